Background: an optimization exercise with open tools, aiming at small area, a short achievable clock period and few clock cycles per item. Do not read the settings as production practice. At most, simulation tests tie the RTL to the original design; equivalence was not proved. The runs stand in the order in which they began. Some may have run side by side, so a run need not build on the results above it, and the first need not be the original design. Not every run is shown, and edits may drop behaviour that the tests do not exercise. No functional check of the RTL was part of runs 4, 5, 7, 10, 13 and 17.

$ cat flow/design.v
module DW_sqrt (a, root);
parameter width   = 20;
parameter tc_mode = 0;
input  [width-1:0]       a;
output [(width+1)/2-1:0] root;
localparam RW = (width + 1) / 2;
reg [RW-1:0]  r;
reg [2*RW-1:0] rem;
reg [2*RW-1:0] trial;
reg [2*RW-1:0] aa;
integer k;
always @(*) begin
    aa  = a;
    r   = {RW{1'b0}};
    rem = {2*RW{1'b0}};
    for (k = RW - 1; k >= 0; k = k - 1) begin
        rem   = {rem[2*RW-3:0], aa[2*k+1], aa[2*k]};
        trial = {{RW{1'b0}}, r} << 2 | {{2*RW-1{1'b0}}, 1'b1};
        if (rem >= trial) begin
            rem = rem - trial;
            r   = {r[RW-2:0], 1'b1};
        end else begin
            r   = {r[RW-2:0], 1'b0};
        end
    end
end
assign root = r;
endmodule
module geofence (clk, reset, X, Y, R, valid, is_inside);
input clk;
input reset;
input [9:0] X;
input [9:0] Y;
input [10:0] R;
output reg valid;
output is_inside;
parameter ST_INIT   = 3'b000,
          ST_READ   = 3'b001,
          ST_SORT   = 3'b010,
          ST_FAREA  = 3'b011,
          ST_CALSIDE= 3'b100,
          ST_OAREA  = 3'b101,
          ST_OUTPUT = 3'b110;
reg [2:0] curr_state, next_state;
reg signed [10:0] x_in [0:6];
reg signed [10:0] y_in [0:6];
reg [10:0] r_in [0:6];
reg [3:0] counter;               
reg [2:0] s_idx;
reg [2:0] o_idx;
reg [9:0] sidelen [0:6];
reg signed [10:0] x_vec [0:4];    
reg signed [10:0] y_vec [0:4];
wire signed [20:0] mul_out1;       
wire signed [20:0] mul_out2;       
reg signed [11:0] mul1, mul2, mul3, mul4;
reg signed [24:0] fence_area;
reg [24:0]  obj_area;
reg [19:0] sqrt_in;
wire [9:0] sqrt_out;
reg [10:0] temp1, temp2;
reg sort, read;
reg [11:0] s;            
wire sort_done;
assign mul_out1 = mul1 * mul2;
assign mul_out2 = mul3 * mul4;
assign sort_done = (s_idx == 3'h4);
assign is_inside = ((fence_area >> 1) >= obj_area);
DW_sqrt #(20,0) Sqrt(.a(sqrt_in), .root(sqrt_out));
always @(*) begin
    case (curr_state)
        ST_INIT: next_state = (!reset) ? ST_READ : ST_INIT;
        ST_READ: next_state = (counter == 4'h5) ? ST_SORT : ST_READ;
        ST_SORT: next_state = (sort_done) ? ST_FAREA : ST_SORT;
        ST_FAREA: next_state = (counter == 4'h5) ? ST_CALSIDE : ST_FAREA;
        ST_CALSIDE: next_state = (counter == 4'h5) ? ST_OAREA : ST_CALSIDE;
        ST_OAREA: next_state = (counter == 4'h6) ? ST_OUTPUT : ST_OAREA;
        ST_OUTPUT: next_state = ST_READ;
        default: next_state = ST_INIT;
    endcase
end
always @(posedge clk or posedge reset) begin
    if (reset)
        curr_state  <= ST_INIT;
    else
        curr_state  <= next_state;
end
always @(*) begin
    case(curr_state)
        ST_INIT: begin
            valid = 1'b0; sort = 1'b0;
            read = (!reset) ? 1'b1 : 1'b0;
        end
        ST_READ: begin
            read = 1'b1; valid = 1'b0; sort = 1'b0;
        end
        ST_SORT: begin
            read = 1'b0; valid = 1'b0; sort = 1'b1;
        end
        ST_FAREA: begin
            read = 1'b0; valid = 1'b0; sort = 1'b0;
        end
        ST_CALSIDE: begin
            read = 1'b0; valid = 1'b0; sort = 1'b0;
        end
        ST_OAREA: begin
            read = 1'b0; valid = 1'b0; sort = 1'b0;
        end
        ST_OUTPUT: begin
            read = 1'b0; valid = 1'b1; sort = 1'b0;
        end
        default: begin
            read = 1'b0; valid = 1'b0; sort = 1'b0;
        end
    endcase
end
always @(posedge clk or posedge reset) begin
    if (reset) begin
        counter     <= 4'h0;
        o_idx       <= 0;
    end
    else begin
        case (curr_state)
            ST_INIT: begin
                counter     <= (reset) ? 4'h0 : counter + 4'b1;
            end
            ST_READ: begin
                counter     <= counter + 4'b1;
            end
            ST_SORT: begin
                counter     <= 4'h0;
            end
            ST_FAREA: begin
                counter     <= (counter == 4'h5) ? 4'h0 : (counter + 4'b1);
            end
            ST_CALSIDE: begin
                counter     <= (counter == 4'h5) ? 4'h0 : (counter + 4'b1);
            end
            ST_OAREA: begin
                counter     <= (o_idx == 3'h3) ? (counter + 4'b1) : counter;
                o_idx       <= (o_idx == 3'h3) ? 3'b0 : (o_idx + 3'b1);
            end
            ST_OUTPUT: begin
                counter     <= 4'h0;
                o_idx       <= 3'h0;
            end
        endcase
    end
end
always @(posedge clk) begin
    if (read)begin
        x_in[counter]   <= X;
        y_in[counter]   <= Y;
        r_in[counter]   <= R;
    end
    else if (sort) begin
        x_in[6]     <= x_in[0];
        y_in[6]     <= y_in[0];
        r_in[6]     <= r_in[0];
        if (mul_out1 < mul_out2 ) begin
            s_idx                  <= 3'b0;
            x_in[s_idx + 3'h1]     <= x_in[s_idx + 3'h2];
            y_in[s_idx + 3'h1]     <= y_in[s_idx + 3'h2];
            r_in[s_idx + 3'h1]     <= r_in[s_idx + 3'h2];
            x_in[s_idx + 3'h2]     <= x_in[s_idx + 3'h1];
            y_in[s_idx + 3'h2]     <= y_in[s_idx + 3'h1];
            r_in[s_idx + 3'h2]     <= r_in[s_idx + 3'h1];
        end
        else begin
            s_idx   <= s_idx + 3'b1;
        end
    end
    else begin
        s_idx   <= 3'b0;
    end
end
always @(posedge clk)begin
    case(curr_state)
        ST_READ: begin
            fence_area  <= 0;
            obj_area    <= 0;
        end
        ST_FAREA: begin
            fence_area  <= fence_area + (mul_out1 - mul_out2);    
        end
        ST_CALSIDE: begin
            sidelen[counter]    <= sqrt_out;
            sidelen[6]          <= sidelen[0];
        end
        ST_OAREA: begin
            case (o_idx) 
                3'h0: begin
                    temp1   <= sqrt_out;
                end
                3'h1: begin
                    temp2   <= sqrt_out;
                end
                3'h2: begin
                    obj_area    <= obj_area + mul_out1;
                end
            endcase
        end
    endcase
end
always @(*) begin
    case (curr_state)
        ST_SORT: begin
           case(s_idx)
               3'h0: begin
                   mul1 = x_vec[0]; mul2 = y_vec[1];
                   mul3 = x_vec[1]; mul4 = y_vec[0];
               end
               3'h1: begin
                   mul1 = x_vec[1]; mul2 = y_vec[2];
                   mul3 = x_vec[2]; mul4 = y_vec[1];
               end
               3'h2: begin
                   mul1 = x_vec[2]; mul2 = y_vec[3];
                   mul3 = x_vec[3]; mul4 = y_vec[2];
               end
               3'h3: begin
                   mul1 = x_vec[3]; mul2 = y_vec[4];
                   mul3 = x_vec[4]; mul4 = y_vec[3];
               end
               default: begin
                   mul1 = 0; mul2 = 0; mul3 = 0; mul4 = 0;
               end
           endcase
        end
        ST_FAREA: begin
           case(counter)
               4'h0: begin
                   mul1 = x_in[0]; mul2 = y_in[1];
                   mul3 = x_in[1]; mul4 = y_in[0];
               end
               4'h1: begin
                   mul1 = x_in[1]; mul2 = y_in[2];
                   mul3 = x_in[2]; mul4 = y_in[1];
               end
               4'h2: begin
                   mul1 = x_in[2]; mul2 = y_in[3];
                   mul3 = x_in[3]; mul4 = y_in[2];
               end
               4'h3: begin
                   mul1 = x_in[3]; mul2 = y_in[4];
                   mul3 = x_in[4]; mul4 = y_in[3];
               end
               4'h4: begin
                   mul1 = x_in[4]; mul2 = y_in[5];
                   mul3 = x_in[5]; mul4 = y_in[4];
               end
               4'h5: begin
                   mul1 = x_in[5]; mul2 = y_in[0];
                   mul3 = x_in[0]; mul4 = y_in[5];
               end
               default: begin
                   mul1 = 0; mul2 = 0; mul3 = 0; mul4 = 0;
               end
           endcase
        end
        ST_CALSIDE: begin
            case (counter)
                4'h0: begin
                    mul1 = (x_in[0] - x_in[1]); mul2 = (x_in[0] - x_in[1]);
                    mul3 = (y_in[0] - y_in[1]); mul4 = (y_in[0] - y_in[1]);
                end
                4'h1: begin
                    mul1 = (x_in[1] - x_in[2]); mul2 = (x_in[1] - x_in[2]);
                    mul3 = (y_in[1] - y_in[2]); mul4 = (y_in[1] - y_in[2]);
                end
                4'h2: begin
                    mul1 = (x_in[2] - x_in[3]); mul2 = (x_in[2] - x_in[3]);
                    mul3 = (y_in[2] - y_in[3]); mul4 = (y_in[2] - y_in[3]);
                end
                4'h3: begin
                    mul1 = (x_in[3] - x_in[4]); mul2 = (x_in[3] - x_in[4]);
                    mul3 = (y_in[3] - y_in[4]); mul4 = (y_in[3] - y_in[4]);
                end
                4'h4: begin
                    mul1 = (x_in[4] - x_in[5]); mul2 = (x_in[4] - x_in[5]);
                    mul3 = (y_in[4] - y_in[5]); mul4 = (y_in[4] - y_in[5]);
                end
                4'h5: begin
                    mul1 = (x_in[5] - x_in[0]); mul2 = (x_in[5] - x_in[0]);
                    mul3 = (y_in[5] - y_in[0]); mul4 = (y_in[5] - y_in[0]);
                end
                default: begin
                    mul1 = 0; mul2 = 0; mul3 = 0; mul4 = 0;
                end
            endcase
        end
        ST_OAREA: begin
            case (o_idx)
                3'h0: begin
                    mul1 = s;
                    mul2 = (s > sidelen[counter]) ? (s - sidelen[counter]) : (sidelen[counter] - s);
                    mul3 = 0; mul4 = 0;
                end
                3'h1: begin
                    mul1 = 0; mul2 = 0;
                    mul3 = (s > r_in[counter]) ? (s - r_in[counter]) : (r_in[counter] - s);
                    mul4 = (s > r_in[counter + 1]) ? (s - r_in[counter + 1]) : (r_in[counter + 1] - s);
                end
                3'h2: begin
                    mul1 = temp1;
                    mul2 = temp2;
                    mul3 = 0; mul4 = 0;
                end
                default: begin
                    mul1 = 0; mul2 = 0; mul3 = 0; mul4 = 0;
                end
            endcase
        end
        default: begin
            mul1 = 0; mul2 = 0; mul3 = 0; mul4 = 0;
        end
    endcase
end
always@(*) begin
    case (counter)
        4'h0: s = (sidelen[0] + r_in[0] + r_in[1]) >> 1;
        4'h1: s = (sidelen[1] + r_in[1] + r_in[2]) >> 1;
        4'h2: s = (sidelen[2] + r_in[2] + r_in[3]) >> 1;
        4'h3: s = (sidelen[3] + r_in[3] + r_in[4]) >> 1;
        4'h4: s = (sidelen[4] + r_in[4] + r_in[5]) >> 1;
        4'h5: s = (sidelen[5] + r_in[5] + r_in[0]) >> 1;
        default: s = 0;
    endcase
end
always @(*) begin
    case (curr_state)
        ST_CALSIDE: begin
            sqrt_in = mul_out1[19:0] + mul_out2[19:0];
        end
        ST_OAREA: begin
            case (o_idx)
                3'h0: sqrt_in = mul_out1[19:0];
                3'h1: sqrt_in = mul_out2[19:0];
                default: sqrt_in = 20'b0;
            endcase
        end
        default: 
            sqrt_in = 20'b0;
    endcase
end
always @(*) begin
    x_vec[0] = x_in[1] - x_in[0]; y_vec[0] = y_in[1] - y_in[0];
    x_vec[1] = x_in[2] - x_in[0]; y_vec[1] = y_in[2] - y_in[0];
    x_vec[2] = x_in[3] - x_in[0]; y_vec[2] = y_in[3] - y_in[0];
    x_vec[3] = x_in[4] - x_in[0]; y_vec[3] = y_in[4] - y_in[0];
    x_vec[4] = x_in[5] - x_in[0]; y_vec[4] = y_in[5] - y_in[0];
end
endmodule    
$ cat flow/run.sh
#!/bin/bash
# synth_recipe.tcl (not shown) runs the flow's synth.tcl, then flattens the netlist and writes it again
# the make line also repeats each setting of config.mk as NAME=value (left out here)
make -C /OpenROAD-flow-scripts/flow DESIGN_CONFIG=/design/flow/config.mk WORK_HOME=/design/flow/orfs CLKGATE_MAP_FILE= SYNTH_SCRIPT=/design/flow/synth_recipe.tcl finish
$ cat flow/config.mk
export PLATFORM = sky130hd
export DESIGN_NAME = geofence
export DESIGN_NICKNAME = geofence
export VERILOG_FILES = /design/flow/design.v
export SDC_FILE = /design/flow/constraint.sdc
export NUM_CORES = 4
export LEC_CHECK = 0
export CAP_MARGIN = 40
export CORE_MARGIN = 2
export CORE_UTILIZATION = 40
export SLEW_MARGIN = 40
$ cat flow/constraint.sdc
create_clock -name core_clock -period 32.0 [get_ports {clk}]
set_input_delay 6.4000 -clock core_clock [delete_from_list [all_inputs] [get_ports {clk}]]
set_output_delay 6.4000 -clock core_clock [all_outputs]
set_load 0.01 [all_outputs]
==> impl_metrics.prom, run 1 <==
# TYPE chip_impl_metric gauge
chip_impl_info{name="outcome",value="finished clean"} 1
chip_impl_metric{name="synthesis.instances",unit=""} 7193
chip_impl_metric{name="worst_case_headroom_to_the_max_slew_limit",unit=""} 0.379
chip_impl_info{name="clk_root_buffer_cell",value="clkbuf_16"} 1
chip_impl_metric{name="io_pins",unit=""} 35
chip_impl_metric{name="grt_pass1_wl",unit="µm"} 370000
chip_impl_metric{name="critical-path-max-stage-delay",unit="ps"} 560
chip_impl_info{name="worst_path_max_delay_cell",value="or4_4"} 1
chip_impl_metric{name="remaining_drc_errors",unit=""} 0
chip_impl_metric{name="layout_cells_sized_above_1",unit=""} 0.116
chip_impl_metric{name="drtIter0Drc",unit=""} 6662
chip_impl_metric{name="max-cap-violations",unit=""} 0
chip_impl_metric{name="cts-hold-fix-buffers",unit=""} 0
chip_impl_metric{name="synth_seq_cells",unit=""} 427
chip_impl_metric{name="number_of_flops_mapped_to_enable_cells_by_yosys",unit=""} 417
chip_impl_metric{name="seqCellArea",unit="µm²"} 12800
chip_impl_metric{name="overflow",unit=""} 0
chip_impl_info{name="startpoint_type",value="flip-flop"} 1
chip_impl_metric{name="placement_rows",unit=""} 145
chip_impl_metric{name="global_route.usage.total",unit=""} 0.303
chip_impl_metric{name="fillerInstances",unit=""} 15200
chip_impl_metric{name="cp.buffers_inverters",unit=""} 23
chip_impl_metric{name="antenna_found_initial",unit=""} 9
chip_impl_info{name="cts_tree",value="built"} 1
chip_impl_metric{name="multiInputGateArea",unit="µm²"} 46500
chip_impl_info{name="path_common_cell",value="ha_1"} 1
chip_impl_metric{name="synth-warning-count",unit=""} 4
chip_impl_metric{name="worstPathArrival",unit="ps"} 30980
chip_impl_metric{name="dieArea",unit="µm²"} 161000
chip_impl_metric{name="detail_route.vias_per_cell",unit=""} 6.24
chip_impl_info{name="setup.worst_path.class",value="reg -> reg"} 1
chip_impl_info{name="min-delay-path-class",value="reg -> reg"} 1
chip_impl_metric{name="grt_start_max_net_pins",unit=""} 67
chip_impl_metric{name="num_vias",unit=""} 58200
chip_impl_metric{name="initial_utilization",unit=""} 0.403
chip_impl_metric{name="slew_violations",unit=""} 0
chip_impl_info{name="r2r_end",value="temp2[0]"} 1
chip_impl_metric{name="detail-route-antenna-nets",unit=""} 0
chip_impl_info{name="timing.rr.start",value="r_in[1][1]"} 1
chip_impl_metric{name="clkLatencyLatePin",unit="ps"} 720
chip_impl_metric{name="core-area",unit="µm²"} 156000
chip_impl_metric{name="floorplan.die.width",unit="µm"} 401
chip_impl_metric{name="reg2reg_depth",unit=""} 153
chip_impl_metric{name="routed_wire_length_per_instance",unit="µm"} 26.8
chip_impl_metric{name="tightest_slew",unit="ps"} 927
chip_impl_metric{name="syn2layout_area_growth",unit="%"} 10.5
chip_impl_info{name="critical_path.top_delay_family",value="compound AO/OA/AOI/OAI gates"} 1
chip_impl_metric{name="grt_pass1_vias",unit=""} 57100
chip_impl_metric{name="period_needed",unit="ps"} 30590
chip_impl_metric{name="clk_transition_reported_paths",unit="ps"} 60
chip_impl_info{name="worstSetupEndpointType",value="flip-flop"} 1
chip_impl_metric{name="place_congestion",unit=""} 0.995
chip_impl_metric{name="netlist-cell-type-count",unit=""} 111
chip_impl_metric{name="core_util_final",unit=""} 0.446
chip_impl_metric{name="worst-endpoint-required",unit="ps"} 32390
chip_impl_metric{name="detailed_place_hpwl",unit="µm"} 187000
chip_impl_metric{name="placement.cell_area",unit="µm²"} 67000
chip_impl_metric{name="drt_pass1_iterations",unit=""} 9
chip_impl_metric{name="setup_viol",unit=""} 0
chip_impl_info{name="synth.top_cells.by_area",value="edfxtp_1, ha_1, fa_1"} 1
chip_impl_metric{name="finish.instance_area",unit="µm²"} 69700
chip_impl_metric{name="die_height",unit="µm"} 401
chip_impl_metric{name="worst_hold_path.num_cells",unit=""} 2
chip_impl_metric{name="clock_skew",unit="ps"} 80.6
chip_impl_metric{name="maxClockFrequency",unit="GHz"} 0.0327
chip_impl_metric{name="mapped_avg_cell_area",unit="µm²"} 8.77
chip_impl_metric{name="mappedNetlistArea",unit="µm²"} 63100
chip_impl_metric{name="rrSetupSlack",unit="ps"} 1410
chip_impl_metric{name="fin_nets",unit=""} 8233
chip_impl_info{name="whs_endpoint",value="o_idx[2]"} 1
chip_impl_metric{name="worst-path-max-fanout",unit=""} 20
chip_impl_metric{name="routed_wirelength",unit="µm"} 250000
chip_impl_metric{name="ctsHtreeMaxLevel",unit=""} 2
chip_impl_metric{name="clock-sinks",unit=""} 427
chip_impl_info{name="hold_path.startpoint",value="o_idx[2]"} 1
chip_impl_metric{name="cts_buffers",unit=""} 55
chip_impl_metric{name="cts_max_path_buffers",unit=""} 3
chip_impl_metric{name="yosys.area.top_type_share",unit=""} 0.199
chip_impl_metric{name="final_min_period_over_clock_period",unit=""} 0.956
chip_impl_info{name="synth_ff_type",value="edfxtp_1"} 1
chip_impl_metric{name="share_of_the_yosys_chip_area_belonging_to_registers",unit=""} 0.202
chip_impl_metric{name="finalHoldViolations",unit=""} 0
chip_impl_metric{name="asyncSetResetFlopFracSynth",unit=""} 0.0234
chip_impl_info{name="synth_top_area_cell",value="edfxtp_1"} 1
chip_impl_metric{name="portbufs",unit=""} 34
[kinds of logic after synthesis]
kind of cell    Yosys count  share of synthesized area
compound gates         2249                      0.231
simple gates           1536                      0.119
buf+inv                1259                     0.0756
fa+ha+maj               985                      0.238
flops                   427                      0.202
xor+xnor                424                     0.0590
mux                     312                     0.0750
other cells               1                  0.0000595
[what timing repair did]
action,in CTS,in global routing
gates cloned,0,2
hold endpoints to repair,0,0
buffers inserted,5,27
pin swaps,2,28
setup endpoints to repair,10,20
resized for setup,7,103
[cells in the mapped netlist, types with 54 or more instances]
cell	number
inv_1	884
ha_1	631
nand2_1	451
a21oi_1	441
o21ai_0	439
edfxtp_1	417
nor2_1	375
fa_1	354
o22ai_1	301
clkbuf_1	283
xnor2_1	277
nand2b_1	267
o211ai_1	215
a21o_1	177
o21bai_1	173
xor2_1	146
mux4_2	118
nor3_1	112
mux2_2	102
mux2i_1	91
a22oi_1	80
a221oi_1	65
buf_1	65
nor2b_1	60
nand3_1	57
o21ai_1	54
[sequential cells by signal (all words and copies together) (netlist names), 4 cells and up]
name / count
r_in: 88
x_in: 88
y_in: 88
sidelen: 80
fence_area: 25
obj_area: 25
temp1: 10
temp2: 10
counter: 4
[stage by stage]
stage,setup TNS [ps],hold slack (ps),setup WS [ps],instances
floorplan,0,500,46.7,7194
global placement,0,523,141,9170
detailed placement,-4630,521,-483,9179
CTS,0,531,3.25,9286
global route,-1140,572,-136,9318
finish,0,534,1410,9321
[worst min-delay path, stage by stage (launching register included)]
cell and delay (ps):
dfrtp_1 370, inv_1 80, a211oi_1 50
[cell usage in the layout (no fill, tap or decap), types with 80 or more instances in the layout]
cell type and n:
xnor2_1 275, nor3_1 99, a21o_1 177, buf_4 259, o22ai_1 298, o211ai_1 215
inv_1 875, nor2_1 358, nand2b_1 267, xor2_1 145, mux2i_1 87, a21oi_1 421
ha_1 616, mux4_2 118, o21ai_0 425, nand2_1 431, a22oi_1 80, o21bai_1 171
mux2_2 102, fa_1 354, edfxtp_1 417
[worst max-delay path by stage]
stage / start / endpoint / slack [ps] / depth (start not counted)
6_report: r_in[1][1] / temp2[0] / 1410 / 153
5_1_grt: r_in[2][1] / temp2[0] / -140 / 161
4_1_cts: r_in[2][1] / temp2[0] / 3 / 153
3_5_place_dp: r_in[1][1] / sidelen[3][0] / -480 / 155
3_3_place_gp: r_in[4][2] / sidelen[0][0] / 140 / 153
2_1_floorplan: r_in[1][1] / sidelen[0][0] / 50 / 164
[area by class of cell]
class,instances,area share
Tap cell,2058,0.0369
Clock inverter,37,0.00644
Sequential cell,427,0.183
Timing Repair Buffer,325,0.0376
Multi-Input combinational cell,5510,0.667
Clock buffer,65,0.0203
Inverter,896,0.0485
Antenna cell,3,0.000108
[metal layers]
| layer | up-vias | track usage | share of wire |
|---|---|---|---|
| met5 | - | 0 | 0.00034 |
| met2 | 3095 | 0.482 | 0.45 |
| met3 | 589 | 0.0563 | 0.096 |
| li1 | 25900 | - | - |
| met1 | 28600 | 0.408 | 0.41 |
| met4 | 12 | 0.119 | 0.044 |
Testbench counts, summed over its fixed seeds: cycles 23,145, objects 384.
Power of run 1 is left out: the tool's default activity adds up to more than one toggle a clock period on the data nets, which glitch-free logic cannot reach.
--- run 2: outline of the changes from run 1 ---
flow/design.v: 353 -> 1610 lines; modules unchanged: 0
  geofence: edited, 325 -> 1610 lines, shown in part
  removed: DW_sqrt
==> module geofence, changes in run 2, first 53 of 1902 lines <==
@@ -6,320 +6,1605 @@
 input [10:0] R;
 output reg valid;
 output is_inside;
-parameter ST_INIT   = 3'b000,
-          ST_READ   = 3'b001,
-          ST_SORT   = 3'b010,
-          ST_FAREA  = 3'b011,
-          ST_CALSIDE= 3'b100,
-          ST_OAREA  = 3'b101,
-          ST_OUTPUT = 3'b110;
-reg [2:0] curr_state, next_state;
-reg signed [10:0] x_in [0:6];
-reg signed [10:0] y_in [0:6];
-reg [10:0] r_in [0:6];
-reg [3:0] counter;               
-reg [2:0] s_idx;
-reg [2:0] o_idx;
-reg [9:0] sidelen [0:6];
-reg signed [10:0] x_vec [0:4];    
-reg signed [10:0] y_vec [0:4];
-wire signed [20:0] mul_out1;       
-wire signed [20:0] mul_out2;       
-reg signed [11:0] mul1, mul2, mul3, mul4;
-reg signed [24:0] fence_area;
-reg [24:0]  obj_area;
-reg [19:0] sqrt_in;
-wire [9:0] sqrt_out;
-reg [10:0] temp1, temp2;
-reg sort, read;
-reg [11:0] s;            
-wire sort_done;
-assign mul_out1 = mul1 * mul2;
-assign mul_out2 = mul3 * mul4;
-assign sort_done = (s_idx == 3'h4);
-assign is_inside = ((fence_area >> 1) >= obj_area);
-DW_sqrt #(20,0) Sqrt(.a(sqrt_in), .root(sqrt_out));
-always @(*) begin
-    case (curr_state)
-        ST_INIT: next_state = (!reset) ? ST_READ : ST_INIT;
-        ST_READ: next_state = (counter == 4'h5) ? ST_SORT : ST_READ;
-        ST_SORT: next_state = (sort_done) ? ST_FAREA : ST_SORT;
-        ST_FAREA: next_state = (counter == 4'h5) ? ST_CALSIDE : ST_FAREA;
-        ST_CALSIDE: next_state = (counter == 4'h5) ? ST_OAREA : ST_CALSIDE;
-        ST_OAREA: next_state = (counter == 4'h6) ? ST_OUTPUT : ST_OAREA;
-        ST_OUTPUT: next_state = ST_READ;
-        default: next_state = ST_INIT;
-    endcase
-end
+localparam KM = 8;             
+localparam KW = KM + 2;        
+localparam C_LAST = 5'd21;     
+reg [4:0] c;
--- a/flow/config.mk
+++ b/flow/config.mk
@@ -5,6 +5,7 @@
 export SDC_FILE = /design/flow/constraint.sdc
 export NUM_CORES = 4
 export LEC_CHECK = 0
+export ABC_AREA = 1
 export CAP_MARGIN = 40
 export CORE_MARGIN = 2
 export CORE_UTILIZATION = 40
==> run 2 against run 1 <==
Compared with the run above:
- synthesized area down 18%
- wire length down 52%
- sequential share of layout area up 6.7 points
- setup slack better by 20000 ps
- register-to-register slack better by 20000 ps
==> impl_metrics.prom, run 2 <==
# TYPE chip_impl_metric gauge
chip_impl_metric{name="detail-route-antenna-nets",unit=""} 0
chip_impl_info{name="commonest_cells_after_routing_fill_and_taps_aside",value="nand2_1, inv_1, ha_1, o21ai_0, nor2_1"} 1
chip_impl_metric{name="routed_wirelength",unit="µm"} 119000
chip_impl_metric{name="syn2layout_area_growth",unit="%"} 8.86
chip_impl_metric{name="grt_pass1_vias",unit=""} 39100
chip_impl_info{name="startpoint_type",value="flip-flop"} 1
chip_impl_metric{name="mappedNetlistArea",unit="µm²"} 52000
chip_impl_metric{name="num_antenna_cells",unit=""} 0
chip_impl_info{name="synth_ff_type",value="dfxtp_1"} 1
chip_impl_metric{name="slew_violations",unit=""} 0
chip_impl_metric{name="grt_pass1_wl",unit="µm"} 198000
chip_impl_metric{name="setup_total_negative_slack",unit="ps"} 0
chip_impl_metric{name="dieArea",unit="µm²"} 133000
chip_impl_metric{name="num_vias",unit=""} 40000
chip_impl_metric{name="remaining_drc_errors",unit=""} 0
chip_impl_info{name="outcome",value="finished clean"} 1
chip_impl_info{name="r2r_end",value="q4_w[6]"} 1
chip_impl_metric{name="max-cap-violations",unit=""} 0
chip_impl_metric{name="maxClockFrequency",unit="GHz"} 0.0976
chip_impl_metric{name="placement_rows",unit=""} 132
chip_impl_metric{name="initial_utilization",unit=""} 0.402
chip_impl_metric{name="place_congestion",unit=""} 0.899
chip_impl_info{name="timing.rr.start",value="q2_root[2]"} 1
chip_impl_metric{name="number_of_flops_mapped_to_enable_cells_by_yosys",unit=""} 220
chip_impl_metric{name="grt_start_max_net_pins",unit=""} 68
chip_impl_metric{name="core-area",unit="µm²"} 129000
chip_impl_info{name="synth.top_cells.by_area",value="dfxtp_1, fa_1, ha_1"} 1
chip_impl_info{name="synth_most_common_cell",value="nand2_1"} 1
chip_impl_metric{name="cts_post_setup_buffers_inserted",unit=""} 0
chip_impl_metric{name="clk_transition_reported_paths",unit="ps"} 60
chip_impl_metric{name="floorplan.die.width",unit="µm"} 365
chip_impl_metric{name="global_route.usage.total",unit=""} 0.182
chip_impl_metric{name="share_of_the_yosys_chip_area_belonging_to_registers",unit=""} 0.272
chip_impl_metric{name="cts_buffers",unit=""} 70
chip_impl_info{name="whs_endpoint",value="ny[5]"} 1
chip_impl_metric{name="cp.buffers_inverters",unit=""} 6
chip_impl_info{name="worstSetupEndpointType",value="flip-flop"} 1
chip_impl_info{name="clk_root_buffer_cell",value="clkbuf_16"} 1
chip_impl_metric{name="tightest_slew",unit="ps"} 852
chip_impl_info{name="setup.worst_path.class",value="reg -> reg"} 1
chip_impl_metric{name="overflow",unit=""} 0
chip_impl_metric{name="drt_pass1_iterations",unit=""} 6
chip_impl_metric{name="detailed_place_hpwl",unit="µm"} 93500
chip_impl_metric{name="ctsHtreeMaxLevel",unit=""} 3
chip_impl_metric{name="clock-sinks",unit=""} 596
chip_impl_metric{name="layout_cells_sized_above_1",unit=""} 0.0465
chip_impl_metric{name="die_height",unit="µm"} 365
chip_impl_metric{name="worst-endpoint-required",unit="ps"} 32510
chip_impl_metric{name="synth_seq_cells",unit=""} 596
chip_impl_metric{name="cts-hold-fix-buffers",unit=""} 0
chip_impl_metric{name="worst_case_headroom_to_the_max_slew_limit",unit=""} 0.431
chip_impl_info{name="worst_path_max_delay_cell",value="and2_1"} 1
chip_impl_info{name="rsz0062_at_grt",value="false"} 1
chip_impl_metric{name="detail_route.vias_per_cell",unit=""} 4.83
chip_impl_metric{name="clock_skew",unit="ps"} 27.4
chip_impl_metric{name="worstPathArrival",unit="ps"} 10760
chip_impl_metric{name="critical-path-max-stage-delay",unit="ps"} 600
chip_impl_metric{name="netlist-cell-type-count",unit=""} 81
chip_impl_metric{name="worst_hold_slack",unit="ps"} 314
chip_impl_info{name="critical_path.top_delay_family",value="compound AO/OA/AOI/OAI gates"} 1
chip_impl_metric{name="ctsResizeCount",unit=""} 0
chip_impl_metric{name="synthesis.instances",unit=""} 6507
chip_impl_metric{name="fin_nets",unit=""} 7435
chip_impl_metric{name="drtIter0Drc",unit=""} 2480
chip_impl_info{name="layout.cells.most_common",value="nand2_1"} 1
chip_impl_metric{name="synth-warning-count",unit=""} 5
chip_impl_info{name="min-delay-path-class",value="reg -> reg"} 1
chip_impl_metric{name="portbufs",unit=""} 33
chip_impl_info{name="cts_tree",value="built"} 1
chip_impl_info{name="hold_path.startpoint",value="py[5]"} 1
chip_impl_info{name="path_common_cell",value="nand2_1"} 1
chip_impl_metric{name="clkLatencyLatePin",unit="ps"} 650
chip_impl_info{name="ys_top_cells_by_count",value="nand2_1, inv_1, ha_1, o21ai_0, nor2_1"} 1
chip_impl_metric{name="period_needed",unit="ps"} 10250
chip_impl_metric{name="finalHoldViolations",unit=""} 0
chip_impl_metric{name="final_min_period_over_clock_period",unit=""} 0.320
chip_impl_metric{name="setup_viol",unit=""} 0
chip_impl_metric{name="yosys.area.top_type_share",unit=""} 0.142
chip_impl_metric{name="io_pins",unit=""} 35
chip_impl_metric{name="asyncSetResetFlopFracSynth",unit=""} 0.0101
chip_impl_metric{name="mapped_avg_cell_area",unit="µm²"} 7.99
chip_impl_metric{name="worst-path-max-fanout",unit=""} 19
chip_impl_info{name="synth_top_area_cell",value="dfxtp_1"} 1
chip_impl_info{name="top_regs",value="sr: 60 flops, sx: 60 flops, sy: 60 flops"} 1
chip_impl_metric{name="cts_max_path_buffers",unit=""} 3
chip_impl_metric{name="reg2reg_depth",unit=""} 47
chip_impl_metric{name="worst_hold_path.num_cells",unit=""} 0
chip_impl_metric{name="routed_wire_length_per_instance",unit="µm"} 14.4
chip_impl_metric{name="rrSetupSlack",unit="ps"} 21750
chip_impl_metric{name="antenna_found_initial",unit=""} 1
-- run 2: cell types whose count changed after synthesis, sizes merged, moves of 120 or more --
| cell | previous run | this run |
|---|---|---|
| o22ai | 301 | 4 |
| a21o | 177 | 22 |
| dfxtp | 0 | 370 |
| xnor2 | 278 | 104 |
| nand2 | 452 | 1349 |
| edfxtp | 417 | 220 |
| xor2 | 146 | 266 |
| nand2b | 267 | 0 |
| inv | 893 | 1279 |
| o211ai | 215 | 13 |
| o21bai | 173 | 34 |
| clkbuf | 283 | 133 |
| nand3 | 59 | 182 |
-- run 2: final cells by class --
cell class | count | area (µm²)
clock inverters | 39 | 418
clock buffers | 91 | 2060
fillers | 12900 | 72700
well taps | 1742 | 2180
multi-input cells | 4466 | 32400
repair buffers | 55 | 508
inverters | 1291 | 4850
flip-flops and latches | 596 | 14200
-- run 2: how the worst max path moves through the flow --
stage	to	startpoint	depth (start not counted)	slack, ps
2_1_floorplan	n_rem[7]	p_d[2]	71	23440
4_1_cts	q4_w[6]	q2_root[4]	47	21610
3_3_place_gp	q4_w[6]	q2_root[4]	47	21750
6_report	q4_w[6]	q2_root[2]	47	21750
5_1_grt	q4_u[6]	q2_root[4]	48	20560
3_5_place_dp	q4_w[6]	q2_root[4]	47	21640
-- run 2: kinds of logic after synthesis --
group                    Yosys count  share of synthesized area
buffers and inverters           1445                      0.105
adder cells (fa/ha/maj)          922                      0.275
AO/OA/AOI/OAI                   1060                      0.112
flip-flops                       596                      0.272
AND/OR/NAND/NOR                 2089                      0.167
multiplexers                      25                    0.00520
XOR/XNOR                         370                     0.0629
-- run 2: worst register-to-register path, delay by kind of cell, from the launching register on --
family / cells / cell delay, ps
compound gates: 20 / 3700
fa+ha+maj: 7 / 2350
simple gates: 12 / 1840
buf+inv: 6 / 1360
xor+xnor: 2 / 500
flops: 1 / 400
-- run 2: through the flow --
step / setup slack (ps) / instance area, µm² / cells / utilization
after floorplan: 23440 / 52000 / 6507 / -
after global placement: 21750 / 54100 / 8149 / 0.418
after detailed placement: 21640 / 54100 / 8149 / 0.419
after CTS: 21610 / 56600 / 8279 / 0.438
after global routing: 20560 / 56600 / 8280 / 0.438
final: 21750 / 56600 / 8280 / 0.438
-- run 2: routing by layer --
| metal | global-route usage | routed length, µm |
|---|---|---|
| met1 | 0.254 | 57800 |
| met3 | 0.0259 | 5690 |
| met5 | 0 | 0 |
| met2 | 0.292 | 52900 |
| met4 | 0.0530 | 2790 |
Testbench counts for the RTL of run 2, summed over its fixed seeds: cycles 8,448, objects 384.
Power of run 2 is left out for the same reason.
## Run 3: large edit since run 2, in outline
flow/design.v: 1610 -> 3907 lines; modules unchanged: 0
  geofence: edited, 1610 -> 3907 lines, shown in part
==> module geofence, changes in run 3, first 52 of 5072 lines <==
@@ -6,8 +6,7 @@
 input [10:0] R;
 output reg valid;
 output is_inside;
-localparam KM = 8;             
-localparam KW = KM + 2;        
+localparam KW = 10;        
 localparam C_LAST = 5'd21;     
 reg [4:0] c;
 always @(posedge clk or posedge reset) begin
@@ -27,86 +26,838 @@
 reg [9:0] sy [0:5];
 reg [9:0] sr [0:5];
 reg [KW-1:0] sk [1:5];
-wire [10:0] kxp = {1'b0, ix} - {1'b0, sx[0]};
-wire [10:0] kxn = {1'b0, sx[0]} - {1'b0, ix};
-wire [10:0] kyp = {1'b0, iy} - {1'b0, sy[0]};
-wire [10:0] kyn = {1'b0, sy[0]} - {1'b0, iy};
-wire kx_neg = kxp[10];
-wire ky_neg = kyp[10];
-wire kx_zero = (ix == sx[0]);
-wire ky_zero = (iy == sy[0]);
-wire [9:0] ax = kx_neg ? kxn[9:0] : kxp[9:0];
-wire [9:0] ay = ky_neg ? kyn[9:0] : kyp[9:0];
+wire [9:0] sx0 = sx[0], sy0 = sy[0], sx5 = sx[5], sy5 = sy[5];
+wire [9:0] sr1 = sr[1], sr2 = sr[2];
+wire kaxp_g0 = ix[0] & ~sx0[0];
+wire kaxp_p0 = ix[0] ^ ~sx0[0];
+wire kaxp_g1 = ix[1] & ~sx0[1];
+wire kaxp_p1 = ix[1] ^ ~sx0[1];
+wire kaxp_g2 = ix[2] & ~sx0[2];
+wire kaxp_p2 = ix[2] ^ ~sx0[2];
+wire kaxp_g3 = ix[3] & ~sx0[3];
+wire kaxp_p3 = ix[3] ^ ~sx0[3];
+wire kaxp_g4 = ix[4] & ~sx0[4];
+wire kaxp_p4 = ix[4] ^ ~sx0[4];
+wire kaxp_g5 = ix[5] & ~sx0[5];
+wire kaxp_p5 = ix[5] ^ ~sx0[5];
+wire kaxp_g6 = ix[6] & ~sx0[6];
+wire kaxp_p6 = ix[6] ^ ~sx0[6];
+wire kaxp_g7 = ix[7] & ~sx0[7];
+wire kaxp_p7 = ix[7] ^ ~sx0[7];
+wire kaxp_g8 = ix[8] & ~sx0[8];
+wire kaxp_p8 = ix[8] ^ ~sx0[8];
+wire kaxp_g9 = ix[9] & ~sx0[9];
+wire kaxp_p9 = ix[9] ^ ~sx0[9];
+wire kaxp_g0c = kaxp_g0 | (kaxp_p0 & 1'b1);
+wire kaxp_G1 = kaxp_g1 | (kaxp_p1 & kaxp_g0c);
+wire kaxp_G2 = kaxp_g3 | (kaxp_p3 & kaxp_g2);
+wire kaxp_P2 = kaxp_p3 & kaxp_p2;
+wire kaxp_G3 = kaxp_g5 | (kaxp_p5 & kaxp_g4);
+wire kaxp_P3 = kaxp_p5 & kaxp_p4;
--- a/flow/config.mk
+++ b/flow/config.mk
@@ -6,7 +6,7 @@
 export NUM_CORES = 4
 export LEC_CHECK = 0
 export ABC_AREA = 1
-export CAP_MARGIN = 40
+export CAP_MARGIN = 20
 export CORE_MARGIN = 2
-export CORE_UTILIZATION = 40
-export SLEW_MARGIN = 40
+export CORE_UTILIZATION = 60
+export SLEW_MARGIN = 20
==> run 3 against run 2 <==
Compared with the run above:
- clock skew up 22 ps
- maximum frequency down 2.1%
- synthesized area down 7.2%
- global-route usage up 9.0 points
- critical path depth down 8
- first-iteration DRC count down 28%
- cell area down 8.3%
- clock-buffer cell count down 2
- sequential cell count down 9
- highest routed layer unchanged
==> impl_metrics.prom, run 3 <==
# TYPE chip_impl_metric gauge
chip_impl_info{name="outcome",value="finished clean"} 1
chip_impl_metric{name="worst_case_headroom_to_the_max_slew_limit",unit=""} 0.311
chip_impl_metric{name="ctsResizeCount",unit=""} 0
chip_impl_metric{name="antenna_found_initial",unit=""} 1
chip_impl_metric{name="slew_violations",unit=""} 0
chip_impl_metric{name="place_congestion",unit=""} 0.937
chip_impl_metric{name="num_vias",unit=""} 33000
chip_impl_info{name="rsz0062_at_grt",value="false"} 1
chip_impl_metric{name="cts-hold-fix-buffers",unit=""} 0
chip_impl_metric{name="worst-path-max-fanout",unit=""} 13
chip_impl_metric{name="setup_viol",unit=""} 0
chip_impl_info{name="layout.cells.most_common",value="inv_1"} 1
chip_impl_metric{name="netlist-cell-type-count",unit=""} 64
chip_impl_metric{name="routed_wirelength",unit="µm"} 106000
chip_impl_metric{name="cts_post_setup_buffers_inserted",unit=""} 0
chip_impl_metric{name="dieArea",unit="µm²"} 82700
chip_impl_metric{name="clock-sinks",unit=""} 587
chip_impl_metric{name="clock_skew",unit="ps"} 49.6
chip_impl_metric{name="global_route.usage.total",unit=""} 0.272
chip_impl_metric{name="grt_pass1_vias",unit=""} 34000
chip_impl_info{name="synth_ff_type",value="dfxtp_1"} 1
chip_impl_metric{name="initial_utilization",unit=""} 0.609
chip_impl_info{name="synth_top_area_cell",value="fa_1"} 1
chip_impl_metric{name="detailed_place_hpwl",unit="µm"} 85100
chip_impl_metric{name="portbufs",unit=""} 33
chip_impl_metric{name="worst-endpoint-required",unit="ps"} 32470
chip_impl_metric{name="setup_total_negative_slack",unit="ps"} 0
chip_impl_info{name="worst_path_max_delay_cell",value="a221oi_1"} 1
chip_impl_metric{name="layout_cells_sized_above_1",unit=""} 0.0450
chip_impl_metric{name="overflow",unit=""} 0
chip_impl_metric{name="placement_rows",unit=""} 103
chip_impl_metric{name="period_needed",unit="ps"} 10460
chip_impl_metric{name="maxClockFrequency",unit="GHz"} 0.0956
chip_impl_metric{name="tightest_slew",unit="ps"} 1030
chip_impl_metric{name="yosys.area.top_type_share",unit=""} 0.239
chip_impl_metric{name="asyncSetResetFlopFracSynth",unit=""} 0.0102
chip_impl_metric{name="routed_wire_length_per_instance",unit="µm"} 16.6
chip_impl_metric{name="die_height",unit="µm"} 288
chip_impl_metric{name="synth_fa_ha_area_frac",unit=""} 0.365
chip_impl_info{name="startpoint_type",value="flip-flop"} 1
chip_impl_metric{name="post_synth_mux_area_share",unit=""} 0.00695
chip_impl_info{name="clk_root_buffer_cell",value="clkbuf_16"} 1
chip_impl_metric{name="number_of_flops_mapped_to_enable_cells_by_yosys",unit=""} 220
chip_impl_info{name="largest_family_of_logic_cells_by_synthesized_area",value="adder cells"} 1
chip_impl_info{name="synth.top_cells.by_area",value="fa_1, dfxtp_1, edfxtp_1"} 1
chip_impl_metric{name="grt_pass1_wl",unit="µm"} 177000
chip_impl_info{name="setup.worst_path.class",value="reg -> reg"} 1
chip_impl_metric{name="ctsHtreeMaxLevel",unit=""} 3
chip_impl_metric{name="detail_route.vias_per_cell",unit=""} 5.15
chip_impl_metric{name="synth_seq_cells",unit=""} 587
chip_impl_metric{name="clkLatencyLatePin",unit="ps"} 650
chip_impl_metric{name="grt_start_max_net_pins",unit=""} 61
chip_impl_info{name="worstSetupEndpointType",value="flip-flop"} 1
chip_impl_metric{name="share_of_the_yosys_chip_area_belonging_to_registers",unit=""} 0.290
chip_impl_metric{name="cts_buffers",unit=""} 68
chip_impl_metric{name="fin_nets",unit=""} 6399
chip_impl_info{name="top_regs",value="sr: 60 flops, sx: 60 flops, sy: 60 flops"} 1
chip_impl_metric{name="synthesis.instances",unit=""} 5309
chip_impl_metric{name="detail-route-antenna-nets",unit=""} 0
chip_impl_metric{name="final_min_period_over_clock_period",unit=""} 0.327
chip_impl_metric{name="synth_xor_xnor_area_share",unit=""} 0.0407
chip_impl_info{name="synth_most_common_cell",value="inv_1"} 1
chip_impl_metric{name="simple_gate_fraction_of_synth_area",unit=""} 0.121
chip_impl_info{name="cts_tree",value="built"} 1
chip_impl_metric{name="mappedNetlistArea",unit="µm²"} 48300
chip_impl_metric{name="synth-compound-area-share",unit=""} 0.0735
chip_impl_metric{name="fillerInstances",unit=""} 6740
chip_impl_metric{name="worstPathArrival",unit="ps"} 10930
chip_impl_info{name="min-delay-path-class",value="reg -> reg"} 1
chip_impl_metric{name="core-area",unit="µm²"} 79300
chip_impl_metric{name="finalHoldViolations",unit=""} 0
chip_impl_metric{name="drt_pass1_iterations",unit=""} 5
chip_impl_metric{name="mapped_avg_cell_area",unit="µm²"} 9.09
chip_impl_metric{name="critical-path-max-stage-delay",unit="ps"} 570
chip_impl_metric{name="drtIter0Drc",unit=""} 1788
chip_impl_metric{name="remaining_drc_errors",unit=""} 0
chip_impl_metric{name="cp.buffers_inverters",unit=""} 9
chip_impl_metric{name="io_pins",unit=""} 35
chip_impl_metric{name="max-cap-violations",unit=""} 0
chip_impl_metric{name="syn2layout_area_growth",unit="%"} 7.67
chip_impl_info{name="path_common_cell",value="inv_1"} 1
chip_impl_info{name="critical_path.top_delay_family",value="compound AO/OA/AOI/OAI gates"} 1
chip_impl_metric{name="synth-warning-count",unit=""} 5
chip_impl_metric{name="cts_max_path_buffers",unit=""} 3
chip_impl_info{name="ys_top_cells_by_count",value="inv_1, nand2_1, fa_1, ha_1, o21ai_0"} 1
chip_impl_metric{name="clk_transition_reported_paths",unit="ps"} 60
chip_impl_info{name="commonest_cells_after_routing_fill_and_taps_aside",value="inv_1, nand2_1, fa_1, ha_1, o21ai_0"} 1
chip_impl_metric{name="floorplan.die.width",unit="µm"} 288
run 3: cell count changes after synthesis, sizes merged, moves of 19 or more:
cell,change
clkbuf,-36
ha,-67
a21oi,-230
inv,-92
fa,+206
o21ai,-134
xnor2,-30
o21bai,-19
nor2,-139
xor2,-119
nand3,-95
nand2,-370
run 3: per-layer routing:
layer / up-vias / routed length, µm / global-route usage
met2: 754 / 49000 / 0.443
met1: 15800 / 48800 / 0.377
met4: 0 / 2680 / 0.0728
met5: - / 0 / 0
li1: 16300 / - / -
met3: 159 / 5980 / 0.0483
run 3: worst paths after layout:
check | start | slack (ps) | cells past startpoint | end
max | q2_root[3] | 21540 | 39 | q4_u[0]
min | q5_b[2] | 320 | 0 | q6b_lo[2]
max reg2reg | q2_root[3] | 21540 | 39 | q4_u[0]
min reg2reg | q5_b[2] | 320 | 0 | q6b_lo[2]
max in group asynchronous | reset | 25730 | 2 | c[4]
min in group asynchronous | reset | 6060 | 2 | c[2]
run 3: through the flow:
step | cell area [µm²] | instances | setup slack, ps | util | hold WS (ps)
floorplan | 48300 | 5309 | 24320 | - | 310
global placement | 49600 | 6284 | 21720 | 0.625 | 310
detailed placement | 49600 | 6284 | 21590 | 0.625 | 312
CTS | 51900 | 6408 | 21560 | 0.655 | 321
global route | 51900 | 6409 | 20790 | 0.655 | 327
finish | 52000 | 6410 | 21540 | 0.655 | 320
run 3: logic make-up (layout without fill, tap and decap cells):
group | Yosys count | in the layout
simple gates | 1445 | 1445
compound gates | 643 | 643
flops | 587 | 587
mux | 31 | 31
xor+xnor | 221 | 221
buf+inv | 1321 | 1371
other cells | 0 | 1
fa+ha+maj | 1061 | 1061
run 3: worst register-to-register path: cells and delay by family, from the launching register on:
kind,cells,cell delay (ps)
adder cells (fa/ha/maj),6,2220
flip-flops,1,520
buffers and inverters,9,1740
XOR/XNOR,1,310
AO/OA/AOI/OAI,15,3740
AND/OR/NAND/NOR,8,1760
run 3: final cells by class:
class	instances	area, µm²	area share
Clock inverter	35	473	0.00910
Timing Repair Buffer	50	470	0.00906
Clock buffer	89	1910	0.0367
Antenna cell	1	2.50	0.0000482
Sequential cell	587	14000	0.269
Tap cell	1050	1310	0.0253
Inverter	1197	4490	0.0865
Multi-Input combinational cell	3401	29300	0.564
Testbench counts for the RTL of run 3, summed over its fixed seeds: cycles 8,448, objects 384.
Power of run 3 is left out for the same reason.
==> run 4: too many edits to list; what changed since run 3 <==
flow/design.v: 3907 -> 4299 lines; modules unchanged: 0
  geofence: edited, 3907 -> 4299 lines, shown in part
==> module geofence as of run 4, first 60 of 4299 lines <==
module geofence (clk, reset, X, Y, R, valid, is_inside);
input clk;
input reset;
input [9:0] X;
input [9:0] Y;
input [10:0] R;
output reg valid;
output is_inside;
localparam KW = 10;        
localparam C_LAST = 5'd21;     
reg [4:0] c;
always @(posedge clk or posedge reset) begin
    if (reset) begin
        c     <= 5'd0;
        valid <= 1'b0;
    end else begin
        c     <= (c == C_LAST) ? 5'd0 : c + 5'd1;
        valid <= (c == C_LAST - 5'd1);
    end
end
reg [9:0] ix, iy, ir;
always @(posedge clk) begin
    ix <= X; iy <= Y; ir <= R[9:0];
end
reg [9:0] sx [0:5];
reg [9:0] sy [0:5];
reg [9:0] sr [0:5];
reg [KW-1:0] sk [1:5];
wire [9:0] sx0 = sx[0], sy0 = sy[0], sx5 = sx[5], sy5 = sy[5];
wire [9:0] sr1 = sr[1], sr2 = sr[2];
wire kaxp_g0 = ix[0] & ~sx0[0];
wire kaxp_p0 = ix[0] ^ ~sx0[0];
wire kaxp_g1 = ix[1] & ~sx0[1];
wire kaxp_p1 = ix[1] ^ ~sx0[1];
wire kaxp_g2 = ix[2] & ~sx0[2];
wire kaxp_p2 = ix[2] ^ ~sx0[2];
wire kaxp_g3 = ix[3] & ~sx0[3];
wire kaxp_p3 = ix[3] ^ ~sx0[3];
wire kaxp_g4 = ix[4] & ~sx0[4];
wire kaxp_p4 = ix[4] ^ ~sx0[4];
wire kaxp_g5 = ix[5] & ~sx0[5];
wire kaxp_p5 = ix[5] ^ ~sx0[5];
wire kaxp_g6 = ix[6] & ~sx0[6];
wire kaxp_p6 = ix[6] ^ ~sx0[6];
wire kaxp_g7 = ix[7] & ~sx0[7];
wire kaxp_p7 = ix[7] ^ ~sx0[7];
wire kaxp_g8 = ix[8] & ~sx0[8];
wire kaxp_p8 = ix[8] ^ ~sx0[8];
wire kaxp_g9 = ix[9] & ~sx0[9];
wire kaxp_p9 = ix[9] ^ ~sx0[9];
wire kaxp_g0c = kaxp_g0 | (kaxp_p0 & 1'b1);
wire kaxp_G1 = kaxp_g1 | (kaxp_p1 & kaxp_g0c);
wire kaxp_G2 = kaxp_g3 | (kaxp_p3 & kaxp_g2);
wire kaxp_P2 = kaxp_p3 & kaxp_p2;
wire kaxp_G3 = kaxp_g5 | (kaxp_p5 & kaxp_g4);
wire kaxp_P3 = kaxp_p5 & kaxp_p4;
wire kaxp_G4 = kaxp_g7 | (kaxp_p7 & kaxp_g6);
wire kaxp_P4 = kaxp_p7 & kaxp_p6;
wire kaxp_G5 = kaxp_g9 | (kaxp_p9 & kaxp_g8);
wire kaxp_P5 = kaxp_p9 & kaxp_p8;
==> run 4 against run 3 <==
Compared with the run above:
- utilization shrank 0.63 points
- sequential cell count grew 22
- clock-buffer cell count grew 6
- maximum frequency grew 17%
- critical endpoint is now q4_u[8]
==> impl_metrics.prom, run 4 <==
# TYPE chip_impl_metric gauge
chip_impl_info{name="layout.cells.most_common",value="inv_1"} 1
chip_impl_metric{name="reg2reg_depth",unit=""} 38
chip_impl_metric{name="detail_route.vias_per_cell",unit=""} 5.21
chip_impl_info{name="commonest_cells_after_routing_fill_and_taps_aside",value="inv_1, nand2_1, ha_1, fa_1, o21ai_0"} 1
chip_impl_metric{name="share_of_the_yosys_chip_area_belonging_to_registers",unit=""} 0.293
chip_impl_metric{name="drt_pass1_iterations",unit=""} 6
chip_impl_metric{name="finalHoldViolations",unit=""} 0
chip_impl_metric{name="place_congestion",unit=""} 0.901
chip_impl_info{name="synth_most_common_cell",value="inv_1"} 1
chip_impl_info{name="largest_family_of_logic_cells_by_synthesized_area",value="adder cells"} 1
chip_impl_metric{name="worstPathArrival",unit="ps"} 9450
chip_impl_metric{name="clock_skew",unit="ps"} 35.8
chip_impl_metric{name="maxClockFrequency",unit="GHz"} 0.112
chip_impl_metric{name="period_needed",unit="ps"} 8930
chip_impl_metric{name="clk_transition_reported_paths",unit="ps"} 50
chip_impl_metric{name="layout_cells_sized_above_1",unit=""} 0.0439
chip_impl_metric{name="syn2layout_area_growth",unit="%"} 7.72
chip_impl_metric{name="asyncSetResetFlopFracSynth",unit=""} 0.00985
chip_impl_info{name="worstSetupEndpointType",value="flip-flop"} 1
chip_impl_info{name="synth_ff_type",value="dfxtp_1"} 1
chip_impl_metric{name="yosys.area.top_type_share",unit=""} 0.208
chip_impl_metric{name="synth-compound-area-share",unit=""} 0.0977
chip_impl_metric{name="io_pins",unit=""} 35
chip_impl_metric{name="global_route.usage.total",unit=""} 0.271
chip_impl_metric{name="post_synth_mux_area_share",unit=""} 0.00615
chip_impl_metric{name="final_min_period_over_clock_period",unit=""} 0.279
chip_impl_metric{name="non_filler_instance_count_after_layout",unit=""} 6602
chip_impl_info{name="clk_root_buffer_cell",value="clkbuf_16"} 1
chip_impl_metric{name="synth_fa_ha_area_frac",unit=""} 0.349
chip_impl_metric{name="number_of_flops_mapped_to_enable_cells_by_yosys",unit=""} 220
chip_impl_metric{name="placement.cell_area",unit="µm²"} 50600
chip_impl_metric{name="worst_hold_path.num_cells",unit=""} 0
chip_impl_metric{name="clkLatencyLatePin",unit="ps"} 660
chip_impl_info{name="rsz0062_at_grt",value="false"} 1
chip_impl_metric{name="grt_pass1_wl",unit="µm"} 183000
chip_impl_metric{name="tightest_slew",unit="ps"} 1150
chip_impl_metric{name="netlist-cell-type-count",unit=""} 67
chip_impl_metric{name="detail-route-antenna-nets",unit=""} 0
chip_impl_metric{name="routed_wire_length_per_instance",unit="µm"} 16.7
chip_impl_metric{name="multiInputGateArea",unit="µm²"} 29900
chip_impl_metric{name="ctsResizeCount",unit=""} 0
chip_impl_metric{name="drtIter0Drc",unit=""} 2075
chip_impl_metric{name="cts_max_path_buffers",unit=""} 3
chip_impl_metric{name="seqCellArea",unit="µm²"} 14400
chip_impl_metric{name="ctsHtreeMaxLevel",unit=""} 3
chip_impl_metric{name="cts-hold-fix-buffers",unit=""} 0
chip_impl_metric{name="synth-warning-count",unit=""} 5
chip_impl_metric{name="die_height",unit="µm"} 290
chip_impl_metric{name="dieArea",unit="µm²"} 84400
chip_impl_metric{name="num_vias",unit=""} 34400
chip_impl_info{name="setup.worst_path.class",value="reg -> reg"} 1
chip_impl_metric{name="synth_seq_cells",unit=""} 609
chip_impl_metric{name="setup_total_negative_slack",unit="ps"} 0
chip_impl_metric{name="worst-path-max-fanout",unit=""} 18
chip_impl_metric{name="detailed_place_hpwl",unit="µm"} 86400
chip_impl_metric{name="portbufs",unit=""} 33
chip_impl_metric{name="routed_wirelength",unit="µm"} 110000
chip_impl_metric{name="setup_viol",unit=""} 0
chip_impl_metric{name="grt_start_max_net_pins",unit=""} 69
chip_impl_metric{name="initial_utilization",unit=""} 0.603
chip_impl_metric{name="overflow",unit=""} 0
chip_impl_metric{name="placement_rows",unit=""} 105
chip_impl_metric{name="worst-endpoint-required",unit="ps"} 32520
chip_impl_metric{name="core-area",unit="µm²"} 81700
chip_impl_metric{name="fillerInstances",unit=""} 6968
chip_impl_info{name="synth.top_cells.by_area",value="fa_1, dfxtp_1, ha_1"} 1
chip_impl_info{name="synth_top_area_cell",value="fa_1"} 1
chip_impl_info{name="startpoint_type",value="flip-flop"} 1
chip_impl_info{name="cts_tree",value="built"} 1
chip_impl_metric{name="mappedNetlistArea",unit="µm²"} 49200
chip_impl_metric{name="cts_buffers",unit=""} 71
chip_impl_metric{name="fin_nets",unit=""} 6573
chip_impl_metric{name="remaining_drc_errors",unit=""} 0
chip_impl_metric{name="simple_gate_fraction_of_synth_area",unit=""} 0.112
chip_impl_info{name="path_common_cell",value="nand2_1"} 1
chip_impl_metric{name="slew_violations",unit=""} 0
chip_impl_metric{name="synthesis.instances",unit=""} 5477
chip_impl_metric{name="synth_xor_xnor_area_share",unit=""} 0.0408
chip_impl_info{name="min-delay-path-class",value="reg -> reg"} 1
chip_impl_metric{name="finish.instance_area",unit="µm²"} 53000
chip_impl_metric{name="clock-sinks",unit=""} 609
chip_impl_metric{name="worst_case_headroom_to_the_max_slew_limit",unit=""} 0.229
chip_impl_info{name="ys_top_cells_by_count",value="inv_1, nand2_1, ha_1, fa_1, o21ai_0"} 1
chip_impl_metric{name="floorplan.die.width",unit="µm"} 290
chip_impl_metric{name="max-cap-violations",unit=""} 0
chip_impl_metric{name="critical-path-max-stage-delay",unit="ps"} 680
chip_impl_metric{name="cts_post_setup_buffers_inserted",unit=""} 0
chip_impl_info{name="top_regs",value="sr: 60 flops, sx: 60 flops, sy: 60 flops"} 1
chip_impl_info{name="outcome",value="finished clean"} 1
chip_impl_info{name="worst_path_max_delay_cell",value="nor2_1"} 1
chip_impl_metric{name="dp_cells",unit=""} 6469
chip_impl_metric{name="grt_pass1_vias",unit=""} 35700
chip_impl_metric{name="antenna_found_initial",unit=""} 2
chip_impl_metric{name="num_antenna_cells",unit=""} 0
chip_impl_metric{name="mapped_avg_cell_area",unit="µm²"} 8.99
run 4: path summary, 6_finish.rpt:
kind / start / endpoint / slack [ps]
worst max-delay path: q2_root[5] / q4_u[8] / 23070
worst min-delay path: q1_d2[2] / q2_lo[2] / 320
worst max register to register: q2_root[5] / q4_u[8] / 23070
worst min register to register: q1_d2[2] / q2_lo[2] / 320
max in group asynchronous: reset / c[2] / 25730
min in group asynchronous: reset / valid / 6050
run 4: metal layers:
layer,vias to the layer above,part of all wire,global-route usage
li1,17100,-,-
met1,16300,0.44,0.356
met2,689,0.48,0.473
met3,191,0.039,0.0259
met4,0,0.034,0.0915
met5,-,0,0
run 4: final cells by class:
| cell class | instances | share of cell area |
|---|---|---|
| Clock buffer | 95 | 0.0383 |
| Timing Repair Buffer | 57 | 0.00958 |
| Tap cell | 1070 | 0.0252 |
| Clock inverter | 37 | 0.00759 |
| Multi-Input combinational cell | 3550 | 0.564 |
| Inverter | 1184 | 0.0838 |
| Sequential cell | 609 | 0.272 |
run 4: critical path, delay by kind of cell, from the launching register on:
| kind | cells | cell delay [ps] |
|---|---|---|
| fa+ha+maj | 4 | 1330 |
| xor+xnor | 1 | 180 |
| compound gates | 11 | 2180 |
| flops | 1 | 540 |
| buf+inv | 6 | 1640 |
| simple gates | 16 | 2950 |
run 4: per-stage QoR:
step | hold WS (ps) | worst slack, ps | util
2_1_floorplan | 310 | 24490 | -
3_3_place_gp | 310 | 22800 | 0.619
3_5_place_dp | 312 | 22710 | 0.619
4_1_cts | 325 | 22660 | 0.649
5_1_grt | 325 | 22180 | 0.649
6_report | 323 | 23070 | 0.649
run 4: kinds of logic (layout without fill, tap and decap cells):
kind of cell,count (synthesis),count (layout)
other,1,1
buffers and inverters,1318,1373
flip-flops,609,609
AND/OR/NAND/NOR,1363,1363
multiplexers,28,28
AO/OA/AOI/OAI,864,864
adder cells (fa/ha/maj),1067,1067
XOR/XNOR,227,227
Power of run 4 is left out for the same reason.
--- run 5: outline of the changes from run 4 ---
flow/design.v: 4299 -> 4299 lines; modules unchanged: 0
  geofence: edited, 4299 -> 4299 lines, shown in part
==> module geofence, changes in run 5, first 37 of 893 lines <==
@@ -1286,9 +1286,9 @@
 wire ey_n = ~edy_ge;
 wire [9:0] ex_m = edx_d ^ {10{ex_n}};
 wire [9:0] ey_m = edy_d ^ {10{ey_n}};
-wire a_on = (c >= 5'd9) && (c <= 5'd14);
-wire b_on = (c >= 5'd15) && (c <= 5'd20);
-wire [10:0] ex = {ex_n, edx_d} & {11{a_on}};
+reg a_on;
+always @(posedge clk) a_on <= (c >= 5'd8) && (c <= 5'd13);
+wire [10:0] ex = {ex_n, edx_d};
 wire eys_g0 = sy5[0] & sy0[0];
 wire eys_p0 = sy5[0] ^ sy0[0];
 wire eys_g1 = sy5[1] & sy0[1];
@@ -1868,70 +1868,70 @@
 wire [7:0] sa10_d = {(sa10_p7 ^ sa10_G11), (sa10_p6 ^ sa10_G8), (sa10_p5 ^ sa10_G10), (sa10_p4 ^ sa10_G5), (sa10_p3 ^ sa10_G9), (sa10_p2 ^ sa10_G1), (sa10_p1 ^ sa10_g0c), (sa10_p0 ^ 1'b1)};
 wire sa10_ge = sa10_G7;
 wire [6:0] sa10_r = sa10_ge ? {sa10_d[6], sa10_d[5], sa10_d[4], sa10_d[3], sa10_d[2], sa10_d[1], sa10_d[0]} : {sa9_r[4], sa9_r[3], sa9_r[2], sa9_r[1], sa9_r[0], q1_d2[7], q1_d2[6]};
-reg [6:0] q2_rem;
-always @(posedge clk) q2_rem <= {sa10_r[6], sa10_r[5], sa10_r[4], sa10_r[3], sa10_r[2], sa10_r[1], sa10_r[0]};
-reg [5:0] q2_root;
-always @(posedge clk) q2_root <= {sa5_ge, sa6_ge, sa7_ge, sa8_ge, sa9_ge, sa10_ge};
-reg [5:0] q2_lo;
-always @(posedge clk) q2_lo <= {q1_d2[5], q1_d2[4], q1_d2[3], q1_d2[2], q1_d2[1], q1_d2[0]};
-wire sb11_g0 = q2_lo[4] & 1'b0;
-wire sb11_p0 = q2_lo[4] ^ 1'b0;
-wire sb11_g1 = q2_lo[5] & 1'b1;
-wire sb11_p1 = q2_lo[5] ^ 1'b1;
-wire sb11_g2 = q2_rem[0] & ~q2_root[0];
-wire sb11_p2 = q2_rem[0] ^ ~q2_root[0];
-wire sb11_g3 = q2_rem[1] & ~q2_root[1];
-wire sb11_p3 = q2_rem[1] ^ ~q2_root[1];
-wire sb11_g4 = q2_rem[2] & ~q2_root[2];
-wire sb11_p4 = q2_rem[2] ^ ~q2_root[2];
-wire sb11_g5 = q2_rem[3] & ~q2_root[3];
-wire sb11_p5 = q2_rem[3] ^ ~q2_root[3];
-wire sb11_g6 = q2_rem[4] & ~q2_root[4];
-wire sb11_p6 = q2_rem[4] ^ ~q2_root[4];
==> run 5 against run 4 <==
Compared with the run above:
- via count increased by 2.9%
- critical path depth decreased by 2
- maximum frequency increased by 7.4%
- still clean
- sequential share of layout area decreased by 0.40 points
- die area increased by 1.6%
- synthesized area increased by 1.6%
- highest routed layer is now met5
==> impl_metrics.prom, run 5 <==
# TYPE chip_impl_metric gauge
chip_impl_info{name="outcome",value="finished clean"} 1
chip_impl_metric{name="detail_route.vias_per_cell",unit=""} 5.25
chip_impl_info{name="synth_ff_type",value="dfxtp_1"} 1
chip_impl_metric{name="period_needed",unit="ps"} 8320
chip_impl_info{name="ys_top_cells_by_count",value="inv_1, nand2_1, ha_1, fa_1, o21ai_0"} 1
chip_impl_metric{name="synth-compound-area-share",unit=""} 0.0976
chip_impl_metric{name="place_congestion",unit=""} 0.935
chip_impl_metric{name="asyncSetResetFlopFracSynth",unit=""} 0.00984
chip_impl_metric{name="clk_transition_reported_paths",unit="ps"} 60
chip_impl_metric{name="rrSetupSlack",unit="ps"} 23680
chip_impl_metric{name="core-area",unit="µm²"} 82400
chip_impl_metric{name="worstPathArrival",unit="ps"} 8810
chip_impl_metric{name="synth_fa_ha_area_frac",unit=""} 0.344
chip_impl_metric{name="finalHoldViolations",unit=""} 0
chip_impl_metric{name="cts-hold-fix-buffers",unit=""} 0
chip_impl_metric{name="cts_max_path_buffers",unit=""} 3
chip_impl_metric{name="syn2layout_area_growth",unit="%"} 7.74
chip_impl_metric{name="synth-warning-count",unit=""} 5
chip_impl_info{name="clk_root_buffer_cell",value="clkbuf_16"} 1
chip_impl_metric{name="post_synth_mux_area_share",unit=""} 0.00457
chip_impl_info{name="rsz0062_at_grt",value="false"} 1
chip_impl_metric{name="overflow",unit=""} 0
chip_impl_info{name="top_regs",value="sr: 60 flops, sx: 60 flops, sy: 60 flops"} 1
chip_impl_metric{name="placement_rows",unit=""} 105
chip_impl_info{name="setup.worst_path.class",value="reg -> reg"} 1
chip_impl_metric{name="number_of_flops_mapped_to_enable_cells_by_yosys",unit=""} 220
chip_impl_metric{name="layout_cells_sized_above_1",unit=""} 0.0502
chip_impl_metric{name="max-cap-violations",unit=""} 0
chip_impl_metric{name="clock-sinks",unit=""} 610
chip_impl_metric{name="worst-endpoint-required",unit="ps"} 32490
chip_impl_metric{name="simple_gate_fraction_of_synth_area",unit=""} 0.117
chip_impl_metric{name="tightest_slew",unit="ps"} 1090
chip_impl_info{name="startpoint_type",value="flip-flop"} 1
chip_impl_metric{name="dieArea",unit="µm²"} 85700
chip_impl_metric{name="fillerInstances",unit=""} 7006
chip_impl_metric{name="worst-path-max-fanout",unit=""} 12
chip_impl_metric{name="drt_pass1_iterations",unit=""} 6
chip_impl_metric{name="num_vias",unit=""} 35400
chip_impl_metric{name="remaining_drc_errors",unit=""} 0
chip_impl_metric{name="synth_xor_xnor_area_share",unit=""} 0.0393
chip_impl_metric{name="die_height",unit="µm"} 293
chip_impl_metric{name="cts_buffers",unit=""} 70
chip_impl_metric{name="ctsResizeCount",unit=""} 0
chip_impl_metric{name="critical-path-max-stage-delay",unit="ps"} 630
chip_impl_metric{name="worst_case_headroom_to_the_max_slew_limit",unit=""} 0.274
chip_impl_info{name="critical_path.top_delay_family",value="adder cells"} 1
chip_impl_info{name="cts_tree",value="built"} 1
chip_impl_metric{name="placement.cell_area",unit="µm²"} 51400
chip_impl_info{name="commonest_cells_after_routing_fill_and_taps_aside",value="inv_1, nand2_1, ha_1, fa_1, o21ai_0"} 1
chip_impl_metric{name="detail-route-antenna-nets",unit=""} 0
chip_impl_info{name="layout.cells.most_common",value="inv_1"} 1
chip_impl_metric{name="synth_seq_cells",unit=""} 610
chip_impl_metric{name="floorplan.die.width",unit="µm"} 293
chip_impl_metric{name="initial_utilization",unit=""} 0.608
chip_impl_metric{name="dp_cells",unit=""} 6604
chip_impl_info{name="synth.top_cells.by_area",value="fa_1, dfxtp_1, ha_1"} 1
chip_impl_info{name="worstSetupEndpointType",value="flip-flop"} 1
chip_impl_info{name="synth_most_common_cell",value="inv_1"} 1
chip_impl_metric{name="share_of_the_yosys_chip_area_belonging_to_registers",unit=""} 0.289
chip_impl_metric{name="cts_post_setup_buffers_inserted",unit=""} 0
chip_impl_info{name="largest_family_of_logic_cells_by_synthesized_area",value="adder cells"} 1
chip_impl_metric{name="fin_nets",unit=""} 6707
chip_impl_metric{name="grt_pass1_wl",unit="µm"} 189000
chip_impl_metric{name="clkLatencyLatePin",unit="ps"} 650
chip_impl_metric{name="grt_pass1_vias",unit=""} 35800
chip_impl_metric{name="finish.instance_area",unit="µm²"} 53900
chip_impl_metric{name="io_pins",unit=""} 35
chip_impl_metric{name="global_route.usage.total",unit=""} 0.278
chip_impl_metric{name="routed_wirelength",unit="µm"} 114000
chip_impl_info{name="worst_path_max_delay_cell",value="ha_1"} 1
chip_impl_metric{name="final_min_period_over_clock_period",unit=""} 0.260
chip_impl_metric{name="grt_start_max_net_pins",unit=""} 91
chip_impl_info{name="min-delay-path-class",value="reg -> reg"} 1
chip_impl_metric{name="mappedNetlistArea",unit="µm²"} 50100
chip_impl_metric{name="setup_viol",unit=""} 0
chip_impl_metric{name="antenna_found_initial",unit=""} 5
chip_impl_metric{name="yosys.area.top_type_share",unit=""} 0.205
chip_impl_metric{name="setup_total_negative_slack",unit="ps"} 0
chip_impl_metric{name="mapped_avg_cell_area",unit="µm²"} 8.91
chip_impl_metric{name="drtIter0Drc",unit=""} 2337
chip_impl_metric{name="maxClockFrequency",unit="GHz"} 0.120
chip_impl_metric{name="synthesis.instances",unit=""} 5617
chip_impl_metric{name="portbufs",unit=""} 33
chip_impl_metric{name="slew_violations",unit=""} 0
chip_impl_metric{name="netlist-cell-type-count",unit=""} 73
chip_impl_info{name="synth_top_area_cell",value="fa_1"} 1
chip_impl_metric{name="detailed_place_hpwl",unit="µm"} 89000
chip_impl_metric{name="non_filler_instance_count_after_layout",unit=""} 6734
chip_impl_metric{name="clock_skew",unit="ps"} 37.7
chip_impl_metric{name="cp.buffers_inverters",unit=""} 5
chip_impl_metric{name="routed_wire_length_per_instance",unit="µm"} 17.0
chip_impl_metric{name="ctsHtreeMaxLevel",unit=""} 3
run 5: cell count changes in the layout (fill, tap and decap cells not counted), moves of 13 or more:
cell / before / now
inv_1: 1162 / 1288
nor2_1: 306 / 206
nand2_1: 863 / 933
a21oi_1: 238 / 208
a22oi_1: 9 / 23
o21ai_1: 13 / 26
xnor2_1: 93 / 80
run 5: layout make-up:
type	instances	area (µm²)	share of cell area
clock inverters	33	489	0.00907
inverters	1313	4940	0.0916
repair buffers	52	473	0.00877
flip-flops and latches	610	14400	0.268
diodes	1	2.50	0.0000464
multi-input cells	3559	30200	0.560
clock buffers	96	2040	0.0379
well taps	1070	1340	0.0248
run 5: layer usage:
layer  up-vias  track usage  share of wire
li1      17500            -              -
met2       774        0.465           0.47
met4         2       0.0827          0.028
met5         -            0       0.000070
met1     17000        0.376           0.45
met3       151       0.0408          0.052
run 5: cell families after synthesis:
family	Yosys count
flip-flops	610
XOR/XNOR	223
AND/OR/NAND/NOR	1374
adder cells (fa/ha/maj)	1068
AO/OA/AOI/OAI	872
multiplexers	21
other	1
buffers and inverters	1448
run 5: path summary, 6_finish.rpt:
| path | start | to | cells after the start |
|---|---|---|---|
| setup / recovery | sx[0][0] | q1_d2[17] | 36 |
| hold / removal | px[4] | nx[4] | 0 |
| setup reg to reg | sx[0][0] | q1_d2[17] | 36 |
| hold reg to reg | px[4] | nx[4] | 0 |
| max in group asynchronous | reset | valid | 2 |
| min in group asynchronous | reset | c[0] | 2 |
run 5: per-stage QoR:
stage	hold slack, ps	setup WS [ps]	utilization
2_1_floorplan	310	24530	-
3_3_place_gp	310	23630	0.624
3_5_place_dp	312	23700	0.624
4_1_cts	308	23620	0.655
5_1_grt	316	23070	0.655
6_report	311	23680	0.655
run 5: worst register-to-register path, delay by kind of cell (launching register included):
kind | cells | cell delay (ps)
AOI/OAI and AO/OA | 8 | 1290
and+or+nand+nor | 10 | 1290
xor gates and xnor gates | 4 | 670
buffers and inverters | 5 | 820
adders and majority gates | 9 | 3680
DFF | 1 | 450
Power of run 5 is left out for the same reason.
==> run 6: changes to the inputs <==
--- a/flow/design.v
+++ b/flow/design.v
@@ -997,7 +997,7 @@
 wire cmp1_G14 = cmp1_g8 | (cmp1_p8 & cmp1_G8);
 wire [9:0] cmp1_d = {(cmp1_p9 ^ cmp1_G14), (cmp1_p8 ^ cmp1_G8), (cmp1_p7 ^ cmp1_G13), (cmp1_p6 ^ cmp1_G9), (cmp1_p5 ^ cmp1_G12), (cmp1_p4 ^ cmp1_G6), (cmp1_p3 ^ cmp1_G11), (cmp1_p2 ^ cmp1_G1), (cmp1_p1 ^ cmp1_g0c), (cmp1_p0 ^ 1'b1)};
 wire cmp1_ge = cmp1_G10;
-assign bef[1] = (c < 5'd5) | ((cmp1_d != 0) & ~cmp1_d[9]);
+assign bef[1] = (c < 5'd5) | ~cmp1_d[9];    
 wire [KW-1:0] sk2 = sk[2];
 wire cmp2_g0 = sk2[0] & ~nkey[0];
 wire cmp2_p0 = sk2[0] ^ ~nkey[0];
@@ -1041,7 +1041,7 @@
 wire cmp2_G14 = cmp2_g8 | (cmp2_p8 & cmp2_G8);
 wire [9:0] cmp2_d = {(cmp2_p9 ^ cmp2_G14), (cmp2_p8 ^ cmp2_G8), (cmp2_p7 ^ cmp2_G13), (cmp2_p6 ^ cmp2_G9), (cmp2_p5 ^ cmp2_G12), (cmp2_p4 ^ cmp2_G6), (cmp2_p3 ^ cmp2_G11), (cmp2_p2 ^ cmp2_G1), (cmp2_p1 ^ cmp2_g0c), (cmp2_p0 ^ 1'b1)};
 wire cmp2_ge = cmp2_G10;
-assign bef[2] = (c < 5'd6) | ((cmp2_d != 0) & ~cmp2_d[9]);
+assign bef[2] = (c < 5'd6) | ~cmp2_d[9];    
 wire [KW-1:0] sk3 = sk[3];
 wire cmp3_g0 = sk3[0] & ~nkey[0];
 wire cmp3_p0 = sk3[0] ^ ~nkey[0];
@@ -1085,7 +1085,7 @@
 wire cmp3_G14 = cmp3_g8 | (cmp3_p8 & cmp3_G8);
 wire [9:0] cmp3_d = {(cmp3_p9 ^ cmp3_G14), (cmp3_p8 ^ cmp3_G8), (cmp3_p7 ^ cmp3_G13), (cmp3_p6 ^ cmp3_G9), (cmp3_p5 ^ cmp3_G12), (cmp3_p4 ^ cmp3_G6), (cmp3_p3 ^ cmp3_G11), (cmp3_p2 ^ cmp3_G1), (cmp3_p1 ^ cmp3_g0c), (cmp3_p0 ^ 1'b1)};
 wire cmp3_ge = cmp3_G10;
-assign bef[3] = (c < 5'd7) | ((cmp3_d != 0) & ~cmp3_d[9]);
+assign bef[3] = (c < 5'd7) | ~cmp3_d[9];    
 wire [KW-1:0] sk4 = sk[4];
 wire cmp4_g0 = sk4[0] & ~nkey[0];
 wire cmp4_p0 = sk4[0] ^ ~nkey[0];
@@ -1129,7 +1129,7 @@
 wire cmp4_G14 = cmp4_g8 | (cmp4_p8 & cmp4_G8);
 wire [9:0] cmp4_d = {(cmp4_p9 ^ cmp4_G14), (cmp4_p8 ^ cmp4_G8), (cmp4_p7 ^ cmp4_G13), (cmp4_p6 ^ cmp4_G9), (cmp4_p5 ^ cmp4_G12), (cmp4_p4 ^ cmp4_G6), (cmp4_p3 ^ cmp4_G11), (cmp4_p2 ^ cmp4_G1), (cmp4_p1 ^ cmp4_g0c), (cmp4_p0 ^ 1'b1)};
 wire cmp4_ge = cmp4_G10;
-assign bef[4] = (c < 5'd8) | ((cmp4_d != 0) & ~cmp4_d[9]);
+assign bef[4] = (c < 5'd8) | ~cmp4_d[9];    
 wire [KW-1:0] sk5 = sk[5];
 wire cmp5_g0 = sk5[0] & ~nkey[0];
 wire cmp5_p0 = sk5[0] ^ ~nkey[0];
@@ -1173,7 +1173,7 @@
 wire cmp5_G14 = cmp5_g8 | (cmp5_p8 & cmp5_G8);
 wire [9:0] cmp5_d = {(cmp5_p9 ^ cmp5_G14), (cmp5_p8 ^ cmp5_G8), (cmp5_p7 ^ cmp5_G13), (cmp5_p6 ^ cmp5_G9), (cmp5_p5 ^ cmp5_G12), (cmp5_p4 ^ cmp5_G6), (cmp5_p3 ^ cmp5_G11), (cmp5_p2 ^ cmp5_G1), (cmp5_p1 ^ cmp5_g0c), (cmp5_p0 ^ 1'b1)};
 wire cmp5_ge = cmp5_G10;
-assign bef[5] = (c < 5'd9) | ((cmp5_d != 0) & ~cmp5_d[9]);
+assign bef[5] = (c < 5'd9) | ~cmp5_d[9];    
 wire ins = (c >= 5'd4) && (c <= 5'd8);
 wire rot = (c >= 5'd9);
 integer s;
@@ -3543,10 +3543,9 @@
 always @(posedge clk) q7_t1 <= {q6a_root[5], q6a_root[4], q6a_root[3], q6a_root[2], q6a_root[1], q6a_root[0], tc25_ge, tc26_ge, tc27_ge, tc28_ge};
 reg [7:0] q7_t2;
 always @(posedge clk) q7_t2 <= {q6b_root[4], q6b_root[3], q6b_root[2], q6b_root[1], q6b_root[0], td29_ge, td30_ge, td31_ge};
-reg [23:0] vs, vc;
+reg [23:0] vs;
 wire v_clr = (c == 5'd8);    
 wire [23:0] vs_in = vs;
-wire [23:0] vc_in = vc;
 wire [9:0] t1m = q7_t1;
 wire acc_1 = ex[0] & eys[0];
 wire acc_2 = ex[0] & eys[1];
@@ -3870,320 +3869,254 @@
 wire acc_320 = a_on & acc_110;
 wire acc_321 = a_on & acc_120;
 wire acc_322 = a_on & acc_121;
-wire acc_323 = vc_in[10] ^ vs_in[10];
-wire acc_324 = vc_in[10] & vs_in[10];
-wire acc_325 = vc_in[11] ^ vs_in[11];
-wire acc_326 = vc_in[11] & vs_in[11];
-wire acc_327 = vc_in[6] ^ vs_in[6];
-wire acc_328 = vc_in[6] & vs_in[6];
-wire acc_329 = vc_in[7] ^ vs_in[7] ^ ~a_on;
-wire acc_330 = (vc_in[7] & vs_in[7]) | (vc_in[7] & ~a_on) | (vs_in[7] & ~a_on);
-wire acc_331 = acc_237 ^ acc_236;
-wire acc_332 = acc_237 & acc_236;
-wire acc_333 = vc_in[8] ^ vs_in[8] ^ ~a_on;
-wire acc_334 = (vc_in[8] & vs_in[8]) | (vc_in[8] & ~a_on) | (vs_in[8] & ~a_on);
-wire acc_335 = acc_246 ^ acc_245 ^ acc_244;
-wire acc_336 = (acc_246 & acc_245) | (acc_246 & acc_244) | (acc_245 & acc_244);
-wire acc_337 = acc_243 ^ acc_242;
-wire acc_338 = acc_243 & acc_242;
-wire acc_339 = vc_in[9] ^ vs_in[9] ^ acc_256;
-wire acc_340 = (vc_in[9] & vs_in[9]) | (vc_in[9] & acc_256) | (vs_in[9] & acc_256);
-wire acc_341 = acc_255 ^ acc_254 ^ acc_253;
-wire acc_342 = (acc_255 & acc_254) | (acc_255 & acc_253) | (acc_254 & acc_253);
-wire acc_343 = acc_252 ^ acc_251 ^ acc_250;
-wire acc_344 = (acc_252 & acc_251) | (acc_252 & acc_250) | (acc_251 & acc_250);
-wire acc_345 = a_on ^ acc_267 ^ acc_266;
-wire acc_346 = (a_on & acc_267) | (a_on & acc_266) | (acc_267 & acc_266);
-wire acc_347 = acc_265 ^ acc_264 ^ acc_263;
-wire acc_348 = (acc_265 & acc_264) | (acc_265 & acc_263) | (acc_264 & acc_263);
-wire acc_349 = acc_262 ^ acc_261 ^ acc_260;
-wire acc_350 = (acc_262 & acc_261) | (acc_262 & acc_260) | (acc_261 & acc_260);
-wire acc_351 = acc_259 ^ acc_258;
-wire acc_352 = acc_259 & acc_258;
-wire acc_353 = ~a_on ^ acc_277 ^ acc_276;
-wire acc_354 = (~a_on & acc_277) | (~a_on & acc_276) | (acc_277 & acc_276);
-wire acc_355 = acc_275 ^ acc_274 ^ acc_273;
-wire acc_356 = (acc_275 & acc_274) | (acc_275 & acc_273) | (acc_274 & acc_273);
-wire acc_357 = acc_272 ^ acc_271 ^ acc_270;
-wire acc_358 = (acc_272 & acc_271) | (acc_272 & acc_270) | (acc_271 & acc_270);
-wire acc_359 = acc_269 ^ acc_268 ^ acc_325;
-wire acc_360 = (acc_269 & acc_268) | (acc_269 & acc_325) | (acc_268 & acc_325);
-wire acc_361 = vc_in[12] ^ vs_in[12] ^ acc_286;
-wire acc_362 = (vc_in[12] & vs_in[12]) | (vc_in[12] & acc_286) | (vs_in[12] & acc_286);
-wire acc_363 = acc_285 ^ acc_284 ^ acc_283;
-wire acc_364 = (acc_285 & acc_284) | (acc_285 & acc_283) | (acc_284 & acc_283);
-wire acc_365 = acc_282 ^ acc_281 ^ acc_280;
-wire acc_366 = (acc_282 & acc_281) | (acc_282 & acc_280) | (acc_281 & acc_280);
-wire acc_367 = acc_279 ^ acc_278;
-wire acc_368 = acc_279 & acc_278;
-wire acc_369 = vc_in[13] ^ vs_in[13] ^ acc_294;
-wire acc_370 = (vc_in[13] & vs_in[13]) | (vc_in[13] & acc_294) | (vs_in[13] & acc_294);
-wire acc_371 = acc_293 ^ acc_292 ^ acc_291;
-wire acc_372 = (acc_293 & acc_292) | (acc_293 & acc_291) | (acc_292 & acc_291);
-wire acc_373 = acc_290 ^ acc_289;
-wire acc_374 = acc_290 & acc_289;
-wire acc_375 = vc_in[14] ^ vs_in[14] ^ acc_301;
-wire acc_376 = (vc_in[14] & vs_in[14]) | (vc_in[14] & acc_301) | (vs_in[14] & acc_301);
-wire acc_377 = acc_300 ^ acc_299;
-wire acc_378 = acc_300 & acc_299;
-wire acc_379 = vc_in[15] ^ vs_in[15];
-wire acc_380 = vc_in[15] & vs_in[15];
-wire acc_381 = vc_in[3] ^ vs_in[3];
-wire acc_382 = vc_in[3] & vs_in[3];
-wire acc_383 = vc_in[4] ^ vs_in[4] ^ ~a_on;
-wire acc_384 = (vc_in[4] & vs_in[4]) | (vc_in[4] & ~a_on) | (vs_in[4] & ~a_on);
-wire acc_385 = acc_216 ^ acc_215;
-wire acc_386 = acc_216 & acc_215;
-wire acc_387 = vc_in[5] ^ vs_in[5] ^ ~a_on;
-wire acc_388 = (vc_in[5] & vs_in[5]) | (vc_in[5] & ~a_on) | (vs_in[5] & ~a_on);
-wire acc_389 = acc_222 ^ acc_221 ^ acc_220;
-wire acc_390 = (acc_222 & acc_221) | (acc_222 & acc_220) | (acc_221 & acc_220);
-wire acc_391 = acc_219 ^ acc_218;
-wire acc_392 = acc_219 & acc_218;
-wire acc_393 = ~a_on ^ acc_229 ^ acc_228;
-wire acc_394 = (~a_on & acc_229) | (~a_on & acc_228) | (acc_229 & acc_228);
-wire acc_395 = acc_227 ^ acc_226 ^ acc_225;
-wire acc_396 = (acc_227 & acc_226) | (acc_227 & acc_225) | (acc_226 & acc_225);
-wire acc_397 = acc_224 ^ acc_223 ^ acc_327;
-wire acc_398 = (acc_224 & acc_223) | (acc_224 & acc_327) | (acc_223 & acc_327);
-wire acc_399 = acc_235 ^ acc_234 ^ acc_233;
-wire acc_400 = (acc_235 & acc_234) | (acc_235 & acc_233) | (acc_234 & acc_233);
-wire acc_401 = acc_232 ^ acc_231 ^ acc_230;
-wire acc_402 = (acc_232 & acc_231) | (acc_232 & acc_230) | (acc_231 & acc_230);
-wire acc_403 = acc_331 ^ acc_329 ^ acc_328;
-wire acc_404 = (acc_331 & acc_329) | (acc_331 & acc_328) | (acc_329 & acc_328);
-wire acc_405 = acc_241 ^ acc_240 ^ acc_239;
-wire acc_406 = (acc_241 & acc_240) | (acc_241 & acc_239) | (acc_240 & acc_239);
-wire acc_407 = acc_238 ^ acc_337 ^ acc_335;
-wire acc_408 = (acc_238 & acc_337) | (acc_238 & acc_335) | (acc_337 & acc_335);
-wire acc_409 = acc_333 ^ acc_332 ^ acc_330;
-wire acc_410 = (acc_333 & acc_332) | (acc_333 & acc_330) | (acc_332 & acc_330);
-wire acc_411 = acc_249 ^ acc_248 ^ acc_247;
-wire acc_412 = (acc_249 & acc_248) | (acc_249 & acc_247) | (acc_248 & acc_247);
-wire acc_413 = acc_343 ^ acc_341 ^ acc_339;
-wire acc_414 = (acc_343 & acc_341) | (acc_343 & acc_339) | (acc_341 & acc_339);
-wire acc_415 = acc_338 ^ acc_336 ^ acc_334;
-wire acc_416 = (acc_338 & acc_336) | (acc_338 & acc_334) | (acc_336 & acc_334);
-wire acc_417 = acc_257 ^ acc_323 ^ acc_351;
-wire acc_418 = (acc_257 & acc_323) | (acc_257 & acc_351) | (acc_323 & acc_351);
-wire acc_419 = acc_349 ^ acc_347 ^ acc_345;
-wire acc_420 = (acc_349 & acc_347) | (acc_349 & acc_345) | (acc_347 & acc_345);
-wire acc_421 = acc_344 ^ acc_342 ^ acc_340;
-wire acc_422 = (acc_344 & acc_342) | (acc_344 & acc_340) | (acc_342 & acc_340);
-wire acc_423 = acc_324 ^ acc_359 ^ acc_357;
-wire acc_424 = (acc_324 & acc_359) | (acc_324 & acc_357) | (acc_359 & acc_357);
-wire acc_425 = acc_355 ^ acc_353 ^ acc_352;
-wire acc_426 = (acc_355 & acc_353) | (acc_355 & acc_352) | (acc_353 & acc_352);
-wire acc_427 = acc_350 ^ acc_348 ^ acc_346;
-wire acc_428 = (acc_350 & acc_348) | (acc_350 & acc_346) | (acc_348 & acc_346);
-wire acc_429 = acc_326 ^ acc_367 ^ acc_365;
-wire acc_430 = (acc_326 & acc_367) | (acc_326 & acc_365) | (acc_367 & acc_365);
-wire acc_431 = acc_363 ^ acc_361 ^ acc_360;
-wire acc_432 = (acc_363 & acc_361) | (acc_363 & acc_360) | (acc_361 & acc_360);
-wire acc_433 = acc_358 ^ acc_356 ^ acc_354;
-wire acc_434 = (acc_358 & acc_356) | (acc_358 & acc_354) | (acc_356 & acc_354);
-wire acc_435 = acc_288 ^ acc_287 ^ acc_373;
-wire acc_436 = (acc_288 & acc_287) | (acc_288 & acc_373) | (acc_287 & acc_373);
-wire acc_437 = acc_371 ^ acc_369 ^ acc_368;
-wire acc_438 = (acc_371 & acc_369) | (acc_371 & acc_368) | (acc_369 & acc_368);
-wire acc_439 = acc_366 ^ acc_364 ^ acc_362;
-wire acc_440 = (acc_366 & acc_364) | (acc_366 & acc_362) | (acc_364 & acc_362);
-wire acc_441 = acc_298 ^ acc_297 ^ acc_296;
-wire acc_442 = (acc_298 & acc_297) | (acc_298 & acc_296) | (acc_297 & acc_296);
-wire acc_443 = acc_295 ^ acc_377 ^ acc_375;
-wire acc_444 = (acc_295 & acc_377) | (acc_295 & acc_375) | (acc_377 & acc_375);
+wire acc_323 = vs_in[7] ^ ~a_on;
+wire acc_324 = vs_in[7] & ~a_on;
+wire acc_325 = vs_in[8] ^ ~a_on ^ acc_246;
+wire acc_326 = (vs_in[8] & ~a_on) | (vs_in[8] & acc_246) | (~a_on & acc_246);
+wire acc_327 = acc_245 ^ acc_244;
+wire acc_328 = acc_245 & acc_244;
+wire acc_329 = vs_in[9] ^ acc_256 ^ acc_255;
+wire acc_330 = (vs_in[9] & acc_256) | (vs_in[9] & acc_255) | (acc_256 & acc_255);
+wire acc_331 = acc_254 ^ acc_253 ^ acc_252;
+wire acc_332 = (acc_254 & acc_253) | (acc_254 & acc_252) | (acc_253 & acc_252);
+wire acc_333 = vs_in[10] ^ a_on ^ acc_267;
+wire acc_334 = (vs_in[10] & a_on) | (vs_in[10] & acc_267) | (a_on & acc_267);
+wire acc_335 = acc_266 ^ acc_265 ^ acc_264;
+wire acc_336 = (acc_266 & acc_265) | (acc_266 & acc_264) | (acc_265 & acc_264);
+wire acc_337 = acc_263 ^ acc_262 ^ acc_261;
+wire acc_338 = (acc_263 & acc_262) | (acc_263 & acc_261) | (acc_262 & acc_261);
+wire acc_339 = vs_in[11] ^ ~a_on ^ acc_277;
+wire acc_340 = (vs_in[11] & ~a_on) | (vs_in[11] & acc_277) | (~a_on & acc_277);
+wire acc_341 = acc_276 ^ acc_275 ^ acc_274;
+wire acc_342 = (acc_276 & acc_275) | (acc_276 & acc_274) | (acc_275 & acc_274);
+wire acc_343 = acc_273 ^ acc_272 ^ acc_271;
+wire acc_344 = (acc_273 & acc_272) | (acc_273 & acc_271) | (acc_272 & acc_271);
+wire acc_345 = vs_in[12] ^ acc_286 ^ acc_285;
+wire acc_346 = (vs_in[12] & acc_286) | (vs_in[12] & acc_285) | (acc_286 & acc_285);
+wire acc_347 = acc_284 ^ acc_283 ^ acc_282;
+wire acc_348 = (acc_284 & acc_283) | (acc_284 & acc_282) | (acc_283 & acc_282);
+wire acc_349 = vs_in[13] ^ acc_294 ^ acc_293;
+wire acc_350 = (vs_in[13] & acc_294) | (vs_in[13] & acc_293) | (acc_294 & acc_293);
+wire acc_351 = vs_in[4] ^ ~a_on;
+wire acc_352 = vs_in[4] & ~a_on;
+wire acc_353 = vs_in[5] ^ ~a_on ^ acc_222;
+wire acc_354 = (vs_in[5] & ~a_on) | (vs_in[5] & acc_222) | (~a_on & acc_222);
+wire acc_355 = acc_221 ^ acc_220;
+wire acc_356 = acc_221 & acc_220;
+wire acc_357 = vs_in[6] ^ ~a_on ^ acc_229;
+wire acc_358 = (vs_in[6] & ~a_on) | (vs_in[6] & acc_229) | (~a_on & acc_229);
+wire acc_359 = acc_228 ^ acc_227 ^ acc_226;
+wire acc_360 = (acc_228 & acc_227) | (acc_228 & acc_226) | (acc_227 & acc_226);
+wire acc_361 = acc_225 ^ acc_224;
+wire acc_362 = acc_225 & acc_224;
+wire acc_363 = acc_237 ^ acc_236 ^ acc_235;
+wire acc_364 = (acc_237 & acc_236) | (acc_237 & acc_235) | (acc_236 & acc_235);
+wire acc_365 = acc_234 ^ acc_233 ^ acc_232;
+wire acc_366 = (acc_234 & acc_233) | (acc_234 & acc_232) | (acc_233 & acc_232);
+wire acc_367 = acc_231 ^ acc_230 ^ acc_323;
+wire acc_368 = (acc_231 & acc_230) | (acc_231 & acc_323) | (acc_230 & acc_323);
+wire acc_369 = acc_243 ^ acc_242 ^ acc_241;
+wire acc_370 = (acc_243 & acc_242) | (acc_243 & acc_241) | (acc_242 & acc_241);
+wire acc_371 = acc_240 ^ acc_239 ^ acc_238;
+wire acc_372 = (acc_240 & acc_239) | (acc_240 & acc_238) | (acc_239 & acc_238);
+wire acc_373 = acc_327 ^ acc_325 ^ acc_324;
+wire acc_374 = (acc_327 & acc_325) | (acc_327 & acc_324) | (acc_325 & acc_324);
+wire acc_375 = acc_251 ^ acc_250 ^ acc_249;
+wire acc_376 = (acc_251 & acc_250) | (acc_251 & acc_249) | (acc_250 & acc_249);
+wire acc_377 = acc_248 ^ acc_247 ^ acc_331;
+wire acc_378 = (acc_248 & acc_247) | (acc_248 & acc_331) | (acc_247 & acc_331);
+wire acc_379 = acc_329 ^ acc_328 ^ acc_326;
+wire acc_380 = (acc_329 & acc_328) | (acc_329 & acc_326) | (acc_328 & acc_326);
+wire acc_381 = acc_260 ^ acc_259 ^ acc_258;
+wire acc_382 = (acc_260 & acc_259) | (acc_260 & acc_258) | (acc_259 & acc_258);
+wire acc_383 = acc_257 ^ acc_337 ^ acc_335;
+wire acc_384 = (acc_257 & acc_337) | (acc_257 & acc_335) | (acc_337 & acc_335);
+wire acc_385 = acc_333 ^ acc_332 ^ acc_330;
+wire acc_386 = (acc_333 & acc_332) | (acc_333 & acc_330) | (acc_332 & acc_330);
+wire acc_387 = acc_270 ^ acc_269 ^ acc_268;
+wire acc_388 = (acc_270 & acc_269) | (acc_270 & acc_268) | (acc_269 & acc_268);
+wire acc_389 = acc_343 ^ acc_341 ^ acc_339;
+wire acc_390 = (acc_343 & acc_341) | (acc_343 & acc_339) | (acc_341 & acc_339);
+wire acc_391 = acc_338 ^ acc_336 ^ acc_334;
+wire acc_392 = (acc_338 & acc_336) | (acc_338 & acc_334) | (acc_336 & acc_334);
+wire acc_393 = acc_281 ^ acc_280 ^ acc_279;
+wire acc_394 = (acc_281 & acc_280) | (acc_281 & acc_279) | (acc_280 & acc_279);
+wire acc_395 = acc_278 ^ acc_347 ^ acc_345;
+wire acc_396 = (acc_278 & acc_347) | (acc_278 & acc_345) | (acc_347 & acc_345);
+wire acc_397 = acc_344 ^ acc_342 ^ acc_340;
+wire acc_398 = (acc_344 & acc_342) | (acc_344 & acc_340) | (acc_342 & acc_340);
+wire acc_399 = acc_292 ^ acc_291 ^ acc_290;
+wire acc_400 = (acc_292 & acc_291) | (acc_292 & acc_290) | (acc_291 & acc_290);
+wire acc_401 = acc_289 ^ acc_288 ^ acc_287;
+wire acc_402 = (acc_289 & acc_288) | (acc_289 & acc_287) | (acc_288 & acc_287);
+wire acc_403 = acc_349 ^ acc_348 ^ acc_346;
+wire acc_404 = (acc_349 & acc_348) | (acc_349 & acc_346) | (acc_348 & acc_346);
+wire acc_405 = vs_in[14] ^ acc_301 ^ acc_300;
+wire acc_406 = (vs_in[14] & acc_301) | (vs_in[14] & acc_300) | (acc_301 & acc_300);
+wire acc_407 = acc_299 ^ acc_298 ^ acc_297;
+wire acc_408 = (acc_299 & acc_298) | (acc_299 & acc_297) | (acc_298 & acc_297);
+wire acc_409 = acc_296 ^ acc_295 ^ acc_350;
+wire acc_410 = (acc_296 & acc_295) | (acc_296 & acc_350) | (acc_295 & acc_350);
+wire acc_411 = vs_in[15] ^ acc_307 ^ acc_306;
+wire acc_412 = (vs_in[15] & acc_307) | (vs_in[15] & acc_306) | (acc_307 & acc_306);
+wire acc_413 = acc_305 ^ acc_304 ^ acc_303;
+wire acc_414 = (acc_305 & acc_304) | (acc_305 & acc_303) | (acc_304 & acc_303);
+wire acc_415 = vs_in[16] ^ acc_312 ^ acc_311;
+wire acc_416 = (vs_in[16] & acc_312) | (vs_in[16] & acc_311) | (acc_312 & acc_311);
+wire acc_417 = vs_in[2] ^ ~a_on;
+wire acc_418 = vs_in[2] & ~a_on;
+wire acc_419 = vs_in[3] ^ ~a_on ^ acc_211;
+wire acc_420 = (vs_in[3] & ~a_on) | (vs_in[3] & acc_211) | (~a_on & acc_211);
+wire acc_421 = acc_210 ^ acc_209;
+wire acc_422 = acc_210 & acc_209;
+wire acc_423 = acc_216 ^ acc_215 ^ acc_214;
+wire acc_424 = (acc_216 & acc_215) | (acc_216 & acc_214) | (acc_215 & acc_214);
+wire acc_425 = acc_213 ^ acc_212 ^ acc_351;
+wire acc_426 = (acc_213 & acc_212) | (acc_213 & acc_351) | (acc_212 & acc_351);
+wire acc_427 = acc_219 ^ acc_218 ^ acc_217;
+wire acc_428 = (acc_219 & acc_218) | (acc_219 & acc_217) | (acc_218 & acc_217);
+wire acc_429 = acc_355 ^ acc_353 ^ acc_352;
+wire acc_430 = (acc_355 & acc_353) | (acc_355 & acc_352) | (acc_353 & acc_352);
+wire acc_431 = acc_223 ^ acc_361 ^ acc_359;
+wire acc_432 = (acc_223 & acc_361) | (acc_223 & acc_359) | (acc_361 & acc_359);
+wire acc_433 = acc_357 ^ acc_356 ^ acc_354;
+wire acc_434 = (acc_357 & acc_356) | (acc_357 & acc_354) | (acc_356 & acc_354);
+wire acc_435 = acc_367 ^ acc_365 ^ acc_363;
+wire acc_436 = (acc_367 & acc_365) | (acc_367 & acc_363) | (acc_365 & acc_363);
+wire acc_437 = acc_362 ^ acc_360 ^ acc_358;
+wire acc_438 = (acc_362 & acc_360) | (acc_362 & acc_358) | (acc_360 & acc_358);
+wire acc_439 = acc_373 ^ acc_371 ^ acc_369;
+wire acc_440 = (acc_373 & acc_371) | (acc_373 & acc_369) | (acc_371 & acc_369);
+wire acc_441 = acc_368 ^ acc_366 ^ acc_364;
+wire acc_442 = (acc_368 & acc_366) | (acc_368 & acc_364) | (acc_366 & acc_364);
+wire acc_443 = acc_379 ^ acc_377 ^ acc_375;
+wire acc_444 = (acc_379 & acc_377) | (acc_379 & acc_375) | (acc_377 & acc_375);
 wire acc_445 = acc_374 ^ acc_372 ^ acc_370;
 wire acc_446 = (acc_374 & acc_372) | (acc_374 & acc_370) | (acc_372 & acc_370);
-wire acc_447 = acc_307 ^ acc_306 ^ acc_305;
-wire acc_448 = (acc_307 & acc_306) | (acc_307 & acc_305) | (acc_306 & acc_305);
-wire acc_449 = acc_304 ^ acc_303 ^ acc_302;
-wire acc_450 = (acc_304 & acc_303) | (acc_304 & acc_302) | (acc_303 & acc_302);
-wire acc_451 = acc_379 ^ acc_378 ^ acc_376;
-wire acc_452 = (acc_379 & acc_378) | (acc_379 & acc_376) | (acc_378 & acc_376);
-wire acc_453 = vc_in[16] ^ vs_in[16] ^ acc_312;
-wire acc_454 = (vc_in[16] & vs_in[16]) | (vc_in[16] & acc_312) | (vs_in[16] & acc_312);
-wire acc_455 = acc_311 ^ acc_310 ^ acc_309;
-wire acc_456 = (acc_311 & acc_310) | (acc_311 & acc_309) | (acc_310 & acc_309);
-wire acc_457 = acc_308 ^ acc_380;
-wire acc_458 = acc_308 & acc_380;
-wire acc_459 = vc_in[17] ^ vs_in[17] ^ acc_316;
-wire acc_460 = (vc_in[17] & vs_in[17]) | (vc_in[17] & acc_316) | (vs_in[17] & acc_316);
-wire acc_461 = acc_315 ^ acc_314;
-wire acc_462 = acc_315 & acc_314;
-wire acc_463 = vc_in[18] ^ vs_in[18];
-wire acc_464 = vc_in[18] & vs_in[18];
-wire acc_465 = vc_in[1] ^ vs_in[1];
-wire acc_466 = vc_in[1] & vs_in[1];
-wire acc_467 = vc_in[2] ^ vs_in[2] ^ ~a_on;
-wire acc_468 = (vc_in[2] & vs_in[2]) | (vc_in[2] & ~a_on) | (vs_in[2] & ~a_on);
-wire acc_469 = acc_207 ^ acc_206;
-wire acc_470 = acc_207 & acc_206;
-wire acc_471 = ~a_on ^ acc_211 ^ acc_210;
-wire acc_472 = (~a_on & acc_211) | (~a_on & acc_210) | (acc_211 & acc_210);
-wire acc_473 = acc_209 ^ acc_208 ^ acc_381;
-wire acc_474 = (acc_209 & acc_208) | (acc_209 & acc_381) | (acc_208 & acc_381);
-wire acc_475 = acc_214 ^ acc_213 ^ acc_212;
-wire acc_476 = (acc_214 & acc_213) | (acc_214 & acc_212) | (acc_213 & acc_212);
-wire acc_477 = acc_385 ^ acc_383 ^ acc_382;
-wire acc_478 = (acc_385 & acc_383) | (acc_385 & acc_382) | (acc_383 & acc_382);
-wire acc_479 = acc_217 ^ acc_391 ^ acc_389;
-wire acc_480 = (acc_217 & acc_391) | (acc_217 & acc_389) | (acc_391 & acc_389);
-wire acc_481 = acc_387 ^ acc_386 ^ acc_384;
-wire acc_482 = (acc_387 & acc_386) | (acc_387 & acc_384) | (acc_386 & acc_384);
-wire acc_483 = acc_397 ^ acc_395 ^ acc_393;
-wire acc_484 = (acc_397 & acc_395) | (acc_397 & acc_393) | (acc_395 & acc_393);
-wire acc_485 = acc_392 ^ acc_390 ^ acc_388;
-wire acc_486 = (acc_392 & acc_390) | (acc_392 & acc_388) | (acc_390 & acc_388);
-wire acc_487 = acc_403 ^ acc_401 ^ acc_399;
-wire acc_488 = (acc_403 & acc_401) | (acc_403 & acc_399) | (acc_401 & acc_399);
-wire acc_489 = acc_398 ^ acc_396 ^ acc_394;
-wire acc_490 = (acc_398 & acc_396) | (acc_398 & acc_394) | (acc_396 & acc_394);
-wire acc_491 = acc_409 ^ acc_407 ^ acc_405;
-wire acc_492 = (acc_409 & acc_407) | (acc_409 & acc_405) | (acc_407 & acc_405);
-wire acc_493 = acc_404 ^ acc_402 ^ acc_400;
-wire acc_494 = (acc_404 & acc_402) | (acc_404 & acc_400) | (acc_402 & acc_400);
-wire acc_495 = acc_415 ^ acc_413 ^ acc_411;
-wire acc_496 = (acc_415 & acc_413) | (acc_415 & acc_411) | (acc_413 & acc_411);
-wire acc_497 = acc_410 ^ acc_408 ^ acc_406;
-wire acc_498 = (acc_410 & acc_408) | (acc_410 & acc_406) | (acc_408 & acc_406);
-wire acc_499 = acc_421 ^ acc_419 ^ acc_417;
-wire acc_500 = (acc_421 & acc_419) | (acc_421 & acc_417) | (acc_419 & acc_417);
-wire acc_501 = acc_416 ^ acc_414 ^ acc_412;
-wire acc_502 = (acc_416 & acc_414) | (acc_416 & acc_412) | (acc_414 & acc_412);
-wire acc_503 = acc_427 ^ acc_425 ^ acc_423;
-wire acc_504 = (acc_427 & acc_425) | (acc_427 & acc_423) | (acc_425 & acc_423);
-wire acc_505 = acc_422 ^ acc_420 ^ acc_418;
-wire acc_506 = (acc_422 & acc_420) | (acc_422 & acc_418) | (acc_420 & acc_418);
-wire acc_507 = acc_433 ^ acc_431 ^ acc_429;
-wire acc_508 = (acc_433 & acc_431) | (acc_433 & acc_429) | (acc_431 & acc_429);
-wire acc_509 = acc_428 ^ acc_426 ^ acc_424;
-wire acc_510 = (acc_428 & acc_426) | (acc_428 & acc_424) | (acc_426 & acc_424);
-wire acc_511 = acc_439 ^ acc_437 ^ acc_435;
-wire acc_512 = (acc_439 & acc_437) | (acc_439 & acc_435) | (acc_437 & acc_435);
-wire acc_513 = acc_434 ^ acc_432 ^ acc_430;
-wire acc_514 = (acc_434 & acc_432) | (acc_434 & acc_430) | (acc_432 & acc_430);
-wire acc_515 = acc_445 ^ acc_443 ^ acc_441;
-wire acc_516 = (acc_445 & acc_443) | (acc_445 & acc_441) | (acc_443 & acc_441);
-wire acc_517 = acc_440 ^ acc_438 ^ acc_436;
-wire acc_518 = (acc_440 & acc_438) | (acc_440 & acc_436) | (acc_438 & acc_436);
-wire acc_519 = acc_451 ^ acc_449 ^ acc_447;
-wire acc_520 = (acc_451 & acc_449) | (acc_451 & acc_447) | (acc_449 & acc_447);
-wire acc_521 = acc_446 ^ acc_444 ^ acc_442;
-wire acc_522 = (acc_446 & acc_444) | (acc_446 & acc_442) | (acc_444 & acc_442);
-wire acc_523 = acc_457 ^ acc_455 ^ acc_453;
-wire acc_524 = (acc_457 & acc_455) | (acc_457 & acc_453) | (acc_455 & acc_453);
-wire acc_525 = acc_452 ^ acc_450 ^ acc_448;
-wire acc_526 = (acc_452 & acc_450) | (acc_452 & acc_448) | (acc_450 & acc_448);
-wire acc_527 = acc_313 ^ acc_461 ^ acc_459;
-wire acc_528 = (acc_313 & acc_461) | (acc_313 & acc_459) | (acc_461 & acc_459);
-wire acc_529 = acc_458 ^ acc_456 ^ acc_454;
-wire acc_530 = (acc_458 & acc_456) | (acc_458 & acc_454) | (acc_456 & acc_454);
-wire acc_531 = acc_319 ^ acc_318 ^ acc_317;
-wire acc_532 = (acc_319 & acc_318) | (acc_319 & acc_317) | (acc_318 & acc_317);
-wire acc_533 = acc_463 ^ acc_462 ^ acc_460;
-wire acc_534 = (acc_463 & acc_462) | (acc_463 & acc_460) | (acc_462 & acc_460);
-wire acc_535 = vc_in[19] ^ vs_in[19] ^ ~a_on;
-wire acc_536 = (vc_in[19] & vs_in[19]) | (vc_in[19] & ~a_on) | (vs_in[19] & ~a_on);
-wire acc_537 = acc_321 ^ acc_320 ^ acc_464;
-wire acc_538 = (acc_321 & acc_320) | (acc_321 & acc_464) | (acc_320 & acc_464);
-wire acc_539 = vc_in[20] ^ vs_in[20] ^ ~a_on;
-wire acc_540 = (vc_in[20] & vs_in[20]) | (vc_in[20] & ~a_on) | (vs_in[20] & ~a_on);
-wire acc_541 = ~a_on ^ acc_204;
-wire acc_542 = ~a_on & acc_204;
-wire acc_543 = acc_205 ^ acc_469 ^ acc_467;
-wire acc_544 = (acc_205 & acc_469) | (acc_205 & acc_467) | (acc_469 & acc_467);
-wire acc_545 = acc_473 ^ acc_471 ^ acc_470;
-wire acc_546 = (acc_473 & acc_471) | (acc_473 & acc_470) | (acc_471 & acc_470);
-wire acc_547 = acc_477 ^ acc_475 ^ acc_474;
-wire acc_548 = (acc_477 & acc_475) | (acc_477 & acc_474) | (acc_475 & acc_474);
-wire acc_549 = acc_481 ^ acc_479 ^ acc_478;
-wire acc_550 = (acc_481 & acc_479) | (acc_481 & acc_478) | (acc_479 & acc_478);
-wire acc_551 = acc_485 ^ acc_483 ^ acc_482;
-wire acc_552 = (acc_485 & acc_483) | (acc_485 & acc_482) | (acc_483 & acc_482);
-wire acc_553 = acc_489 ^ acc_487 ^ acc_486;
-wire acc_554 = (acc_489 & acc_487) | (acc_489 & acc_486) | (acc_487 & acc_486);
-wire acc_555 = acc_493 ^ acc_491 ^ acc_490;
-wire acc_556 = (acc_493 & acc_491) | (acc_493 & acc_490) | (acc_491 & acc_490);
-wire acc_557 = acc_497 ^ acc_495 ^ acc_494;
-wire acc_558 = (acc_497 & acc_495) | (acc_497 & acc_494) | (acc_495 & acc_494);
-wire acc_559 = acc_501 ^ acc_499 ^ acc_498;
-wire acc_560 = (acc_501 & acc_499) | (acc_501 & acc_498) | (acc_499 & acc_498);
-wire acc_561 = acc_505 ^ acc_503 ^ acc_502;
-wire acc_562 = (acc_505 & acc_503) | (acc_505 & acc_502) | (acc_503 & acc_502);
-wire acc_563 = acc_509 ^ acc_507 ^ acc_506;
-wire acc_564 = (acc_509 & acc_507) | (acc_509 & acc_506) | (acc_507 & acc_506);
-wire acc_565 = acc_513 ^ acc_511 ^ acc_510;
-wire acc_566 = (acc_513 & acc_511) | (acc_513 & acc_510) | (acc_511 & acc_510);
-wire acc_567 = acc_517 ^ acc_515 ^ acc_514;
-wire acc_568 = (acc_517 & acc_515) | (acc_517 & acc_514) | (acc_515 & acc_514);
-wire acc_569 = acc_521 ^ acc_519 ^ acc_518;
-wire acc_570 = (acc_521 & acc_519) | (acc_521 & acc_518) | (acc_519 & acc_518);
-wire acc_571 = acc_525 ^ acc_523 ^ acc_522;
-wire acc_572 = (acc_525 & acc_523) | (acc_525 & acc_522) | (acc_523 & acc_522);
-wire acc_573 = acc_529 ^ acc_527 ^ acc_526;
-wire acc_574 = (acc_529 & acc_527) | (acc_529 & acc_526) | (acc_527 & acc_526);
-wire acc_575 = acc_533 ^ acc_531 ^ acc_530;
-wire acc_576 = (acc_533 & acc_531) | (acc_533 & acc_530) | (acc_531 & acc_530);
-wire acc_577 = acc_537 ^ acc_535 ^ acc_534;
-wire acc_578 = (acc_537 & acc_535) | (acc_537 & acc_534) | (acc_535 & acc_534);
-wire acc_579 = acc_322 ^ acc_539 ^ acc_538;
-wire acc_580 = (acc_322 & acc_539) | (acc_322 & acc_538) | (acc_539 & acc_538);
-wire acc_581 = vc_in[21] ^ vs_in[21] ^ 1'b1;
-wire acc_582 = (vc_in[21] & vs_in[21]) | (vc_in[21] & 1'b1) | (vs_in[21] & 1'b1);
-wire acc_583 = vc_in[22] ^ vs_in[22];
-wire acc_584 = vc_in[22] & vs_in[22];
-wire acc_585 = vc_in[23] ^ vs_in[23];
-wire acc_586 = vc_in[23] & vs_in[23];
-wire acc_587 = vc_in[0] ^ vs_in[0];
-wire acc_588 = vc_in[0] & vs_in[0];
-wire acc_589 = acc_203 ^ acc_465 ^ acc_541;
-wire acc_590 = (acc_203 & acc_465) | (acc_203 & acc_541) | (acc_465 & acc_541);
-wire acc_591 = acc_466 ^ acc_543 ^ acc_542;
-wire acc_592 = (acc_466 & acc_543) | (acc_466 & acc_542) | (acc_543 & acc_542);
-wire acc_593 = acc_468 ^ acc_545 ^ acc_544;
-wire acc_594 = (acc_468 & acc_545) | (acc_468 & acc_544) | (acc_545 & acc_544);
-wire acc_595 = acc_472 ^ acc_547 ^ acc_546;
-wire acc_596 = (acc_472 & acc_547) | (acc_472 & acc_546) | (acc_547 & acc_546);
-wire acc_597 = acc_476 ^ acc_549 ^ acc_548;
-wire acc_598 = (acc_476 & acc_549) | (acc_476 & acc_548) | (acc_549 & acc_548);
-wire acc_599 = acc_480 ^ acc_551 ^ acc_550;
-wire acc_600 = (acc_480 & acc_551) | (acc_480 & acc_550) | (acc_551 & acc_550);
-wire acc_601 = acc_484 ^ acc_553 ^ acc_552;
-wire acc_602 = (acc_484 & acc_553) | (acc_484 & acc_552) | (acc_553 & acc_552);
-wire acc_603 = acc_488 ^ acc_555 ^ acc_554;
-wire acc_604 = (acc_488 & acc_555) | (acc_488 & acc_554) | (acc_555 & acc_554);
-wire acc_605 = acc_492 ^ acc_557 ^ acc_556;
-wire acc_606 = (acc_492 & acc_557) | (acc_492 & acc_556) | (acc_557 & acc_556);
-wire acc_607 = acc_496 ^ acc_559 ^ acc_558;
-wire acc_608 = (acc_496 & acc_559) | (acc_496 & acc_558) | (acc_559 & acc_558);
-wire acc_609 = acc_500 ^ acc_561 ^ acc_560;
-wire acc_610 = (acc_500 & acc_561) | (acc_500 & acc_560) | (acc_561 & acc_560);
-wire acc_611 = acc_504 ^ acc_563 ^ acc_562;
-wire acc_612 = (acc_504 & acc_563) | (acc_504 & acc_562) | (acc_563 & acc_562);
-wire acc_613 = acc_508 ^ acc_565 ^ acc_564;
-wire acc_614 = (acc_508 & acc_565) | (acc_508 & acc_564) | (acc_565 & acc_564);
-wire acc_615 = acc_512 ^ acc_567 ^ acc_566;
-wire acc_616 = (acc_512 & acc_567) | (acc_512 & acc_566) | (acc_567 & acc_566);
-wire acc_617 = acc_516 ^ acc_569 ^ acc_568;
-wire acc_618 = (acc_516 & acc_569) | (acc_516 & acc_568) | (acc_569 & acc_568);
-wire acc_619 = acc_520 ^ acc_571 ^ acc_570;
-wire acc_620 = (acc_520 & acc_571) | (acc_520 & acc_570) | (acc_571 & acc_570);
-wire acc_621 = acc_524 ^ acc_573 ^ acc_572;
-wire acc_622 = (acc_524 & acc_573) | (acc_524 & acc_572) | (acc_573 & acc_572);
-wire acc_623 = acc_528 ^ acc_575 ^ acc_574;
-wire acc_624 = (acc_528 & acc_575) | (acc_528 & acc_574) | (acc_575 & acc_574);
-wire acc_625 = acc_532 ^ acc_577 ^ acc_576;
-wire acc_626 = (acc_532 & acc_577) | (acc_532 & acc_576) | (acc_577 & acc_576);
-wire acc_627 = acc_536 ^ acc_579 ^ acc_578;
-wire acc_628 = (acc_536 & acc_579) | (acc_536 & acc_578) | (acc_579 & acc_578);
-wire acc_629 = acc_540 ^ acc_581 ^ acc_580;
-wire acc_630 = (acc_540 & acc_581) | (acc_540 & acc_580) | (acc_581 & acc_580);
-wire acc_631 = 1'b1 ^ acc_583 ^ acc_582;
-wire acc_632 = (1'b1 & acc_583) | (1'b1 & acc_582) | (acc_583 & acc_582);
-wire acc_633 = 1'b1 ^ acc_585 ^ acc_584;
-wire acc_634 = (1'b1 & acc_585) | (1'b1 & acc_584) | (acc_585 & acc_584);
-wire [23:0] v_s = {acc_632, acc_630, acc_628, acc_626, acc_624, acc_622, acc_620, acc_618, acc_616, acc_614, acc_612, acc_610, acc_608, acc_606, acc_604, acc_602, acc_600, acc_598, acc_596, acc_594, acc_592, acc_590, acc_588, acc_587};
-wire [23:0] v_c = {acc_633, acc_631, acc_629, acc_627, acc_625, acc_623, acc_621, acc_619, acc_617, acc_615, acc_613, acc_611, acc_609, acc_607, acc_605, acc_603, acc_601, acc_599, acc_597, acc_595, acc_593, acc_591, acc_589, acc_202};
+wire acc_447 = acc_385 ^ acc_383 ^ acc_381;
+wire acc_448 = (acc_385 & acc_383) | (acc_385 & acc_381) | (acc_383 & acc_381);
+wire acc_449 = acc_380 ^ acc_378 ^ acc_376;
+wire acc_450 = (acc_380 & acc_378) | (acc_380 & acc_376) | (acc_378 & acc_376);
+wire acc_451 = acc_391 ^ acc_389 ^ acc_387;
+wire acc_452 = (acc_391 & acc_389) | (acc_391 & acc_387) | (acc_389 & acc_387);
+wire acc_453 = acc_386 ^ acc_384 ^ acc_382;
+wire acc_454 = (acc_386 & acc_384) | (acc_386 & acc_382) | (acc_384 & acc_382);
+wire acc_455 = acc_397 ^ acc_395 ^ acc_393;
+wire acc_456 = (acc_397 & acc_395) | (acc_397 & acc_393) | (acc_395 & acc_393);
+wire acc_457 = acc_392 ^ acc_390 ^ acc_388;
+wire acc_458 = (acc_392 & acc_390) | (acc_392 & acc_388) | (acc_390 & acc_388);
+wire acc_459 = acc_403 ^ acc_401 ^ acc_399;
+wire acc_460 = (acc_403 & acc_401) | (acc_403 & acc_399) | (acc_401 & acc_399);
+wire acc_461 = acc_398 ^ acc_396 ^ acc_394;
+wire acc_462 = (acc_398 & acc_396) | (acc_398 & acc_394) | (acc_396 & acc_394);
+wire acc_463 = acc_409 ^ acc_407 ^ acc_405;
+wire acc_464 = (acc_409 & acc_407) | (acc_409 & acc_405) | (acc_407 & acc_405);
+wire acc_465 = acc_404 ^ acc_402 ^ acc_400;
+wire acc_466 = (acc_404 & acc_402) | (acc_404 & acc_400) | (acc_402 & acc_400);
+wire acc_467 = acc_302 ^ acc_413 ^ acc_411;
+wire acc_468 = (acc_302 & acc_413) | (acc_302 & acc_411) | (acc_413 & acc_411);
+wire acc_469 = acc_410 ^ acc_408 ^ acc_406;
+wire acc_470 = (acc_410 & acc_408) | (acc_410 & acc_406) | (acc_408 & acc_406);
+wire acc_471 = acc_310 ^ acc_309 ^ acc_308;
+wire acc_472 = (acc_310 & acc_309) | (acc_310 & acc_308) | (acc_309 & acc_308);
+wire acc_473 = acc_415 ^ acc_414 ^ acc_412;
+wire acc_474 = (acc_415 & acc_414) | (acc_415 & acc_412) | (acc_414 & acc_412);
+wire acc_475 = vs_in[17] ^ acc_316 ^ acc_315;
+wire acc_476 = (vs_in[17] & acc_316) | (vs_in[17] & acc_315) | (acc_316 & acc_315);
+wire acc_477 = acc_314 ^ acc_313 ^ acc_416;
+wire acc_478 = (acc_314 & acc_313) | (acc_314 & acc_416) | (acc_313 & acc_416);
+wire acc_479 = vs_in[18] ^ acc_319 ^ acc_318;
+wire acc_480 = (vs_in[18] & acc_319) | (vs_in[18] & acc_318) | (acc_319 & acc_318);
+wire acc_481 = vs_in[19] ^ ~a_on;
+wire acc_482 = vs_in[19] & ~a_on;
+wire acc_483 = vs_in[1] ^ ~a_on;
+wire acc_484 = vs_in[1] & ~a_on;
+wire acc_485 = acc_207 ^ acc_206 ^ acc_205;
+wire acc_486 = (acc_207 & acc_206) | (acc_207 & acc_205) | (acc_206 & acc_205);
+wire acc_487 = acc_208 ^ acc_421 ^ acc_419;
+wire acc_488 = (acc_208 & acc_421) | (acc_208 & acc_419) | (acc_421 & acc_419);
+wire acc_489 = acc_425 ^ acc_423 ^ acc_422;
+wire acc_490 = (acc_425 & acc_423) | (acc_425 & acc_422) | (acc_423 & acc_422);
+wire acc_491 = acc_429 ^ acc_427 ^ acc_426;
+wire acc_492 = (acc_429 & acc_427) | (acc_429 & acc_426) | (acc_427 & acc_426);
+wire acc_493 = acc_433 ^ acc_431 ^ acc_430;
+wire acc_494 = (acc_433 & acc_431) | (acc_433 & acc_430) | (acc_431 & acc_430);
+wire acc_495 = acc_437 ^ acc_435 ^ acc_434;
+wire acc_496 = (acc_437 & acc_435) | (acc_437 & acc_434) | (acc_435 & acc_434);
+wire acc_497 = acc_441 ^ acc_439 ^ acc_438;
+wire acc_498 = (acc_441 & acc_439) | (acc_441 & acc_438) | (acc_439 & acc_438);
+wire acc_499 = acc_445 ^ acc_443 ^ acc_442;
+wire acc_500 = (acc_445 & acc_443) | (acc_445 & acc_442) | (acc_443 & acc_442);
+wire acc_501 = acc_449 ^ acc_447 ^ acc_446;
+wire acc_502 = (acc_449 & acc_447) | (acc_449 & acc_446) | (acc_447 & acc_446);
+wire acc_503 = acc_453 ^ acc_451 ^ acc_450;
+wire acc_504 = (acc_453 & acc_451) | (acc_453 & acc_450) | (acc_451 & acc_450);
+wire acc_505 = acc_457 ^ acc_455 ^ acc_454;
+wire acc_506 = (acc_457 & acc_455) | (acc_457 & acc_454) | (acc_455 & acc_454);
+wire acc_507 = acc_461 ^ acc_459 ^ acc_458;
+wire acc_508 = (acc_461 & acc_459) | (acc_461 & acc_458) | (acc_459 & acc_458);
+wire acc_509 = acc_465 ^ acc_463 ^ acc_462;
+wire acc_510 = (acc_465 & acc_463) | (acc_465 & acc_462) | (acc_463 & acc_462);
+wire acc_511 = acc_469 ^ acc_467 ^ acc_466;
+wire acc_512 = (acc_469 & acc_467) | (acc_469 & acc_466) | (acc_467 & acc_466);
+wire acc_513 = acc_473 ^ acc_471 ^ acc_470;
+wire acc_514 = (acc_473 & acc_471) | (acc_473 & acc_470) | (acc_471 & acc_470);
+wire acc_515 = acc_477 ^ acc_475 ^ acc_474;
+wire acc_516 = (acc_477 & acc_475) | (acc_477 & acc_474) | (acc_475 & acc_474);
+wire acc_517 = acc_317 ^ acc_479 ^ acc_478;
+wire acc_518 = (acc_317 & acc_479) | (acc_317 & acc_478) | (acc_479 & acc_478);
+wire acc_519 = acc_321 ^ acc_320 ^ acc_481;
+wire acc_520 = (acc_321 & acc_320) | (acc_321 & acc_481) | (acc_320 & acc_481);
+wire acc_521 = vs_in[20] ^ ~a_on ^ acc_322;
+wire acc_522 = (vs_in[20] & ~a_on) | (vs_in[20] & acc_322) | (~a_on & acc_322);
+wire acc_523 = acc_204 ^ acc_203;
+wire acc_524 = acc_204 & acc_203;
+wire acc_525 = acc_417 ^ acc_485 ^ acc_484;
+wire acc_526 = (acc_417 & acc_485) | (acc_417 & acc_484) | (acc_485 & acc_484);
+wire acc_527 = acc_418 ^ acc_487 ^ acc_486;
+wire acc_528 = (acc_418 & acc_487) | (acc_418 & acc_486) | (acc_487 & acc_486);
+wire acc_529 = acc_420 ^ acc_489 ^ acc_488;
+wire acc_530 = (acc_420 & acc_489) | (acc_420 & acc_488) | (acc_489 & acc_488);
+wire acc_531 = acc_424 ^ acc_491 ^ acc_490;
+wire acc_532 = (acc_424 & acc_491) | (acc_424 & acc_490) | (acc_491 & acc_490);
+wire acc_533 = acc_428 ^ acc_493 ^ acc_492;
+wire acc_534 = (acc_428 & acc_493) | (acc_428 & acc_492) | (acc_493 & acc_492);
+wire acc_535 = acc_432 ^ acc_495 ^ acc_494;
+wire acc_536 = (acc_432 & acc_495) | (acc_432 & acc_494) | (acc_495 & acc_494);
+wire acc_537 = acc_436 ^ acc_497 ^ acc_496;
+wire acc_538 = (acc_436 & acc_497) | (acc_436 & acc_496) | (acc_497 & acc_496);
+wire acc_539 = acc_440 ^ acc_499 ^ acc_498;
+wire acc_540 = (acc_440 & acc_499) | (acc_440 & acc_498) | (acc_499 & acc_498);
+wire acc_541 = acc_444 ^ acc_501 ^ acc_500;
+wire acc_542 = (acc_444 & acc_501) | (acc_444 & acc_500) | (acc_501 & acc_500);
+wire acc_543 = acc_448 ^ acc_503 ^ acc_502;
+wire acc_544 = (acc_448 & acc_503) | (acc_448 & acc_502) | (acc_503 & acc_502);
+wire acc_545 = acc_452 ^ acc_505 ^ acc_504;
+wire acc_546 = (acc_452 & acc_505) | (acc_452 & acc_504) | (acc_505 & acc_504);
+wire acc_547 = acc_456 ^ acc_507 ^ acc_506;
+wire acc_548 = (acc_456 & acc_507) | (acc_456 & acc_506) | (acc_507 & acc_506);
+wire acc_549 = acc_460 ^ acc_509 ^ acc_508;
+wire acc_550 = (acc_460 & acc_509) | (acc_460 & acc_508) | (acc_509 & acc_508);
+wire acc_551 = acc_464 ^ acc_511 ^ acc_510;
+wire acc_552 = (acc_464 & acc_511) | (acc_464 & acc_510) | (acc_511 & acc_510);
+wire acc_553 = acc_468 ^ acc_513 ^ acc_512;
+wire acc_554 = (acc_468 & acc_513) | (acc_468 & acc_512) | (acc_513 & acc_512);
+wire acc_555 = acc_472 ^ acc_515 ^ acc_514;
+wire acc_556 = (acc_472 & acc_515) | (acc_472 & acc_514) | (acc_515 & acc_514);
+wire acc_557 = acc_476 ^ acc_517 ^ acc_516;
+wire acc_558 = (acc_476 & acc_517) | (acc_476 & acc_516) | (acc_517 & acc_516);
+wire acc_559 = acc_480 ^ acc_519 ^ acc_518;
+wire acc_560 = (acc_480 & acc_519) | (acc_480 & acc_518) | (acc_519 & acc_518);
+wire acc_561 = acc_482 ^ acc_521 ^ acc_520;
+wire acc_562 = (acc_482 & acc_521) | (acc_482 & acc_520) | (acc_521 & acc_520);
+wire acc_563 = vs_in[21] ^ 1'b1 ^ acc_522;
+wire acc_564 = (vs_in[21] & 1'b1) | (vs_in[21] & acc_522) | (1'b1 & acc_522);
+wire acc_565 = vs_in[22] ^ 1'b1;
+wire acc_566 = vs_in[22] & 1'b1;
+wire acc_567 = vs_in[23] ^ 1'b1;
+wire acc_568 = vs_in[23] & 1'b1;
+wire [23:0] v_s = {acc_566, acc_564, acc_562, acc_560, acc_558, acc_556, acc_554, acc_552, acc_550, acc_548, acc_546, acc_544, acc_542, acc_540, acc_538, acc_536, acc_534, acc_532, acc_530, acc_528, acc_526, acc_524, acc_523, acc_202};
+wire [23:0] v_c = {acc_567, acc_565, acc_563, acc_561, acc_559, acc_557, acc_555, acc_553, acc_551, acc_549, acc_547, acc_545, acc_543, acc_541, acc_539, acc_537, acc_535, acc_533, acc_531, acc_529, acc_527, acc_525, acc_483, vs_in[0]};
 wire vsum_g0 = v_s[0] & v_c[0];
 wire vsum_p0 = v_s[0] ^ v_c[0];
 wire vsum_g1 = v_s[1] & v_c[1];
@@ -4293,7 +4226,7 @@
 wire vsum_G41 = vsum_g22 | (vsum_p22 & vsum_G30);
 reg v_neg;
 always @(posedge clk) begin
-    vs <= v_s & {24{~v_clr}}; vc <= v_c & {24{~v_clr}}; v_neg <= (vsum_p23 ^ vsum_G41);
+    vs <= {(vsum_p23 ^ vsum_G41), (vsum_p22 ^ vsum_G30), (vsum_p21 ^ vsum_G40), (vsum_p20 ^ vsum_G25), (vsum_p19 ^ vsum_G39), (vsum_p18 ^ vsum_G29), (vsum_p17 ^ vsum_G38), (vsum_p16 ^ vsum_G22), (vsum_p15 ^ vsum_G37), (vsum_p14 ^ vsum_G28), (vsum_p13 ^ vsum_G36), (vsum_p12 ^ vsum_G24), (vsum_p11 ^ vsum_G35), (vsum_p10 ^ vsum_G27), (vsum_p9 ^ vsum_G34), (vsum_p8 ^ vsum_G19), (vsum_p7 ^ vsum_G33), (vsum_p6 ^ vsum_G26), (vsum_p5 ^ vsum_G32), (vsum_p4 ^ vsum_G13), (vsum_p3 ^ vsum_G31), (vsum_p2 ^ vsum_G1), (vsum_p1 ^ vsum_g0), vsum_p0} & {24{~v_clr}}; v_neg <= (vsum_p23 ^ vsum_G41);
 end
 assign is_inside = !v_neg;
 endmodule
==> run 6 against run 5 <==
Compared with the run above:
- critical path depth decreased by 1
- critical endpoint is now vs[22]
- clock-buffer cell count fell by 13
- via count is 0.83% lower
- maximum frequency is 6.9% lower
==> impl_metrics.prom, run 6 <==
# TYPE chip_impl_metric gauge
chip_impl_metric{name="asyncSetResetFlopFracSynth",unit=""} 0.0102
chip_impl_metric{name="place_congestion",unit=""} 0.918
chip_impl_metric{name="routed_wire_length_per_instance",unit="µm"} 16.9
chip_impl_metric{name="cts-hold-fix-buffers",unit=""} 0
chip_impl_metric{name="mappedNetlistArea",unit="µm²"} 48900
chip_impl_info{name="rsz0062_at_grt",value="false"} 1
chip_impl_info{name="setup.worst_path.class",value="reg -> reg"} 1
chip_impl_metric{name="ctsHtreeMaxLevel",unit=""} 3
chip_impl_metric{name="number_of_flops_mapped_to_enable_cells_by_yosys",unit=""} 220
chip_impl_metric{name="synthesis.instances",unit=""} 5547
chip_impl_metric{name="slew_violations",unit=""} 0
chip_impl_info{name="worstSetupEndpointType",value="flip-flop"} 1
chip_impl_metric{name="core_util_final",unit=""} 0.654
chip_impl_metric{name="setup_viol",unit=""} 0
chip_impl_metric{name="worst_case_headroom_to_the_max_slew_limit",unit=""} 0.401
chip_impl_metric{name="die_height",unit="µm"} 289
chip_impl_metric{name="grt_pass1_wl",unit="µm"} 183000
chip_impl_metric{name="placement.cell_area",unit="µm²"} 50200
chip_impl_info{name="ys_top_cells_by_count",value="inv_1, nand2_1, ha_1, fa_1, dfxtp_1"} 1
chip_impl_metric{name="portbufs",unit=""} 33
chip_impl_metric{name="detail-route-antenna-nets",unit=""} 0
chip_impl_metric{name="global_route.usage.total",unit=""} 0.279
chip_impl_metric{name="clock_skew",unit="ps"} 46.7
chip_impl_info{name="commonest_cells_after_routing_fill_and_taps_aside",value="inv_1, nand2_1, ha_1, fa_1, dfxtp_1"} 1
chip_impl_metric{name="netlist-cell-type-count",unit=""} 70
chip_impl_metric{name="antenna_found_initial",unit=""} 3
chip_impl_info{name="synth_most_common_cell",value="inv_1"} 1
chip_impl_metric{name="synth-warning-count",unit=""} 5
chip_impl_metric{name="cts_max_path_buffers",unit=""} 3
chip_impl_metric{name="layout_cells_sized_above_1",unit=""} 0.0545
chip_impl_metric{name="fillerInstances",unit=""} 6789
chip_impl_metric{name="io_pins",unit=""} 35
chip_impl_info{name="synth.top_cells.by_area",value="fa_1, dfxtp_1, ha_1"} 1
chip_impl_metric{name="max-cap-violations",unit=""} 0
chip_impl_metric{name="drt_pass1_iterations",unit=""} 6
chip_impl_info{name="worst_path_max_delay_cell",value="fa_1"} 1
chip_impl_metric{name="core-area",unit="µm²"} 80500
chip_impl_metric{name="clk_transition_reported_paths",unit="ps"} 60
chip_impl_metric{name="worstPathArrival",unit="ps"} 9510
chip_impl_metric{name="overflow",unit=""} 0
chip_impl_metric{name="finalHoldViolations",unit=""} 0
chip_impl_info{name="cts_tree",value="built"} 1
chip_impl_metric{name="placement_rows",unit=""} 104
chip_impl_metric{name="detail_route.vias_per_cell",unit=""} 5.27
chip_impl_metric{name="final_min_period_over_clock_period",unit=""} 0.279
chip_impl_metric{name="routed_wirelength",unit="µm"} 112000
chip_impl_info{name="min-delay-path-class",value="reg -> reg"} 1
chip_impl_info{name="clk_root_buffer_cell",value="clkbuf_16"} 1
chip_impl_info{name="layout.cells.most_common",value="inv_1"} 1
chip_impl_metric{name="drtIter0Drc",unit=""} 2309
chip_impl_metric{name="detailed_place_hpwl",unit="µm"} 88300
chip_impl_metric{name="synth_seq_cells",unit=""} 586
chip_impl_metric{name="syn2layout_area_growth",unit="%"} 7.82
chip_impl_metric{name="grt_start_max_net_pins",unit=""} 78
chip_impl_metric{name="maxClockFrequency",unit="GHz"} 0.112
chip_impl_info{name="outcome",value="finished clean"} 1
chip_impl_metric{name="initial_utilization",unit=""} 0.607
chip_impl_metric{name="setup_total_negative_slack",unit="ps"} 0
chip_impl_info{name="synth_top_area_cell",value="fa_1"} 1
chip_impl_metric{name="cts_buffers",unit=""} 70
chip_impl_metric{name="preCtsSetupSlack",unit="ps"} 23100
chip_impl_metric{name="share_of_the_yosys_chip_area_belonging_to_registers",unit=""} 0.286
chip_impl_metric{name="cts_post_setup_buffers_inserted",unit=""} 0
chip_impl_metric{name="final.setup.worst_slack",unit="ps"} 23060
chip_impl_metric{name="worst-endpoint-required",unit="ps"} 32580
chip_impl_metric{name="clkLatencyLatePin",unit="ps"} 650
chip_impl_metric{name="remaining_drc_errors",unit=""} 0
chip_impl_metric{name="num_vias",unit=""} 35100
chip_impl_metric{name="yosys.area.top_type_share",unit=""} 0.201
chip_impl_metric{name="critical-path-max-stage-delay",unit="ps"} 640
chip_impl_info{name="synth_ff_type",value="dfxtp_1"} 1
chip_impl_metric{name="fin_nets",unit=""} 6602
chip_impl_metric{name="finish.instance_area",unit="µm²"} 52700
chip_impl_metric{name="dieArea",unit="µm²"} 83700
chip_impl_info{name="startpoint_type",value="flip-flop"} 1
chip_impl_metric{name="grt_pass1_vias",unit=""} 34900
chip_impl_info{name="top_regs",value="sr: 60 flops, sx: 60 flops, sy: 60 flops"} 1
chip_impl_metric{name="ctsResizeCount",unit=""} 0
chip_impl_info{name="path_common_cell",value="inv_1"} 1
chip_impl_metric{name="clock-sinks",unit=""} 586
chip_impl_metric{name="period_needed",unit="ps"} 8940
chip_impl_metric{name="worst-path-max-fanout",unit=""} 6
chip_impl_metric{name="tightest_slew",unit="ps"} 895
chip_impl_metric{name="mapped_avg_cell_area",unit="µm²"} 8.81
chip_impl_metric{name="floorplan.die.width",unit="µm"} 289
==> run 6: cell types whose count changed after synthesis, sizes merged, moves of 11 or more <==
cell    delta
ha        -11
dfxtp     -24
fa        -22
clkbuf    -15
o21ai    -129
buf       +23
nand2    +131
inv      -136
nand3    +114
or2       +12
nor2      +19
==> run 6: cells by family (layout without fill, tap and decap cells) <==
group / Yosys count / after routing / share of synthesized area
simple gates: 1639 / 1639 / 0.143
other cells: 0 / 2 / 0
fa+ha+maj: 1035 / 1035 / 0.340
xor+xnor: 216 / 216 / 0.0390
compound gates: 731 / 731 / 0.0846
buf+inv: 1319 / 1364 / 0.102
mux: 21 / 21 / 0.00469
flops: 586 / 586 / 0.286
==> run 6: final cells by class <==
| cell class | count | area, µm² | share of cell area |
|---|---|---|---|
| antenna | 2 | 5.00 | 0.0000950 |
| tap | 1060 | 1330 | 0.0252 |
| multi-input combinational | 3642 | 29900 | 0.568 |
| timing repair buffer | 58 | 538 | 0.0102 |
| clock inverter | 47 | 612 | 0.0116 |
| sequential | 586 | 14000 | 0.265 |
| clock buffer | 83 | 1890 | 0.0359 |
| inverter | 1176 | 4420 | 0.0840 |
==> run 6: stage by stage <==
step,cells,hold WS (ps)
3_5_place_dp,6522,312
3_3_place_gp,6520,310
4_1_cts,6652,306
2_1_floorplan,5547,310
6_report,6654,316
5_1_grt,6652,323
==> run 6: path summary, 6_finish.rpt <==
kind | startpoint | end | slack (ps) | cells after the start
worst max-delay path | sy[0][2] | vs[22] | 23060 | 35
worst min-delay path | py[2] | ny[2] | 320 | 0
worst max register to register | sy[0][2] | vs[22] | 23060 | 35
worst min register to register | py[2] | ny[2] | 320 | 0
max in group asynchronous | reset | c[1] | 25810 | 2
min in group asynchronous | reset | c[4] | 6000 | 2
==> run 6: worst max-delay path: cells and delay by family, from the launching register on <==
family          cells  cell delay, ps
buf+inv             8             790
simple gates       10            1370
compound gates      8            1940
flops               1             480
fa+ha+maj           9            4230
==> run 6: routing by layer <==
layer	global-route usage	vias to the layer above	routed length, µm
li1	-	17300	-
met1	0.400	16700	51400
met5	0	-	0
met3	0.0461	161	7500
met4	0.0704	0	2800
met2	0.441	902	50700
Testbench counts for the RTL of run 6, summed over its fixed seeds: cycles 8,448, objects 384.
Power of run 6 is left out for the same reason.
==> run 7: changes to the inputs <==
--- a/flow/design.v
+++ b/flow/design.v
@@ -1654,84 +1654,7 @@
 wire e_d2_212 = (e_d2_136 & e_d2_175) | (e_d2_136 & e_d2_174) | (e_d2_175 & e_d2_174);
 wire e_d2_213 = e_d2_140 ^ e_d2_177 ^ e_d2_176;
 wire e_d2_214 = (e_d2_140 & e_d2_177) | (e_d2_140 & e_d2_176) | (e_d2_177 & e_d2_176);
-wire e_d2_215bk_g0 = e_d2_179 & e_d2_145;
-wire e_d2_215bk_p0 = e_d2_179 ^ e_d2_145;
-wire e_d2_215bk_g1 = e_d2_180 & e_d2_181;
-wire e_d2_215bk_p1 = e_d2_180 ^ e_d2_181;
-wire e_d2_215bk_g2 = e_d2_182 & e_d2_183;
-wire e_d2_215bk_p2 = e_d2_182 ^ e_d2_183;
-wire e_d2_215bk_g3 = e_d2_184 & e_d2_185;
-wire e_d2_215bk_p3 = e_d2_184 ^ e_d2_185;
-wire e_d2_215bk_g4 = e_d2_186 & e_d2_187;
-wire e_d2_215bk_p4 = e_d2_186 ^ e_d2_187;
-wire e_d2_215bk_g5 = e_d2_188 & e_d2_189;
-wire e_d2_215bk_p5 = e_d2_188 ^ e_d2_189;
-wire e_d2_215bk_g6 = e_d2_190 & e_d2_191;
-wire e_d2_215bk_p6 = e_d2_190 ^ e_d2_191;
-wire e_d2_215bk_g7 = e_d2_192 & e_d2_193;
-wire e_d2_215bk_p7 = e_d2_192 ^ e_d2_193;
-wire e_d2_215bk_g8 = e_d2_194 & e_d2_195;
-wire e_d2_215bk_p8 = e_d2_194 ^ e_d2_195;
-wire e_d2_215bk_g9 = e_d2_196 & e_d2_197;
-wire e_d2_215bk_p9 = e_d2_196 ^ e_d2_197;
-wire e_d2_215bk_g10 = e_d2_198 & e_d2_199;
-wire e_d2_215bk_p10 = e_d2_198 ^ e_d2_199;
-wire e_d2_215bk_g11 = e_d2_200 & e_d2_201;
-wire e_d2_215bk_p11 = e_d2_200 ^ e_d2_201;
-wire e_d2_215bk_g12 = e_d2_202 & e_d2_203;
-wire e_d2_215bk_p12 = e_d2_202 ^ e_d2_203;
-wire e_d2_215bk_g13 = e_d2_204 & e_d2_205;
-wire e_d2_215bk_p13 = e_d2_204 ^ e_d2_205;
-wire e_d2_215bk_g14 = e_d2_206 & e_d2_207;
-wire e_d2_215bk_p14 = e_d2_206 ^ e_d2_207;
-wire e_d2_215bk_g15 = e_d2_208 & e_d2_209;
-wire e_d2_215bk_p15 = e_d2_208 ^ e_d2_209;
-wire e_d2_215bk_g16 = e_d2_210 & e_d2_211;
-wire e_d2_215bk_p16 = e_d2_210 ^ e_d2_211;
-wire e_d2_215bk_g17 = e_d2_212 & e_d2_213;
-wire e_d2_215bk_p17 = e_d2_212 ^ e_d2_213;
-wire e_d2_215bk_G1 = e_d2_215bk_g1 | (e_d2_215bk_p1 & e_d2_215bk_g0);
-wire e_d2_215bk_G2 = e_d2_215bk_g3 | (e_d2_215bk_p3 & e_d2_215bk_g2);
-wire e_d2_215bk_P2 = e_d2_215bk_p3 & e_d2_215bk_p2;
-wire e_d2_215bk_G3 = e_d2_215bk_g5 | (e_d2_215bk_p5 & e_d2_215bk_g4);
-wire e_d2_215bk_P3 = e_d2_215bk_p5 & e_d2_215bk_p4;
-wire e_d2_215bk_G4 = e_d2_215bk_g7 | (e_d2_215bk_p7 & e_d2_215bk_g6);
-wire e_d2_215bk_P4 = e_d2_215bk_p7 & e_d2_215bk_p6;
-wire e_d2_215bk_G5 = e_d2_215bk_g9 | (e_d2_215bk_p9 & e_d2_215bk_g8);
-wire e_d2_215bk_P5 = e_d2_215bk_p9 & e_d2_215bk_p8;
-wire e_d2_215bk_G6 = e_d2_215bk_g11 | (e_d2_215bk_p11 & e_d2_215bk_g10);
-wire e_d2_215bk_P6 = e_d2_215bk_p11 & e_d2_215bk_p10;
-wire e_d2_215bk_G7 = e_d2_215bk_g13 | (e_d2_215bk_p13 & e_d2_215bk_g12);
-wire e_d2_215bk_P7 = e_d2_215bk_p13 & e_d2_215bk_p12;
-wire e_d2_215bk_G8 = e_d2_215bk_g15 | (e_d2_215bk_p15 & e_d2_215bk_g14);
-wire e_d2_215bk_P8 = e_d2_215bk_p15 & e_d2_215bk_p14;
-wire e_d2_215bk_G9 = e_d2_215bk_g17 | (e_d2_215bk_p17 & e_d2_215bk_g16);
-wire e_d2_215bk_P9 = e_d2_215bk_p17 & e_d2_215bk_p16;
-wire e_d2_215bk_G10 = e_d2_215bk_G2 | (e_d2_215bk_P2 & e_d2_215bk_G1);
-wire e_d2_215bk_G11 = e_d2_215bk_G4 | (e_d2_215bk_P4 & e_d2_215bk_G3);
-wire e_d2_215bk_P11 = e_d2_215bk_P4 & e_d2_215bk_P3;
-wire e_d2_215bk_G12 = e_d2_215bk_G6 | (e_d2_215bk_P6 & e_d2_215bk_G5);
-wire e_d2_215bk_P12 = e_d2_215bk_P6 & e_d2_215bk_P5;
-wire e_d2_215bk_G13 = e_d2_215bk_G8 | (e_d2_215bk_P8 & e_d2_215bk_G7);
-wire e_d2_215bk_P13 = e_d2_215bk_P8 & e_d2_215bk_P7;
-wire e_d2_215bk_G14 = e_d2_215bk_G11 | (e_d2_215bk_P11 & e_d2_215bk_G10);
-wire e_d2_215bk_G15 = e_d2_215bk_G13 | (e_d2_215bk_P13 & e_d2_215bk_G12);
-wire e_d2_215bk_P15 = e_d2_215bk_P13 & e_d2_215bk_P12;
-wire e_d2_215bk_G16 = e_d2_215bk_G15 | (e_d2_215bk_P15 & e_d2_215bk_G14);
-wire e_d2_215bk_G17 = e_d2_215bk_G12 | (e_d2_215bk_P12 & e_d2_215bk_G14);
-wire e_d2_215bk_G18 = e_d2_215bk_G3 | (e_d2_215bk_P3 & e_d2_215bk_G10);
-wire e_d2_215bk_G19 = e_d2_215bk_G5 | (e_d2_215bk_P5 & e_d2_215bk_G14);
-wire e_d2_215bk_G20 = e_d2_215bk_G7 | (e_d2_215bk_P7 & e_d2_215bk_G17);
-wire e_d2_215bk_G21 = e_d2_215bk_G9 | (e_d2_215bk_P9 & e_d2_215bk_G16);
-wire e_d2_215bk_G22 = e_d2_215bk_g2 | (e_d2_215bk_p2 & e_d2_215bk_G1);
-wire e_d2_215bk_G23 = e_d2_215bk_g4 | (e_d2_215bk_p4 & e_d2_215bk_G10);
-wire e_d2_215bk_G24 = e_d2_215bk_g6 | (e_d2_215bk_p6 & e_d2_215bk_G18);
-wire e_d2_215bk_G25 = e_d2_215bk_g8 | (e_d2_215bk_p8 & e_d2_215bk_G14);
-wire e_d2_215bk_G26 = e_d2_215bk_g10 | (e_d2_215bk_p10 & e_d2_215bk_G19);
-wire e_d2_215bk_G27 = e_d2_215bk_g12 | (e_d2_215bk_p12 & e_d2_215bk_G17);
-wire e_d2_215bk_G28 = e_d2_215bk_g14 | (e_d2_215bk_p14 & e_d2_215bk_G20);
-wire e_d2_215bk_G29 = e_d2_215bk_g16 | (e_d2_215bk_p16 & e_d2_215bk_G16);
-wire [17:0] e_d2 = {(e_d2_215bk_p17 ^ e_d2_215bk_G29), (e_d2_215bk_p16 ^ e_d2_215bk_G16), (e_d2_215bk_p15 ^ e_d2_215bk_G28), (e_d2_215bk_p14 ^ e_d2_215bk_G20), (e_d2_215bk_p13 ^ e_d2_215bk_G27), (e_d2_215bk_p12 ^ e_d2_215bk_G17), (e_d2_215bk_p11 ^ e_d2_215bk_G26), (e_d2_215bk_p10 ^ e_d2_215bk_G19), (e_d2_215bk_p9 ^ e_d2_215bk_G25), (e_d2_215bk_p8 ^ e_d2_215bk_G14), (e_d2_215bk_p7 ^ e_d2_215bk_G24), (e_d2_215bk_p6 ^ e_d2_215bk_G18), (e_d2_215bk_p5 ^ e_d2_215bk_G23), (e_d2_215bk_p4 ^ e_d2_215bk_G10), (e_d2_215bk_p3 ^ e_d2_215bk_G22), (e_d2_215bk_p2 ^ e_d2_215bk_G1), (e_d2_215bk_p1 ^ e_d2_215bk_g0), e_d2_215bk_p0};
+wire [17:0] e_d2 = ({e_d2_212, e_d2_210, e_d2_208, e_d2_206, e_d2_204, e_d2_202, e_d2_200, e_d2_198, e_d2_196, e_d2_194, e_d2_192, e_d2_190, e_d2_188, e_d2_186, e_d2_184, e_d2_182, e_d2_180, e_d2_179} + {e_d2_213, e_d2_211, e_d2_209, e_d2_207, e_d2_205, e_d2_203, e_d2_201, e_d2_199, e_d2_197, e_d2_195, e_d2_193, e_d2_191, e_d2_189, e_d2_187, e_d2_185, e_d2_183, e_d2_181, e_d2_145});
 reg [17:0] q1_d2;
 always @(posedge clk) q1_d2 <= {e_d2[17], e_d2[16], e_d2[15], e_d2[14], e_d2[13], e_d2[12], e_d2[11], e_d2[10], e_d2[9], e_d2[8], e_d2[7], e_d2[6], e_d2[5], e_d2[4], e_d2[3], e_d2[2], e_d2[1], e_d2[0]};
 wire sa5_g0 = q1_d2[16] & 1'b0;
--- a/flow/config.mk
+++ b/flow/config.mk
@@ -8,5 +8,5 @@
 export ABC_AREA = 1
 export CAP_MARGIN = 20
 export CORE_MARGIN = 2
-export CORE_UTILIZATION = 60
+export CORE_UTILIZATION = 70
 export SLEW_MARGIN = 20
==> run 7 against run 6 <==
Compared with the run above:
- maximum frequency shrank 0.93%
- setup slack worse by 84 ps
- still clean
- critical path depth increased by 1
- cell area down 0.41%
- utilization grew 11 points
- final cell count shrank 1.7%
- synthesized area about the same
- clock-buffer cell count is 6 higher
- non-clock buffer count is 6 lower
- first-iteration DRC count up 17%
- clock skew is 15 ps lower
- sequential share of layout area increased by 0.11 points
==> impl_metrics.prom, run 7 <==
# TYPE chip_impl_metric gauge
chip_impl_metric{name="detail-route-antenna-nets",unit=""} 0
chip_impl_metric{name="reg2reg_depth",unit=""} 36
chip_impl_metric{name="num_antenna_cells",unit=""} 0
chip_impl_info{name="synth_most_common_cell",value="inv_1"} 1
chip_impl_info{name="clk_root_buffer_cell",value="clkbuf_16"} 1
chip_impl_metric{name="core_util_final",unit=""} 0.762
chip_impl_metric{name="critical-path-max-stage-delay",unit="ps"} 510
chip_impl_metric{name="worstPathArrival",unit="ps"} 9590
chip_impl_metric{name="floorplan.die.width",unit="µm"} 268
chip_impl_metric{name="ctsResizeCount",unit=""} 0
chip_impl_metric{name="clk_transition_reported_paths",unit="ps"} 60
chip_impl_metric{name="number_of_flops_mapped_to_enable_cells_by_yosys",unit=""} 220
chip_impl_info{name="top_regs",value="sr: 60 flops, sx: 60 flops, sy: 60 flops"} 1
chip_impl_metric{name="multiInputGateArea",unit="µm²"} 29900
chip_impl_info{name="worstSetupEndpointType",value="flip-flop"} 1
chip_impl_metric{name="final_min_period_over_clock_period",unit=""} 0.282
chip_impl_metric{name="cts_post_setup_buffers_inserted",unit=""} 0
chip_impl_metric{name="maxClockFrequency",unit="GHz"} 0.111
chip_impl_info{name="ys_top_cells_by_count",value="inv_1, nand2_1, ha_1, fa_1, dfxtp_1"} 1
chip_impl_metric{name="cts-hold-fix-buffers",unit=""} 0
chip_impl_metric{name="io_pins",unit=""} 35
chip_impl_info{name="synth_top_area_cell",value="fa_1"} 1
chip_impl_metric{name="fillerInstances",unit=""} 4986
chip_impl_info{name="cts_tree",value="built"} 1
chip_impl_info{name="commonest_cells_after_routing_fill_and_taps_aside",value="inv_1, nand2_1, ha_1, fa_1, dfxtp_1"} 1
chip_impl_info{name="layout.cells.most_common",value="inv_1"} 1
chip_impl_metric{name="dieArea",unit="µm²"} 71900
chip_impl_metric{name="mappedNetlistArea",unit="µm²"} 48800
chip_impl_metric{name="remaining_drc_errors",unit=""} 0
chip_impl_metric{name="portbufs",unit=""} 33
chip_impl_info{name="startpoint",value="sy[0][0]"} 1
chip_impl_metric{name="die_height",unit="µm"} 268
chip_impl_metric{name="non_filler_instance_count_after_layout",unit=""} 6538
chip_impl_metric{name="synthesis.instances",unit=""} 5575
chip_impl_metric{name="setup_total_negative_slack",unit="ps"} 0
chip_impl_info{name="rsz0062_at_grt",value="false"} 1
chip_impl_metric{name="ctsHtreeMaxLevel",unit=""} 3
chip_impl_metric{name="synth-warning-count",unit=""} 5
chip_impl_metric{name="layout_cells_sized_above_1",unit=""} 0.0498
chip_impl_info{name="synth_ff_type",value="dfxtp_1"} 1
chip_impl_metric{name="worst-endpoint-required",unit="ps"} 32570
chip_impl_info{name="timing.rr.start",value="sy[0][0]"} 1
chip_impl_metric{name="routed_wirelength",unit="µm"} 111000
chip_impl_metric{name="seqCellArea",unit="µm²"} 14000
chip_impl_metric{name="detailed_place_hpwl",unit="µm"} 85100
chip_impl_metric{name="clock-sinks",unit=""} 586
chip_impl_metric{name="tightest_slew",unit="ps"} 944
chip_impl_info{name="synth.top_cells.by_area",value="fa_1, dfxtp_1, ha_1"} 1
chip_impl_metric{name="grt_pass1_wl",unit="µm"} 182000
chip_impl_metric{name="routed_wire_length_per_instance",unit="µm"} 16.9
chip_impl_info{name="startpoint_type",value="flip-flop"} 1
chip_impl_metric{name="period_needed",unit="ps"} 9020
chip_impl_info{name="min-delay-path-class",value="reg -> reg"} 1
chip_impl_metric{name="clock_skew",unit="ps"} 31.4
chip_impl_info{name="outcome",value="finished clean"} 1
chip_impl_metric{name="asyncSetResetFlopFracSynth",unit=""} 0.0102
chip_impl_metric{name="global_route.usage.total",unit=""} 0.319
chip_impl_metric{name="place_congestion",unit=""} 0.950
chip_impl_metric{name="initial_utilization",unit=""} 0.710
chip_impl_metric{name="cts_buffers",unit=""} 67
chip_impl_metric{name="slew_violations",unit=""} 0
chip_impl_metric{name="rrSetupSlack",unit="ps"} 22980
chip_impl_metric{name="netlist-cell-type-count",unit=""} 66
chip_impl_metric{name="dp_cells",unit=""} 6414
chip_impl_metric{name="mapped_avg_cell_area",unit="µm²"} 8.76
chip_impl_info{name="setup.worst_path.class",value="reg -> reg"} 1
chip_impl_metric{name="worst-path-max-fanout",unit=""} 7
chip_impl_metric{name="share_of_the_yosys_chip_area_belonging_to_registers",unit=""} 0.286
chip_impl_metric{name="detail_route.vias_per_cell",unit=""} 5.50
chip_impl_metric{name="max-cap-violations",unit=""} 0
chip_impl_metric{name="grt_pass1_vias",unit=""} 36000
chip_impl_metric{name="syn2layout_area_growth",unit="%"} 7.39
chip_impl_metric{name="placement_rows",unit=""} 96
chip_impl_metric{name="fin_nets",unit=""} 6614
chip_impl_metric{name="antenna_found_initial",unit=""} 0
chip_impl_metric{name="drtIter0Drc",unit=""} 2708
chip_impl_metric{name="finalHoldViolations",unit=""} 0
chip_impl_metric{name="synth_seq_cells",unit=""} 586
chip_impl_metric{name="num_vias",unit=""} 36000
chip_impl_info{name="worst_path_max_delay_cell",value="fa_1"} 1
chip_impl_metric{name="worst_case_headroom_to_the_max_slew_limit",unit=""} 0.369
chip_impl_metric{name="yosys.area.top_type_share",unit=""} 0.198
chip_impl_metric{name="grt_start_max_net_pins",unit=""} 95
chip_impl_metric{name="core-area",unit="µm²"} 68800
chip_impl_metric{name="overflow",unit=""} 0
chip_impl_metric{name="drt_pass1_iterations",unit=""} 5
chip_impl_info{name="worst_setup_path_endpoint",value="vs[22]"} 1
chip_impl_metric{name="setup_viol",unit=""} 0
chip_impl_metric{name="cts_max_path_buffers",unit=""} 3
chip_impl_info{name="r2r_end",value="vs[22]"} 1
chip_impl_metric{name="clkLatencyLatePin",unit="ps"} 630
-- run 7: cell count changes in the layout (fill, tap and decap cells not counted), sizes merged, moves of 9 or more --
cell	before	now
inv	1179	1192
clkinv	29	20
nand2	1104	1120
nand3	215	200
a21oi	217	243
o21ai	341	310
xnor2	75	92
-- run 7: cells by family after synthesis --
family | synth area share
AO/OA/AOI/OAI | 0.0864
XOR/XNOR | 0.0415
adder cells (fa/ha/maj) | 0.338
buffers and inverters | 0.103
flip-flops | 0.286
multiplexers | 0.00489
AND/OR/NAND/NOR | 0.141
-- run 7: layer usage --
layer,share of wire,vias up,track usage
li1,-,17400,-
met1,0.42,17200,0.420
met2,0.49,1120,0.547
met3,0.060,216,0.0413
met4,0.032,0,0.106
met5,0,-,0
-- run 7: how the worst min path moves through the flow --
stage                        start  slack [ps]  cells after the start         to
after global placement       px[1]         310                      0      nx[1]
after detailed placement     pr[8]         310                      0      nr[8]
after global routing      q1_d2[1]         330                      0   q2_lo[1]
after floorplan            p_hi[0]         310                      0    n_hi[4]
final                      q5_b[2]         320                      0  q6b_lo[2]
after CTS                  q5_b[2]         320                      0  q6b_lo[2]
-- run 7: stage by stage --
step / hold slack (ps) / cell area (µm²) / setup slack [ps]
4_1_cts: 323 / 52400 / 23020
5_1_grt: 327 / 52500 / 22380
2_1_floorplan: 310 / 48800 / 24110
6_report: 323 / 52500 / 22980
3_3_place_gp: 310 / 50000 / 23140
3_5_place_dp: 312 / 50000 / 23080
-- run 7: worst max-delay path: cells and delay by family, from the launching register on --
family | cells | cell delay (ps)
fa+ha+maj | 10 | 4170
compound gates | 10 | 2030
buf+inv | 6 | 630
simple gates | 9 | 1420
xor+xnor | 1 | 210
flops | 1 | 470
-- run 7: cell type report --
type	instances	area share
multi-input cells	3658	0.570
flip-flops and latches	586	0.266
inverters	1187	0.0850
clock buffers	89	0.0376
well taps	931	0.0222
clock inverters	35	0.00985
repair buffers	52	0.00902
Power of run 7 is left out for the same reason.
==> run 8: changes to the inputs <==
--- a/flow/design.v
+++ b/flow/design.v
@@ -3466,9 +3466,10 @@
 always @(posedge clk) q7_t1 <= {q6a_root[5], q6a_root[4], q6a_root[3], q6a_root[2], q6a_root[1], q6a_root[0], tc25_ge, tc26_ge, tc27_ge, tc28_ge};
 reg [7:0] q7_t2;
 always @(posedge clk) q7_t2 <= {q6b_root[4], q6b_root[3], q6b_root[2], q6b_root[1], q6b_root[0], td29_ge, td30_ge, td31_ge};
-reg [23:0] vs;
+reg [23:0] vs, vc;
 wire v_clr = (c == 5'd8);    
 wire [23:0] vs_in = vs;
+wire [23:0] vc_in = vc;
 wire [9:0] t1m = q7_t1;
 wire acc_1 = ex[0] & eys[0];
 wire acc_2 = ex[0] & eys[1];
@@ -3792,254 +3793,320 @@
 wire acc_320 = a_on & acc_110;
 wire acc_321 = a_on & acc_120;
 wire acc_322 = a_on & acc_121;
-wire acc_323 = vs_in[7] ^ ~a_on;
-wire acc_324 = vs_in[7] & ~a_on;
-wire acc_325 = vs_in[8] ^ ~a_on ^ acc_246;
-wire acc_326 = (vs_in[8] & ~a_on) | (vs_in[8] & acc_246) | (~a_on & acc_246);
-wire acc_327 = acc_245 ^ acc_244;
-wire acc_328 = acc_245 & acc_244;
-wire acc_329 = vs_in[9] ^ acc_256 ^ acc_255;
-wire acc_330 = (vs_in[9] & acc_256) | (vs_in[9] & acc_255) | (acc_256 & acc_255);
-wire acc_331 = acc_254 ^ acc_253 ^ acc_252;
-wire acc_332 = (acc_254 & acc_253) | (acc_254 & acc_252) | (acc_253 & acc_252);
-wire acc_333 = vs_in[10] ^ a_on ^ acc_267;
-wire acc_334 = (vs_in[10] & a_on) | (vs_in[10] & acc_267) | (a_on & acc_267);
-wire acc_335 = acc_266 ^ acc_265 ^ acc_264;
-wire acc_336 = (acc_266 & acc_265) | (acc_266 & acc_264) | (acc_265 & acc_264);
-wire acc_337 = acc_263 ^ acc_262 ^ acc_261;
-wire acc_338 = (acc_263 & acc_262) | (acc_263 & acc_261) | (acc_262 & acc_261);
-wire acc_339 = vs_in[11] ^ ~a_on ^ acc_277;
-wire acc_340 = (vs_in[11] & ~a_on) | (vs_in[11] & acc_277) | (~a_on & acc_277);
-wire acc_341 = acc_276 ^ acc_275 ^ acc_274;
-wire acc_342 = (acc_276 & acc_275) | (acc_276 & acc_274) | (acc_275 & acc_274);
-wire acc_343 = acc_273 ^ acc_272 ^ acc_271;
-wire acc_344 = (acc_273 & acc_272) | (acc_273 & acc_271) | (acc_272 & acc_271);
-wire acc_345 = vs_in[12] ^ acc_286 ^ acc_285;
-wire acc_346 = (vs_in[12] & acc_286) | (vs_in[12] & acc_285) | (acc_286 & acc_285);
-wire acc_347 = acc_284 ^ acc_283 ^ acc_282;
-wire acc_348 = (acc_284 & acc_283) | (acc_284 & acc_282) | (acc_283 & acc_282);
-wire acc_349 = vs_in[13] ^ acc_294 ^ acc_293;
-wire acc_350 = (vs_in[13] & acc_294) | (vs_in[13] & acc_293) | (acc_294 & acc_293);
-wire acc_351 = vs_in[4] ^ ~a_on;
-wire acc_352 = vs_in[4] & ~a_on;
-wire acc_353 = vs_in[5] ^ ~a_on ^ acc_222;
-wire acc_354 = (vs_in[5] & ~a_on) | (vs_in[5] & acc_222) | (~a_on & acc_222);
-wire acc_355 = acc_221 ^ acc_220;
-wire acc_356 = acc_221 & acc_220;
-wire acc_357 = vs_in[6] ^ ~a_on ^ acc_229;
-wire acc_358 = (vs_in[6] & ~a_on) | (vs_in[6] & acc_229) | (~a_on & acc_229);
-wire acc_359 = acc_228 ^ acc_227 ^ acc_226;
-wire acc_360 = (acc_228 & acc_227) | (acc_228 & acc_226) | (acc_227 & acc_226);
-wire acc_361 = acc_225 ^ acc_224;
-wire acc_362 = acc_225 & acc_224;
-wire acc_363 = acc_237 ^ acc_236 ^ acc_235;
-wire acc_364 = (acc_237 & acc_236) | (acc_237 & acc_235) | (acc_236 & acc_235);
-wire acc_365 = acc_234 ^ acc_233 ^ acc_232;
-wire acc_366 = (acc_234 & acc_233) | (acc_234 & acc_232) | (acc_233 & acc_232);
-wire acc_367 = acc_231 ^ acc_230 ^ acc_323;
-wire acc_368 = (acc_231 & acc_230) | (acc_231 & acc_323) | (acc_230 & acc_323);
-wire acc_369 = acc_243 ^ acc_242 ^ acc_241;
-wire acc_370 = (acc_243 & acc_242) | (acc_243 & acc_241) | (acc_242 & acc_241);
-wire acc_371 = acc_240 ^ acc_239 ^ acc_238;
-wire acc_372 = (acc_240 & acc_239) | (acc_240 & acc_238) | (acc_239 & acc_238);
-wire acc_373 = acc_327 ^ acc_325 ^ acc_324;
-wire acc_374 = (acc_327 & acc_325) | (acc_327 & acc_324) | (acc_325 & acc_324);
-wire acc_375 = acc_251 ^ acc_250 ^ acc_249;
-wire acc_376 = (acc_251 & acc_250) | (acc_251 & acc_249) | (acc_250 & acc_249);
-wire acc_377 = acc_248 ^ acc_247 ^ acc_331;
-wire acc_378 = (acc_248 & acc_247) | (acc_248 & acc_331) | (acc_247 & acc_331);
-wire acc_379 = acc_329 ^ acc_328 ^ acc_326;
-wire acc_380 = (acc_329 & acc_328) | (acc_329 & acc_326) | (acc_328 & acc_326);
-wire acc_381 = acc_260 ^ acc_259 ^ acc_258;
-wire acc_382 = (acc_260 & acc_259) | (acc_260 & acc_258) | (acc_259 & acc_258);
-wire acc_383 = acc_257 ^ acc_337 ^ acc_335;
-wire acc_384 = (acc_257 & acc_337) | (acc_257 & acc_335) | (acc_337 & acc_335);
-wire acc_385 = acc_333 ^ acc_332 ^ acc_330;
-wire acc_386 = (acc_333 & acc_332) | (acc_333 & acc_330) | (acc_332 & acc_330);
-wire acc_387 = acc_270 ^ acc_269 ^ acc_268;
-wire acc_388 = (acc_270 & acc_269) | (acc_270 & acc_268) | (acc_269 & acc_268);
-wire acc_389 = acc_343 ^ acc_341 ^ acc_339;
-wire acc_390 = (acc_343 & acc_341) | (acc_343 & acc_339) | (acc_341 & acc_339);
-wire acc_391 = acc_338 ^ acc_336 ^ acc_334;
-wire acc_392 = (acc_338 & acc_336) | (acc_338 & acc_334) | (acc_336 & acc_334);
-wire acc_393 = acc_281 ^ acc_280 ^ acc_279;
-wire acc_394 = (acc_281 & acc_280) | (acc_281 & acc_279) | (acc_280 & acc_279);
-wire acc_395 = acc_278 ^ acc_347 ^ acc_345;
-wire acc_396 = (acc_278 & acc_347) | (acc_278 & acc_345) | (acc_347 & acc_345);
-wire acc_397 = acc_344 ^ acc_342 ^ acc_340;
-wire acc_398 = (acc_344 & acc_342) | (acc_344 & acc_340) | (acc_342 & acc_340);
-wire acc_399 = acc_292 ^ acc_291 ^ acc_290;
-wire acc_400 = (acc_292 & acc_291) | (acc_292 & acc_290) | (acc_291 & acc_290);
-wire acc_401 = acc_289 ^ acc_288 ^ acc_287;
-wire acc_402 = (acc_289 & acc_288) | (acc_289 & acc_287) | (acc_288 & acc_287);
-wire acc_403 = acc_349 ^ acc_348 ^ acc_346;
-wire acc_404 = (acc_349 & acc_348) | (acc_349 & acc_346) | (acc_348 & acc_346);
-wire acc_405 = vs_in[14] ^ acc_301 ^ acc_300;
-wire acc_406 = (vs_in[14] & acc_301) | (vs_in[14] & acc_300) | (acc_301 & acc_300);
-wire acc_407 = acc_299 ^ acc_298 ^ acc_297;
-wire acc_408 = (acc_299 & acc_298) | (acc_299 & acc_297) | (acc_298 & acc_297);
-wire acc_409 = acc_296 ^ acc_295 ^ acc_350;
-wire acc_410 = (acc_296 & acc_295) | (acc_296 & acc_350) | (acc_295 & acc_350);
-wire acc_411 = vs_in[15] ^ acc_307 ^ acc_306;
-wire acc_412 = (vs_in[15] & acc_307) | (vs_in[15] & acc_306) | (acc_307 & acc_306);
-wire acc_413 = acc_305 ^ acc_304 ^ acc_303;
-wire acc_414 = (acc_305 & acc_304) | (acc_305 & acc_303) | (acc_304 & acc_303);
-wire acc_415 = vs_in[16] ^ acc_312 ^ acc_311;
-wire acc_416 = (vs_in[16] & acc_312) | (vs_in[16] & acc_311) | (acc_312 & acc_311);
-wire acc_417 = vs_in[2] ^ ~a_on;
-wire acc_418 = vs_in[2] & ~a_on;
-wire acc_419 = vs_in[3] ^ ~a_on ^ acc_211;
-wire acc_420 = (vs_in[3] & ~a_on) | (vs_in[3] & acc_211) | (~a_on & acc_211);
-wire acc_421 = acc_210 ^ acc_209;
-wire acc_422 = acc_210 & acc_209;
-wire acc_423 = acc_216 ^ acc_215 ^ acc_214;
-wire acc_424 = (acc_216 & acc_215) | (acc_216 & acc_214) | (acc_215 & acc_214);
-wire acc_425 = acc_213 ^ acc_212 ^ acc_351;
-wire acc_426 = (acc_213 & acc_212) | (acc_213 & acc_351) | (acc_212 & acc_351);
-wire acc_427 = acc_219 ^ acc_218 ^ acc_217;
-wire acc_428 = (acc_219 & acc_218) | (acc_219 & acc_217) | (acc_218 & acc_217);
-wire acc_429 = acc_355 ^ acc_353 ^ acc_352;
-wire acc_430 = (acc_355 & acc_353) | (acc_355 & acc_352) | (acc_353 & acc_352);
-wire acc_431 = acc_223 ^ acc_361 ^ acc_359;
-wire acc_432 = (acc_223 & acc_361) | (acc_223 & acc_359) | (acc_361 & acc_359);
-wire acc_433 = acc_357 ^ acc_356 ^ acc_354;
-wire acc_434 = (acc_357 & acc_356) | (acc_357 & acc_354) | (acc_356 & acc_354);
-wire acc_435 = acc_367 ^ acc_365 ^ acc_363;
-wire acc_436 = (acc_367 & acc_365) | (acc_367 & acc_363) | (acc_365 & acc_363);
-wire acc_437 = acc_362 ^ acc_360 ^ acc_358;
-wire acc_438 = (acc_362 & acc_360) | (acc_362 & acc_358) | (acc_360 & acc_358);
-wire acc_439 = acc_373 ^ acc_371 ^ acc_369;
-wire acc_440 = (acc_373 & acc_371) | (acc_373 & acc_369) | (acc_371 & acc_369);
-wire acc_441 = acc_368 ^ acc_366 ^ acc_364;
-wire acc_442 = (acc_368 & acc_366) | (acc_368 & acc_364) | (acc_366 & acc_364);
-wire acc_443 = acc_379 ^ acc_377 ^ acc_375;
-wire acc_444 = (acc_379 & acc_377) | (acc_379 & acc_375) | (acc_377 & acc_375);
+wire acc_323 = vc_in[10] ^ vs_in[10];
+wire acc_324 = vc_in[10] & vs_in[10];
+wire acc_325 = vc_in[11] ^ vs_in[11];
+wire acc_326 = vc_in[11] & vs_in[11];
+wire acc_327 = vc_in[6] ^ vs_in[6];
+wire acc_328 = vc_in[6] & vs_in[6];
+wire acc_329 = vc_in[7] ^ vs_in[7] ^ ~a_on;
+wire acc_330 = (vc_in[7] & vs_in[7]) | (vc_in[7] & ~a_on) | (vs_in[7] & ~a_on);
+wire acc_331 = acc_237 ^ acc_236;
+wire acc_332 = acc_237 & acc_236;
+wire acc_333 = vc_in[8] ^ vs_in[8] ^ ~a_on;
+wire acc_334 = (vc_in[8] & vs_in[8]) | (vc_in[8] & ~a_on) | (vs_in[8] & ~a_on);
+wire acc_335 = acc_246 ^ acc_245 ^ acc_244;
+wire acc_336 = (acc_246 & acc_245) | (acc_246 & acc_244) | (acc_245 & acc_244);
+wire acc_337 = acc_243 ^ acc_242;
+wire acc_338 = acc_243 & acc_242;
+wire acc_339 = vc_in[9] ^ vs_in[9] ^ acc_256;
+wire acc_340 = (vc_in[9] & vs_in[9]) | (vc_in[9] & acc_256) | (vs_in[9] & acc_256);
+wire acc_341 = acc_255 ^ acc_254 ^ acc_253;
+wire acc_342 = (acc_255 & acc_254) | (acc_255 & acc_253) | (acc_254 & acc_253);
+wire acc_343 = acc_252 ^ acc_251 ^ acc_250;
+wire acc_344 = (acc_252 & acc_251) | (acc_252 & acc_250) | (acc_251 & acc_250);
+wire acc_345 = a_on ^ acc_267 ^ acc_266;
+wire acc_346 = (a_on & acc_267) | (a_on & acc_266) | (acc_267 & acc_266);
+wire acc_347 = acc_265 ^ acc_264 ^ acc_263;
+wire acc_348 = (acc_265 & acc_264) | (acc_265 & acc_263) | (acc_264 & acc_263);
+wire acc_349 = acc_262 ^ acc_261 ^ acc_260;
+wire acc_350 = (acc_262 & acc_261) | (acc_262 & acc_260) | (acc_261 & acc_260);
+wire acc_351 = acc_259 ^ acc_258;
+wire acc_352 = acc_259 & acc_258;
+wire acc_353 = ~a_on ^ acc_277 ^ acc_276;
+wire acc_354 = (~a_on & acc_277) | (~a_on & acc_276) | (acc_277 & acc_276);
+wire acc_355 = acc_275 ^ acc_274 ^ acc_273;
+wire acc_356 = (acc_275 & acc_274) | (acc_275 & acc_273) | (acc_274 & acc_273);
+wire acc_357 = acc_272 ^ acc_271 ^ acc_270;
+wire acc_358 = (acc_272 & acc_271) | (acc_272 & acc_270) | (acc_271 & acc_270);
+wire acc_359 = acc_269 ^ acc_268 ^ acc_325;
+wire acc_360 = (acc_269 & acc_268) | (acc_269 & acc_325) | (acc_268 & acc_325);
+wire acc_361 = vc_in[12] ^ vs_in[12] ^ acc_286;
+wire acc_362 = (vc_in[12] & vs_in[12]) | (vc_in[12] & acc_286) | (vs_in[12] & acc_286);
+wire acc_363 = acc_285 ^ acc_284 ^ acc_283;
+wire acc_364 = (acc_285 & acc_284) | (acc_285 & acc_283) | (acc_284 & acc_283);
+wire acc_365 = acc_282 ^ acc_281 ^ acc_280;
+wire acc_366 = (acc_282 & acc_281) | (acc_282 & acc_280) | (acc_281 & acc_280);
+wire acc_367 = acc_279 ^ acc_278;
+wire acc_368 = acc_279 & acc_278;
+wire acc_369 = vc_in[13] ^ vs_in[13] ^ acc_294;
+wire acc_370 = (vc_in[13] & vs_in[13]) | (vc_in[13] & acc_294) | (vs_in[13] & acc_294);
+wire acc_371 = acc_293 ^ acc_292 ^ acc_291;
+wire acc_372 = (acc_293 & acc_292) | (acc_293 & acc_291) | (acc_292 & acc_291);
+wire acc_373 = acc_290 ^ acc_289;
+wire acc_374 = acc_290 & acc_289;
+wire acc_375 = vc_in[14] ^ vs_in[14] ^ acc_301;
+wire acc_376 = (vc_in[14] & vs_in[14]) | (vc_in[14] & acc_301) | (vs_in[14] & acc_301);
+wire acc_377 = acc_300 ^ acc_299;
+wire acc_378 = acc_300 & acc_299;
+wire acc_379 = vc_in[15] ^ vs_in[15];
+wire acc_380 = vc_in[15] & vs_in[15];
+wire acc_381 = vc_in[3] ^ vs_in[3];
+wire acc_382 = vc_in[3] & vs_in[3];
+wire acc_383 = vc_in[4] ^ vs_in[4] ^ ~a_on;
+wire acc_384 = (vc_in[4] & vs_in[4]) | (vc_in[4] & ~a_on) | (vs_in[4] & ~a_on);
+wire acc_385 = acc_216 ^ acc_215;
+wire acc_386 = acc_216 & acc_215;
+wire acc_387 = vc_in[5] ^ vs_in[5] ^ ~a_on;
+wire acc_388 = (vc_in[5] & vs_in[5]) | (vc_in[5] & ~a_on) | (vs_in[5] & ~a_on);
+wire acc_389 = acc_222 ^ acc_221 ^ acc_220;
+wire acc_390 = (acc_222 & acc_221) | (acc_222 & acc_220) | (acc_221 & acc_220);
+wire acc_391 = acc_219 ^ acc_218;
+wire acc_392 = acc_219 & acc_218;
+wire acc_393 = ~a_on ^ acc_229 ^ acc_228;
+wire acc_394 = (~a_on & acc_229) | (~a_on & acc_228) | (acc_229 & acc_228);
+wire acc_395 = acc_227 ^ acc_226 ^ acc_225;
+wire acc_396 = (acc_227 & acc_226) | (acc_227 & acc_225) | (acc_226 & acc_225);
+wire acc_397 = acc_224 ^ acc_223 ^ acc_327;
+wire acc_398 = (acc_224 & acc_223) | (acc_224 & acc_327) | (acc_223 & acc_327);
+wire acc_399 = acc_235 ^ acc_234 ^ acc_233;
+wire acc_400 = (acc_235 & acc_234) | (acc_235 & acc_233) | (acc_234 & acc_233);
+wire acc_401 = acc_232 ^ acc_231 ^ acc_230;
+wire acc_402 = (acc_232 & acc_231) | (acc_232 & acc_230) | (acc_231 & acc_230);
+wire acc_403 = acc_331 ^ acc_329 ^ acc_328;
+wire acc_404 = (acc_331 & acc_329) | (acc_331 & acc_328) | (acc_329 & acc_328);
+wire acc_405 = acc_241 ^ acc_240 ^ acc_239;
+wire acc_406 = (acc_241 & acc_240) | (acc_241 & acc_239) | (acc_240 & acc_239);
+wire acc_407 = acc_238 ^ acc_337 ^ acc_335;
+wire acc_408 = (acc_238 & acc_337) | (acc_238 & acc_335) | (acc_337 & acc_335);
+wire acc_409 = acc_333 ^ acc_332 ^ acc_330;
+wire acc_410 = (acc_333 & acc_332) | (acc_333 & acc_330) | (acc_332 & acc_330);
+wire acc_411 = acc_249 ^ acc_248 ^ acc_247;
+wire acc_412 = (acc_249 & acc_248) | (acc_249 & acc_247) | (acc_248 & acc_247);
+wire acc_413 = acc_343 ^ acc_341 ^ acc_339;
+wire acc_414 = (acc_343 & acc_341) | (acc_343 & acc_339) | (acc_341 & acc_339);
+wire acc_415 = acc_338 ^ acc_336 ^ acc_334;
+wire acc_416 = (acc_338 & acc_336) | (acc_338 & acc_334) | (acc_336 & acc_334);
+wire acc_417 = acc_257 ^ acc_323 ^ acc_351;
+wire acc_418 = (acc_257 & acc_323) | (acc_257 & acc_351) | (acc_323 & acc_351);
+wire acc_419 = acc_349 ^ acc_347 ^ acc_345;
+wire acc_420 = (acc_349 & acc_347) | (acc_349 & acc_345) | (acc_347 & acc_345);
+wire acc_421 = acc_344 ^ acc_342 ^ acc_340;
+wire acc_422 = (acc_344 & acc_342) | (acc_344 & acc_340) | (acc_342 & acc_340);
+wire acc_423 = acc_324 ^ acc_359 ^ acc_357;
+wire acc_424 = (acc_324 & acc_359) | (acc_324 & acc_357) | (acc_359 & acc_357);
+wire acc_425 = acc_355 ^ acc_353 ^ acc_352;
+wire acc_426 = (acc_355 & acc_353) | (acc_355 & acc_352) | (acc_353 & acc_352);
+wire acc_427 = acc_350 ^ acc_348 ^ acc_346;
+wire acc_428 = (acc_350 & acc_348) | (acc_350 & acc_346) | (acc_348 & acc_346);
+wire acc_429 = acc_326 ^ acc_367 ^ acc_365;
+wire acc_430 = (acc_326 & acc_367) | (acc_326 & acc_365) | (acc_367 & acc_365);
+wire acc_431 = acc_363 ^ acc_361 ^ acc_360;
+wire acc_432 = (acc_363 & acc_361) | (acc_363 & acc_360) | (acc_361 & acc_360);
+wire acc_433 = acc_358 ^ acc_356 ^ acc_354;
+wire acc_434 = (acc_358 & acc_356) | (acc_358 & acc_354) | (acc_356 & acc_354);
+wire acc_435 = acc_288 ^ acc_287 ^ acc_373;
+wire acc_436 = (acc_288 & acc_287) | (acc_288 & acc_373) | (acc_287 & acc_373);
+wire acc_437 = acc_371 ^ acc_369 ^ acc_368;
+wire acc_438 = (acc_371 & acc_369) | (acc_371 & acc_368) | (acc_369 & acc_368);
+wire acc_439 = acc_366 ^ acc_364 ^ acc_362;
+wire acc_440 = (acc_366 & acc_364) | (acc_366 & acc_362) | (acc_364 & acc_362);
+wire acc_441 = acc_298 ^ acc_297 ^ acc_296;
+wire acc_442 = (acc_298 & acc_297) | (acc_298 & acc_296) | (acc_297 & acc_296);
+wire acc_443 = acc_295 ^ acc_377 ^ acc_375;
+wire acc_444 = (acc_295 & acc_377) | (acc_295 & acc_375) | (acc_377 & acc_375);
 wire acc_445 = acc_374 ^ acc_372 ^ acc_370;
 wire acc_446 = (acc_374 & acc_372) | (acc_374 & acc_370) | (acc_372 & acc_370);
-wire acc_447 = acc_385 ^ acc_383 ^ acc_381;
-wire acc_448 = (acc_385 & acc_383) | (acc_385 & acc_381) | (acc_383 & acc_381);
-wire acc_449 = acc_380 ^ acc_378 ^ acc_376;
-wire acc_450 = (acc_380 & acc_378) | (acc_380 & acc_376) | (acc_378 & acc_376);
-wire acc_451 = acc_391 ^ acc_389 ^ acc_387;
-wire acc_452 = (acc_391 & acc_389) | (acc_391 & acc_387) | (acc_389 & acc_387);
-wire acc_453 = acc_386 ^ acc_384 ^ acc_382;
-wire acc_454 = (acc_386 & acc_384) | (acc_386 & acc_382) | (acc_384 & acc_382);
-wire acc_455 = acc_397 ^ acc_395 ^ acc_393;
-wire acc_456 = (acc_397 & acc_395) | (acc_397 & acc_393) | (acc_395 & acc_393);
-wire acc_457 = acc_392 ^ acc_390 ^ acc_388;
-wire acc_458 = (acc_392 & acc_390) | (acc_392 & acc_388) | (acc_390 & acc_388);
-wire acc_459 = acc_403 ^ acc_401 ^ acc_399;
-wire acc_460 = (acc_403 & acc_401) | (acc_403 & acc_399) | (acc_401 & acc_399);
-wire acc_461 = acc_398 ^ acc_396 ^ acc_394;
-wire acc_462 = (acc_398 & acc_396) | (acc_398 & acc_394) | (acc_396 & acc_394);
-wire acc_463 = acc_409 ^ acc_407 ^ acc_405;
-wire acc_464 = (acc_409 & acc_407) | (acc_409 & acc_405) | (acc_407 & acc_405);
-wire acc_465 = acc_404 ^ acc_402 ^ acc_400;
-wire acc_466 = (acc_404 & acc_402) | (acc_404 & acc_400) | (acc_402 & acc_400);
-wire acc_467 = acc_302 ^ acc_413 ^ acc_411;
-wire acc_468 = (acc_302 & acc_413) | (acc_302 & acc_411) | (acc_413 & acc_411);
-wire acc_469 = acc_410 ^ acc_408 ^ acc_406;
-wire acc_470 = (acc_410 & acc_408) | (acc_410 & acc_406) | (acc_408 & acc_406);
-wire acc_471 = acc_310 ^ acc_309 ^ acc_308;
-wire acc_472 = (acc_310 & acc_309) | (acc_310 & acc_308) | (acc_309 & acc_308);
-wire acc_473 = acc_415 ^ acc_414 ^ acc_412;
-wire acc_474 = (acc_415 & acc_414) | (acc_415 & acc_412) | (acc_414 & acc_412);
-wire acc_475 = vs_in[17] ^ acc_316 ^ acc_315;
-wire acc_476 = (vs_in[17] & acc_316) | (vs_in[17] & acc_315) | (acc_316 & acc_315);
-wire acc_477 = acc_314 ^ acc_313 ^ acc_416;
-wire acc_478 = (acc_314 & acc_313) | (acc_314 & acc_416) | (acc_313 & acc_416);
-wire acc_479 = vs_in[18] ^ acc_319 ^ acc_318;
-wire acc_480 = (vs_in[18] & acc_319) | (vs_in[18] & acc_318) | (acc_319 & acc_318);
-wire acc_481 = vs_in[19] ^ ~a_on;
-wire acc_482 = vs_in[19] & ~a_on;
-wire acc_483 = vs_in[1] ^ ~a_on;
-wire acc_484 = vs_in[1] & ~a_on;
-wire acc_485 = acc_207 ^ acc_206 ^ acc_205;
-wire acc_486 = (acc_207 & acc_206) | (acc_207 & acc_205) | (acc_206 & acc_205);
-wire acc_487 = acc_208 ^ acc_421 ^ acc_419;
-wire acc_488 = (acc_208 & acc_421) | (acc_208 & acc_419) | (acc_421 & acc_419);
-wire acc_489 = acc_425 ^ acc_423 ^ acc_422;
-wire acc_490 = (acc_425 & acc_423) | (acc_425 & acc_422) | (acc_423 & acc_422);
-wire acc_491 = acc_429 ^ acc_427 ^ acc_426;
-wire acc_492 = (acc_429 & acc_427) | (acc_429 & acc_426) | (acc_427 & acc_426);
-wire acc_493 = acc_433 ^ acc_431 ^ acc_430;
-wire acc_494 = (acc_433 & acc_431) | (acc_433 & acc_430) | (acc_431 & acc_430);
-wire acc_495 = acc_437 ^ acc_435 ^ acc_434;
-wire acc_496 = (acc_437 & acc_435) | (acc_437 & acc_434) | (acc_435 & acc_434);
-wire acc_497 = acc_441 ^ acc_439 ^ acc_438;
-wire acc_498 = (acc_441 & acc_439) | (acc_441 & acc_438) | (acc_439 & acc_438);
-wire acc_499 = acc_445 ^ acc_443 ^ acc_442;
-wire acc_500 = (acc_445 & acc_443) | (acc_445 & acc_442) | (acc_443 & acc_442);
-wire acc_501 = acc_449 ^ acc_447 ^ acc_446;
-wire acc_502 = (acc_449 & acc_447) | (acc_449 & acc_446) | (acc_447 & acc_446);
-wire acc_503 = acc_453 ^ acc_451 ^ acc_450;
-wire acc_504 = (acc_453 & acc_451) | (acc_453 & acc_450) | (acc_451 & acc_450);
-wire acc_505 = acc_457 ^ acc_455 ^ acc_454;
-wire acc_506 = (acc_457 & acc_455) | (acc_457 & acc_454) | (acc_455 & acc_454);
-wire acc_507 = acc_461 ^ acc_459 ^ acc_458;
-wire acc_508 = (acc_461 & acc_459) | (acc_461 & acc_458) | (acc_459 & acc_458);
-wire acc_509 = acc_465 ^ acc_463 ^ acc_462;
-wire acc_510 = (acc_465 & acc_463) | (acc_465 & acc_462) | (acc_463 & acc_462);
-wire acc_511 = acc_469 ^ acc_467 ^ acc_466;
-wire acc_512 = (acc_469 & acc_467) | (acc_469 & acc_466) | (acc_467 & acc_466);
-wire acc_513 = acc_473 ^ acc_471 ^ acc_470;
-wire acc_514 = (acc_473 & acc_471) | (acc_473 & acc_470) | (acc_471 & acc_470);
-wire acc_515 = acc_477 ^ acc_475 ^ acc_474;
-wire acc_516 = (acc_477 & acc_475) | (acc_477 & acc_474) | (acc_475 & acc_474);
-wire acc_517 = acc_317 ^ acc_479 ^ acc_478;
-wire acc_518 = (acc_317 & acc_479) | (acc_317 & acc_478) | (acc_479 & acc_478);
-wire acc_519 = acc_321 ^ acc_320 ^ acc_481;
-wire acc_520 = (acc_321 & acc_320) | (acc_321 & acc_481) | (acc_320 & acc_481);
-wire acc_521 = vs_in[20] ^ ~a_on ^ acc_322;
-wire acc_522 = (vs_in[20] & ~a_on) | (vs_in[20] & acc_322) | (~a_on & acc_322);
-wire acc_523 = acc_204 ^ acc_203;
-wire acc_524 = acc_204 & acc_203;
-wire acc_525 = acc_417 ^ acc_485 ^ acc_484;
-wire acc_526 = (acc_417 & acc_485) | (acc_417 & acc_484) | (acc_485 & acc_484);
-wire acc_527 = acc_418 ^ acc_487 ^ acc_486;
-wire acc_528 = (acc_418 & acc_487) | (acc_418 & acc_486) | (acc_487 & acc_486);
-wire acc_529 = acc_420 ^ acc_489 ^ acc_488;
-wire acc_530 = (acc_420 & acc_489) | (acc_420 & acc_488) | (acc_489 & acc_488);
-wire acc_531 = acc_424 ^ acc_491 ^ acc_490;
-wire acc_532 = (acc_424 & acc_491) | (acc_424 & acc_490) | (acc_491 & acc_490);
-wire acc_533 = acc_428 ^ acc_493 ^ acc_492;
-wire acc_534 = (acc_428 & acc_493) | (acc_428 & acc_492) | (acc_493 & acc_492);
-wire acc_535 = acc_432 ^ acc_495 ^ acc_494;
-wire acc_536 = (acc_432 & acc_495) | (acc_432 & acc_494) | (acc_495 & acc_494);
-wire acc_537 = acc_436 ^ acc_497 ^ acc_496;
-wire acc_538 = (acc_436 & acc_497) | (acc_436 & acc_496) | (acc_497 & acc_496);
-wire acc_539 = acc_440 ^ acc_499 ^ acc_498;
-wire acc_540 = (acc_440 & acc_499) | (acc_440 & acc_498) | (acc_499 & acc_498);
-wire acc_541 = acc_444 ^ acc_501 ^ acc_500;
-wire acc_542 = (acc_444 & acc_501) | (acc_444 & acc_500) | (acc_501 & acc_500);
-wire acc_543 = acc_448 ^ acc_503 ^ acc_502;
-wire acc_544 = (acc_448 & acc_503) | (acc_448 & acc_502) | (acc_503 & acc_502);
-wire acc_545 = acc_452 ^ acc_505 ^ acc_504;
-wire acc_546 = (acc_452 & acc_505) | (acc_452 & acc_504) | (acc_505 & acc_504);
-wire acc_547 = acc_456 ^ acc_507 ^ acc_506;
-wire acc_548 = (acc_456 & acc_507) | (acc_456 & acc_506) | (acc_507 & acc_506);
-wire acc_549 = acc_460 ^ acc_509 ^ acc_508;
-wire acc_550 = (acc_460 & acc_509) | (acc_460 & acc_508) | (acc_509 & acc_508);
-wire acc_551 = acc_464 ^ acc_511 ^ acc_510;
-wire acc_552 = (acc_464 & acc_511) | (acc_464 & acc_510) | (acc_511 & acc_510);
-wire acc_553 = acc_468 ^ acc_513 ^ acc_512;
-wire acc_554 = (acc_468 & acc_513) | (acc_468 & acc_512) | (acc_513 & acc_512);
-wire acc_555 = acc_472 ^ acc_515 ^ acc_514;
-wire acc_556 = (acc_472 & acc_515) | (acc_472 & acc_514) | (acc_515 & acc_514);
-wire acc_557 = acc_476 ^ acc_517 ^ acc_516;
-wire acc_558 = (acc_476 & acc_517) | (acc_476 & acc_516) | (acc_517 & acc_516);
-wire acc_559 = acc_480 ^ acc_519 ^ acc_518;
-wire acc_560 = (acc_480 & acc_519) | (acc_480 & acc_518) | (acc_519 & acc_518);
-wire acc_561 = acc_482 ^ acc_521 ^ acc_520;
-wire acc_562 = (acc_482 & acc_521) | (acc_482 & acc_520) | (acc_521 & acc_520);
-wire acc_563 = vs_in[21] ^ 1'b1 ^ acc_522;
-wire acc_564 = (vs_in[21] & 1'b1) | (vs_in[21] & acc_522) | (1'b1 & acc_522);
-wire acc_565 = vs_in[22] ^ 1'b1;
-wire acc_566 = vs_in[22] & 1'b1;
-wire acc_567 = vs_in[23] ^ 1'b1;
-wire acc_568 = vs_in[23] & 1'b1;
-wire [23:0] v_s = {acc_566, acc_564, acc_562, acc_560, acc_558, acc_556, acc_554, acc_552, acc_550, acc_548, acc_546, acc_544, acc_542, acc_540, acc_538, acc_536, acc_534, acc_532, acc_530, acc_528, acc_526, acc_524, acc_523, acc_202};
-wire [23:0] v_c = {acc_567, acc_565, acc_563, acc_561, acc_559, acc_557, acc_555, acc_553, acc_551, acc_549, acc_547, acc_545, acc_543, acc_541, acc_539, acc_537, acc_535, acc_533, acc_531, acc_529, acc_527, acc_525, acc_483, vs_in[0]};
+wire acc_447 = acc_307 ^ acc_306 ^ acc_305;
+wire acc_448 = (acc_307 & acc_306) | (acc_307 & acc_305) | (acc_306 & acc_305);
+wire acc_449 = acc_304 ^ acc_303 ^ acc_302;
+wire acc_450 = (acc_304 & acc_303) | (acc_304 & acc_302) | (acc_303 & acc_302);
+wire acc_451 = acc_379 ^ acc_378 ^ acc_376;
+wire acc_452 = (acc_379 & acc_378) | (acc_379 & acc_376) | (acc_378 & acc_376);
+wire acc_453 = vc_in[16] ^ vs_in[16] ^ acc_312;
+wire acc_454 = (vc_in[16] & vs_in[16]) | (vc_in[16] & acc_312) | (vs_in[16] & acc_312);
+wire acc_455 = acc_311 ^ acc_310 ^ acc_309;
+wire acc_456 = (acc_311 & acc_310) | (acc_311 & acc_309) | (acc_310 & acc_309);
+wire acc_457 = acc_308 ^ acc_380;
+wire acc_458 = acc_308 & acc_380;
+wire acc_459 = vc_in[17] ^ vs_in[17] ^ acc_316;
+wire acc_460 = (vc_in[17] & vs_in[17]) | (vc_in[17] & acc_316) | (vs_in[17] & acc_316);
+wire acc_461 = acc_315 ^ acc_314;
+wire acc_462 = acc_315 & acc_314;
+wire acc_463 = vc_in[18] ^ vs_in[18];
+wire acc_464 = vc_in[18] & vs_in[18];
+wire acc_465 = vc_in[1] ^ vs_in[1];
+wire acc_466 = vc_in[1] & vs_in[1];
+wire acc_467 = vc_in[2] ^ vs_in[2] ^ ~a_on;
+wire acc_468 = (vc_in[2] & vs_in[2]) | (vc_in[2] & ~a_on) | (vs_in[2] & ~a_on);
+wire acc_469 = acc_207 ^ acc_206;
+wire acc_470 = acc_207 & acc_206;
+wire acc_471 = ~a_on ^ acc_211 ^ acc_210;
+wire acc_472 = (~a_on & acc_211) | (~a_on & acc_210) | (acc_211 & acc_210);
+wire acc_473 = acc_209 ^ acc_208 ^ acc_381;
+wire acc_474 = (acc_209 & acc_208) | (acc_209 & acc_381) | (acc_208 & acc_381);
+wire acc_475 = acc_214 ^ acc_213 ^ acc_212;
+wire acc_476 = (acc_214 & acc_213) | (acc_214 & acc_212) | (acc_213 & acc_212);
+wire acc_477 = acc_385 ^ acc_383 ^ acc_382;
+wire acc_478 = (acc_385 & acc_383) | (acc_385 & acc_382) | (acc_383 & acc_382);
+wire acc_479 = acc_217 ^ acc_391 ^ acc_389;
+wire acc_480 = (acc_217 & acc_391) | (acc_217 & acc_389) | (acc_391 & acc_389);
+wire acc_481 = acc_387 ^ acc_386 ^ acc_384;
+wire acc_482 = (acc_387 & acc_386) | (acc_387 & acc_384) | (acc_386 & acc_384);
+wire acc_483 = acc_397 ^ acc_395 ^ acc_393;
+wire acc_484 = (acc_397 & acc_395) | (acc_397 & acc_393) | (acc_395 & acc_393);
+wire acc_485 = acc_392 ^ acc_390 ^ acc_388;
+wire acc_486 = (acc_392 & acc_390) | (acc_392 & acc_388) | (acc_390 & acc_388);
+wire acc_487 = acc_403 ^ acc_401 ^ acc_399;
+wire acc_488 = (acc_403 & acc_401) | (acc_403 & acc_399) | (acc_401 & acc_399);
+wire acc_489 = acc_398 ^ acc_396 ^ acc_394;
+wire acc_490 = (acc_398 & acc_396) | (acc_398 & acc_394) | (acc_396 & acc_394);
+wire acc_491 = acc_409 ^ acc_407 ^ acc_405;
+wire acc_492 = (acc_409 & acc_407) | (acc_409 & acc_405) | (acc_407 & acc_405);
+wire acc_493 = acc_404 ^ acc_402 ^ acc_400;
+wire acc_494 = (acc_404 & acc_402) | (acc_404 & acc_400) | (acc_402 & acc_400);
+wire acc_495 = acc_415 ^ acc_413 ^ acc_411;
+wire acc_496 = (acc_415 & acc_413) | (acc_415 & acc_411) | (acc_413 & acc_411);
+wire acc_497 = acc_410 ^ acc_408 ^ acc_406;
+wire acc_498 = (acc_410 & acc_408) | (acc_410 & acc_406) | (acc_408 & acc_406);
+wire acc_499 = acc_421 ^ acc_419 ^ acc_417;
+wire acc_500 = (acc_421 & acc_419) | (acc_421 & acc_417) | (acc_419 & acc_417);
+wire acc_501 = acc_416 ^ acc_414 ^ acc_412;
+wire acc_502 = (acc_416 & acc_414) | (acc_416 & acc_412) | (acc_414 & acc_412);
+wire acc_503 = acc_427 ^ acc_425 ^ acc_423;
+wire acc_504 = (acc_427 & acc_425) | (acc_427 & acc_423) | (acc_425 & acc_423);
+wire acc_505 = acc_422 ^ acc_420 ^ acc_418;
+wire acc_506 = (acc_422 & acc_420) | (acc_422 & acc_418) | (acc_420 & acc_418);
+wire acc_507 = acc_433 ^ acc_431 ^ acc_429;
+wire acc_508 = (acc_433 & acc_431) | (acc_433 & acc_429) | (acc_431 & acc_429);
+wire acc_509 = acc_428 ^ acc_426 ^ acc_424;
+wire acc_510 = (acc_428 & acc_426) | (acc_428 & acc_424) | (acc_426 & acc_424);
+wire acc_511 = acc_439 ^ acc_437 ^ acc_435;
+wire acc_512 = (acc_439 & acc_437) | (acc_439 & acc_435) | (acc_437 & acc_435);
+wire acc_513 = acc_434 ^ acc_432 ^ acc_430;
+wire acc_514 = (acc_434 & acc_432) | (acc_434 & acc_430) | (acc_432 & acc_430);
+wire acc_515 = acc_445 ^ acc_443 ^ acc_441;
+wire acc_516 = (acc_445 & acc_443) | (acc_445 & acc_441) | (acc_443 & acc_441);
+wire acc_517 = acc_440 ^ acc_438 ^ acc_436;
+wire acc_518 = (acc_440 & acc_438) | (acc_440 & acc_436) | (acc_438 & acc_436);
+wire acc_519 = acc_451 ^ acc_449 ^ acc_447;
+wire acc_520 = (acc_451 & acc_449) | (acc_451 & acc_447) | (acc_449 & acc_447);
+wire acc_521 = acc_446 ^ acc_444 ^ acc_442;
+wire acc_522 = (acc_446 & acc_444) | (acc_446 & acc_442) | (acc_444 & acc_442);
+wire acc_523 = acc_457 ^ acc_455 ^ acc_453;
+wire acc_524 = (acc_457 & acc_455) | (acc_457 & acc_453) | (acc_455 & acc_453);
+wire acc_525 = acc_452 ^ acc_450 ^ acc_448;
+wire acc_526 = (acc_452 & acc_450) | (acc_452 & acc_448) | (acc_450 & acc_448);
+wire acc_527 = acc_313 ^ acc_461 ^ acc_459;
+wire acc_528 = (acc_313 & acc_461) | (acc_313 & acc_459) | (acc_461 & acc_459);
+wire acc_529 = acc_458 ^ acc_456 ^ acc_454;
+wire acc_530 = (acc_458 & acc_456) | (acc_458 & acc_454) | (acc_456 & acc_454);
+wire acc_531 = acc_319 ^ acc_318 ^ acc_317;
+wire acc_532 = (acc_319 & acc_318) | (acc_319 & acc_317) | (acc_318 & acc_317);
+wire acc_533 = acc_463 ^ acc_462 ^ acc_460;
+wire acc_534 = (acc_463 & acc_462) | (acc_463 & acc_460) | (acc_462 & acc_460);
+wire acc_535 = vc_in[19] ^ vs_in[19] ^ ~a_on;
+wire acc_536 = (vc_in[19] & vs_in[19]) | (vc_in[19] & ~a_on) | (vs_in[19] & ~a_on);
+wire acc_537 = acc_321 ^ acc_320 ^ acc_464;
+wire acc_538 = (acc_321 & acc_320) | (acc_321 & acc_464) | (acc_320 & acc_464);
+wire acc_539 = vc_in[20] ^ vs_in[20] ^ ~a_on;
+wire acc_540 = (vc_in[20] & vs_in[20]) | (vc_in[20] & ~a_on) | (vs_in[20] & ~a_on);
+wire acc_541 = ~a_on ^ acc_204;
+wire acc_542 = ~a_on & acc_204;
+wire acc_543 = acc_205 ^ acc_469 ^ acc_467;
+wire acc_544 = (acc_205 & acc_469) | (acc_205 & acc_467) | (acc_469 & acc_467);
+wire acc_545 = acc_473 ^ acc_471 ^ acc_470;
+wire acc_546 = (acc_473 & acc_471) | (acc_473 & acc_470) | (acc_471 & acc_470);
+wire acc_547 = acc_477 ^ acc_475 ^ acc_474;
+wire acc_548 = (acc_477 & acc_475) | (acc_477 & acc_474) | (acc_475 & acc_474);
+wire acc_549 = acc_481 ^ acc_479 ^ acc_478;
+wire acc_550 = (acc_481 & acc_479) | (acc_481 & acc_478) | (acc_479 & acc_478);
+wire acc_551 = acc_485 ^ acc_483 ^ acc_482;
+wire acc_552 = (acc_485 & acc_483) | (acc_485 & acc_482) | (acc_483 & acc_482);
+wire acc_553 = acc_489 ^ acc_487 ^ acc_486;
+wire acc_554 = (acc_489 & acc_487) | (acc_489 & acc_486) | (acc_487 & acc_486);
+wire acc_555 = acc_493 ^ acc_491 ^ acc_490;
+wire acc_556 = (acc_493 & acc_491) | (acc_493 & acc_490) | (acc_491 & acc_490);
+wire acc_557 = acc_497 ^ acc_495 ^ acc_494;
+wire acc_558 = (acc_497 & acc_495) | (acc_497 & acc_494) | (acc_495 & acc_494);
+wire acc_559 = acc_501 ^ acc_499 ^ acc_498;
+wire acc_560 = (acc_501 & acc_499) | (acc_501 & acc_498) | (acc_499 & acc_498);
+wire acc_561 = acc_505 ^ acc_503 ^ acc_502;
+wire acc_562 = (acc_505 & acc_503) | (acc_505 & acc_502) | (acc_503 & acc_502);
+wire acc_563 = acc_509 ^ acc_507 ^ acc_506;
+wire acc_564 = (acc_509 & acc_507) | (acc_509 & acc_506) | (acc_507 & acc_506);
+wire acc_565 = acc_513 ^ acc_511 ^ acc_510;
+wire acc_566 = (acc_513 & acc_511) | (acc_513 & acc_510) | (acc_511 & acc_510);
+wire acc_567 = acc_517 ^ acc_515 ^ acc_514;
+wire acc_568 = (acc_517 & acc_515) | (acc_517 & acc_514) | (acc_515 & acc_514);
+wire acc_569 = acc_521 ^ acc_519 ^ acc_518;
+wire acc_570 = (acc_521 & acc_519) | (acc_521 & acc_518) | (acc_519 & acc_518);
+wire acc_571 = acc_525 ^ acc_523 ^ acc_522;
+wire acc_572 = (acc_525 & acc_523) | (acc_525 & acc_522) | (acc_523 & acc_522);
+wire acc_573 = acc_529 ^ acc_527 ^ acc_526;
+wire acc_574 = (acc_529 & acc_527) | (acc_529 & acc_526) | (acc_527 & acc_526);
+wire acc_575 = acc_533 ^ acc_531 ^ acc_530;
+wire acc_576 = (acc_533 & acc_531) | (acc_533 & acc_530) | (acc_531 & acc_530);
+wire acc_577 = acc_537 ^ acc_535 ^ acc_534;
+wire acc_578 = (acc_537 & acc_535) | (acc_537 & acc_534) | (acc_535 & acc_534);
+wire acc_579 = acc_322 ^ acc_539 ^ acc_538;
+wire acc_580 = (acc_322 & acc_539) | (acc_322 & acc_538) | (acc_539 & acc_538);
+wire acc_581 = vc_in[21] ^ vs_in[21] ^ 1'b1;
+wire acc_582 = (vc_in[21] & vs_in[21]) | (vc_in[21] & 1'b1) | (vs_in[21] & 1'b1);
+wire acc_583 = vc_in[22] ^ vs_in[22];
+wire acc_584 = vc_in[22] & vs_in[22];
+wire acc_585 = vc_in[23] ^ vs_in[23];
+wire acc_586 = vc_in[23] & vs_in[23];
+wire acc_587 = vc_in[0] ^ vs_in[0];
+wire acc_588 = vc_in[0] & vs_in[0];
+wire acc_589 = acc_203 ^ acc_465 ^ acc_541;
+wire acc_590 = (acc_203 & acc_465) | (acc_203 & acc_541) | (acc_465 & acc_541);
+wire acc_591 = acc_466 ^ acc_543 ^ acc_542;
+wire acc_592 = (acc_466 & acc_543) | (acc_466 & acc_542) | (acc_543 & acc_542);
+wire acc_593 = acc_468 ^ acc_545 ^ acc_544;
+wire acc_594 = (acc_468 & acc_545) | (acc_468 & acc_544) | (acc_545 & acc_544);
+wire acc_595 = acc_472 ^ acc_547 ^ acc_546;
+wire acc_596 = (acc_472 & acc_547) | (acc_472 & acc_546) | (acc_547 & acc_546);
+wire acc_597 = acc_476 ^ acc_549 ^ acc_548;
+wire acc_598 = (acc_476 & acc_549) | (acc_476 & acc_548) | (acc_549 & acc_548);
+wire acc_599 = acc_480 ^ acc_551 ^ acc_550;
+wire acc_600 = (acc_480 & acc_551) | (acc_480 & acc_550) | (acc_551 & acc_550);
+wire acc_601 = acc_484 ^ acc_553 ^ acc_552;
+wire acc_602 = (acc_484 & acc_553) | (acc_484 & acc_552) | (acc_553 & acc_552);
+wire acc_603 = acc_488 ^ acc_555 ^ acc_554;
+wire acc_604 = (acc_488 & acc_555) | (acc_488 & acc_554) | (acc_555 & acc_554);
+wire acc_605 = acc_492 ^ acc_557 ^ acc_556;
+wire acc_606 = (acc_492 & acc_557) | (acc_492 & acc_556) | (acc_557 & acc_556);
+wire acc_607 = acc_496 ^ acc_559 ^ acc_558;
+wire acc_608 = (acc_496 & acc_559) | (acc_496 & acc_558) | (acc_559 & acc_558);
+wire acc_609 = acc_500 ^ acc_561 ^ acc_560;
+wire acc_610 = (acc_500 & acc_561) | (acc_500 & acc_560) | (acc_561 & acc_560);
+wire acc_611 = acc_504 ^ acc_563 ^ acc_562;
+wire acc_612 = (acc_504 & acc_563) | (acc_504 & acc_562) | (acc_563 & acc_562);
+wire acc_613 = acc_508 ^ acc_565 ^ acc_564;
+wire acc_614 = (acc_508 & acc_565) | (acc_508 & acc_564) | (acc_565 & acc_564);
+wire acc_615 = acc_512 ^ acc_567 ^ acc_566;
+wire acc_616 = (acc_512 & acc_567) | (acc_512 & acc_566) | (acc_567 & acc_566);
+wire acc_617 = acc_516 ^ acc_569 ^ acc_568;
+wire acc_618 = (acc_516 & acc_569) | (acc_516 & acc_568) | (acc_569 & acc_568);
+wire acc_619 = acc_520 ^ acc_571 ^ acc_570;
+wire acc_620 = (acc_520 & acc_571) | (acc_520 & acc_570) | (acc_571 & acc_570);
+wire acc_621 = acc_524 ^ acc_573 ^ acc_572;
+wire acc_622 = (acc_524 & acc_573) | (acc_524 & acc_572) | (acc_573 & acc_572);
+wire acc_623 = acc_528 ^ acc_575 ^ acc_574;
+wire acc_624 = (acc_528 & acc_575) | (acc_528 & acc_574) | (acc_575 & acc_574);
+wire acc_625 = acc_532 ^ acc_577 ^ acc_576;
+wire acc_626 = (acc_532 & acc_577) | (acc_532 & acc_576) | (acc_577 & acc_576);
+wire acc_627 = acc_536 ^ acc_579 ^ acc_578;
+wire acc_628 = (acc_536 & acc_579) | (acc_536 & acc_578) | (acc_579 & acc_578);
+wire acc_629 = acc_540 ^ acc_581 ^ acc_580;
+wire acc_630 = (acc_540 & acc_581) | (acc_540 & acc_580) | (acc_581 & acc_580);
+wire acc_631 = 1'b1 ^ acc_583 ^ acc_582;
+wire acc_632 = (1'b1 & acc_583) | (1'b1 & acc_582) | (acc_583 & acc_582);
+wire acc_633 = 1'b1 ^ acc_585 ^ acc_584;
+wire acc_634 = (1'b1 & acc_585) | (1'b1 & acc_584) | (acc_585 & acc_584);
+wire [23:0] v_s = {acc_632, acc_630, acc_628, acc_626, acc_624, acc_622, acc_620, acc_618, acc_616, acc_614, acc_612, acc_610, acc_608, acc_606, acc_604, acc_602, acc_600, acc_598, acc_596, acc_594, acc_592, acc_590, acc_588, acc_587};
+wire [23:0] v_c = {acc_633, acc_631, acc_629, acc_627, acc_625, acc_623, acc_621, acc_619, acc_617, acc_615, acc_613, acc_611, acc_609, acc_607, acc_605, acc_603, acc_601, acc_599, acc_597, acc_595, acc_593, acc_591, acc_589, acc_202};
 wire vsum_g0 = v_s[0] & v_c[0];
 wire vsum_p0 = v_s[0] ^ v_c[0];
 wire vsum_g1 = v_s[1] & v_c[1];
@@ -4149,7 +4216,7 @@
 wire vsum_G41 = vsum_g22 | (vsum_p22 & vsum_G30);
 reg v_neg;
 always @(posedge clk) begin
-    vs <= {(vsum_p23 ^ vsum_G41), (vsum_p22 ^ vsum_G30), (vsum_p21 ^ vsum_G40), (vsum_p20 ^ vsum_G25), (vsum_p19 ^ vsum_G39), (vsum_p18 ^ vsum_G29), (vsum_p17 ^ vsum_G38), (vsum_p16 ^ vsum_G22), (vsum_p15 ^ vsum_G37), (vsum_p14 ^ vsum_G28), (vsum_p13 ^ vsum_G36), (vsum_p12 ^ vsum_G24), (vsum_p11 ^ vsum_G35), (vsum_p10 ^ vsum_G27), (vsum_p9 ^ vsum_G34), (vsum_p8 ^ vsum_G19), (vsum_p7 ^ vsum_G33), (vsum_p6 ^ vsum_G26), (vsum_p5 ^ vsum_G32), (vsum_p4 ^ vsum_G13), (vsum_p3 ^ vsum_G31), (vsum_p2 ^ vsum_G1), (vsum_p1 ^ vsum_g0), vsum_p0} & {24{~v_clr}}; v_neg <= (vsum_p23 ^ vsum_G41);
+    vs <= v_s & {24{~v_clr}}; vc <= v_c & {24{~v_clr}}; v_neg <= (vsum_p23 ^ vsum_G41);
 end
 assign is_inside = !v_neg;
 endmodule
--- a/flow/config.mk
+++ b/flow/config.mk
@@ -8,5 +8,5 @@
 export ABC_AREA = 1
 export CAP_MARGIN = 20
 export CORE_MARGIN = 2
-export CORE_UTILIZATION = 70
+export CORE_UTILIZATION = 60
 export SLEW_MARGIN = 20
==> run 8 against run 7 <==
Compared with the run above:
- global-route usage decreased by 4.2 points
- hold slack got worse by 9.3 ps
- largest cell class unchanged
- setup slack improved by 720 ps
- die area increased by 19%
- synthesized area increased by 2.4%
- sequential cell count increased by 24
- cell area increased by 2.3%
- register-to-register slack improved by 720 ps
- non-clock buffer count increased by 2
- wire length increased by 4.1%
- sequential share of layout area increased by 0.28 points
==> impl_metrics.prom, run 8 <==
# TYPE chip_impl_metric gauge
chip_impl_metric{name="tightest_slew",unit="ps"} 1020
chip_impl_metric{name="clock-sinks",unit=""} 610
chip_impl_metric{name="placement_rows",unit=""} 105
chip_impl_metric{name="detailed_place_hpwl",unit="µm"} 90300
chip_impl_metric{name="worst-path-max-fanout",unit=""} 8
chip_impl_metric{name="cts_buffers",unit=""} 70
chip_impl_metric{name="clkLatencyLatePin",unit="ps"} 650
chip_impl_info{name="worstSetupEndpointType",value="flip-flop"} 1
chip_impl_info{name="cts_tree",value="built"} 1
chip_impl_metric{name="place_congestion",unit=""} 0.899
chip_impl_metric{name="cts_max_path_buffers",unit=""} 3
chip_impl_metric{name="grt_pass1_wl",unit="µm"} 188000
chip_impl_info{name="rsz0062_at_grt",value="false"} 1
chip_impl_metric{name="ctsHtreeMaxLevel",unit=""} 3
chip_impl_info{name="synth_top_area_cell",value="fa_1"} 1
chip_impl_metric{name="maxClockFrequency",unit="GHz"} 0.121
chip_impl_metric{name="clk_transition_reported_paths",unit="ps"} 60
chip_impl_metric{name="die_height",unit="µm"} 293
chip_impl_metric{name="fillerInstances",unit=""} 7111
chip_impl_metric{name="routed_wirelength",unit="µm"} 115000
chip_impl_metric{name="core-area",unit="µm²"} 82400
chip_impl_metric{name="core_util_final",unit=""} 0.652
chip_impl_metric{name="synth_xor_xnor_area_share",unit=""} 0.0395
chip_impl_info{name="clk_root_buffer_cell",value="clkbuf_16"} 1
chip_impl_info{name="top_regs",value="sr: 60 flops, sx: 60 flops, sy: 60 flops"} 1
chip_impl_metric{name="period_needed",unit="ps"} 8300
chip_impl_metric{name="portbufs",unit=""} 33
chip_impl_info{name="r2r_end",value="v_neg"} 1
chip_impl_info{name="worst_setup_path_endpoint",value="v_neg"} 1
chip_impl_metric{name="floorplan.die.width",unit="µm"} 293
chip_impl_metric{name="global_route.usage.total",unit=""} 0.276
chip_impl_metric{name="post_synth_mux_area_share",unit=""} 0.00478
chip_impl_metric{name="clock_skew",unit="ps"} 37.7
chip_impl_metric{name="final_min_period_over_clock_period",unit=""} 0.259
chip_impl_metric{name="detail_route.vias_per_cell",unit=""} 5.25
chip_impl_metric{name="synth_fa_ha_area_frac",unit=""} 0.335
chip_impl_metric{name="setup_viol",unit=""} 0
chip_impl_metric{name="worst_case_headroom_to_the_max_slew_limit",unit=""} 0.312
chip_impl_info{name="synth.top_cells.by_area",value="fa_1, dfxtp_1, ha_1"} 1
chip_impl_info{name="timing.rr.start",value="sx[5][0]"} 1
chip_impl_metric{name="cp.buffers_inverters",unit=""} 8
chip_impl_metric{name="number_of_flops_mapped_to_enable_cells_by_yosys",unit=""} 220
chip_impl_metric{name="ctsResizeCount",unit=""} 0
chip_impl_metric{name="setup_total_negative_slack",unit="ps"} 0
chip_impl_metric{name="worstPathArrival",unit="ps"} 8850
chip_impl_info{name="worst_path_max_delay_cell",value="fa_1"} 1
chip_impl_metric{name="detail-route-antenna-nets",unit=""} 0
chip_impl_metric{name="num_antenna_cells",unit=""} 0
chip_impl_metric{name="netlist-cell-type-count",unit=""} 73
chip_impl_metric{name="max-cap-violations",unit=""} 0
chip_impl_metric{name="routed_wire_length_per_instance",unit="µm"} 16.9
chip_impl_metric{name="drt_pass1_iterations",unit=""} 6
chip_impl_metric{name="share_of_the_yosys_chip_area_belonging_to_registers",unit=""} 0.289
chip_impl_metric{name="fin_nets",unit=""} 6789
chip_impl_metric{name="synth-warning-count",unit=""} 5
chip_impl_metric{name="overflow",unit=""} 0
chip_impl_info{name="ys_top_cells_by_count",value="inv_1, nand2_1, ha_1, fa_1, dfxtp_1"} 1
chip_impl_info{name="startpoint",value="sx[5][0]"} 1
chip_impl_info{name="outcome",value="finished clean"} 1
chip_impl_metric{name="cts_post_setup_buffers_inserted",unit=""} 0
chip_impl_metric{name="reg2reg_depth",unit=""} 35
chip_impl_metric{name="drtIter0Drc",unit=""} 2256
chip_impl_metric{name="cts-hold-fix-buffers",unit=""} 0
chip_impl_metric{name="layout_cells_sized_above_1",unit=""} 0.0473
chip_impl_metric{name="finalHoldViolations",unit=""} 0
chip_impl_metric{name="slew_violations",unit=""} 0
chip_impl_metric{name="mapped_avg_cell_area",unit="µm²"} 8.73
chip_impl_metric{name="worst-endpoint-required",unit="ps"} 32560
chip_impl_metric{name="critical-path-max-stage-delay",unit="ps"} 920
chip_impl_metric{name="grt_pass1_vias",unit=""} 35500
chip_impl_metric{name="initial_utilization",unit=""} 0.607
chip_impl_metric{name="simple_gate_fraction_of_synth_area",unit=""} 0.141
chip_impl_metric{name="yosys.area.top_type_share",unit=""} 0.195
chip_impl_info{name="synth_most_common_cell",value="inv_1"} 1
chip_impl_metric{name="dieArea",unit="µm²"} 85700
chip_impl_metric{name="asyncSetResetFlopFracSynth",unit=""} 0.00984
chip_impl_metric{name="synthesis.instances",unit=""} 5730
chip_impl_metric{name="multiInputGateArea",unit="µm²"} 30300
chip_impl_metric{name="grt_start_max_net_pins",unit=""} 88
chip_impl_info{name="path_common_cell",value="inv_1"} 1
chip_impl_info{name="startpoint_type",value="flip-flop"} 1
chip_impl_info{name="commonest_cells_after_routing_fill_and_taps_aside",value="inv_1, nand2_1, ha_1, fa_1, dfxtp_1"} 1
chip_impl_info{name="largest_family_of_logic_cells_by_synthesized_area",value="adder cells"} 1
chip_impl_metric{name="antenna_found_initial",unit=""} 0
chip_impl_info{name="synth_ff_type",value="dfxtp_1"} 1
chip_impl_info{name="layout.cells.most_common",value="inv_1"} 1
chip_impl_metric{name="syn2layout_area_growth",unit="%"} 7.33
chip_impl_metric{name="remaining_drc_errors",unit=""} 0
chip_impl_metric{name="num_vias",unit=""} 35900
chip_impl_metric{name="seqCellArea",unit="µm²"} 14400
chip_impl_metric{name="mappedNetlistArea",unit="µm²"} 50000
chip_impl_info{name="critical_path.top_delay_family",value="adder cells"} 1
chip_impl_metric{name="synth_seq_cells",unit=""} 610
chip_impl_metric{name="rrSetupSlack",unit="ps"} 23700
chip_impl_metric{name="synth-compound-area-share",unit=""} 0.0838
chip_impl_info{name="setup.worst_path.class",value="reg -> reg"} 1
chip_impl_metric{name="io_pins",unit=""} 35
chip_impl_info{name="min-delay-path-class",value="reg -> reg"} 1
chip_impl_metric{name="crit_cells",unit=""} 35
==> run 8: metal layers <==
metal / track usage / part of all wire
met1: 0.358 / 0.43
met2: 0.493 / 0.50
met3: 0.0327 / 0.041
met4: 0.0658 / 0.022
met5: 0 / 0
==> run 8: area by class of cell <==
type | count | share of cell area
Clock inverter | 44 | 0.00872
Multi-Input combinational cell | 3694 | 0.564
Timing Repair Buffer | 54 | 0.00909
Clock buffer | 86 | 0.0349
Sequential cell | 610 | 0.269
Tap cell | 1070 | 0.0249
Inverter | 1280 | 0.0897
==> run 8: kinds of logic (layout without fill, tap and decap cells) <==
logic type	after synthesis	after routing
xor+xnor	224	224
mux	22	22
compound gates	744	744
simple gates	1657	1657
buf+inv	1426	1464
flops	610	610
fa+ha+maj	1046	1046
other cells	1	1
==> run 8: how the worst min path moves through the flow <==
stage / endpoint / depth (start not counted) / start
floorplan: n_hi[4] / 0 / p_hi[0]
global placement: nr[9] / 0 / pr[9]
detailed placement: nx[9] / 0 / px[9]
CTS: nx[9] / 0 / px[9]
global route: nx[9] / 0 / px[9]
finish: nx[9] / 0 / px[9]
==> run 8: through the flow <==
stage	worst slack, ps	hold slack [ps]	cells	cell area, µm²
global placement	23760	310	6708	51300
floorplan	24960	310	5730	50000
CTS	23690	317	6838	53700
global route	23140	322	6838	53700
detailed placement	23750	312	6708	51300
finish	23700	314	6838	53700
Testbench counts for the RTL of run 8, summed over its fixed seeds: cycles 8,448, objects 384.
Power of run 8 is left out for the same reason.
==> run 9: too many edits to list; what changed since run 8 <==
flow/design.v: 4222 -> 4100 lines; modules unchanged: 0
  geofence: edited, 4222 -> 4100 lines, shown in part
==> module geofence, changes in run 9, first 61 of 2447 lines <==
@@ -7,7 +7,7 @@
 output reg valid;
 output is_inside;
 localparam KW = 10;        
-localparam C_LAST = 5'd21;     
+localparam C_LAST = 5'd20;     
 reg [4:0] c;
 always @(posedge clk or posedge reset) begin
     if (reset) begin
@@ -18,36 +18,36 @@
         valid <= (c == C_LAST - 5'd1);
     end
 end
-reg [9:0] ix, iy, ir;
-always @(posedge clk) begin
-    ix <= X; iy <= Y; ir <= R[9:0];
-end
 reg [9:0] sx [0:5];
 reg [9:0] sy [0:5];
 reg [9:0] sr [0:5];
 reg [KW-1:0] sk [1:5];
 wire [9:0] sx0 = sx[0], sy0 = sy[0], sx5 = sx[5], sy5 = sy[5];
 wire [9:0] sr1 = sr[1], sr2 = sr[2];
-wire kaxp_g0 = ix[0] & ~sx0[0];
-wire kaxp_p0 = ix[0] ^ ~sx0[0];
-wire kaxp_g1 = ix[1] & ~sx0[1];
-wire kaxp_p1 = ix[1] ^ ~sx0[1];
-wire kaxp_g2 = ix[2] & ~sx0[2];
-wire kaxp_p2 = ix[2] ^ ~sx0[2];
-wire kaxp_g3 = ix[3] & ~sx0[3];
-wire kaxp_p3 = ix[3] ^ ~sx0[3];
-wire kaxp_g4 = ix[4] & ~sx0[4];
-wire kaxp_p4 = ix[4] ^ ~sx0[4];
-wire kaxp_g5 = ix[5] & ~sx0[5];
-wire kaxp_p5 = ix[5] ^ ~sx0[5];
-wire kaxp_g6 = ix[6] & ~sx0[6];
-wire kaxp_p6 = ix[6] ^ ~sx0[6];
-wire kaxp_g7 = ix[7] & ~sx0[7];
-wire kaxp_p7 = ix[7] ^ ~sx0[7];
-wire kaxp_g8 = ix[8] & ~sx0[8];
-wire kaxp_p8 = ix[8] ^ ~sx0[8];
-wire kaxp_g9 = ix[9] & ~sx0[9];
-wire kaxp_p9 = ix[9] ^ ~sx0[9];
+reg [9:0] ix, iy, ir;
+always @(posedge clk) begin
+    ix <= X; iy <= Y; ir <= R[9:0];
+end
+wire kaxp_g0 = X[0] & ~sx0[0];
+wire kaxp_p0 = X[0] ^ ~sx0[0];
+wire kaxp_g1 = X[1] & ~sx0[1];
+wire kaxp_p1 = X[1] ^ ~sx0[1];
+wire kaxp_g2 = X[2] & ~sx0[2];
+wire kaxp_p2 = X[2] ^ ~sx0[2];
+wire kaxp_g3 = X[3] & ~sx0[3];
+wire kaxp_p3 = X[3] ^ ~sx0[3];
+wire kaxp_g4 = X[4] & ~sx0[4];
+wire kaxp_p4 = X[4] ^ ~sx0[4];
+wire kaxp_g5 = X[5] & ~sx0[5];
+wire kaxp_p5 = X[5] ^ ~sx0[5];
+wire kaxp_g6 = X[6] & ~sx0[6];
+wire kaxp_p6 = X[6] ^ ~sx0[6];
==> run 9 against run 8 <==
Compared with the run above:
- still clean on timing, DRC and antenna
- non-clock buffer count shrank 6
- via count grew 0.87%
- critical path depth shrank 20
- cell area shrank 0.71%
- sequential cell count shrank 43
- first-iteration DRC count shrank 4.7%
- clock-buffer cell count grew 6
- synthesized area shrank 0.42%
- synthesized cell count grew 0.47%
- die area shrank 0.42%
- final cell count grew 0.12%
- utilization shrank 0.26 points
- critical path type is now in -> reg
==> impl_metrics.prom, run 9 <==
# TYPE chip_impl_metric gauge
chip_impl_info{name="outcome",value="finished clean"} 1
chip_impl_metric{name="synthesis.instances",unit=""} 5757
chip_impl_info{name="cts_tree",value="built"} 1
chip_impl_info{name="synth.top_cells.by_area",value="fa_1, ha_1, dfxtp_1"} 1
chip_impl_metric{name="clock_skew",unit="ps"} 26.6
chip_impl_metric{name="core_util_final",unit=""} 0.649
chip_impl_metric{name="number_of_flops_mapped_to_enable_cells_by_yosys",unit=""} 220
chip_impl_metric{name="routed_wirelength",unit="µm"} 116000
chip_impl_metric{name="detail-route-antenna-nets",unit=""} 0
chip_impl_metric{name="cts_max_path_buffers",unit=""} 3
chip_impl_info{name="synth_top_area_cell",value="fa_1"} 1
chip_impl_metric{name="drt_pass1_iterations",unit=""} 6
chip_impl_metric{name="layout_cells_sized_above_1",unit=""} 0.0455
chip_impl_info{name="synth_most_common_cell",value="inv_1"} 1
chip_impl_metric{name="tightest_slew",unit="ps"} 1030
chip_impl_metric{name="global_route.usage.total",unit=""} 0.278
chip_impl_metric{name="setup_total_negative_slack",unit="ps"} 0
chip_impl_metric{name="worst-path-max-fanout",unit=""} 10
chip_impl_metric{name="worst_hold_path.num_cells",unit=""} 0
chip_impl_metric{name="finish.instance_area",unit="µm²"} 53300
chip_impl_metric{name="antenna_found_initial",unit=""} 0
chip_impl_metric{name="syn2layout_area_growth",unit="%"} 7.02
chip_impl_metric{name="maxClockFrequency",unit="GHz"} 0.113
chip_impl_metric{name="mapped_avg_cell_area",unit="µm²"} 8.65
chip_impl_metric{name="num_vias",unit=""} 36200
chip_impl_metric{name="place_congestion",unit=""} 0.906
chip_impl_metric{name="setup_viol",unit=""} 0
chip_impl_metric{name="drtIter0Drc",unit=""} 2151
chip_impl_metric{name="die_height",unit="µm"} 292
chip_impl_metric{name="max-cap-violations",unit=""} 0
chip_impl_info{name="worstSetupEndpointType",value="flip-flop"} 1
chip_impl_metric{name="remaining_drc_errors",unit=""} 0
chip_impl_metric{name="io_pins",unit=""} 35
chip_impl_info{name="rsz0062_at_grt",value="false"} 1
chip_impl_metric{name="clk_transition_reported_paths",unit="ps"} 60
chip_impl_info{name="min-delay-path-class",value="reg -> reg"} 1
chip_impl_metric{name="reg2reg_depth",unit=""} 36
chip_impl_metric{name="placement.cell_area",unit="µm²"} 50900
chip_impl_metric{name="grt_pass1_vias",unit=""} 36200
chip_impl_info{name="hold_path.startpoint",value="q5_b[4]"} 1
chip_impl_info{name="timing.rr.start",value="iyn"} 1
chip_impl_metric{name="grt_pass1_wl",unit="µm"} 190000
chip_impl_metric{name="worstPathArrival",unit="ps"} 9400
chip_impl_metric{name="overflow",unit=""} 0
chip_impl_metric{name="netlist-cell-type-count",unit=""} 68
chip_impl_metric{name="asyncSetResetFlopFracSynth",unit=""} 0.0106
chip_impl_metric{name="finalHoldViolations",unit=""} 0
chip_impl_metric{name="share_of_the_yosys_chip_area_belonging_to_registers",unit=""} 0.273
chip_impl_metric{name="worst_case_headroom_to_the_max_slew_limit",unit=""} 0.312
chip_impl_metric{name="cts_buffers",unit=""} 68
chip_impl_info{name="startpoint_type",value="input pin"} 1
chip_impl_metric{name="ctsHtreeMaxLevel",unit=""} 3
chip_impl_info{name="ys_top_cells_by_count",value="inv_1, nand2_1, ha_1, fa_1, dfxtp_1"} 1
chip_impl_metric{name="dieArea",unit="µm²"} 85300
chip_impl_metric{name="initial_utilization",unit=""} 0.607
chip_impl_metric{name="cts-hold-fix-buffers",unit=""} 0
chip_impl_metric{name="clock-sinks",unit=""} 567
chip_impl_metric{name="final_min_period_over_clock_period",unit=""} 0.277
chip_impl_metric{name="grt_start_max_net_pins",unit=""} 183
chip_impl_metric{name="fillerInstances",unit=""} 7047
chip_impl_metric{name="ctsResizeCount",unit=""} 0
chip_impl_metric{name="yosys.area.top_type_share",unit=""} 0.199
chip_impl_metric{name="period_needed",unit="ps"} 8850
chip_impl_metric{name="synth_seq_cells",unit=""} 567
chip_impl_metric{name="worst-endpoint-required",unit="ps"} 32540
chip_impl_metric{name="cts_post_setup_buffers_inserted",unit=""} 0
chip_impl_metric{name="placement_rows",unit=""} 105
chip_impl_metric{name="detail_route.vias_per_cell",unit=""} 5.29
chip_impl_info{name="startpoint",value="Y[0]"} 1
chip_impl_metric{name="floorplan.die.width",unit="µm"} 292
chip_impl_metric{name="fin_nets",unit=""} 6819
chip_impl_metric{name="synth-warning-count",unit=""} 7
chip_impl_info{name="synth_ff_type",value="dfxtp_1"} 1
chip_impl_info{name="setup.worst_path.class",value="in -> reg"} 1
chip_impl_metric{name="routed_wire_length_per_instance",unit="µm"} 17.0
chip_impl_info{name="layout.cells.most_common",value="inv_1"} 1
chip_impl_metric{name="mappedNetlistArea",unit="µm²"} 49800
chip_impl_metric{name="num_antenna_cells",unit=""} 0
chip_impl_info{name="commonest_cells_after_routing_fill_and_taps_aside",value="inv_1, nand2_1, ha_1, fa_1, dfxtp_1"} 1
chip_impl_info{name="top_regs",value="sr: 60 flops, sx: 60 flops, sy: 60 flops"} 1
chip_impl_metric{name="slew_violations",unit=""} 0
chip_impl_metric{name="clkLatencyLatePin",unit="ps"} 640
chip_impl_metric{name="portbufs",unit=""} 33
chip_impl_metric{name="core-area",unit="µm²"} 82100
chip_impl_metric{name="detailed_place_hpwl",unit="µm"} 92000
chip_impl_info{name="clk_root_buffer_cell",value="clkbuf_16"} 1
## run 9: area by class of cell
class / instances / area (µm²) / area share
multi-input cells: 3787 / 30800 / 0.578
flip-flops and latches: 567 / 13600 / 0.255
inverters: 1250 / 4700 / 0.0881
clock buffers: 92 / 1990 / 0.0373
well taps: 1070 / 1340 / 0.0251
repair buffers: 48 / 455 / 0.00854
clock inverters: 32 / 420 / 0.00789
## run 9: stage by stage
stage,std cells,hold WS [ps],setup slack (ps)
2_1_floorplan,5757,310,23680
3_3_place_gp,6722,310,22460
3_5_place_dp,6722,312,22530
4_1_cts,6846,319,23180
5_1_grt,6846,319,22790
6_report,6846,318,23150
## run 9: path summary, 6_finish.rpt
kind	slack [ps]	to
worst max-delay path	23150	iay[5]
worst min-delay path	320	q6b_lo[4]
worst max register to register	23580	p_rem[8]
worst min register to register	320	q6b_lo[4]
max in group asynchronous	25630	c[1]
min in group asynchronous	6060	valid
## run 9: kinds of logic after synthesis
kind of cell | count (synthesis) | synth area share
compound gates | 724 | 0.0832
xor+xnor | 231 | 0.0409
fa+ha+maj | 1064 | 0.342
buf+inv | 1403 | 0.109
flops | 567 | 0.273
mux | 26 | 0.00553
other cells | 1 | 0.0000753
simple gates | 1741 | 0.147
## run 9: layer usage
layer	up-vias	global-route usage	share of wire
met5	-	0	0
met4	0	0.0883	0.032
met3	189	0.0316	0.038
met2	745	0.497	0.50
met1	17400	0.353	0.43
li1	17900	-	-
## run 9: critical path: stages
cell	delay, ps
clkdlybuf4s50_1	580
inv_1	90
ha_1	220
fa_1	430
nor3_1	210
nor2_1	60
nand2_1	120
nand2_1	70
o2111ai_1	130
nand3_1	120
nand2_1	410
inv_1	230
nand2_1	100
nand2_1	60
xnor2_1	180
Testbench counts for the RTL of run 9, summed over its fixed seeds: cycles 8,064, objects 384.
Power of run 9 is left out for the same reason.
--- run 10: outline of the changes from run 9 ---
flow/design.v: 4100 -> 4176 lines; modules unchanged: 0
  geofence: edited, 4100 -> 4176 lines, shown in part
==> module geofence, changes in run 10, first 42 of 1563 lines <==
@@ -1164,8 +1164,7 @@
 wire ey_n = ~edy_ge;
 wire [9:0] ex_m = edx_d ^ {10{ex_n}};
 wire [9:0] ey_m = edy_d ^ {10{ey_n}};
-reg a_on;
-always @(posedge clk) a_on <= (c >= 5'd7) && (c <= 5'd12);
+wire a_win = (c >= 5'd8) && (c <= 5'd13);    
 wire [10:0] ex = {ex_n, edx_d};
 wire eys_g0 = sy5[0] & sy0[0];
 wire eys_p0 = sy5[0] ^ sy0[0];
@@ -1669,70 +1668,70 @@
 wire [7:0] sa9_d = {(sa9_p7 ^ sa9_G11), (sa9_p6 ^ sa9_G8), (sa9_p5 ^ sa9_G10), (sa9_p4 ^ sa9_G5), (sa9_p3 ^ sa9_G9), (sa9_p2 ^ sa9_G1), (sa9_p1 ^ sa9_g0c), (sa9_p0 ^ 1'b1)};
 wire sa9_ge = sa9_G7;
 wire [6:0] sa9_r = sa9_ge ? {sa9_d[6], sa9_d[5], sa9_d[4], sa9_d[3], sa9_d[2], sa9_d[1], sa9_d[0]} : {sa8_r[4], sa8_r[3], sa8_r[2], sa8_r[1], sa8_r[0], q1_d2[7], q1_d2[6]};
-wire sa10_g0 = q1_d2[4] & 1'b0;
-wire sa10_p0 = q1_d2[4] ^ 1'b0;
-wire sa10_g1 = q1_d2[5] & 1'b1;
-wire sa10_p1 = q1_d2[5] ^ 1'b1;
-wire sa10_g2 = sa9_r[0] & ~sa9_ge;
-wire sa10_p2 = sa9_r[0] ^ ~sa9_ge;
-wire sa10_g3 = sa9_r[1] & ~sa8_ge;
-wire sa10_p3 = sa9_r[1] ^ ~sa8_ge;
-wire sa10_g4 = sa9_r[2] & ~sa7_ge;
-wire sa10_p4 = sa9_r[2] ^ ~sa7_ge;
-wire sa10_g5 = sa9_r[3] & ~sa6_ge;
-wire sa10_p5 = sa9_r[3] ^ ~sa6_ge;
-wire sa10_g6 = sa9_r[4] & ~sa5_ge;
-wire sa10_p6 = sa9_r[4] ^ ~sa5_ge;
-wire sa10_g7 = sa9_r[5] & ~sa4_ge;
-wire sa10_p7 = sa9_r[5] ^ ~sa4_ge;
-wire sa10_g8 = sa9_r[6] & 1'b1;
-wire sa10_p8 = sa9_r[6] ^ 1'b1;
-wire sa10_g0c = sa10_g0 | (sa10_p0 & 1'b1);
-wire sa10_G1 = sa10_g1 | (sa10_p1 & sa10_g0c);
-wire sa10_G2 = sa10_g3 | (sa10_p3 & sa10_g2);
-wire sa10_P2 = sa10_p3 & sa10_p2;
-wire sa10_G3 = sa10_g5 | (sa10_p5 & sa10_g4);
-wire sa10_P3 = sa10_p5 & sa10_p4;
-wire sa10_G4 = sa10_g7 | (sa10_p7 & sa10_g6);
-wire sa10_P4 = sa10_p7 & sa10_p6;
-wire sa10_G5 = sa10_G2 | (sa10_P2 & sa10_G1);
-wire sa10_G6 = sa10_G4 | (sa10_P4 & sa10_G3);
==> run 10 against run 9 <==
Compared with the run above:
- final cell count increased by 5.1%
- global-route usage down 0.70 points
- non-clock buffer count up 7
- clock skew is 20 ps higher
- die area is 5.9% higher
- critical path depth unchanged
- clock-buffer cell count up 11
- hold slack got worse by 4.9 ps
- via count up 2.7%
- register-to-register slack worse by 40 ps
- sequential cell count grew 41
- critical path type unchanged
- largest cell class unchanged
==> impl_metrics.prom, run 10 <==
# TYPE chip_impl_metric gauge
chip_impl_metric{name="clock-sinks",unit=""} 608
chip_impl_metric{name="multiInputGateArea",unit="µm²"} 32700
chip_impl_metric{name="slew_violations",unit=""} 0
chip_impl_metric{name="drtIter0Drc",unit=""} 2237
chip_impl_metric{name="detailed_place_hpwl",unit="µm"} 92500
chip_impl_metric{name="routed_wirelength",unit="µm"} 117000
chip_impl_metric{name="grt_start_max_net_pins",unit=""} 183
chip_impl_info{name="synth_most_common_cell",value="inv_1"} 1
chip_impl_metric{name="worst-endpoint-required",unit="ps"} 32540
chip_impl_metric{name="cts_post_setup_buffers_inserted",unit=""} 0
chip_impl_metric{name="num_vias",unit=""} 37200
chip_impl_metric{name="global_route.usage.total",unit=""} 0.271
chip_impl_info{name="clk_root_buffer_cell",value="clkbuf_16"} 1
chip_impl_info{name="setup.worst_path.class",value="in -> reg"} 1
chip_impl_info{name="synth_top_area_cell",value="fa_1"} 1
chip_impl_metric{name="remaining_drc_errors",unit=""} 0
chip_impl_metric{name="maxClockFrequency",unit="GHz"} 0.112
chip_impl_info{name="synth.top_cells.by_area",value="fa_1, dfxtp_1, ha_1"} 1
chip_impl_metric{name="place_congestion",unit=""} 0.910
chip_impl_metric{name="detail_route.vias_per_cell",unit=""} 5.16
chip_impl_metric{name="fin_nets",unit=""} 7174
chip_impl_info{name="worstSetupEndpointType",value="flip-flop"} 1
chip_impl_metric{name="share_of_the_yosys_chip_area_belonging_to_registers",unit=""} 0.273
chip_impl_metric{name="placement_rows",unit=""} 108
chip_impl_metric{name="number_of_flops_mapped_to_enable_cells_by_yosys",unit=""} 220
chip_impl_metric{name="portbufs",unit=""} 33
chip_impl_metric{name="grt_pass1_vias",unit=""} 38000
chip_impl_metric{name="max-cap-violations",unit=""} 0
chip_impl_metric{name="tightest_slew",unit="ps"} 1130
chip_impl_metric{name="worst-path-max-fanout",unit=""} 10
chip_impl_metric{name="ctsResizeCount",unit=""} 0
chip_impl_metric{name="final_min_period_over_clock_period",unit=""} 0.280
chip_impl_metric{name="num_antenna_cells",unit=""} 0
chip_impl_metric{name="fillerInstances",unit=""} 7420
chip_impl_metric{name="yosys.area.top_type_share",unit=""} 0.216
chip_impl_metric{name="netlist-cell-type-count",unit=""} 69
chip_impl_metric{name="drt_pass1_iterations",unit=""} 5
chip_impl_metric{name="syn2layout_area_growth",unit="%"} 7.17
chip_impl_metric{name="synth_seq_cells",unit=""} 608
chip_impl_metric{name="mapped_avg_cell_area",unit="µm²"} 8.77
chip_impl_metric{name="die_height",unit="µm"} 301
chip_impl_metric{name="clk_transition_reported_paths",unit="ps"} 60
chip_impl_metric{name="mappedNetlistArea",unit="µm²"} 52800
chip_impl_info{name="ys_top_cells_by_count",value="inv_1, nand2_1, ha_1, fa_1, dfxtp_1"} 1
chip_impl_metric{name="core-area",unit="µm²"} 87000
chip_impl_metric{name="asyncSetResetFlopFracSynth",unit=""} 0.00987
chip_impl_metric{name="overflow",unit=""} 0
chip_impl_metric{name="cts_max_path_buffers",unit=""} 3
chip_impl_info{name="rsz0062_at_grt",value="false"} 1
chip_impl_metric{name="detail-route-antenna-nets",unit=""} 0
chip_impl_metric{name="ctsHtreeMaxLevel",unit=""} 3
chip_impl_metric{name="finalHoldViolations",unit=""} 0
chip_impl_metric{name="synth-warning-count",unit=""} 7
chip_impl_info{name="layout.cells.most_common",value="inv_1"} 1
chip_impl_metric{name="floorplan.die.width",unit="µm"} 301
chip_impl_info{name="outcome",value="finished clean"} 1
chip_impl_info{name="synth_ff_type",value="dfxtp_1"} 1
chip_impl_metric{name="period_needed",unit="ps"} 8960
chip_impl_metric{name="dieArea",unit="µm²"} 90400
chip_impl_metric{name="initial_utilization",unit=""} 0.607
chip_impl_metric{name="antenna_found_initial",unit=""} 6
chip_impl_metric{name="dp_cells",unit=""} 7066
chip_impl_info{name="top_regs",value="sr: 60 flops, sx: 60 flops, sy: 60 flops"} 1
chip_impl_metric{name="worst_case_headroom_to_the_max_slew_limit",unit=""} 0.247
chip_impl_metric{name="synthesis.instances",unit=""} 6020
chip_impl_metric{name="clkLatencyLatePin",unit="ps"} 660
chip_impl_metric{name="clock_skew",unit="ps"} 46.9
chip_impl_metric{name="setup_viol",unit=""} 0
chip_impl_metric{name="non_filler_instance_count_after_layout",unit=""} 7197
chip_impl_info{name="startpoint_type",value="input pin"} 1
chip_impl_info{name="commonest_cells_after_routing_fill_and_taps_aside",value="inv_1, nand2_1, ha_1, fa_1, dfxtp_1"} 1
chip_impl_metric{name="setup_total_negative_slack",unit="ps"} 0
chip_impl_info{name="min-delay-path-class",value="reg -> reg"} 1
chip_impl_metric{name="grt_pass1_wl",unit="µm"} 196000
chip_impl_metric{name="seqCellArea",unit="µm²"} 14400
chip_impl_metric{name="routed_wire_length_per_instance",unit="µm"} 16.3
chip_impl_metric{name="cts_buffers",unit=""} 72
chip_impl_metric{name="cts-hold-fix-buffers",unit=""} 0
chip_impl_metric{name="io_pins",unit=""} 35
chip_impl_info{name="cts_tree",value="built"} 1
chip_impl_metric{name="worstPathArrival",unit="ps"} 9500
chip_impl_metric{name="layout_cells_sized_above_1",unit=""} 0.0505
run 10: cell types whose count changed after synthesis, sizes merged, moves of 16 or more:
cell,previous run,this run
o21ai,335,207
fa,495,571
inv,1244,1329
nand4,20,37
nor2,269,339
nand2,1130,1231
dfxtp,341,382
ha,569,585
a22oi,21,1
run 10: per-stage QoR:
stage | cell area (µm²) | utilization | hold slack (ps) | setup WS [ps]
2_1_floorplan | 52800 | - | 310 | 23680
3_3_place_gp | 54000 | 0.621 | 310 | 22470
3_5_place_dp | 54000 | 0.621 | 312 | 22440
4_1_cts | 56600 | 0.650 | 312 | 23110
5_1_grt | 56600 | 0.650 | 319 | 22720
6_report | 56600 | 0.650 | 313 | 23040
run 10: final cells by class:
cell class              instances  area share
repair buffers                 55     0.00933
well taps                    1155      0.0255
multi-input cells            3916       0.577
clock inverters                28     0.00657
flip-flops and latches        608       0.255
clock buffers                 103      0.0382
inverters                    1332      0.0883
run 10: kinds of logic after synthesis:
logic type | Yosys count | synth area share
AOI/OAI and AO/OA | 568 | 0.0648
xor gates and xnor gates | 237 | 0.0396
adders and majority gates | 1156 | 0.355
buffers and inverters | 1496 | 0.109
DFF | 608 | 0.273
muxes | 25 | 0.00502
and+or+nand+nor | 1930 | 0.153
run 10: worst max-delay path, stage by stage:
cell and delay (ps):
clkdlybuf4s50_1 580, inv_1 80, ha_1 210, fa_1 400, nor3_1 220, nor2_1 60, nand2_1 140, nand2_1 80
o2111ai_1 120, nand3_1 130, nand2_1 430, inv_1 280, nand2_1 110, nand2_1 60, xnor2_1 190
run 10: final timing paths:
kind | start | endpoint | slack [ps] | depth (start not counted)
max | Y[0] | iay[5] | 23040 | 15
max reg2reg | q2_root[1] | q4_u[8] | 23540 | 38
max in group asynchronous | reset | c[3] | 25780 | 2
min | q1_d2[5] | q2_lo[5] | 310 | 0
min in group asynchronous | reset | c[2] | 5990 | 2
min reg2reg | q1_d2[5] | q2_lo[5] | 310 | 0
run 10: per-layer routing:
metal  up-vias  GRT usage  part of all wire
li1      18500          -                 -
met1     17800      0.370              0.46
met2       747      0.452              0.47
met3       162     0.0395             0.049
met4         2     0.0783             0.028
met5         -          0          0.000094
Power of run 10 is left out for the same reason.
==> run 11: changes to the inputs <==
==> flow/design.v: back to that of run 8 <==
--- a/flow/config.mk
+++ b/flow/config.mk
@@ -6,7 +6,7 @@
 export NUM_CORES = 4
 export LEC_CHECK = 0
 export ABC_AREA = 1
-export CAP_MARGIN = 20
+export CAP_MARGIN = 5
 export CORE_MARGIN = 2
 export CORE_UTILIZATION = 60
-export SLEW_MARGIN = 20
+export SLEW_MARGIN = 5
==> run 11 against run 10 <==
Compared with the run above:
- still clean on timing, DRC and antenna
- non-clock buffer count fell by 1
- synthesized cell count shrank 4.8%
- wire length is 1.9% lower
- die area fell by 5.2%
- largest cell class unchanged
==> impl_metrics.prom, run 11 <==
# TYPE chip_impl_metric gauge
chip_impl_metric{name="syn2layout_area_growth",unit="%"} 7.31
chip_impl_metric{name="slew_violations",unit=""} 0
chip_impl_metric{name="floorplan.die.width",unit="µm"} 293
chip_impl_info{name="layout.cells.most_common",value="inv_1"} 1
chip_impl_metric{name="clkLatencyLatePin",unit="ps"} 640
chip_impl_info{name="commonest_cells_after_routing_fill_and_taps_aside",value="inv_1, nand2_1, ha_1, fa_1, dfxtp_1"} 1
chip_impl_metric{name="dp_cells",unit=""} 6708
chip_impl_metric{name="ctsHtreeMaxLevel",unit=""} 3
chip_impl_metric{name="worst_case_headroom_to_the_max_slew_limit",unit=""} 0.267
chip_impl_metric{name="cts_post_setup_buffers_inserted",unit=""} 0
chip_impl_metric{name="netlist-cell-type-count",unit=""} 73
chip_impl_info{name="startpoint",value="sy[0][0]"} 1
chip_impl_info{name="clk_root_buffer_cell",value="clkbuf_16"} 1
chip_impl_metric{name="cts_max_path_buffers",unit=""} 3
chip_impl_metric{name="remaining_drc_errors",unit=""} 0
chip_impl_info{name="rsz0062_at_grt",value="false"} 1
chip_impl_metric{name="rrSetupSlack",unit="ps"} 23700
chip_impl_metric{name="ctsResizeCount",unit=""} 0
chip_impl_metric{name="global_route.usage.total",unit=""} 0.276
chip_impl_metric{name="routed_wire_length_per_instance",unit="µm"} 16.8
chip_impl_metric{name="synth-compound-area-share",unit=""} 0.0838
chip_impl_metric{name="synth_xor_xnor_area_share",unit=""} 0.0395
chip_impl_metric{name="portbufs",unit=""} 33
chip_impl_metric{name="detail-route-antenna-nets",unit=""} 0
chip_impl_info{name="startpoint_type",value="flip-flop"} 1
chip_impl_info{name="r2r_end",value="v_neg"} 1
chip_impl_info{name="worst_setup_path_endpoint",value="v_neg"} 1
chip_impl_info{name="min-delay-path-class",value="reg -> reg"} 1
chip_impl_info{name="timing.rr.start",value="sy[0][0]"} 1
chip_impl_metric{name="synth_seq_cells",unit=""} 610
chip_impl_metric{name="clk_transition_reported_paths",unit="ps"} 60
chip_impl_metric{name="synth_fa_ha_area_frac",unit=""} 0.335
chip_impl_metric{name="mapped_avg_cell_area",unit="µm²"} 8.73
chip_impl_metric{name="clock_skew",unit="ps"} 36.8
chip_impl_metric{name="synthesis.instances",unit=""} 5730
chip_impl_info{name="synth_ff_type",value="dfxtp_1"} 1
chip_impl_metric{name="initial_utilization",unit=""} 0.607
chip_impl_metric{name="place_congestion",unit=""} 0.899
chip_impl_info{name="path_common_cell",value="fa_1"} 1
chip_impl_info{name="setup.worst_path.class",value="reg -> reg"} 1
chip_impl_info{name="cts_tree",value="built"} 1
chip_impl_info{name="synth_most_common_cell",value="inv_1"} 1
chip_impl_metric{name="setup_viol",unit=""} 0
chip_impl_metric{name="finalHoldViolations",unit=""} 0
chip_impl_metric{name="setup_total_negative_slack",unit="ps"} 0
chip_impl_info{name="worstSetupEndpointType",value="flip-flop"} 1
chip_impl_metric{name="num_vias",unit=""} 35900
chip_impl_metric{name="drtIter0Drc",unit=""} 2294
chip_impl_metric{name="worst-endpoint-required",unit="ps"} 32560
chip_impl_metric{name="yosys.area.top_type_share",unit=""} 0.195
chip_impl_metric{name="overflow",unit=""} 0
chip_impl_info{name="largest_family_of_logic_cells_by_synthesized_area",value="adder cells"} 1
chip_impl_metric{name="cts-hold-fix-buffers",unit=""} 0
chip_impl_info{name="outcome",value="finished clean"} 1
chip_impl_metric{name="number_of_flops_mapped_to_enable_cells_by_yosys",unit=""} 220
chip_impl_metric{name="dieArea",unit="µm²"} 85700
chip_impl_metric{name="fin_nets",unit=""} 6789
chip_impl_metric{name="io_pins",unit=""} 35
chip_impl_metric{name="cts_buffers",unit=""} 70
chip_impl_metric{name="detailed_place_hpwl",unit="µm"} 90300
chip_impl_metric{name="asyncSetResetFlopFracSynth",unit=""} 0.00984
chip_impl_info{name="synth.top_cells.by_area",value="fa_1, dfxtp_1, ha_1"} 1
chip_impl_metric{name="clock-sinks",unit=""} 610
chip_impl_metric{name="critical-path-max-stage-delay",unit="ps"} 600
chip_impl_metric{name="synth-warning-count",unit=""} 5
chip_impl_metric{name="worst-path-max-fanout",unit=""} 7
chip_impl_metric{name="maxClockFrequency",unit="GHz"} 0.120
chip_impl_metric{name="core-area",unit="µm²"} 82400
chip_impl_metric{name="grt_pass1_vias",unit=""} 35500
chip_impl_metric{name="simple_gate_fraction_of_synth_area",unit=""} 0.141
chip_impl_metric{name="num_antenna_cells",unit=""} 0
chip_impl_metric{name="share_of_the_yosys_chip_area_belonging_to_registers",unit=""} 0.289
chip_impl_metric{name="drt_pass1_iterations",unit=""} 6
chip_impl_metric{name="grt_start_max_net_pins",unit=""} 88
chip_impl_info{name="synth_top_area_cell",value="fa_1"} 1
chip_impl_metric{name="layout_cells_sized_above_1",unit=""} 0.0470
chip_impl_metric{name="worstPathArrival",unit="ps"} 8860
chip_impl_metric{name="non_filler_instance_count_after_layout",unit=""} 6838
chip_impl_metric{name="detail_route.vias_per_cell",unit=""} 5.24
chip_impl_metric{name="final_min_period_over_clock_period",unit=""} 0.259
chip_impl_metric{name="post_synth_mux_area_share",unit=""} 0.00478
chip_impl_metric{name="grt_pass1_wl",unit="µm"} 188000
chip_impl_metric{name="period_needed",unit="ps"} 8300
chip_impl_info{name="ys_top_cells_by_count",value="inv_1, nand2_1, ha_1, fa_1, dfxtp_1"} 1
chip_impl_metric{name="reg2reg_depth",unit=""} 36
chip_impl_metric{name="max-cap-violations",unit=""} 0
chip_impl_metric{name="routed_wirelength",unit="µm"} 115000
chip_impl_metric{name="antenna_found_initial",unit=""} 0
chip_impl_metric{name="placement_rows",unit=""} 105
chip_impl_info{name="top_regs",value="sr: 60 flops, sx: 60 flops, sy: 60 flops"} 1
chip_impl_info{name="worst_path_max_delay_cell",value="fa_1"} 1
chip_impl_metric{name="die_height",unit="µm"} 293
chip_impl_metric{name="mappedNetlistArea",unit="µm²"} 50000
chip_impl_metric{name="tightest_slew",unit="ps"} 1100
==> run 11: worst min-delay path by stage <==
stage               startpoint  endpoint  slack, ps  cells past startpoint
detailed placement       px[9]     nx[9]        310                      0
floorplan              p_hi[0]   n_hi[4]        310                      0
global placement         pr[9]     nr[9]        310                      0
finish                   px[9]     nx[9]        310                      0
global route             px[9]     nx[9]        320                      0
CTS                      px[9]     nx[9]        320                      0
==> run 11: worst max-delay path: cells and delay by family, from the launching register on <==
| kind | cells | cell delay (ps) |
|---|---|---|
| DFF | 1 | 470 |
| AOI/OAI and AO/OA | 9 | 1930 |
| xor gates and xnor gates | 1 | 160 |
| and+or+nand+nor | 11 | 1330 |
| adders and majority gates | 9 | 3860 |
| buffers and inverters | 6 | 470 |
==> run 11: area by class of cell <==
class                           count  area, µm²
Fill cell                        7109      28700
Clock buffer                       86       1870
Multi-Input combinational cell   3694      30300
Sequential cell                   610      14400
Inverter                         1280       4820
Timing Repair Buffer               54        488
Clock inverter                     44        468
Tap cell                         1070       1340
==> run 11: kinds of logic after synthesis <==
kind of cell / after synthesis
and+or+nand+nor: 1657
buffers and inverters: 1426
adders and majority gates: 1046
AOI/OAI and AO/OA: 744
DFF: 610
xor gates and xnor gates: 224
muxes: 22
other: 1
==> run 11: metal layers <==
| metal | global-route usage | up-vias | share of wire |
|---|---|---|---|
| li1 | - | 17800 | - |
| met1 | 0.358 | 17100 | 0.43 |
| met2 | 0.493 | 783 | 0.50 |
| met3 | 0.0327 | 155 | 0.043 |
| met4 | 0.0658 | 0 | 0.022 |
| met5 | 0 | - | 0 |
==> run 11: per-stage QoR <==
stage,area (µm²),setup WS (ps),utilization,hold slack [ps]
2_1_floorplan,50000,24960,-,310
3_3_place_gp,51300,23760,0.623,310
3_5_place_dp,51300,23750,0.623,312
4_1_cts,53700,23690,0.652,317
5_1_grt,53700,23120,0.652,322
6_report,53700,23700,0.652,315
Testbench counts for the RTL of run 11, summed over its fixed seeds: cycles 8,448, objects 384.
Power of run 11 is left out for the same reason.
==> run 12: too many edits to list; what changed since run 11 <==
flow/design.v: 4222 -> 4097 lines; modules unchanged: 0
  geofence: edited, 4222 -> 4097 lines, shown in part
==> module geofence, changes in run 12, first 55 of 2598 lines <==
@@ -7,7 +7,7 @@
 output reg valid;
 output is_inside;
 localparam KW = 10;        
-localparam C_LAST = 5'd21;     
+localparam C_LAST = 5'd20;     
 reg [4:0] c;
 always @(posedge clk or posedge reset) begin
     if (reset) begin
@@ -18,218 +18,218 @@
         valid <= (c == C_LAST - 5'd1);
     end
 end
-reg [9:0] ix, iy, ir;
-always @(posedge clk) begin
-    ix <= X; iy <= Y; ir <= R[9:0];
-end
 reg [9:0] sx [0:5];
 reg [9:0] sy [0:5];
 reg [9:0] sr [0:5];
 reg [KW-1:0] sk [1:5];
 wire [9:0] sx0 = sx[0], sy0 = sy[0], sx5 = sx[5], sy5 = sy[5];
 wire [9:0] sr1 = sr[1], sr2 = sr[2];
-wire kaxp_g0 = ix[0] & ~sx0[0];
-wire kaxp_p0 = ix[0] ^ ~sx0[0];
-wire kaxp_g1 = ix[1] & ~sx0[1];
-wire kaxp_p1 = ix[1] ^ ~sx0[1];
-wire kaxp_g2 = ix[2] & ~sx0[2];
-wire kaxp_p2 = ix[2] ^ ~sx0[2];
-wire kaxp_g3 = ix[3] & ~sx0[3];
-wire kaxp_p3 = ix[3] ^ ~sx0[3];
-wire kaxp_g4 = ix[4] & ~sx0[4];
-wire kaxp_p4 = ix[4] ^ ~sx0[4];
-wire kaxp_g5 = ix[5] & ~sx0[5];
-wire kaxp_p5 = ix[5] ^ ~sx0[5];
-wire kaxp_g6 = ix[6] & ~sx0[6];
-wire kaxp_p6 = ix[6] ^ ~sx0[6];
-wire kaxp_g7 = ix[7] & ~sx0[7];
-wire kaxp_p7 = ix[7] ^ ~sx0[7];
-wire kaxp_g8 = ix[8] & ~sx0[8];
-wire kaxp_p8 = ix[8] ^ ~sx0[8];
-wire kaxp_g9 = ix[9] & ~sx0[9];
-wire kaxp_p9 = ix[9] ^ ~sx0[9];
-wire kaxp_g0c = kaxp_g0 | (kaxp_p0 & 1'b1);
-wire kaxp_G1 = kaxp_g1 | (kaxp_p1 & kaxp_g0c);
-wire kaxp_G2 = kaxp_g3 | (kaxp_p3 & kaxp_g2);
-wire kaxp_P2 = kaxp_p3 & kaxp_p2;
-wire kaxp_G3 = kaxp_g5 | (kaxp_p5 & kaxp_g4);
-wire kaxp_P3 = kaxp_p5 & kaxp_p4;
-wire kaxp_G4 = kaxp_g7 | (kaxp_p7 & kaxp_g6);
-wire kaxp_P4 = kaxp_p7 & kaxp_p6;
-wire kaxp_G5 = kaxp_g9 | (kaxp_p9 & kaxp_g8);
-wire kaxp_P5 = kaxp_p9 & kaxp_p8;
-wire kaxp_G6 = kaxp_G2 | (kaxp_P2 & kaxp_G1);
-wire kaxp_G7 = kaxp_G4 | (kaxp_P4 & kaxp_G3);
--- a/flow/config.mk
+++ b/flow/config.mk
@@ -6,7 +6,7 @@
 export NUM_CORES = 4
 export LEC_CHECK = 0
 export ABC_AREA = 1
-export CAP_MARGIN = 5
+export CAP_MARGIN = 20
 export CORE_MARGIN = 2
 export CORE_UTILIZATION = 60
-export SLEW_MARGIN = 5
+export SLEW_MARGIN = 20
==> run 12 against run 11 <==
Compared with the run above:
- still clean on timing, DRC and antenna
- critical path depth decreased by 1
- setup slack got worse by 280 ps
- hold slack got worse by 3.3 ps
- synthesized area increased by 0.88%
- register-to-register slack got worse by 280 ps
- clock-buffer cell count increased by 9
- wire length increased by 2.4%
- non-clock buffer count increased by 5
==> impl_metrics.prom, run 12 <==
# TYPE chip_impl_metric gauge
chip_impl_metric{name="ctsHtreeMaxLevel",unit=""} 3
chip_impl_metric{name="cp.buffers_inverters",unit=""} 8
chip_impl_metric{name="netlist-cell-type-count",unit=""} 77
chip_impl_metric{name="portbufs",unit=""} 33
chip_impl_metric{name="worst-path-max-fanout",unit=""} 9
chip_impl_metric{name="cts-hold-fix-buffers",unit=""} 0
chip_impl_info{name="worst_path_max_delay_cell",value="fa_1"} 1
chip_impl_metric{name="setup_viol",unit=""} 0
chip_impl_metric{name="asyncSetResetFlopFracSynth",unit=""} 0.0103
chip_impl_metric{name="overflow",unit=""} 0
chip_impl_metric{name="core-area",unit="µm²"} 83400
chip_impl_metric{name="die_height",unit="µm"} 294
chip_impl_metric{name="num_vias",unit=""} 36300
chip_impl_info{name="rsz0062_at_grt",value="false"} 1
chip_impl_metric{name="synthesis.instances",unit=""} 5777
chip_impl_info{name="worstSetupEndpointType",value="flip-flop"} 1
chip_impl_metric{name="critical-path-max-stage-delay",unit="ps"} 840
chip_impl_metric{name="worst-endpoint-required",unit="ps"} 32500
chip_impl_info{name="whs_endpoint",value="q6b_lo[0]"} 1
chip_impl_metric{name="clk_transition_reported_paths",unit="ps"} 60
chip_impl_metric{name="detailed_place_hpwl",unit="µm"} 92800
chip_impl_info{name="cts_tree",value="built"} 1
chip_impl_metric{name="dieArea",unit="µm²"} 86400
chip_impl_metric{name="mappedNetlistArea",unit="µm²"} 50500
chip_impl_metric{name="share_of_the_yosys_chip_area_belonging_to_registers",unit=""} 0.276
chip_impl_metric{name="grt_pass1_vias",unit=""} 36400
chip_impl_info{name="synth_ff_type",value="dfxtp_1"} 1
chip_impl_metric{name="drt_pass1_iterations",unit=""} 6
chip_impl_metric{name="max-cap-violations",unit=""} 0
chip_impl_metric{name="routed_wirelength",unit="µm"} 118000
chip_impl_metric{name="period_needed",unit="ps"} 8580
chip_impl_metric{name="reg2reg_depth",unit=""} 35
chip_impl_info{name="synth.top_cells.by_area",value="fa_1, dfxtp_1, ha_1"} 1
chip_impl_metric{name="drtIter0Drc",unit=""} 2305
chip_impl_metric{name="clkLatencyLatePin",unit="ps"} 650
chip_impl_metric{name="worst_case_headroom_to_the_max_slew_limit",unit=""} 0.263
chip_impl_metric{name="io_pins",unit=""} 35
chip_impl_metric{name="number_of_flops_mapped_to_enable_cells_by_yosys",unit=""} 220
chip_impl_metric{name="layout_cells_sized_above_1",unit=""} 0.0513
chip_impl_metric{name="worstPathArrival",unit="ps"} 9080
chip_impl_metric{name="cts_buffers",unit=""} 69
chip_impl_metric{name="rrSetupSlack",unit="ps"} 23420
chip_impl_info{name="startpoint_type",value="flip-flop"} 1
chip_impl_metric{name="grt_pass1_wl",unit="µm"} 191000
chip_impl_info{name="critical_path.top_delay_family",value="adder cells"} 1
chip_impl_metric{name="synth-warning-count",unit=""} 7
chip_impl_metric{name="remaining_drc_errors",unit=""} 0
chip_impl_metric{name="routed_wire_length_per_instance",unit="µm"} 17.1
chip_impl_info{name="synth_most_common_cell",value="inv_1"} 1
chip_impl_info{name="synth_top_area_cell",value="fa_1"} 1
chip_impl_metric{name="placement_rows",unit=""} 106
chip_impl_info{name="timing.rr.start",value="sx[5][0]"} 1
chip_impl_metric{name="slew_violations",unit=""} 0
chip_impl_metric{name="yosys.area.top_type_share",unit=""} 0.198
chip_impl_info{name="ys_top_cells_by_count",value="inv_1, nand2_1, ha_1, fa_1, dfxtp_1"} 1
chip_impl_metric{name="global_route.usage.total",unit=""} 0.281
chip_impl_metric{name="cts_max_path_buffers",unit=""} 3
chip_impl_metric{name="antenna_found_initial",unit=""} 1
chip_impl_metric{name="clock_skew",unit="ps"} 30.2
chip_impl_info{name="startpoint",value="sx[5][0]"} 1
chip_impl_info{name="layout.cells.most_common",value="inv_1"} 1
chip_impl_metric{name="crit_cells",unit=""} 35
chip_impl_info{name="top_regs",value="sr: 60 flops, sx: 60 flops, sy: 60 flops"} 1
chip_impl_info{name="hold_path.startpoint",value="q5_b[0]"} 1
chip_impl_info{name="clk_root_buffer_cell",value="clkbuf_16"} 1
chip_impl_metric{name="place_congestion",unit=""} 0.904
chip_impl_metric{name="grt_start_max_net_pins",unit=""} 94
chip_impl_metric{name="floorplan.die.width",unit="µm"} 294
chip_impl_metric{name="final_min_period_over_clock_period",unit=""} 0.268
chip_impl_metric{name="detail-route-antenna-nets",unit=""} 0
chip_impl_metric{name="fin_nets",unit=""} 6858
chip_impl_metric{name="setup_total_negative_slack",unit="ps"} 0
chip_impl_info{name="r2r_end",value="v_neg"} 1
chip_impl_info{name="outcome",value="finished clean"} 1
chip_impl_metric{name="clock-sinks",unit=""} 585
chip_impl_info{name="commonest_cells_after_routing_fill_and_taps_aside",value="inv_1, nand2_1, ha_1, fa_1, dfxtp_1"} 1
chip_impl_metric{name="synth_seq_cells",unit=""} 585
chip_impl_metric{name="tightest_slew",unit="ps"} 1110
chip_impl_metric{name="detail_route.vias_per_cell",unit=""} 5.28
chip_impl_metric{name="mapped_avg_cell_area",unit="µm²"} 8.74
chip_impl_metric{name="finalHoldViolations",unit=""} 0
chip_impl_info{name="setup.worst_path.class",value="reg -> reg"} 1
chip_impl_metric{name="ctsResizeCount",unit=""} 0
chip_impl_metric{name="initial_utilization",unit=""} 0.605
chip_impl_metric{name="cts_post_setup_buffers_inserted",unit=""} 0
chip_impl_metric{name="maxClockFrequency",unit="GHz"} 0.117
chip_impl_metric{name="syn2layout_area_growth",unit="%"} 7.12
chip_impl_info{name="min-delay-path-class",value="reg -> reg"} 1
chip_impl_metric{name="num_antenna_cells",unit=""} 0
chip_impl_metric{name="worst_hold_path.num_cells",unit=""} 0
[run 12: cell families after synthesis]
kind of cell    Yosys count  share of synthesized area
other cells               1                  0.0000743
mux                      15                    0.00327
xor+xnor                239                     0.0418
simple gates           1684                      0.142
fa+ha+maj              1073                      0.340
flops                   585                      0.276
buf+inv                1419                      0.108
compound gates          761                     0.0882
[run 12: worst max-delay path by stage]
stage	endpoint
floorplan	idyp[9]
global placement	idyp[9]
detailed placement	idyp[9]
CTS	v_neg
global route	p_rem[7]
finish	v_neg
[run 12: routing by layer]
| layer | wire [µm] | global-route usage | vias up |
|---|---|---|---|
| met5 | 10 | 0 | - |
| met4 | 4460 | 0.101 | 2 |
| met3 | 5700 | 0.0376 | 201 |
| met2 | 57500 | 0.485 | 805 |
| met1 | 50200 | 0.363 | 17300 |
| li1 | - | - | 18000 |
[run 12: area by class of cell]
cell class,instances,area (µm²)
Fill cell,7209,29400
Inverter,1264,4750
Sequential cell,585,13900
Clock buffer,95,1980
Multi-Input combinational cell,3773,31100
Clock inverter,32,394
Tap cell,1080,1350
Timing Repair Buffer,59,526
[run 12: through the flow]
step	instances	hold WS (ps)	instance area, µm²	util	setup WS (ps)
3_3_place_gp	6761	310	51700	0.619	22940
4_1_cts	6888	311	54000	0.648	23440
5_1_grt	6888	313	54100	0.648	22790
6_report	6888	312	54100	0.648	23420
3_5_place_dp	6761	312	51700	0.619	22960
2_1_floorplan	5777	310	50500	-	23860
Testbench counts for the RTL of run 12, summed over its fixed seeds: cycles 8,064, objects 384.
Power of run 12 is left out for the same reason.
--- run 13: outline of the changes from run 12 ---
flow/design.v: 4097 -> 4080 lines; modules unchanged: 0
  geofence: edited, 4097 -> 4080 lines, shown in part
==> module geofence, changes in run 13, first 42 of 1448 lines <==
@@ -295,144 +295,81 @@
 wire kd3b_G15 = kd3b_g10 | (kd3b_p10 & kd3b_G10);
 wire [11:0] kd3b_s = {kd3b_G15, {(kd3b_p10 ^ kd3b_G10), (kd3b_p9 ^ kd3b_G14), (kd3b_p8 ^ kd3b_G8), (kd3b_p7 ^ kd3b_G13), (kd3b_p6 ^ kd3b_G9), (kd3b_p5 ^ kd3b_G12), (kd3b_p4 ^ kd3b_G6), (kd3b_p3 ^ kd3b_G11), (kd3b_p2 ^ kd3b_G1), (kd3b_p1 ^ kd3b_g0), kd3b_p0}};
 wire [11:0] kdv3 = {kd3b_s[11], kd3b_s[10], kd3b_s[9], kd3b_s[8], kd3b_s[7], kd3b_s[6], kd3b_s[5], kd3b_s[4], kd3b_s[3], kd3b_s[2], kd3b_s[1], kd3b_s[0]};
-wire kn3_g0 = kn[0] & 1'b0;
-wire kn3_p0 = kn[0] ^ 1'b0;
-wire kn3_g1 = kn[1] & kn[0];
-wire kn3_p1 = kn[1] ^ kn[0];
-wire kn3_g2 = kn[2] & kn[1];
-wire kn3_p2 = kn[2] ^ kn[1];
-wire kn3_g3 = kn[3] & kn[2];
-wire kn3_p3 = kn[3] ^ kn[2];
-wire kn3_g4 = kn[4] & kn[3];
-wire kn3_p4 = kn[4] ^ kn[3];
-wire kn3_g5 = kn[5] & kn[4];
-wire kn3_p5 = kn[5] ^ kn[4];
-wire kn3_g6 = kn[6] & kn[5];
-wire kn3_p6 = kn[6] ^ kn[5];
-wire kn3_g7 = kn[7] & kn[6];
-wire kn3_p7 = kn[7] ^ kn[6];
-wire kn3_g8 = kn[8] & kn[7];
-wire kn3_p8 = kn[8] ^ kn[7];
-wire kn3_g9 = kn[9] & kn[8];
-wire kn3_p9 = kn[9] ^ kn[8];
-wire kn3_g10 = 1'b0 & kn[9];
-wire kn3_p10 = 1'b0 ^ kn[9];
-wire kn3_G1 = kn3_g1 | (kn3_p1 & kn3_g0);
-wire kn3_G2 = kn3_g3 | (kn3_p3 & kn3_g2);
-wire kn3_P2 = kn3_p3 & kn3_p2;
-wire kn3_G3 = kn3_g5 | (kn3_p5 & kn3_g4);
-wire kn3_P3 = kn3_p5 & kn3_p4;
-wire kn3_G4 = kn3_g7 | (kn3_p7 & kn3_g6);
-wire kn3_P4 = kn3_p7 & kn3_p6;
-wire kn3_G5 = kn3_g9 | (kn3_p9 & kn3_g8);
-wire kn3_P5 = kn3_p9 & kn3_p8;
-wire kn3_G6 = kn3_G2 | (kn3_P2 & kn3_G1);
-wire kn3_G7 = kn3_G4 | (kn3_P4 & kn3_G3);
-wire kn3_P7 = kn3_P4 & kn3_P3;
-wire kn3_G8 = kn3_G7 | (kn3_P7 & kn3_G6);
-wire kn3_G9 = kn3_G3 | (kn3_P3 & kn3_G6);
-wire kn3_G10 = kn3_G5 | (kn3_P5 & kn3_G8);
-wire kn3_G11 = kn3_g2 | (kn3_p2 & kn3_G1);
==> run 13 against run 12 <==
Compared with the run above:
- critical path type is now in -> reg
- clock skew rose by 4.5 ps
- still clean
- die area rose by 0.81%
- maximum frequency increased by 2.0%
- synthesized area rose by 0.83%
==> impl_metrics.prom, run 13 <==
# TYPE chip_impl_metric gauge
chip_impl_metric{name="detail_route.vias_per_cell",unit=""} 5.21
chip_impl_info{name="worst_path_max_delay_cell",value="clkdlybuf4s50_1"} 1
chip_impl_metric{name="global_route.usage.total",unit=""} 0.277
chip_impl_metric{name="dr_wl_met3",unit="µm"} 4900
chip_impl_metric{name="setup_total_negative_slack",unit="ps"} 0
chip_impl_metric{name="ctsResizeCount",unit=""} 0
chip_impl_metric{name="non_filler_instance_count_after_layout",unit=""} 7011
chip_impl_metric{name="drt_pass1_iterations",unit=""} 7
chip_impl_info{name="outcome",value="finished clean"} 1
chip_impl_info{name="min-delay-path-class",value="reg -> reg"} 1
chip_impl_metric{name="layout_cells_sized_above_1",unit=""} 0.0480
chip_impl_metric{name="remaining_drc_errors",unit=""} 0
chip_impl_metric{name="slew_violations",unit=""} 0
chip_impl_info{name="top_signal_layer_used",value="met5"} 1
chip_impl_metric{name="synthesis.instances",unit=""} 5855
chip_impl_metric{name="preCtsSetupSlack",unit="ps"} 22970
chip_impl_metric{name="io_pins",unit=""} 35
chip_impl_metric{name="die_height",unit="µm"} 295
chip_impl_metric{name="routed_wire_length_per_instance",unit="µm"} 16.7
chip_impl_metric{name="synth_seq_cells",unit=""} 597
chip_impl_metric{name="critical-path-max-stage-delay",unit="ps"} 580
chip_impl_metric{name="mapped_avg_cell_area",unit="µm²"} 8.69
chip_impl_metric{name="clk_transition_reported_paths",unit="ps"} 60
chip_impl_info{name="top_regs",value="sr: 60 flops, sx: 60 flops, sy: 60 flops"} 1
chip_impl_info{name="clk_root_buffer_cell",value="clkbuf_16"} 1
chip_impl_metric{name="max-cap-violations",unit=""} 0
chip_impl_metric{name="worstPathArrival",unit="ps"} 8920
chip_impl_metric{name="core-area",unit="µm²"} 83800
chip_impl_info{name="rsz0062_at_grt",value="false"} 1
chip_impl_metric{name="route.layer.met1.wl",unit="µm"} 49400
chip_impl_info{name="synth_ff_type",value="dfxtp_1"} 1
chip_impl_metric{name="ctsHtreeMaxLevel",unit=""} 3
chip_impl_metric{name="worst-path-max-fanout",unit=""} 3
chip_impl_metric{name="worst_case_headroom_to_the_max_slew_limit",unit=""} 0.289
chip_impl_info{name="synth_top_area_cell",value="fa_1"} 1
chip_impl_info{name="setup.worst_path.class",value="in -> reg"} 1
chip_impl_metric{name="dp_cells",unit=""} 6888
chip_impl_metric{name="number_of_flops_mapped_to_enable_cells_by_yosys",unit=""} 220
chip_impl_metric{name="detail-route-antenna-nets",unit=""} 0
chip_impl_metric{name="maxClockFrequency",unit="GHz"} 0.119
chip_impl_metric{name="period_needed",unit="ps"} 8420
chip_impl_metric{name="cts_buffers",unit=""} 67
chip_impl_metric{name="netlist-cell-type-count",unit=""} 71
chip_impl_info{name="cts_tree",value="built"} 1
chip_impl_metric{name="finalHoldViolations",unit=""} 0
chip_impl_metric{name="asyncSetResetFlopFracSynth",unit=""} 0.0101
chip_impl_info{name="layout.cells.most_common",value="inv_1"} 1
chip_impl_metric{name="num_vias",unit=""} 36500
chip_impl_info{name="critical_path.top_delay_family",value="adder cells"} 1
chip_impl_metric{name="portbufs",unit=""} 33
chip_impl_metric{name="clock_skew",unit="ps"} 34.7
chip_impl_metric{name="core_util_final",unit=""} 0.650
chip_impl_metric{name="share_of_the_yosys_chip_area_belonging_to_registers",unit=""} 0.279
chip_impl_metric{name="clock-sinks",unit=""} 597
chip_impl_metric{name="grt_pass1_wl",unit="µm"} 192000
chip_impl_metric{name="final.setup.worst_slack",unit="ps"} 23580
chip_impl_info{name="ys_top_cells_by_count",value="inv_1, nand2_1, ha_1, fa_1, dfxtp_1"} 1
chip_impl_metric{name="overflow",unit=""} 0
chip_impl_metric{name="detailed_place_hpwl",unit="µm"} 92200
chip_impl_metric{name="tightest_slew",unit="ps"} 1060
chip_impl_metric{name="placement_rows",unit=""} 106
chip_impl_metric{name="cts_post_setup_buffers_inserted",unit=""} 0
chip_impl_info{name="synth.top_cells.by_area",value="fa_1, dfxtp_1, ha_1"} 1
chip_impl_info{name="startpoint_type",value="input pin"} 1
chip_impl_metric{name="num_antenna_cells",unit=""} 0
chip_impl_metric{name="clkLatencyLatePin",unit="ps"} 650
chip_impl_info{name="commonest_cells_after_routing_fill_and_taps_aside",value="inv_1, nand2_1, ha_1, fa_1, dfxtp_1"} 1
chip_impl_metric{name="grt_start_max_net_pins",unit=""} 96
chip_impl_metric{name="place_congestion",unit=""} 0.934
chip_impl_metric{name="final_min_period_over_clock_period",unit=""} 0.263
chip_impl_metric{name="worst-endpoint-required",unit="ps"} 32500
chip_impl_metric{name="syn2layout_area_growth",unit="%"} 7.14
chip_impl_metric{name="fin_nets",unit=""} 6934
chip_impl_metric{name="grt_pass1_vias",unit=""} 37000
chip_impl_metric{name="yosys.area.top_type_share",unit=""} 0.200
chip_impl_metric{name="mappedNetlistArea",unit="µm²"} 50900
chip_impl_metric{name="routed_wirelength",unit="µm"} 117000
chip_impl_metric{name="cts-hold-fix-buffers",unit=""} 0
chip_impl_metric{name="setup_viol",unit=""} 0
chip_impl_metric{name="met2RoutedLength",unit="µm"} 58900
chip_impl_info{name="critical_path.cell_chain",value="clkdlybuf4s50_1, inv_1, ha_1, fa_1, nor3_1, nor2_1, nand2_1, nand2_1, o2111ai_1, inv_1, fa_1, xnor2_1"} 1
chip_impl_metric{name="dieArea",unit="µm²"} 87100
chip_impl_metric{name="synth-warning-count",unit=""} 7
chip_impl_metric{name="cts_max_path_buffers",unit=""} 3
chip_impl_info{name="synth_most_common_cell",value="inv_1"} 1
chip_impl_metric{name="antenna_found_initial",unit=""} 3
chip_impl_metric{name="drtIter0Drc",unit=""} 2291
chip_impl_metric{name="floorplan.die.width",unit="µm"} 295
chip_impl_metric{name="cp.buffers_inverters",unit=""} 3
chip_impl_metric{name="initial_utilization",unit=""} 0.607
chip_impl_info{name="worstSetupEndpointType",value="flip-flop"} 1
-- run 13: cell count changes in the layout (fill, tap and decap cells not counted), sizes merged, moves of 8 or more --
cell,before,now
a21oi,214,199
clkbuf,95,87
dfxtp,359,371
fa,499,508
inv,1272,1320
nand2,1106,1119
nor2,269,280
o21ai,336,349
-- run 13: metal layers --
layer	vias to the layer above	track usage
li1	18100	-
met1	17400	0.348
met2	754	0.496
met3	207	0.0340
met4	6	0.0906
met5	-	0
-- run 13: cells by family after synthesis --
| kind of cell | synth area share |
|---|---|
| other | 0.0000737 |
| adders and majority gates | 0.340 |
| buffers and inverters | 0.112 |
| AOI/OAI and AO/OA | 0.0841 |
| DFF | 0.279 |
| and+or+nand+nor | 0.142 |
| muxes | 0.00325 |
| xor gates and xnor gates | 0.0399 |
-- run 13: stage by stage --
step	hold slack, ps	cell area (µm²)
finish	323	54500
global route	326	54500
CTS	321	54500
detailed placement	312	52100
global placement	310	52100
floorplan	310	50900
-- run 13: final timing paths --
kind	start	end	slack, ps	cells after the start
setup / recovery	Y[0]	idyp[9]	23580	12
hold / removal	ix[1]	px[1]	320	0
setup reg to reg	igy	p_rem[2]	23960	37
hold reg to reg	ix[1]	px[1]	320	0
max in group asynchronous	reset	c[3]	25620	2
min in group asynchronous	reset	c[1]	6080	2
-- run 13: cell type report --
cell class,instances,area [µm²]
clock inverter,36,549
fill,7193,29300
multi-input combinational,3779,31000
sequential,597,14200
tap,1134,1420
inverter,1319,4960
clock buffer,87,1840
timing repair buffer,59,526
Power of run 13 is left out for the same reason.
==> run 14: changes to the inputs <==
--- a/flow/design.v
+++ b/flow/design.v
@@ -28,174 +28,18 @@
 always @(posedge clk) begin
     ix <= X; iy <= Y; ir <= R[9:0];
 end
-wire kdxp_g0 = X[0] & ~sx0[0];
-wire kdxp_p0 = X[0] ^ ~sx0[0];
-wire kdxp_g1 = X[1] & ~sx0[1];
-wire kdxp_p1 = X[1] ^ ~sx0[1];
-wire kdxp_g2 = X[2] & ~sx0[2];
-wire kdxp_p2 = X[2] ^ ~sx0[2];
-wire kdxp_g3 = X[3] & ~sx0[3];
-wire kdxp_p3 = X[3] ^ ~sx0[3];
-wire kdxp_g4 = X[4] & ~sx0[4];
-wire kdxp_p4 = X[4] ^ ~sx0[4];
-wire kdxp_g5 = X[5] & ~sx0[5];
-wire kdxp_p5 = X[5] ^ ~sx0[5];
-wire kdxp_g6 = X[6] & ~sx0[6];
-wire kdxp_p6 = X[6] ^ ~sx0[6];
-wire kdxp_g7 = X[7] & ~sx0[7];
-wire kdxp_p7 = X[7] ^ ~sx0[7];
-wire kdxp_g8 = X[8] & ~sx0[8];
-wire kdxp_p8 = X[8] ^ ~sx0[8];
-wire kdxp_g9 = X[9] & ~sx0[9];
-wire kdxp_p9 = X[9] ^ ~sx0[9];
-wire kdxp_g0c = kdxp_g0 | (kdxp_p0 & 1'b1);
-wire kdxp_G1 = kdxp_g1 | (kdxp_p1 & kdxp_g0c);
-wire kdxp_G2 = kdxp_g3 | (kdxp_p3 & kdxp_g2);
-wire kdxp_P2 = kdxp_p3 & kdxp_p2;
-wire kdxp_G3 = kdxp_g5 | (kdxp_p5 & kdxp_g4);
-wire kdxp_P3 = kdxp_p5 & kdxp_p4;
-wire kdxp_G4 = kdxp_g7 | (kdxp_p7 & kdxp_g6);
-wire kdxp_P4 = kdxp_p7 & kdxp_p6;
-wire kdxp_G5 = kdxp_g9 | (kdxp_p9 & kdxp_g8);
-wire kdxp_P5 = kdxp_p9 & kdxp_p8;
-wire kdxp_G6 = kdxp_G2 | (kdxp_P2 & kdxp_G1);
-wire kdxp_G7 = kdxp_G4 | (kdxp_P4 & kdxp_G3);
-wire kdxp_P7 = kdxp_P4 & kdxp_P3;
-wire kdxp_G8 = kdxp_G7 | (kdxp_P7 & kdxp_G6);
-wire kdxp_G9 = kdxp_G3 | (kdxp_P3 & kdxp_G6);
-wire kdxp_G10 = kdxp_G5 | (kdxp_P5 & kdxp_G8);
-wire kdxp_G11 = kdxp_g2 | (kdxp_p2 & kdxp_G1);
-wire kdxp_G12 = kdxp_g4 | (kdxp_p4 & kdxp_G6);
-wire kdxp_G13 = kdxp_g6 | (kdxp_p6 & kdxp_G9);
-wire kdxp_G14 = kdxp_g8 | (kdxp_p8 & kdxp_G8);
-wire [9:0] kdxp_d = {(kdxp_p9 ^ kdxp_G14), (kdxp_p8 ^ kdxp_G8), (kdxp_p7 ^ kdxp_G13), (kdxp_p6 ^ kdxp_G9), (kdxp_p5 ^ kdxp_G12), (kdxp_p4 ^ kdxp_G6), (kdxp_p3 ^ kdxp_G11), (kdxp_p2 ^ kdxp_G1), (kdxp_p1 ^ kdxp_g0c), (kdxp_p0 ^ 1'b1)};
-wire kdxp_ge = kdxp_G10;
-wire kdxn_g0 = sx0[0] & ~X[0];
-wire kdxn_p0 = sx0[0] ^ ~X[0];
-wire kdxn_g1 = sx0[1] & ~X[1];
-wire kdxn_p1 = sx0[1] ^ ~X[1];
-wire kdxn_g2 = sx0[2] & ~X[2];
-wire kdxn_p2 = sx0[2] ^ ~X[2];
-wire kdxn_g3 = sx0[3] & ~X[3];
-wire kdxn_p3 = sx0[3] ^ ~X[3];
-wire kdxn_g4 = sx0[4] & ~X[4];
-wire kdxn_p4 = sx0[4] ^ ~X[4];
-wire kdxn_g5 = sx0[5] & ~X[5];
-wire kdxn_p5 = sx0[5] ^ ~X[5];
-wire kdxn_g6 = sx0[6] & ~X[6];
-wire kdxn_p6 = sx0[6] ^ ~X[6];
-wire kdxn_g7 = sx0[7] & ~X[7];
-wire kdxn_p7 = sx0[7] ^ ~X[7];
-wire kdxn_g8 = sx0[8] & ~X[8];
-wire kdxn_p8 = sx0[8] ^ ~X[8];
-wire kdxn_g9 = sx0[9] & ~X[9];
-wire kdxn_p9 = sx0[9] ^ ~X[9];
-wire kdxn_g0c = kdxn_g0 | (kdxn_p0 & 1'b1);
-wire kdxn_G1 = kdxn_g1 | (kdxn_p1 & kdxn_g0c);
-wire kdxn_G2 = kdxn_g3 | (kdxn_p3 & kdxn_g2);
-wire kdxn_P2 = kdxn_p3 & kdxn_p2;
-wire kdxn_G3 = kdxn_g5 | (kdxn_p5 & kdxn_g4);
-wire kdxn_P3 = kdxn_p5 & kdxn_p4;
-wire kdxn_G4 = kdxn_g7 | (kdxn_p7 & kdxn_g6);
-wire kdxn_P4 = kdxn_p7 & kdxn_p6;
-wire kdxn_G5 = kdxn_g9 | (kdxn_p9 & kdxn_g8);
-wire kdxn_P5 = kdxn_p9 & kdxn_p8;
-wire kdxn_G6 = kdxn_G2 | (kdxn_P2 & kdxn_G1);
-wire kdxn_G7 = kdxn_G4 | (kdxn_P4 & kdxn_G3);
-wire kdxn_P7 = kdxn_P4 & kdxn_P3;
-wire kdxn_G8 = kdxn_G7 | (kdxn_P7 & kdxn_G6);
-wire kdxn_G9 = kdxn_G3 | (kdxn_P3 & kdxn_G6);
-wire kdxn_G10 = kdxn_G5 | (kdxn_P5 & kdxn_G8);
-wire kdxn_G11 = kdxn_g2 | (kdxn_p2 & kdxn_G1);
-wire kdxn_G12 = kdxn_g4 | (kdxn_p4 & kdxn_G6);
-wire kdxn_G13 = kdxn_g6 | (kdxn_p6 & kdxn_G9);
-wire kdxn_G14 = kdxn_g8 | (kdxn_p8 & kdxn_G8);
-wire [9:0] kdxn_d = {(kdxn_p9 ^ kdxn_G14), (kdxn_p8 ^ kdxn_G8), (kdxn_p7 ^ kdxn_G13), (kdxn_p6 ^ kdxn_G9), (kdxn_p5 ^ kdxn_G12), (kdxn_p4 ^ kdxn_G6), (kdxn_p3 ^ kdxn_G11), (kdxn_p2 ^ kdxn_G1), (kdxn_p1 ^ kdxn_g0c), (kdxn_p0 ^ 1'b1)};
-wire kdxn_ge = kdxn_G10;
-wire kdyp_g0 = Y[0] & ~sy0[0];
-wire kdyp_p0 = Y[0] ^ ~sy0[0];
-wire kdyp_g1 = Y[1] & ~sy0[1];
-wire kdyp_p1 = Y[1] ^ ~sy0[1];
-wire kdyp_g2 = Y[2] & ~sy0[2];
-wire kdyp_p2 = Y[2] ^ ~sy0[2];
-wire kdyp_g3 = Y[3] & ~sy0[3];
-wire kdyp_p3 = Y[3] ^ ~sy0[3];
-wire kdyp_g4 = Y[4] & ~sy0[4];
-wire kdyp_p4 = Y[4] ^ ~sy0[4];
-wire kdyp_g5 = Y[5] & ~sy0[5];
-wire kdyp_p5 = Y[5] ^ ~sy0[5];
-wire kdyp_g6 = Y[6] & ~sy0[6];
-wire kdyp_p6 = Y[6] ^ ~sy0[6];
-wire kdyp_g7 = Y[7] & ~sy0[7];
-wire kdyp_p7 = Y[7] ^ ~sy0[7];
-wire kdyp_g8 = Y[8] & ~sy0[8];
-wire kdyp_p8 = Y[8] ^ ~sy0[8];
-wire kdyp_g9 = Y[9] & ~sy0[9];
-wire kdyp_p9 = Y[9] ^ ~sy0[9];
-wire kdyp_g0c = kdyp_g0 | (kdyp_p0 & 1'b1);
-wire kdyp_G1 = kdyp_g1 | (kdyp_p1 & kdyp_g0c);
-wire kdyp_G2 = kdyp_g3 | (kdyp_p3 & kdyp_g2);
-wire kdyp_P2 = kdyp_p3 & kdyp_p2;
-wire kdyp_G3 = kdyp_g5 | (kdyp_p5 & kdyp_g4);
-wire kdyp_P3 = kdyp_p5 & kdyp_p4;
-wire kdyp_G4 = kdyp_g7 | (kdyp_p7 & kdyp_g6);
-wire kdyp_P4 = kdyp_p7 & kdyp_p6;
-wire kdyp_G5 = kdyp_g9 | (kdyp_p9 & kdyp_g8);
-wire kdyp_P5 = kdyp_p9 & kdyp_p8;
-wire kdyp_G6 = kdyp_G2 | (kdyp_P2 & kdyp_G1);
-wire kdyp_G7 = kdyp_G4 | (kdyp_P4 & kdyp_G3);
-wire kdyp_P7 = kdyp_P4 & kdyp_P3;
-wire kdyp_G8 = kdyp_G7 | (kdyp_P7 & kdyp_G6);
-wire kdyp_G9 = kdyp_G3 | (kdyp_P3 & kdyp_G6);
-wire kdyp_G10 = kdyp_G5 | (kdyp_P5 & kdyp_G8);
-wire kdyp_G11 = kdyp_g2 | (kdyp_p2 & kdyp_G1);
-wire kdyp_G12 = kdyp_g4 | (kdyp_p4 & kdyp_G6);
-wire kdyp_G13 = kdyp_g6 | (kdyp_p6 & kdyp_G9);
-wire kdyp_G14 = kdyp_g8 | (kdyp_p8 & kdyp_G8);
-wire [9:0] kdyp_d = {(kdyp_p9 ^ kdyp_G14), (kdyp_p8 ^ kdyp_G8), (kdyp_p7 ^ kdyp_G13), (kdyp_p6 ^ kdyp_G9), (kdyp_p5 ^ kdyp_G12), (kdyp_p4 ^ kdyp_G6), (kdyp_p3 ^ kdyp_G11), (kdyp_p2 ^ kdyp_G1), (kdyp_p1 ^ kdyp_g0c), (kdyp_p0 ^ 1'b1)};
-wire kdyp_ge = kdyp_G10;
-wire kdyn_g0 = sy0[0] & ~Y[0];
-wire kdyn_p0 = sy0[0] ^ ~Y[0];
-wire kdyn_g1 = sy0[1] & ~Y[1];
-wire kdyn_p1 = sy0[1] ^ ~Y[1];
-wire kdyn_g2 = sy0[2] & ~Y[2];
-wire kdyn_p2 = sy0[2] ^ ~Y[2];
-wire kdyn_g3 = sy0[3] & ~Y[3];
-wire kdyn_p3 = sy0[3] ^ ~Y[3];
-wire kdyn_g4 = sy0[4] & ~Y[4];
-wire kdyn_p4 = sy0[4] ^ ~Y[4];
-wire kdyn_g5 = sy0[5] & ~Y[5];
-wire kdyn_p5 = sy0[5] ^ ~Y[5];
-wire kdyn_g6 = sy0[6] & ~Y[6];
-wire kdyn_p6 = sy0[6] ^ ~Y[6];
-wire kdyn_g7 = sy0[7] & ~Y[7];
-wire kdyn_p7 = sy0[7] ^ ~Y[7];
-wire kdyn_g8 = sy0[8] & ~Y[8];
-wire kdyn_p8 = sy0[8] ^ ~Y[8];
-wire kdyn_g9 = sy0[9] & ~Y[9];
-wire kdyn_p9 = sy0[9] ^ ~Y[9];
-wire kdyn_g0c = kdyn_g0 | (kdyn_p0 & 1'b1);
-wire kdyn_G1 = kdyn_g1 | (kdyn_p1 & kdyn_g0c);
-wire kdyn_G2 = kdyn_g3 | (kdyn_p3 & kdyn_g2);
-wire kdyn_P2 = kdyn_p3 & kdyn_p2;
-wire kdyn_G3 = kdyn_g5 | (kdyn_p5 & kdyn_g4);
-wire kdyn_P3 = kdyn_p5 & kdyn_p4;
-wire kdyn_G4 = kdyn_g7 | (kdyn_p7 & kdyn_g6);
-wire kdyn_P4 = kdyn_p7 & kdyn_p6;
-wire kdyn_G5 = kdyn_g9 | (kdyn_p9 & kdyn_g8);
-wire kdyn_P5 = kdyn_p9 & kdyn_p8;
-wire kdyn_G6 = kdyn_G2 | (kdyn_P2 & kdyn_G1);
-wire kdyn_G7 = kdyn_G4 | (kdyn_P4 & kdyn_G3);
-wire kdyn_P7 = kdyn_P4 & kdyn_P3;
-wire kdyn_G8 = kdyn_G7 | (kdyn_P7 & kdyn_G6);
-wire kdyn_G9 = kdyn_G3 | (kdyn_P3 & kdyn_G6);
-wire kdyn_G10 = kdyn_G5 | (kdyn_P5 & kdyn_G8);
-wire kdyn_G11 = kdyn_g2 | (kdyn_p2 & kdyn_G1);
-wire kdyn_G12 = kdyn_g4 | (kdyn_p4 & kdyn_G6);
-wire kdyn_G13 = kdyn_g6 | (kdyn_p6 & kdyn_G9);
-wire kdyn_G14 = kdyn_g8 | (kdyn_p8 & kdyn_G8);
-wire [9:0] kdyn_d = {(kdyn_p9 ^ kdyn_G14), (kdyn_p8 ^ kdyn_G8), (kdyn_p7 ^ kdyn_G13), (kdyn_p6 ^ kdyn_G9), (kdyn_p5 ^ kdyn_G12), (kdyn_p4 ^ kdyn_G6), (kdyn_p3 ^ kdyn_G11), (kdyn_p2 ^ kdyn_G1), (kdyn_p1 ^ kdyn_g0c), (kdyn_p0 ^ 1'b1)};
-wire kdyn_ge = kdyn_G10;
+wire [10:0] kdxp_f = {1'b0, X} - {1'b0, sx0};
+wire [9:0] kdxp_d = kdxp_f[9:0];
+wire kdxp_ge = ~kdxp_f[10];
+wire [10:0] kdxn_f = {1'b0, sx0} - {1'b0, X};
+wire [9:0] kdxn_d = kdxn_f[9:0];
+wire kdxn_ge = ~kdxn_f[10];
+wire [10:0] kdyp_f = {1'b0, Y} - {1'b0, sy0};
+wire [9:0] kdyp_d = kdyp_f[9:0];
+wire kdyp_ge = ~kdyp_f[10];
+wire [10:0] kdyn_f = {1'b0, sy0} - {1'b0, Y};
+wire [9:0] kdyn_d = kdyn_f[9:0];
+wire kdyn_ge = ~kdyn_f[10];
 reg [9:0] idxp, idxn, idyp, idyn;
 reg igx, igy, ixz, iyz;
 always @(posedge clk) begin
@@ -1141,8 +985,6 @@
 wire edy_ge = edy_G10;
 wire ex_n = ~edx_ge;
 wire ey_n = ~edy_ge;
-wire [9:0] ex_m = edx_d ^ {10{ex_n}};
-wire [9:0] ey_m = edy_d ^ {10{ey_n}};
 reg a_on;
 always @(posedge clk) a_on <= (c >= 5'd7) && (c <= 5'd12);
 wire [10:0] ex = {ex_n, edx_d};
@@ -1187,331 +1029,297 @@
 wire eys_G14 = eys_g8 | (eys_p8 & eys_G8);
 wire [10:0] eys_s = {eys_G10, {(eys_p9 ^ eys_G14), (eys_p8 ^ eys_G8), (eys_p7 ^ eys_G13), (eys_p6 ^ eys_G9), (eys_p5 ^ eys_G12), (eys_p4 ^ eys_G6), (eys_p3 ^ eys_G11), (eys_p2 ^ eys_G1), (eys_p1 ^ eys_g0), eys_p0}};
 wire [10:0] eys = {eys_s[10], eys_s[9], eys_s[8], eys_s[7], eys_s[6], eys_s[5], eys_s[4], eys_s[3], eys_s[2], eys_s[1], eys_s[0]};
-wire sq_1 = ex_m[0] & ex_m[1];
-wire sq_2 = ex_m[0] & ex_m[2];
-wire sq_3 = ex_m[0] & ex_m[3];
-wire sq_4 = ex_m[0] & ex_m[4];
-wire sq_5 = ex_m[0] & ex_m[5];
-wire sq_6 = ex_m[0] & ex_m[6];
-wire sq_7 = ex_m[0] & ex_m[7];
-wire sq_8 = ex_m[0] & ex_m[8];
-wire sq_9 = ex_m[0] & ex_m[9];
-wire sq_10 = ex_m[1] & ex_m[2];
-wire sq_11 = ex_m[1] & ex_m[3];
-wire sq_12 = ex_m[1] & ex_m[4];
-wire sq_13 = ex_m[1] & ex_m[5];
-wire sq_14 = ex_m[1] & ex_m[6];
-wire sq_15 = ex_m[1] & ex_m[7];
-wire sq_16 = ex_m[1] & ex_m[8];
-wire sq_17 = ex_m[1] & ex_m[9];
-wire sq_18 = ex_m[2] & ex_m[3];
-wire sq_19 = ex_m[2] & ex_m[4];
-wire sq_20 = ex_m[2] & ex_m[5];
-wire sq_21 = ex_m[2] & ex_m[6];
-wire sq_22 = ex_m[2] & ex_m[7];
-wire sq_23 = ex_m[2] & ex_m[8];
-wire sq_24 = ex_m[2] & ex_m[9];
-wire sq_25 = ex_m[3] & ex_m[4];
-wire sq_26 = ex_m[3] & ex_m[5];
-wire sq_27 = ex_m[3] & ex_m[6];
-wire sq_28 = ex_m[3] & ex_m[7];
-wire sq_29 = ex_m[3] & ex_m[8];
-wire sq_30 = ex_m[3] & ex_m[9];
-wire sq_31 = ex_m[4] & ex_m[5];
-wire sq_32 = ex_m[4] & ex_m[6];
-wire sq_33 = ex_m[4] & ex_m[7];
-wire sq_34 = ex_m[4] & ex_m[8];
-wire sq_35 = ex_m[4] & ex_m[9];
-wire sq_36 = ex_m[5] & ex_m[6];
-wire sq_37 = ex_m[5] & ex_m[7];
-wire sq_38 = ex_m[5] & ex_m[8];
-wire sq_39 = ex_m[5] & ex_m[9];
-wire sq_40 = ex_m[6] & ex_m[7];
-wire sq_41 = ex_m[6] & ex_m[8];
-wire sq_42 = ex_m[6] & ex_m[9];
-wire sq_43 = ex_m[7] & ex_m[8];
-wire sq_44 = ex_m[7] & ex_m[9];
-wire sq_45 = ex_m[8] & ex_m[9];
-wire sq_46 = ex_n & ex_m[0];
-wire sq_47 = ex_n & ex_m[1];
-wire sq_48 = ex_n & ex_m[2];
-wire sq_49 = ex_n & ex_m[3];
-wire sq_50 = ex_n & ex_m[4];
-wire sq_51 = ex_n & ex_m[5];
-wire sq_52 = ex_n & ex_m[6];
-wire sq_53 = ex_n & ex_m[7];
-wire sq_54 = ex_n & ex_m[8];
-wire sq_55 = ex_n & ex_m[9];
-wire sq_56 = ey_m[0] & ey_m[1];
-wire sq_57 = ey_m[0] & ey_m[2];
-wire sq_58 = ey_m[0] & ey_m[3];
-wire sq_59 = ey_m[0] & ey_m[4];
-wire sq_60 = ey_m[0] & ey_m[5];
-wire sq_61 = ey_m[0] & ey_m[6];
-wire sq_62 = ey_m[0] & ey_m[7];
-wire sq_63 = ey_m[0] & ey_m[8];
-wire sq_64 = ey_m[0] & ey_m[9];
-wire sq_65 = ey_m[1] & ey_m[2];
-wire sq_66 = ey_m[1] & ey_m[3];
-wire sq_67 = ey_m[1] & ey_m[4];
-wire sq_68 = ey_m[1] & ey_m[5];
-wire sq_69 = ey_m[1] & ey_m[6];
-wire sq_70 = ey_m[1] & ey_m[7];
-wire sq_71 = ey_m[1] & ey_m[8];
-wire sq_72 = ey_m[1] & ey_m[9];
-wire sq_73 = ey_m[2] & ey_m[3];
-wire sq_74 = ey_m[2] & ey_m[4];
-wire sq_75 = ey_m[2] & ey_m[5];
-wire sq_76 = ey_m[2] & ey_m[6];
-wire sq_77 = ey_m[2] & ey_m[7];
-wire sq_78 = ey_m[2] & ey_m[8];
-wire sq_79 = ey_m[2] & ey_m[9];
-wire sq_80 = ey_m[3] & ey_m[4];
-wire sq_81 = ey_m[3] & ey_m[5];
-wire sq_82 = ey_m[3] & ey_m[6];
-wire sq_83 = ey_m[3] & ey_m[7];
-wire sq_84 = ey_m[3] & ey_m[8];
-wire sq_85 = ey_m[3] & ey_m[9];
-wire sq_86 = ey_m[4] & ey_m[5];
-wire sq_87 = ey_m[4] & ey_m[6];
-wire sq_88 = ey_m[4] & ey_m[7];
-wire sq_89 = ey_m[4] & ey_m[8];
-wire sq_90 = ey_m[4] & ey_m[9];
-wire sq_91 = ey_m[5] & ey_m[6];
-wire sq_92 = ey_m[5] & ey_m[7];
-wire sq_93 = ey_m[5] & ey_m[8];
-wire sq_94 = ey_m[5] & ey_m[9];
-wire sq_95 = ey_m[6] & ey_m[7];
-wire sq_96 = ey_m[6] & ey_m[8];
-wire sq_97 = ey_m[6] & ey_m[9];
-wire sq_98 = ey_m[7] & ey_m[8];
-wire sq_99 = ey_m[7] & ey_m[9];
-wire sq_100 = ey_m[8] & ey_m[9];
-wire sq_101 = ey_n & ey_m[0];
-wire sq_102 = ey_n & ey_m[1];
-wire sq_103 = ey_n & ey_m[2];
-wire sq_104 = ey_n & ey_m[3];
-wire sq_105 = ey_n & ey_m[4];
-wire sq_106 = ey_n & ey_m[5];
-wire sq_107 = ey_n & ey_m[6];
-wire sq_108 = ey_n & ey_m[7];
-wire sq_109 = ey_n & ey_m[8];
-wire sq_110 = ey_n & ey_m[9];
-wire e_d2_1 = sq_110 ^ ey_m[5];
-wire e_d2_2 = sq_110 & ey_m[5];
-wire e_d2_3 = sq_106 ^ ey_m[3];
-wire e_d2_4 = sq_106 & ey_m[3];
-wire e_d2_5 = sq_108 ^ ey_m[4] ^ sq_80;
-wire e_d2_6 = (sq_108 & ey_m[4]) | (sq_108 & sq_80) | (ey_m[4] & sq_80);
-wire e_d2_7 = sq_75 ^ sq_69;
-wire e_d2_8 = sq_75 & sq_69;
-wire e_d2_9 = sq_109 ^ sq_81 ^ sq_76;
-wire e_d2_10 = (sq_109 & sq_81) | (sq_109 & sq_76) | (sq_81 & sq_76);
-wire e_d2_11 = sq_70 ^ sq_63;
-wire e_d2_12 = sq_70 & sq_63;
-wire e_d2_13 = sq_86 ^ sq_82 ^ sq_77;
-wire e_d2_14 = (sq_86 & sq_82) | (sq_86 & sq_77) | (sq_82 & sq_77);
-wire e_d2_15 = sq_71 ^ sq_64 ^ sq_55;
-wire e_d2_16 = (sq_71 & sq_64) | (sq_71 & sq_55) | (sq_64 & sq_55);
-wire e_d2_17 = ex_m[5] ^ sq_31 ^ sq_27;
-wire e_d2_18 = (ex_m[5] & sq_31) | (ex_m[5] & sq_27) | (sq_31 & sq_27);
-wire e_d2_19 = sq_87 ^ sq_83 ^ sq_78;
-wire e_d2_20 = (sq_87 & sq_83) | (sq_87 & sq_78) | (sq_83 & sq_78);
-wire e_d2_21 = sq_72 ^ sq_32;
-wire e_d2_22 = sq_72 & sq_32;
-wire e_d2_23 = ey_m[6] ^ sq_91 ^ sq_88;
-wire e_d2_24 = (ey_m[6] & sq_91) | (ey_m[6] & sq_88) | (sq_91 & sq_88);
-wire e_d2_25 = sq_84 ^ sq_79;
-wire e_d2_26 = sq_84 & sq_79;
-wire e_d2_27 = sq_104 ^ ey_m[2] ^ sq_65;
-wire e_d2_28 = (sq_104 & ey_m[2]) | (sq_104 & sq_65) | (ey_m[2] & sq_65);
-wire e_d2_29 = sq_105 ^ sq_66;
-wire e_d2_30 = sq_105 & sq_66;
-wire e_d2_31 = sq_73 ^ sq_67 ^ sq_60;
-wire e_d2_32 = (sq_73 & sq_67) | (sq_73 & sq_60) | (sq_67 & sq_60);
-wire e_d2_33 = sq_51 ^ ex_m[3] ^ sq_18;
-wire e_d2_34 = (sq_51 & ex_m[3]) | (sq_51 & sq_18) | (ex_m[3] & sq_18);
-wire e_d2_35 = sq_107 ^ sq_74 ^ sq_68;
-wire e_d2_36 = (sq_107 & sq_74) | (sq_107 & sq_68) | (sq_74 & sq_68);
-wire e_d2_37 = sq_61 ^ sq_52 ^ sq_19;
-wire e_d2_38 = (sq_61 & sq_52) | (sq_61 & sq_19) | (sq_52 & sq_19);
-wire e_d2_39 = sq_13 ^ sq_6;
-wire e_d2_40 = sq_13 & sq_6;
-wire e_d2_41 = sq_62 ^ sq_53 ^ ex_m[4];
-wire e_d2_42 = (sq_62 & sq_53) | (sq_62 & ex_m[4]) | (sq_53 & ex_m[4]);
-wire e_d2_43 = sq_25 ^ sq_20 ^ sq_14;
-wire e_d2_44 = (sq_25 & sq_20) | (sq_25 & sq_14) | (sq_20 & sq_14);
-wire e_d2_45 = sq_7 ^ e_d2_7 ^ e_d2_5;
-wire e_d2_46 = (sq_7 & e_d2_7) | (sq_7 & e_d2_5) | (e_d2_7 & e_d2_5);
-wire e_d2_47 = sq_54 ^ sq_26 ^ sq_21;
-wire e_d2_48 = (sq_54 & sq_26) | (sq_54 & sq_21) | (sq_26 & sq_21);
-wire e_d2_49 = sq_15 ^ sq_8 ^ e_d2_11;
-wire e_d2_50 = (sq_15 & sq_8) | (sq_15 & e_d2_11) | (sq_8 & e_d2_11);
-wire e_d2_51 = e_d2_9 ^ e_d2_8 ^ e_d2_6;
-wire e_d2_52 = (e_d2_9 & e_d2_8) | (e_d2_9 & e_d2_6) | (e_d2_8 & e_d2_6);
-wire e_d2_53 = sq_22 ^ sq_16 ^ sq_9;
-wire e_d2_54 = (sq_22 & sq_16) | (sq_22 & sq_9) | (sq_16 & sq_9);
-wire e_d2_55 = e_d2_1 ^ e_d2_17 ^ e_d2_15;
-wire e_d2_56 = (e_d2_1 & e_d2_17) | (e_d2_1 & e_d2_15) | (e_d2_17 & e_d2_15);
-wire e_d2_57 = e_d2_13 ^ e_d2_12 ^ e_d2_10;
-wire e_d2_58 = (e_d2_13 & e_d2_12) | (e_d2_13 & e_d2_10) | (e_d2_12 & e_d2_10);
-wire e_d2_59 = sq_28 ^ sq_23 ^ sq_17;
-wire e_d2_60 = (sq_28 & sq_23) | (sq_28 & sq_17) | (sq_23 & sq_17);
-wire e_d2_61 = e_d2_2 ^ e_d2_21 ^ e_d2_19;
-wire e_d2_62 = (e_d2_2 & e_d2_21) | (e_d2_2 & e_d2_19) | (e_d2_21 & e_d2_19);
-wire e_d2_63 = e_d2_18 ^ e_d2_16 ^ e_d2_14;
-wire e_d2_64 = (e_d2_18 & e_d2_16) | (e_d2_18 & e_d2_14) | (e_d2_16 & e_d2_14);
-wire e_d2_65 = ex_m[6] ^ sq_36 ^ sq_33;
-wire e_d2_66 = (ex_m[6] & sq_36) | (ex_m[6] & sq_33) | (sq_36 & sq_33);
-wire e_d2_67 = sq_29 ^ sq_24 ^ e_d2_25;
-wire e_d2_68 = (sq_29 & sq_24) | (sq_29 & e_d2_25) | (sq_24 & e_d2_25);
-wire e_d2_69 = e_d2_23 ^ e_d2_22 ^ e_d2_20;
-wire e_d2_70 = (e_d2_23 & e_d2_22) | (e_d2_23 & e_d2_20) | (e_d2_22 & e_d2_20);
-wire e_d2_71 = sq_92 ^ sq_89 ^ sq_85;
-wire e_d2_72 = (sq_92 & sq_89) | (sq_92 & sq_85) | (sq_89 & sq_85);
-wire e_d2_73 = sq_37 ^ sq_34 ^ sq_30;
-wire e_d2_74 = (sq_37 & sq_34) | (sq_37 & sq_30) | (sq_34 & sq_30);
-wire e_d2_75 = e_d2_26 ^ e_d2_24;
-wire e_d2_76 = e_d2_26 & e_d2_24;
-wire e_d2_77 = ey_m[7] ^ sq_95 ^ sq_93;
-wire e_d2_78 = (ey_m[7] & sq_95) | (ey_m[7] & sq_93) | (sq_95 & sq_93);
-wire e_d2_79 = sq_90 ^ ex_m[7] ^ sq_40;
-wire e_d2_80 = (sq_90 & ex_m[7]) | (sq_90 & sq_40) | (ex_m[7] & sq_40);
-wire e_d2_81 = sq_38 ^ sq_35;
-wire e_d2_82 = sq_38 & sq_35;
-wire e_d2_83 = sq_96 ^ sq_94;
-wire e_d2_84 = sq_96 & sq_94;
-wire e_d2_85 = ey_m[8] ^ sq_98;
-wire e_d2_86 = ey_m[8] & sq_98;
-wire e_d2_87 = sq_102 ^ ey_m[1] ^ sq_56;
-wire e_d2_88 = (sq_102 & ey_m[1]) | (sq_102 & sq_56) | (ey_m[1] & sq_56);
-wire e_d2_89 = sq_103 ^ sq_57;
-wire e_d2_90 = sq_103 & sq_57;
-wire e_d2_91 = sq_58 ^ sq_49 ^ ex_m[2];
-wire e_d2_92 = (sq_58 & sq_49) | (sq_58 & ex_m[2]) | (sq_49 & ex_m[2]);
-wire e_d2_93 = sq_10 ^ sq_3;
-wire e_d2_94 = sq_10 & sq_3;
-wire e_d2_95 = sq_59 ^ sq_50 ^ sq_11;
-wire e_d2_96 = (sq_59 & sq_50) | (sq_59 & sq_11) | (sq_50 & sq_11);
-wire e_d2_97 = sq_4 ^ e_d2_29 ^ e_d2_28;
-wire e_d2_98 = (sq_4 & e_d2_29) | (sq_4 & e_d2_28) | (e_d2_29 & e_d2_28);
-wire e_d2_99 = sq_12 ^ sq_5 ^ e_d2_3;
-wire e_d2_100 = (sq_12 & sq_5) | (sq_12 & e_d2_3) | (sq_5 & e_d2_3);
-wire e_d2_101 = e_d2_33 ^ e_d2_31 ^ e_d2_30;
-wire e_d2_102 = (e_d2_33 & e_d2_31) | (e_d2_33 & e_d2_30) | (e_d2_31 & e_d2_30);
-wire e_d2_103 = e_d2_4 ^ e_d2_39 ^ e_d2_37;
-wire e_d2_104 = (e_d2_4 & e_d2_39) | (e_d2_4 & e_d2_37) | (e_d2_39 & e_d2_37);
-wire e_d2_105 = e_d2_35 ^ e_d2_34 ^ e_d2_32;
-wire e_d2_106 = (e_d2_35 & e_d2_34) | (e_d2_35 & e_d2_32) | (e_d2_34 & e_d2_32);
-wire e_d2_107 = e_d2_45 ^ e_d2_43 ^ e_d2_41;
-wire e_d2_108 = (e_d2_45 & e_d2_43) | (e_d2_45 & e_d2_41) | (e_d2_43 & e_d2_41);
-wire e_d2_109 = e_d2_40 ^ e_d2_38 ^ e_d2_36;
-wire e_d2_110 = (e_d2_40 & e_d2_38) | (e_d2_40 & e_d2_36) | (e_d2_38 & e_d2_36);
-wire e_d2_111 = e_d2_51 ^ e_d2_49 ^ e_d2_47;
-wire e_d2_112 = (e_d2_51 & e_d2_49) | (e_d2_51 & e_d2_47) | (e_d2_49 & e_d2_47);
-wire e_d2_113 = e_d2_46 ^ e_d2_44 ^ e_d2_42;
-wire e_d2_114 = (e_d2_46 & e_d2_44) | (e_d2_46 & e_d2_42) | (e_d2_44 & e_d2_42);
-wire e_d2_115 = e_d2_57 ^ e_d2_55 ^ e_d2_53;
-wire e_d2_116 = (e_d2_57 & e_d2_55) | (e_d2_57 & e_d2_53) | (e_d2_55 & e_d2_53);
-wire e_d2_117 = e_d2_52 ^ e_d2_50 ^ e_d2_48;
-wire e_d2_118 = (e_d2_52 & e_d2_50) | (e_d2_52 & e_d2_48) | (e_d2_50 & e_d2_48);
-wire e_d2_119 = e_d2_63 ^ e_d2_61 ^ e_d2_59;
-wire e_d2_120 = (e_d2_63 & e_d2_61) | (e_d2_63 & e_d2_59) | (e_d2_61 & e_d2_59);
-wire e_d2_121 = e_d2_58 ^ e_d2_56 ^ e_d2_54;
-wire e_d2_122 = (e_d2_58 & e_d2_56) | (e_d2_58 & e_d2_54) | (e_d2_56 & e_d2_54);
-wire e_d2_123 = e_d2_69 ^ e_d2_67 ^ e_d2_65;
-wire e_d2_124 = (e_d2_69 & e_d2_67) | (e_d2_69 & e_d2_65) | (e_d2_67 & e_d2_65);
-wire e_d2_125 = e_d2_64 ^ e_d2_62 ^ e_d2_60;
-wire e_d2_126 = (e_d2_64 & e_d2_62) | (e_d2_64 & e_d2_60) | (e_d2_62 & e_d2_60);
-wire e_d2_127 = e_d2_75 ^ e_d2_73 ^ e_d2_71;
-wire e_d2_128 = (e_d2_75 & e_d2_73) | (e_d2_75 & e_d2_71) | (e_d2_73 & e_d2_71);
-wire e_d2_129 = e_d2_70 ^ e_d2_68 ^ e_d2_66;
-wire e_d2_130 = (e_d2_70 & e_d2_68) | (e_d2_70 & e_d2_66) | (e_d2_68 & e_d2_66);
-wire e_d2_131 = e_d2_81 ^ e_d2_79 ^ e_d2_77;
-wire e_d2_132 = (e_d2_81 & e_d2_79) | (e_d2_81 & e_d2_77) | (e_d2_79 & e_d2_77);
-wire e_d2_133 = e_d2_76 ^ e_d2_74 ^ e_d2_72;
-wire e_d2_134 = (e_d2_76 & e_d2_74) | (e_d2_76 & e_d2_72) | (e_d2_74 & e_d2_72);
-wire e_d2_135 = sq_41 ^ sq_39 ^ e_d2_83;
-wire e_d2_136 = (sq_41 & sq_39) | (sq_41 & e_d2_83) | (sq_39 & e_d2_83);
-wire e_d2_137 = e_d2_82 ^ e_d2_80 ^ e_d2_78;
-wire e_d2_138 = (e_d2_82 & e_d2_80) | (e_d2_82 & e_d2_78) | (e_d2_80 & e_d2_78);
-wire e_d2_139 = sq_97 ^ ex_m[8] ^ sq_43;
-wire e_d2_140 = (sq_97 & ex_m[8]) | (sq_97 & sq_43) | (ex_m[8] & sq_43);
-wire e_d2_141 = sq_42 ^ e_d2_85 ^ e_d2_84;
-wire e_d2_142 = (sq_42 & e_d2_85) | (sq_42 & e_d2_84) | (e_d2_85 & e_d2_84);
-wire e_d2_143 = sq_99 ^ sq_44;
-wire e_d2_144 = sq_99 & sq_44;
-wire e_d2_145 = ey_n ^ ey_m[0];
-wire e_d2_146 = ey_n & ey_m[0];
-wire e_d2_147 = sq_47 ^ ex_m[1];
-wire e_d2_148 = sq_47 & ex_m[1];
-wire e_d2_149 = sq_48 ^ sq_2 ^ e_d2_89;
-wire e_d2_150 = (sq_48 & sq_2) | (sq_48 & e_d2_89) | (sq_2 & e_d2_89);
-wire e_d2_151 = e_d2_27 ^ e_d2_93 ^ e_d2_91;
-wire e_d2_152 = (e_d2_27 & e_d2_93) | (e_d2_27 & e_d2_91) | (e_d2_93 & e_d2_91);
-wire e_d2_153 = e_d2_97 ^ e_d2_95 ^ e_d2_94;
-wire e_d2_154 = (e_d2_97 & e_d2_95) | (e_d2_97 & e_d2_94) | (e_d2_95 & e_d2_94);
-wire e_d2_155 = e_d2_101 ^ e_d2_99 ^ e_d2_98;
-wire e_d2_156 = (e_d2_101 & e_d2_99) | (e_d2_101 & e_d2_98) | (e_d2_99 & e_d2_98);
-wire e_d2_157 = e_d2_105 ^ e_d2_103 ^ e_d2_102;
-wire e_d2_158 = (e_d2_105 & e_d2_103) | (e_d2_105 & e_d2_102) | (e_d2_103 & e_d2_102);
-wire e_d2_159 = e_d2_109 ^ e_d2_107 ^ e_d2_106;
-wire e_d2_160 = (e_d2_109 & e_d2_107) | (e_d2_109 & e_d2_106) | (e_d2_107 & e_d2_106);
-wire e_d2_161 = e_d2_113 ^ e_d2_111 ^ e_d2_110;
-wire e_d2_162 = (e_d2_113 & e_d2_111) | (e_d2_113 & e_d2_110) | (e_d2_111 & e_d2_110);
-wire e_d2_163 = e_d2_117 ^ e_d2_115 ^ e_d2_114;
-wire e_d2_164 = (e_d2_117 & e_d2_115) | (e_d2_117 & e_d2_114) | (e_d2_115 & e_d2_114);
-wire e_d2_165 = e_d2_121 ^ e_d2_119 ^ e_d2_118;
-wire e_d2_166 = (e_d2_121 & e_d2_119) | (e_d2_121 & e_d2_118) | (e_d2_119 & e_d2_118);
-wire e_d2_167 = e_d2_125 ^ e_d2_123 ^ e_d2_122;
-wire e_d2_168 = (e_d2_125 & e_d2_123) | (e_d2_125 & e_d2_122) | (e_d2_123 & e_d2_122);
-wire e_d2_169 = e_d2_129 ^ e_d2_127 ^ e_d2_126;
-wire e_d2_170 = (e_d2_129 & e_d2_127) | (e_d2_129 & e_d2_126) | (e_d2_127 & e_d2_126);
-wire e_d2_171 = e_d2_133 ^ e_d2_131 ^ e_d2_130;
-wire e_d2_172 = (e_d2_133 & e_d2_131) | (e_d2_133 & e_d2_130) | (e_d2_131 & e_d2_130);
-wire e_d2_173 = e_d2_137 ^ e_d2_135 ^ e_d2_134;
-wire e_d2_174 = (e_d2_137 & e_d2_135) | (e_d2_137 & e_d2_134) | (e_d2_135 & e_d2_134);
-wire e_d2_175 = e_d2_141 ^ e_d2_139 ^ e_d2_138;
-wire e_d2_176 = (e_d2_141 & e_d2_139) | (e_d2_141 & e_d2_138) | (e_d2_139 & e_d2_138);
-wire e_d2_177 = e_d2_86 ^ e_d2_143 ^ e_d2_142;
-wire e_d2_178 = (e_d2_86 & e_d2_143) | (e_d2_86 & e_d2_142) | (e_d2_143 & e_d2_142);
-wire e_d2_179 = ex_n ^ ex_m[0];
-wire e_d2_180 = ex_n & ex_m[0];
-wire e_d2_181 = sq_101 ^ sq_46 ^ e_d2_146;
-wire e_d2_182 = (sq_101 & sq_46) | (sq_101 & e_d2_146) | (sq_46 & e_d2_146);
-wire e_d2_183 = sq_1 ^ e_d2_87 ^ e_d2_147;
-wire e_d2_184 = (sq_1 & e_d2_87) | (sq_1 & e_d2_147) | (e_d2_87 & e_d2_147);
-wire e_d2_185 = e_d2_88 ^ e_d2_149 ^ e_d2_148;
-wire e_d2_186 = (e_d2_88 & e_d2_149) | (e_d2_88 & e_d2_148) | (e_d2_149 & e_d2_148);
-wire e_d2_187 = e_d2_90 ^ e_d2_151 ^ e_d2_150;
-wire e_d2_188 = (e_d2_90 & e_d2_151) | (e_d2_90 & e_d2_150) | (e_d2_151 & e_d2_150);
-wire e_d2_189 = e_d2_92 ^ e_d2_153 ^ e_d2_152;
-wire e_d2_190 = (e_d2_92 & e_d2_153) | (e_d2_92 & e_d2_152) | (e_d2_153 & e_d2_152);
-wire e_d2_191 = e_d2_96 ^ e_d2_155 ^ e_d2_154;
-wire e_d2_192 = (e_d2_96 & e_d2_155) | (e_d2_96 & e_d2_154) | (e_d2_155 & e_d2_154);
-wire e_d2_193 = e_d2_100 ^ e_d2_157 ^ e_d2_156;
-wire e_d2_194 = (e_d2_100 & e_d2_157) | (e_d2_100 & e_d2_156) | (e_d2_157 & e_d2_156);
-wire e_d2_195 = e_d2_104 ^ e_d2_159 ^ e_d2_158;
-wire e_d2_196 = (e_d2_104 & e_d2_159) | (e_d2_104 & e_d2_158) | (e_d2_159 & e_d2_158);
-wire e_d2_197 = e_d2_108 ^ e_d2_161 ^ e_d2_160;
-wire e_d2_198 = (e_d2_108 & e_d2_161) | (e_d2_108 & e_d2_160) | (e_d2_161 & e_d2_160);
-wire e_d2_199 = e_d2_112 ^ e_d2_163 ^ e_d2_162;
-wire e_d2_200 = (e_d2_112 & e_d2_163) | (e_d2_112 & e_d2_162) | (e_d2_163 & e_d2_162);
-wire e_d2_201 = e_d2_116 ^ e_d2_165 ^ e_d2_164;
-wire e_d2_202 = (e_d2_116 & e_d2_165) | (e_d2_116 & e_d2_164) | (e_d2_165 & e_d2_164);
-wire e_d2_203 = e_d2_120 ^ e_d2_167 ^ e_d2_166;
-wire e_d2_204 = (e_d2_120 & e_d2_167) | (e_d2_120 & e_d2_166) | (e_d2_167 & e_d2_166);
-wire e_d2_205 = e_d2_124 ^ e_d2_169 ^ e_d2_168;
-wire e_d2_206 = (e_d2_124 & e_d2_169) | (e_d2_124 & e_d2_168) | (e_d2_169 & e_d2_168);
-wire e_d2_207 = e_d2_128 ^ e_d2_171 ^ e_d2_170;
-wire e_d2_208 = (e_d2_128 & e_d2_171) | (e_d2_128 & e_d2_170) | (e_d2_171 & e_d2_170);
-wire e_d2_209 = e_d2_132 ^ e_d2_173 ^ e_d2_172;
-wire e_d2_210 = (e_d2_132 & e_d2_173) | (e_d2_132 & e_d2_172) | (e_d2_173 & e_d2_172);
-wire e_d2_211 = e_d2_136 ^ e_d2_175 ^ e_d2_174;
-wire e_d2_212 = (e_d2_136 & e_d2_175) | (e_d2_136 & e_d2_174) | (e_d2_175 & e_d2_174);
-wire e_d2_213 = e_d2_140 ^ e_d2_177 ^ e_d2_176;
-wire e_d2_214 = (e_d2_140 & e_d2_177) | (e_d2_140 & e_d2_176) | (e_d2_177 & e_d2_176);
-wire [17:0] e_d2 = ({e_d2_212, e_d2_210, e_d2_208, e_d2_206, e_d2_204, e_d2_202, e_d2_200, e_d2_198, e_d2_196, e_d2_194, e_d2_192, e_d2_190, e_d2_188, e_d2_186, e_d2_184, e_d2_182, e_d2_180, e_d2_179} + {e_d2_213, e_d2_211, e_d2_209, e_d2_207, e_d2_205, e_d2_203, e_d2_201, e_d2_199, e_d2_197, e_d2_195, e_d2_193, e_d2_191, e_d2_189, e_d2_187, e_d2_185, e_d2_183, e_d2_181, e_d2_145});
+wire sq_1 = edx_d[0] & edx_d[1];
+wire sq_2 = edx_d[0] & edx_d[2];
+wire sq_3 = edx_d[0] & edx_d[3];
+wire sq_4 = edx_d[0] & edx_d[4];
+wire sq_5 = edx_d[0] & edx_d[5];
+wire sq_6 = edx_d[0] & edx_d[6];
+wire sq_7 = edx_d[0] & edx_d[7];
+wire sq_8 = edx_d[0] & edx_d[8];
+wire sq_9 = edx_d[0] & edx_d[9];
+wire sq_10 = edx_d[1] & edx_d[2];
+wire sq_11 = edx_d[1] & edx_d[3];
+wire sq_12 = edx_d[1] & edx_d[4];
+wire sq_13 = edx_d[1] & edx_d[5];
+wire sq_14 = edx_d[1] & edx_d[6];
+wire sq_15 = edx_d[1] & edx_d[7];
+wire sq_16 = edx_d[1] & edx_d[8];
+wire sq_17 = edx_d[1] & edx_d[9];
+wire sq_18 = edx_d[2] & edx_d[3];
+wire sq_19 = edx_d[2] & edx_d[4];
+wire sq_20 = edx_d[2] & edx_d[5];
+wire sq_21 = edx_d[2] & edx_d[6];
+wire sq_22 = edx_d[2] & edx_d[7];
+wire sq_23 = edx_d[2] & edx_d[8];
+wire sq_24 = edx_d[2] & edx_d[9];
+wire sq_25 = edx_d[3] & edx_d[4];
+wire sq_26 = edx_d[3] & edx_d[5];
+wire sq_27 = edx_d[3] & edx_d[6];
+wire sq_28 = edx_d[3] & edx_d[7];
+wire sq_29 = edx_d[3] & edx_d[8];
+wire sq_30 = edx_d[3] & edx_d[9];
+wire sq_31 = edx_d[4] & edx_d[5];
+wire sq_32 = edx_d[4] & edx_d[6];
+wire sq_33 = edx_d[4] & edx_d[7];
+wire sq_34 = edx_d[4] & edx_d[8];
+wire sq_35 = edx_d[4] & edx_d[9];
+wire sq_36 = edx_d[5] & edx_d[6];
+wire sq_37 = edx_d[5] & edx_d[7];
+wire sq_38 = edx_d[5] & edx_d[8];
+wire sq_39 = edx_d[5] & edx_d[9];
+wire sq_40 = edx_d[6] & edx_d[7];
+wire sq_41 = edx_d[6] & edx_d[8];
+wire sq_42 = edx_d[6] & edx_d[9];
+wire sq_43 = edx_d[7] & edx_d[8];
+wire sq_44 = edx_d[7] & edx_d[9];
+wire sq_45 = edx_d[8] & edx_d[9];
+wire sq_46 = ~(ex_n & edx_d[0]);
+wire sq_47 = ~(ex_n & edx_d[1]);
+wire sq_48 = ~(ex_n & edx_d[2]);
+wire sq_49 = ~(ex_n & edx_d[3]);
+wire sq_50 = ~(ex_n & edx_d[4]);
+wire sq_51 = ~(ex_n & edx_d[5]);
+wire sq_52 = ~(ex_n & edx_d[6]);
+wire sq_53 = edy_d[0] & edy_d[1];
+wire sq_54 = edy_d[0] & edy_d[2];
+wire sq_55 = edy_d[0] & edy_d[3];
+wire sq_56 = edy_d[0] & edy_d[4];
+wire sq_57 = edy_d[0] & edy_d[5];
+wire sq_58 = edy_d[0] & edy_d[6];
+wire sq_59 = edy_d[0] & edy_d[7];
+wire sq_60 = edy_d[0] & edy_d[8];
+wire sq_61 = edy_d[0] & edy_d[9];
+wire sq_62 = edy_d[1] & edy_d[2];
+wire sq_63 = edy_d[1] & edy_d[3];
+wire sq_64 = edy_d[1] & edy_d[4];
+wire sq_65 = edy_d[1] & edy_d[5];
+wire sq_66 = edy_d[1] & edy_d[6];
+wire sq_67 = edy_d[1] & edy_d[7];
+wire sq_68 = edy_d[1] & edy_d[8];
+wire sq_69 = edy_d[1] & edy_d[9];
+wire sq_70 = edy_d[2] & edy_d[3];
+wire sq_71 = edy_d[2] & edy_d[4];
+wire sq_72 = edy_d[2] & edy_d[5];
+wire sq_73 = edy_d[2] & edy_d[6];
+wire sq_74 = edy_d[2] & edy_d[7];
+wire sq_75 = edy_d[2] & edy_d[8];
+wire sq_76 = edy_d[2] & edy_d[9];
+wire sq_77 = edy_d[3] & edy_d[4];
+wire sq_78 = edy_d[3] & edy_d[5];
+wire sq_79 = edy_d[3] & edy_d[6];
+wire sq_80 = edy_d[3] & edy_d[7];
+wire sq_81 = edy_d[3] & edy_d[8];
+wire sq_82 = edy_d[3] & edy_d[9];
+wire sq_83 = edy_d[4] & edy_d[5];
+wire sq_84 = edy_d[4] & edy_d[6];
+wire sq_85 = edy_d[4] & edy_d[7];
+wire sq_86 = edy_d[4] & edy_d[8];
+wire sq_87 = edy_d[4] & edy_d[9];
+wire sq_88 = edy_d[5] & edy_d[6];
+wire sq_89 = edy_d[5] & edy_d[7];
+wire sq_90 = edy_d[5] & edy_d[8];
+wire sq_91 = edy_d[5] & edy_d[9];
+wire sq_92 = edy_d[6] & edy_d[7];
+wire sq_93 = edy_d[6] & edy_d[8];
+wire sq_94 = edy_d[6] & edy_d[9];
+wire sq_95 = edy_d[7] & edy_d[8];
+wire sq_96 = edy_d[7] & edy_d[9];
+wire sq_97 = edy_d[8] & edy_d[9];
+wire sq_98 = ~(ey_n & edy_d[0]);
+wire sq_99 = ~(ey_n & edy_d[1]);
+wire sq_100 = ~(ey_n & edy_d[2]);
+wire sq_101 = ~(ey_n & edy_d[3]);
+wire sq_102 = ~(ey_n & edy_d[4]);
+wire sq_103 = ~(ey_n & edy_d[5]);
+wire sq_104 = ~(ey_n & edy_d[6]);
+wire e_d2_1 = edy_d[4] ^ sq_77;
+wire e_d2_2 = edy_d[4] & sq_77;
+wire e_d2_3 = edy_d[5] ^ sq_83 ^ sq_79;
+wire e_d2_4 = (edy_d[5] & sq_83) | (edy_d[5] & sq_79) | (sq_83 & sq_79);
+wire e_d2_5 = sq_74 ^ sq_68;
+wire e_d2_6 = sq_74 & sq_68;
+wire e_d2_7 = sq_98 ^ sq_84 ^ sq_80;
+wire e_d2_8 = (sq_98 & sq_84) | (sq_98 & sq_80) | (sq_84 & sq_80);
+wire e_d2_9 = sq_75 ^ sq_69;
+wire e_d2_10 = sq_75 & sq_69;
+wire e_d2_11 = 1'b1 ^ sq_99 ^ edy_d[6];
+wire e_d2_12 = (1'b1 & sq_99) | (1'b1 & edy_d[6]) | (sq_99 & edy_d[6]);
+wire e_d2_13 = sq_88 ^ sq_85 ^ sq_81;
+wire e_d2_14 = (sq_88 & sq_85) | (sq_88 & sq_81) | (sq_85 & sq_81);
+wire e_d2_15 = sq_76 ^ sq_47 ^ edx_d[6];
+wire e_d2_16 = (sq_76 & sq_47) | (sq_76 & edx_d[6]) | (sq_47 & edx_d[6]);
+wire e_d2_17 = sq_100 ^ sq_89 ^ sq_86;
+wire e_d2_18 = (sq_100 & sq_89) | (sq_100 & sq_86) | (sq_89 & sq_86);
+wire e_d2_19 = sq_101 ^ edy_d[7] ^ sq_92;
+wire e_d2_20 = (sq_101 & edy_d[7]) | (sq_101 & sq_92) | (edy_d[7] & sq_92);
+wire e_d2_21 = edy_d[3] ^ sq_70 ^ sq_64;
+wire e_d2_22 = (edy_d[3] & sq_70) | (edy_d[3] & sq_64) | (sq_70 & sq_64);
+wire e_d2_23 = sq_71 ^ sq_65;
+wire e_d2_24 = sq_71 & sq_65;
+wire e_d2_25 = sq_72 ^ sq_66 ^ sq_59;
+wire e_d2_26 = (sq_72 & sq_66) | (sq_72 & sq_59) | (sq_66 & sq_59);
+wire e_d2_27 = edx_d[4] ^ sq_25 ^ sq_20;
+wire e_d2_28 = (edx_d[4] & sq_25) | (edx_d[4] & sq_20) | (sq_25 & sq_20);
+wire e_d2_29 = sq_78 ^ sq_73 ^ sq_67;
+wire e_d2_30 = (sq_78 & sq_73) | (sq_78 & sq_67) | (sq_73 & sq_67);
+wire e_d2_31 = sq_60 ^ sq_26 ^ sq_21;
+wire e_d2_32 = (sq_60 & sq_26) | (sq_60 & sq_21) | (sq_26 & sq_21);
+wire e_d2_33 = sq_15 ^ sq_8;
+wire e_d2_34 = sq_15 & sq_8;
+wire e_d2_35 = sq_61 ^ edx_d[5] ^ sq_31;
+wire e_d2_36 = (sq_61 & edx_d[5]) | (sq_61 & sq_31) | (edx_d[5] & sq_31);
+wire e_d2_37 = sq_27 ^ sq_22 ^ sq_16;
+wire e_d2_38 = (sq_27 & sq_22) | (sq_27 & sq_16) | (sq_22 & sq_16);
+wire e_d2_39 = sq_9 ^ e_d2_5 ^ e_d2_3;
+wire e_d2_40 = (sq_9 & e_d2_5) | (sq_9 & e_d2_3) | (e_d2_5 & e_d2_3);
+wire e_d2_41 = sq_46 ^ sq_32 ^ sq_28;
+wire e_d2_42 = (sq_46 & sq_32) | (sq_46 & sq_28) | (sq_32 & sq_28);
+wire e_d2_43 = sq_23 ^ sq_17 ^ e_d2_9;
+wire e_d2_44 = (sq_23 & sq_17) | (sq_23 & e_d2_9) | (sq_17 & e_d2_9);
+wire e_d2_45 = e_d2_7 ^ e_d2_6 ^ e_d2_4;
+wire e_d2_46 = (e_d2_7 & e_d2_6) | (e_d2_7 & e_d2_4) | (e_d2_6 & e_d2_4);
+wire e_d2_47 = sq_36 ^ sq_33 ^ sq_29;
+wire e_d2_48 = (sq_36 & sq_33) | (sq_36 & sq_29) | (sq_33 & sq_29);
+wire e_d2_49 = sq_24 ^ e_d2_15 ^ e_d2_13;
+wire e_d2_50 = (sq_24 & e_d2_15) | (sq_24 & e_d2_13) | (e_d2_15 & e_d2_13);
+wire e_d2_51 = e_d2_11 ^ e_d2_10 ^ e_d2_8;
+wire e_d2_52 = (e_d2_11 & e_d2_10) | (e_d2_11 & e_d2_8) | (e_d2_10 & e_d2_8);
+wire e_d2_53 = sq_82 ^ sq_48 ^ sq_37;
+wire e_d2_54 = (sq_82 & sq_48) | (sq_82 & sq_37) | (sq_48 & sq_37);
+wire e_d2_55 = sq_34 ^ sq_30 ^ e_d2_17;
+wire e_d2_56 = (sq_34 & sq_30) | (sq_34 & e_d2_17) | (sq_30 & e_d2_17);
+wire e_d2_57 = e_d2_16 ^ e_d2_14 ^ e_d2_12;
+wire e_d2_58 = (e_d2_16 & e_d2_14) | (e_d2_16 & e_d2_12) | (e_d2_14 & e_d2_12);
+wire e_d2_59 = sq_90 ^ sq_87 ^ sq_49;
+wire e_d2_60 = (sq_90 & sq_87) | (sq_90 & sq_49) | (sq_87 & sq_49);
+wire e_d2_61 = edx_d[7] ^ sq_40 ^ sq_38;
+wire e_d2_62 = (edx_d[7] & sq_40) | (edx_d[7] & sq_38) | (sq_40 & sq_38);
+wire e_d2_63 = sq_35 ^ e_d2_19 ^ e_d2_18;
+wire e_d2_64 = (sq_35 & e_d2_19) | (sq_35 & e_d2_18) | (e_d2_19 & e_d2_18);
+wire e_d2_65 = sq_102 ^ sq_93 ^ sq_91;
+wire e_d2_66 = (sq_102 & sq_93) | (sq_102 & sq_91) | (sq_93 & sq_91);
+wire e_d2_67 = sq_50 ^ sq_41 ^ sq_39;
+wire e_d2_68 = (sq_50 & sq_41) | (sq_50 & sq_39) | (sq_41 & sq_39);
+wire e_d2_69 = sq_103 ^ edy_d[8] ^ sq_95;
+wire e_d2_70 = (sq_103 & edy_d[8]) | (sq_103 & sq_95) | (edy_d[8] & sq_95);
+wire e_d2_71 = sq_94 ^ sq_51 ^ edx_d[8];
+wire e_d2_72 = (sq_94 & sq_51) | (sq_94 & edx_d[8]) | (sq_51 & edx_d[8]);
+wire e_d2_73 = edy_d[2] ^ sq_62 ^ sq_55;
+wire e_d2_74 = (edy_d[2] & sq_62) | (edy_d[2] & sq_55) | (sq_62 & sq_55);
+wire e_d2_75 = sq_63 ^ sq_56;
+wire e_d2_76 = sq_63 & sq_56;
+wire e_d2_77 = sq_57 ^ edx_d[3] ^ sq_18;
+wire e_d2_78 = (sq_57 & edx_d[3]) | (sq_57 & sq_18) | (edx_d[3] & sq_18);
+wire e_d2_79 = sq_12 ^ sq_5;
+wire e_d2_80 = sq_12 & sq_5;
+wire e_d2_81 = sq_58 ^ sq_19 ^ sq_13;
+wire e_d2_82 = (sq_58 & sq_19) | (sq_58 & sq_13) | (sq_19 & sq_13);
+wire e_d2_83 = sq_6 ^ e_d2_23 ^ e_d2_22;
+wire e_d2_84 = (sq_6 & e_d2_23) | (sq_6 & e_d2_22) | (e_d2_23 & e_d2_22);
+wire e_d2_85 = sq_14 ^ sq_7 ^ e_d2_1;
+wire e_d2_86 = (sq_14 & sq_7) | (sq_14 & e_d2_1) | (sq_7 & e_d2_1);
+wire e_d2_87 = e_d2_27 ^ e_d2_25 ^ e_d2_24;
+wire e_d2_88 = (e_d2_27 & e_d2_25) | (e_d2_27 & e_d2_24) | (e_d2_25 & e_d2_24);
+wire e_d2_89 = e_d2_2 ^ e_d2_33 ^ e_d2_31;
+wire e_d2_90 = (e_d2_2 & e_d2_33) | (e_d2_2 & e_d2_31) | (e_d2_33 & e_d2_31);
+wire e_d2_91 = e_d2_29 ^ e_d2_28 ^ e_d2_26;
+wire e_d2_92 = (e_d2_29 & e_d2_28) | (e_d2_29 & e_d2_26) | (e_d2_28 & e_d2_26);
+wire e_d2_93 = e_d2_39 ^ e_d2_37 ^ e_d2_35;
+wire e_d2_94 = (e_d2_39 & e_d2_37) | (e_d2_39 & e_d2_35) | (e_d2_37 & e_d2_35);
+wire e_d2_95 = e_d2_34 ^ e_d2_32 ^ e_d2_30;
+wire e_d2_96 = (e_d2_34 & e_d2_32) | (e_d2_34 & e_d2_30) | (e_d2_32 & e_d2_30);
+wire e_d2_97 = e_d2_45 ^ e_d2_43 ^ e_d2_41;
+wire e_d2_98 = (e_d2_45 & e_d2_43) | (e_d2_45 & e_d2_41) | (e_d2_43 & e_d2_41);
+wire e_d2_99 = e_d2_40 ^ e_d2_38 ^ e_d2_36;
+wire e_d2_100 = (e_d2_40 & e_d2_38) | (e_d2_40 & e_d2_36) | (e_d2_38 & e_d2_36);
+wire e_d2_101 = e_d2_51 ^ e_d2_49 ^ e_d2_47;
+wire e_d2_102 = (e_d2_51 & e_d2_49) | (e_d2_51 & e_d2_47) | (e_d2_49 & e_d2_47);
+wire e_d2_103 = e_d2_46 ^ e_d2_44 ^ e_d2_42;
+wire e_d2_104 = (e_d2_46 & e_d2_44) | (e_d2_46 & e_d2_42) | (e_d2_44 & e_d2_42);
+wire e_d2_105 = e_d2_57 ^ e_d2_55 ^ e_d2_53;
+wire e_d2_106 = (e_d2_57 & e_d2_55) | (e_d2_57 & e_d2_53) | (e_d2_55 & e_d2_53);
+wire e_d2_107 = e_d2_52 ^ e_d2_50 ^ e_d2_48;
+wire e_d2_108 = (e_d2_52 & e_d2_50) | (e_d2_52 & e_d2_48) | (e_d2_50 & e_d2_48);
+wire e_d2_109 = e_d2_63 ^ e_d2_61 ^ e_d2_59;
+wire e_d2_110 = (e_d2_63 & e_d2_61) | (e_d2_63 & e_d2_59) | (e_d2_61 & e_d2_59);
+wire e_d2_111 = e_d2_58 ^ e_d2_56 ^ e_d2_54;
+wire e_d2_112 = (e_d2_58 & e_d2_56) | (e_d2_58 & e_d2_54) | (e_d2_56 & e_d2_54);
+wire e_d2_113 = e_d2_20 ^ e_d2_67 ^ e_d2_65;
+wire e_d2_114 = (e_d2_20 & e_d2_67) | (e_d2_20 & e_d2_65) | (e_d2_67 & e_d2_65);
+wire e_d2_115 = e_d2_64 ^ e_d2_62 ^ e_d2_60;
+wire e_d2_116 = (e_d2_64 & e_d2_62) | (e_d2_64 & e_d2_60) | (e_d2_62 & e_d2_60);
+wire e_d2_117 = sq_43 ^ sq_42 ^ e_d2_71;
+wire e_d2_118 = (sq_43 & sq_42) | (sq_43 & e_d2_71) | (sq_42 & e_d2_71);
+wire e_d2_119 = e_d2_69 ^ e_d2_68 ^ e_d2_66;
+wire e_d2_120 = (e_d2_69 & e_d2_68) | (e_d2_69 & e_d2_66) | (e_d2_68 & e_d2_66);
+wire e_d2_121 = sq_104 ^ sq_96 ^ sq_52;
+wire e_d2_122 = (sq_104 & sq_96) | (sq_104 & sq_52) | (sq_96 & sq_52);
+wire e_d2_123 = sq_44 ^ e_d2_72 ^ e_d2_70;
+wire e_d2_124 = (sq_44 & e_d2_72) | (sq_44 & e_d2_70) | (e_d2_72 & e_d2_70);
+wire e_d2_125 = edy_d[1] ^ sq_53;
+wire e_d2_126 = edy_d[1] & sq_53;
+wire e_d2_127 = edx_d[2] ^ sq_10;
+wire e_d2_128 = edx_d[2] & sq_10;
+wire e_d2_129 = sq_11 ^ sq_4 ^ e_d2_75;
+wire e_d2_130 = (sq_11 & sq_4) | (sq_11 & e_d2_75) | (sq_4 & e_d2_75);
+wire e_d2_131 = e_d2_21 ^ e_d2_79 ^ e_d2_77;
+wire e_d2_132 = (e_d2_21 & e_d2_79) | (e_d2_21 & e_d2_77) | (e_d2_79 & e_d2_77);
+wire e_d2_133 = e_d2_83 ^ e_d2_81 ^ e_d2_80;
+wire e_d2_134 = (e_d2_83 & e_d2_81) | (e_d2_83 & e_d2_80) | (e_d2_81 & e_d2_80);
+wire e_d2_135 = e_d2_87 ^ e_d2_85 ^ e_d2_84;
+wire e_d2_136 = (e_d2_87 & e_d2_85) | (e_d2_87 & e_d2_84) | (e_d2_85 & e_d2_84);
+wire e_d2_137 = e_d2_91 ^ e_d2_89 ^ e_d2_88;
+wire e_d2_138 = (e_d2_91 & e_d2_89) | (e_d2_91 & e_d2_88) | (e_d2_89 & e_d2_88);
+wire e_d2_139 = e_d2_95 ^ e_d2_93 ^ e_d2_92;
+wire e_d2_140 = (e_d2_95 & e_d2_93) | (e_d2_95 & e_d2_92) | (e_d2_93 & e_d2_92);
+wire e_d2_141 = e_d2_99 ^ e_d2_97 ^ e_d2_96;
+wire e_d2_142 = (e_d2_99 & e_d2_97) | (e_d2_99 & e_d2_96) | (e_d2_97 & e_d2_96);
+wire e_d2_143 = e_d2_103 ^ e_d2_101 ^ e_d2_100;
+wire e_d2_144 = (e_d2_103 & e_d2_101) | (e_d2_103 & e_d2_100) | (e_d2_101 & e_d2_100);
+wire e_d2_145 = e_d2_107 ^ e_d2_105 ^ e_d2_104;
+wire e_d2_146 = (e_d2_107 & e_d2_105) | (e_d2_107 & e_d2_104) | (e_d2_105 & e_d2_104);
+wire e_d2_147 = e_d2_111 ^ e_d2_109 ^ e_d2_108;
+wire e_d2_148 = (e_d2_111 & e_d2_109) | (e_d2_111 & e_d2_108) | (e_d2_109 & e_d2_108);
+wire e_d2_149 = e_d2_115 ^ e_d2_113 ^ e_d2_112;
+wire e_d2_150 = (e_d2_115 & e_d2_113) | (e_d2_115 & e_d2_112) | (e_d2_113 & e_d2_112);
+wire e_d2_151 = e_d2_119 ^ e_d2_117 ^ e_d2_116;
+wire e_d2_152 = (e_d2_119 & e_d2_117) | (e_d2_119 & e_d2_116) | (e_d2_117 & e_d2_116);
+wire e_d2_153 = e_d2_123 ^ e_d2_121 ^ e_d2_120;
+wire e_d2_154 = (e_d2_123 & e_d2_121) | (e_d2_123 & e_d2_120) | (e_d2_121 & e_d2_120);
+wire e_d2_155 = edx_d[1] ^ sq_1;
+wire e_d2_156 = edx_d[1] & sq_1;
+wire e_d2_157 = sq_54 ^ sq_2 ^ e_d2_126;
+wire e_d2_158 = (sq_54 & sq_2) | (sq_54 & e_d2_126) | (sq_2 & e_d2_126);
+wire e_d2_159 = sq_3 ^ e_d2_73 ^ e_d2_127;
+wire e_d2_160 = (sq_3 & e_d2_73) | (sq_3 & e_d2_127) | (e_d2_73 & e_d2_127);
+wire e_d2_161 = e_d2_74 ^ e_d2_129 ^ e_d2_128;
+wire e_d2_162 = (e_d2_74 & e_d2_129) | (e_d2_74 & e_d2_128) | (e_d2_129 & e_d2_128);
+wire e_d2_163 = e_d2_76 ^ e_d2_131 ^ e_d2_130;
+wire e_d2_164 = (e_d2_76 & e_d2_131) | (e_d2_76 & e_d2_130) | (e_d2_131 & e_d2_130);
+wire e_d2_165 = e_d2_78 ^ e_d2_133 ^ e_d2_132;
+wire e_d2_166 = (e_d2_78 & e_d2_133) | (e_d2_78 & e_d2_132) | (e_d2_133 & e_d2_132);
+wire e_d2_167 = e_d2_82 ^ e_d2_135 ^ e_d2_134;
+wire e_d2_168 = (e_d2_82 & e_d2_135) | (e_d2_82 & e_d2_134) | (e_d2_135 & e_d2_134);
+wire e_d2_169 = e_d2_86 ^ e_d2_137 ^ e_d2_136;
+wire e_d2_170 = (e_d2_86 & e_d2_137) | (e_d2_86 & e_d2_136) | (e_d2_137 & e_d2_136);
+wire e_d2_171 = e_d2_90 ^ e_d2_139 ^ e_d2_138;
+wire e_d2_172 = (e_d2_90 & e_d2_139) | (e_d2_90 & e_d2_138) | (e_d2_139 & e_d2_138);
+wire e_d2_173 = e_d2_94 ^ e_d2_141 ^ e_d2_140;
+wire e_d2_174 = (e_d2_94 & e_d2_141) | (e_d2_94 & e_d2_140) | (e_d2_141 & e_d2_140);
+wire e_d2_175 = e_d2_98 ^ e_d2_143 ^ e_d2_142;
+wire e_d2_176 = (e_d2_98 & e_d2_143) | (e_d2_98 & e_d2_142) | (e_d2_143 & e_d2_142);
+wire e_d2_177 = e_d2_102 ^ e_d2_145 ^ e_d2_144;
+wire e_d2_178 = (e_d2_102 & e_d2_145) | (e_d2_102 & e_d2_144) | (e_d2_145 & e_d2_144);
+wire e_d2_179 = e_d2_106 ^ e_d2_147 ^ e_d2_146;
+wire e_d2_180 = (e_d2_106 & e_d2_147) | (e_d2_106 & e_d2_146) | (e_d2_147 & e_d2_146);
+wire e_d2_181 = e_d2_110 ^ e_d2_149 ^ e_d2_148;
+wire e_d2_182 = (e_d2_110 & e_d2_149) | (e_d2_110 & e_d2_148) | (e_d2_149 & e_d2_148);
+wire e_d2_183 = e_d2_114 ^ e_d2_151 ^ e_d2_150;
+wire e_d2_184 = (e_d2_114 & e_d2_151) | (e_d2_114 & e_d2_150) | (e_d2_151 & e_d2_150);
+wire e_d2_185 = e_d2_118 ^ e_d2_153 ^ e_d2_152;
+wire e_d2_186 = (e_d2_118 & e_d2_153) | (e_d2_118 & e_d2_152) | (e_d2_153 & e_d2_152);
+wire [17:0] e_d2 = ({e_d2_184, e_d2_182, e_d2_180, e_d2_178, e_d2_176, e_d2_174, e_d2_172, e_d2_170, e_d2_168, e_d2_166, e_d2_164, e_d2_162, e_d2_160, e_d2_158, e_d2_156, e_d2_155, 1'b0, edx_d[0]} + {e_d2_185, e_d2_183, e_d2_181, e_d2_179, e_d2_177, e_d2_175, e_d2_173, e_d2_171, e_d2_169, e_d2_167, e_d2_165, e_d2_163, e_d2_161, e_d2_159, e_d2_157, e_d2_125, 1'b0, edy_d[0]});
 reg [17:0] q1_d2;
 always @(posedge clk) q1_d2 <= {e_d2[17], e_d2[16], e_d2[15], e_d2[14], e_d2[13], e_d2[12], e_d2[11], e_d2[10], e_d2[9], e_d2[8], e_d2[7], e_d2[6], e_d2[5], e_d2[4], e_d2[3], e_d2[2], e_d2[1], e_d2[0]};
 wire sa4_g0 = q1_d2[16] & 1'b0;
--- a/flow/config.mk
+++ b/flow/config.mk
@@ -8,5 +8,5 @@
 export ABC_AREA = 1
 export CAP_MARGIN = 20
 export CORE_MARGIN = 2
-export CORE_UTILIZATION = 60
+export CORE_UTILIZATION = 75
 export SLEW_MARGIN = 20
==> run 14 against run 13 <==
Compared with the run above:
- non-clock buffer count is 5 higher
- wire length rose by 1.5%
- clock-buffer cell count up 11
- sequential share of layout area increased by 0.49 points
- first-iteration DRC count rose by 40%
- utilization rose by 16 points
- still clean
- die area shrank 21%
- highest routed layer is now met4
- critical path type is now reg -> reg
- clock skew decreased by 2.4 ps
- setup slack gained 95 ps
==> impl_metrics.prom, run 14 <==
# TYPE chip_impl_metric gauge
chip_impl_info{name="hold_path.startpoint",value="ir[5]"} 1
chip_impl_info{name="top_signal_layer_used",value="met4"} 1
chip_impl_metric{name="antenna_found_initial",unit=""} 0
chip_impl_metric{name="worstPathArrival",unit="ps"} 8820
chip_impl_metric{name="number_of_flops_mapped_to_enable_cells_by_yosys",unit=""} 220
chip_impl_info{name="largest_family_of_logic_cells_by_synthesized_area",value="adder cells"} 1
chip_impl_metric{name="ctsResizeCount",unit=""} 0
chip_impl_metric{name="clkLatencyLatePin",unit="ps"} 640
chip_impl_info{name="synth_top_area_cell",value="fa_1"} 1
chip_impl_metric{name="cts-hold-fix-buffers",unit=""} 0
chip_impl_metric{name="dp_cells",unit=""} 6573
chip_impl_metric{name="drtIter0Drc",unit=""} 3200
chip_impl_info{name="worst_path_max_delay_cell",value="fa_1"} 1
chip_impl_metric{name="cts_post_setup_buffers_inserted",unit=""} 0
chip_impl_metric{name="portbufs",unit=""} 33
chip_impl_metric{name="detailed_place_hpwl",unit="µm"} 91000
chip_impl_metric{name="tightest_slew",unit="ps"} 1120
chip_impl_info{name="cts_tree",value="built"} 1
chip_impl_metric{name="maxClockFrequency",unit="GHz"} 0.120
chip_impl_metric{name="global_route.usage.total",unit=""} 0.352
chip_impl_info{name="synth_most_common_cell",value="inv_1"} 1
chip_impl_metric{name="num_vias",unit=""} 38000
chip_impl_metric{name="preCtsSetupSlack",unit="ps"} 23220
chip_impl_info{name="min-delay-path-class",value="reg -> reg"} 1
chip_impl_info{name="r2r_end",value="v_neg"} 1
chip_impl_info{name="path_common_cell",value="inv_1"} 1
chip_impl_metric{name="syn2layout_area_growth",unit="%"} 6.44
chip_impl_metric{name="reg2reg_depth",unit=""} 34
chip_impl_metric{name="netlist-cell-type-count",unit=""} 70
chip_impl_metric{name="num_antenna_cells",unit=""} 0
chip_impl_info{name="layout.cells.most_common",value="inv_1"} 1
chip_impl_metric{name="slew_violations",unit=""} 0
chip_impl_metric{name="place_congestion",unit=""} 0.972
chip_impl_metric{name="grt_start_max_net_pins",unit=""} 94
chip_impl_metric{name="routed_wire_length_per_instance",unit="µm"} 17.8
chip_impl_metric{name="grt_pass1_wl",unit="µm"} 196000
chip_impl_metric{name="share_of_the_yosys_chip_area_belonging_to_registers",unit=""} 0.282
chip_impl_metric{name="max-cap-violations",unit=""} 0
chip_impl_metric{name="route.layer.met1.wl",unit="µm"} 47000
chip_impl_metric{name="finalHoldViolations",unit=""} 0
chip_impl_metric{name="synth_xor_xnor_area_share",unit=""} 0.0430
chip_impl_metric{name="synthesis.instances",unit=""} 5813
chip_impl_metric{name="worst-path-max-fanout",unit=""} 16
chip_impl_metric{name="cts_buffers",unit=""} 68
chip_impl_metric{name="dr_wl_met3",unit="µm"} 8210
chip_impl_metric{name="critical-path-max-stage-delay",unit="ps"} 970
chip_impl_metric{name="clk_transition_reported_paths",unit="ps"} 60
chip_impl_info{name="worstSetupEndpointType",value="flip-flop"} 1
chip_impl_info{name="outcome",value="finished clean"} 1
chip_impl_metric{name="detail_route.vias_per_cell",unit=""} 5.67
chip_impl_metric{name="cp.buffers_inverters",unit=""} 8
chip_impl_metric{name="synth_fa_ha_area_frac",unit=""} 0.328
chip_impl_metric{name="yosys.area.top_type_share",unit=""} 0.194
chip_impl_metric{name="layout_cells_sized_above_1",unit=""} 0.0476
chip_impl_metric{name="post_synth_mux_area_share",unit=""} 0.00348
chip_impl_metric{name="synth_seq_cells",unit=""} 597
chip_impl_metric{name="clock-sinks",unit=""} 597
chip_impl_metric{name="initial_utilization",unit=""} 0.761
chip_impl_metric{name="period_needed",unit="ps"} 8320
chip_impl_metric{name="met2RoutedLength",unit="µm"} 58700
chip_impl_info{name="commonest_cells_after_routing_fill_and_taps_aside",value="inv_1, nand2_1, ha_1, fa_1, dfxtp_1"} 1
chip_impl_metric{name="final.setup.worst_slack",unit="ps"} 23680
chip_impl_metric{name="mappedNetlistArea",unit="µm²"} 50300
chip_impl_metric{name="setup_total_negative_slack",unit="ps"} 0
chip_impl_metric{name="synth-warning-count",unit=""} 7
chip_impl_metric{name="non_filler_instance_count_after_layout",unit=""} 6699
chip_impl_metric{name="remaining_drc_errors",unit=""} 0
chip_impl_info{name="clk_root_buffer_cell",value="clkbuf_16"} 1
chip_impl_metric{name="placement_rows",unit=""} 94
chip_impl_metric{name="worst_case_headroom_to_the_max_slew_limit",unit=""} 0.250
chip_impl_metric{name="cts_max_path_buffers",unit=""} 3
chip_impl_metric{name="dieArea",unit="µm²"} 69100
chip_impl_metric{name="simple_gate_fraction_of_synth_area",unit=""} 0.146
chip_impl_metric{name="asyncSetResetFlopFracSynth",unit=""} 0.0101
chip_impl_metric{name="mapped_avg_cell_area",unit="µm²"} 8.65
chip_impl_metric{name="final_min_period_over_clock_period",unit=""} 0.260
chip_impl_metric{name="clock_skew",unit="ps"} 32.3
chip_impl_metric{name="worst_hold_path.num_cells",unit=""} 0
chip_impl_metric{name="drt_pass1_iterations",unit=""} 9
chip_impl_metric{name="fin_nets",unit=""} 6839
chip_impl_metric{name="rrSetupSlack",unit="ps"} 23680
chip_impl_metric{name="die_height",unit="µm"} 263
chip_impl_metric{name="floorplan.die.width",unit="µm"} 263
chip_impl_info{name="startpoint_type",value="flip-flop"} 1
chip_impl_metric{name="worst-endpoint-required",unit="ps"} 32500
chip_impl_info{name="whs_endpoint",value="pr[5]"} 1
chip_impl_metric{name="grt_pass1_vias",unit=""} 39400
chip_impl_info{name="synth_ff_type",value="dfxtp_1"} 1
chip_impl_metric{name="overflow",unit=""} 0
chip_impl_info{name="rsz0062_at_grt",value="false"} 1
chip_impl_metric{name="routed_wirelength",unit="µm"} 119000
chip_impl_info{name="setup.worst_path.class",value="reg -> reg"} 1
chip_impl_info{name="ys_top_cells_by_count",value="inv_1, nand2_1, ha_1, fa_1, dfxtp_1"} 1
chip_impl_info{name="synth.top_cells.by_area",value="fa_1, dfxtp_1, ha_1"} 1
chip_impl_metric{name="io_pins",unit=""} 35
chip_impl_metric{name="synth-compound-area-share",unit=""} 0.0884
chip_impl_info{name="timing.rr.start",value="sx[5][0]"} 1
chip_impl_info{name="critical_path.top_delay_family",value="adder cells"} 1
chip_impl_metric{name="detail-route-antenna-nets",unit=""} 0
chip_impl_metric{name="ctsHtreeMaxLevel",unit=""} 3
chip_impl_metric{name="core-area",unit="µm²"} 66100
chip_impl_metric{name="setup_viol",unit=""} 0
chip_impl_info{name="top_regs",value="sr: 60 flops, sx: 60 flops, sy: 60 flops"} 1
## run 14: layer usage
metal / track usage / up-vias
li1: - / 18100
met1: 0.439 / 18200
met2: 0.618 / 1366
met3: 0.0505 / 342
met4: 0.143 / 0
met5: 0 / -
## run 14: layout make-up
type / count / area [µm²]
Clock buffer: 98 / 1930
Clock inverter: 28 / 390
Fill cell: 4391 / 12600
Inverter: 1251 / 4700
Multi-Input combinational cell: 3797 / 30700
Sequential cell: 597 / 14200
Tap cell: 864 / 1080
Timing Repair Buffer: 64 / 563
## run 14: kinds of logic (layout without fill, tap and decap cells)
| kind of cell | after synthesis | after routing |
|---|---|---|
| adders and majority gates | 1027 | 1027 |
| muxes | 16 | 16 |
| buffers and inverters | 1419 | 1441 |
| and+or+nand+nor | 1741 | 1741 |
| other | 1 | 1 |
| AOI/OAI and AO/OA | 767 | 767 |
| xor gates and xnor gates | 245 | 245 |
| DFF | 597 | 597 |
## run 14: worst max path at each step
stage / slack [ps] / depth (start not counted) / to / startpoint
2_1_floorplan: 24020 / 11 / idyn[8] / Y[3]
3_3_place_gp: 23280 / 9 / idyp[9] / Y[1]
3_5_place_dp: 23220 / 9 / idyn[9] / Y[2]
4_1_cts: 23780 / 34 / v_neg / sx[5][0]
5_1_grt: 23200 / 43 / p_rem[5] / igy
6_report: 23680 / 34 / v_neg / sx[5][0]
## run 14: stage by stage
| step | area, µm² | utilization | hold WS [ps] |
|---|---|---|---|
| floorplan | 50300 | - | 310 |
| global route | 53500 | 0.810 | 331 |
| CTS | 53500 | 0.809 | 325 |
| detailed placement | 51200 | 0.774 | 312 |
| global placement | 51200 | 0.774 | 310 |
| finish | 53500 | 0.810 | 326 |
## run 14: worst register-to-register path, delay by kind of cell, from the launching register on
| kind | cells | cell delay (ps) |
|---|---|---|
| adder cells (fa/ha/maj) | 9 | 4460 |
| AO/OA/AOI/OAI | 10 | 1710 |
| buffers and inverters | 8 | 1040 |
| flip-flops | 1 | 440 |
| AND/OR/NAND/NOR | 6 | 410 |
| XOR/XNOR | 1 | 110 |
Testbench counts for the RTL of run 14, summed over its fixed seeds: cycles 8,064, objects 384.
Power of run 14 is left out for the same reason.
==> run 15: changes to the inputs <==
--- a/flow/config.mk
+++ b/flow/config.mk
@@ -8,5 +8,5 @@
 export ABC_AREA = 1
 export CAP_MARGIN = 20
 export CORE_MARGIN = 2
-export CORE_UTILIZATION = 75
+export CORE_UTILIZATION = 60
 export SLEW_MARGIN = 20
==> run 15 against run 14 <==
Compared with the run above:
- still clean on timing, DRC and antenna
- cell area grew 0.76%
- setup slack gained 110 ps
- via count down 3.7%
==> impl_metrics.prom, run 15 <==
# TYPE chip_impl_metric gauge
chip_impl_metric{name="core-area",unit="µm²"} 83300
chip_impl_info{name="setup.worst_path.class",value="in -> reg"} 1
chip_impl_metric{name="finalHoldViolations",unit=""} 0
chip_impl_metric{name="worst-path-max-fanout",unit=""} 7
chip_impl_metric{name="clock-sinks",unit=""} 597
chip_impl_metric{name="asyncSetResetFlopFracSynth",unit=""} 0.0101
chip_impl_metric{name="ctsResizeCount",unit=""} 0
chip_impl_metric{name="place_congestion",unit=""} 0.929
chip_impl_metric{name="routed_wirelength",unit="µm"} 118000
chip_impl_metric{name="rrSetupSlack",unit="ps"} 23880
chip_impl_metric{name="synth_xor_xnor_area_share",unit=""} 0.0430
chip_impl_metric{name="maxClockFrequency",unit="GHz"} 0.122
chip_impl_metric{name="setup_viol",unit=""} 0
chip_impl_metric{name="die_height",unit="µm"} 293
chip_impl_metric{name="tightest_slew",unit="ps"} 977
chip_impl_metric{name="critical-path-max-stage-delay",unit="ps"} 630
chip_impl_metric{name="overflow",unit=""} 0
chip_impl_metric{name="num_antenna_cells",unit=""} 0
chip_impl_info{name="synth.top_cells.by_area",value="fa_1, dfxtp_1, ha_1"} 1
chip_impl_metric{name="antenna_found_initial",unit=""} 0
chip_impl_metric{name="grt_pass1_wl",unit="µm"} 192000
chip_impl_metric{name="mappedNetlistArea",unit="µm²"} 50300
chip_impl_metric{name="netlist-cell-type-count",unit=""} 70
chip_impl_metric{name="layout_cells_sized_above_1",unit=""} 0.0498
chip_impl_metric{name="routed_wire_length_per_instance",unit="µm"} 17.0
chip_impl_metric{name="fin_nets",unit=""} 6848
chip_impl_metric{name="portbufs",unit=""} 33
chip_impl_metric{name="cts_max_path_buffers",unit=""} 3
chip_impl_metric{name="synth_seq_cells",unit=""} 597
chip_impl_info{name="timing.rr.start",value="sy[0][0]"} 1
chip_impl_metric{name="max-cap-violations",unit=""} 0
chip_impl_metric{name="slew_violations",unit=""} 0
chip_impl_metric{name="ctsHtreeMaxLevel",unit=""} 3
chip_impl_info{name="synth_top_area_cell",value="fa_1"} 1
chip_impl_info{name="largest_family_of_logic_cells_by_synthesized_area",value="adder cells"} 1
chip_impl_metric{name="number_of_flops_mapped_to_enable_cells_by_yosys",unit=""} 220
chip_impl_info{name="worstSetupEndpointType",value="flip-flop"} 1
chip_impl_metric{name="synthesis.instances",unit=""} 5813
chip_impl_metric{name="cts-hold-fix-buffers",unit=""} 0
chip_impl_info{name="top_regs",value="sr: 60 flops, sx: 60 flops, sy: 60 flops"} 1
chip_impl_metric{name="syn2layout_area_growth",unit="%"} 7.24
chip_impl_metric{name="drtIter0Drc",unit=""} 2215
chip_impl_metric{name="share_of_the_yosys_chip_area_belonging_to_registers",unit=""} 0.282
chip_impl_metric{name="detail-route-antenna-nets",unit=""} 0
chip_impl_metric{name="yosys.area.top_type_share",unit=""} 0.194
chip_impl_metric{name="worst_case_headroom_to_the_max_slew_limit",unit=""} 0.348
chip_impl_metric{name="worst_hold_path.num_cells",unit=""} 0
chip_impl_metric{name="remaining_drc_errors",unit=""} 0
chip_impl_info{name="synth_ff_type",value="dfxtp_1"} 1
chip_impl_metric{name="cts_post_setup_buffers_inserted",unit=""} 0
chip_impl_metric{name="detail_route.vias_per_cell",unit=""} 5.28
chip_impl_metric{name="period_needed",unit="ps"} 8210
chip_impl_metric{name="global_route.usage.total",unit=""} 0.281
chip_impl_info{name="min-delay-path-class",value="reg -> reg"} 1
chip_impl_metric{name="mapped_avg_cell_area",unit="µm²"} 8.65
chip_impl_info{name="whs_endpoint",value="q6b_lo[2]"} 1
chip_impl_info{name="r2r_end",value="v_neg"} 1
chip_impl_metric{name="cts_buffers",unit=""} 71
chip_impl_metric{name="detailed_place_hpwl",unit="µm"} 92300
chip_impl_metric{name="worstPathArrival",unit="ps"} 8720
chip_impl_info{name="hold_path.startpoint",value="q5_b[2]"} 1
chip_impl_metric{name="io_pins",unit=""} 35
chip_impl_metric{name="worst-endpoint-required",unit="ps"} 32510
chip_impl_info{name="worst_path_max_delay_cell",value="clkdlybuf4s50_1"} 1
chip_impl_info{name="critical_path.cell_chain",value="clkdlybuf4s50_1, inv_1, ha_1, nand2_1, o21ai_0, a21oi_1, o21bai_1, a21oi_1, nor2_1, nor2_1, xnor2_1"} 1
chip_impl_metric{name="initial_utilization",unit=""} 0.604
chip_impl_info{name="startpoint_type",value="input pin"} 1
chip_impl_metric{name="clkLatencyLatePin",unit="ps"} 640
chip_impl_metric{name="drt_pass1_iterations",unit=""} 6
chip_impl_info{name="synth_most_common_cell",value="inv_1"} 1
chip_impl_info{name="layout.cells.most_common",value="inv_1"} 1
chip_impl_metric{name="clk_transition_reported_paths",unit="ps"} 60
chip_impl_metric{name="synth-compound-area-share",unit=""} 0.0884
chip_impl_metric{name="simple_gate_fraction_of_synth_area",unit=""} 0.146
chip_impl_metric{name="setup_total_negative_slack",unit="ps"} 0
chip_impl_info{name="rsz0062_at_grt",value="false"} 1
chip_impl_info{name="commonest_cells_after_routing_fill_and_taps_aside",value="inv_1, nand2_1, ha_1, fa_1, dfxtp_1"} 1
chip_impl_info{name="ys_top_cells_by_count",value="inv_1, nand2_1, ha_1, fa_1, dfxtp_1"} 1
chip_impl_metric{name="post_synth_mux_area_share",unit=""} 0.00348
chip_impl_metric{name="floorplan.die.width",unit="µm"} 293
chip_impl_metric{name="clock_skew",unit="ps"} 40.3
chip_impl_metric{name="grt_pass1_vias",unit=""} 36600
chip_impl_metric{name="reg2reg_depth",unit=""} 32
chip_impl_metric{name="num_vias",unit=""} 36600
chip_impl_metric{name="synth-warning-count",unit=""} 7
chip_impl_metric{name="dieArea",unit="µm²"} 86100
chip_impl_metric{name="final_min_period_over_clock_period",unit=""} 0.257
chip_impl_info{name="cts_tree",value="built"} 1
chip_impl_metric{name="placement_rows",unit=""} 106
chip_impl_metric{name="synth_fa_ha_area_frac",unit=""} 0.328
chip_impl_info{name="clk_root_buffer_cell",value="clkbuf_16"} 1
chip_impl_metric{name="grt_start_max_net_pins",unit=""} 104
chip_impl_info{name="outcome",value="finished clean"} 1
run 15: cell counts after synthesis:
No cell type changed its count.
run 15: area by class of cell:
class	instances	area, µm²
fill	7274	29400
sequential	597	14200
multi-input combinational	3797	30700
tap	1080	1350
clock inverter	35	470
clock buffer	95	1940
inverter	1251	4700
timing repair buffer	70	608
run 15: cell families after synthesis:
kind of cell	count (synthesis)
flip-flops	597
multiplexers	16
buffers and inverters	1419
XOR/XNOR	245
AO/OA/AOI/OAI	767
other	1
AND/OR/NAND/NOR	1741
adder cells (fa/ha/maj)	1027
run 15: how the worst max path moves through the flow:
| stage | startpoint | end | slack [ps] | cells past startpoint |
|---|---|---|---|---|
| after floorplan | Y[3] | idyn[8] | 24020 | 11 |
| after global placement | Y[0] | idyn[8] | 23180 | 10 |
| after detailed placement | Y[0] | idyn[8] | 23180 | 10 |
| after CTS | v_neg | is_inside | 23720 | 2 |
| after global routing | igy | p_rem[4] | 23190 | 43 |
| final | Y[3] | idyn[8] | 23790 | 11 |
run 15: per-layer routing:
layer | global-route usage | wire length [µm] | share of wire | vias to the layer above
met3 | 0.0299 | 5110 | 0.043 | 207
met2 | 0.496 | 58500 | 0.50 | 789
met4 | 0.0865 | 3420 | 0.029 | 0
met1 | 0.364 | 50800 | 0.43 | 17500
met5 | 0 | 0 | 0 | -
li1 | - | - | - | 18100
run 15: critical path: cells and delay by family:
family / cells / cell delay [ps]
buffers and inverters: 2 / 730
and+or+nand+nor: 3 / 280
adders and majority gates: 1 / 420
AOI/OAI and AO/OA: 4 / 760
xor gates and xnor gates: 1 / 130
run 15: per-stage QoR:
stage	cell area [µm²]	instances	utilization	hold WS, ps	setup WS, ps
final	53900	6925	0.647	293	23790
after global routing	53900	6925	0.647	309	23190
after CTS	53900	6924	0.647	300	23720
after detailed placement	51500	6794	0.618	312	23180
after global placement	51500	6794	0.618	310	23180
after floorplan	50300	5813	-	310	24020
Power of run 15 is left out for the same reason.
==> run 16: changes to the inputs <==
--- a/flow/config.mk
+++ b/flow/config.mk
@@ -9,4 +9,6 @@
 export CAP_MARGIN = 20
 export CORE_MARGIN = 2
 export CORE_UTILIZATION = 60
+export CTS_BUF_LIST = sky130_fd_sc_hd__clkbuf_8
+export CTS_CLUSTER_SIZE = 30
 export SLEW_MARGIN = 20
==> run 16 against run 15 <==
Compared with the run above:
- critical path depth is 9 lower
- global-route usage is essentially flat
- non-clock buffer count stayed put
- first-iteration DRC count up 7.3%
- largest cell class unchanged
- utilization barely moved
- cell area about the same
- clock skew grew 7.6 ps
- via count up 0.95%
- wire length up 0.31%
- hold slack better by 5.3 ps
- die area did not move
- register-to-register slack improved by 40 ps
==> impl_metrics.prom, run 16 <==
# TYPE chip_impl_metric gauge
chip_impl_metric{name="routed_wire_length_per_instance",unit="µm"} 16.9
chip_impl_metric{name="asyncSetResetFlopFracSynth",unit=""} 0.0101
chip_impl_info{name="critical_path.top_delay_family",value="flip-flops"} 1
chip_impl_metric{name="clkLatencyLatePin",unit="ps"} 790
chip_impl_metric{name="placement_rows",unit=""} 106
chip_impl_metric{name="max-cap-violations",unit=""} 0
chip_impl_info{name="clk_root_buffer_cell",value="clkbuf_8"} 1
chip_impl_info{name="hold_path.startpoint",value="iy[3]"} 1
chip_impl_info{name="min-delay-path-class",value="reg -> reg"} 1
chip_impl_metric{name="antenna_found_initial",unit=""} 2
chip_impl_metric{name="cts_post_setup_buffers_inserted",unit=""} 0
chip_impl_info{name="timing.rr.start",value="sy[5][0]"} 1
chip_impl_info{name="cts_tree",value="built"} 1
chip_impl_metric{name="clock-sinks",unit=""} 597
chip_impl_info{name="rsz0062_at_grt",value="false"} 1
chip_impl_metric{name="multiInputGateArea",unit="µm²"} 30700
chip_impl_metric{name="synthesis.instances",unit=""} 5813
chip_impl_info{name="commonest_cells_after_routing_fill_and_taps_aside",value="inv_1, nand2_1, ha_1, fa_1, dfxtp_1"} 1
chip_impl_info{name="critical_path.cell_chain",value="inv_1, clkdlybuf4s50_1"} 1
chip_impl_metric{name="critical-path-max-stage-delay",unit="ps"} 570
chip_impl_metric{name="reg2reg_depth",unit=""} 32
chip_impl_metric{name="detail-route-antenna-nets",unit=""} 0
chip_impl_metric{name="core-area",unit="µm²"} 83300
chip_impl_metric{name="ctsResizeCount",unit=""} 0
chip_impl_metric{name="synth-warning-count",unit=""} 7
chip_impl_info{name="synth_most_common_cell",value="inv_1"} 1
chip_impl_info{name="worst_path_max_delay_cell",value="dfxtp_1"} 1
chip_impl_metric{name="slew_violations",unit=""} 0
chip_impl_metric{name="seqCellArea",unit="µm²"} 14200
chip_impl_info{name="r2r_end",value="v_neg"} 1
chip_impl_metric{name="global_route.usage.total",unit=""} 0.281
chip_impl_metric{name="io_pins",unit=""} 35
chip_impl_metric{name="detail_route.vias_per_cell",unit=""} 5.28
chip_impl_metric{name="routed_wirelength",unit="µm"} 118000
chip_impl_info{name="synth_ff_type",value="dfxtp_1"} 1
chip_impl_info{name="synth_top_area_cell",value="fa_1"} 1
chip_impl_info{name="worstSetupEndpointType",value="output port"} 1
chip_impl_info{name="setup.worst_path.class",value="reg -> out"} 1
chip_impl_metric{name="worstPathArrival",unit="ps"} 1890
chip_impl_info{name="outcome",value="finished clean"} 1
chip_impl_metric{name="die_height",unit="µm"} 293
chip_impl_metric{name="layout_cells_sized_above_1",unit=""} 0.0606
chip_impl_info{name="synth.top_cells.by_area",value="fa_1, dfxtp_1, ha_1"} 1
chip_impl_metric{name="setup_total_negative_slack",unit="ps"} 0
chip_impl_metric{name="detailed_place_hpwl",unit="µm"} 92300
chip_impl_metric{name="grt_pass1_vias",unit=""} 36700
chip_impl_metric{name="grt_start_max_net_pins",unit=""} 104
chip_impl_metric{name="setup_viol",unit=""} 0
chip_impl_metric{name="drtIter0Drc",unit=""} 2377
chip_impl_metric{name="cts_max_path_buffers",unit=""} 3
chip_impl_info{name="layout.cells.most_common",value="inv_1"} 1
chip_impl_metric{name="clk_transition_reported_paths",unit="ps"} 70
chip_impl_metric{name="share_of_the_yosys_chip_area_belonging_to_registers",unit=""} 0.282
chip_impl_info{name="startpoint_type",value="flip-flop"} 1
chip_impl_info{name="ys_top_cells_by_count",value="inv_1, nand2_1, ha_1, fa_1, dfxtp_1"} 1
chip_impl_metric{name="portbufs",unit=""} 33
chip_impl_metric{name="final_min_period_over_clock_period",unit=""} 0.259
chip_impl_metric{name="fin_nets",unit=""} 6881
chip_impl_metric{name="cp.buffers_inverters",unit=""} 2
chip_impl_metric{name="tightest_slew",unit="ps"} 979
chip_impl_metric{name="place_congestion",unit=""} 0.929
chip_impl_info{name="whs_endpoint",value="py[3]"} 1
chip_impl_metric{name="worst-endpoint-required",unit="ps"} 25600
chip_impl_metric{name="worst_hold_path.num_cells",unit=""} 0
chip_impl_metric{name="cts-hold-fix-buffers",unit=""} 0
chip_impl_metric{name="worst_case_headroom_to_the_max_slew_limit",unit=""} 0.347
chip_impl_metric{name="maxClockFrequency",unit="GHz"} 0.121
chip_impl_metric{name="cts_buffers",unit=""} 104
chip_impl_metric{name="worst-path-max-fanout",unit=""} 1
chip_impl_metric{name="netlist-cell-type-count",unit=""} 70
chip_impl_metric{name="grt_pass1_wl",unit="µm"} 192000
chip_impl_metric{name="rrSetupSlack",unit="ps"} 23920
chip_impl_metric{name="drt_pass1_iterations",unit=""} 6
chip_impl_metric{name="period_needed",unit="ps"} 8290
chip_impl_metric{name="yosys.area.top_type_share",unit=""} 0.194
chip_impl_metric{name="number_of_flops_mapped_to_enable_cells_by_yosys",unit=""} 220
chip_impl_info{name="top_regs",value="sr: 60 flops, sx: 60 flops, sy: 60 flops"} 1
chip_impl_metric{name="floorplan.die.width",unit="µm"} 293
chip_impl_metric{name="remaining_drc_errors",unit=""} 0
chip_impl_metric{name="mapped_avg_cell_area",unit="µm²"} 8.65
chip_impl_metric{name="finalHoldViolations",unit=""} 0
chip_impl_metric{name="initial_utilization",unit=""} 0.604
chip_impl_metric{name="dieArea",unit="µm²"} 86100
chip_impl_metric{name="overflow",unit=""} 0
chip_impl_metric{name="syn2layout_area_growth",unit="%"} 7.31
chip_impl_metric{name="ctsHtreeMaxLevel",unit=""} 3
chip_impl_metric{name="synth_seq_cells",unit=""} 597
chip_impl_metric{name="mappedNetlistArea",unit="µm²"} 50300
chip_impl_metric{name="clock_skew",unit="ps"} 47.9
chip_impl_metric{name="num_vias",unit=""} 36900
chip_impl_metric{name="fillerInstances",unit=""} 7314
## run 16: how the worst max path moves through the flow
stage                     cells after the start  startpoint  slack, ps   endpoint
after floorplan                              11        Y[3]      24020    idyn[8]
after global placement                       10        Y[0]      23180    idyn[8]
after detailed placement                     10        Y[0]      23180    idyn[8]
after CTS                                     2       v_neg      23560  is_inside
after global routing                         43         igy      23200   p_rem[4]
final                                         2       v_neg      23710  is_inside
## run 16: kinds of logic after synthesis
group,synth area share
other cells,0.0000746
mux,0.00348
fa+ha+maj,0.328
buf+inv,0.108
compound gates,0.0884
xor+xnor,0.0430
flops,0.282
simple gates,0.146
## run 16: area by class of cell
class | instances | share of cell area
multi-input cells | 3797 | 0.568
inverters | 1251 | 0.0871
flip-flops and latches | 597 | 0.263
clock inverters | 59 | 0.0104
diodes | 3 | 0.000139
repair buffers | 70 | 0.0113
clock buffers | 136 | 0.0347
well taps | 1080 | 0.0250
## run 16: per-layer routing
metal	up-vias	GRT usage	wire length, µm
met5	-	0	0
met4	0	0.0851	3280
met3	236	0.0356	5570
met2	866	0.494	58400
met1	17600	0.363	51000
li1	18200	-	-
## run 16: stage by stage
step	worst slack [ps]	std cells	instance area, µm²	hold WS, ps	util
floorplan	24020	5813	50300	310	-
global placement	23180	6794	51500	310	0.618
detailed placement	23180	6794	51500	312	0.618
CTS	23560	6989	53900	303	0.648
global route	23200	6992	53900	327	0.648
finish	23710	6993	53900	298	0.648
Power of run 16 is left out for the same reason.
==> run 17: changes to the inputs <==
--- a/flow/design.v
+++ b/flow/design.v
@@ -3131,7 +3131,7 @@
 always @(posedge clk) q7_t1 <= {q6a_root[5], q6a_root[4], q6a_root[3], q6a_root[2], q6a_root[1], q6a_root[0], tc24_ge, tc25_ge, tc26_ge, tc27_ge};
 reg [7:0] q7_t2;
 always @(posedge clk) q7_t2 <= {q6b_root[4], q6b_root[3], q6b_root[2], q6b_root[1], q6b_root[0], td28_ge, td29_ge, td30_ge};
-reg [23:0] vs, vc;
+reg [23:0] vs;
 wire v_clr = (c == 5'd7);    
 wire [23:0] vs_in = vs;
 reg ex_sr;
@@ -3140,7 +3140,6 @@
     ex_sr <= ex[10] & (c >= 5'd8) & (c <= 5'd13);
     eys_r <= eys;
 end
-wire [23:0] vc_in = vc;
 wire [9:0] t1m = q7_t1;
 wire acc_1 = ex[0] & eys[0];
 wire acc_2 = ex[0] & eys[1];
@@ -3453,326 +3452,260 @@
 wire acc_309 = ~(ex_sr & eys_r[8]);
 wire acc_310 = ~(ex_sr & eys_r[9]);
 wire acc_311 = ~(ex_sr & eys_r[10]);
-wire acc_312 = vc_in[10] ^ vs_in[10];
-wire acc_313 = vc_in[10] & vs_in[10];
-wire acc_314 = vc_in[11] ^ vs_in[11];
-wire acc_315 = vc_in[11] & vs_in[11];
-wire acc_316 = vc_in[6] ^ vs_in[6];
-wire acc_317 = vc_in[6] & vs_in[6];
-wire acc_318 = vc_in[7] ^ vs_in[7] ^ ~a_on;
-wire acc_319 = (vc_in[7] & vs_in[7]) | (vc_in[7] & ~a_on) | (vs_in[7] & ~a_on);
-wire acc_320 = acc_226 ^ acc_225;
-wire acc_321 = acc_226 & acc_225;
-wire acc_322 = vc_in[8] ^ vs_in[8] ^ ~a_on;
-wire acc_323 = (vc_in[8] & vs_in[8]) | (vc_in[8] & ~a_on) | (vs_in[8] & ~a_on);
-wire acc_324 = acc_235 ^ acc_234 ^ acc_233;
-wire acc_325 = (acc_235 & acc_234) | (acc_235 & acc_233) | (acc_234 & acc_233);
-wire acc_326 = acc_232 ^ acc_231;
-wire acc_327 = acc_232 & acc_231;
-wire acc_328 = vc_in[9] ^ vs_in[9] ^ acc_245;
-wire acc_329 = (vc_in[9] & vs_in[9]) | (vc_in[9] & acc_245) | (vs_in[9] & acc_245);
-wire acc_330 = acc_244 ^ acc_243 ^ acc_242;
-wire acc_331 = (acc_244 & acc_243) | (acc_244 & acc_242) | (acc_243 & acc_242);
-wire acc_332 = acc_241 ^ acc_240 ^ acc_239;
-wire acc_333 = (acc_241 & acc_240) | (acc_241 & acc_239) | (acc_240 & acc_239);
-wire acc_334 = 1'b1 ^ acc_301 ^ acc_255;
-wire acc_335 = (1'b1 & acc_301) | (1'b1 & acc_255) | (acc_301 & acc_255);
-wire acc_336 = acc_254 ^ acc_253 ^ acc_252;
-wire acc_337 = (acc_254 & acc_253) | (acc_254 & acc_252) | (acc_253 & acc_252);
-wire acc_338 = acc_251 ^ acc_250 ^ acc_249;
-wire acc_339 = (acc_251 & acc_250) | (acc_251 & acc_249) | (acc_250 & acc_249);
-wire acc_340 = acc_248 ^ acc_247;
-wire acc_341 = acc_248 & acc_247;
-wire acc_342 = acc_302 ^ ~a_on ^ acc_264;
-wire acc_343 = (acc_302 & ~a_on) | (acc_302 & acc_264) | (~a_on & acc_264);
-wire acc_344 = acc_263 ^ acc_262 ^ acc_261;
-wire acc_345 = (acc_263 & acc_262) | (acc_263 & acc_261) | (acc_262 & acc_261);
-wire acc_346 = acc_260 ^ acc_259 ^ acc_258;
-wire acc_347 = (acc_260 & acc_259) | (acc_260 & acc_258) | (acc_259 & acc_258);
-wire acc_348 = acc_257 ^ acc_256 ^ acc_314;
-wire acc_349 = (acc_257 & acc_256) | (acc_257 & acc_314) | (acc_256 & acc_314);
-wire acc_350 = vc_in[12] ^ vs_in[12] ^ acc_303;
-wire acc_351 = (vc_in[12] & vs_in[12]) | (vc_in[12] & acc_303) | (vs_in[12] & acc_303);
-wire acc_352 = acc_272 ^ acc_271 ^ acc_270;
-wire acc_353 = (acc_272 & acc_271) | (acc_272 & acc_270) | (acc_271 & acc_270);
-wire acc_354 = acc_269 ^ acc_268 ^ acc_267;
-wire acc_355 = (acc_269 & acc_268) | (acc_269 & acc_267) | (acc_268 & acc_267);
-wire acc_356 = acc_266 ^ acc_265;
-wire acc_357 = acc_266 & acc_265;
-wire acc_358 = vc_in[13] ^ vs_in[13] ^ acc_304;
-wire acc_359 = (vc_in[13] & vs_in[13]) | (vc_in[13] & acc_304) | (vs_in[13] & acc_304);
-wire acc_360 = acc_279 ^ acc_278 ^ acc_277;
-wire acc_361 = (acc_279 & acc_278) | (acc_279 & acc_277) | (acc_278 & acc_277);
-wire acc_362 = acc_276 ^ acc_275;
-wire acc_363 = acc_276 & acc_275;
-wire acc_364 = vc_in[14] ^ vs_in[14] ^ acc_305;
-wire acc_365 = (vc_in[14] & vs_in[14]) | (vc_in[14] & acc_305) | (vs_in[14] & acc_305);
-wire acc_366 = acc_285 ^ acc_284;
-wire acc_367 = acc_285 & acc_284;
-wire acc_368 = vc_in[15] ^ vs_in[15];
-wire acc_369 = vc_in[15] & vs_in[15];
-wire acc_370 = vc_in[3] ^ vs_in[3];
-wire acc_371 = vc_in[3] & vs_in[3];
-wire acc_372 = vc_in[4] ^ vs_in[4] ^ ~a_on;
-wire acc_373 = (vc_in[4] & vs_in[4]) | (vc_in[4] & ~a_on) | (vs_in[4] & ~a_on);
-wire acc_374 = acc_205 ^ acc_204;
-wire acc_375 = acc_205 & acc_204;
-wire acc_376 = vc_in[5] ^ vs_in[5] ^ ~a_on;
-wire acc_377 = (vc_in[5] & vs_in[5]) | (vc_in[5] & ~a_on) | (vs_in[5] & ~a_on);
-wire acc_378 = acc_211 ^ acc_210 ^ acc_209;
-wire acc_379 = (acc_211 & acc_210) | (acc_211 & acc_209) | (acc_210 & acc_209);
-wire acc_380 = acc_208 ^ acc_207;
-wire acc_381 = acc_208 & acc_207;
-wire acc_382 = ~a_on ^ acc_218 ^ acc_217;
-wire acc_383 = (~a_on & acc_218) | (~a_on & acc_217) | (acc_218 & acc_217);
-wire acc_384 = acc_216 ^ acc_215 ^ acc_214;
-wire acc_385 = (acc_216 & acc_215) | (acc_216 & acc_214) | (acc_215 & acc_214);
-wire acc_386 = acc_213 ^ acc_212 ^ acc_316;
-wire acc_387 = (acc_213 & acc_212) | (acc_213 & acc_316) | (acc_212 & acc_316);
-wire acc_388 = acc_224 ^ acc_223 ^ acc_222;
-wire acc_389 = (acc_224 & acc_223) | (acc_224 & acc_222) | (acc_223 & acc_222);
-wire acc_390 = acc_221 ^ acc_220 ^ acc_219;
-wire acc_391 = (acc_221 & acc_220) | (acc_221 & acc_219) | (acc_220 & acc_219);
-wire acc_392 = acc_320 ^ acc_318 ^ acc_317;
-wire acc_393 = (acc_320 & acc_318) | (acc_320 & acc_317) | (acc_318 & acc_317);
-wire acc_394 = acc_230 ^ acc_229 ^ acc_228;
-wire acc_395 = (acc_230 & acc_229) | (acc_230 & acc_228) | (acc_229 & acc_228);
-wire acc_396 = acc_227 ^ acc_326 ^ acc_324;
-wire acc_397 = (acc_227 & acc_326) | (acc_227 & acc_324) | (acc_326 & acc_324);
-wire acc_398 = acc_322 ^ acc_321 ^ acc_319;
-wire acc_399 = (acc_322 & acc_321) | (acc_322 & acc_319) | (acc_321 & acc_319);
-wire acc_400 = acc_238 ^ acc_237 ^ acc_236;
-wire acc_401 = (acc_238 & acc_237) | (acc_238 & acc_236) | (acc_237 & acc_236);
-wire acc_402 = acc_332 ^ acc_330 ^ acc_328;
-wire acc_403 = (acc_332 & acc_330) | (acc_332 & acc_328) | (acc_330 & acc_328);
-wire acc_404 = acc_327 ^ acc_325 ^ acc_323;
-wire acc_405 = (acc_327 & acc_325) | (acc_327 & acc_323) | (acc_325 & acc_323);
-wire acc_406 = acc_246 ^ acc_312 ^ acc_340;
-wire acc_407 = (acc_246 & acc_312) | (acc_246 & acc_340) | (acc_312 & acc_340);
-wire acc_408 = acc_338 ^ acc_336 ^ acc_334;
-wire acc_409 = (acc_338 & acc_336) | (acc_338 & acc_334) | (acc_336 & acc_334);
-wire acc_410 = acc_333 ^ acc_331 ^ acc_329;
-wire acc_411 = (acc_333 & acc_331) | (acc_333 & acc_329) | (acc_331 & acc_329);
-wire acc_412 = acc_313 ^ acc_348 ^ acc_346;
-wire acc_413 = (acc_313 & acc_348) | (acc_313 & acc_346) | (acc_348 & acc_346);
-wire acc_414 = acc_344 ^ acc_342 ^ acc_341;
-wire acc_415 = (acc_344 & acc_342) | (acc_344 & acc_341) | (acc_342 & acc_341);
-wire acc_416 = acc_339 ^ acc_337 ^ acc_335;
-wire acc_417 = (acc_339 & acc_337) | (acc_339 & acc_335) | (acc_337 & acc_335);
-wire acc_418 = acc_315 ^ acc_356 ^ acc_354;
-wire acc_419 = (acc_315 & acc_356) | (acc_315 & acc_354) | (acc_356 & acc_354);
-wire acc_420 = acc_352 ^ acc_350 ^ acc_349;
-wire acc_421 = (acc_352 & acc_350) | (acc_352 & acc_349) | (acc_350 & acc_349);
-wire acc_422 = acc_347 ^ acc_345 ^ acc_343;
-wire acc_423 = (acc_347 & acc_345) | (acc_347 & acc_343) | (acc_345 & acc_343);
-wire acc_424 = acc_274 ^ acc_273 ^ acc_362;
-wire acc_425 = (acc_274 & acc_273) | (acc_274 & acc_362) | (acc_273 & acc_362);
-wire acc_426 = acc_360 ^ acc_358 ^ acc_357;
-wire acc_427 = (acc_360 & acc_358) | (acc_360 & acc_357) | (acc_358 & acc_357);
-wire acc_428 = acc_355 ^ acc_353 ^ acc_351;
-wire acc_429 = (acc_355 & acc_353) | (acc_355 & acc_351) | (acc_353 & acc_351);
-wire acc_430 = acc_283 ^ acc_282 ^ acc_281;
-wire acc_431 = (acc_283 & acc_282) | (acc_283 & acc_281) | (acc_282 & acc_281);
-wire acc_432 = acc_280 ^ acc_366 ^ acc_364;
-wire acc_433 = (acc_280 & acc_366) | (acc_280 & acc_364) | (acc_366 & acc_364);
+wire acc_312 = vs_in[7] ^ ~a_on;
+wire acc_313 = vs_in[7] & ~a_on;
+wire acc_314 = vs_in[8] ^ ~a_on ^ acc_235;
+wire acc_315 = (vs_in[8] & ~a_on) | (vs_in[8] & acc_235) | (~a_on & acc_235);
+wire acc_316 = acc_234 ^ acc_233;
+wire acc_317 = acc_234 & acc_233;
+wire acc_318 = vs_in[9] ^ acc_245 ^ acc_244;
+wire acc_319 = (vs_in[9] & acc_245) | (vs_in[9] & acc_244) | (acc_245 & acc_244);
+wire acc_320 = acc_243 ^ acc_242 ^ acc_241;
+wire acc_321 = (acc_243 & acc_242) | (acc_243 & acc_241) | (acc_242 & acc_241);
+wire acc_322 = vs_in[10] ^ 1'b1 ^ acc_301;
+wire acc_323 = (vs_in[10] & 1'b1) | (vs_in[10] & acc_301) | (1'b1 & acc_301);
+wire acc_324 = acc_255 ^ acc_254 ^ acc_253;
+wire acc_325 = (acc_255 & acc_254) | (acc_255 & acc_253) | (acc_254 & acc_253);
+wire acc_326 = acc_252 ^ acc_251 ^ acc_250;
+wire acc_327 = (acc_252 & acc_251) | (acc_252 & acc_250) | (acc_251 & acc_250);
+wire acc_328 = vs_in[11] ^ acc_302 ^ ~a_on;
+wire acc_329 = (vs_in[11] & acc_302) | (vs_in[11] & ~a_on) | (acc_302 & ~a_on);
+wire acc_330 = acc_264 ^ acc_263 ^ acc_262;
+wire acc_331 = (acc_264 & acc_263) | (acc_264 & acc_262) | (acc_263 & acc_262);
+wire acc_332 = acc_261 ^ acc_260 ^ acc_259;
+wire acc_333 = (acc_261 & acc_260) | (acc_261 & acc_259) | (acc_260 & acc_259);
+wire acc_334 = vs_in[12] ^ acc_303 ^ acc_272;
+wire acc_335 = (vs_in[12] & acc_303) | (vs_in[12] & acc_272) | (acc_303 & acc_272);
+wire acc_336 = acc_271 ^ acc_270 ^ acc_269;
+wire acc_337 = (acc_271 & acc_270) | (acc_271 & acc_269) | (acc_270 & acc_269);
+wire acc_338 = vs_in[13] ^ acc_304 ^ acc_279;
+wire acc_339 = (vs_in[13] & acc_304) | (vs_in[13] & acc_279) | (acc_304 & acc_279);
+wire acc_340 = vs_in[4] ^ ~a_on;
+wire acc_341 = vs_in[4] & ~a_on;
+wire acc_342 = vs_in[5] ^ ~a_on ^ acc_211;
+wire acc_343 = (vs_in[5] & ~a_on) | (vs_in[5] & acc_211) | (~a_on & acc_211);
+wire acc_344 = acc_210 ^ acc_209;
+wire acc_345 = acc_210 & acc_209;
+wire acc_346 = vs_in[6] ^ ~a_on ^ acc_218;
+wire acc_347 = (vs_in[6] & ~a_on) | (vs_in[6] & acc_218) | (~a_on & acc_218);
+wire acc_348 = acc_217 ^ acc_216 ^ acc_215;
+wire acc_349 = (acc_217 & acc_216) | (acc_217 & acc_215) | (acc_216 & acc_215);
+wire acc_350 = acc_214 ^ acc_213;
+wire acc_351 = acc_214 & acc_213;
+wire acc_352 = acc_226 ^ acc_225 ^ acc_224;
+wire acc_353 = (acc_226 & acc_225) | (acc_226 & acc_224) | (acc_225 & acc_224);
+wire acc_354 = acc_223 ^ acc_222 ^ acc_221;
+wire acc_355 = (acc_223 & acc_222) | (acc_223 & acc_221) | (acc_222 & acc_221);
+wire acc_356 = acc_220 ^ acc_219 ^ acc_312;
+wire acc_357 = (acc_220 & acc_219) | (acc_220 & acc_312) | (acc_219 & acc_312);
+wire acc_358 = acc_232 ^ acc_231 ^ acc_230;
+wire acc_359 = (acc_232 & acc_231) | (acc_232 & acc_230) | (acc_231 & acc_230);
+wire acc_360 = acc_229 ^ acc_228 ^ acc_227;
+wire acc_361 = (acc_229 & acc_228) | (acc_229 & acc_227) | (acc_228 & acc_227);
+wire acc_362 = acc_316 ^ acc_314 ^ acc_313;
+wire acc_363 = (acc_316 & acc_314) | (acc_316 & acc_313) | (acc_314 & acc_313);
+wire acc_364 = acc_240 ^ acc_239 ^ acc_238;
+wire acc_365 = (acc_240 & acc_239) | (acc_240 & acc_238) | (acc_239 & acc_238);
+wire acc_366 = acc_237 ^ acc_236 ^ acc_320;
+wire acc_367 = (acc_237 & acc_236) | (acc_237 & acc_320) | (acc_236 & acc_320);
+wire acc_368 = acc_318 ^ acc_317 ^ acc_315;
+wire acc_369 = (acc_318 & acc_317) | (acc_318 & acc_315) | (acc_317 & acc_315);
+wire acc_370 = acc_249 ^ acc_248 ^ acc_247;
+wire acc_371 = (acc_249 & acc_248) | (acc_249 & acc_247) | (acc_248 & acc_247);
+wire acc_372 = acc_246 ^ acc_326 ^ acc_324;
+wire acc_373 = (acc_246 & acc_326) | (acc_246 & acc_324) | (acc_326 & acc_324);
+wire acc_374 = acc_322 ^ acc_321 ^ acc_319;
+wire acc_375 = (acc_322 & acc_321) | (acc_322 & acc_319) | (acc_321 & acc_319);
+wire acc_376 = acc_258 ^ acc_257 ^ acc_256;
+wire acc_377 = (acc_258 & acc_257) | (acc_258 & acc_256) | (acc_257 & acc_256);
+wire acc_378 = acc_332 ^ acc_330 ^ acc_328;
+wire acc_379 = (acc_332 & acc_330) | (acc_332 & acc_328) | (acc_330 & acc_328);
+wire acc_380 = acc_327 ^ acc_325 ^ acc_323;
+wire acc_381 = (acc_327 & acc_325) | (acc_327 & acc_323) | (acc_325 & acc_323);
+wire acc_382 = acc_268 ^ acc_267 ^ acc_266;
+wire acc_383 = (acc_268 & acc_267) | (acc_268 & acc_266) | (acc_267 & acc_266);
+wire acc_384 = acc_265 ^ acc_336 ^ acc_334;
+wire acc_385 = (acc_265 & acc_336) | (acc_265 & acc_334) | (acc_336 & acc_334);
+wire acc_386 = acc_333 ^ acc_331 ^ acc_329;
+wire acc_387 = (acc_333 & acc_331) | (acc_333 & acc_329) | (acc_331 & acc_329);
+wire acc_388 = acc_278 ^ acc_277 ^ acc_276;
+wire acc_389 = (acc_278 & acc_277) | (acc_278 & acc_276) | (acc_277 & acc_276);
+wire acc_390 = acc_275 ^ acc_274 ^ acc_273;
+wire acc_391 = (acc_275 & acc_274) | (acc_275 & acc_273) | (acc_274 & acc_273);
+wire acc_392 = acc_338 ^ acc_337 ^ acc_335;
+wire acc_393 = (acc_338 & acc_337) | (acc_338 & acc_335) | (acc_337 & acc_335);
+wire acc_394 = vs_in[14] ^ acc_305 ^ acc_285;
+wire acc_395 = (vs_in[14] & acc_305) | (vs_in[14] & acc_285) | (acc_305 & acc_285);
+wire acc_396 = acc_284 ^ acc_283 ^ acc_282;
+wire acc_397 = (acc_284 & acc_283) | (acc_284 & acc_282) | (acc_283 & acc_282);
+wire acc_398 = acc_281 ^ acc_280 ^ acc_339;
+wire acc_399 = (acc_281 & acc_280) | (acc_281 & acc_339) | (acc_280 & acc_339);
+wire acc_400 = vs_in[15] ^ acc_306 ^ acc_290;
+wire acc_401 = (vs_in[15] & acc_306) | (vs_in[15] & acc_290) | (acc_306 & acc_290);
+wire acc_402 = acc_289 ^ acc_288 ^ acc_287;
+wire acc_403 = (acc_289 & acc_288) | (acc_289 & acc_287) | (acc_288 & acc_287);
+wire acc_404 = vs_in[16] ^ acc_307 ^ acc_294;
+wire acc_405 = (vs_in[16] & acc_307) | (vs_in[16] & acc_294) | (acc_307 & acc_294);
+wire acc_406 = vs_in[2] ^ ~a_on;
+wire acc_407 = vs_in[2] & ~a_on;
+wire acc_408 = vs_in[3] ^ ~a_on ^ acc_200;
+wire acc_409 = (vs_in[3] & ~a_on) | (vs_in[3] & acc_200) | (~a_on & acc_200);
+wire acc_410 = acc_199 ^ acc_198;
+wire acc_411 = acc_199 & acc_198;
+wire acc_412 = acc_205 ^ acc_204 ^ acc_203;
+wire acc_413 = (acc_205 & acc_204) | (acc_205 & acc_203) | (acc_204 & acc_203);
+wire acc_414 = acc_202 ^ acc_201 ^ acc_340;
+wire acc_415 = (acc_202 & acc_201) | (acc_202 & acc_340) | (acc_201 & acc_340);
+wire acc_416 = acc_208 ^ acc_207 ^ acc_206;
+wire acc_417 = (acc_208 & acc_207) | (acc_208 & acc_206) | (acc_207 & acc_206);
+wire acc_418 = acc_344 ^ acc_342 ^ acc_341;
+wire acc_419 = (acc_344 & acc_342) | (acc_344 & acc_341) | (acc_342 & acc_341);
+wire acc_420 = acc_212 ^ acc_350 ^ acc_348;
+wire acc_421 = (acc_212 & acc_350) | (acc_212 & acc_348) | (acc_350 & acc_348);
+wire acc_422 = acc_346 ^ acc_345 ^ acc_343;
+wire acc_423 = (acc_346 & acc_345) | (acc_346 & acc_343) | (acc_345 & acc_343);
+wire acc_424 = acc_356 ^ acc_354 ^ acc_352;
+wire acc_425 = (acc_356 & acc_354) | (acc_356 & acc_352) | (acc_354 & acc_352);
+wire acc_426 = acc_351 ^ acc_349 ^ acc_347;
+wire acc_427 = (acc_351 & acc_349) | (acc_351 & acc_347) | (acc_349 & acc_347);
+wire acc_428 = acc_362 ^ acc_360 ^ acc_358;
+wire acc_429 = (acc_362 & acc_360) | (acc_362 & acc_358) | (acc_360 & acc_358);
+wire acc_430 = acc_357 ^ acc_355 ^ acc_353;
+wire acc_431 = (acc_357 & acc_355) | (acc_357 & acc_353) | (acc_355 & acc_353);
+wire acc_432 = acc_368 ^ acc_366 ^ acc_364;
+wire acc_433 = (acc_368 & acc_366) | (acc_368 & acc_364) | (acc_366 & acc_364);
 wire acc_434 = acc_363 ^ acc_361 ^ acc_359;
 wire acc_435 = (acc_363 & acc_361) | (acc_363 & acc_359) | (acc_361 & acc_359);
-wire acc_436 = acc_306 ^ acc_290 ^ acc_289;
-wire acc_437 = (acc_306 & acc_290) | (acc_306 & acc_289) | (acc_290 & acc_289);
-wire acc_438 = acc_288 ^ acc_287 ^ acc_286;
-wire acc_439 = (acc_288 & acc_287) | (acc_288 & acc_286) | (acc_287 & acc_286);
-wire acc_440 = acc_368 ^ acc_367 ^ acc_365;
-wire acc_441 = (acc_368 & acc_367) | (acc_368 & acc_365) | (acc_367 & acc_365);
-wire acc_442 = vc_in[16] ^ vs_in[16] ^ acc_307;
-wire acc_443 = (vc_in[16] & vs_in[16]) | (vc_in[16] & acc_307) | (vs_in[16] & acc_307);
-wire acc_444 = acc_294 ^ acc_293 ^ acc_292;
-wire acc_445 = (acc_294 & acc_293) | (acc_294 & acc_292) | (acc_293 & acc_292);
-wire acc_446 = acc_291 ^ acc_369;
-wire acc_447 = acc_291 & acc_369;
-wire acc_448 = vc_in[17] ^ vs_in[17] ^ acc_308;
-wire acc_449 = (vc_in[17] & vs_in[17]) | (vc_in[17] & acc_308) | (vs_in[17] & acc_308);
-wire acc_450 = acc_297 ^ acc_296;
-wire acc_451 = acc_297 & acc_296;
-wire acc_452 = vc_in[18] ^ vs_in[18];
-wire acc_453 = vc_in[18] & vs_in[18];
-wire acc_454 = vc_in[1] ^ vs_in[1];
-wire acc_455 = vc_in[1] & vs_in[1];
-wire acc_456 = vc_in[2] ^ vs_in[2] ^ ~a_on;
-wire acc_457 = (vc_in[2] & vs_in[2]) | (vc_in[2] & ~a_on) | (vs_in[2] & ~a_on);
-wire acc_458 = acc_196 ^ acc_195;
-wire acc_459 = acc_196 & acc_195;
-wire acc_460 = ~a_on ^ acc_200 ^ acc_199;
-wire acc_461 = (~a_on & acc_200) | (~a_on & acc_199) | (acc_200 & acc_199);
-wire acc_462 = acc_198 ^ acc_197 ^ acc_370;
-wire acc_463 = (acc_198 & acc_197) | (acc_198 & acc_370) | (acc_197 & acc_370);
-wire acc_464 = acc_203 ^ acc_202 ^ acc_201;
-wire acc_465 = (acc_203 & acc_202) | (acc_203 & acc_201) | (acc_202 & acc_201);
-wire acc_466 = acc_374 ^ acc_372 ^ acc_371;
-wire acc_467 = (acc_374 & acc_372) | (acc_374 & acc_371) | (acc_372 & acc_371);
-wire acc_468 = acc_206 ^ acc_380 ^ acc_378;
-wire acc_469 = (acc_206 & acc_380) | (acc_206 & acc_378) | (acc_380 & acc_378);
-wire acc_470 = acc_376 ^ acc_375 ^ acc_373;
-wire acc_471 = (acc_376 & acc_375) | (acc_376 & acc_373) | (acc_375 & acc_373);
-wire acc_472 = acc_386 ^ acc_384 ^ acc_382;
-wire acc_473 = (acc_386 & acc_384) | (acc_386 & acc_382) | (acc_384 & acc_382);
-wire acc_474 = acc_381 ^ acc_379 ^ acc_377;
-wire acc_475 = (acc_381 & acc_379) | (acc_381 & acc_377) | (acc_379 & acc_377);
-wire acc_476 = acc_392 ^ acc_390 ^ acc_388;
-wire acc_477 = (acc_392 & acc_390) | (acc_392 & acc_388) | (acc_390 & acc_388);
-wire acc_478 = acc_387 ^ acc_385 ^ acc_383;
-wire acc_479 = (acc_387 & acc_385) | (acc_387 & acc_383) | (acc_385 & acc_383);
-wire acc_480 = acc_398 ^ acc_396 ^ acc_394;
-wire acc_481 = (acc_398 & acc_396) | (acc_398 & acc_394) | (acc_396 & acc_394);
-wire acc_482 = acc_393 ^ acc_391 ^ acc_389;
-wire acc_483 = (acc_393 & acc_391) | (acc_393 & acc_389) | (acc_391 & acc_389);
-wire acc_484 = acc_404 ^ acc_402 ^ acc_400;
-wire acc_485 = (acc_404 & acc_402) | (acc_404 & acc_400) | (acc_402 & acc_400);
-wire acc_486 = acc_399 ^ acc_397 ^ acc_395;
-wire acc_487 = (acc_399 & acc_397) | (acc_399 & acc_395) | (acc_397 & acc_395);
-wire acc_488 = acc_410 ^ acc_408 ^ acc_406;
-wire acc_489 = (acc_410 & acc_408) | (acc_410 & acc_406) | (acc_408 & acc_406);
-wire acc_490 = acc_405 ^ acc_403 ^ acc_401;
-wire acc_491 = (acc_405 & acc_403) | (acc_405 & acc_401) | (acc_403 & acc_401);
-wire acc_492 = acc_416 ^ acc_414 ^ acc_412;
-wire acc_493 = (acc_416 & acc_414) | (acc_416 & acc_412) | (acc_414 & acc_412);
-wire acc_494 = acc_411 ^ acc_409 ^ acc_407;
-wire acc_495 = (acc_411 & acc_409) | (acc_411 & acc_407) | (acc_409 & acc_407);
-wire acc_496 = acc_422 ^ acc_420 ^ acc_418;
-wire acc_497 = (acc_422 & acc_420) | (acc_422 & acc_418) | (acc_420 & acc_418);
-wire acc_498 = acc_417 ^ acc_415 ^ acc_413;
-wire acc_499 = (acc_417 & acc_415) | (acc_417 & acc_413) | (acc_415 & acc_413);
-wire acc_500 = acc_428 ^ acc_426 ^ acc_424;
-wire acc_501 = (acc_428 & acc_426) | (acc_428 & acc_424) | (acc_426 & acc_424);
-wire acc_502 = acc_423 ^ acc_421 ^ acc_419;
-wire acc_503 = (acc_423 & acc_421) | (acc_423 & acc_419) | (acc_421 & acc_419);
-wire acc_504 = acc_434 ^ acc_432 ^ acc_430;
-wire acc_505 = (acc_434 & acc_432) | (acc_434 & acc_430) | (acc_432 & acc_430);
-wire acc_506 = acc_429 ^ acc_427 ^ acc_425;
-wire acc_507 = (acc_429 & acc_427) | (acc_429 & acc_425) | (acc_427 & acc_425);
-wire acc_508 = acc_440 ^ acc_438 ^ acc_436;
-wire acc_509 = (acc_440 & acc_438) | (acc_440 & acc_436) | (acc_438 & acc_436);
-wire acc_510 = acc_435 ^ acc_433 ^ acc_431;
-wire acc_511 = (acc_435 & acc_433) | (acc_435 & acc_431) | (acc_433 & acc_431);
-wire acc_512 = acc_446 ^ acc_444 ^ acc_442;
-wire acc_513 = (acc_446 & acc_444) | (acc_446 & acc_442) | (acc_444 & acc_442);
-wire acc_514 = acc_441 ^ acc_439 ^ acc_437;
-wire acc_515 = (acc_441 & acc_439) | (acc_441 & acc_437) | (acc_439 & acc_437);
-wire acc_516 = acc_295 ^ acc_450 ^ acc_448;
-wire acc_517 = (acc_295 & acc_450) | (acc_295 & acc_448) | (acc_450 & acc_448);
-wire acc_518 = acc_447 ^ acc_445 ^ acc_443;
-wire acc_519 = (acc_447 & acc_445) | (acc_447 & acc_443) | (acc_445 & acc_443);
-wire acc_520 = acc_309 ^ acc_299 ^ acc_298;
-wire acc_521 = (acc_309 & acc_299) | (acc_309 & acc_298) | (acc_299 & acc_298);
-wire acc_522 = acc_452 ^ acc_451 ^ acc_449;
-wire acc_523 = (acc_452 & acc_451) | (acc_452 & acc_449) | (acc_451 & acc_449);
-wire acc_524 = vc_in[19] ^ vs_in[19] ^ acc_310;
-wire acc_525 = (vc_in[19] & vs_in[19]) | (vc_in[19] & acc_310) | (vs_in[19] & acc_310);
-wire acc_526 = ~a_on ^ acc_300 ^ acc_453;
-wire acc_527 = (~a_on & acc_300) | (~a_on & acc_453) | (acc_300 & acc_453);
-wire acc_528 = vc_in[20] ^ vs_in[20] ^ acc_311;
-wire acc_529 = (vc_in[20] & vs_in[20]) | (vc_in[20] & acc_311) | (vs_in[20] & acc_311);
-wire acc_530 = vc_in[21] ^ vs_in[21];
-wire acc_531 = vc_in[21] & vs_in[21];
-wire acc_532 = vc_in[22] ^ vs_in[22];
-wire acc_533 = vc_in[22] & vs_in[22];
-wire acc_534 = vc_in[23] ^ vs_in[23];
-wire acc_535 = vc_in[23] & vs_in[23];
-wire acc_536 = ~a_on ^ acc_193;
-wire acc_537 = ~a_on & acc_193;
-wire acc_538 = acc_194 ^ acc_458 ^ acc_456;
-wire acc_539 = (acc_194 & acc_458) | (acc_194 & acc_456) | (acc_458 & acc_456);
-wire acc_540 = acc_462 ^ acc_460 ^ acc_459;
-wire acc_541 = (acc_462 & acc_460) | (acc_462 & acc_459) | (acc_460 & acc_459);
-wire acc_542 = acc_466 ^ acc_464 ^ acc_463;
-wire acc_543 = (acc_466 & acc_464) | (acc_466 & acc_463) | (acc_464 & acc_463);
-wire acc_544 = acc_470 ^ acc_468 ^ acc_467;
-wire acc_545 = (acc_470 & acc_468) | (acc_470 & acc_467) | (acc_468 & acc_467);
-wire acc_546 = acc_474 ^ acc_472 ^ acc_471;
-wire acc_547 = (acc_474 & acc_472) | (acc_474 & acc_471) | (acc_472 & acc_471);
-wire acc_548 = acc_478 ^ acc_476 ^ acc_475;
-wire acc_549 = (acc_478 & acc_476) | (acc_478 & acc_475) | (acc_476 & acc_475);
-wire acc_550 = acc_482 ^ acc_480 ^ acc_479;
-wire acc_551 = (acc_482 & acc_480) | (acc_482 & acc_479) | (acc_480 & acc_479);
-wire acc_552 = acc_486 ^ acc_484 ^ acc_483;
-wire acc_553 = (acc_486 & acc_484) | (acc_486 & acc_483) | (acc_484 & acc_483);
-wire acc_554 = acc_490 ^ acc_488 ^ acc_487;
-wire acc_555 = (acc_490 & acc_488) | (acc_490 & acc_487) | (acc_488 & acc_487);
-wire acc_556 = acc_494 ^ acc_492 ^ acc_491;
-wire acc_557 = (acc_494 & acc_492) | (acc_494 & acc_491) | (acc_492 & acc_491);
-wire acc_558 = acc_498 ^ acc_496 ^ acc_495;
-wire acc_559 = (acc_498 & acc_496) | (acc_498 & acc_495) | (acc_496 & acc_495);
-wire acc_560 = acc_502 ^ acc_500 ^ acc_499;
-wire acc_561 = (acc_502 & acc_500) | (acc_502 & acc_499) | (acc_500 & acc_499);
-wire acc_562 = acc_506 ^ acc_504 ^ acc_503;
-wire acc_563 = (acc_506 & acc_504) | (acc_506 & acc_503) | (acc_504 & acc_503);
-wire acc_564 = acc_510 ^ acc_508 ^ acc_507;
-wire acc_565 = (acc_510 & acc_508) | (acc_510 & acc_507) | (acc_508 & acc_507);
-wire acc_566 = acc_514 ^ acc_512 ^ acc_511;
-wire acc_567 = (acc_514 & acc_512) | (acc_514 & acc_511) | (acc_512 & acc_511);
-wire acc_568 = acc_518 ^ acc_516 ^ acc_515;
-wire acc_569 = (acc_518 & acc_516) | (acc_518 & acc_515) | (acc_516 & acc_515);
-wire acc_570 = acc_522 ^ acc_520 ^ acc_519;
-wire acc_571 = (acc_522 & acc_520) | (acc_522 & acc_519) | (acc_520 & acc_519);
-wire acc_572 = acc_526 ^ acc_524 ^ acc_523;
-wire acc_573 = (acc_526 & acc_524) | (acc_526 & acc_523) | (acc_524 & acc_523);
-wire acc_574 = ~a_on ^ acc_528 ^ acc_527;
-wire acc_575 = (~a_on & acc_528) | (~a_on & acc_527) | (acc_528 & acc_527);
-wire acc_576 = 1'b1 ^ ~a_on ^ acc_530;
-wire acc_577 = (1'b1 & ~a_on) | (1'b1 & acc_530) | (~a_on & acc_530);
-wire acc_578 = 1'b1 ^ ~a_on ^ acc_532;
-wire acc_579 = (1'b1 & ~a_on) | (1'b1 & acc_532) | (~a_on & acc_532);
-wire acc_580 = 1'b1 ^ ~a_on ^ acc_534;
-wire acc_581 = (1'b1 & ~a_on) | (1'b1 & acc_534) | (~a_on & acc_534);
-wire acc_582 = vc_in[0] ^ vs_in[0];
-wire acc_583 = vc_in[0] & vs_in[0];
-wire acc_584 = acc_192 ^ acc_454 ^ acc_536;
-wire acc_585 = (acc_192 & acc_454) | (acc_192 & acc_536) | (acc_454 & acc_536);
-wire acc_586 = acc_455 ^ acc_538 ^ acc_537;
-wire acc_587 = (acc_455 & acc_538) | (acc_455 & acc_537) | (acc_538 & acc_537);
-wire acc_588 = acc_457 ^ acc_540 ^ acc_539;
-wire acc_589 = (acc_457 & acc_540) | (acc_457 & acc_539) | (acc_540 & acc_539);
-wire acc_590 = acc_461 ^ acc_542 ^ acc_541;
-wire acc_591 = (acc_461 & acc_542) | (acc_461 & acc_541) | (acc_542 & acc_541);
-wire acc_592 = acc_465 ^ acc_544 ^ acc_543;
-wire acc_593 = (acc_465 & acc_544) | (acc_465 & acc_543) | (acc_544 & acc_543);
-wire acc_594 = acc_469 ^ acc_546 ^ acc_545;
-wire acc_595 = (acc_469 & acc_546) | (acc_469 & acc_545) | (acc_546 & acc_545);
-wire acc_596 = acc_473 ^ acc_548 ^ acc_547;
-wire acc_597 = (acc_473 & acc_548) | (acc_473 & acc_547) | (acc_548 & acc_547);
-wire acc_598 = acc_477 ^ acc_550 ^ acc_549;
-wire acc_599 = (acc_477 & acc_550) | (acc_477 & acc_549) | (acc_550 & acc_549);
-wire acc_600 = acc_481 ^ acc_552 ^ acc_551;
-wire acc_601 = (acc_481 & acc_552) | (acc_481 & acc_551) | (acc_552 & acc_551);
-wire acc_602 = acc_485 ^ acc_554 ^ acc_553;
-wire acc_603 = (acc_485 & acc_554) | (acc_485 & acc_553) | (acc_554 & acc_553);
-wire acc_604 = acc_489 ^ acc_556 ^ acc_555;
-wire acc_605 = (acc_489 & acc_556) | (acc_489 & acc_555) | (acc_556 & acc_555);
-wire acc_606 = acc_493 ^ acc_558 ^ acc_557;
-wire acc_607 = (acc_493 & acc_558) | (acc_493 & acc_557) | (acc_558 & acc_557);
-wire acc_608 = acc_497 ^ acc_560 ^ acc_559;
-wire acc_609 = (acc_497 & acc_560) | (acc_497 & acc_559) | (acc_560 & acc_559);
-wire acc_610 = acc_501 ^ acc_562 ^ acc_561;
-wire acc_611 = (acc_501 & acc_562) | (acc_501 & acc_561) | (acc_562 & acc_561);
-wire acc_612 = acc_505 ^ acc_564 ^ acc_563;
-wire acc_613 = (acc_505 & acc_564) | (acc_505 & acc_563) | (acc_564 & acc_563);
-wire acc_614 = acc_509 ^ acc_566 ^ acc_565;
-wire acc_615 = (acc_509 & acc_566) | (acc_509 & acc_565) | (acc_566 & acc_565);
-wire acc_616 = acc_513 ^ acc_568 ^ acc_567;
-wire acc_617 = (acc_513 & acc_568) | (acc_513 & acc_567) | (acc_568 & acc_567);
-wire acc_618 = acc_517 ^ acc_570 ^ acc_569;
-wire acc_619 = (acc_517 & acc_570) | (acc_517 & acc_569) | (acc_570 & acc_569);
-wire acc_620 = acc_521 ^ acc_572 ^ acc_571;
-wire acc_621 = (acc_521 & acc_572) | (acc_521 & acc_571) | (acc_572 & acc_571);
-wire acc_622 = acc_525 ^ acc_574 ^ acc_573;
-wire acc_623 = (acc_525 & acc_574) | (acc_525 & acc_573) | (acc_574 & acc_573);
-wire acc_624 = acc_529 ^ acc_576 ^ acc_575;
-wire acc_625 = (acc_529 & acc_576) | (acc_529 & acc_575) | (acc_576 & acc_575);
-wire acc_626 = acc_531 ^ acc_578 ^ acc_577;
-wire acc_627 = (acc_531 & acc_578) | (acc_531 & acc_577) | (acc_578 & acc_577);
-wire acc_628 = acc_533 ^ acc_580 ^ acc_579;
-wire acc_629 = (acc_533 & acc_580) | (acc_533 & acc_579) | (acc_580 & acc_579);
-wire [23:0] v_s = {acc_627, acc_625, acc_623, acc_621, acc_619, acc_617, acc_615, acc_613, acc_611, acc_609, acc_607, acc_605, acc_603, acc_601, acc_599, acc_597, acc_595, acc_593, acc_591, acc_589, acc_587, acc_585, acc_583, acc_582};
-wire [23:0] v_c = {acc_628, acc_626, acc_624, acc_622, acc_620, acc_618, acc_616, acc_614, acc_612, acc_610, acc_608, acc_606, acc_604, acc_602, acc_600, acc_598, acc_596, acc_594, acc_592, acc_590, acc_588, acc_586, acc_584, acc_191};
+wire acc_436 = acc_374 ^ acc_372 ^ acc_370;
+wire acc_437 = (acc_374 & acc_372) | (acc_374 & acc_370) | (acc_372 & acc_370);
+wire acc_438 = acc_369 ^ acc_367 ^ acc_365;
+wire acc_439 = (acc_369 & acc_367) | (acc_369 & acc_365) | (acc_367 & acc_365);
+wire acc_440 = acc_380 ^ acc_378 ^ acc_376;
+wire acc_441 = (acc_380 & acc_378) | (acc_380 & acc_376) | (acc_378 & acc_376);
+wire acc_442 = acc_375 ^ acc_373 ^ acc_371;
+wire acc_443 = (acc_375 & acc_373) | (acc_375 & acc_371) | (acc_373 & acc_371);
+wire acc_444 = acc_386 ^ acc_384 ^ acc_382;
+wire acc_445 = (acc_386 & acc_384) | (acc_386 & acc_382) | (acc_384 & acc_382);
+wire acc_446 = acc_381 ^ acc_379 ^ acc_377;
+wire acc_447 = (acc_381 & acc_379) | (acc_381 & acc_377) | (acc_379 & acc_377);
+wire acc_448 = acc_392 ^ acc_390 ^ acc_388;
+wire acc_449 = (acc_392 & acc_390) | (acc_392 & acc_388) | (acc_390 & acc_388);
+wire acc_450 = acc_387 ^ acc_385 ^ acc_383;
+wire acc_451 = (acc_387 & acc_385) | (acc_387 & acc_383) | (acc_385 & acc_383);
+wire acc_452 = acc_398 ^ acc_396 ^ acc_394;
+wire acc_453 = (acc_398 & acc_396) | (acc_398 & acc_394) | (acc_396 & acc_394);
+wire acc_454 = acc_393 ^ acc_391 ^ acc_389;
+wire acc_455 = (acc_393 & acc_391) | (acc_393 & acc_389) | (acc_391 & acc_389);
+wire acc_456 = acc_286 ^ acc_402 ^ acc_400;
+wire acc_457 = (acc_286 & acc_402) | (acc_286 & acc_400) | (acc_402 & acc_400);
+wire acc_458 = acc_399 ^ acc_397 ^ acc_395;
+wire acc_459 = (acc_399 & acc_397) | (acc_399 & acc_395) | (acc_397 & acc_395);
+wire acc_460 = acc_293 ^ acc_292 ^ acc_291;
+wire acc_461 = (acc_293 & acc_292) | (acc_293 & acc_291) | (acc_292 & acc_291);
+wire acc_462 = acc_404 ^ acc_403 ^ acc_401;
+wire acc_463 = (acc_404 & acc_403) | (acc_404 & acc_401) | (acc_403 & acc_401);
+wire acc_464 = vs_in[17] ^ acc_308 ^ acc_297;
+wire acc_465 = (vs_in[17] & acc_308) | (vs_in[17] & acc_297) | (acc_308 & acc_297);
+wire acc_466 = acc_296 ^ acc_295 ^ acc_405;
+wire acc_467 = (acc_296 & acc_295) | (acc_296 & acc_405) | (acc_295 & acc_405);
+wire acc_468 = vs_in[18] ^ acc_309 ^ acc_299;
+wire acc_469 = (vs_in[18] & acc_309) | (vs_in[18] & acc_299) | (acc_309 & acc_299);
+wire acc_470 = vs_in[19] ^ acc_310;
+wire acc_471 = vs_in[19] & acc_310;
+wire acc_472 = vs_in[1] ^ ~a_on;
+wire acc_473 = vs_in[1] & ~a_on;
+wire acc_474 = acc_196 ^ acc_195 ^ acc_194;
+wire acc_475 = (acc_196 & acc_195) | (acc_196 & acc_194) | (acc_195 & acc_194);
+wire acc_476 = acc_197 ^ acc_410 ^ acc_408;
+wire acc_477 = (acc_197 & acc_410) | (acc_197 & acc_408) | (acc_410 & acc_408);
+wire acc_478 = acc_414 ^ acc_412 ^ acc_411;
+wire acc_479 = (acc_414 & acc_412) | (acc_414 & acc_411) | (acc_412 & acc_411);
+wire acc_480 = acc_418 ^ acc_416 ^ acc_415;
+wire acc_481 = (acc_418 & acc_416) | (acc_418 & acc_415) | (acc_416 & acc_415);
+wire acc_482 = acc_422 ^ acc_420 ^ acc_419;
+wire acc_483 = (acc_422 & acc_420) | (acc_422 & acc_419) | (acc_420 & acc_419);
+wire acc_484 = acc_426 ^ acc_424 ^ acc_423;
+wire acc_485 = (acc_426 & acc_424) | (acc_426 & acc_423) | (acc_424 & acc_423);
+wire acc_486 = acc_430 ^ acc_428 ^ acc_427;
+wire acc_487 = (acc_430 & acc_428) | (acc_430 & acc_427) | (acc_428 & acc_427);
+wire acc_488 = acc_434 ^ acc_432 ^ acc_431;
+wire acc_489 = (acc_434 & acc_432) | (acc_434 & acc_431) | (acc_432 & acc_431);
+wire acc_490 = acc_438 ^ acc_436 ^ acc_435;
+wire acc_491 = (acc_438 & acc_436) | (acc_438 & acc_435) | (acc_436 & acc_435);
+wire acc_492 = acc_442 ^ acc_440 ^ acc_439;
+wire acc_493 = (acc_442 & acc_440) | (acc_442 & acc_439) | (acc_440 & acc_439);
+wire acc_494 = acc_446 ^ acc_444 ^ acc_443;
+wire acc_495 = (acc_446 & acc_444) | (acc_446 & acc_443) | (acc_444 & acc_443);
+wire acc_496 = acc_450 ^ acc_448 ^ acc_447;
+wire acc_497 = (acc_450 & acc_448) | (acc_450 & acc_447) | (acc_448 & acc_447);
+wire acc_498 = acc_454 ^ acc_452 ^ acc_451;
+wire acc_499 = (acc_454 & acc_452) | (acc_454 & acc_451) | (acc_452 & acc_451);
+wire acc_500 = acc_458 ^ acc_456 ^ acc_455;
+wire acc_501 = (acc_458 & acc_456) | (acc_458 & acc_455) | (acc_456 & acc_455);
+wire acc_502 = acc_462 ^ acc_460 ^ acc_459;
+wire acc_503 = (acc_462 & acc_460) | (acc_462 & acc_459) | (acc_460 & acc_459);
+wire acc_504 = acc_466 ^ acc_464 ^ acc_463;
+wire acc_505 = (acc_466 & acc_464) | (acc_466 & acc_463) | (acc_464 & acc_463);
+wire acc_506 = acc_298 ^ acc_468 ^ acc_467;
+wire acc_507 = (acc_298 & acc_468) | (acc_298 & acc_467) | (acc_468 & acc_467);
+wire acc_508 = ~a_on ^ acc_300 ^ acc_470;
+wire acc_509 = (~a_on & acc_300) | (~a_on & acc_470) | (acc_300 & acc_470);
+wire acc_510 = vs_in[20] ^ acc_311 ^ ~a_on;
+wire acc_511 = (vs_in[20] & acc_311) | (vs_in[20] & ~a_on) | (acc_311 & ~a_on);
+wire acc_512 = vs_in[21] ^ 1'b1;
+wire acc_513 = vs_in[21] & 1'b1;
+wire acc_514 = vs_in[22] ^ 1'b1;
+wire acc_515 = vs_in[22] & 1'b1;
+wire acc_516 = vs_in[23] ^ 1'b1;
+wire acc_517 = vs_in[23] & 1'b1;
+wire acc_518 = acc_193 ^ acc_192;
+wire acc_519 = acc_193 & acc_192;
+wire acc_520 = acc_406 ^ acc_474 ^ acc_473;
+wire acc_521 = (acc_406 & acc_474) | (acc_406 & acc_473) | (acc_474 & acc_473);
+wire acc_522 = acc_407 ^ acc_476 ^ acc_475;
+wire acc_523 = (acc_407 & acc_476) | (acc_407 & acc_475) | (acc_476 & acc_475);
+wire acc_524 = acc_409 ^ acc_478 ^ acc_477;
+wire acc_525 = (acc_409 & acc_478) | (acc_409 & acc_477) | (acc_478 & acc_477);
+wire acc_526 = acc_413 ^ acc_480 ^ acc_479;
+wire acc_527 = (acc_413 & acc_480) | (acc_413 & acc_479) | (acc_480 & acc_479);
+wire acc_528 = acc_417 ^ acc_482 ^ acc_481;
+wire acc_529 = (acc_417 & acc_482) | (acc_417 & acc_481) | (acc_482 & acc_481);
+wire acc_530 = acc_421 ^ acc_484 ^ acc_483;
+wire acc_531 = (acc_421 & acc_484) | (acc_421 & acc_483) | (acc_484 & acc_483);
+wire acc_532 = acc_425 ^ acc_486 ^ acc_485;
+wire acc_533 = (acc_425 & acc_486) | (acc_425 & acc_485) | (acc_486 & acc_485);
+wire acc_534 = acc_429 ^ acc_488 ^ acc_487;
+wire acc_535 = (acc_429 & acc_488) | (acc_429 & acc_487) | (acc_488 & acc_487);
+wire acc_536 = acc_433 ^ acc_490 ^ acc_489;
+wire acc_537 = (acc_433 & acc_490) | (acc_433 & acc_489) | (acc_490 & acc_489);
+wire acc_538 = acc_437 ^ acc_492 ^ acc_491;
+wire acc_539 = (acc_437 & acc_492) | (acc_437 & acc_491) | (acc_492 & acc_491);
+wire acc_540 = acc_441 ^ acc_494 ^ acc_493;
+wire acc_541 = (acc_441 & acc_494) | (acc_441 & acc_493) | (acc_494 & acc_493);
+wire acc_542 = acc_445 ^ acc_496 ^ acc_495;
+wire acc_543 = (acc_445 & acc_496) | (acc_445 & acc_495) | (acc_496 & acc_495);
+wire acc_544 = acc_449 ^ acc_498 ^ acc_497;
+wire acc_545 = (acc_449 & acc_498) | (acc_449 & acc_497) | (acc_498 & acc_497);
+wire acc_546 = acc_453 ^ acc_500 ^ acc_499;
+wire acc_547 = (acc_453 & acc_500) | (acc_453 & acc_499) | (acc_500 & acc_499);
+wire acc_548 = acc_457 ^ acc_502 ^ acc_501;
+wire acc_549 = (acc_457 & acc_502) | (acc_457 & acc_501) | (acc_502 & acc_501);
+wire acc_550 = acc_461 ^ acc_504 ^ acc_503;
+wire acc_551 = (acc_461 & acc_504) | (acc_461 & acc_503) | (acc_504 & acc_503);
+wire acc_552 = acc_465 ^ acc_506 ^ acc_505;
+wire acc_553 = (acc_465 & acc_506) | (acc_465 & acc_505) | (acc_506 & acc_505);
+wire acc_554 = acc_469 ^ acc_508 ^ acc_507;
+wire acc_555 = (acc_469 & acc_508) | (acc_469 & acc_507) | (acc_508 & acc_507);
+wire acc_556 = acc_471 ^ acc_510 ^ acc_509;
+wire acc_557 = (acc_471 & acc_510) | (acc_471 & acc_509) | (acc_510 & acc_509);
+wire acc_558 = ~a_on ^ acc_512 ^ acc_511;
+wire acc_559 = (~a_on & acc_512) | (~a_on & acc_511) | (acc_512 & acc_511);
+wire acc_560 = ~a_on ^ acc_514 ^ acc_513;
+wire acc_561 = (~a_on & acc_514) | (~a_on & acc_513) | (acc_514 & acc_513);
+wire acc_562 = ~a_on ^ acc_516 ^ acc_515;
+wire acc_563 = (~a_on & acc_516) | (~a_on & acc_515) | (acc_516 & acc_515);
+wire [23:0] v_s = {acc_561, acc_559, acc_557, acc_555, acc_553, acc_551, acc_549, acc_547, acc_545, acc_543, acc_541, acc_539, acc_537, acc_535, acc_533, acc_531, acc_529, acc_527, acc_525, acc_523, acc_521, acc_519, acc_518, acc_191};
+wire [23:0] v_c = {acc_562, acc_560, acc_558, acc_556, acc_554, acc_552, acc_550, acc_548, acc_546, acc_544, acc_542, acc_540, acc_538, acc_536, acc_534, acc_532, acc_530, acc_528, acc_526, acc_524, acc_522, acc_520, acc_472, vs_in[0]};
 wire vsum_g0 = v_s[0] & v_c[0];
 wire vsum_p0 = v_s[0] ^ v_c[0];
 wire vsum_g1 = v_s[1] & v_c[1];
@@ -3880,9 +3813,6 @@
 wire vsum_G39 = vsum_g18 | (vsum_p18 & vsum_G29);
 wire vsum_G40 = vsum_g20 | (vsum_p20 & vsum_G25);
 wire vsum_G41 = vsum_g22 | (vsum_p22 & vsum_G30);
-reg v_neg;
-always @(posedge clk) begin
-    vs <= v_s & {24{~v_clr}}; vc <= v_c & {24{~v_clr}}; v_neg <= (vsum_p23 ^ vsum_G41);
-end
-assign is_inside = !v_neg;
+always @(posedge clk) vs <= {(vsum_p23 ^ vsum_G41), (vsum_p22 ^ vsum_G30), (vsum_p21 ^ vsum_G40), (vsum_p20 ^ vsum_G25), (vsum_p19 ^ vsum_G39), (vsum_p18 ^ vsum_G29), (vsum_p17 ^ vsum_G38), (vsum_p16 ^ vsum_G22), (vsum_p15 ^ vsum_G37), (vsum_p14 ^ vsum_G28), (vsum_p13 ^ vsum_G36), (vsum_p12 ^ vsum_G24), (vsum_p11 ^ vsum_G35), (vsum_p10 ^ vsum_G27), (vsum_p9 ^ vsum_G34), (vsum_p8 ^ vsum_G19), (vsum_p7 ^ vsum_G33), (vsum_p6 ^ vsum_G26), (vsum_p5 ^ vsum_G32), (vsum_p4 ^ vsum_G13), (vsum_p3 ^ vsum_G31), (vsum_p2 ^ vsum_G1), (vsum_p1 ^ vsum_g0), vsum_p0} & {24{~v_clr}};
+assign is_inside = !vs[23];
 endmodule
--- a/flow/config.mk
+++ b/flow/config.mk
@@ -9,6 +9,4 @@
 export CAP_MARGIN = 20
 export CORE_MARGIN = 2
 export CORE_UTILIZATION = 60
-export CTS_BUF_LIST = sky130_fd_sc_hd__clkbuf_8
-export CTS_CLUSTER_SIZE = 30
 export SLEW_MARGIN = 20
==> run 17 against run 16 <==
Compared with the run above:
- clock-buffer cell count down 46
- largest cell class unchanged
- setup slack lost 660 ps
- still clean
- die area down 2.3%
- critical endpoint is now vs[22]
- global-route usage up 0.12 points
- critical path type is now reg -> reg
- highest routed layer unchanged
- non-clock buffer count is 2 lower
==> impl_metrics.prom, run 17 <==
# TYPE chip_impl_metric gauge
chip_impl_info{name="rsz0062_at_grt",value="false"} 1
chip_impl_metric{name="synth-warning-count",unit=""} 7
chip_impl_metric{name="simple_gate_fraction_of_synth_area",unit=""} 0.148
chip_impl_metric{name="die_height",unit="µm"} 290
chip_impl_metric{name="core_util_final",unit=""} 0.652
chip_impl_metric{name="cts_max_path_buffers",unit=""} 3
chip_impl_metric{name="placement_rows",unit=""} 104
chip_impl_metric{name="clk_transition_reported_paths",unit="ps"} 60
chip_impl_metric{name="grt_pass1_wl",unit="µm"} 191000
chip_impl_metric{name="synth_xor_xnor_area_share",unit=""} 0.0442
chip_impl_info{name="worstSetupEndpointType",value="flip-flop"} 1
chip_impl_info{name="worst_path_max_delay_cell",value="a221oi_1"} 1
chip_impl_metric{name="setup_viol",unit=""} 0
chip_impl_metric{name="global_route.usage.total",unit=""} 0.283
chip_impl_metric{name="grt_pass1_vias",unit=""} 35900
chip_impl_metric{name="dp_cells",unit=""} 6648
chip_impl_metric{name="mapped_avg_cell_area",unit="µm²"} 8.64
chip_impl_info{name="synth_top_area_cell",value="fa_1"} 1
chip_impl_metric{name="slew_violations",unit=""} 0
chip_impl_metric{name="non_filler_instance_count_after_layout",unit=""} 6770
chip_impl_metric{name="io_pins",unit=""} 35
chip_impl_info{name="synth_ff_type",value="dfxtp_1"} 1
chip_impl_metric{name="drt_pass1_iterations",unit=""} 7
chip_impl_metric{name="yosys.area.top_type_share",unit=""} 0.196
chip_impl_metric{name="initial_utilization",unit=""} 0.608
chip_impl_metric{name="seqCellArea",unit="µm²"} 13700
chip_impl_metric{name="clock-sinks",unit=""} 572
chip_impl_metric{name="worst-path-max-fanout",unit=""} 12
chip_impl_metric{name="antenna_found_initial",unit=""} 0
chip_impl_info{name="synth.top_cells.by_area",value="fa_1, dfxtp_1, edfxtp_1"} 1
chip_impl_metric{name="setup_total_negative_slack",unit="ps"} 0
chip_impl_metric{name="num_antenna_cells",unit=""} 0
chip_impl_metric{name="fillerInstances",unit=""} 6873
chip_impl_metric{name="overflow",unit=""} 0
chip_impl_info{name="ys_top_cells_by_count",value="inv_1, nand2_1, ha_1, fa_1, dfxtp_1"} 1
chip_impl_info{name="synth_most_common_cell",value="inv_1"} 1
chip_impl_info{name="layout.cells.most_common",value="inv_1"} 1
chip_impl_metric{name="grt_util_met2",unit=""} 0.484
chip_impl_info{name="outcome",value="finished clean"} 1
chip_impl_metric{name="synth_seq_cells",unit=""} 572
chip_impl_metric{name="num_vias",unit=""} 35900
chip_impl_metric{name="mappedNetlistArea",unit="µm²"} 49100
chip_impl_metric{name="period_needed",unit="ps"} 8950
chip_impl_metric{name="cts-hold-fix-buffers",unit=""} 0
chip_impl_metric{name="fin_nets",unit=""} 6697
chip_impl_metric{name="worstPathArrival",unit="ps"} 9500
chip_impl_metric{name="number_of_flops_mapped_to_enable_cells_by_yosys",unit=""} 220
chip_impl_info{name="path_common_cell",value="fa_1"} 1
chip_impl_metric{name="synth-compound-area-share",unit=""} 0.0904
chip_impl_metric{name="grtUsageMet3",unit=""} 0.0355
chip_impl_metric{name="routed_wire_length_per_instance",unit="µm"} 17.2
chip_impl_metric{name="maxClockFrequency",unit="GHz"} 0.112
chip_impl_metric{name="detailed_place_hpwl",unit="µm"} 89600
chip_impl_metric{name="portbufs",unit=""} 33
chip_impl_metric{name="groute.layer.met1.usage",unit=""} 0.376
chip_impl_metric{name="post_synth_mux_area_share",unit=""} 0.00336
chip_impl_metric{name="dieArea",unit="µm²"} 84100
chip_impl_info{name="startpoint_type",value="flip-flop"} 1
chip_impl_metric{name="final_min_period_over_clock_period",unit=""} 0.280
chip_impl_metric{name="netlist-cell-type-count",unit=""} 69
chip_impl_metric{name="floorplan.die.width",unit="µm"} 290
chip_impl_info{name="top_regs",value="sr: 60 flops, sx: 60 flops, sy: 60 flops"} 1
chip_impl_metric{name="critical-path-max-stage-delay",unit="ps"} 670
chip_impl_info{name="setup.worst_path.class",value="reg -> reg"} 1
chip_impl_metric{name="synth_fa_ha_area_frac",unit=""} 0.330
chip_impl_metric{name="multiInputGateArea",unit="µm²"} 30300
chip_impl_metric{name="rrSetupSlack",unit="ps"} 23050
chip_impl_metric{name="clkLatencyLatePin",unit="ps"} 620
chip_impl_metric{name="detail-route-antenna-nets",unit=""} 0
chip_impl_metric{name="routed_wirelength",unit="µm"} 116000
chip_impl_metric{name="tightest_slew",unit="ps"} 975
chip_impl_metric{name="max-cap-violations",unit=""} 0
chip_impl_metric{name="drtIter0Drc",unit=""} 2311
chip_impl_info{name="commonest_cells_after_routing_fill_and_taps_aside",value="inv_1, nand2_1, ha_1, fa_1, dfxtp_1"} 1
chip_impl_metric{name="remaining_drc_errors",unit=""} 0
chip_impl_metric{name="layout_cells_sized_above_1",unit=""} 0.0482
chip_impl_metric{name="syn2layout_area_growth",unit="%"} 7.38
chip_impl_metric{name="share_of_the_yosys_chip_area_belonging_to_registers",unit=""} 0.279
chip_impl_info{name="clk_root_buffer_cell",value="clkbuf_16"} 1
chip_impl_metric{name="cts_post_setup_buffers_inserted",unit=""} 0
chip_impl_metric{name="clock_skew",unit="ps"} 31.2
chip_impl_info{name="min-delay-path-class",value="reg -> reg"} 1
chip_impl_metric{name="cts_buffers",unit=""} 67
chip_impl_metric{name="finalHoldViolations",unit=""} 0
chip_impl_metric{name="detail_route.vias_per_cell",unit=""} 5.31
chip_impl_metric{name="worst-endpoint-required",unit="ps"} 32560
chip_impl_metric{name="worst_case_headroom_to_the_max_slew_limit",unit=""} 0.350
chip_impl_info{name="grt-busiest-layer",value="met2"} 1
chip_impl_metric{name="synthesis.instances",unit=""} 5682
chip_impl_metric{name="place_congestion",unit=""} 0.940
chip_impl_metric{name="ctsHtreeMaxLevel",unit=""} 3
chip_impl_metric{name="grt_start_max_net_pins",unit=""} 102
chip_impl_metric{name="core-area",unit="µm²"} 80800
chip_impl_info{name="cts_tree",value="built"} 1
chip_impl_metric{name="ctsResizeCount",unit=""} 0
chip_impl_info{name="largest_family_of_logic_cells_by_synthesized_area",value="adder cells"} 1
chip_impl_metric{name="asyncSetResetFlopFracSynth",unit=""} 0.0105
## run 17: layer usage
metal  vias to the layer above  wire length, µm
li1                      17700                -
met1                     17100            50400
met2                       875            56400
met3                       216             5640
met4                         0             3820
met5                         -                0
## run 17: final timing paths
path                          start         to  cells past startpoint
min                         q5_a[7]  q6a_lo[7]                      0
min reg2reg                 q5_a[7]  q6a_lo[7]                      0
max                        sx[5][0]     vs[22]                     33
max in group asynchronous     reset       c[3]                      2
min in group asynchronous     reset       c[1]                      2
max reg2reg                sx[5][0]     vs[22]                     33
## run 17: final cells by class
cell class / instances / share of cell area
Multi-Input combinational cell: 3759 / 0.574
Sequential cell: 572 / 0.260
Inverter: 1189 / 0.0848
Clock buffer: 90 / 0.0363
Tap cell: 1060 / 0.0252
Timing Repair Buffer: 68 / 0.0113
Clock inverter: 32 / 0.00871
## run 17: critical path, delay by kind of cell, from the launching register on
| family | cells | cell delay (ps) |
|---|---|---|
| buffers and inverters | 5 | 780 |
| and+or+nand+nor | 9 | 1440 |
| adders and majority gates | 9 | 3670 |
| AOI/OAI and AO/OA | 10 | 2560 |
| DFF | 1 | 410 |
## run 17: logic make-up (layout without fill, tap and decap cells)
kind of cell,after synthesis,after routing
simple gates,1725,1725
buf+inv,1351,1379
fa+ha+maj,1007,1007
compound gates,766,766
flops,572,572
xor+xnor,246,246
mux,15,15
## run 17: per-stage QoR
step,area (µm²),hold slack (ps),worst slack [ps]
after floorplan,49100,310,24110
after global placement,50300,310,23000
after detailed placement,50300,312,22950
after CTS,52700,303,22920
after global routing,52700,308,22350
final,52700,306,23050
Power of run 17 is left out for the same reason.

==> re-timing with driven ports <==
How much do the figures lean on ideal ports? The routed layouts below were timed once more, with nothing changed but the port constraints.
Step 1: set_driving_cell puts a clkbuf_16 on clk and a buf_2 on each other input, an assumption about the parent block.
Step 2 times the ports against the registers' clock, not the clock port: input delays grow and output delays shrink by t, the midpoint of the rising clock arrivals with the driver on.
Slacks: ideal ports / drivers / drivers and shift; pairs: ideal ports / drivers.
run | t, ns | setup WS [ns] | worst setup path after step 2 | slew at the worst register clock pin (ns) | worst data-port slew with drivers (ns)
run 1 | 0.760 | 1.411 / 1.411 / 1.411 | register to register | 0.07 / 0.07 | 0.07
run 2 | 0.704 | 21.753 / 21.753 / 21.753 | register to register | 0.07 / 0.07 | 0.08
run 3 | 0.691 | 21.536 / 21.536 / 21.536 | register to register | 0.06 / 0.06 | 0.07
run 4 | 0.708 | 23.069 / 23.069 / 23.069 | register to register | 0.07 / 0.07 | 0.11
run 5 | 0.692 | 23.683 / 23.683 / 23.683 | register to register | 0.07 / 0.07 | 0.09
run 6 | 0.693 | 23.063 / 23.063 / 23.063 | register to register | 0.07 / 0.07 | 0.05
run 7 | 0.686 | 22.979 / 22.979 / 22.979 | register to register | 0.07 / 0.07 | 0.05
run 8 | 0.695 | 23.703 / 23.703 / 23.703 | register to register | 0.06 / 0.06 | 0.05
run 9 | 0.695 | 23.146 / 23.188 / 22.493 | input to register | 0.08 / 0.08 | 0.05
run 10 | 0.708 | 23.041 / 23.093 / 22.386 | input to register | 0.07 / 0.07 | 0.16
run 11 | 0.693 | 23.700 / 23.700 / 23.700 | register to register | 0.07 / 0.07 | 0.05
run 12 | 0.698 | 23.417 / 23.417 / 22.890 | input to register | 0.07 / 0.07 | 0.08
run 13 | 0.700 | 23.582 / 23.601 / 22.901 | input to register | 0.07 / 0.07 | 0.10
run 14 | 0.695 | 23.677 / 23.677 / 23.118 | input to register | 0.07 / 0.07 | 0.06
run 15 | 0.692 | 23.786 / 23.768 / 23.142 | input to register | 0.07 / 0.07 | 0.07
run 16 | 0.824 | 23.709 / 23.651 / 23.148 | input to register | 0.07 / 0.07 | 0.07
run 17 | 0.682 | 23.052 / 23.052 / 23.052 | register to register | 0.07 / 0.07 | 0.04
After both steps every run listed still meets setup and hold. The setup slack of run 13, which loses most, moves by +0.019 ns with the drivers and by -0.681 ns with both steps.
